Source: an optimization exercise on an open RTL-to-GDS flow (aim: small area and a short achievable clock period). Production flows keep margins and buffers that such runs may drop. Only simulation tests tie the RTL to the original design; equivalence was not proved. Order is by start time. A run may have started before the one above it ended, and the first run may already hold edits. Some runs may be left out. An edit can pass the tests and still lose a function that they never use. Power figures rest on the tool's default switching activity, not on a simulated workload.

### design.v
module akkanat (
    input  wire clk_i,             
    input  wire rst_i,              
    input  wire [31:0]  inst_i,           
    input  wire [31:0]  data_mem_rdata_i,  
    output reg  [31:0]  pc_o,            
    output reg  [31:0]  data_mem_addr_o,    
    output reg  [31:0]  data_mem_wdata_o,   
    output reg data_mem_we_o,     
    output wire [1023:0] regs_o,          
    output reg  [1:0]  cur_stage_o        
);
    reg [2:0] state_q, state_next;
    reg [31:0] pc_next;
    reg [31:0] alu_out;   
    reg [31:0] mem_wdata_reg;   
    reg [31:0] temp_val_a;      
    reg [31:0] temp_val_b;     
    reg [31:0] cycle_cnt;      
    reg  found;         
    integer idx;           
    reg [1:0]  step;         
    reg [31:0] registers [0:31];
    integer i;
    genvar k;
    localparam S_FETCH = 3'b000;
    localparam S_DECODE= 3'b001;
    localparam S_EXECUTE = 3'b010;
    localparam S_WRITE = 3'b011;
    localparam OPC_LUI= 7'b0110111;
    localparam OPC_AUIPC = 7'b0010111;
    localparam OPC_JAL  = 7'b1101111;
    localparam OPC_JALR  = 7'b1100111;
    localparam OPC_BRANCH    = 7'b1100011;
    localparam OPC_LOAD = 7'b0000011;
    localparam OPC_STORE  = 7'b0100011;
    localparam OPC_OP_IMM    = 7'b0010011;  
    localparam OPC_OP = 7'b0110011;  
    localparam OPC_CUSTOM_1  = 7'b1110111;  
    localparam OPC_CUSTOM_2  = 7'b1111111;  
    wire [6:0] opcode = inst_i[6:0];
    wire [4:0] rd  = inst_i[11:7];
    wire [2:0] funct3 = inst_i[14:12];
    wire [4:0] rs1 = inst_i[19:15];
    wire [4:0] rs2 = inst_i[24:20];
    wire [6:0] funct7 = inst_i[31:25];
    wire [1:0] select_s2 = inst_i[26:25];
    wire [31:0] imm_I={{20{inst_i[31]}}, inst_i[31:20]};
    wire [31:0] imm_S={{20{inst_i[31]}}, inst_i[31:25], inst_i[11:7]};
    wire [31:0] imm_B={{19{inst_i[31]}}, inst_i[31], inst_i[7], inst_i[30:25], inst_i[11:8], 1'b0};
    wire [31:0] imm_U = {inst_i[31:12], 12'b0};
    wire [31:0] imm_J = {{11{inst_i[31]}}, inst_i[31], inst_i[19:12], inst_i[20], inst_i[30:21], 1'b0};
    wire [31:0] rdata1 = (rs1 == 0)?0:registers[rs1];
    wire [31:0] rdata2 = (rs2 == 0)?0:registers[rs2];
    generate
        for (k = 0; k < 32; k = k + 1) begin : reg_dump
            assign regs_o[k*32 +: 32] = registers[k];
        end
    endgenerate
    always @(posedge clk_i or posedge rst_i) begin
        if (rst_i) begin
            pc_next  <= 0;
            pc_o   <= 0;
            state_q  <= S_FETCH;
            cur_stage_o   <= S_FETCH[1:0];
            alu_out  <= 0;
            mem_wdata_reg  <= 0;
            cycle_cnt  <= 0;
            temp_val_a  <= 0;
            temp_val_b <= 0;
            step  <= 0;
            found  <= 0;
            for (i = 0; i < 32; i = i + 1) begin
                registers[i] <= 0;
            end
        end else begin
            state_q      <= state_next;
            cur_stage_o  <= state_next[1:0];
            if (state_q == S_DECODE) begin
                cycle_cnt <= 0;
            end
            if (state_q == S_EXECUTE) begin
                cycle_cnt <= cycle_cnt + 1;
                pc_next <= pc_o + 4;  
                case (opcode)
                    OPC_LUI:   alu_out <= imm_U;
                    OPC_AUIPC: alu_out <= pc_o+imm_U;
                    OPC_JAL: begin
                        alu_out <= pc_o + 4;
                        pc_next <= pc_o + imm_J;
                    end
                    OPC_JALR: begin
                        alu_out <= pc_o + 4;
                        pc_next <= rdata1 + imm_I;
                    end
                    OPC_BRANCH: begin
                        case (funct3)
                            3'b000: if (rdata1 == rdata2) pc_next<=pc_o+imm_B;  
                            3'b101: if ($signed(rdata1) >= $signed(rdata2)) pc_next <= pc_o + imm_B;  
                        endcase
                    end
                    OPC_LOAD:  alu_out <= rdata1 + imm_I;
                    OPC_STORE: begin
                        alu_out       <= rdata1 + imm_S;
                        mem_wdata_reg <= rdata2;
                    end
                    OPC_OP_IMM: begin
                        case (funct3)
                            3'b000: alu_out <= rdata1 + imm_I;      
                            3'b001: alu_out <= rdata1 << imm_I[4:0];          
                            3'b010: alu_out <= ($signed(rdata1) < $signed(imm_I)) ? 1 : 0;    
                            3'b011: alu_out <= (rdata1 < imm_I) ? 1 : 0;        
                            3'b100: alu_out <= rdata1 ^ imm_I;    
                            3'b110: alu_out <= rdata1 | imm_I;     
                            3'b111: alu_out <= rdata1 & imm_I;   
                        endcase
                    end
                    OPC_OP: begin
                        case (funct3)
                            3'b000: if (funct7[5]) alu_out <= rdata1 - rdata2;     
                                    else  alu_out <= rdata1 + rdata2;      
                            3'b001: alu_out <= rdata1 << rdata2[4:0];    
                            3'b010: alu_out <= ($signed(rdata1) < $signed(rdata2)) ? 1 : 0;   
                            3'b011: alu_out <= (rdata1 < rdata2) ? 1 : 0;     
                            3'b100: alu_out <= rdata1 ^ rdata2;          
                            3'b101: if (funct7[5]) alu_out <= $signed(rdata1) >>> rdata2[4:0];  
                                    else  
                                        alu_out <= rdata1 >> rdata2[4:0];    
                            3'b110: alu_out <= rdata1 | rdata2;   
                            3'b111: alu_out <= rdata1 & rdata2;      
                        endcase
                    end
                    OPC_CUSTOM_1: begin
                        case (funct3)
                            3'b000: alu_out <= (rdata1 > rdata2) ? (rdata1 - rdata2) : (rdata2 - rdata1); 
                            3'b010: begin 
                                if (inst_i[20] == 1'b1) alu_out <= {16'b0, rdata1[31:16]};
                                else                    alu_out <= {16'b0, rdata1[15:0]};
                            end
                            3'b100: alu_out <= ($signed(rdata1) + $signed(imm_I)) >>> 1; 
                            3'b101: alu_out <= {20'b0, inst_i[31:20]}; 
                            3'b111: begin
                                found = 0;
                                for (idx = 0; idx <= 24; idx = idx + 1) begin
                                    if (rdata1[idx +: 8] == rdata2[7:0]) found = 1;
                                end
                                alu_out <= found;
                            end
                            3'b001: begin 
                                if (cycle_cnt == 0) begin
                                    alu_out  <= ($signed(rdata1) < $signed(rdata2)) ? rdata1 : rdata2;  
                                    temp_val_a  <= ($signed(rdata1) < $signed(rdata2)) ? rdata2 : rdata1;  
                                end else begin
                                    alu_out  <= registers[rd] + 4;
                                    mem_wdata_reg <= temp_val_a; 
                                end
                            end
                            3'b110: begin 
                                if (cycle_cnt == 0) temp_val_a <= data_mem_rdata_i;  
                                if (cycle_cnt == 1) temp_val_b<=data_mem_rdata_i;  
                                if (cycle_cnt == 2) begin
                                    if (temp_val_a >= temp_val_b && temp_val_a>=data_mem_rdata_i)
                                        alu_out <= temp_val_a;
                                    else if (temp_val_b >= temp_val_a && temp_val_b>=data_mem_rdata_i)
                                        alu_out <= temp_val_b;
                                    else
                                        alu_out<=data_mem_rdata_i;
                                end
                            end
                        endcase
                    end
                    OPC_CUSTOM_2: begin
                        case (funct3)
                            3'b000: begin 
                                case (select_s2)
                                    2'b00: if ($signed(rdata1) == $signed(rdata2)) pc_next <= pc_o + imm_B;
                                    2'b01: if ($signed(rdata1) >= $signed(rdata2)) pc_next <= pc_o + imm_B;
                                    2'b10: if ($signed(rdata1) <  $signed(rdata2)) pc_next <= pc_o + imm_B;
                                    2'b11: pc_next <= pc_o + 4;  
                                endcase
                            end
                            3'b111: begin
                                step = cycle_cnt[1:0];  
                                if (step == 0) temp_val_a <= data_mem_rdata_i;  
                                if (step == 1) temp_val_b <= temp_val_a * data_mem_rdata_i;  
                            end
                        endcase
                    end
                endcase
            end
            if (state_q ==S_WRITE) begin
                if (opcode == OPC_JAL || opcode == OPC_JALR || opcode == OPC_BRANCH || (opcode == OPC_CUSTOM_2 && funct3 == 3'b000)) begin
                    pc_o <= pc_next;
                end else begin
                    pc_o <= pc_o + 4;
                end
                if (opcode != OPC_STORE && opcode != OPC_BRANCH && opcode != OPC_CUSTOM_2 &&
                    !(opcode == OPC_CUSTOM_1 && funct3 == 3'b001)) begin  
                    if (opcode == OPC_LOAD) begin if (rd != 0) registers[rd] <= data_mem_rdata_i; end  
                    else if (rd != 0)   registers[rd] <= alu_out;
                end
            end
        end
    end
    always @(*) begin
        state_next = state_q;
        data_mem_we_o = 0;
        data_mem_addr_o  = 0;
        data_mem_wdata_o = 0;
        case (state_q)
            S_FETCH:  state_next = S_DECODE;
            S_DECODE: state_next = S_EXECUTE;
            S_EXECUTE: begin
                state_next = S_WRITE; 
                if (opcode == OPC_LOAD) begin
                    data_mem_addr_o = alu_out;
                end
                if (opcode == OPC_CUSTOM_1) begin
                    if (funct3 ==3'b001) begin 
                        if (cycle_cnt == 0) begin
                            state_next= S_EXECUTE;
                            data_mem_we_o = 1;
                            data_mem_addr_o= registers[rd]; 
                            data_mem_wdata_o = ($signed(rdata1) < $signed(rdata2)) ? rdata1 : rdata2;  
                        end else begin
                            data_mem_we_o = 1;
                            data_mem_addr_o  = registers[rd] + 4; 
                            data_mem_wdata_o = temp_val_a;  
                        end
                    end
                    else if (funct3 == 3'b110) begin 
                        if (cycle_cnt == 0) begin state_next = S_EXECUTE; data_mem_addr_o = registers[rd]; end
                        if (cycle_cnt == 1) begin state_next = S_EXECUTE; data_mem_addr_o = registers[rs1]; end
                        if (cycle_cnt == 2) begin state_next = S_WRITE; data_mem_addr_o = registers[rs2]; end
                    end
                end
                if (opcode == OPC_CUSTOM_2 && funct3 == 3'b111) begin 
                    if (cycle_cnt < ((select_s2 + 1) * 4) - 1) begin
                        state_next = S_EXECUTE;
                    end
                    if (cycle_cnt[1:0] == 0) data_mem_addr_o = registers[rs1] + (cycle_cnt[31:2] << 2);
                    else if (cycle_cnt[1:0] == 1) data_mem_addr_o = registers[rs2] + (cycle_cnt[31:2] << 2);
                    else if (cycle_cnt[1:0] == 2) data_mem_addr_o = imm_S; 
                    else if (cycle_cnt[1:0] == 3) begin
                        data_mem_addr_o  = imm_S;
                        data_mem_we_o    = 1;
                        data_mem_wdata_o = data_mem_rdata_i + temp_val_b; 
                    end
                end
            end
            S_WRITE: begin
                state_next = S_FETCH;
                if (opcode==OPC_LOAD || opcode==OPC_STORE) begin
                     data_mem_addr_o = alu_out;
                     if (opcode==OPC_STORE) begin
                         data_mem_we_o =1;
                         data_mem_wdata_o = mem_wdata_reg;
                     end
                end
            end
        endcase
    end
endmodule
### config.mk
export PLATFORM = sky130hd
export DESIGN_NAME = akkanat
export DESIGN_NICKNAME = akkanat
export VERILOG_FILES = /design/flow/design.v
export SDC_FILE = /design/flow/constraint.sdc
export NUM_CORES = 8
export LEC_CHECK = 0
export CAP_MARGIN = 20
export CORE_MARGIN = 2
export CORE_UTILIZATION = 25
export PLACE_DENSITY = 0.3
export SETUP_SLACK_MARGIN = 0.6
export SLEW_MARGIN = 20
### run.sh
#!/bin/bash
# synth_recipe.tcl (not shown) runs the flow's synth.tcl, then flattens the netlist and writes it again
# the make line also repeats each setting of config.mk as NAME=value (left out here)
make -C /OpenROAD-flow-scripts/flow DESIGN_CONFIG=/design/flow/config.mk WORK_HOME=/design/flow/orfs CLKGATE_MAP_FILE= SYNTH_SCRIPT=/design/flow/synth_recipe.tcl finish
### constraint.sdc
create_clock -name core_clock -period 12.5 [get_ports {clk_i}]
set_input_delay 2.5000 -clock core_clock [delete_from_list [all_inputs] [get_ports {clk_i}]]
set_output_delay 2.5000 -clock core_clock [all_outputs]
set_load 0.01 [all_outputs]
==> key figures, run 1 <==
Status
  • Status: no timing/DRC/antenna violations

Timing
  • Fin Hold WS: 478 ps
  • Slew headroom: 0.0789
  • Fin. Hold Viols: 0
  • Final Critical Period: 12210 ps
  • Final period util: 0.977
  • Slew @ Worst Pin: 1380 ps
  • RSZ-0062 raised after global routing: false
  • Final Setup Violations: 0
  • Max Freq: 81.9 MHz
  • Final count of pins violating max slew: 0
  • TNS Setup: 0 ps
  • Worst Skew: 106 ps

Die
  • Die H: 707 um
  • Initial core utilization: 0.251
  • Ports: 1189
  • Die area: 0.500 mm^2
  • Die X: 707 um
  • Core ar.: 0.493 mm^2
  • # rows: 258

Placed design
  • RD Place Congestion: 1.12
  • Placed Cells: 23638
  • Dpl cell area: 0.149 mm^2
  • IO Port Bufs: 1156
  • Dpl hpwl: 958000 um

Routing
  • Antenna-violating nets left: 0
  • Pre-antenna DRT Iters: 14
  • DRC: 0
  • Initial DRC Count: 25862
  • DR vias: 157237
  • Routed len/inst: 51.5 um
  • Drt total wl: 1240000 um
  • Vias per std cell: 6.52

Power
  • P_leak: 0.0679 uW
  • Max VDD drop: 165 uV
  • Tot Pwr: 43900 uW
  • PD cells: 281 mW/mm^2

Synthesis
  • Share of flip-flops with an asynchronous set or reset: 1.00
  • Netlist Area Pre-Place: 0.124 mm^2
  • Sequential share of the synthesized area: 0.246
  • Top_reg_cell synth: dfrtp_1
  • Top-count cell post-synth: a21oi_1
  • Top cell type by total area after synthesis: dfrtp_1
  • Count of cell types in the netlist: 107
  • Post-Syn Area per Cell: 7.63 um^2
  • Yosys top cell area share: 0.246
  • Synth Register Bits: 1218
  • Post-synth EDFFs: 0
  • Area contributors post-synth: dfrtp_1 (25%), a21oi_1 (7.8%), ha_1 (6.9%)
  • Ys Warns: 2
  • Most instantiated cells after synthesis: a21oi_1 (1919), nor2_1 (1790), nand2_1 (1372), dfrtp_1 (1218), clkbuf_1 (1120)
  • Syn Inst Count: 16203

Final layout
  • Most flops, register: registers
  • Share of cells above drive strength 1: 0.118
  • Area growth, synth to finish: 26.4%
  • Finished Cell Area: 0.156 mm^2
  • Non-Filler Instances: 24131
  • Number of flip-flops in the largest register: 992
  • Nets: 18529

Global routing
  • Pin count of the biggest net entering global routing: 158
  • Global-route wire length before repair: 1580000 um
  • GRT overflow: 0
  • Number of antenna violations at the first check in global routing: 207
  • GRT Total Usage: 0.477
  • Vias in the first global route: 145027

Clock tree
  • CTS clk-pin slew, worst paths: 50 ps
  • Clk latency of the worst-skew pair: 990 ps
  • TritonCTS clock tree: built
  • Num Clock Sinks: 1218
  • Clk root buf: clkbuf_16
  • Clock Path Buffers: 4
  • CTS H-tree lvls: 4
  • Hold buffer count at CTS: 0
  • CTS buffer count: 167

Setup path
  • CP Class: primary input to primary output
  • Worst path slowest cell: a21oi_1
  • Max incr delay on CP: 760 ps
  • Worst Setup Start Kind: primary input
  • Crit. End Element: primary output
  • Crit-path most repeated cell: buf_4
  • Crit path max fanout: 13
  • Crit path arrival time: 9710 ps
  • Crit-path cells: buf_2, and3b_4, and2_2, buf_4, buf_4, a22oi_1, nand3_1, or4_1, nand2_1, nor3_1, nand4_1, nor2_1, xnor2_1, a2111oi_0, a21oi_1, or3b_1, clkdlybuf4s50_1
  • Req. time, crit path: 10000 ps

Worst hold path
  • HP Class: flip-flop to flip-flop

Flow run
  • Max-Cap Viols: 0
[worst max-delay path, delay by kind of cell]
family	cells	cell delay (ps)
and+or+nand+nor	9	3860
buffers and inverters	4	2080
xor gates and xnor gates	1	130
AOI/OAI and AO/OA	3	1010
[final timing paths]
kind	from	to	slack, ps	depth (start not counted)
min	pc_next[1]	pc_next[1]	480	1
max reg2reg	temp_val_a[3]	temp_val_b[31]	2650	30
max in group asynchronous	rst_i	registers[16][6]	8130	5
min in group asynchronous	rst_i	registers[11][27]	2180	3
min reg2reg	pc_next[1]	pc_next[1]	480	1
max	inst_i[10]	data_mem_addr_o[29]	290	17
[cells in the final DEF (no fill, tap or decap), drive strengths merged, types with 44 or more instances in the layout]
master / count
nand4: 270
o22ai: 88
o21a: 53
nor2: 1790
clkbuf: 237
o221ai: 72
nand2: 1374
conb: 59
nor2b: 86
nor4: 135
a222oi: 44
a21oi: 1921
a211oi: 126
a31oi: 110
o21bai: 68
nand3: 640
nor3: 193
xnor2: 476
xor2: 133
a21o: 125
fa: 419
buf: 1257
diode: 137
a221oi: 147
nand2b: 66
and2: 101
dfrtp: 1218
a22oi: 703
mux2i: 178
o21ai: 855
clkdlybuf4s50: 1130
a2111oi: 197
clkinv: 48
a22o: 85
inv: 861
or3: 55
and3: 658
ha: 678
o211ai: 135
[logic make-up after synthesis]
family,count (synthesis),share of synthesized area
adder cells (fa/ha/maj),1097,0.136
flip-flops,1218,0.246
other,2,0.0000607
multiplexers,237,0.0218
AO/OA/AOI/OAI,5130,0.265
XOR/XNOR,609,0.0431
AND/OR/NAND/NOR,5593,0.214
buffers and inverters,2317,0.0731
[stage by stage]
stage | utilization | worst slack, ps
after floorplan | - | -6830
after CTS | 0.314 | 591
after global placement | 0.302 | -427
final | 0.317 | 285
after global routing | 0.316 | 602
after detailed placement | 0.302 | -365
[report_power, final]
group	leakage (uW)	internal, uW	total, uW	switching (uW)
Clock	0.00276	2940	5220	2280
Combinational	0.0494	8720	26100	17400
Sequential	0.0158	5510	12600	7100
[metal layers]
metal	global-route usage	share of wire
met1	0.563	0.37
met2	0.683	0.41
met3	0.180	0.11
met4	0.398	0.10
met5	0.00682	0.0010
[final cells by class]
cell class | count | area (um^2)
Fill cell | 53321 | 337000
Multi-Input combinational cell | 12725 | 86700
Sequential cell | 1218 | 30500
Timing Repair Buffer | 2388 | 21800
Tap cell | 6500 | 8130
Clock buffer | 236 | 4720
Inverter | 866 | 3260
Clock inverter | 61 | 901
Antenna cell | 137 | 343
[what timing repair did]
item / CTS / global route
gates cloned: 0 / 1
buffers inserted: 20 / 34
endpoints found under the hold margin: 0 / 0
resized for setup: 58 / 80
pin swaps: 13 / 23
endpoints found under the setup margin: 43 / 42
==> run 2: changes to the inputs <==
==> design.v (replaced) <==
module akkanat (
    input  wire          clk_i,
    input  wire          rst_i,
    input  wire [31:0]   inst_i,
    input  wire [31:0]   data_mem_rdata_i,
    output wire [31:0]   pc_o,
    output wire [31:0]   data_mem_addr_o,
    output wire [31:0]   data_mem_wdata_o,
    output wire          data_mem_we_o,
    output wire [1023:0] regs_o,
    output wire [1:0]    cur_stage_o
);
    localparam S_F = 2'd0, S_D = 2'd1, S_E = 2'd2, S_W = 2'd3;
    reg  [1:0]  st;
    reg  [3:0]  cnt;
    reg  [31:0] pc;
    reg  [31:0] ir;        
    reg  [31:0] ra;        
    reg  [31:0] rb;        
    reg  [31:0] xq, yq;    
    reg  [31:0] res;       
    reg  [31:0] addr_q;
    reg  [31:0] wd_q;
    reg         we_q;
    reg  [31:0] rf [1:31];
    assign pc_o             = pc;
    assign cur_stage_o      = st;
    assign data_mem_addr_o  = addr_q;
    assign data_mem_wdata_o = wd_q;
    assign data_mem_we_o    = we_q;
    genvar g;
    assign regs_o[31:0] = 32'b0;
    generate
        for (g = 1; g < 32; g = g + 1) begin : dump
            assign regs_o[32*g +: 32] = rf[g];
        end
    endgenerate
    wire is_f = (st == S_F);
    wire is_d = (st == S_D);
    wire is_e = (st == S_E);
    wire is_w = (st == S_W);
    wire [4:0] idx1 = is_f ? inst_i[19:15] : ir[11:7];
    wire [4:0] idx2 = inst_i[24:20];
    reg  [31:0] p1, p2;
    integer k;
    always @(*) begin
        p1 = 32'b0;
        p2 = 32'b0;
        for (k = 1; k < 32; k = k + 1) begin
            p1 = p1 | ({32{idx1 == k}} & rf[k]);
            p2 = p2 | ({32{idx2 == k}} & rf[k]);
        end
    end
    wire [4:0] op = ir[6:2];
    wire [2:0] f3 = ir[14:12];
    wire [4:0] rd = ir[11:7];
    wire o_c    = (op[4:2] == 3'b111);                
    wire o_c2   = o_c & op[1];
    wire o_c1   = o_c & ~op[1];
    wire o_j    = op[4] & op[3] & ~op[2];             
    wire o_jal  = o_j & op[1];
    wire o_jalr = o_j & ~op[1] & op[0];
    wire o_br   = o_j & ~op[1] & ~op[0];
    wire o_lo   = ~op[4];                             
    wire o_u    = o_lo & op[0];                       
    wire o_lui  = o_u & op[3];
    wire o_auipc= o_u & ~op[3];
    wire o_mem  = o_lo & ~op[0] & ~op[2];             
    wire o_ld   = o_mem & ~op[3];
    wire o_st   = o_mem & op[3];
    wire o_alu  = o_lo & ~op[0] & op[2];              
    wire o_opr  = o_alu & op[3];
    wire o_opi  = o_alu & ~op[3];
    wire c_abs  = o_c1 & (f3 == 3'b000);
    wire c_srt  = o_c1 & (f3 == 3'b001);
    wire c_selp = o_c1 & (f3 == 3'b010);
    wire c_avg  = o_c1 & (f3 == 3'b100);
    wire c_movu = o_c1 & (f3 == 3'b101);
    wire c_ldm  = o_c1 & (f3 == 3'b110);
    wire c_srch = o_c1 & (f3 == 3'b111);
    wire c_mac  = o_c2 & f3[0];
    wire c_selc = o_c2 & ~f3[0];
    wire [1:0] s2 = ir[26:25];
    wire [31:0] imm_i = {{20{ir[31]}}, ir[31:20]};
    wire [31:0] imm_s = {{20{ir[31]}}, ir[31:25], ir[11:7]};
    wire [31:0] imm_b = {{19{ir[31]}}, ir[31], ir[7], ir[30:25], ir[11:8], 1'b0};
    wire [31:0] imm_u = {ir[31:12], 12'b0};
    wire [31:0] imm_j = {{11{ir[31]}}, ir[31], ir[19:12], ir[20], ir[30:21], 1'b0};
    wire [31:0] imm_s_in = {{20{inst_i[31]}}, inst_i[31:25], inst_i[11:7]};
    wire use_b = o_opr | o_br | o_c2 | (o_c1 & ~c_avg);
    wire [31:0] op2 = use_b ? rb : (o_st ? imm_s : imm_i);
    wire sub = (o_opr & (f3 == 3'b000) & ir[30]) | ((o_opr | o_opi) & (f3[2:1] == 2'b01))
             | o_br | (o_c & ~c_avg);
    wire [32:0] sum33 = {1'b0, ra} + {1'b0, op2 ^ {32{sub}}} + {32'b0, sub};
    wire [31:0] sum = sum33[31:0];
    wire cout = sum33[32];
    wire ltu = ~cout;
    wire lt  = (ra[31] ^ op2[31]) ? ra[31] : sum[31];
    wire [31:0] xr = ra ^ op2;
    wire eq  = ~|xr;
    wire [4:0] sh = op2[4:0];
    wire [31:0] shl = ra << sh;
    wire [31:0] shr = ($signed({ir[30] & ra[31], ra}) >>> sh);
    reg found;
    integer i;
    always @(*) begin
        found = 1'b0;
        for (i = 0; i <= 24; i = i + 1)
            if (ra[i +: 8] == rb[7:0]) found = 1'b1;
    end
    wire [31:0] absd = cout ? sum : (rb - ra);
    wire [31:0] pc4 = pc + 32'd4;
    wire [31:0] pcadd = pc + (o_jal ? imm_j : (o_u ? imm_u : imm_b));
    reg [31:0] alu;
    always @(*) begin
        alu = sum;
        if (o_alu) begin
            case (f3)
                3'b000: alu = sum;
                3'b001: alu = shl;
                3'b010: alu = {31'b0, lt};
                3'b011: alu = {31'b0, ltu};
                3'b100: alu = xr;
                3'b101: alu = shr;
                3'b110: alu = ra | op2;
                3'b111: alu = ra & op2;
            endcase
        end else if (o_lui) alu = imm_u;
        else if (o_auipc) alu = pcadd;
        else if (o_j) alu = pc4;
        else if (o_c1) begin
            case (f3)
                3'b000: alu = absd;
                3'b010: alu = {16'b0, ir[20] ? ra[31:16] : ra[15:0]};
                3'b100: alu = {sum[31], sum[31:1]};
                3'b101: alu = {20'b0, ir[31:20]};
                3'b111: alu = {31'b0, found};
                default: alu = sum;
            endcase
        end
    end
    reg taken;
    always @(*) begin
        if (o_br) taken = f3[2] ? ~lt : eq;
        else case (s2)
            2'b00: taken = eq;
            2'b01: taken = ~lt;
            2'b10: taken = lt;
            default: taken = 1'b0;
        endcase
    end
    wire [31:0] npc = o_jalr ? sum : ((o_jal | ((o_br | c_selc) & taken)) ? pcadd : pc4);
    wire x_ge_y = (xq >= yq);
    wire [31:0] mxy = x_ge_y ? xq : yq;
    wire [31:0] minab = lt ? ra : rb;
    wire [31:0] maxab = lt ? rb : ra;
    wire [1:0] jj = cnt[3:2];
    wire [1:0] kk = (cnt[1:0] == 2'b11) ? jj + 2'd1 : jj;
    wire [31:0] madd = ((cnt[1:0] == 2'b00) ? rb : ra) + {26'b0, kk, 2'b00};
    wire e_last = c_srt ? (cnt[0]) :
                  c_ldm ? (cnt[1]) :
                  c_mac ? ((cnt[1:0] == 2'b11) & (cnt[3:2] == s2)) : 1'b1;
    wire wr_en = ~(o_st | o_br | o_c2 | c_srt) & (rd != 5'd0);
    wire [31:0] wdata_rf = c_ldm ? mxy : res;
    always @(posedge clk_i or posedge rst_i) begin
        if (rst_i) begin
            st   <= S_F;
            pc   <= 32'b0;
            we_q <= 1'b0;
        end else begin
            case (st)
                S_F: begin st <= S_D; we_q <= 1'b0; end
                S_D: begin
                    st <= S_E;
                    we_q <= c_srt;
                end
                S_E: begin
                    if (e_last) st <= S_W;
                    we_q <= o_st | (c_srt & ~cnt[0]) | (c_mac & (cnt[1:0] == 2'b10));
                end
                default: begin
                    st <= S_F;
                    we_q <= 1'b0;
                    pc <= npc;
                end
            endcase
        end
    end
    integer r;
    always @(posedge clk_i or posedge rst_i) begin
        if (rst_i) begin
            for (r = 1; r < 32; r = r + 1) rf[r] <= 32'b0;
        end else if (is_w & wr_en) begin
            rf[rd] <= wdata_rf;
        end
    end
    always @(posedge clk_i) begin
        ir <= inst_i;
        rb <= p2;
        if (is_f) ra <= p1;
        cnt <= is_e ? cnt + 4'd1 : 4'd0;
        if (is_f) addr_q <= imm_s_in;
        else if (is_d) begin
            if (c_srt) addr_q <= p1;
            else if (o_mem) addr_q <= sum;
            else addr_q <= ra;                 
        end else if (is_e) begin
            if (o_st) addr_q <= sum;
            else if (c_srt) addr_q <= addr_q + 32'd4;
            else if (c_ldm) addr_q <= cnt[0] ? p1 : rb;
            else if (c_mac) begin
                if (cnt[1:0] == 2'b01) addr_q <= imm_s;
                else if (cnt[1:0] != 2'b10) addr_q <= madd;
            end
        end
        if (is_d) begin
            if (c_srt) wd_q <= minab;
            else wd_q <= data_mem_rdata_i;     
        end else if (is_e) begin
            if (o_st) wd_q <= rb;
            else if (c_srt) wd_q <= maxab;
            else if (c_mac & (cnt[1:0] == 2'b10)) wd_q <= wd_q + xq * yq;
        end
        if (is_e) begin
            if (c_mac) begin
                if (cnt[1:0] == 2'b00) xq <= data_mem_rdata_i;
                if (cnt[1:0] == 2'b01) yq <= data_mem_rdata_i;
            end else begin
                case (cnt[1:0])
                    2'b00: xq <= data_mem_rdata_i;
                    2'b01: yq <= data_mem_rdata_i;
                    default: begin xq <= mxy; yq <= data_mem_rdata_i; end
                endcase
            end
        end
        if (is_e) res <= o_ld ? data_mem_rdata_i : alu;
    end
endmodule
==> run 2 against run 1 <==
Clock skew shrank 11 ps; area after synthesis is 22% lower; register-to-register slack better by 730 ps; synthesized cell count shrank 31%; critical path type is now flip-flop to flip-flop; critical endpoint is now res[6]; largest cell class unchanged.
==> key figures, run 2 <==
Clock tree
  • Clk root buf: clkbuf_16
  • Hold buffer count at CTS: 0
  • Num Clock Sinks: 1285
  • Clock Path Buffers: 4
  • Post-CTS setup buffer count: 0
  • CTS clk-pin slew, worst paths: 70 ps
  • Clk latency of the worst-skew pair: 940 ps
  • CTS buffer count: 174
  • CTS resizes: 0
  • TritonCTS clock tree: built
  • CTS H-tree lvls: 4

Die
  • Core ar.: 0.383 mm^2
  • # rows: 227
  • Die H: 625 um
  • Die X: 625 um
  • Initial core utilization: 0.251
  • Ports: 1189
  • Die area: 0.390 mm^2

Final layout
  • Nets: 12914
  • Most flops, register: rf
  • Register area: 0.0328 mm^2
  • Area growth, synth to finish: 25.7%
  • Number of flip-flops in the largest register: 992
  • Number of fill cells in the layout: 40103
  • Area of the multi-input gates: 0.0585 mm^2
  • Most frequent cells in the layout: nand2_1 (1822), o21ai_0 (1405), clkdlybuf4s50_1 (1154)
  • Share of cells above drive strength 1: 0.0802
  • Non-Filler Instances: 17327
  • Commonest non-fill, non-tap cell in the layout: nand2_1

Timing
  • Slew headroom: 0.113
  • Worst Skew: 95.1 ps
  • Final count of pins violating max slew: 0
  • Fin. Hold Viols: 0
  • Slew @ Worst Pin: 1330 ps
  • Final period util: 0.729
  • RSZ-0062 raised after global routing: false
  • Final Setup Violations: 0
  • Final Critical Period: 9120 ps
  • Max Freq: 110 MHz

Synthesis
  • Top_reg_cell synth: dfrtp_1
  • Netlist Area Pre-Place: 0.0963 mm^2
  • Sequential share of the synthesized area: 0.341
  • Top cell type by total area after synthesis: dfrtp_1
  • Count of cell types in the netlist: 100
  • Share of flip-flops with an asynchronous set or reset: 0.799
  • Most instantiated cells after synthesis: nand2_1 (1856), o21ai_0 (1406), dfrtp_1 (1027), clkbuf_1 (792), inv_1 (626)
  • Synth Register Bits: 1285
  • Syn Inst Count: 11234
  • Post-synth EDFFs: 192
  • Yosys top cell area share: 0.267
  • Ys Warns: 2
  • Top-count cell post-synth: nand2_1
  • Area contributors post-synth: dfrtp_1 (27%), fa_1 (9.2%), o21ai_0 (7.3%)
  • Post-Syn Area per Cell: 8.57 um^2

Global routing
  • Number of antenna violations at the first check in global routing: 112
  • Vias in the first global route: 100174
  • GRT Total Usage: 0.413
  • Pin count of the biggest net entering global routing: 148
  • GRT overflow: 0
  • Global-route wire length before repair: 1070000 um

Routing
  • DRC: 0
  • Routed len/inst: 48.0 um
  • Initial DRC Count: 15155
  • DR vias: 106215
  • Pre-antenna DRT Iters: 10
  • Vias per std cell: 6.13
  • Drt total wl: 833000 um
  • Antenna-violating nets left: 0

Setup path
  • Crit path arrival time: 9650 ps
  • Crit. End Element: flip-flop
  • Crit path max fanout: 32
  • Worst Setup Start Kind: flip-flop
  • Req. time, crit path: 13030 ps
  • CP Class: flip-flop to flip-flop

Placed design
  • Placed Cells: 16927
  • RD Place Congestion: 0.989
  • IO Port Bufs: 1154
  • Dpl hpwl: 603000 um

Status
  • Status: no timing/DRC/antenna violations

Flow run
  • Max-Cap Viols: 0

Worst hold path
  • HP Class: flip-flop to flip-flop
[run 2: changes by cell type in the layout (fill, tap and decap cells not counted), moves of 209 or more]
| cell | delta |
|---|---|
| buf_4 | -701 |
| nor2_1 | -1279 |
| inv_1 | -209 |
| nand3_1 | -372 |
| o21ai_0 | +583 |
| a21oi_1 | -1401 |
| ha_1 | -338 |
| nand2_1 | +463 |
| and3_1 | -616 |
[run 2: cell type report]
class | instances | area share
clock inverters | 63 | 0.00569
inverters | 635 | 0.0197
well taps | 5038 | 0.0521
flip-flops and latches | 1285 | 0.271
diodes | 83 | 0.00172
repair buffers | 1610 | 0.124
clock buffers | 254 | 0.0416
multi-input cells | 8359 | 0.484
[run 2: metrics by stage]
step | utilization | cell area [um^2] | TNS (ps) | hold WS [ps] | worst slack (ps)
5_1_grt | 0.316 | 121000 | 0 | 573 | 3430
3_3_place_gp | 0.300 | 115000 | 0 | 515 | 3710
6_report | 0.316 | 121000 | 0 | 550 | 3380
3_5_place_dp | 0.300 | 115000 | 0 | 530 | 3740
2_1_floorplan | - | 96400 | -4268110 | 545 | -4160
4_1_cts | 0.315 | 121000 | 0 | 547 | 3670
[run 2: path summary, 6_finish.rpt]
check / start / endpoint / slack (ps) / cells past startpoint
max in group asynchronous: rst_i / rf[1][1] / 8010 / 5
hold / removal: rf[26][29] / rf[26][29] / 550 / 2
setup reg to reg: ir[14] / res[6] / 3380 / 20
min in group asynchronous: rst_i / rf[2][23] / 2130 / 3
setup / recovery: ir[14] / res[6] / 3380 / 20
hold reg to reg: rf[26][29] / rf[26][29] / 550 / 2
[run 2: logic make-up (layout without fill, tap and decap cells)]
kind of cell,count (synthesis),after routing,synth area share
buf+inv,1621,2562,0.0661
other cells,1,115,0.0000390
mux,206,206,0.0220
flops,1285,1285,0.341
compound gates,3616,3616,0.244
xor+xnor,481,481,0.0438
fa+ha+maj,783,783,0.136
simple gates,3241,3241,0.147
[run 2: layer usage]
metal  global-route usage  part of all wire
met4                0.305             0.091
met2                0.629              0.43
met1                0.493              0.38
met5             0.000864           0.00033
met3                0.121             0.095
[run 2: critical path, stage by stage, from the launching register on]
cell and delay, ps:
dfxtp_1 310, buf_4 310, or3b_1 740, o221ai_2 780, nand3_1 230, o21a_1 330
inv_2 90, buf_4 410, xnor2_1 130, ha_1 360, nor2b_1 170, o31a_1 290
o41ai_1 820, o211ai_1 550, a31oi_1 670, o211ai_1 180, buf_4 230, o221ai_1 830
a211oi_1 240, nor4_1 270, a221o_1 730
Power of run 2 is left out: the tool's default activity adds up to more than one toggle a clock period on the data nets, which glitch-free logic cannot reach.
==> run 3: changes to the inputs <==
==> flow/run.sh (new file) <==
#!/bin/bash
# Standard ORFS layout (standard.sh) with two changes:
#  - setup repair aims for a larger slack margin, so that the resizer works on paths
#    well below the clock period (the clock period and constraints are unchanged);
#  - port buffers use buf_1 instead of the default choice.
set -uo pipefail
MARGIN=$(cat flow/margin.txt 2>/dev/null || echo 6)
bash standard.sh SETUP_SLACK_MARGIN=$MARGIN \
  "BUFFER_PORTS_ARGS=-buffer_cell sky130_fd_sc_hd__buf_1" finish > standard.log 2>&1
==> flow/margin.txt (new file) <==
7
==> standard.sh (new file) <==
#!/bin/bash
# synth_recipe.tcl (not shown) runs the flow's synth.tcl, then flattens the netlist and writes it again
# the make line also repeats each setting of config.mk as NAME=value (left out here)
make -C /OpenROAD-flow-scripts/flow DESIGN_CONFIG=/design/flow/config.mk WORK_HOME=/design/flow/orfs CLKGATE_MAP_FILE= SYNTH_SCRIPT=/design/flow/synth_recipe.tcl "${@:-finish}"
--- a/config.mk
+++ b/config.mk
@@ -9,5 +9,4 @@
 export CORE_MARGIN = 2
 export CORE_UTILIZATION = 25
 export PLACE_DENSITY = 0.3
-export SETUP_SLACK_MARGIN = 0.6
 export SLEW_MARGIN = 20
removed: run.sh
==> run 3 against run 2 <==
Still clean on timing, DRC and antenna; highest routed layer unchanged; die area is the same; first-iteration DRC count shrank 2.5%; clock skew grew 43 ps.
==> key figures, run 3 <==
Status
  • Status: no timing/DRC/antenna violations

Final layout
  • Most flops, register: rf
  • Number of flip-flops in the largest register: 992
  • Commonest non-fill, non-tap cell in the layout: nand2_1
  • Post-layout util: 0.323
  • Number of fill cells in the layout: 40363
  • Nets: 13372
  • Most frequent cells in the layout: nand2_1 (1785), o21ai_0 (1370), buf_1 (1150)
  • Area growth, synth to finish: 28.3%
  • Share of cells above drive strength 1: 0.152

Setup path
  • Worst Setup Start Kind: flip-flop
  • Reg2reg setup slack: 5030 ps
  • Reg-to-Reg Start: yq[4]
  • CP startpoint: yq[4]
  • Reg-to-Reg End: wd_q[27]
  • Req. time, crit path: 13040 ps
  • Crit. End Element: flip-flop
  • Worst path slowest cell: fa_2
  • Max incr delay on CP: 570 ps
  • Crit path max fanout: 15
  • Bufs and invs on worst path: 6
  • Crit-path most repeated cell: fa_1
  • Stages on the worst setup path: 25
  • Crit path arrival time: 8010 ps
  • CP Class: flip-flop to flip-flop
  • Reg2Reg Depth: 25
  • CP endpoint: wd_q[27]
  • Crit path max-delay family: adder cells

Synthesis
  • Post-Syn Area per Cell: 8.57 um^2
  • Count of cell types in the netlist: 100
  • Netlist Area Pre-Place: 0.0963 mm^2
  • Ys Warns: 2
  • Post-synth EDFFs: 192
  • Most instantiated cells after synthesis: nand2_1 (1856), o21ai_0 (1406), dfrtp_1 (1027), clkbuf_1 (792), inv_1 (626)
  • Share of flip-flops with an asynchronous set or reset: 0.799
  • Sequential share of the synthesized area: 0.341
  • Yosys top cell area share: 0.267
  • Area contributors post-synth: dfrtp_1 (27%), fa_1 (9.2%), o21ai_0 (7.3%)
  • Syn Inst Count: 11234
  • Top_reg_cell synth: dfrtp_1
  • Top cell type by total area after synthesis: dfrtp_1
  • Synth Register Bits: 1285
  • Top-count cell post-synth: nand2_1

Global routing
  • GRT Total Usage: 0.418
  • Global-route wire length before repair: 1080000 um
  • Vias in the first global route: 102428
  • Pin count of the biggest net entering global routing: 150
  • GRT overflow: 0
  • Number of antenna violations at the first check in global routing: 90

Timing
  • Fin Hold WS: 540 ps
  • RSZ-0062 raised after global routing: true
  • Fin. Hold Viols: 0
  • Max Freq: 134 MHz
  • Slew @ Worst Pin: 1320 ps
  • Final count of pins violating max slew: 0
  • Final Setup Violations: 0
  • Final Critical Period: 7470 ps
  • Worst Skew: 138 ps
  • Slew headroom: 0.104
  • Final period util: 0.598

Placed design
  • Dpl hpwl: 594000 um
  • RD Place Congestion: 1.00
  • IO Port Bufs: 1154

Routing
  • DRC: 0
  • Routed len/inst: 47.6 um
  • Initial DRC Count: 14781
  • Drt total wl: 845000 um
  • Vias per std cell: 6.08
  • Pre-antenna DRT Iters: 9
  • Antenna-violating nets left: 0
  • DR vias: 107972

Die
  • Die H: 625 um
  • # rows: 227
  • Ports: 1189
  • Initial core utilization: 0.251
  • Die X: 625 um
  • Core ar.: 0.383 mm^2
  • Die area: 0.390 mm^2

Clock tree
  • CTS H-tree lvls: 4
  • Num Clock Sinks: 1285
  • CTS clk-pin slew, worst paths: 60 ps
  • TritonCTS clock tree: built
  • Hold buffer count at CTS: 0
  • CTS buffer count: 178
  • Clk root buf: clkbuf_16
  • Clock Path Buffers: 4
  • Clk latency of the worst-skew pair: 970 ps

Flow run
  • Max-Cap Viols: 0

Worst hold path
  • HP Class: flip-flop to flip-flop
==> run 3: cell types whose count changed in the layout (fill, tap and decap cells not counted), moves of 45 or more <==
cell / previous run / this run
a21oi_1: 452 / 396
buf_1: 0 / 1150
buf_12: 5 / 99
buf_4: 450 / 636
buf_6: 1 / 110
clkdlybuf4s50_1: 1154 / 0
fa_1: 442 / 397
fa_2: 0 / 45
ha_1: 336 / 291
==> run 3: worst min-delay path by stage <==
stage          startpoint          to  depth (start not counted)
3_3_place_gp    rf[31][7]   rf[31][7]                          2
3_5_place_dp     rf[2][3]    rf[2][3]                          2
4_1_cts          rf[2][3]    rf[2][3]                          2
5_1_grt        rf[19][28]  rf[19][28]                          2
6_report         rf[2][3]    rf[2][3]                          2
2_1_floorplan  rf[25][24]  rf[25][24]                          2
==> run 3: metal layers <==
| metal | global-route usage | routed length (um) | share of wire | vias up |
|---|---|---|---|---|
| li1 | - | - | - | 42648 |
| met1 | 0.500 | 321000 | 0.38 | 55670 |
| met2 | 0.627 | 361000 | 0.43 | 7408 |
| met3 | 0.130 | 84400 | 0.10 | 2206 |
| met4 | 0.314 | 79000 | 0.093 | 40 |
| met5 | 0.000988 | 289 | 0.00034 | - |
==> run 3: cell families after synthesis <==
family,Yosys count,share of synthesized area
compound gates,3616,0.244
xor+xnor,481,0.0438
fa+ha+maj,783,0.136
buf+inv,1621,0.0661
flops,1285,0.341
mux,206,0.0220
other cells,1,0.0000390
simple gates,3241,0.147
==> run 3: metrics by stage <==
stage                      TNS, ps  setup slack (ps)  cells  instance area [um^2]
after floorplan           -4268110             -4160  11265                 96700
after CTS                        0              5000  17599                121000
final                            0              5030  17753                124000
after detailed placement         0              3500  16927                108000
after global routing             0              4840  17711                123000
after global placement           0              3500  16923                108000
==> run 3: repair_timing <==
item,CTS,global route
resized for setup,731,283
pin swaps,240,177
buffers inserted,315,99
setup endpoints to repair,1160,253
gates cloned,31,7
==> run 3: worst min-delay path, delay by kind of cell (launching register included) <==
kind             cells  cell delay, ps
flip-flops           1             370
AND/OR/NAND/NOR      1              60
AO/OA/AOI/OAI        1              70
==> run 3: area by class of cell <==
type,instances,area [um^2],share of cell area
Multi-Input combinational cell,8364,62100,0.502
Antenna cell,46,115,0.000932
Timing Repair inverter,1,8.76,0.0000709
Tap cell,5038,6300,0.0510
Timing Repair Buffer,2058,13700,0.111
Inverter,635,2420,0.0196
Clock buffer,256,5160,0.0418
Sequential cell,1285,32800,0.266
Clock inverter,70,915,0.00740
Power of run 3 is left out for the same reason.
==> run 4: changes to the inputs <==
==> design.v (replaced) <==
module akkanat (
    input  wire          clk_i,
    input  wire          rst_i,
    input  wire [31:0]   inst_i,
    input  wire [31:0]   data_mem_rdata_i,
    output wire [31:0]   pc_o,
    output wire [31:0]   data_mem_addr_o,
    output wire [31:0]   data_mem_wdata_o,
    output wire          data_mem_we_o,
    output wire [1023:0] regs_o,
    output wire [1:0]    cur_stage_o
);
    localparam S_F = 2'd0, S_D = 2'd1, S_E = 2'd2, S_W = 2'd3;
    reg  [1:0]  st;
    reg  [3:0]  cnt;       
    reg  [31:0] pc;
    reg  [31:0] ir;        
    reg  [31:0] ra;        
    reg  [31:0] rb;        
    reg  [31:0] xq;        
    reg  [31:0] res;       
    reg  [31:0] addr_q;
    reg  [31:0] wd_q;
    reg         we_q;
    reg         taken_q;
    reg         fnd_q;
    reg         gt_q;
    reg  [31:0] rf [1:31];
    assign pc_o             = pc;
    assign cur_stage_o      = st;
    assign data_mem_addr_o  = addr_q;
    assign data_mem_wdata_o = wd_q;
    assign data_mem_we_o    = we_q;
    genvar g;
    assign regs_o[31:0] = 32'b0;
    generate
        for (g = 1; g < 32; g = g + 1) begin : dump
            assign regs_o[32*g +: 32] = rf[g];
        end
    endgenerate
    wire is_f = (st == S_F);
    wire is_d = (st == S_D);
    wire is_e = (st == S_E);
    wire is_w = (st == S_W);
    wire [4:0] idx1 = is_f ? inst_i[19:15] : ir[11:7];
    wire [4:0] idx2 = inst_i[24:20];
    reg  [31:0] p1, p2;
    integer k;
    always @(*) begin
        p1 = 32'b0;
        p2 = 32'b0;
        for (k = 1; k < 32; k = k + 1) begin
            p1 = p1 | ({32{idx1 == k}} & rf[k]);
            p2 = p2 | ({32{idx2 == k}} & rf[k]);
        end
    end
    wire [4:0] iop = inst_i[6:2];
    wire [2:0] if3 = inst_i[14:12];
    wire i_c    = (iop[4:2] == 3'b111);               
    wire i_c2   = i_c & iop[1];
    wire i_c1   = i_c & ~iop[1];
    wire i_j    = iop[4] & iop[3] & ~iop[2];          
    wire i_jal  = i_j & iop[1];
    wire i_jalr = i_j & ~iop[1] & iop[0];
    wire i_br   = i_j & ~iop[1] & ~iop[0];
    wire i_lo   = ~iop[4];                            
    wire i_u    = i_lo & iop[0];                      
    wire i_lui  = i_u & iop[3];
    wire i_auipc= i_u & ~iop[3];
    wire i_mem  = i_lo & ~iop[0] & ~iop[2];           
    wire i_ld   = i_mem & ~iop[3];
    wire i_st   = i_mem & iop[3];
    wire i_alu  = i_lo & ~iop[0] & iop[2];            
    wire i_opr  = i_alu & iop[3];
    wire i_abs  = i_c1 & (if3 == 3'b000);
    wire i_srt  = i_c1 & (if3 == 3'b001);
    wire i_avg  = i_c1 & (if3 == 3'b100);
    wire i_ldm  = i_c1 & (if3 == 3'b110);
    wire i_mac  = i_c2 & if3[0];
    wire i_selc = i_c2 & ~if3[0];
    wire i_bra  = i_br | i_selc;
    reg d_jal, d_jalr, d_bra, d_br, d_st, d_ld, d_mem, d_abs, d_srt, d_ldm, d_mac;
    reg d_useb, d_sub, d_wr, d_auipc;
    reg r_sum, r_sh, r_slt, r_sltu, r_log, r_imu, r_pc, r_absd, r_selp, r_avg, r_movu, r_srch;
    always @(posedge clk_i) begin
        d_jal  <= i_jal;
        d_jalr <= i_jalr;
        d_bra  <= i_bra;
        d_br   <= i_br;
        d_st   <= i_st;
        d_ld   <= i_ld;
        d_mem  <= i_mem;
        d_abs  <= i_abs;
        d_srt  <= i_srt;
        d_ldm  <= i_ldm;
        d_mac  <= i_mac;
        d_auipc<= i_auipc;
        d_useb <= i_opr | i_bra | (i_c1 & ~i_avg);
        d_sub  <= (i_opr & (if3 == 3'b000) & inst_i[30]) | (i_alu & (if3[2:1] == 2'b01))
                | i_bra | (i_c1 & ~i_avg);
        d_wr   <= ~(i_st | i_br | i_c2 | i_srt) & (inst_i[11:7] != 5'd0);
        r_sum  <= (i_alu & (if3 == 3'b000));
        r_sh   <= (i_alu & (if3[1:0] == 2'b01));
        r_slt  <= (i_alu & (if3 == 3'b010));
        r_sltu <= (i_alu & (if3 == 3'b011));
        r_log  <= (i_alu & if3[2] & (if3 != 3'b101));
        r_imu  <= i_lui;
        r_pc   <= i_u & ~iop[3] | i_j | i_selc;
        r_absd <= i_abs;
        r_selp <= i_c1 & (if3 == 3'b010);
        r_avg  <= i_avg;
        r_movu <= i_c1 & (if3 == 3'b101);
        r_srch <= i_c1 & (if3 == 3'b111);
    end
    wire [2:0] f3 = ir[14:12];
    wire [4:0] rd = ir[11:7];
    wire [1:0] s2 = ir[26:25];
    wire [31:0] imm_i = {{20{ir[31]}}, ir[31:20]};
    wire [31:0] imm_s = {{20{ir[31]}}, ir[31:25], ir[11:7]};
    wire [31:0] imm_b = {{19{ir[31]}}, ir[31], ir[7], ir[30:25], ir[11:8], 1'b0};
    wire [31:0] imm_u = {ir[31:12], 12'b0};
    wire [31:0] imm_j = {{11{ir[31]}}, ir[31], ir[19:12], ir[20], ir[30:21], 1'b0};
    wire [31:0] imm_s_in = {{20{inst_i[31]}}, inst_i[31:25], inst_i[11:7]};
    wire [31:0] op2 = d_useb ? rb : (d_st ? imm_s : imm_i);
    wire cin = d_sub & ~(d_abs & is_d);
    wire [32:0] sum33 = {1'b0, ra} + {1'b0, op2 ^ {32{d_sub}}} + {32'b0, cin};
    wire [31:0] sum = sum33[31:0];
    wire cout = sum33[32];                            
    wire lt  = (ra[31] ^ op2[31]) ? ra[31] : sum[31];
    wire [31:0] xr = ra ^ op2;
    wire eq  = ~|xr;
    function [31:0] rev32(input [31:0] v);
        integer n;
        for (n = 0; n < 32; n = n + 1) rev32[n] = v[31 - n];
    endfunction
    wire sh_left = ~f3[2];
    wire [31:0] sh_in = sh_left ? rev32(ra) : ra;
    wire [31:0] sh_r = $signed({ir[30] & ra[31] & ~sh_left, sh_in}) >>> op2[4:0];
    wire [31:0] sh_out = sh_left ? rev32(sh_r) : sh_r;
    wire [19:0] win = is_d ? ra[19:0] : ra[31:12];
    reg fnd;
    integer i;
    always @(*) begin
        fnd = 1'b0;
        for (i = 0; i <= 12; i = i + 1)
            if (win[i +: 8] == rb[7:0]) fnd = 1'b1;
    end
    wire [31:0] pcimm = is_w ? (d_jal ? imm_j : 32'd4)
                             : (d_auipc ? imm_u : (d_bra ? imm_b : 32'd4));
    wire [31:0] pcadd = pc + pcimm;
    wire [31:0] logic_out = (f3[1:0] == 2'b00) ? xr : ((f3[1:0] == 2'b10) ? (ra | op2) : (ra & op2));
    wire [31:0] alu =
          ({32{r_sum}}  & sum)
        | ({32{r_sh}}   & sh_out)
        | ({32{r_slt}}  & {31'b0, lt})
        | ({32{r_sltu}} & {31'b0, ~cout})
        | ({32{r_log}}  & logic_out)
        | ({32{r_imu}}  & imm_u)
        | ({32{r_pc}}   & pcadd)
        | ({32{r_absd}} & (gt_q ? sum : res))
        | ({32{r_selp}} & {16'b0, ir[20] ? ra[31:16] : ra[15:0]})
        | ({32{r_avg}}  & {sum[31], sum[31:1]})
        | ({32{r_movu}} & {20'b0, ir[31:20]})
        | ({32{r_srch}} & {31'b0, fnd | fnd_q});
    reg taken;
    always @(*) begin
        if (d_br) taken = f3[2] ? ~lt : eq;
        else case (s2)
            2'b00: taken = eq;
            2'b01: taken = ~lt;
            2'b10: taken = lt;
            default: taken = 1'b0;
        endcase
    end
    wire [31:0] npc = d_jalr ? sum : ((d_bra & taken_q) ? res : pcadd);
    wire [31:0] mx = (res >= xq) ? res : xq;          
    wire [31:0] wd_srt = (lt ^ is_e) ? ra : rb;       
    wire [1:0] jj = cnt[3:2];
    reg  [31:0] mbase;
    reg  [1:0]  mk;
    always @(*) begin
        mbase = ra; mk = 2'd0;
        if (is_e) begin
            if (d_srt) begin mbase = addr_q; mk = 2'd1; end
            else if (cnt[1:0] == 2'b00) begin mbase = rb; mk = jj; end
            else mk = jj + 2'd1;
        end
    end
    wire [31:0] madd = mbase + {26'b0, mk, 2'b00};
    wire e_last = d_srt ? cnt[0] :
                  d_ldm ? cnt[1] :
                  d_mac ? ((cnt[1:0] == 2'b11) & (cnt[3:2] == s2)) : 1'b1;
    wire [165:0] cs_d;
    reg  [165:0] cs_q;
    wire [31:0]  mac_out;
    mac_s1 u_mac1 (.x(xq), .y(data_mem_rdata_i), .acc(wd_q), .cs(cs_d));
    mac_s2 u_mac2 (.cs(cs_q), .out(mac_out));
    always @(posedge clk_i or posedge rst_i) begin
        if (rst_i) begin
            st   <= S_F;
            pc   <= 32'b0;
            we_q <= 1'b0;
        end else begin
            case (st)
                S_F: begin st <= S_D; we_q <= 1'b0; end
                S_D: begin st <= S_E; we_q <= d_srt; end
                S_E: begin
                    if (e_last) st <= S_W;
                    we_q <= d_st | (d_srt & ~cnt[0]) | (d_mac & (cnt[1:0] == 2'b10));
                end
                default: begin
                    st <= S_F;
                    we_q <= 1'b0;
                    pc <= npc;
                end
            endcase
        end
    end
    integer r;
    always @(posedge clk_i or posedge rst_i) begin
        if (rst_i) begin
            for (r = 1; r < 32; r = r + 1) rf[r] <= 32'b0;
        end else if (is_w & d_wr) begin
            rf[rd] <= res;
        end
    end
    always @(posedge clk_i) begin
        ir <= inst_i;
        rb <= p2;
        if (is_f) ra <= p1;
        cnt <= is_e ? cnt + 4'd1 : 4'd0;
        cs_q <= cs_d;
        xq <= data_mem_rdata_i;
        taken_q <= taken;
        fnd_q <= fnd;
        gt_q <= cout;
        if (is_d) res <= d_ldm ? data_mem_rdata_i : ~sum;
        else if (d_ld) res <= data_mem_rdata_i;
        else if (d_ldm) res <= mx;
        else res <= alu;
        if (is_f) addr_q <= (i_ldm ? p1 : imm_s_in);
        else if (is_d) begin
            if (d_srt | d_ldm) addr_q <= p1;
            else if (d_mem) addr_q <= sum;
            else addr_q <= madd;
        end else if (is_e) begin
            if (d_st) addr_q <= sum;
            else if (d_ldm) addr_q <= rb;
            else if (d_mac & (cnt[1:0] == 2'b01)) addr_q <= imm_s;
            else if (~(d_mac & (cnt[1:0] == 2'b10))) addr_q <= madd;
        end
        if (is_d) begin
            if (d_srt) wd_q <= wd_srt;
            else wd_q <= data_mem_rdata_i;     
        end else if (is_e) begin
            if (d_st) wd_q <= rb;
            else if (d_srt) wd_q <= wd_srt;
            else if (d_mac & (cnt[1:0] == 2'b10)) wd_q <= mac_out;
        end
    end
endmodule
module mac_s1(input [31:0] x, input [31:0] y, input [31:0] acc, output [165:0] cs);
  wire [31:0] x3 = x + {x[30:0], 1'b0};
  wire [3:0] q0 = {y[2],y[1],y[0],1'b0};
  wire neg0 = q0[3] & ~(q0[2] & q0[1] & q0[0]);
  wire m1_0 = (q0==4'b0001)|(q0==4'b0010)|(q0==4'b1101)|(q0==4'b1110);
  wire m2_0 = (q0==4'b0011)|(q0==4'b0100)|(q0==4'b1011)|(q0==4'b1100);
  wire m3_0 = (q0==4'b0101)|(q0==4'b0110)|(q0==4'b1001)|(q0==4'b1010);
  wire m4_0 = (q0==4'b0111)|(q0==4'b1000);
  wire p1 = ((m1_0 & x[0]) | (m2_0 & 1'b0) | (m3_0 & x3[0]) | (m4_0 & 1'b0)) ^ neg0;
  wire p2 = ((m1_0 & x[1]) | (m2_0 & x[0]) | (m3_0 & x3[1]) | (m4_0 & 1'b0)) ^ neg0;
  wire p3 = ((m1_0 & x[2]) | (m2_0 & x[1]) | (m3_0 & x3[2]) | (m4_0 & x[0])) ^ neg0;
  wire p4 = ((m1_0 & x[3]) | (m2_0 & x[2]) | (m3_0 & x3[3]) | (m4_0 & x[1])) ^ neg0;
  wire p5 = ((m1_0 & x[4]) | (m2_0 & x[3]) | (m3_0 & x3[4]) | (m4_0 & x[2])) ^ neg0;
  wire p6 = ((m1_0 & x[5]) | (m2_0 & x[4]) | (m3_0 & x3[5]) | (m4_0 & x[3])) ^ neg0;
  wire p7 = ((m1_0 & x[6]) | (m2_0 & x[5]) | (m3_0 & x3[6]) | (m4_0 & x[4])) ^ neg0;
  wire p8 = ((m1_0 & x[7]) | (m2_0 & x[6]) | (m3_0 & x3[7]) | (m4_0 & x[5])) ^ neg0;
  wire p9 = ((m1_0 & x[8]) | (m2_0 & x[7]) | (m3_0 & x3[8]) | (m4_0 & x[6])) ^ neg0;
  wire p10 = ((m1_0 & x[9]) | (m2_0 & x[8]) | (m3_0 & x3[9]) | (m4_0 & x[7])) ^ neg0;
  wire p11 = ((m1_0 & x[10]) | (m2_0 & x[9]) | (m3_0 & x3[10]) | (m4_0 & x[8])) ^ neg0;
  wire p12 = ((m1_0 & x[11]) | (m2_0 & x[10]) | (m3_0 & x3[11]) | (m4_0 & x[9])) ^ neg0;
  wire p13 = ((m1_0 & x[12]) | (m2_0 & x[11]) | (m3_0 & x3[12]) | (m4_0 & x[10])) ^ neg0;
  wire p14 = ((m1_0 & x[13]) | (m2_0 & x[12]) | (m3_0 & x3[13]) | (m4_0 & x[11])) ^ neg0;
  wire p15 = ((m1_0 & x[14]) | (m2_0 & x[13]) | (m3_0 & x3[14]) | (m4_0 & x[12])) ^ neg0;
  wire p16 = ((m1_0 & x[15]) | (m2_0 & x[14]) | (m3_0 & x3[15]) | (m4_0 & x[13])) ^ neg0;
  wire p17 = ((m1_0 & x[16]) | (m2_0 & x[15]) | (m3_0 & x3[16]) | (m4_0 & x[14])) ^ neg0;
  wire p18 = ((m1_0 & x[17]) | (m2_0 & x[16]) | (m3_0 & x3[17]) | (m4_0 & x[15])) ^ neg0;
  wire p19 = ((m1_0 & x[18]) | (m2_0 & x[17]) | (m3_0 & x3[18]) | (m4_0 & x[16])) ^ neg0;
  wire p20 = ((m1_0 & x[19]) | (m2_0 & x[18]) | (m3_0 & x3[19]) | (m4_0 & x[17])) ^ neg0;
  wire p21 = ((m1_0 & x[20]) | (m2_0 & x[19]) | (m3_0 & x3[20]) | (m4_0 & x[18])) ^ neg0;
  wire p22 = ((m1_0 & x[21]) | (m2_0 & x[20]) | (m3_0 & x3[21]) | (m4_0 & x[19])) ^ neg0;
  wire p23 = ((m1_0 & x[22]) | (m2_0 & x[21]) | (m3_0 & x3[22]) | (m4_0 & x[20])) ^ neg0;
  wire p24 = ((m1_0 & x[23]) | (m2_0 & x[22]) | (m3_0 & x3[23]) | (m4_0 & x[21])) ^ neg0;
  wire p25 = ((m1_0 & x[24]) | (m2_0 & x[23]) | (m3_0 & x3[24]) | (m4_0 & x[22])) ^ neg0;
  wire p26 = ((m1_0 & x[25]) | (m2_0 & x[24]) | (m3_0 & x3[25]) | (m4_0 & x[23])) ^ neg0;
  wire p27 = ((m1_0 & x[26]) | (m2_0 & x[25]) | (m3_0 & x3[26]) | (m4_0 & x[24])) ^ neg0;
  wire p28 = ((m1_0 & x[27]) | (m2_0 & x[26]) | (m3_0 & x3[27]) | (m4_0 & x[25])) ^ neg0;
  wire p29 = ((m1_0 & x[28]) | (m2_0 & x[27]) | (m3_0 & x3[28]) | (m4_0 & x[26])) ^ neg0;
  wire p30 = ((m1_0 & x[29]) | (m2_0 & x[28]) | (m3_0 & x3[29]) | (m4_0 & x[27])) ^ neg0;
  wire p31 = ((m1_0 & x[30]) | (m2_0 & x[29]) | (m3_0 & x3[30]) | (m4_0 & x[28])) ^ neg0;
  wire p32 = ((m1_0 & x[31]) | (m2_0 & x[30]) | (m3_0 & x3[31]) | (m4_0 & x[29])) ^ neg0;
  wire [3:0] q1 = {y[5],y[4],y[3],y[2]};
  wire neg1 = q1[3] & ~(q1[2] & q1[1] & q1[0]);
  wire m1_1 = (q1==4'b0001)|(q1==4'b0010)|(q1==4'b1101)|(q1==4'b1110);
  wire m2_1 = (q1==4'b0011)|(q1==4'b0100)|(q1==4'b1011)|(q1==4'b1100);
  wire m3_1 = (q1==4'b0101)|(q1==4'b0110)|(q1==4'b1001)|(q1==4'b1010);
  wire m4_1 = (q1==4'b0111)|(q1==4'b1000);
  wire p33 = ((m1_1 & x[0]) | (m2_1 & 1'b0) | (m3_1 & x3[0]) | (m4_1 & 1'b0)) ^ neg1;
  wire p34 = ((m1_1 & x[1]) | (m2_1 & x[0]) | (m3_1 & x3[1]) | (m4_1 & 1'b0)) ^ neg1;
  wire p35 = ((m1_1 & x[2]) | (m2_1 & x[1]) | (m3_1 & x3[2]) | (m4_1 & x[0])) ^ neg1;
  wire p36 = ((m1_1 & x[3]) | (m2_1 & x[2]) | (m3_1 & x3[3]) | (m4_1 & x[1])) ^ neg1;
  wire p37 = ((m1_1 & x[4]) | (m2_1 & x[3]) | (m3_1 & x3[4]) | (m4_1 & x[2])) ^ neg1;
  wire p38 = ((m1_1 & x[5]) | (m2_1 & x[4]) | (m3_1 & x3[5]) | (m4_1 & x[3])) ^ neg1;
  wire p39 = ((m1_1 & x[6]) | (m2_1 & x[5]) | (m3_1 & x3[6]) | (m4_1 & x[4])) ^ neg1;
  wire p40 = ((m1_1 & x[7]) | (m2_1 & x[6]) | (m3_1 & x3[7]) | (m4_1 & x[5])) ^ neg1;
  wire p41 = ((m1_1 & x[8]) | (m2_1 & x[7]) | (m3_1 & x3[8]) | (m4_1 & x[6])) ^ neg1;
  wire p42 = ((m1_1 & x[9]) | (m2_1 & x[8]) | (m3_1 & x3[9]) | (m4_1 & x[7])) ^ neg1;
  wire p43 = ((m1_1 & x[10]) | (m2_1 & x[9]) | (m3_1 & x3[10]) | (m4_1 & x[8])) ^ neg1;
  wire p44 = ((m1_1 & x[11]) | (m2_1 & x[10]) | (m3_1 & x3[11]) | (m4_1 & x[9])) ^ neg1;
  wire p45 = ((m1_1 & x[12]) | (m2_1 & x[11]) | (m3_1 & x3[12]) | (m4_1 & x[10])) ^ neg1;
  wire p46 = ((m1_1 & x[13]) | (m2_1 & x[12]) | (m3_1 & x3[13]) | (m4_1 & x[11])) ^ neg1;
  wire p47 = ((m1_1 & x[14]) | (m2_1 & x[13]) | (m3_1 & x3[14]) | (m4_1 & x[12])) ^ neg1;
  wire p48 = ((m1_1 & x[15]) | (m2_1 & x[14]) | (m3_1 & x3[15]) | (m4_1 & x[13])) ^ neg1;
  wire p49 = ((m1_1 & x[16]) | (m2_1 & x[15]) | (m3_1 & x3[16]) | (m4_1 & x[14])) ^ neg1;
  wire p50 = ((m1_1 & x[17]) | (m2_1 & x[16]) | (m3_1 & x3[17]) | (m4_1 & x[15])) ^ neg1;
  wire p51 = ((m1_1 & x[18]) | (m2_1 & x[17]) | (m3_1 & x3[18]) | (m4_1 & x[16])) ^ neg1;
  wire p52 = ((m1_1 & x[19]) | (m2_1 & x[18]) | (m3_1 & x3[19]) | (m4_1 & x[17])) ^ neg1;
  wire p53 = ((m1_1 & x[20]) | (m2_1 & x[19]) | (m3_1 & x3[20]) | (m4_1 & x[18])) ^ neg1;
  wire p54 = ((m1_1 & x[21]) | (m2_1 & x[20]) | (m3_1 & x3[21]) | (m4_1 & x[19])) ^ neg1;
  wire p55 = ((m1_1 & x[22]) | (m2_1 & x[21]) | (m3_1 & x3[22]) | (m4_1 & x[20])) ^ neg1;
  wire p56 = ((m1_1 & x[23]) | (m2_1 & x[22]) | (m3_1 & x3[23]) | (m4_1 & x[21])) ^ neg1;
  wire p57 = ((m1_1 & x[24]) | (m2_1 & x[23]) | (m3_1 & x3[24]) | (m4_1 & x[22])) ^ neg1;
  wire p58 = ((m1_1 & x[25]) | (m2_1 & x[24]) | (m3_1 & x3[25]) | (m4_1 & x[23])) ^ neg1;
  wire p59 = ((m1_1 & x[26]) | (m2_1 & x[25]) | (m3_1 & x3[26]) | (m4_1 & x[24])) ^ neg1;
  wire p60 = ((m1_1 & x[27]) | (m2_1 & x[26]) | (m3_1 & x3[27]) | (m4_1 & x[25])) ^ neg1;
  wire p61 = ((m1_1 & x[28]) | (m2_1 & x[27]) | (m3_1 & x3[28]) | (m4_1 & x[26])) ^ neg1;
  wire [3:0] q2 = {y[8],y[7],y[6],y[5]};
  wire neg2 = q2[3] & ~(q2[2] & q2[1] & q2[0]);
  wire m1_2 = (q2==4'b0001)|(q2==4'b0010)|(q2==4'b1101)|(q2==4'b1110);
  wire m2_2 = (q2==4'b0011)|(q2==4'b0100)|(q2==4'b1011)|(q2==4'b1100);
  wire m3_2 = (q2==4'b0101)|(q2==4'b0110)|(q2==4'b1001)|(q2==4'b1010);
  wire m4_2 = (q2==4'b0111)|(q2==4'b1000);
  wire p62 = ((m1_2 & x[0]) | (m2_2 & 1'b0) | (m3_2 & x3[0]) | (m4_2 & 1'b0)) ^ neg2;
  wire p63 = ((m1_2 & x[1]) | (m2_2 & x[0]) | (m3_2 & x3[1]) | (m4_2 & 1'b0)) ^ neg2;
  wire p64 = ((m1_2 & x[2]) | (m2_2 & x[1]) | (m3_2 & x3[2]) | (m4_2 & x[0])) ^ neg2;
  wire p65 = ((m1_2 & x[3]) | (m2_2 & x[2]) | (m3_2 & x3[3]) | (m4_2 & x[1])) ^ neg2;
  wire p66 = ((m1_2 & x[4]) | (m2_2 & x[3]) | (m3_2 & x3[4]) | (m4_2 & x[2])) ^ neg2;
  wire p67 = ((m1_2 & x[5]) | (m2_2 & x[4]) | (m3_2 & x3[5]) | (m4_2 & x[3])) ^ neg2;
  wire p68 = ((m1_2 & x[6]) | (m2_2 & x[5]) | (m3_2 & x3[6]) | (m4_2 & x[4])) ^ neg2;
  wire p69 = ((m1_2 & x[7]) | (m2_2 & x[6]) | (m3_2 & x3[7]) | (m4_2 & x[5])) ^ neg2;
  wire p70 = ((m1_2 & x[8]) | (m2_2 & x[7]) | (m3_2 & x3[8]) | (m4_2 & x[6])) ^ neg2;
  wire p71 = ((m1_2 & x[9]) | (m2_2 & x[8]) | (m3_2 & x3[9]) | (m4_2 & x[7])) ^ neg2;
  wire p72 = ((m1_2 & x[10]) | (m2_2 & x[9]) | (m3_2 & x3[10]) | (m4_2 & x[8])) ^ neg2;
  wire p73 = ((m1_2 & x[11]) | (m2_2 & x[10]) | (m3_2 & x3[11]) | (m4_2 & x[9])) ^ neg2;
  wire p74 = ((m1_2 & x[12]) | (m2_2 & x[11]) | (m3_2 & x3[12]) | (m4_2 & x[10])) ^ neg2;
  wire p75 = ((m1_2 & x[13]) | (m2_2 & x[12]) | (m3_2 & x3[13]) | (m4_2 & x[11])) ^ neg2;
  wire p76 = ((m1_2 & x[14]) | (m2_2 & x[13]) | (m3_2 & x3[14]) | (m4_2 & x[12])) ^ neg2;
  wire p77 = ((m1_2 & x[15]) | (m2_2 & x[14]) | (m3_2 & x3[15]) | (m4_2 & x[13])) ^ neg2;
  wire p78 = ((m1_2 & x[16]) | (m2_2 & x[15]) | (m3_2 & x3[16]) | (m4_2 & x[14])) ^ neg2;
  wire p79 = ((m1_2 & x[17]) | (m2_2 & x[16]) | (m3_2 & x3[17]) | (m4_2 & x[15])) ^ neg2;
  wire p80 = ((m1_2 & x[18]) | (m2_2 & x[17]) | (m3_2 & x3[18]) | (m4_2 & x[16])) ^ neg2;
  wire p81 = ((m1_2 & x[19]) | (m2_2 & x[18]) | (m3_2 & x3[19]) | (m4_2 & x[17])) ^ neg2;
  wire p82 = ((m1_2 & x[20]) | (m2_2 & x[19]) | (m3_2 & x3[20]) | (m4_2 & x[18])) ^ neg2;
  wire p83 = ((m1_2 & x[21]) | (m2_2 & x[20]) | (m3_2 & x3[21]) | (m4_2 & x[19])) ^ neg2;
  wire p84 = ((m1_2 & x[22]) | (m2_2 & x[21]) | (m3_2 & x3[22]) | (m4_2 & x[20])) ^ neg2;
  wire p85 = ((m1_2 & x[23]) | (m2_2 & x[22]) | (m3_2 & x3[23]) | (m4_2 & x[21])) ^ neg2;
  wire p86 = ((m1_2 & x[24]) | (m2_2 & x[23]) | (m3_2 & x3[24]) | (m4_2 & x[22])) ^ neg2;
  wire p87 = ((m1_2 & x[25]) | (m2_2 & x[24]) | (m3_2 & x3[25]) | (m4_2 & x[23])) ^ neg2;
  wire [3:0] q3 = {y[11],y[10],y[9],y[8]};
  wire neg3 = q3[3] & ~(q3[2] & q3[1] & q3[0]);
  wire m1_3 = (q3==4'b0001)|(q3==4'b0010)|(q3==4'b1101)|(q3==4'b1110);
  wire m2_3 = (q3==4'b0011)|(q3==4'b0100)|(q3==4'b1011)|(q3==4'b1100);
  wire m3_3 = (q3==4'b0101)|(q3==4'b0110)|(q3==4'b1001)|(q3==4'b1010);
  wire m4_3 = (q3==4'b0111)|(q3==4'b1000);
  wire p88 = ((m1_3 & x[0]) | (m2_3 & 1'b0) | (m3_3 & x3[0]) | (m4_3 & 1'b0)) ^ neg3;
  wire p89 = ((m1_3 & x[1]) | (m2_3 & x[0]) | (m3_3 & x3[1]) | (m4_3 & 1'b0)) ^ neg3;
  wire p90 = ((m1_3 & x[2]) | (m2_3 & x[1]) | (m3_3 & x3[2]) | (m4_3 & x[0])) ^ neg3;
  wire p91 = ((m1_3 & x[3]) | (m2_3 & x[2]) | (m3_3 & x3[3]) | (m4_3 & x[1])) ^ neg3;
  wire p92 = ((m1_3 & x[4]) | (m2_3 & x[3]) | (m3_3 & x3[4]) | (m4_3 & x[2])) ^ neg3;
  wire p93 = ((m1_3 & x[5]) | (m2_3 & x[4]) | (m3_3 & x3[5]) | (m4_3 & x[3])) ^ neg3;
  wire p94 = ((m1_3 & x[6]) | (m2_3 & x[5]) | (m3_3 & x3[6]) | (m4_3 & x[4])) ^ neg3;
  wire p95 = ((m1_3 & x[7]) | (m2_3 & x[6]) | (m3_3 & x3[7]) | (m4_3 & x[5])) ^ neg3;
  wire p96 = ((m1_3 & x[8]) | (m2_3 & x[7]) | (m3_3 & x3[8]) | (m4_3 & x[6])) ^ neg3;
  wire p97 = ((m1_3 & x[9]) | (m2_3 & x[8]) | (m3_3 & x3[9]) | (m4_3 & x[7])) ^ neg3;
  wire p98 = ((m1_3 & x[10]) | (m2_3 & x[9]) | (m3_3 & x3[10]) | (m4_3 & x[8])) ^ neg3;
  wire p99 = ((m1_3 & x[11]) | (m2_3 & x[10]) | (m3_3 & x3[11]) | (m4_3 & x[9])) ^ neg3;
  wire p100 = ((m1_3 & x[12]) | (m2_3 & x[11]) | (m3_3 & x3[12]) | (m4_3 & x[10])) ^ neg3;
  wire p101 = ((m1_3 & x[13]) | (m2_3 & x[12]) | (m3_3 & x3[13]) | (m4_3 & x[11])) ^ neg3;
  wire p102 = ((m1_3 & x[14]) | (m2_3 & x[13]) | (m3_3 & x3[14]) | (m4_3 & x[12])) ^ neg3;
  wire p103 = ((m1_3 & x[15]) | (m2_3 & x[14]) | (m3_3 & x3[15]) | (m4_3 & x[13])) ^ neg3;
  wire p104 = ((m1_3 & x[16]) | (m2_3 & x[15]) | (m3_3 & x3[16]) | (m4_3 & x[14])) ^ neg3;
  wire p105 = ((m1_3 & x[17]) | (m2_3 & x[16]) | (m3_3 & x3[17]) | (m4_3 & x[15])) ^ neg3;
  wire p106 = ((m1_3 & x[18]) | (m2_3 & x[17]) | (m3_3 & x3[18]) | (m4_3 & x[16])) ^ neg3;
  wire p107 = ((m1_3 & x[19]) | (m2_3 & x[18]) | (m3_3 & x3[19]) | (m4_3 & x[17])) ^ neg3;
  wire p108 = ((m1_3 & x[20]) | (m2_3 & x[19]) | (m3_3 & x3[20]) | (m4_3 & x[18])) ^ neg3;
  wire p109 = ((m1_3 & x[21]) | (m2_3 & x[20]) | (m3_3 & x3[21]) | (m4_3 & x[19])) ^ neg3;
  wire p110 = ((m1_3 & x[22]) | (m2_3 & x[21]) | (m3_3 & x3[22]) | (m4_3 & x[20])) ^ neg3;
  wire [3:0] q4 = {y[14],y[13],y[12],y[11]};
  wire neg4 = q4[3] & ~(q4[2] & q4[1] & q4[0]);
  wire m1_4 = (q4==4'b0001)|(q4==4'b0010)|(q4==4'b1101)|(q4==4'b1110);
  wire m2_4 = (q4==4'b0011)|(q4==4'b0100)|(q4==4'b1011)|(q4==4'b1100);
  wire m3_4 = (q4==4'b0101)|(q4==4'b0110)|(q4==4'b1001)|(q4==4'b1010);
  wire m4_4 = (q4==4'b0111)|(q4==4'b1000);
  wire p111 = ((m1_4 & x[0]) | (m2_4 & 1'b0) | (m3_4 & x3[0]) | (m4_4 & 1'b0)) ^ neg4;
  wire p112 = ((m1_4 & x[1]) | (m2_4 & x[0]) | (m3_4 & x3[1]) | (m4_4 & 1'b0)) ^ neg4;
  wire p113 = ((m1_4 & x[2]) | (m2_4 & x[1]) | (m3_4 & x3[2]) | (m4_4 & x[0])) ^ neg4;
  wire p114 = ((m1_4 & x[3]) | (m2_4 & x[2]) | (m3_4 & x3[3]) | (m4_4 & x[1])) ^ neg4;
  wire p115 = ((m1_4 & x[4]) | (m2_4 & x[3]) | (m3_4 & x3[4]) | (m4_4 & x[2])) ^ neg4;
  wire p116 = ((m1_4 & x[5]) | (m2_4 & x[4]) | (m3_4 & x3[5]) | (m4_4 & x[3])) ^ neg4;
  wire p117 = ((m1_4 & x[6]) | (m2_4 & x[5]) | (m3_4 & x3[6]) | (m4_4 & x[4])) ^ neg4;
  wire p118 = ((m1_4 & x[7]) | (m2_4 & x[6]) | (m3_4 & x3[7]) | (m4_4 & x[5])) ^ neg4;
  wire p119 = ((m1_4 & x[8]) | (m2_4 & x[7]) | (m3_4 & x3[8]) | (m4_4 & x[6])) ^ neg4;
  wire p120 = ((m1_4 & x[9]) | (m2_4 & x[8]) | (m3_4 & x3[9]) | (m4_4 & x[7])) ^ neg4;
  wire p121 = ((m1_4 & x[10]) | (m2_4 & x[9]) | (m3_4 & x3[10]) | (m4_4 & x[8])) ^ neg4;
  wire p122 = ((m1_4 & x[11]) | (m2_4 & x[10]) | (m3_4 & x3[11]) | (m4_4 & x[9])) ^ neg4;
  wire p123 = ((m1_4 & x[12]) | (m2_4 & x[11]) | (m3_4 & x3[12]) | (m4_4 & x[10])) ^ neg4;
  wire p124 = ((m1_4 & x[13]) | (m2_4 & x[12]) | (m3_4 & x3[13]) | (m4_4 & x[11])) ^ neg4;
  wire p125 = ((m1_4 & x[14]) | (m2_4 & x[13]) | (m3_4 & x3[14]) | (m4_4 & x[12])) ^ neg4;
  wire p126 = ((m1_4 & x[15]) | (m2_4 & x[14]) | (m3_4 & x3[15]) | (m4_4 & x[13])) ^ neg4;
  wire p127 = ((m1_4 & x[16]) | (m2_4 & x[15]) | (m3_4 & x3[16]) | (m4_4 & x[14])) ^ neg4;
  wire p128 = ((m1_4 & x[17]) | (m2_4 & x[16]) | (m3_4 & x3[17]) | (m4_4 & x[15])) ^ neg4;
  wire p129 = ((m1_4 & x[18]) | (m2_4 & x[17]) | (m3_4 & x3[18]) | (m4_4 & x[16])) ^ neg4;
  wire p130 = ((m1_4 & x[19]) | (m2_4 & x[18]) | (m3_4 & x3[19]) | (m4_4 & x[17])) ^ neg4;
  wire [3:0] q5 = {y[17],y[16],y[15],y[14]};
  wire neg5 = q5[3] & ~(q5[2] & q5[1] & q5[0]);
  wire m1_5 = (q5==4'b0001)|(q5==4'b0010)|(q5==4'b1101)|(q5==4'b1110);
  wire m2_5 = (q5==4'b0011)|(q5==4'b0100)|(q5==4'b1011)|(q5==4'b1100);
  wire m3_5 = (q5==4'b0101)|(q5==4'b0110)|(q5==4'b1001)|(q5==4'b1010);
  wire m4_5 = (q5==4'b0111)|(q5==4'b1000);
  wire p131 = ((m1_5 & x[0]) | (m2_5 & 1'b0) | (m3_5 & x3[0]) | (m4_5 & 1'b0)) ^ neg5;
  wire p132 = ((m1_5 & x[1]) | (m2_5 & x[0]) | (m3_5 & x3[1]) | (m4_5 & 1'b0)) ^ neg5;
  wire p133 = ((m1_5 & x[2]) | (m2_5 & x[1]) | (m3_5 & x3[2]) | (m4_5 & x[0])) ^ neg5;
  wire p134 = ((m1_5 & x[3]) | (m2_5 & x[2]) | (m3_5 & x3[3]) | (m4_5 & x[1])) ^ neg5;
  wire p135 = ((m1_5 & x[4]) | (m2_5 & x[3]) | (m3_5 & x3[4]) | (m4_5 & x[2])) ^ neg5;
  wire p136 = ((m1_5 & x[5]) | (m2_5 & x[4]) | (m3_5 & x3[5]) | (m4_5 & x[3])) ^ neg5;
  wire p137 = ((m1_5 & x[6]) | (m2_5 & x[5]) | (m3_5 & x3[6]) | (m4_5 & x[4])) ^ neg5;
  wire p138 = ((m1_5 & x[7]) | (m2_5 & x[6]) | (m3_5 & x3[7]) | (m4_5 & x[5])) ^ neg5;
  wire p139 = ((m1_5 & x[8]) | (m2_5 & x[7]) | (m3_5 & x3[8]) | (m4_5 & x[6])) ^ neg5;
  wire p140 = ((m1_5 & x[9]) | (m2_5 & x[8]) | (m3_5 & x3[9]) | (m4_5 & x[7])) ^ neg5;
  wire p141 = ((m1_5 & x[10]) | (m2_5 & x[9]) | (m3_5 & x3[10]) | (m4_5 & x[8])) ^ neg5;
  wire p142 = ((m1_5 & x[11]) | (m2_5 & x[10]) | (m3_5 & x3[11]) | (m4_5 & x[9])) ^ neg5;
  wire p143 = ((m1_5 & x[12]) | (m2_5 & x[11]) | (m3_5 & x3[12]) | (m4_5 & x[10])) ^ neg5;
  wire p144 = ((m1_5 & x[13]) | (m2_5 & x[12]) | (m3_5 & x3[13]) | (m4_5 & x[11])) ^ neg5;
  wire p145 = ((m1_5 & x[14]) | (m2_5 & x[13]) | (m3_5 & x3[14]) | (m4_5 & x[12])) ^ neg5;
  wire p146 = ((m1_5 & x[15]) | (m2_5 & x[14]) | (m3_5 & x3[15]) | (m4_5 & x[13])) ^ neg5;
  wire p147 = ((m1_5 & x[16]) | (m2_5 & x[15]) | (m3_5 & x3[16]) | (m4_5 & x[14])) ^ neg5;
  wire [3:0] q6 = {y[20],y[19],y[18],y[17]};
  wire neg6 = q6[3] & ~(q6[2] & q6[1] & q6[0]);
  wire m1_6 = (q6==4'b0001)|(q6==4'b0010)|(q6==4'b1101)|(q6==4'b1110);
  wire m2_6 = (q6==4'b0011)|(q6==4'b0100)|(q6==4'b1011)|(q6==4'b1100);
  wire m3_6 = (q6==4'b0101)|(q6==4'b0110)|(q6==4'b1001)|(q6==4'b1010);
  wire m4_6 = (q6==4'b0111)|(q6==4'b1000);
  wire p148 = ((m1_6 & x[0]) | (m2_6 & 1'b0) | (m3_6 & x3[0]) | (m4_6 & 1'b0)) ^ neg6;
  wire p149 = ((m1_6 & x[1]) | (m2_6 & x[0]) | (m3_6 & x3[1]) | (m4_6 & 1'b0)) ^ neg6;
  wire p150 = ((m1_6 & x[2]) | (m2_6 & x[1]) | (m3_6 & x3[2]) | (m4_6 & x[0])) ^ neg6;
  wire p151 = ((m1_6 & x[3]) | (m2_6 & x[2]) | (m3_6 & x3[3]) | (m4_6 & x[1])) ^ neg6;
  wire p152 = ((m1_6 & x[4]) | (m2_6 & x[3]) | (m3_6 & x3[4]) | (m4_6 & x[2])) ^ neg6;
  wire p153 = ((m1_6 & x[5]) | (m2_6 & x[4]) | (m3_6 & x3[5]) | (m4_6 & x[3])) ^ neg6;
  wire p154 = ((m1_6 & x[6]) | (m2_6 & x[5]) | (m3_6 & x3[6]) | (m4_6 & x[4])) ^ neg6;
  wire p155 = ((m1_6 & x[7]) | (m2_6 & x[6]) | (m3_6 & x3[7]) | (m4_6 & x[5])) ^ neg6;
  wire p156 = ((m1_6 & x[8]) | (m2_6 & x[7]) | (m3_6 & x3[8]) | (m4_6 & x[6])) ^ neg6;
  wire p157 = ((m1_6 & x[9]) | (m2_6 & x[8]) | (m3_6 & x3[9]) | (m4_6 & x[7])) ^ neg6;
  wire p158 = ((m1_6 & x[10]) | (m2_6 & x[9]) | (m3_6 & x3[10]) | (m4_6 & x[8])) ^ neg6;
  wire p159 = ((m1_6 & x[11]) | (m2_6 & x[10]) | (m3_6 & x3[11]) | (m4_6 & x[9])) ^ neg6;
  wire p160 = ((m1_6 & x[12]) | (m2_6 & x[11]) | (m3_6 & x3[12]) | (m4_6 & x[10])) ^ neg6;
  wire p161 = ((m1_6 & x[13]) | (m2_6 & x[12]) | (m3_6 & x3[13]) | (m4_6 & x[11])) ^ neg6;
  wire [3:0] q7 = {y[23],y[22],y[21],y[20]};
  wire neg7 = q7[3] & ~(q7[2] & q7[1] & q7[0]);
  wire m1_7 = (q7==4'b0001)|(q7==4'b0010)|(q7==4'b1101)|(q7==4'b1110);
  wire m2_7 = (q7==4'b0011)|(q7==4'b0100)|(q7==4'b1011)|(q7==4'b1100);
  wire m3_7 = (q7==4'b0101)|(q7==4'b0110)|(q7==4'b1001)|(q7==4'b1010);
  wire m4_7 = (q7==4'b0111)|(q7==4'b1000);
  wire p162 = ((m1_7 & x[0]) | (m2_7 & 1'b0) | (m3_7 & x3[0]) | (m4_7 & 1'b0)) ^ neg7;
  wire p163 = ((m1_7 & x[1]) | (m2_7 & x[0]) | (m3_7 & x3[1]) | (m4_7 & 1'b0)) ^ neg7;
  wire p164 = ((m1_7 & x[2]) | (m2_7 & x[1]) | (m3_7 & x3[2]) | (m4_7 & x[0])) ^ neg7;
  wire p165 = ((m1_7 & x[3]) | (m2_7 & x[2]) | (m3_7 & x3[3]) | (m4_7 & x[1])) ^ neg7;
  wire p166 = ((m1_7 & x[4]) | (m2_7 & x[3]) | (m3_7 & x3[4]) | (m4_7 & x[2])) ^ neg7;
  wire p167 = ((m1_7 & x[5]) | (m2_7 & x[4]) | (m3_7 & x3[5]) | (m4_7 & x[3])) ^ neg7;
  wire p168 = ((m1_7 & x[6]) | (m2_7 & x[5]) | (m3_7 & x3[6]) | (m4_7 & x[4])) ^ neg7;
  wire p169 = ((m1_7 & x[7]) | (m2_7 & x[6]) | (m3_7 & x3[7]) | (m4_7 & x[5])) ^ neg7;
  wire p170 = ((m1_7 & x[8]) | (m2_7 & x[7]) | (m3_7 & x3[8]) | (m4_7 & x[6])) ^ neg7;
  wire p171 = ((m1_7 & x[9]) | (m2_7 & x[8]) | (m3_7 & x3[9]) | (m4_7 & x[7])) ^ neg7;
  wire p172 = ((m1_7 & x[10]) | (m2_7 & x[9]) | (m3_7 & x3[10]) | (m4_7 & x[8])) ^ neg7;
  wire [3:0] q8 = {y[26],y[25],y[24],y[23]};
  wire neg8 = q8[3] & ~(q8[2] & q8[1] & q8[0]);
  wire m1_8 = (q8==4'b0001)|(q8==4'b0010)|(q8==4'b1101)|(q8==4'b1110);
  wire m2_8 = (q8==4'b0011)|(q8==4'b0100)|(q8==4'b1011)|(q8==4'b1100);
  wire m3_8 = (q8==4'b0101)|(q8==4'b0110)|(q8==4'b1001)|(q8==4'b1010);
  wire m4_8 = (q8==4'b0111)|(q8==4'b1000);
  wire p173 = ((m1_8 & x[0]) | (m2_8 & 1'b0) | (m3_8 & x3[0]) | (m4_8 & 1'b0)) ^ neg8;
  wire p174 = ((m1_8 & x[1]) | (m2_8 & x[0]) | (m3_8 & x3[1]) | (m4_8 & 1'b0)) ^ neg8;
  wire p175 = ((m1_8 & x[2]) | (m2_8 & x[1]) | (m3_8 & x3[2]) | (m4_8 & x[0])) ^ neg8;
  wire p176 = ((m1_8 & x[3]) | (m2_8 & x[2]) | (m3_8 & x3[3]) | (m4_8 & x[1])) ^ neg8;
  wire p177 = ((m1_8 & x[4]) | (m2_8 & x[3]) | (m3_8 & x3[4]) | (m4_8 & x[2])) ^ neg8;
  wire p178 = ((m1_8 & x[5]) | (m2_8 & x[4]) | (m3_8 & x3[5]) | (m4_8 & x[3])) ^ neg8;
  wire p179 = ((m1_8 & x[6]) | (m2_8 & x[5]) | (m3_8 & x3[6]) | (m4_8 & x[4])) ^ neg8;
  wire p180 = ((m1_8 & x[7]) | (m2_8 & x[6]) | (m3_8 & x3[7]) | (m4_8 & x[5])) ^ neg8;
  wire [3:0] q9 = {y[29],y[28],y[27],y[26]};
  wire neg9 = q9[3] & ~(q9[2] & q9[1] & q9[0]);
  wire m1_9 = (q9==4'b0001)|(q9==4'b0010)|(q9==4'b1101)|(q9==4'b1110);
  wire m2_9 = (q9==4'b0011)|(q9==4'b0100)|(q9==4'b1011)|(q9==4'b1100);
  wire m3_9 = (q9==4'b0101)|(q9==4'b0110)|(q9==4'b1001)|(q9==4'b1010);
  wire m4_9 = (q9==4'b0111)|(q9==4'b1000);
  wire p181 = ((m1_9 & x[0]) | (m2_9 & 1'b0) | (m3_9 & x3[0]) | (m4_9 & 1'b0)) ^ neg9;
  wire p182 = ((m1_9 & x[1]) | (m2_9 & x[0]) | (m3_9 & x3[1]) | (m4_9 & 1'b0)) ^ neg9;
  wire p183 = ((m1_9 & x[2]) | (m2_9 & x[1]) | (m3_9 & x3[2]) | (m4_9 & x[0])) ^ neg9;
  wire p184 = ((m1_9 & x[3]) | (m2_9 & x[2]) | (m3_9 & x3[3]) | (m4_9 & x[1])) ^ neg9;
  wire p185 = ((m1_9 & x[4]) | (m2_9 & x[3]) | (m3_9 & x3[4]) | (m4_9 & x[2])) ^ neg9;
  wire [3:0] q10 = {y[31],y[31],y[30],y[29]};
  wire neg10 = q10[3] & ~(q10[2] & q10[1] & q10[0]);
  wire m1_10 = (q10==4'b0001)|(q10==4'b0010)|(q10==4'b1101)|(q10==4'b1110);
  wire m2_10 = (q10==4'b0011)|(q10==4'b0100)|(q10==4'b1011)|(q10==4'b1100);
  wire m3_10 = (q10==4'b0101)|(q10==4'b0110)|(q10==4'b1001)|(q10==4'b1010);
  wire m4_10 = (q10==4'b0111)|(q10==4'b1000);
  wire p186 = ((m1_10 & x[0]) | (m2_10 & 1'b0) | (m3_10 & x3[0]) | (m4_10 & 1'b0)) ^ neg10;
  wire p187 = ((m1_10 & x[1]) | (m2_10 & x[0]) | (m3_10 & x3[1]) | (m4_10 & 1'b0)) ^ neg10;
  wire s188 = p22 ^ p51;
  wire c189 = p22 & p51;
  wire s190 = p23 ^ p52;
  wire c191 = p23 & p52;
  wire s192 = p24 ^ p53;
  wire c193 = p24 & p53;
  wire s194 = p25 ^ p54 ^ p80;
  wire c195 = (p25 & p54) | (p25 & p80) | (p54 & p80);
  wire s196 = p103 ^ p123;
  wire c197 = p103 & p123;
  wire s198 = p26 ^ p55 ^ p81;
  wire c199 = (p26 & p55) | (p26 & p81) | (p55 & p81);
  wire s200 = p104 ^ p124;
  wire c201 = p104 & p124;
  wire s202 = p27 ^ p56 ^ p82;
  wire c203 = (p27 & p56) | (p27 & p82) | (p56 & p82);
  wire s204 = p105 ^ p125;
  wire c205 = p105 & p125;
  wire s206 = p28 ^ p57 ^ p83;
  wire c207 = (p28 & p57) | (p28 & p83) | (p57 & p83);
  wire s208 = p106 ^ p126 ^ p143;
  wire c209 = (p106 & p126) | (p106 & p143) | (p126 & p143);
  wire s210 = p157 ^ p168;
  wire c211 = p157 & p168;
  wire s212 = p29 ^ p58 ^ p84;
  wire c213 = (p29 & p58) | (p29 & p84) | (p58 & p84);
  wire s214 = p107 ^ p127 ^ p144;
  wire c215 = (p107 & p127) | (p107 & p144) | (p127 & p144);
  wire s216 = p158 ^ p169;
  wire c217 = p158 & p169;
  wire s218 = p30 ^ p59 ^ p85;
  wire c219 = (p30 & p59) | (p30 & p85) | (p59 & p85);
  wire s220 = p108 ^ p128 ^ p145;
  wire c221 = (p108 & p128) | (p108 & p145) | (p128 & p145);
  wire s222 = p159 ^ p170;
  wire c223 = p159 & p170;
  wire s224 = p31 ^ p60 ^ p86;
  wire c225 = (p31 & p60) | (p31 & p86) | (p60 & p86);
  wire s226 = p109 ^ p129 ^ p146;
  wire c227 = (p109 & p129) | (p109 & p146) | (p129 & p146);
  wire s228 = p160 ^ p171 ^ p179;
  wire c229 = (p160 & p171) | (p160 & p179) | (p171 & p179);
  wire s230 = p184 ^ p186;
  wire c231 = p184 & p186;
  wire s232 = p32 ^ p61 ^ p87;
  wire c233 = (p32 & p61) | (p32 & p87) | (p61 & p87);
  wire s234 = p110 ^ p130 ^ p147;
  wire c235 = (p110 & p130) | (p110 & p147) | (p130 & p147);
  wire s236 = p161 ^ p172 ^ p180;
  wire c237 = (p161 & p172) | (p161 & p180) | (p172 & p180);
  wire s238 = p185 ^ p187;
  wire c239 = p185 & p187;
  wire s240 = p13 ^ p42;
  wire c241 = p13 & p42;
  wire s242 = p14 ^ p43;
  wire c243 = p14 & p43;
  wire s244 = p15 ^ p44;
  wire c245 = p15 & p44;
  wire s246 = p16 ^ p45 ^ p71;
  wire c247 = (p16 & p45) | (p16 & p71) | (p45 & p71);
  wire s248 = p94 ^ p114;
  wire c249 = p94 & p114;
  wire s250 = p17 ^ p46 ^ p72;
  wire c251 = (p17 & p46) | (p17 & p72) | (p46 & p72);
  wire s252 = p95 ^ p115;
  wire c253 = p95 & p115;
  wire s254 = p18 ^ p47 ^ p73;
  wire c255 = (p18 & p47) | (p18 & p73) | (p47 & p73);
  wire s256 = p96 ^ p116;
  wire c257 = p96 & p116;
  wire s258 = p19 ^ p48 ^ p74;
  wire c259 = (p19 & p48) | (p19 & p74) | (p48 & p74);
  wire s260 = p97 ^ p117 ^ p134;
  wire c261 = (p97 & p117) | (p97 & p134) | (p117 & p134);
  wire s262 = p148 ^ neg6;
  wire c263 = p148 & neg6;
  wire s264 = p20 ^ p49 ^ p75;
  wire c265 = (p20 & p49) | (p20 & p75) | (p49 & p75);
  wire s266 = p98 ^ p118 ^ p135;
  wire c267 = (p98 & p118) | (p98 & p135) | (p118 & p135);
  wire s268 = p149 ^ acc[19];
  wire c269 = p149 & acc[19];
  wire s270 = p21 ^ p50 ^ p76;
  wire c271 = (p21 & p50) | (p21 & p76) | (p50 & p76);
  wire s272 = p99 ^ p119 ^ p136;
  wire c273 = (p99 & p119) | (p99 & p136) | (p119 & p136);
  wire s274 = p150 ^ acc[20];
  wire c275 = p150 & acc[20];
  wire s276 = p77 ^ p100 ^ p120;
  wire c277 = (p77 & p100) | (p77 & p120) | (p100 & p120);
  wire s278 = p137 ^ p151 ^ p162;
  wire c279 = (p137 & p151) | (p137 & p162) | (p151 & p162);
  wire s280 = neg7 ^ acc[21] ^ s188;
  wire c281 = (neg7 & acc[21]) | (neg7 & s188) | (acc[21] & s188);
  wire s282 = p78 ^ p101 ^ p121;
  wire c283 = (p78 & p101) | (p78 & p121) | (p101 & p121);
  wire s284 = p138 ^ p152 ^ p163;
  wire c285 = (p138 & p152) | (p138 & p163) | (p152 & p163);
  wire s286 = acc[22] ^ s190 ^ c189;
  wire c287 = (acc[22] & s190) | (acc[22] & c189) | (s190 & c189);
  wire s288 = p79 ^ p102 ^ p122;
  wire c289 = (p79 & p102) | (p79 & p122) | (p102 & p122);
  wire s290 = p139 ^ p153 ^ p164;
  wire c291 = (p139 & p153) | (p139 & p164) | (p153 & p164);
  wire s292 = acc[23] ^ s192 ^ c191;
  wire c293 = (acc[23] & s192) | (acc[23] & c191) | (s192 & c191);
  wire s294 = p140 ^ p154 ^ p165;
  wire c295 = (p140 & p154) | (p140 & p165) | (p154 & p165);
  wire s296 = p173 ^ neg8 ^ acc[24];
  wire c297 = (p173 & neg8) | (p173 & acc[24]) | (neg8 & acc[24]);
  wire s298 = s194 ^ s196 ^ c193;
  wire c299 = (s194 & s196) | (s194 & c193) | (s196 & c193);
  wire s300 = p141 ^ p155 ^ p166;
  wire c301 = (p141 & p155) | (p141 & p166) | (p155 & p166);
  wire s302 = p174 ^ acc[25] ^ s198;
  wire c303 = (p174 & acc[25]) | (p174 & s198) | (acc[25] & s198);
  wire s304 = s200 ^ c195 ^ c197;
  wire c305 = (s200 & c195) | (s200 & c197) | (c195 & c197);
  wire s306 = p142 ^ p156 ^ p167;
  wire c307 = (p142 & p156) | (p142 & p167) | (p156 & p167);
  wire s308 = p175 ^ acc[26] ^ s202;
  wire c309 = (p175 & acc[26]) | (p175 & s202) | (acc[26] & s202);
  wire s310 = s204 ^ c199 ^ c201;
  wire c311 = (s204 & c199) | (s204 & c201) | (c199 & c201);
  wire s312 = p176 ^ p181 ^ neg9;
  wire c313 = (p176 & p181) | (p176 & neg9) | (p181 & neg9);
  wire s314 = acc[27] ^ s206 ^ s208;
  wire c315 = (acc[27] & s206) | (acc[27] & s208) | (s206 & s208);
  wire s316 = s210 ^ c203 ^ c205;
  wire c317 = (s210 & c203) | (s210 & c205) | (c203 & c205);
  wire s318 = p177 ^ p182 ^ acc[28];
  wire c319 = (p177 & p182) | (p177 & acc[28]) | (p182 & acc[28]);
  wire s320 = s212 ^ s214 ^ s216;
  wire c321 = (s212 & s214) | (s212 & s216) | (s214 & s216);
  wire s322 = c207 ^ c209 ^ c211;
  wire c323 = (c207 & c209) | (c207 & c211) | (c209 & c211);
  wire s324 = p178 ^ p183 ^ acc[29];
  wire c325 = (p178 & p183) | (p178 & acc[29]) | (p183 & acc[29]);
  wire s326 = s218 ^ s220 ^ s222;
  wire c327 = (s218 & s220) | (s218 & s222) | (s220 & s222);
  wire s328 = c213 ^ c215 ^ c217;
  wire c329 = (c213 & c215) | (c213 & c217) | (c215 & c217);
  wire s330 = neg10 ^ acc[30] ^ s224;
  wire c331 = (neg10 & acc[30]) | (neg10 & s224) | (acc[30] & s224);
  wire s332 = s226 ^ s228 ^ s230;
  wire c333 = (s226 & s228) | (s226 & s230) | (s228 & s230);
  wire s334 = c219 ^ c221 ^ c223;
  wire c335 = (c219 & c221) | (c219 & c223) | (c221 & c223);
  wire s336 = acc[31] ^ s232 ^ s234;
  wire c337 = (acc[31] & s232) | (acc[31] & s234) | (s232 & s234);
  wire s338 = s236 ^ s238 ^ c225;
  wire c339 = (s236 & s238) | (s236 & c225) | (s238 & c225);
  wire s340 = c227 ^ c229 ^ c231;
  wire c341 = (c227 & c229) | (c227 & c231) | (c229 & c231);
  assign cs = {c335, c333, c331, s340, s338, s336, c329, c327, c325, s334, s332, s330, c323, c321, c319, s328, s326, s324, c317, c315, c313, s322, s320, s318, c311, c309, c307, s316, s314, s312, c305, c303, c301, s310, s308, s306, c299, c297, c295, s304, s302, s300, c293, c291, c289, s298, s296, s294, c287, c285, c283, s292, s290, s288, c281, c279, c277, s286, s284, s282, c275, c273, c271, s280, s278, s276, c269, c267, c265, s274, s272, s270, c263, c261, c259, s268, s266, s264, c257, c255, s262, s260, s258, acc[18], c253, c251, s256, s254, acc[17], p133, c249, c247, s252, s250, acc[16], p132, c245, s248, s246, acc[15], neg5, p131, c243, s244, acc[14], p113, p93, p70, c241, s242, acc[13], p112, p92, p69, s240, acc[12], neg4, p111, p91, p68, acc[11], p90, p67, p41, p12, acc[10], p89, p66, p40, p11, acc[9], neg3, p88, p65, p39, p10, acc[8], p64, p38, p9, acc[7], p63, p37, p8, acc[6], neg2, p62, p36, p7, acc[5], p35, p6, acc[4], p34, p5, acc[3], neg1, p33, p4, acc[2], p3, acc[1], p2, acc[0], neg0, p1};
endmodule
module mac_s2(input [165:0] cs, output [31:0] out);
  wire s342 = cs[17] ^ cs[18];
  wire c343 = cs[17] & cs[18];
  wire s344 = cs[22] ^ cs[23];
  wire c345 = cs[22] & cs[23];
  wire s346 = cs[26] ^ cs[27];
  wire c347 = cs[26] & cs[27];
  wire s348 = cs[30] ^ cs[31] ^ cs[32];
  wire c349 = (cs[30] & cs[31]) | (cs[30] & cs[32]) | (cs[31] & cs[32]);
  wire s350 = cs[33] ^ cs[34];
  wire c351 = cs[33] & cs[34];
  wire s352 = cs[36] ^ cs[37] ^ cs[38];
  wire c353 = (cs[36] & cs[37]) | (cs[36] & cs[38]) | (cs[37] & cs[38]);
  wire s354 = cs[39] ^ cs[40];
  wire c355 = cs[39] & cs[40];
  wire s356 = cs[41] ^ cs[42] ^ cs[43];
  wire c357 = (cs[41] & cs[42]) | (cs[41] & cs[43]) | (cs[42] & cs[43]);
  wire s358 = cs[44] ^ cs[45];
  wire c359 = cs[44] & cs[45];
  wire s360 = cs[46] ^ cs[47] ^ cs[48];
  wire c361 = (cs[46] & cs[47]) | (cs[46] & cs[48]) | (cs[47] & cs[48]);
  wire s362 = cs[49] ^ cs[50] ^ cs[51];
  wire c363 = (cs[49] & cs[50]) | (cs[49] & cs[51]) | (cs[50] & cs[51]);
  wire s364 = cs[52] ^ cs[53] ^ cs[54];
  wire c365 = (cs[52] & cs[53]) | (cs[52] & cs[54]) | (cs[53] & cs[54]);
  wire s366 = cs[55] ^ cs[56] ^ cs[57];
  wire c367 = (cs[55] & cs[56]) | (cs[55] & cs[57]) | (cs[56] & cs[57]);
  wire s368 = cs[58] ^ cs[59] ^ cs[60];
  wire c369 = (cs[58] & cs[59]) | (cs[58] & cs[60]) | (cs[59] & cs[60]);
  wire s370 = cs[61] ^ cs[62] ^ cs[63];
  wire c371 = (cs[61] & cs[62]) | (cs[61] & cs[63]) | (cs[62] & cs[63]);
  wire s372 = cs[64] ^ cs[65] ^ cs[66];
  wire c373 = (cs[64] & cs[65]) | (cs[64] & cs[66]) | (cs[65] & cs[66]);
  wire s374 = cs[67] ^ cs[68] ^ cs[69];
  wire c375 = (cs[67] & cs[68]) | (cs[67] & cs[69]) | (cs[68] & cs[69]);
  wire s376 = cs[70] ^ cs[71] ^ cs[72];
  wire c377 = (cs[70] & cs[71]) | (cs[70] & cs[72]) | (cs[71] & cs[72]);
  wire s378 = cs[73] ^ cs[74] ^ cs[75];
  wire c379 = (cs[73] & cs[74]) | (cs[73] & cs[75]) | (cs[74] & cs[75]);
  wire s380 = cs[76] ^ cs[77] ^ cs[78];
  wire c381 = (cs[76] & cs[77]) | (cs[76] & cs[78]) | (cs[77] & cs[78]);
  wire s382 = cs[79] ^ cs[80] ^ cs[81];
  wire c383 = (cs[79] & cs[80]) | (cs[79] & cs[81]) | (cs[80] & cs[81]);
  wire s384 = cs[82] ^ cs[83] ^ cs[84];
  wire c385 = (cs[82] & cs[83]) | (cs[82] & cs[84]) | (cs[83] & cs[84]);
  wire s386 = cs[85] ^ cs[86] ^ cs[87];
  wire c387 = (cs[85] & cs[86]) | (cs[85] & cs[87]) | (cs[86] & cs[87]);
  wire s388 = cs[88] ^ cs[89] ^ cs[90];
  wire c389 = (cs[88] & cs[89]) | (cs[88] & cs[90]) | (cs[89] & cs[90]);
  wire s390 = cs[91] ^ cs[92] ^ cs[93];
  wire c391 = (cs[91] & cs[92]) | (cs[91] & cs[93]) | (cs[92] & cs[93]);
  wire s392 = cs[94] ^ cs[95] ^ cs[96];
  wire c393 = (cs[94] & cs[95]) | (cs[94] & cs[96]) | (cs[95] & cs[96]);
  wire s394 = cs[97] ^ cs[98] ^ cs[99];
  wire c395 = (cs[97] & cs[98]) | (cs[97] & cs[99]) | (cs[98] & cs[99]);
  wire s396 = cs[100] ^ cs[101] ^ cs[102];
  wire c397 = (cs[100] & cs[101]) | (cs[100] & cs[102]) | (cs[101] & cs[102]);
  wire s398 = cs[103] ^ cs[104] ^ cs[105];
  wire c399 = (cs[103] & cs[104]) | (cs[103] & cs[105]) | (cs[104] & cs[105]);
  wire s400 = cs[106] ^ cs[107] ^ cs[108];
  wire c401 = (cs[106] & cs[107]) | (cs[106] & cs[108]) | (cs[107] & cs[108]);
  wire s402 = cs[109] ^ cs[110] ^ cs[111];
  wire c403 = (cs[109] & cs[110]) | (cs[109] & cs[111]) | (cs[110] & cs[111]);
  wire s404 = cs[112] ^ cs[113] ^ cs[114];
  wire c405 = (cs[112] & cs[113]) | (cs[112] & cs[114]) | (cs[113] & cs[114]);
  wire s406 = cs[115] ^ cs[116] ^ cs[117];
  wire c407 = (cs[115] & cs[116]) | (cs[115] & cs[117]) | (cs[116] & cs[117]);
  wire s408 = cs[118] ^ cs[119] ^ cs[120];
  wire c409 = (cs[118] & cs[119]) | (cs[118] & cs[120]) | (cs[119] & cs[120]);
  wire s410 = cs[121] ^ cs[122] ^ cs[123];
  wire c411 = (cs[121] & cs[122]) | (cs[121] & cs[123]) | (cs[122] & cs[123]);
  wire s412 = cs[124] ^ cs[125] ^ cs[126];
  wire c413 = (cs[124] & cs[125]) | (cs[124] & cs[126]) | (cs[125] & cs[126]);
  wire s414 = cs[127] ^ cs[128] ^ cs[129];
  wire c415 = (cs[127] & cs[128]) | (cs[127] & cs[129]) | (cs[128] & cs[129]);
  wire s416 = cs[130] ^ cs[131] ^ cs[132];
  wire c417 = (cs[130] & cs[131]) | (cs[130] & cs[132]) | (cs[131] & cs[132]);
  wire s418 = cs[133] ^ cs[134] ^ cs[135];
  wire c419 = (cs[133] & cs[134]) | (cs[133] & cs[135]) | (cs[134] & cs[135]);
  wire s420 = cs[136] ^ cs[137] ^ cs[138];
  wire c421 = (cs[136] & cs[137]) | (cs[136] & cs[138]) | (cs[137] & cs[138]);
  wire s422 = cs[139] ^ cs[140] ^ cs[141];
  wire c423 = (cs[139] & cs[140]) | (cs[139] & cs[141]) | (cs[140] & cs[141]);
  wire s424 = cs[142] ^ cs[143] ^ cs[144];
  wire c425 = (cs[142] & cs[143]) | (cs[142] & cs[144]) | (cs[143] & cs[144]);
  wire s426 = cs[145] ^ cs[146] ^ cs[147];
  wire c427 = (cs[145] & cs[146]) | (cs[145] & cs[147]) | (cs[146] & cs[147]);
  wire s428 = cs[148] ^ cs[149] ^ cs[150];
  wire c429 = (cs[148] & cs[149]) | (cs[148] & cs[150]) | (cs[149] & cs[150]);
  wire s430 = cs[151] ^ cs[152] ^ cs[153];
  wire c431 = (cs[151] & cs[152]) | (cs[151] & cs[153]) | (cs[152] & cs[153]);
  wire s432 = cs[154] ^ cs[155] ^ cs[156];
  wire c433 = (cs[154] & cs[155]) | (cs[154] & cs[156]) | (cs[155] & cs[156]);
  wire s434 = cs[157] ^ cs[158] ^ cs[159];
  wire c435 = (cs[157] & cs[158]) | (cs[157] & cs[159]) | (cs[158] & cs[159]);
  wire s436 = cs[160] ^ cs[161] ^ cs[162];
  wire c437 = (cs[160] & cs[161]) | (cs[160] & cs[162]) | (cs[161] & cs[162]);
  wire s438 = cs[163] ^ cs[164] ^ cs[165];
  wire c439 = (cs[163] & cs[164]) | (cs[163] & cs[165]) | (cs[164] & cs[165]);
  wire s440 = cs[7] ^ cs[8];
  wire c441 = cs[7] & cs[8];
  wire s442 = cs[11] ^ cs[12];
  wire c443 = cs[11] & cs[12];
  wire s444 = cs[14] ^ cs[15];
  wire c445 = cs[14] & cs[15];
  wire s446 = cs[19] ^ cs[20] ^ cs[21];
  wire c447 = (cs[19] & cs[20]) | (cs[19] & cs[21]) | (cs[20] & cs[21]);
  wire s448 = cs[24] ^ cs[25] ^ s344;
  wire c449 = (cs[24] & cs[25]) | (cs[24] & s344) | (cs[25] & s344);
  wire s450 = cs[28] ^ cs[29] ^ s346;
  wire c451 = (cs[28] & cs[29]) | (cs[28] & s346) | (cs[29] & s346);
  wire s452 = cs[35] ^ s348 ^ s350;
  wire c453 = (cs[35] & s348) | (cs[35] & s350) | (s348 & s350);
  wire s454 = s352 ^ s354 ^ c349;
  wire c455 = (s352 & s354) | (s352 & c349) | (s354 & c349);
  wire s456 = s356 ^ s358 ^ c353;
  wire c457 = (s356 & s358) | (s356 & c353) | (s358 & c353);
  wire s458 = s360 ^ s362 ^ c357;
  wire c459 = (s360 & s362) | (s360 & c357) | (s362 & c357);
  wire s460 = s364 ^ s366 ^ c361;
  wire c461 = (s364 & s366) | (s364 & c361) | (s366 & c361);
  wire s462 = s368 ^ s370 ^ c365;
  wire c463 = (s368 & s370) | (s368 & c365) | (s370 & c365);
  wire s464 = s372 ^ s374 ^ c369;
  wire c465 = (s372 & s374) | (s372 & c369) | (s374 & c369);
  wire s466 = s376 ^ s378 ^ c373;
  wire c467 = (s376 & s378) | (s376 & c373) | (s378 & c373);
  wire s468 = s380 ^ s382 ^ c377;
  wire c469 = (s380 & s382) | (s380 & c377) | (s382 & c377);
  wire s470 = s384 ^ s386 ^ c381;
  wire c471 = (s384 & s386) | (s384 & c381) | (s386 & c381);
  wire s472 = s388 ^ s390 ^ c385;
  wire c473 = (s388 & s390) | (s388 & c385) | (s390 & c385);
  wire s474 = s392 ^ s394 ^ c389;
  wire c475 = (s392 & s394) | (s392 & c389) | (s394 & c389);
  wire s476 = s396 ^ s398 ^ c393;
  wire c477 = (s396 & s398) | (s396 & c393) | (s398 & c393);
  wire s478 = s400 ^ s402 ^ c397;
  wire c479 = (s400 & s402) | (s400 & c397) | (s402 & c397);
  wire s480 = s404 ^ s406 ^ c401;
  wire c481 = (s404 & s406) | (s404 & c401) | (s406 & c401);
  wire s482 = s408 ^ s410 ^ c405;
  wire c483 = (s408 & s410) | (s408 & c405) | (s410 & c405);
  wire s484 = s412 ^ s414 ^ c409;
  wire c485 = (s412 & s414) | (s412 & c409) | (s414 & c409);
  wire s486 = s416 ^ s418 ^ c413;
  wire c487 = (s416 & s418) | (s416 & c413) | (s418 & c413);
  wire s488 = s420 ^ s422 ^ c417;
  wire c489 = (s420 & s422) | (s420 & c417) | (s422 & c417);
  wire s490 = s424 ^ s426 ^ c421;
  wire c491 = (s424 & s426) | (s424 & c421) | (s426 & c421);
  wire s492 = s428 ^ s430 ^ c425;
  wire c493 = (s428 & s430) | (s428 & c425) | (s430 & c425);
  wire s494 = s432 ^ s434 ^ c429;
  wire c495 = (s432 & s434) | (s432 & c429) | (s434 & c429);
  wire s496 = s436 ^ s438 ^ c433;
  wire c497 = (s436 & s438) | (s436 & c433) | (s438 & c433);
  wire s498 = cs[0] ^ cs[1];
  wire c499 = cs[0] & cs[1];
  wire s500 = cs[3] ^ cs[4];
  wire c501 = cs[3] & cs[4];
  wire s502 = cs[5] ^ cs[6];
  wire c503 = cs[5] & cs[6];
  wire s504 = cs[9] ^ cs[10] ^ s440;
  wire c505 = (cs[9] & cs[10]) | (cs[9] & s440) | (cs[10] & s440);
  wire s506 = cs[13] ^ s442 ^ c441;
  wire c507 = (cs[13] & s442) | (cs[13] & c441) | (s442 & c441);
  wire s508 = cs[16] ^ s444 ^ c443;
  wire c509 = (cs[16] & s444) | (cs[16] & c443) | (s444 & c443);
  wire s510 = s342 ^ s446 ^ c445;
  wire c511 = (s342 & s446) | (s342 & c445) | (s446 & c445);
  wire s512 = c343 ^ s448 ^ c447;
  wire c513 = (c343 & s448) | (c343 & c447) | (s448 & c447);
  wire s514 = c345 ^ s450 ^ c449;
  wire c515 = (c345 & s450) | (c345 & c449) | (s450 & c449);
  wire s516 = c347 ^ s452 ^ c451;
  wire c517 = (c347 & s452) | (c347 & c451) | (s452 & c451);
  wire s518 = c351 ^ s454 ^ c453;
  wire c519 = (c351 & s454) | (c351 & c453) | (s454 & c453);
  wire s520 = c355 ^ s456 ^ c455;
  wire c521 = (c355 & s456) | (c355 & c455) | (s456 & c455);
  wire s522 = c359 ^ s458 ^ c457;
  wire c523 = (c359 & s458) | (c359 & c457) | (s458 & c457);
  wire s524 = c363 ^ s460 ^ c459;
  wire c525 = (c363 & s460) | (c363 & c459) | (s460 & c459);
  wire s526 = c367 ^ s462 ^ c461;
  wire c527 = (c367 & s462) | (c367 & c461) | (s462 & c461);
  wire s528 = c371 ^ s464 ^ c463;
  wire c529 = (c371 & s464) | (c371 & c463) | (s464 & c463);
  wire s530 = c375 ^ s466 ^ c465;
  wire c531 = (c375 & s466) | (c375 & c465) | (s466 & c465);
  wire s532 = c379 ^ s468 ^ c467;
  wire c533 = (c379 & s468) | (c379 & c467) | (s468 & c467);
  wire s534 = c383 ^ s470 ^ c469;
  wire c535 = (c383 & s470) | (c383 & c469) | (s470 & c469);
  wire s536 = c387 ^ s472 ^ c471;
  wire c537 = (c387 & s472) | (c387 & c471) | (s472 & c471);
  wire s538 = c391 ^ s474 ^ c473;
  wire c539 = (c391 & s474) | (c391 & c473) | (s474 & c473);
  wire s540 = c395 ^ s476 ^ c475;
  wire c541 = (c395 & s476) | (c395 & c475) | (s476 & c475);
  wire s542 = c399 ^ s478 ^ c477;
  wire c543 = (c399 & s478) | (c399 & c477) | (s478 & c477);
  wire s544 = c403 ^ s480 ^ c479;
  wire c545 = (c403 & s480) | (c403 & c479) | (s480 & c479);
  wire s546 = c407 ^ s482 ^ c481;
  wire c547 = (c407 & s482) | (c407 & c481) | (s482 & c481);
  wire s548 = c411 ^ s484 ^ c483;
  wire c549 = (c411 & s484) | (c411 & c483) | (s484 & c483);
  wire s550 = c415 ^ s486 ^ c485;
  wire c551 = (c415 & s486) | (c415 & c485) | (s486 & c485);
  wire s552 = c419 ^ s488 ^ c487;
  wire c553 = (c419 & s488) | (c419 & c487) | (s488 & c487);
  wire s554 = c423 ^ s490 ^ c489;
  wire c555 = (c423 & s490) | (c423 & c489) | (s490 & c489);
  wire s556 = c427 ^ s492 ^ c491;
  wire c557 = (c427 & s492) | (c427 & c491) | (s492 & c491);
  wire s558 = c431 ^ s494 ^ c493;
  wire c559 = (c431 & s494) | (c431 & c493) | (s494 & c493);
  wire s560 = c435 ^ s496 ^ c495;
  wire c561 = (c435 & s496) | (c435 & c495) | (s496 & c495);
  wire [31:0] ra = {s560, s558, s556, s554, s552, s550, s548, s546, s544, s542, s540, s538, s536, s534, s532, s530, s528, s526, s524, s522, s520, s518, s516, s514, s512, s510, s508, s506, s504, s502, s500, cs[2]};
  wire [31:0] rb = {c559, c557, c555, c553, c551, c549, c547, c545, c543, c541, c539, c537, c535, c533, c531, c529, c527, c525, c523, c521, c519, c517, c515, c513, c511, c509, c507, c505, c503, c501, c499, s498};
  assign out = ra + rb;
endmodule
==> flow/margin.txt (replaced) <==
8
==> run 4 against run 3 <==
Area after synthesis shrank 3.0%; wire length is 5.1% lower; critical path depth is 11 lower; clock-buffer cell count is 41 higher; flip-flop and latch count up 157; setup slack improved by 2300 ps; clock skew down 50 ps; critical path type is now primary input to flip-flop; critical endpoint is now addr_q[11]; highest routed layer unchanged.
==> key figures, run 4 <==
Status
  • Status: no timing/DRC/antenna violations

Final layout
  • Most flops, register: rf
  • Biggest regs: rf x992, cs_q x166
  • Most frequent cells in the layout: buf_1 (1116), mux2_2 (1033), dfrtp_1 (1025)
  • Area growth, synth to finish: 31.3%
  • Non-Filler Instances: 16025
  • Number of fill cells in the layout: 38585
  • Number of flip-flops in the largest register: 992
  • Post-layout util: 0.330
  • Share of cells above drive strength 1: 0.282
  • Nets: 11283
  • Commonest non-fill, non-tap cell in the layout: buf_1

Routing
  • Routed len/inst: 50.1 um
  • Initial DRC Count: 14894
  • Wire length on met1: 298000 um
  • Drt total wl: 802000 um
  • Pre-antenna DRT Iters: 12
  • Max layer used: met5
  • DR vias: 100109
  • Antenna-violating nets left: 0
  • Met2 WL: 350000 um
  • DRC: 0
  • WL met3: 80600 um
  • Vias per std cell: 6.25

Global routing
  • Global-route wire length before repair: 1020000 um
  • Number of antenna violations at the first check in global routing: 107
  • Pin count of the biggest net entering global routing: 138
  • GRT Total Usage: 0.407
  • Vias in the first global route: 94429
  • GRT overflow: 0

Clock tree
  • Clock Path Buffers: 4
  • Hold buffer count at CTS: 0
  • TritonCTS clock tree: built
  • CTS buffer count: 195
  • Num Clock Sinks: 1442
  • CTS clk-pin slew, worst paths: 60 ps
  • Clk latency of the worst-skew pair: 970 ps
  • Clk root buf: clkbuf_16
  • CTS H-tree lvls: 4

Setup path
  • Reg2Reg Depth: 17
  • CP endpoint: addr_q[11]
  • Reg2reg setup slack: 7470 ps
  • Crit path max fanout: 9
  • Worst Setup Start Kind: primary input
  • Reg-to-Reg Start: st[0]
  • Req. time, crit path: 13270 ps
  • Crit. End Element: flip-flop
  • Reg-to-Reg End: addr_q[11]
  • CP startpoint: inst_i[16]
  • CP Class: primary input to flip-flop
  • Crit path arrival time: 5930 ps

Timing
  • Slew headroom: 0.159
  • Final Setup Violations: 0
  • Final period util: 0.413
  • Final Critical Period: 5160 ps
  • Final count of pins violating max slew: 0
  • RSZ-0062 raised after global routing: true
  • Fin Hold WS: 396 ps
  • Fin. Hold Viols: 0
  • Max Freq: 194 MHz
  • Worst Skew: 88.1 ps
  • Slew @ Worst Pin: 1260 ps
  • TNS Setup: 0 ps

Synthesis
  • Sequential share of the synthesized area: 0.378
  • Top-count cell post-synth: mux2_2
  • Netlist Area Pre-Place: 0.0934 mm^2
  • Synth Register Bits: 1442
  • Area contributors post-synth: dfrtp_1 (28%), mux2_2 (12%), dfxtp_1 (6.2%)
  • Top_reg_cell synth: dfrtp_1
  • Most instantiated cells after synthesis: mux2_2 (1036), dfrtp_1 (1027), nand2_1 (655), clkbuf_1 (646), a22oi_1 (581)
  • Syn Inst Count: 9387
  • Ys Warns: 2
  • Count of cell types in the netlist: 117
  • Post-synth EDFFs: 128
  • Top cell type by total area after synthesis: dfrtp_1
  • Share of flip-flops with an asynchronous set or reset: 0.712
  • Yosys top cell area share: 0.275
  • Post-Syn Area per Cell: 9.95 um^2

Die
  • Initial core utilization: 0.251
  • Die H: 615 um
  • Ports: 1189
  • # rows: 224
  • Die area: 0.378 mm^2
  • Die X: 615 um
  • Core ar.: 0.372 mm^2

Power
  • Tot Pwr: 38200 uW
  • P_leak: 0.0515 uW
  • PD cells: 311 mW/mm^2
  • Max VDD drop: 568 uV

Worst hold path
  • HP Class: flip-flop to flip-flop
  • Hold wc startpoint: wd_q[14]

Placed design
  • RD Place Congestion: 0.971
  • Dpl hpwl: 559000 um
  • Placed Cells: 15136
  • IO Port Bufs: 1154

Flow run
  • Max-Cap Viols: 0
-- run 4: cell types whose count changed in the layout (fill, tap and decap cells not counted), sizes merged, moves of 64 or more --
cell	before	now
dfxtp	66	287
inv	637	371
nor2	479	345
fa	442	149
xor2	178	106
edfxtp	192	128
nand2	1857	657
a222oi	80	204
and2	101	21
mux2	25	1039
o21ai	1421	468
ha	341	262
xnor2	303	371
-- run 4: layout make-up --
| class | count | area [um^2] | area share |
|---|---|---|---|
| Antenna cell | 89 | 223 | 0.00182 |
| Clock buffer | 297 | 5850 | 0.0477 |
| Clock inverter | 58 | 783 | 0.00639 |
| Inverter | 377 | 1470 | 0.0120 |
| Multi-Input combinational cell | 6711 | 58100 | 0.474 |
| Sequential cell | 1442 | 35400 | 0.289 |
| Tap cell | 4972 | 6220 | 0.0508 |
| Timing Repair Buffer | 2077 | 14500 | 0.118 |
| Timing Repair inverter | 2 | 15.0 | 0.000122 |
-- run 4: worst min-delay path by stage --
stage | to | slack, ps | cells past startpoint
2_1_floorplan | cs_q[10] | 420 | 0
3_3_place_gp | cs_q[61] | 390 | 0
3_5_place_dp | cs_q[61] | 400 | 0
4_1_cts | cs_q[61] | 410 | 0
5_1_grt | cs_q[40] | 410 | 0
6_report | cs_q[61] | 400 | 0
-- run 4: repair_timing --
action	in CTS	in global routing
buffers inserted	331	84
gates cloned	30	0
pin swaps	279	259
endpoints found under the setup margin	283	188
gates resized for setup	914	398
-- run 4: logic make-up after synthesis --
| group | after synthesis | synth area share |
|---|---|---|
| AO/OA/AOI/OAI | 2755 | 0.213 |
| XOR/XNOR | 478 | 0.0451 |
| adder cells (fa/ha/maj) | 411 | 0.0671 |
| buffers and inverters | 1267 | 0.0549 |
| flip-flops | 1442 | 0.378 |
| multiplexers | 1264 | 0.151 |
| other | 1 | 0.0000402 |
| AND/OR/NAND/NOR | 1769 | 0.0905 |
-- run 4: power by group --
group | internal [uW] | total (uW) | switching, uW
Sequential | 6260 | 8390 | 2130
Clock | 3510 | 6050 | 2540
Combinational | 8570 | 23700 | 15100
-- run 4: critical path, stage by stage --
cell and delay [ps]:
buf_6 120, nor3b_2 420, o21ai_4 110, buf_12 170
nor2_4 590, buf_4 420, a22oi_1 140, nand3_1 90
nor2_1 40, nand4_1 610, buf_6 260, o21ai_2 60
a21oi_1 180, o21a_1 140
-- run 4: per-layer routing --
layer  global-route usage  vias to the layer above
li1                     -                    38280
met1                0.475                    52191
met2                0.625                     7386
met3                0.131                     2228
met4                0.301                       24
met5                    0                        -
-- run 4: metrics by stage --
step                instance area (um^2)  setup slack (ps)
finish                            123000              7340
CTS                               120000              7550
global placement                  105000              4820
floorplan                          93800             -4160
detailed placement                105000              4850
global route                      122000              7380
==> run 5: changes to the inputs <==
==> design.v (replaced) <==
module akkanat (
    input  wire          clk_i,
    input  wire          rst_i,
    input  wire [31:0]   inst_i,
    input  wire [31:0]   data_mem_rdata_i,
    output wire [31:0]   pc_o,
    output wire [31:0]   data_mem_addr_o,
    output wire [31:0]   data_mem_wdata_o,
    output wire          data_mem_we_o,
    output wire [1023:0] regs_o,
    output wire [1:0]    cur_stage_o
);
    localparam S_F = 2'd0, S_D = 2'd1, S_E = 2'd2, S_W = 2'd3;
    reg  [1:0]  st;
    reg  [3:0]  cnt;       
    reg  [31:0] pc;
    reg  [31:0] ir;        
    reg  [31:0] ra;        
    reg  [31:0] rb;        
    reg  [31:0] xq;        
    reg  [31:0] res;       
    reg  [31:0] addr_q;
    reg  [31:0] wd_q;
    reg         we_q;
    reg         taken_q;
    reg         fnd_q;
    reg         gt_q;
    reg  [31:0] x3q;       
    reg  [31:0] rf [1:31];
    assign pc_o             = pc;
    assign cur_stage_o      = st;
    assign data_mem_addr_o  = addr_q;
    assign data_mem_wdata_o = wd_q;
    assign data_mem_we_o    = we_q;
    genvar g;
    assign regs_o[31:0] = 32'b0;
    generate
        for (g = 1; g < 32; g = g + 1) begin : dump
            assign regs_o[32*g +: 32] = rf[g];
        end
    endgenerate
    wire is_f = (st == S_F);
    wire is_d = (st == S_D);
    wire is_e = (st == S_E);
    wire is_w = (st == S_W);
    wire [4:0] idx1 = is_f ? inst_i[19:15] : ir[11:7];
    wire [4:0] idx2 = inst_i[24:20];
    wire [31:0] sel1, sel2;
    dec5 u_dec1 (.a(idx1), .y(sel1));
    dec5 u_dec2 (.a(idx2), .y(sel2));
    wire [1023:0] rflat;
    assign rflat[31:0] = 32'b0;
    generate
        for (g = 1; g < 32; g = g + 1) begin : flat
            assign rflat[32*g +: 32] = rf[g];
        end
    endgenerate
    wire [31:0] p1, p2;
    rdport u_p1 (.sel(sel1), .rf(rflat), .p(p1));
    rdport u_p2 (.sel(sel2), .rf(rflat), .p(p2));
    wire [4:0] iop = inst_i[6:2];
    wire [2:0] if3 = inst_i[14:12];
    wire i_c    = (iop[4:2] == 3'b111);               
    wire i_c2   = i_c & iop[1];
    wire i_c1   = i_c & ~iop[1];
    wire i_j    = iop[4] & iop[3] & ~iop[2];          
    wire i_jal  = i_j & iop[1];
    wire i_jalr = i_j & ~iop[1] & iop[0];
    wire i_br   = i_j & ~iop[1] & ~iop[0];
    wire i_lo   = ~iop[4];                            
    wire i_u    = i_lo & iop[0];                      
    wire i_lui  = i_u & iop[3];
    wire i_auipc= i_u & ~iop[3];
    wire i_mem  = i_lo & ~iop[0] & ~iop[2];           
    wire i_ld   = i_mem & ~iop[3];
    wire i_st   = i_mem & iop[3];
    wire i_alu  = i_lo & ~iop[0] & iop[2];            
    wire i_opr  = i_alu & iop[3];
    wire i_abs  = i_c1 & (if3 == 3'b000);
    wire i_srt  = i_c1 & (if3 == 3'b001);
    wire i_avg  = i_c1 & (if3 == 3'b100);
    wire i_ldm  = i_c1 & (if3 == 3'b110);
    wire i_mac  = i_c2 & if3[0];
    wire i_selc = i_c2 & ~if3[0];
    wire i_bra  = i_br | i_selc;
    reg d_jal, d_jalr, d_bra, d_br, d_st, d_ld, d_mem, d_abs, d_srt, d_ldm, d_mac;
    reg d_useb, d_sub, d_wr, d_auipc;
    reg r_sum, r_sh, r_slt, r_sltu, r_log, r_imu, r_pc, r_absd, r_selp, r_avg, r_movu, r_srch;
    always @(posedge clk_i) begin
        d_jal  <= i_jal;
        d_jalr <= i_jalr;
        d_bra  <= i_bra;
        d_br   <= i_br;
        d_st   <= i_st;
        d_ld   <= i_ld;
        d_mem  <= i_mem;
        d_abs  <= i_abs;
        d_srt  <= i_srt;
        d_ldm  <= i_ldm;
        d_mac  <= i_mac;
        d_auipc<= i_auipc;
        d_useb <= i_opr | i_bra | (i_c1 & ~i_avg);
        d_sub  <= (i_opr & (if3 == 3'b000) & inst_i[30]) | (i_alu & (if3[2:1] == 2'b01))
                | i_bra | (i_c1 & ~i_avg);
        d_wr   <= ~(i_st | i_br | i_c2 | i_srt) & (inst_i[11:7] != 5'd0);
        r_sum  <= (i_alu & (if3 == 3'b000));
        r_sh   <= (i_alu & (if3[1:0] == 2'b01));
        r_slt  <= (i_alu & (if3 == 3'b010));
        r_sltu <= (i_alu & (if3 == 3'b011));
        r_log  <= (i_alu & if3[2] & (if3 != 3'b101));
        r_imu  <= i_lui;
        r_pc   <= i_u & ~iop[3] | i_j | i_selc;
        r_absd <= i_abs;
        r_selp <= i_c1 & (if3 == 3'b010);
        r_avg  <= i_avg;
        r_movu <= i_c1 & (if3 == 3'b101);
        r_srch <= i_c1 & (if3 == 3'b111);
    end
    wire [2:0] f3 = ir[14:12];
    wire [4:0] rd = ir[11:7];
    wire [1:0] s2 = ir[26:25];
    wire [31:0] imm_i = {{20{ir[31]}}, ir[31:20]};
    wire [31:0] imm_s = {{20{ir[31]}}, ir[31:25], ir[11:7]};
    wire [31:0] imm_b = {{19{ir[31]}}, ir[31], ir[7], ir[30:25], ir[11:8], 1'b0};
    wire [31:0] imm_u = {ir[31:12], 12'b0};
    wire [31:0] imm_j = {{11{ir[31]}}, ir[31], ir[19:12], ir[20], ir[30:21], 1'b0};
    wire [31:0] imm_s_in = {{20{inst_i[31]}}, inst_i[31:25], inst_i[11:7]};
    wire [31:0] op2 = d_useb ? rb : (d_st ? imm_s : imm_i);
    wire cin = d_sub & ~(d_abs & is_d);
    wire [32:0] sum33 = {1'b0, ra} + {1'b0, op2 ^ {32{d_sub}}} + {32'b0, cin};
    wire [31:0] sum = sum33[31:0];
    wire cout = sum33[32];                            
    wire lt  = (ra[31] ^ op2[31]) ? ra[31] : sum[31];
    wire [31:0] xr = ra ^ op2;
    wire eq  = ~|xr;
    wire [31:0] sh_r, sh_l;
    m_shift u_sh (.a(ra), .sh(op2[4:0]), .left(~f3[2]), .arith(ir[30]), .o(sh_r), .ol(sh_l));
    wire [31:0] sh_out = f3[2] ? sh_r : sh_l;
    wire [19:0] win = is_d ? ra[19:0] : ra[31:12];
    reg fnd;
    integer i;
    always @(*) begin
        fnd = 1'b0;
        for (i = 0; i <= 12; i = i + 1)
            if (win[i +: 8] == rb[7:0]) fnd = 1'b1;
    end
    wire [31:0] pcimm = is_w ? (d_jal ? imm_j : 32'd4)
                             : (d_auipc ? imm_u : (d_bra ? imm_b : 32'd4));
    wire [31:0] pcadd = pc + pcimm;
    wire [31:0] logic_out = (f3[1:0] == 2'b00) ? xr : ((f3[1:0] == 2'b10) ? (ra | op2) : (ra & op2));
    wire [31:0] alu =
          ({32{r_sum}}  & sum)
        | ({32{r_sh}}   & sh_out)
        | ({32{r_slt}}  & {31'b0, lt})
        | ({32{r_sltu}} & {31'b0, ~cout})
        | ({32{r_log}}  & logic_out)
        | ({32{r_imu}}  & imm_u)
        | ({32{r_pc}}   & pcadd)
        | ({32{r_absd}} & (gt_q ? sum : res))
        | ({32{r_selp}} & {16'b0, ir[20] ? ra[31:16] : ra[15:0]})
        | ({32{r_avg}}  & {sum[31], sum[31:1]})
        | ({32{r_movu}} & {20'b0, ir[31:20]})
        | ({32{r_srch}} & {31'b0, fnd | fnd_q});
    reg taken;
    always @(*) begin
        if (d_br) taken = f3[2] ? ~lt : eq;
        else case (s2)
            2'b00: taken = eq;
            2'b01: taken = ~lt;
            2'b10: taken = lt;
            default: taken = 1'b0;
        endcase
    end
    wire [31:0] npc = d_jalr ? sum : ((d_bra & taken_q) ? res : pcadd);
    wire [31:0] mx = (res >= xq) ? res : xq;          
    wire [31:0] wd_srt = (lt ^ is_e) ? ra : rb;       
    wire [1:0] jj = cnt[3:2];
    reg  [31:0] mbase;
    reg  [1:0]  mk;
    always @(*) begin
        mbase = ra; mk = 2'd0;
        if (is_e) begin
            if (d_srt) begin mbase = addr_q; mk = 2'd1; end
            else if (cnt[1:0] == 2'b00) begin mbase = rb; mk = jj; end
            else mk = jj + 2'd1;
        end
    end
    wire [31:0] madd = mbase + {26'b0, mk, 2'b00};
    wire e_last = d_srt ? cnt[0] :
                  d_ldm ? cnt[1] :
                  d_mac ? ((cnt[1:0] == 2'b11) & (cnt[3:2] == s2)) : 1'b1;
    wire [165:0] cs_d;
    reg  [165:0] cs_q;
    wire [31:0]  mac_out;
    mac_s1 u_mac1 (.x(xq), .x3(x3q), .y(data_mem_rdata_i), .acc(wd_q), .cs(cs_d));
    mac_s2 u_mac2 (.cs(cs_q), .out(mac_out));
    always @(posedge clk_i or posedge rst_i) begin
        if (rst_i) begin
            st   <= S_F;
            pc   <= 32'b0;
            we_q <= 1'b0;
        end else begin
            case (st)
                S_F: begin st <= S_D; we_q <= 1'b0; end
                S_D: begin st <= S_E; we_q <= d_srt; end
                S_E: begin
                    if (e_last) st <= S_W;
                    we_q <= d_st | (d_srt & ~cnt[0]) | (d_mac & (cnt[1:0] == 2'b10));
                end
                default: begin
                    st <= S_F;
                    we_q <= 1'b0;
                    pc <= npc;
                end
            endcase
        end
    end
    integer r;
    always @(posedge clk_i or posedge rst_i) begin
        if (rst_i) begin
            for (r = 1; r < 32; r = r + 1) rf[r] <= 32'b0;
        end else if (is_w & d_wr) begin
            rf[rd] <= d_ldm ? mx : res;
        end
    end
    always @(posedge clk_i) begin
        ir <= inst_i;
        rb <= p2;
        if (is_f) ra <= p1;
        cnt <= is_e ? cnt + 4'd1 : 4'd0;
        cs_q <= cs_d;
        xq <= data_mem_rdata_i;
        x3q <= data_mem_rdata_i + {data_mem_rdata_i[30:0], 1'b0};
        taken_q <= taken;
        fnd_q <= fnd;
        gt_q <= cout;
        if (is_d) res <= ~sum;
        else if (d_ld | (d_ldm & (cnt[1:0] == 2'b00))) res <= data_mem_rdata_i;
        else if (d_ldm) res <= mx;
        else res <= alu;
        if (is_f) addr_q <= imm_s_in;
        else if (is_d) begin
            if (d_srt) addr_q <= p1;
            else if (d_mem) addr_q <= sum;
            else addr_q <= madd;
        end else if (is_e) begin
            if (d_st) addr_q <= sum;
            else if (d_ldm) addr_q <= cnt[0] ? p1 : rb;
            else if (d_mac & (cnt[1:0] == 2'b01)) addr_q <= imm_s;
            else if (~(d_mac & (cnt[1:0] == 2'b10))) addr_q <= madd;
        end
        if (is_d) begin
            if (d_srt) wd_q <= wd_srt;
            else wd_q <= data_mem_rdata_i;     
        end else if (is_e) begin
            if (d_st) wd_q <= rb;
            else if (d_srt) wd_q <= wd_srt;
            else if (d_mac & (cnt[1:0] == 2'b10)) wd_q <= mac_out;
        end
    end
endmodule
module m_mux2i(input a, input b, input s, output y);
  assign y = ~(s ? b : a);
endmodule
module m_shift(input [31:0] a, input [4:0] sh, input left, input arith, output [31:0] o, output [31:0] ol);
  wire [31:0] t0, t1, t2, t3, t4, t5;    
  wire f = arith & a[31] & ~left;
  wire fn = ~f;
  genvar i;
  generate for (i = 0; i < 32; i = i + 1) begin : g
    m_mux2i r0 (.a(a[i]), .b(a[31-i]), .s(left), .y(t0[i]));                           
    m_mux2i r1 (.a(t0[i]), .b(i+1  < 32 ? t0[i+1]  : fn), .s(sh[0]), .y(t1[i]));     
    m_mux2i r2 (.a(t1[i]), .b(i+2  < 32 ? t1[i+2]  : f),  .s(sh[1]), .y(t2[i]));
    m_mux2i r3 (.a(t2[i]), .b(i+4  < 32 ? t2[i+4]  : fn), .s(sh[2]), .y(t3[i]));
    m_mux2i r4 (.a(t3[i]), .b(i+8  < 32 ? t3[i+8]  : f),  .s(sh[3]), .y(t4[i]));
    m_mux2i r5 (.a(t4[i]), .b(i+16 < 32 ? t4[i+16] : fn), .s(sh[4]), .y(t5[i]));
    assign o[i] = t5[i];
    assign ol[i] = t5[31-i];
  end endgenerate
endmodule
module mac_s1(input [31:0] x, input [31:0] x3, input [31:0] y, input [31:0] acc, output [165:0] cs);
  wire neg0, m1_0, m2_0, m3_0, m4_0;
  m_r8 r0 (.q({y[2],y[1],y[0],1'b0}), .neg(neg0), .m1(m1_0), .m2(m2_0), .m3(m3_0), .m4(m4_0));
  wire p1; m_ppb u2 (.m1(m1_0), .m2(m2_0), .m3(m3_0), .m4(m4_0), .neg(neg0), .x0(x[0]), .x1(1'b0), .x3(x3[0]), .x2(1'b0), .p(p1));
  wire p3; m_ppb u4 (.m1(m1_0), .m2(m2_0), .m3(m3_0), .m4(m4_0), .neg(neg0), .x0(x[1]), .x1(x[0]), .x3(x3[1]), .x2(1'b0), .p(p3));
  wire p5; m_ppb u6 (.m1(m1_0), .m2(m2_0), .m3(m3_0), .m4(m4_0), .neg(neg0), .x0(x[2]), .x1(x[1]), .x3(x3[2]), .x2(x[0]), .p(p5));
  wire p7; m_ppb u8 (.m1(m1_0), .m2(m2_0), .m3(m3_0), .m4(m4_0), .neg(neg0), .x0(x[3]), .x1(x[2]), .x3(x3[3]), .x2(x[1]), .p(p7));
  wire p9; m_ppb u10 (.m1(m1_0), .m2(m2_0), .m3(m3_0), .m4(m4_0), .neg(neg0), .x0(x[4]), .x1(x[3]), .x3(x3[4]), .x2(x[2]), .p(p9));
  wire p11; m_ppb u12 (.m1(m1_0), .m2(m2_0), .m3(m3_0), .m4(m4_0), .neg(neg0), .x0(x[5]), .x1(x[4]), .x3(x3[5]), .x2(x[3]), .p(p11));
  wire p13; m_ppb u14 (.m1(m1_0), .m2(m2_0), .m3(m3_0), .m4(m4_0), .neg(neg0), .x0(x[6]), .x1(x[5]), .x3(x3[6]), .x2(x[4]), .p(p13));
  wire p15; m_ppb u16 (.m1(m1_0), .m2(m2_0), .m3(m3_0), .m4(m4_0), .neg(neg0), .x0(x[7]), .x1(x[6]), .x3(x3[7]), .x2(x[5]), .p(p15));
  wire p17; m_ppb u18 (.m1(m1_0), .m2(m2_0), .m3(m3_0), .m4(m4_0), .neg(neg0), .x0(x[8]), .x1(x[7]), .x3(x3[8]), .x2(x[6]), .p(p17));
  wire p19; m_ppb u20 (.m1(m1_0), .m2(m2_0), .m3(m3_0), .m4(m4_0), .neg(neg0), .x0(x[9]), .x1(x[8]), .x3(x3[9]), .x2(x[7]), .p(p19));
  wire p21; m_ppb u22 (.m1(m1_0), .m2(m2_0), .m3(m3_0), .m4(m4_0), .neg(neg0), .x0(x[10]), .x1(x[9]), .x3(x3[10]), .x2(x[8]), .p(p21));
  wire p23; m_ppb u24 (.m1(m1_0), .m2(m2_0), .m3(m3_0), .m4(m4_0), .neg(neg0), .x0(x[11]), .x1(x[10]), .x3(x3[11]), .x2(x[9]), .p(p23));
  wire p25; m_ppb u26 (.m1(m1_0), .m2(m2_0), .m3(m3_0), .m4(m4_0), .neg(neg0), .x0(x[12]), .x1(x[11]), .x3(x3[12]), .x2(x[10]), .p(p25));
  wire p27; m_ppb u28 (.m1(m1_0), .m2(m2_0), .m3(m3_0), .m4(m4_0), .neg(neg0), .x0(x[13]), .x1(x[12]), .x3(x3[13]), .x2(x[11]), .p(p27));
  wire p29; m_ppb u30 (.m1(m1_0), .m2(m2_0), .m3(m3_0), .m4(m4_0), .neg(neg0), .x0(x[14]), .x1(x[13]), .x3(x3[14]), .x2(x[12]), .p(p29));
  wire p31; m_ppb u32 (.m1(m1_0), .m2(m2_0), .m3(m3_0), .m4(m4_0), .neg(neg0), .x0(x[15]), .x1(x[14]), .x3(x3[15]), .x2(x[13]), .p(p31));
  wire p33; m_ppb u34 (.m1(m1_0), .m2(m2_0), .m3(m3_0), .m4(m4_0), .neg(neg0), .x0(x[16]), .x1(x[15]), .x3(x3[16]), .x2(x[14]), .p(p33));
  wire p35; m_ppb u36 (.m1(m1_0), .m2(m2_0), .m3(m3_0), .m4(m4_0), .neg(neg0), .x0(x[17]), .x1(x[16]), .x3(x3[17]), .x2(x[15]), .p(p35));
  wire p37; m_ppb u38 (.m1(m1_0), .m2(m2_0), .m3(m3_0), .m4(m4_0), .neg(neg0), .x0(x[18]), .x1(x[17]), .x3(x3[18]), .x2(x[16]), .p(p37));
  wire p39; m_ppb u40 (.m1(m1_0), .m2(m2_0), .m3(m3_0), .m4(m4_0), .neg(neg0), .x0(x[19]), .x1(x[18]), .x3(x3[19]), .x2(x[17]), .p(p39));
  wire p41; m_ppb u42 (.m1(m1_0), .m2(m2_0), .m3(m3_0), .m4(m4_0), .neg(neg0), .x0(x[20]), .x1(x[19]), .x3(x3[20]), .x2(x[18]), .p(p41));
  wire p43; m_ppb u44 (.m1(m1_0), .m2(m2_0), .m3(m3_0), .m4(m4_0), .neg(neg0), .x0(x[21]), .x1(x[20]), .x3(x3[21]), .x2(x[19]), .p(p43));
  wire p45; m_ppb u46 (.m1(m1_0), .m2(m2_0), .m3(m3_0), .m4(m4_0), .neg(neg0), .x0(x[22]), .x1(x[21]), .x3(x3[22]), .x2(x[20]), .p(p45));
  wire p47; m_ppb u48 (.m1(m1_0), .m2(m2_0), .m3(m3_0), .m4(m4_0), .neg(neg0), .x0(x[23]), .x1(x[22]), .x3(x3[23]), .x2(x[21]), .p(p47));
  wire p49; m_ppb u50 (.m1(m1_0), .m2(m2_0), .m3(m3_0), .m4(m4_0), .neg(neg0), .x0(x[24]), .x1(x[23]), .x3(x3[24]), .x2(x[22]), .p(p49));
  wire p51; m_ppb u52 (.m1(m1_0), .m2(m2_0), .m3(m3_0), .m4(m4_0), .neg(neg0), .x0(x[25]), .x1(x[24]), .x3(x3[25]), .x2(x[23]), .p(p51));
  wire p53; m_ppb u54 (.m1(m1_0), .m2(m2_0), .m3(m3_0), .m4(m4_0), .neg(neg0), .x0(x[26]), .x1(x[25]), .x3(x3[26]), .x2(x[24]), .p(p53));
  wire p55; m_ppb u56 (.m1(m1_0), .m2(m2_0), .m3(m3_0), .m4(m4_0), .neg(neg0), .x0(x[27]), .x1(x[26]), .x3(x3[27]), .x2(x[25]), .p(p55));
  wire p57; m_ppb u58 (.m1(m1_0), .m2(m2_0), .m3(m3_0), .m4(m4_0), .neg(neg0), .x0(x[28]), .x1(x[27]), .x3(x3[28]), .x2(x[26]), .p(p57));
  wire p59; m_ppb u60 (.m1(m1_0), .m2(m2_0), .m3(m3_0), .m4(m4_0), .neg(neg0), .x0(x[29]), .x1(x[28]), .x3(x3[29]), .x2(x[27]), .p(p59));
  wire p61; m_ppb u62 (.m1(m1_0), .m2(m2_0), .m3(m3_0), .m4(m4_0), .neg(neg0), .x0(x[30]), .x1(x[29]), .x3(x3[30]), .x2(x[28]), .p(p61));
  wire p63; m_ppb u64 (.m1(m1_0), .m2(m2_0), .m3(m3_0), .m4(m4_0), .neg(neg0), .x0(x[31]), .x1(x[30]), .x3(x3[31]), .x2(x[29]), .p(p63));
  wire neg1, m1_1, m2_1, m3_1, m4_1;
  m_r8 r1 (.q({y[5],y[4],y[3],y[2]}), .neg(neg1), .m1(m1_1), .m2(m2_1), .m3(m3_1), .m4(m4_1));
  wire p65; m_ppb u66 (.m1(m1_1), .m2(m2_1), .m3(m3_1), .m4(m4_1), .neg(neg1), .x0(x[0]), .x1(1'b0), .x3(x3[0]), .x2(1'b0), .p(p65));
  wire p67; m_ppb u68 (.m1(m1_1), .m2(m2_1), .m3(m3_1), .m4(m4_1), .neg(neg1), .x0(x[1]), .x1(x[0]), .x3(x3[1]), .x2(1'b0), .p(p67));
  wire p69; m_ppb u70 (.m1(m1_1), .m2(m2_1), .m3(m3_1), .m4(m4_1), .neg(neg1), .x0(x[2]), .x1(x[1]), .x3(x3[2]), .x2(x[0]), .p(p69));
  wire p71; m_ppb u72 (.m1(m1_1), .m2(m2_1), .m3(m3_1), .m4(m4_1), .neg(neg1), .x0(x[3]), .x1(x[2]), .x3(x3[3]), .x2(x[1]), .p(p71));
  wire p73; m_ppb u74 (.m1(m1_1), .m2(m2_1), .m3(m3_1), .m4(m4_1), .neg(neg1), .x0(x[4]), .x1(x[3]), .x3(x3[4]), .x2(x[2]), .p(p73));
  wire p75; m_ppb u76 (.m1(m1_1), .m2(m2_1), .m3(m3_1), .m4(m4_1), .neg(neg1), .x0(x[5]), .x1(x[4]), .x3(x3[5]), .x2(x[3]), .p(p75));
  wire p77; m_ppb u78 (.m1(m1_1), .m2(m2_1), .m3(m3_1), .m4(m4_1), .neg(neg1), .x0(x[6]), .x1(x[5]), .x3(x3[6]), .x2(x[4]), .p(p77));
  wire p79; m_ppb u80 (.m1(m1_1), .m2(m2_1), .m3(m3_1), .m4(m4_1), .neg(neg1), .x0(x[7]), .x1(x[6]), .x3(x3[7]), .x2(x[5]), .p(p79));
  wire p81; m_ppb u82 (.m1(m1_1), .m2(m2_1), .m3(m3_1), .m4(m4_1), .neg(neg1), .x0(x[8]), .x1(x[7]), .x3(x3[8]), .x2(x[6]), .p(p81));
  wire p83; m_ppb u84 (.m1(m1_1), .m2(m2_1), .m3(m3_1), .m4(m4_1), .neg(neg1), .x0(x[9]), .x1(x[8]), .x3(x3[9]), .x2(x[7]), .p(p83));
  wire p85; m_ppb u86 (.m1(m1_1), .m2(m2_1), .m3(m3_1), .m4(m4_1), .neg(neg1), .x0(x[10]), .x1(x[9]), .x3(x3[10]), .x2(x[8]), .p(p85));
  wire p87; m_ppb u88 (.m1(m1_1), .m2(m2_1), .m3(m3_1), .m4(m4_1), .neg(neg1), .x0(x[11]), .x1(x[10]), .x3(x3[11]), .x2(x[9]), .p(p87));
  wire p89; m_ppb u90 (.m1(m1_1), .m2(m2_1), .m3(m3_1), .m4(m4_1), .neg(neg1), .x0(x[12]), .x1(x[11]), .x3(x3[12]), .x2(x[10]), .p(p89));
  wire p91; m_ppb u92 (.m1(m1_1), .m2(m2_1), .m3(m3_1), .m4(m4_1), .neg(neg1), .x0(x[13]), .x1(x[12]), .x3(x3[13]), .x2(x[11]), .p(p91));
  wire p93; m_ppb u94 (.m1(m1_1), .m2(m2_1), .m3(m3_1), .m4(m4_1), .neg(neg1), .x0(x[14]), .x1(x[13]), .x3(x3[14]), .x2(x[12]), .p(p93));
  wire p95; m_ppb u96 (.m1(m1_1), .m2(m2_1), .m3(m3_1), .m4(m4_1), .neg(neg1), .x0(x[15]), .x1(x[14]), .x3(x3[15]), .x2(x[13]), .p(p95));
  wire p97; m_ppb u98 (.m1(m1_1), .m2(m2_1), .m3(m3_1), .m4(m4_1), .neg(neg1), .x0(x[16]), .x1(x[15]), .x3(x3[16]), .x2(x[14]), .p(p97));
  wire p99; m_ppb u100 (.m1(m1_1), .m2(m2_1), .m3(m3_1), .m4(m4_1), .neg(neg1), .x0(x[17]), .x1(x[16]), .x3(x3[17]), .x2(x[15]), .p(p99));
  wire p101; m_ppb u102 (.m1(m1_1), .m2(m2_1), .m3(m3_1), .m4(m4_1), .neg(neg1), .x0(x[18]), .x1(x[17]), .x3(x3[18]), .x2(x[16]), .p(p101));
  wire p103; m_ppb u104 (.m1(m1_1), .m2(m2_1), .m3(m3_1), .m4(m4_1), .neg(neg1), .x0(x[19]), .x1(x[18]), .x3(x3[19]), .x2(x[17]), .p(p103));
  wire p105; m_ppb u106 (.m1(m1_1), .m2(m2_1), .m3(m3_1), .m4(m4_1), .neg(neg1), .x0(x[20]), .x1(x[19]), .x3(x3[20]), .x2(x[18]), .p(p105));
  wire p107; m_ppb u108 (.m1(m1_1), .m2(m2_1), .m3(m3_1), .m4(m4_1), .neg(neg1), .x0(x[21]), .x1(x[20]), .x3(x3[21]), .x2(x[19]), .p(p107));
  wire p109; m_ppb u110 (.m1(m1_1), .m2(m2_1), .m3(m3_1), .m4(m4_1), .neg(neg1), .x0(x[22]), .x1(x[21]), .x3(x3[22]), .x2(x[20]), .p(p109));
  wire p111; m_ppb u112 (.m1(m1_1), .m2(m2_1), .m3(m3_1), .m4(m4_1), .neg(neg1), .x0(x[23]), .x1(x[22]), .x3(x3[23]), .x2(x[21]), .p(p111));
  wire p113; m_ppb u114 (.m1(m1_1), .m2(m2_1), .m3(m3_1), .m4(m4_1), .neg(neg1), .x0(x[24]), .x1(x[23]), .x3(x3[24]), .x2(x[22]), .p(p113));
  wire p115; m_ppb u116 (.m1(m1_1), .m2(m2_1), .m3(m3_1), .m4(m4_1), .neg(neg1), .x0(x[25]), .x1(x[24]), .x3(x3[25]), .x2(x[23]), .p(p115));
  wire p117; m_ppb u118 (.m1(m1_1), .m2(m2_1), .m3(m3_1), .m4(m4_1), .neg(neg1), .x0(x[26]), .x1(x[25]), .x3(x3[26]), .x2(x[24]), .p(p117));
  wire p119; m_ppb u120 (.m1(m1_1), .m2(m2_1), .m3(m3_1), .m4(m4_1), .neg(neg1), .x0(x[27]), .x1(x[26]), .x3(x3[27]), .x2(x[25]), .p(p119));
  wire p121; m_ppb u122 (.m1(m1_1), .m2(m2_1), .m3(m3_1), .m4(m4_1), .neg(neg1), .x0(x[28]), .x1(x[27]), .x3(x3[28]), .x2(x[26]), .p(p121));
  wire neg2, m1_2, m2_2, m3_2, m4_2;
  m_r8 r2 (.q({y[8],y[7],y[6],y[5]}), .neg(neg2), .m1(m1_2), .m2(m2_2), .m3(m3_2), .m4(m4_2));
  wire p123; m_ppb u124 (.m1(m1_2), .m2(m2_2), .m3(m3_2), .m4(m4_2), .neg(neg2), .x0(x[0]), .x1(1'b0), .x3(x3[0]), .x2(1'b0), .p(p123));
  wire p125; m_ppb u126 (.m1(m1_2), .m2(m2_2), .m3(m3_2), .m4(m4_2), .neg(neg2), .x0(x[1]), .x1(x[0]), .x3(x3[1]), .x2(1'b0), .p(p125));
  wire p127; m_ppb u128 (.m1(m1_2), .m2(m2_2), .m3(m3_2), .m4(m4_2), .neg(neg2), .x0(x[2]), .x1(x[1]), .x3(x3[2]), .x2(x[0]), .p(p127));
  wire p129; m_ppb u130 (.m1(m1_2), .m2(m2_2), .m3(m3_2), .m4(m4_2), .neg(neg2), .x0(x[3]), .x1(x[2]), .x3(x3[3]), .x2(x[1]), .p(p129));
  wire p131; m_ppb u132 (.m1(m1_2), .m2(m2_2), .m3(m3_2), .m4(m4_2), .neg(neg2), .x0(x[4]), .x1(x[3]), .x3(x3[4]), .x2(x[2]), .p(p131));
  wire p133; m_ppb u134 (.m1(m1_2), .m2(m2_2), .m3(m3_2), .m4(m4_2), .neg(neg2), .x0(x[5]), .x1(x[4]), .x3(x3[5]), .x2(x[3]), .p(p133));
  wire p135; m_ppb u136 (.m1(m1_2), .m2(m2_2), .m3(m3_2), .m4(m4_2), .neg(neg2), .x0(x[6]), .x1(x[5]), .x3(x3[6]), .x2(x[4]), .p(p135));
  wire p137; m_ppb u138 (.m1(m1_2), .m2(m2_2), .m3(m3_2), .m4(m4_2), .neg(neg2), .x0(x[7]), .x1(x[6]), .x3(x3[7]), .x2(x[5]), .p(p137));
  wire p139; m_ppb u140 (.m1(m1_2), .m2(m2_2), .m3(m3_2), .m4(m4_2), .neg(neg2), .x0(x[8]), .x1(x[7]), .x3(x3[8]), .x2(x[6]), .p(p139));
  wire p141; m_ppb u142 (.m1(m1_2), .m2(m2_2), .m3(m3_2), .m4(m4_2), .neg(neg2), .x0(x[9]), .x1(x[8]), .x3(x3[9]), .x2(x[7]), .p(p141));
  wire p143; m_ppb u144 (.m1(m1_2), .m2(m2_2), .m3(m3_2), .m4(m4_2), .neg(neg2), .x0(x[10]), .x1(x[9]), .x3(x3[10]), .x2(x[8]), .p(p143));
  wire p145; m_ppb u146 (.m1(m1_2), .m2(m2_2), .m3(m3_2), .m4(m4_2), .neg(neg2), .x0(x[11]), .x1(x[10]), .x3(x3[11]), .x2(x[9]), .p(p145));
  wire p147; m_ppb u148 (.m1(m1_2), .m2(m2_2), .m3(m3_2), .m4(m4_2), .neg(neg2), .x0(x[12]), .x1(x[11]), .x3(x3[12]), .x2(x[10]), .p(p147));
  wire p149; m_ppb u150 (.m1(m1_2), .m2(m2_2), .m3(m3_2), .m4(m4_2), .neg(neg2), .x0(x[13]), .x1(x[12]), .x3(x3[13]), .x2(x[11]), .p(p149));
  wire p151; m_ppb u152 (.m1(m1_2), .m2(m2_2), .m3(m3_2), .m4(m4_2), .neg(neg2), .x0(x[14]), .x1(x[13]), .x3(x3[14]), .x2(x[12]), .p(p151));
  wire p153; m_ppb u154 (.m1(m1_2), .m2(m2_2), .m3(m3_2), .m4(m4_2), .neg(neg2), .x0(x[15]), .x1(x[14]), .x3(x3[15]), .x2(x[13]), .p(p153));
  wire p155; m_ppb u156 (.m1(m1_2), .m2(m2_2), .m3(m3_2), .m4(m4_2), .neg(neg2), .x0(x[16]), .x1(x[15]), .x3(x3[16]), .x2(x[14]), .p(p155));
  wire p157; m_ppb u158 (.m1(m1_2), .m2(m2_2), .m3(m3_2), .m4(m4_2), .neg(neg2), .x0(x[17]), .x1(x[16]), .x3(x3[17]), .x2(x[15]), .p(p157));
  wire p159; m_ppb u160 (.m1(m1_2), .m2(m2_2), .m3(m3_2), .m4(m4_2), .neg(neg2), .x0(x[18]), .x1(x[17]), .x3(x3[18]), .x2(x[16]), .p(p159));
  wire p161; m_ppb u162 (.m1(m1_2), .m2(m2_2), .m3(m3_2), .m4(m4_2), .neg(neg2), .x0(x[19]), .x1(x[18]), .x3(x3[19]), .x2(x[17]), .p(p161));
  wire p163; m_ppb u164 (.m1(m1_2), .m2(m2_2), .m3(m3_2), .m4(m4_2), .neg(neg2), .x0(x[20]), .x1(x[19]), .x3(x3[20]), .x2(x[18]), .p(p163));
  wire p165; m_ppb u166 (.m1(m1_2), .m2(m2_2), .m3(m3_2), .m4(m4_2), .neg(neg2), .x0(x[21]), .x1(x[20]), .x3(x3[21]), .x2(x[19]), .p(p165));
  wire p167; m_ppb u168 (.m1(m1_2), .m2(m2_2), .m3(m3_2), .m4(m4_2), .neg(neg2), .x0(x[22]), .x1(x[21]), .x3(x3[22]), .x2(x[20]), .p(p167));
  wire p169; m_ppb u170 (.m1(m1_2), .m2(m2_2), .m3(m3_2), .m4(m4_2), .neg(neg2), .x0(x[23]), .x1(x[22]), .x3(x3[23]), .x2(x[21]), .p(p169));
  wire p171; m_ppb u172 (.m1(m1_2), .m2(m2_2), .m3(m3_2), .m4(m4_2), .neg(neg2), .x0(x[24]), .x1(x[23]), .x3(x3[24]), .x2(x[22]), .p(p171));
  wire p173; m_ppb u174 (.m1(m1_2), .m2(m2_2), .m3(m3_2), .m4(m4_2), .neg(neg2), .x0(x[25]), .x1(x[24]), .x3(x3[25]), .x2(x[23]), .p(p173));
  wire neg3, m1_3, m2_3, m3_3, m4_3;
  m_r8 r3 (.q({y[11],y[10],y[9],y[8]}), .neg(neg3), .m1(m1_3), .m2(m2_3), .m3(m3_3), .m4(m4_3));
  wire p175; m_ppb u176 (.m1(m1_3), .m2(m2_3), .m3(m3_3), .m4(m4_3), .neg(neg3), .x0(x[0]), .x1(1'b0), .x3(x3[0]), .x2(1'b0), .p(p175));
  wire p177; m_ppb u178 (.m1(m1_3), .m2(m2_3), .m3(m3_3), .m4(m4_3), .neg(neg3), .x0(x[1]), .x1(x[0]), .x3(x3[1]), .x2(1'b0), .p(p177));
  wire p179; m_ppb u180 (.m1(m1_3), .m2(m2_3), .m3(m3_3), .m4(m4_3), .neg(neg3), .x0(x[2]), .x1(x[1]), .x3(x3[2]), .x2(x[0]), .p(p179));
  wire p181; m_ppb u182 (.m1(m1_3), .m2(m2_3), .m3(m3_3), .m4(m4_3), .neg(neg3), .x0(x[3]), .x1(x[2]), .x3(x3[3]), .x2(x[1]), .p(p181));
  wire p183; m_ppb u184 (.m1(m1_3), .m2(m2_3), .m3(m3_3), .m4(m4_3), .neg(neg3), .x0(x[4]), .x1(x[3]), .x3(x3[4]), .x2(x[2]), .p(p183));
  wire p185; m_ppb u186 (.m1(m1_3), .m2(m2_3), .m3(m3_3), .m4(m4_3), .neg(neg3), .x0(x[5]), .x1(x[4]), .x3(x3[5]), .x2(x[3]), .p(p185));
  wire p187; m_ppb u188 (.m1(m1_3), .m2(m2_3), .m3(m3_3), .m4(m4_3), .neg(neg3), .x0(x[6]), .x1(x[5]), .x3(x3[6]), .x2(x[4]), .p(p187));
  wire p189; m_ppb u190 (.m1(m1_3), .m2(m2_3), .m3(m3_3), .m4(m4_3), .neg(neg3), .x0(x[7]), .x1(x[6]), .x3(x3[7]), .x2(x[5]), .p(p189));
  wire p191; m_ppb u192 (.m1(m1_3), .m2(m2_3), .m3(m3_3), .m4(m4_3), .neg(neg3), .x0(x[8]), .x1(x[7]), .x3(x3[8]), .x2(x[6]), .p(p191));
  wire p193; m_ppb u194 (.m1(m1_3), .m2(m2_3), .m3(m3_3), .m4(m4_3), .neg(neg3), .x0(x[9]), .x1(x[8]), .x3(x3[9]), .x2(x[7]), .p(p193));
  wire p195; m_ppb u196 (.m1(m1_3), .m2(m2_3), .m3(m3_3), .m4(m4_3), .neg(neg3), .x0(x[10]), .x1(x[9]), .x3(x3[10]), .x2(x[8]), .p(p195));
  wire p197; m_ppb u198 (.m1(m1_3), .m2(m2_3), .m3(m3_3), .m4(m4_3), .neg(neg3), .x0(x[11]), .x1(x[10]), .x3(x3[11]), .x2(x[9]), .p(p197));
  wire p199; m_ppb u200 (.m1(m1_3), .m2(m2_3), .m3(m3_3), .m4(m4_3), .neg(neg3), .x0(x[12]), .x1(x[11]), .x3(x3[12]), .x2(x[10]), .p(p199));
  wire p201; m_ppb u202 (.m1(m1_3), .m2(m2_3), .m3(m3_3), .m4(m4_3), .neg(neg3), .x0(x[13]), .x1(x[12]), .x3(x3[13]), .x2(x[11]), .p(p201));
  wire p203; m_ppb u204 (.m1(m1_3), .m2(m2_3), .m3(m3_3), .m4(m4_3), .neg(neg3), .x0(x[14]), .x1(x[13]), .x3(x3[14]), .x2(x[12]), .p(p203));
  wire p205; m_ppb u206 (.m1(m1_3), .m2(m2_3), .m3(m3_3), .m4(m4_3), .neg(neg3), .x0(x[15]), .x1(x[14]), .x3(x3[15]), .x2(x[13]), .p(p205));
  wire p207; m_ppb u208 (.m1(m1_3), .m2(m2_3), .m3(m3_3), .m4(m4_3), .neg(neg3), .x0(x[16]), .x1(x[15]), .x3(x3[16]), .x2(x[14]), .p(p207));
  wire p209; m_ppb u210 (.m1(m1_3), .m2(m2_3), .m3(m3_3), .m4(m4_3), .neg(neg3), .x0(x[17]), .x1(x[16]), .x3(x3[17]), .x2(x[15]), .p(p209));
  wire p211; m_ppb u212 (.m1(m1_3), .m2(m2_3), .m3(m3_3), .m4(m4_3), .neg(neg3), .x0(x[18]), .x1(x[17]), .x3(x3[18]), .x2(x[16]), .p(p211));
  wire p213; m_ppb u214 (.m1(m1_3), .m2(m2_3), .m3(m3_3), .m4(m4_3), .neg(neg3), .x0(x[19]), .x1(x[18]), .x3(x3[19]), .x2(x[17]), .p(p213));
  wire p215; m_ppb u216 (.m1(m1_3), .m2(m2_3), .m3(m3_3), .m4(m4_3), .neg(neg3), .x0(x[20]), .x1(x[19]), .x3(x3[20]), .x2(x[18]), .p(p215));
  wire p217; m_ppb u218 (.m1(m1_3), .m2(m2_3), .m3(m3_3), .m4(m4_3), .neg(neg3), .x0(x[21]), .x1(x[20]), .x3(x3[21]), .x2(x[19]), .p(p217));
  wire p219; m_ppb u220 (.m1(m1_3), .m2(m2_3), .m3(m3_3), .m4(m4_3), .neg(neg3), .x0(x[22]), .x1(x[21]), .x3(x3[22]), .x2(x[20]), .p(p219));
  wire neg4, m1_4, m2_4, m3_4, m4_4;
  m_r8 r4 (.q({y[14],y[13],y[12],y[11]}), .neg(neg4), .m1(m1_4), .m2(m2_4), .m3(m3_4), .m4(m4_4));
  wire p221; m_ppb u222 (.m1(m1_4), .m2(m2_4), .m3(m3_4), .m4(m4_4), .neg(neg4), .x0(x[0]), .x1(1'b0), .x3(x3[0]), .x2(1'b0), .p(p221));
  wire p223; m_ppb u224 (.m1(m1_4), .m2(m2_4), .m3(m3_4), .m4(m4_4), .neg(neg4), .x0(x[1]), .x1(x[0]), .x3(x3[1]), .x2(1'b0), .p(p223));
  wire p225; m_ppb u226 (.m1(m1_4), .m2(m2_4), .m3(m3_4), .m4(m4_4), .neg(neg4), .x0(x[2]), .x1(x[1]), .x3(x3[2]), .x2(x[0]), .p(p225));
  wire p227; m_ppb u228 (.m1(m1_4), .m2(m2_4), .m3(m3_4), .m4(m4_4), .neg(neg4), .x0(x[3]), .x1(x[2]), .x3(x3[3]), .x2(x[1]), .p(p227));
  wire p229; m_ppb u230 (.m1(m1_4), .m2(m2_4), .m3(m3_4), .m4(m4_4), .neg(neg4), .x0(x[4]), .x1(x[3]), .x3(x3[4]), .x2(x[2]), .p(p229));
  wire p231; m_ppb u232 (.m1(m1_4), .m2(m2_4), .m3(m3_4), .m4(m4_4), .neg(neg4), .x0(x[5]), .x1(x[4]), .x3(x3[5]), .x2(x[3]), .p(p231));
  wire p233; m_ppb u234 (.m1(m1_4), .m2(m2_4), .m3(m3_4), .m4(m4_4), .neg(neg4), .x0(x[6]), .x1(x[5]), .x3(x3[6]), .x2(x[4]), .p(p233));
  wire p235; m_ppb u236 (.m1(m1_4), .m2(m2_4), .m3(m3_4), .m4(m4_4), .neg(neg4), .x0(x[7]), .x1(x[6]), .x3(x3[7]), .x2(x[5]), .p(p235));
  wire p237; m_ppb u238 (.m1(m1_4), .m2(m2_4), .m3(m3_4), .m4(m4_4), .neg(neg4), .x0(x[8]), .x1(x[7]), .x3(x3[8]), .x2(x[6]), .p(p237));
  wire p239; m_ppb u240 (.m1(m1_4), .m2(m2_4), .m3(m3_4), .m4(m4_4), .neg(neg4), .x0(x[9]), .x1(x[8]), .x3(x3[9]), .x2(x[7]), .p(p239));
  wire p241; m_ppb u242 (.m1(m1_4), .m2(m2_4), .m3(m3_4), .m4(m4_4), .neg(neg4), .x0(x[10]), .x1(x[9]), .x3(x3[10]), .x2(x[8]), .p(p241));
  wire p243; m_ppb u244 (.m1(m1_4), .m2(m2_4), .m3(m3_4), .m4(m4_4), .neg(neg4), .x0(x[11]), .x1(x[10]), .x3(x3[11]), .x2(x[9]), .p(p243));
  wire p245; m_ppb u246 (.m1(m1_4), .m2(m2_4), .m3(m3_4), .m4(m4_4), .neg(neg4), .x0(x[12]), .x1(x[11]), .x3(x3[12]), .x2(x[10]), .p(p245));
  wire p247; m_ppb u248 (.m1(m1_4), .m2(m2_4), .m3(m3_4), .m4(m4_4), .neg(neg4), .x0(x[13]), .x1(x[12]), .x3(x3[13]), .x2(x[11]), .p(p247));
  wire p249; m_ppb u250 (.m1(m1_4), .m2(m2_4), .m3(m3_4), .m4(m4_4), .neg(neg4), .x0(x[14]), .x1(x[13]), .x3(x3[14]), .x2(x[12]), .p(p249));
  wire p251; m_ppb u252 (.m1(m1_4), .m2(m2_4), .m3(m3_4), .m4(m4_4), .neg(neg4), .x0(x[15]), .x1(x[14]), .x3(x3[15]), .x2(x[13]), .p(p251));
  wire p253; m_ppb u254 (.m1(m1_4), .m2(m2_4), .m3(m3_4), .m4(m4_4), .neg(neg4), .x0(x[16]), .x1(x[15]), .x3(x3[16]), .x2(x[14]), .p(p253));
  wire p255; m_ppb u256 (.m1(m1_4), .m2(m2_4), .m3(m3_4), .m4(m4_4), .neg(neg4), .x0(x[17]), .x1(x[16]), .x3(x3[17]), .x2(x[15]), .p(p255));
  wire p257; m_ppb u258 (.m1(m1_4), .m2(m2_4), .m3(m3_4), .m4(m4_4), .neg(neg4), .x0(x[18]), .x1(x[17]), .x3(x3[18]), .x2(x[16]), .p(p257));
  wire p259; m_ppb u260 (.m1(m1_4), .m2(m2_4), .m3(m3_4), .m4(m4_4), .neg(neg4), .x0(x[19]), .x1(x[18]), .x3(x3[19]), .x2(x[17]), .p(p259));
  wire neg5, m1_5, m2_5, m3_5, m4_5;
  m_r8 r5 (.q({y[17],y[16],y[15],y[14]}), .neg(neg5), .m1(m1_5), .m2(m2_5), .m3(m3_5), .m4(m4_5));
  wire p261; m_ppb u262 (.m1(m1_5), .m2(m2_5), .m3(m3_5), .m4(m4_5), .neg(neg5), .x0(x[0]), .x1(1'b0), .x3(x3[0]), .x2(1'b0), .p(p261));
  wire p263; m_ppb u264 (.m1(m1_5), .m2(m2_5), .m3(m3_5), .m4(m4_5), .neg(neg5), .x0(x[1]), .x1(x[0]), .x3(x3[1]), .x2(1'b0), .p(p263));
  wire p265; m_ppb u266 (.m1(m1_5), .m2(m2_5), .m3(m3_5), .m4(m4_5), .neg(neg5), .x0(x[2]), .x1(x[1]), .x3(x3[2]), .x2(x[0]), .p(p265));
  wire p267; m_ppb u268 (.m1(m1_5), .m2(m2_5), .m3(m3_5), .m4(m4_5), .neg(neg5), .x0(x[3]), .x1(x[2]), .x3(x3[3]), .x2(x[1]), .p(p267));
  wire p269; m_ppb u270 (.m1(m1_5), .m2(m2_5), .m3(m3_5), .m4(m4_5), .neg(neg5), .x0(x[4]), .x1(x[3]), .x3(x3[4]), .x2(x[2]), .p(p269));
  wire p271; m_ppb u272 (.m1(m1_5), .m2(m2_5), .m3(m3_5), .m4(m4_5), .neg(neg5), .x0(x[5]), .x1(x[4]), .x3(x3[5]), .x2(x[3]), .p(p271));
  wire p273; m_ppb u274 (.m1(m1_5), .m2(m2_5), .m3(m3_5), .m4(m4_5), .neg(neg5), .x0(x[6]), .x1(x[5]), .x3(x3[6]), .x2(x[4]), .p(p273));
  wire p275; m_ppb u276 (.m1(m1_5), .m2(m2_5), .m3(m3_5), .m4(m4_5), .neg(neg5), .x0(x[7]), .x1(x[6]), .x3(x3[7]), .x2(x[5]), .p(p275));
  wire p277; m_ppb u278 (.m1(m1_5), .m2(m2_5), .m3(m3_5), .m4(m4_5), .neg(neg5), .x0(x[8]), .x1(x[7]), .x3(x3[8]), .x2(x[6]), .p(p277));
  wire p279; m_ppb u280 (.m1(m1_5), .m2(m2_5), .m3(m3_5), .m4(m4_5), .neg(neg5), .x0(x[9]), .x1(x[8]), .x3(x3[9]), .x2(x[7]), .p(p279));
  wire p281; m_ppb u282 (.m1(m1_5), .m2(m2_5), .m3(m3_5), .m4(m4_5), .neg(neg5), .x0(x[10]), .x1(x[9]), .x3(x3[10]), .x2(x[8]), .p(p281));
  wire p283; m_ppb u284 (.m1(m1_5), .m2(m2_5), .m3(m3_5), .m4(m4_5), .neg(neg5), .x0(x[11]), .x1(x[10]), .x3(x3[11]), .x2(x[9]), .p(p283));
  wire p285; m_ppb u286 (.m1(m1_5), .m2(m2_5), .m3(m3_5), .m4(m4_5), .neg(neg5), .x0(x[12]), .x1(x[11]), .x3(x3[12]), .x2(x[10]), .p(p285));
  wire p287; m_ppb u288 (.m1(m1_5), .m2(m2_5), .m3(m3_5), .m4(m4_5), .neg(neg5), .x0(x[13]), .x1(x[12]), .x3(x3[13]), .x2(x[11]), .p(p287));
  wire p289; m_ppb u290 (.m1(m1_5), .m2(m2_5), .m3(m3_5), .m4(m4_5), .neg(neg5), .x0(x[14]), .x1(x[13]), .x3(x3[14]), .x2(x[12]), .p(p289));
  wire p291; m_ppb u292 (.m1(m1_5), .m2(m2_5), .m3(m3_5), .m4(m4_5), .neg(neg5), .x0(x[15]), .x1(x[14]), .x3(x3[15]), .x2(x[13]), .p(p291));
  wire p293; m_ppb u294 (.m1(m1_5), .m2(m2_5), .m3(m3_5), .m4(m4_5), .neg(neg5), .x0(x[16]), .x1(x[15]), .x3(x3[16]), .x2(x[14]), .p(p293));
  wire neg6, m1_6, m2_6, m3_6, m4_6;
  m_r8 r6 (.q({y[20],y[19],y[18],y[17]}), .neg(neg6), .m1(m1_6), .m2(m2_6), .m3(m3_6), .m4(m4_6));
  wire p295; m_ppb u296 (.m1(m1_6), .m2(m2_6), .m3(m3_6), .m4(m4_6), .neg(neg6), .x0(x[0]), .x1(1'b0), .x3(x3[0]), .x2(1'b0), .p(p295));
  wire p297; m_ppb u298 (.m1(m1_6), .m2(m2_6), .m3(m3_6), .m4(m4_6), .neg(neg6), .x0(x[1]), .x1(x[0]), .x3(x3[1]), .x2(1'b0), .p(p297));
  wire p299; m_ppb u300 (.m1(m1_6), .m2(m2_6), .m3(m3_6), .m4(m4_6), .neg(neg6), .x0(x[2]), .x1(x[1]), .x3(x3[2]), .x2(x[0]), .p(p299));
  wire p301; m_ppb u302 (.m1(m1_6), .m2(m2_6), .m3(m3_6), .m4(m4_6), .neg(neg6), .x0(x[3]), .x1(x[2]), .x3(x3[3]), .x2(x[1]), .p(p301));
  wire p303; m_ppb u304 (.m1(m1_6), .m2(m2_6), .m3(m3_6), .m4(m4_6), .neg(neg6), .x0(x[4]), .x1(x[3]), .x3(x3[4]), .x2(x[2]), .p(p303));
  wire p305; m_ppb u306 (.m1(m1_6), .m2(m2_6), .m3(m3_6), .m4(m4_6), .neg(neg6), .x0(x[5]), .x1(x[4]), .x3(x3[5]), .x2(x[3]), .p(p305));
  wire p307; m_ppb u308 (.m1(m1_6), .m2(m2_6), .m3(m3_6), .m4(m4_6), .neg(neg6), .x0(x[6]), .x1(x[5]), .x3(x3[6]), .x2(x[4]), .p(p307));
  wire p309; m_ppb u310 (.m1(m1_6), .m2(m2_6), .m3(m3_6), .m4(m4_6), .neg(neg6), .x0(x[7]), .x1(x[6]), .x3(x3[7]), .x2(x[5]), .p(p309));
  wire p311; m_ppb u312 (.m1(m1_6), .m2(m2_6), .m3(m3_6), .m4(m4_6), .neg(neg6), .x0(x[8]), .x1(x[7]), .x3(x3[8]), .x2(x[6]), .p(p311));
  wire p313; m_ppb u314 (.m1(m1_6), .m2(m2_6), .m3(m3_6), .m4(m4_6), .neg(neg6), .x0(x[9]), .x1(x[8]), .x3(x3[9]), .x2(x[7]), .p(p313));
  wire p315; m_ppb u316 (.m1(m1_6), .m2(m2_6), .m3(m3_6), .m4(m4_6), .neg(neg6), .x0(x[10]), .x1(x[9]), .x3(x3[10]), .x2(x[8]), .p(p315));
  wire p317; m_ppb u318 (.m1(m1_6), .m2(m2_6), .m3(m3_6), .m4(m4_6), .neg(neg6), .x0(x[11]), .x1(x[10]), .x3(x3[11]), .x2(x[9]), .p(p317));
  wire p319; m_ppb u320 (.m1(m1_6), .m2(m2_6), .m3(m3_6), .m4(m4_6), .neg(neg6), .x0(x[12]), .x1(x[11]), .x3(x3[12]), .x2(x[10]), .p(p319));
  wire p321; m_ppb u322 (.m1(m1_6), .m2(m2_6), .m3(m3_6), .m4(m4_6), .neg(neg6), .x0(x[13]), .x1(x[12]), .x3(x3[13]), .x2(x[11]), .p(p321));
  wire neg7, m1_7, m2_7, m3_7, m4_7;
  m_r8 r7 (.q({y[23],y[22],y[21],y[20]}), .neg(neg7), .m1(m1_7), .m2(m2_7), .m3(m3_7), .m4(m4_7));
  wire p323; m_ppb u324 (.m1(m1_7), .m2(m2_7), .m3(m3_7), .m4(m4_7), .neg(neg7), .x0(x[0]), .x1(1'b0), .x3(x3[0]), .x2(1'b0), .p(p323));
  wire p325; m_ppb u326 (.m1(m1_7), .m2(m2_7), .m3(m3_7), .m4(m4_7), .neg(neg7), .x0(x[1]), .x1(x[0]), .x3(x3[1]), .x2(1'b0), .p(p325));
  wire p327; m_ppb u328 (.m1(m1_7), .m2(m2_7), .m3(m3_7), .m4(m4_7), .neg(neg7), .x0(x[2]), .x1(x[1]), .x3(x3[2]), .x2(x[0]), .p(p327));
  wire p329; m_ppb u330 (.m1(m1_7), .m2(m2_7), .m3(m3_7), .m4(m4_7), .neg(neg7), .x0(x[3]), .x1(x[2]), .x3(x3[3]), .x2(x[1]), .p(p329));
  wire p331; m_ppb u332 (.m1(m1_7), .m2(m2_7), .m3(m3_7), .m4(m4_7), .neg(neg7), .x0(x[4]), .x1(x[3]), .x3(x3[4]), .x2(x[2]), .p(p331));
  wire p333; m_ppb u334 (.m1(m1_7), .m2(m2_7), .m3(m3_7), .m4(m4_7), .neg(neg7), .x0(x[5]), .x1(x[4]), .x3(x3[5]), .x2(x[3]), .p(p333));
  wire p335; m_ppb u336 (.m1(m1_7), .m2(m2_7), .m3(m3_7), .m4(m4_7), .neg(neg7), .x0(x[6]), .x1(x[5]), .x3(x3[6]), .x2(x[4]), .p(p335));
  wire p337; m_ppb u338 (.m1(m1_7), .m2(m2_7), .m3(m3_7), .m4(m4_7), .neg(neg7), .x0(x[7]), .x1(x[6]), .x3(x3[7]), .x2(x[5]), .p(p337));
  wire p339; m_ppb u340 (.m1(m1_7), .m2(m2_7), .m3(m3_7), .m4(m4_7), .neg(neg7), .x0(x[8]), .x1(x[7]), .x3(x3[8]), .x2(x[6]), .p(p339));
  wire p341; m_ppb u342 (.m1(m1_7), .m2(m2_7), .m3(m3_7), .m4(m4_7), .neg(neg7), .x0(x[9]), .x1(x[8]), .x3(x3[9]), .x2(x[7]), .p(p341));
  wire p343; m_ppb u344 (.m1(m1_7), .m2(m2_7), .m3(m3_7), .m4(m4_7), .neg(neg7), .x0(x[10]), .x1(x[9]), .x3(x3[10]), .x2(x[8]), .p(p343));
  wire neg8, m1_8, m2_8, m3_8, m4_8;
  m_r8 r8 (.q({y[26],y[25],y[24],y[23]}), .neg(neg8), .m1(m1_8), .m2(m2_8), .m3(m3_8), .m4(m4_8));
  wire p345; m_ppb u346 (.m1(m1_8), .m2(m2_8), .m3(m3_8), .m4(m4_8), .neg(neg8), .x0(x[0]), .x1(1'b0), .x3(x3[0]), .x2(1'b0), .p(p345));
  wire p347; m_ppb u348 (.m1(m1_8), .m2(m2_8), .m3(m3_8), .m4(m4_8), .neg(neg8), .x0(x[1]), .x1(x[0]), .x3(x3[1]), .x2(1'b0), .p(p347));
  wire p349; m_ppb u350 (.m1(m1_8), .m2(m2_8), .m3(m3_8), .m4(m4_8), .neg(neg8), .x0(x[2]), .x1(x[1]), .x3(x3[2]), .x2(x[0]), .p(p349));
  wire p351; m_ppb u352 (.m1(m1_8), .m2(m2_8), .m3(m3_8), .m4(m4_8), .neg(neg8), .x0(x[3]), .x1(x[2]), .x3(x3[3]), .x2(x[1]), .p(p351));
  wire p353; m_ppb u354 (.m1(m1_8), .m2(m2_8), .m3(m3_8), .m4(m4_8), .neg(neg8), .x0(x[4]), .x1(x[3]), .x3(x3[4]), .x2(x[2]), .p(p353));
  wire p355; m_ppb u356 (.m1(m1_8), .m2(m2_8), .m3(m3_8), .m4(m4_8), .neg(neg8), .x0(x[5]), .x1(x[4]), .x3(x3[5]), .x2(x[3]), .p(p355));
  wire p357; m_ppb u358 (.m1(m1_8), .m2(m2_8), .m3(m3_8), .m4(m4_8), .neg(neg8), .x0(x[6]), .x1(x[5]), .x3(x3[6]), .x2(x[4]), .p(p357));
  wire p359; m_ppb u360 (.m1(m1_8), .m2(m2_8), .m3(m3_8), .m4(m4_8), .neg(neg8), .x0(x[7]), .x1(x[6]), .x3(x3[7]), .x2(x[5]), .p(p359));
  wire neg9, m1_9, m2_9, m3_9, m4_9;
  m_r8 r9 (.q({y[29],y[28],y[27],y[26]}), .neg(neg9), .m1(m1_9), .m2(m2_9), .m3(m3_9), .m4(m4_9));
  wire p361; m_ppb u362 (.m1(m1_9), .m2(m2_9), .m3(m3_9), .m4(m4_9), .neg(neg9), .x0(x[0]), .x1(1'b0), .x3(x3[0]), .x2(1'b0), .p(p361));
  wire p363; m_ppb u364 (.m1(m1_9), .m2(m2_9), .m3(m3_9), .m4(m4_9), .neg(neg9), .x0(x[1]), .x1(x[0]), .x3(x3[1]), .x2(1'b0), .p(p363));
  wire p365; m_ppb u366 (.m1(m1_9), .m2(m2_9), .m3(m3_9), .m4(m4_9), .neg(neg9), .x0(x[2]), .x1(x[1]), .x3(x3[2]), .x2(x[0]), .p(p365));
  wire p367; m_ppb u368 (.m1(m1_9), .m2(m2_9), .m3(m3_9), .m4(m4_9), .neg(neg9), .x0(x[3]), .x1(x[2]), .x3(x3[3]), .x2(x[1]), .p(p367));
  wire p369; m_ppb u370 (.m1(m1_9), .m2(m2_9), .m3(m3_9), .m4(m4_9), .neg(neg9), .x0(x[4]), .x1(x[3]), .x3(x3[4]), .x2(x[2]), .p(p369));
  wire neg10, m1_10, m2_10, m3_10, m4_10;
  m_r8 r10 (.q({y[31],y[31],y[30],y[29]}), .neg(neg10), .m1(m1_10), .m2(m2_10), .m3(m3_10), .m4(m4_10));
  wire p371; m_ppb u372 (.m1(m1_10), .m2(m2_10), .m3(m3_10), .m4(m4_10), .neg(neg10), .x0(x[0]), .x1(1'b0), .x3(x3[0]), .x2(1'b0), .p(p371));
  wire p373; m_ppb u374 (.m1(m1_10), .m2(m2_10), .m3(m3_10), .m4(m4_10), .neg(neg10), .x0(x[1]), .x1(x[0]), .x3(x3[1]), .x2(1'b0), .p(p373));
  wire s375, c376; m_ha u377 (.a(p43), .b(p101), .s(s375), .co(c376));
  wire s378, c379; m_ha u380 (.a(p45), .b(p103), .s(s378), .co(c379));
  wire s381, c382; m_ha u383 (.a(p47), .b(p105), .s(s381), .co(c382));
  wire s384, c385; m_fa u386 (.a(p49), .b(p107), .c(p159), .s(s384), .co(c385));
  wire s387, c388; m_ha u389 (.a(p205), .b(p245), .s(s387), .co(c388));
  wire s390, c391; m_fa u392 (.a(p51), .b(p109), .c(p161), .s(s390), .co(c391));
  wire s393, c394; m_ha u395 (.a(p207), .b(p247), .s(s393), .co(c394));
  wire s396, c397; m_fa u398 (.a(p53), .b(p111), .c(p163), .s(s396), .co(c397));
  wire s399, c400; m_ha u401 (.a(p209), .b(p249), .s(s399), .co(c400));
  wire s402, c403; m_fa u404 (.a(p55), .b(p113), .c(p165), .s(s402), .co(c403));
  wire s405, c406; m_fa u407 (.a(p211), .b(p251), .c(p285), .s(s405), .co(c406));
  wire s408, c409; m_ha u410 (.a(p313), .b(p335), .s(s408), .co(c409));
  wire s411, c412; m_fa u413 (.a(p57), .b(p115), .c(p167), .s(s411), .co(c412));
  wire s414, c415; m_fa u416 (.a(p213), .b(p253), .c(p287), .s(s414), .co(c415));
  wire s417, c418; m_ha u419 (.a(p315), .b(p337), .s(s417), .co(c418));
  wire s420, c421; m_fa u422 (.a(p59), .b(p117), .c(p169), .s(s420), .co(c421));
  wire s423, c424; m_fa u425 (.a(p215), .b(p255), .c(p289), .s(s423), .co(c424));
  wire s426, c427; m_ha u428 (.a(p317), .b(p339), .s(s426), .co(c427));
  wire s429, c430; m_fa u431 (.a(p61), .b(p119), .c(p171), .s(s429), .co(c430));
  wire s432, c433; m_fa u434 (.a(p217), .b(p257), .c(p291), .s(s432), .co(c433));
  wire s435, c436; m_fa u437 (.a(p319), .b(p341), .c(p357), .s(s435), .co(c436));
  wire s438, c439; m_ha u440 (.a(p367), .b(p371), .s(s438), .co(c439));
  wire s441 = p63 ^ p121 ^ p173;
  wire s443 = p219 ^ p259 ^ p293;
  wire s445 = p321 ^ p343 ^ p359;
  wire s447 = p369 ^ p373;
  wire s449, c450; m_ha u451 (.a(p25), .b(p83), .s(s449), .co(c450));
  wire s452, c453; m_ha u454 (.a(p27), .b(p85), .s(s452), .co(c453));
  wire s455, c456; m_ha u457 (.a(p29), .b(p87), .s(s455), .co(c456));
  wire s458, c459; m_fa u460 (.a(p31), .b(p89), .c(p141), .s(s458), .co(c459));
  wire s461, c462; m_ha u463 (.a(p187), .b(p227), .s(s461), .co(c462));
  wire s464, c465; m_fa u466 (.a(p33), .b(p91), .c(p143), .s(s464), .co(c465));
  wire s467, c468; m_ha u469 (.a(p189), .b(p229), .s(s467), .co(c468));
  wire s470, c471; m_fa u472 (.a(p35), .b(p93), .c(p145), .s(s470), .co(c471));
  wire s473, c474; m_ha u475 (.a(p191), .b(p231), .s(s473), .co(c474));
  wire s476, c477; m_fa u478 (.a(p37), .b(p95), .c(p147), .s(s476), .co(c477));
  wire s479, c480; m_fa u481 (.a(p193), .b(p233), .c(p267), .s(s479), .co(c480));
  wire s482, c483; m_ha u484 (.a(p295), .b(neg6), .s(s482), .co(c483));
  wire s485, c486; m_fa u487 (.a(p39), .b(p97), .c(p149), .s(s485), .co(c486));
  wire s488, c489; m_fa u490 (.a(p195), .b(p235), .c(p269), .s(s488), .co(c489));
  wire s491, c492; m_ha u493 (.a(p297), .b(acc[19]), .s(s491), .co(c492));
  wire s494, c495; m_fa u496 (.a(p41), .b(p99), .c(p151), .s(s494), .co(c495));
  wire s497, c498; m_fa u499 (.a(p197), .b(p237), .c(p271), .s(s497), .co(c498));
  wire s500, c501; m_ha u502 (.a(p299), .b(acc[20]), .s(s500), .co(c501));
  wire s503, c504; m_fa u505 (.a(p153), .b(p199), .c(p239), .s(s503), .co(c504));
  wire s506, c507; m_fa u508 (.a(p273), .b(p301), .c(p323), .s(s506), .co(c507));
  wire s509, c510; m_fa u511 (.a(neg7), .b(acc[21]), .c(s375), .s(s509), .co(c510));
  wire s512, c513; m_fa u514 (.a(p155), .b(p201), .c(p241), .s(s512), .co(c513));
  wire s515, c516; m_fa u517 (.a(p275), .b(p303), .c(p325), .s(s515), .co(c516));
  wire s518, c519; m_fa u520 (.a(acc[22]), .b(s378), .c(c376), .s(s518), .co(c519));
  wire s521, c522; m_fa u523 (.a(p157), .b(p203), .c(p243), .s(s521), .co(c522));
  wire s524, c525; m_fa u526 (.a(p277), .b(p305), .c(p327), .s(s524), .co(c525));
  wire s527, c528; m_fa u529 (.a(acc[23]), .b(s381), .c(c379), .s(s527), .co(c528));
  wire s530, c531; m_fa u532 (.a(p279), .b(p307), .c(p329), .s(s530), .co(c531));
  wire s533, c534; m_fa u535 (.a(p345), .b(neg8), .c(acc[24]), .s(s533), .co(c534));
  wire s536, c537; m_fa u538 (.a(s384), .b(s387), .c(c382), .s(s536), .co(c537));
  wire s539, c540; m_fa u541 (.a(p281), .b(p309), .c(p331), .s(s539), .co(c540));
  wire s542, c543; m_fa u544 (.a(p347), .b(acc[25]), .c(s390), .s(s542), .co(c543));
  wire s545, c546; m_fa u547 (.a(s393), .b(c385), .c(c388), .s(s545), .co(c546));
  wire s548, c549; m_fa u550 (.a(p283), .b(p311), .c(p333), .s(s548), .co(c549));
  wire s551, c552; m_fa u553 (.a(p349), .b(acc[26]), .c(s396), .s(s551), .co(c552));
  wire s554, c555; m_fa u556 (.a(s399), .b(c391), .c(c394), .s(s554), .co(c555));
  wire s557, c558; m_fa u559 (.a(p351), .b(p361), .c(neg9), .s(s557), .co(c558));
  wire s560, c561; m_fa u562 (.a(acc[27]), .b(s402), .c(s405), .s(s560), .co(c561));
  wire s563, c564; m_fa u565 (.a(s408), .b(c397), .c(c400), .s(s563), .co(c564));
  wire s566, c567; m_fa u568 (.a(p353), .b(p363), .c(acc[28]), .s(s566), .co(c567));
  wire s569, c570; m_fa u571 (.a(s411), .b(s414), .c(s417), .s(s569), .co(c570));
  wire s572, c573; m_fa u574 (.a(c403), .b(c406), .c(c409), .s(s572), .co(c573));
  wire s575, c576; m_fa u577 (.a(p355), .b(p365), .c(acc[29]), .s(s575), .co(c576));
  wire s578, c579; m_fa u580 (.a(s420), .b(s423), .c(s426), .s(s578), .co(c579));
  wire s581, c582; m_fa u583 (.a(c412), .b(c415), .c(c418), .s(s581), .co(c582));
  wire s584, c585; m_fa u586 (.a(neg10), .b(acc[30]), .c(s429), .s(s584), .co(c585));
  wire s587, c588; m_fa u589 (.a(s432), .b(s435), .c(s438), .s(s587), .co(c588));
  wire s590, c591; m_fa u592 (.a(c421), .b(c424), .c(c427), .s(s590), .co(c591));
  wire s593 = acc[31] ^ s441 ^ s443;
  wire s595 = s445 ^ s447 ^ c430;
  wire s597 = c433 ^ c436 ^ c439;
  assign cs = {c591, c588, c585, s597, s595, s593, c582, c579, c576, s590, s587, s584, c573, c570, c567, s581, s578, s575, c564, c561, c558, s572, s569, s566, c555, c552, c549, s563, s560, s557, c546, c543, c540, s554, s551, s548, c537, c534, c531, s545, s542, s539, c528, c525, c522, s536, s533, s530, c519, c516, c513, s527, s524, s521, c510, c507, c504, s518, s515, s512, c501, c498, c495, s509, s506, s503, c492, c489, c486, s500, s497, s494, c483, c480, c477, s491, s488, s485, c474, c471, s482, s479, s476, acc[18], c468, c465, s473, s470, acc[17], p265, c462, c459, s467, s464, acc[16], p263, c456, s461, s458, acc[15], neg5, p261, c453, s455, acc[14], p225, p185, p139, c450, s452, acc[13], p223, p183, p137, s449, acc[12], neg4, p221, p181, p135, acc[11], p179, p133, p81, p23, acc[10], p177, p131, p79, p21, acc[9], neg3, p175, p129, p77, p19, acc[8], p127, p75, p17, acc[7], p125, p73, p15, acc[6], neg2, p123, p71, p13, acc[5], p69, p11, acc[4], p67, p9, acc[3], neg1, p65, p7, acc[2], p5, acc[1], p3, acc[0], neg0, p1};
endmodule
module mac_s2(input [165:0] cs, output [31:0] out);
  wire s599, c600; m_ha u601 (.a(cs[17]), .b(cs[18]), .s(s599), .co(c600));
  wire s602, c603; m_ha u604 (.a(cs[22]), .b(cs[23]), .s(s602), .co(c603));
  wire s605, c606; m_ha u607 (.a(cs[26]), .b(cs[27]), .s(s605), .co(c606));
  wire s608, c609; m_fa u610 (.a(cs[30]), .b(cs[31]), .c(cs[32]), .s(s608), .co(c609));
  wire s611, c612; m_ha u613 (.a(cs[33]), .b(cs[34]), .s(s611), .co(c612));
  wire s614, c615; m_fa u616 (.a(cs[36]), .b(cs[37]), .c(cs[38]), .s(s614), .co(c615));
  wire s617, c618; m_ha u619 (.a(cs[39]), .b(cs[40]), .s(s617), .co(c618));
  wire s620, c621; m_fa u622 (.a(cs[41]), .b(cs[42]), .c(cs[43]), .s(s620), .co(c621));
  wire s623, c624; m_ha u625 (.a(cs[44]), .b(cs[45]), .s(s623), .co(c624));
  wire s626, c627; m_fa u628 (.a(cs[46]), .b(cs[47]), .c(cs[48]), .s(s626), .co(c627));
  wire s629, c630; m_fa u631 (.a(cs[49]), .b(cs[50]), .c(cs[51]), .s(s629), .co(c630));
  wire s632, c633; m_fa u634 (.a(cs[52]), .b(cs[53]), .c(cs[54]), .s(s632), .co(c633));
  wire s635, c636; m_fa u637 (.a(cs[55]), .b(cs[56]), .c(cs[57]), .s(s635), .co(c636));
  wire s638, c639; m_fa u640 (.a(cs[58]), .b(cs[59]), .c(cs[60]), .s(s638), .co(c639));
  wire s641, c642; m_fa u643 (.a(cs[61]), .b(cs[62]), .c(cs[63]), .s(s641), .co(c642));
  wire s644, c645; m_fa u646 (.a(cs[64]), .b(cs[65]), .c(cs[66]), .s(s644), .co(c645));
  wire s647, c648; m_fa u649 (.a(cs[67]), .b(cs[68]), .c(cs[69]), .s(s647), .co(c648));
  wire s650, c651; m_fa u652 (.a(cs[70]), .b(cs[71]), .c(cs[72]), .s(s650), .co(c651));
  wire s653, c654; m_fa u655 (.a(cs[73]), .b(cs[74]), .c(cs[75]), .s(s653), .co(c654));
  wire s656, c657; m_fa u658 (.a(cs[76]), .b(cs[77]), .c(cs[78]), .s(s656), .co(c657));
  wire s659, c660; m_fa u661 (.a(cs[79]), .b(cs[80]), .c(cs[81]), .s(s659), .co(c660));
  wire s662, c663; m_fa u664 (.a(cs[82]), .b(cs[83]), .c(cs[84]), .s(s662), .co(c663));
  wire s665, c666; m_fa u667 (.a(cs[85]), .b(cs[86]), .c(cs[87]), .s(s665), .co(c666));
  wire s668, c669; m_fa u670 (.a(cs[88]), .b(cs[89]), .c(cs[90]), .s(s668), .co(c669));
  wire s671, c672; m_fa u673 (.a(cs[91]), .b(cs[92]), .c(cs[93]), .s(s671), .co(c672));
  wire s674, c675; m_fa u676 (.a(cs[94]), .b(cs[95]), .c(cs[96]), .s(s674), .co(c675));
  wire s677, c678; m_fa u679 (.a(cs[97]), .b(cs[98]), .c(cs[99]), .s(s677), .co(c678));
  wire s680, c681; m_fa u682 (.a(cs[100]), .b(cs[101]), .c(cs[102]), .s(s680), .co(c681));
  wire s683, c684; m_fa u685 (.a(cs[103]), .b(cs[104]), .c(cs[105]), .s(s683), .co(c684));
  wire s686, c687; m_fa u688 (.a(cs[106]), .b(cs[107]), .c(cs[108]), .s(s686), .co(c687));
  wire s689, c690; m_fa u691 (.a(cs[109]), .b(cs[110]), .c(cs[111]), .s(s689), .co(c690));
  wire s692, c693; m_fa u694 (.a(cs[112]), .b(cs[113]), .c(cs[114]), .s(s692), .co(c693));
  wire s695, c696; m_fa u697 (.a(cs[115]), .b(cs[116]), .c(cs[117]), .s(s695), .co(c696));
  wire s698, c699; m_fa u700 (.a(cs[118]), .b(cs[119]), .c(cs[120]), .s(s698), .co(c699));
  wire s701, c702; m_fa u703 (.a(cs[121]), .b(cs[122]), .c(cs[123]), .s(s701), .co(c702));
  wire s704, c705; m_fa u706 (.a(cs[124]), .b(cs[125]), .c(cs[126]), .s(s704), .co(c705));
  wire s707, c708; m_fa u709 (.a(cs[127]), .b(cs[128]), .c(cs[129]), .s(s707), .co(c708));
  wire s710, c711; m_fa u712 (.a(cs[130]), .b(cs[131]), .c(cs[132]), .s(s710), .co(c711));
  wire s713, c714; m_fa u715 (.a(cs[133]), .b(cs[134]), .c(cs[135]), .s(s713), .co(c714));
  wire s716, c717; m_fa u718 (.a(cs[136]), .b(cs[137]), .c(cs[138]), .s(s716), .co(c717));
  wire s719, c720; m_fa u721 (.a(cs[139]), .b(cs[140]), .c(cs[141]), .s(s719), .co(c720));
  wire s722, c723; m_fa u724 (.a(cs[142]), .b(cs[143]), .c(cs[144]), .s(s722), .co(c723));
  wire s725, c726; m_fa u727 (.a(cs[145]), .b(cs[146]), .c(cs[147]), .s(s725), .co(c726));
  wire s728, c729; m_fa u730 (.a(cs[148]), .b(cs[149]), .c(cs[150]), .s(s728), .co(c729));
  wire s731, c732; m_fa u733 (.a(cs[151]), .b(cs[152]), .c(cs[153]), .s(s731), .co(c732));
  wire s734, c735; m_fa u736 (.a(cs[154]), .b(cs[155]), .c(cs[156]), .s(s734), .co(c735));
  wire s737, c738; m_fa u739 (.a(cs[157]), .b(cs[158]), .c(cs[159]), .s(s737), .co(c738));
  wire s740 = cs[160] ^ cs[161] ^ cs[162];
  wire s742 = cs[163] ^ cs[164] ^ cs[165];
  wire s744, c745; m_ha u746 (.a(cs[7]), .b(cs[8]), .s(s744), .co(c745));
  wire s747, c748; m_ha u749 (.a(cs[11]), .b(cs[12]), .s(s747), .co(c748));
  wire s750, c751; m_ha u752 (.a(cs[14]), .b(cs[15]), .s(s750), .co(c751));
  wire s753, c754; m_fa u755 (.a(cs[19]), .b(cs[20]), .c(cs[21]), .s(s753), .co(c754));
  wire s756, c757; m_fa u758 (.a(cs[24]), .b(cs[25]), .c(s602), .s(s756), .co(c757));
  wire s759, c760; m_fa u761 (.a(cs[28]), .b(cs[29]), .c(s605), .s(s759), .co(c760));
  wire s762, c763; m_fa u764 (.a(cs[35]), .b(s608), .c(s611), .s(s762), .co(c763));
  wire s765, c766; m_fa u767 (.a(s614), .b(s617), .c(c609), .s(s765), .co(c766));
  wire s768, c769; m_fa u770 (.a(s620), .b(s623), .c(c615), .s(s768), .co(c769));
  wire s771, c772; m_fa u773 (.a(s626), .b(s629), .c(c621), .s(s771), .co(c772));
  wire s774, c775; m_fa u776 (.a(s632), .b(s635), .c(c627), .s(s774), .co(c775));
  wire s777, c778; m_fa u779 (.a(s638), .b(s641), .c(c633), .s(s777), .co(c778));
  wire s780, c781; m_fa u782 (.a(s644), .b(s647), .c(c639), .s(s780), .co(c781));
  wire s783, c784; m_fa u785 (.a(s650), .b(s653), .c(c645), .s(s783), .co(c784));
  wire s786, c787; m_fa u788 (.a(s656), .b(s659), .c(c651), .s(s786), .co(c787));
  wire s789, c790; m_fa u791 (.a(s662), .b(s665), .c(c657), .s(s789), .co(c790));
  wire s792, c793; m_fa u794 (.a(s668), .b(s671), .c(c663), .s(s792), .co(c793));
  wire s795, c796; m_fa u797 (.a(s674), .b(s677), .c(c669), .s(s795), .co(c796));
  wire s798, c799; m_fa u800 (.a(s680), .b(s683), .c(c675), .s(s798), .co(c799));
  wire s801, c802; m_fa u803 (.a(s686), .b(s689), .c(c681), .s(s801), .co(c802));
  wire s804, c805; m_fa u806 (.a(s692), .b(s695), .c(c687), .s(s804), .co(c805));
  wire s807, c808; m_fa u809 (.a(s698), .b(s701), .c(c693), .s(s807), .co(c808));
  wire s810, c811; m_fa u812 (.a(s704), .b(s707), .c(c699), .s(s810), .co(c811));
  wire s813, c814; m_fa u815 (.a(s710), .b(s713), .c(c705), .s(s813), .co(c814));
  wire s816, c817; m_fa u818 (.a(s716), .b(s719), .c(c711), .s(s816), .co(c817));
  wire s819, c820; m_fa u821 (.a(s722), .b(s725), .c(c717), .s(s819), .co(c820));
  wire s822, c823; m_fa u824 (.a(s728), .b(s731), .c(c723), .s(s822), .co(c823));
  wire s825, c826; m_fa u827 (.a(s734), .b(s737), .c(c729), .s(s825), .co(c826));
  wire s828 = s740 ^ s742 ^ c735;
  wire s830, c831; m_ha u832 (.a(cs[0]), .b(cs[1]), .s(s830), .co(c831));
  wire s833, c834; m_ha u835 (.a(cs[3]), .b(cs[4]), .s(s833), .co(c834));
  wire s836, c837; m_ha u838 (.a(cs[5]), .b(cs[6]), .s(s836), .co(c837));
  wire s839, c840; m_fa u841 (.a(cs[9]), .b(cs[10]), .c(s744), .s(s839), .co(c840));
  wire s842, c843; m_fa u844 (.a(cs[13]), .b(s747), .c(c745), .s(s842), .co(c843));
  wire s845, c846; m_fa u847 (.a(cs[16]), .b(s750), .c(c748), .s(s845), .co(c846));
  wire s848, c849; m_fa u850 (.a(s599), .b(s753), .c(c751), .s(s848), .co(c849));
  wire s851, c852; m_fa u853 (.a(c600), .b(s756), .c(c754), .s(s851), .co(c852));
  wire s854, c855; m_fa u856 (.a(c603), .b(s759), .c(c757), .s(s854), .co(c855));
  wire s857, c858; m_fa u859 (.a(c606), .b(s762), .c(c760), .s(s857), .co(c858));
  wire s860, c861; m_fa u862 (.a(c612), .b(s765), .c(c763), .s(s860), .co(c861));
  wire s863, c864; m_fa u865 (.a(c618), .b(s768), .c(c766), .s(s863), .co(c864));
  wire s866, c867; m_fa u868 (.a(c624), .b(s771), .c(c769), .s(s866), .co(c867));
  wire s869, c870; m_fa u871 (.a(c630), .b(s774), .c(c772), .s(s869), .co(c870));
  wire s872, c873; m_fa u874 (.a(c636), .b(s777), .c(c775), .s(s872), .co(c873));
  wire s875, c876; m_fa u877 (.a(c642), .b(s780), .c(c778), .s(s875), .co(c876));
  wire s878, c879; m_fa u880 (.a(c648), .b(s783), .c(c781), .s(s878), .co(c879));
  wire s881, c882; m_fa u883 (.a(c654), .b(s786), .c(c784), .s(s881), .co(c882));
  wire s884, c885; m_fa u886 (.a(c660), .b(s789), .c(c787), .s(s884), .co(c885));
  wire s887, c888; m_fa u889 (.a(c666), .b(s792), .c(c790), .s(s887), .co(c888));
  wire s890, c891; m_fa u892 (.a(c672), .b(s795), .c(c793), .s(s890), .co(c891));
  wire s893, c894; m_fa u895 (.a(c678), .b(s798), .c(c796), .s(s893), .co(c894));
  wire s896, c897; m_fa u898 (.a(c684), .b(s801), .c(c799), .s(s896), .co(c897));
  wire s899, c900; m_fa u901 (.a(c690), .b(s804), .c(c802), .s(s899), .co(c900));
  wire s902, c903; m_fa u904 (.a(c696), .b(s807), .c(c805), .s(s902), .co(c903));
  wire s905, c906; m_fa u907 (.a(c702), .b(s810), .c(c808), .s(s905), .co(c906));
  wire s908, c909; m_fa u910 (.a(c708), .b(s813), .c(c811), .s(s908), .co(c909));
  wire s911, c912; m_fa u913 (.a(c714), .b(s816), .c(c814), .s(s911), .co(c912));
  wire s914, c915; m_fa u916 (.a(c720), .b(s819), .c(c817), .s(s914), .co(c915));
  wire s917, c918; m_fa u919 (.a(c726), .b(s822), .c(c820), .s(s917), .co(c918));
  wire s920, c921; m_fa u922 (.a(c732), .b(s825), .c(c823), .s(s920), .co(c921));
  wire s923 = c738 ^ s828 ^ c826;
  wire [31:0] ra = {s923, s920, s917, s914, s911, s908, s905, s902, s899, s896, s893, s890, s887, s884, s881, s878, s875, s872, s869, s866, s863, s860, s857, s854, s851, s848, s845, s842, s839, s836, s833, cs[2]};
  wire [31:0] rb = {c921, c918, c915, c912, c909, c906, c903, c900, c897, c894, c891, c888, c885, c882, c879, c876, c873, c870, c867, c864, c861, c858, c855, c852, c849, c846, c843, c840, c837, c834, c831, s830};
  m_add32 u_add (.a(ra), .b(rb), .s(out));
endmodule
module m_fa(input a, input b, input c, output s, output co);
  assign s = a ^ b ^ c;
  assign co = (a & b) | (a & c) | (b & c);
endmodule
module m_ha(input a, input b, output s, output co);
  assign s = a ^ b;
  assign co = a & b;
endmodule
module m_r8(input [3:0] q, output neg, output m1, output m2, output m3, output m4);
  assign neg = q[3] & ~(q[2] & q[1] & q[0]);
  assign m1 = (q == 4'b0001) | (q == 4'b0010) | (q == 4'b1101) | (q == 4'b1110);
  assign m2 = (q == 4'b0011) | (q == 4'b0100) | (q == 4'b1011) | (q == 4'b1100);
  assign m3 = (q == 4'b0101) | (q == 4'b0110) | (q == 4'b1001) | (q == 4'b1010);
  assign m4 = (q == 4'b0111) | (q == 4'b1000);
endmodule
module m_ppb(input m1, input m2, input m3, input m4, input neg, input x0, input x1, input x3, input x2, output p);
  assign p = ((m1 & x0) | (m2 & x1) | (m3 & x3) | (m4 & x2)) ^ neg;
endmodule
module m_add32(input [31:0] a, input [31:0] b, output [31:0] s);
  assign s = a + b;
endmodule
module dec5(input [4:0] a, output [31:0] y);
  genvar i;
  generate for (i = 0; i < 32; i = i + 1) begin : o
    assign y[i] = (a == i);
  end endgenerate
endmodule
module m_aoi22(input a1, input a2, input b1, input b2, output y);
  assign y = ~((a1 & a2) | (b1 & b2));
endmodule
module m_nand2(input a, input b, output y);
  assign y = ~(a & b);
endmodule
module m_nor2(input a, input b, output y);
  assign y = ~(a | b);
endmodule
module m_inv(input a, output y);
  assign y = ~a;
endmodule
module rdport(input [31:0] sel, input [1023:0] rf, output [31:0] p);
  genvar b, j;
  generate for (b = 0; b < 32; b = b + 1) begin : bt
    wire [15:0] t;    
    wire [7:0]  u;    
    wire [3:0]  v;    
    wire [1:0]  w;    
    wire        x;    
    for (j = 0; j < 16; j = j + 1) begin : pr
      if (j == 0)
        m_nand2 a (.a(sel[1]), .b(rf[32+b]), .y(t[0]));
      else
        m_aoi22 a (.a1(sel[2*j]), .a2(rf[32*(2*j)+b]), .b1(sel[2*j+1]), .b2(rf[32*(2*j+1)+b]), .y(t[j]));
    end
    for (j = 0; j < 8; j = j + 1) begin : l1
      m_nand2 n (.a(t[2*j]), .b(t[2*j+1]), .y(u[j]));
    end
    for (j = 0; j < 4; j = j + 1) begin : l2
      m_nor2 n (.a(u[2*j]), .b(u[2*j+1]), .y(v[j]));
    end
    for (j = 0; j < 2; j = j + 1) begin : l3
      m_nand2 n (.a(v[2*j]), .b(v[2*j+1]), .y(w[j]));
    end
    m_nor2 l4 (.a(w[0]), .b(w[1]), .y(x));
    m_inv l5 (.a(x), .y(p[b]));
  end endgenerate
endmodule
==> flow/run.sh (replaced) <==
#!/bin/bash
# The standard layout (standard.sh: ORFS with the standard flow's config and synthesis), with
# three repair settings changed; the clock period and constraints are untouched:
#  - setup repair aims for a slack margin of MARGIN ns (flow/margin.txt), so that the
#    resizer also works on paths well inside the clock period;
#  - the resizer may swap cells of different footprints (MATCH_CELL_FOOTPRINT=0);
#  - port buffers are buf_1 cells.
# Every tool's output goes to ORFS's own logs under orfs/logs; make's output to standard.log.
set -uo pipefail
MARGIN=$(cat flow/margin.txt 2>/dev/null || echo 8)
bash standard.sh SETUP_SLACK_MARGIN=$MARGIN MATCH_CELL_FOOTPRINT=0 \
  "BUFFER_PORTS_ARGS=-buffer_cell sky130_fd_sc_hd__buf_1" finish > standard.log 2>&1
--- a/config.mk
+++ b/config.mk
@@ -7,6 +7,8 @@
 export LEC_CHECK = 0
 export CAP_MARGIN = 20
 export CORE_MARGIN = 2
-export CORE_UTILIZATION = 25
-export PLACE_DENSITY = 0.3
+export CORE_UTILIZATION = 50
+export CTS_BUF_LIST = sky130_fd_sc_hd__clkbuf_4 sky130_fd_sc_hd__clkbuf_8
+export PLACE_DENSITY = 0.6
 export SLEW_MARGIN = 20
+export SYNTH_HIERARCHICAL = 1
==> run 5 against run 4 <==
Still clean; first-iteration DRC count grew 9.5%; clock-buffer cell count grew 151; clock skew grew 31 ps; synthesized cell count grew 12%; utilization grew 28 points.
==> key figures, run 5 <==
Clock tree
  • CTS clk-pin slew, worst paths: 60 ps
  • Clk root buf: clkbuf_8
  • TritonCTS clock tree: built
  • Hold buffer count at CTS: 0
  • CTS H-tree lvls: 5
  • Clk latency of the worst-skew pair: 1160 ps
  • Clock Path Buffers: 4
  • Num Clock Sinks: 1474
  • CTS buffer count: 291

Routing
  • DR vias: 102441
  • Pre-antenna DRT Iters: 9
  • Routed len/inst: 39.1 um
  • DRC: 0
  • Drt total wl: 577000 um
  • Antenna-violating nets left: 0
  • Initial DRC Count: 16316
  • Vias per std cell: 6.93

Timing
  • Min setup slack post-route: 7890 ps
  • Slew @ Worst Pin: 1330 ps
  • RSZ-0062 raised after global routing: true
  • Final Setup Violations: 0
  • Max Freq: 217 MHz
  • Fin. Hold Viols: 0
  • Final Critical Period: 4610 ps
  • Final period util: 0.369
  • Final count of pins violating max slew: 0
  • Worst Skew: 119 ps
  • Slew headroom: 0.108

Synthesis
  • Syn Inst Count: 10542
  • Post-Syn Area per Cell: 9.29 um^2
  • Ys Warns: 8
  • Netlist Area Pre-Place: 0.0979 mm^2

Die
  • Die area: 0.199 mm^2
  • Die H: 447 um
  • Die X: 447 um
  • Ports: 1189
  • Initial core utilization: 0.503
  • # rows: 162
  • Core ar.: 0.195 mm^2

Placed design
  • Pre-CTS setup slack: 5470 ps
  • Placed Cells: 14000
  • Dpl hpwl: 408000 um
  • RD Place Congestion: 1.08
  • IO Port Bufs: 1154

Final layout
  • Commonest non-fill, non-tap cell in the layout: nand2_1
  • Biggest regs: rf x992, cs_q x166
  • Nets: 12397
  • Number of flip-flops in the largest register: 992
  • Number of fill cells in the layout: 17140
  • Most flops, register: rf
  • Share of cells above drive strength 1: 0.251
  • Most frequent cells in the layout: nand2_1 (1380), nor2_1 (1170), buf_1 (1063)
  • Area growth, synth to finish: 20.4%
  • Non-Filler Instances: 14773

Status
  • Status: no timing/DRC/antenna violations

Setup path
  • Reg-to-Reg End: wd_q[14]
  • Crit-path cells: buf_12, mux2_4, or3b_4, buf_4, nor2_4, buf_6, a22oi_2, nand2_1, nor2_4, nand2_1, nor2_1, inv_2, mux2i_1, nor2_1, a21oi_1, o21ai_1, o21ai_2, o21ai_1
  • Crit. End Element: flip-flop
  • CP startpoint: inst_i[16]
  • CP endpoint: addr_q[4]
  • Req. time, crit path: 13320 ps
  • Worst Setup Start Kind: primary input
  • Worst path slowest cell: mux2_4
  • Reg-to-Reg Start: ir[31]
  • Max incr delay on CP: 340 ps
  • Reg2Reg Depth: 16
  • Crit path max fanout: 17
  • Crit path arrival time: 5430 ps
  • CP Class: primary input to flip-flop
  • Reg2reg setup slack: 7940 ps

Global routing
  • Number of antenna violations at the first check in global routing: 37
  • Global-route wire length before repair: 770000 um
  • GRT Total Usage: 0.554
  • Pin count of the biggest net entering global routing: 147
  • GRT overflow: 0
  • Vias in the first global route: 93346

Flow run
  • Max-Cap Viols: 0

Worst hold path
  • HP Class: flip-flop to flip-flop
## run 5: worst max-delay path: cells and delay by family
kind / cells / cell delay [ps]
compound gates: 5 / 780
buf+inv: 4 / 510
mux: 2 / 480
simple gates: 7 / 1070
## run 5: final cells by class
class / instances / area (um^2) / share of cell area
Clock buffer: 448 / 5620 / 0.0477
Antenna cell: 29 / 72.6 / 0.000615
Timing Repair Buffer: 1776 / 10700 / 0.0908
Inverter: 231 / 890 / 0.00754
Tap cell: 2624 / 3280 / 0.0278
Clock inverter: 44 / 344 / 0.00292
Sequential cell: 1474 / 35700 / 0.302
Multi-Input combinational cell: 8147 / 61300 / 0.520
## run 5: metrics by stage
step | setup TNS, ps | cell area [um^2] | utilization | hold slack (ps)
after floorplan | -4268110 | 98500 | - | 443
after global placement | 0 | 106000 | 0.546 | 355
after detailed placement | 0 | 106000 | 0.546 | 357
after CTS | 0 | 115000 | 0.593 | 377
after global routing | 0 | 118000 | 0.605 | 394
final | 0 | 118000 | 0.605 | 373
## run 5: how the worst min path moves through the flow
stage                     startpoint  endpoint  slack (ps)  depth (start not counted)
after floorplan                 d_br   taken_q         440                          1
final                        wd_q[9]  cs_q[35]         370                          0
after global routing         wd_q[9]  cs_q[35]         390                          0
after detailed placement     wd_q[9]  cs_q[35]         360                          0
after global placement       wd_q[3]  cs_q[10]         350                          0
after CTS                    wd_q[9]  cs_q[35]         380                          0
## run 5: routing by layer
metal,track usage,up-vias,wire length [um]
li1,-,40831,-
met1,0.644,49856,191000
met2,0.770,8918,231000
met3,0.214,2810,83600
met4,0.533,26,71900
met5,0.00391,-,273
## run 5: repair_timing
action / in CTS / in global routing
setup endpoints to repair: 1291 / 765
pin swaps: 64 / 167
gates cloned: 18 / 10
resized for setup: 478 / 351
hold endpoints to repair: 0 / 0
setup buffers: 132 / 92
Power of run 5 is not shown: the default activity estimate is doubtful for this run.
==> run 6: changes to the inputs <==
--- a/design.v
+++ b/design.v
@@ -83,8 +83,14 @@
     wire i_mac  = i_c2 & if3[0];
     wire i_selc = i_c2 & ~if3[0];
     wire i_bra  = i_br | i_selc;
+    wire i_useb = i_opr | i_bra | (i_c1 & ~i_avg);
+    wire i_sub  = (i_opr & (if3 == 3'b000) & inst_i[30]) | (i_alu & (if3[2:1] == 2'b01))
+                | i_bra | (i_c1 & ~i_avg);
+    wire [31:0] imm_i_in = {{20{inst_i[31]}}, inst_i[31:20]};
+    wire [31:0] imm_s_in = {{20{inst_i[31]}}, inst_i[31:25], inst_i[11:7]};
     reg d_jal, d_jalr, d_bra, d_br, d_st, d_ld, d_mem, d_abs, d_srt, d_ldm, d_mac;
-    reg d_useb, d_sub, d_wr, d_auipc;
+    reg d_sub, d_wr, d_auipc;
+    reg [31:0] opx;
     reg r_sum, r_sh, r_slt, r_sltu, r_log, r_imu, r_pc, r_absd, r_selp, r_avg, r_movu, r_srch;
     always @(posedge clk_i) begin
         d_jal  <= i_jal;
@@ -99,9 +105,8 @@
         d_ldm  <= i_ldm;
         d_mac  <= i_mac;
         d_auipc<= i_auipc;
-        d_useb <= i_opr | i_bra | (i_c1 & ~i_avg);
-        d_sub  <= (i_opr & (if3 == 3'b000) & inst_i[30]) | (i_alu & (if3[2:1] == 2'b01))
-                | i_bra | (i_c1 & ~i_avg);
+        d_sub  <= i_sub;
+        opx    <= (i_useb ? p2 : (i_st ? imm_s_in : imm_i_in)) ^ {32{i_sub}};
         d_wr   <= ~(i_st | i_br | i_c2 | i_srt) & (inst_i[11:7] != 5'd0);
         r_sum  <= (i_alu & (if3 == 3'b000));
         r_sh   <= (i_alu & (if3[1:0] == 2'b01));
@@ -124,17 +129,15 @@
     wire [31:0] imm_b = {{19{ir[31]}}, ir[31], ir[7], ir[30:25], ir[11:8], 1'b0};
     wire [31:0] imm_u = {ir[31:12], 12'b0};
     wire [31:0] imm_j = {{11{ir[31]}}, ir[31], ir[19:12], ir[20], ir[30:21], 1'b0};
-    wire [31:0] imm_s_in = {{20{inst_i[31]}}, inst_i[31:25], inst_i[11:7]};
-    wire [31:0] op2 = d_useb ? rb : (d_st ? imm_s : imm_i);
     wire cin = d_sub & ~(d_abs & is_d);
-    wire [32:0] sum33 = {1'b0, ra} + {1'b0, op2 ^ {32{d_sub}}} + {32'b0, cin};
-    wire [31:0] sum = sum33[31:0];
-    wire cout = sum33[32];                            
-    wire lt  = (ra[31] ^ op2[31]) ? ra[31] : sum[31];
-    wire [31:0] xr = ra ^ op2;
-    wire eq  = ~|xr;
+    wire [31:0] sum;
+    wire cout;                                        
+    m_add33 u_add (.a(ra), .b(opx), .cin(cin), .s(sum), .co(cout));
+    wire lt  = (ra[31] == opx[31]) ? ra[31] : sum[31];    
+    wire [31:0] xr = ra ^ opx;
+    wire eq  = &xr;                                   
     wire [31:0] sh_r, sh_l;
-    m_shift u_sh (.a(ra), .sh(op2[4:0]), .left(~f3[2]), .arith(ir[30]), .o(sh_r), .ol(sh_l));
+    m_shift u_sh (.a(ra), .sh(opx[4:0]), .left(~f3[2]), .arith(ir[30]), .o(sh_r), .ol(sh_l));
     wire [31:0] sh_out = f3[2] ? sh_r : sh_l;
     wire [19:0] win = is_d ? ra[19:0] : ra[31:12];
     reg fnd;
@@ -147,7 +150,7 @@
     wire [31:0] pcimm = is_w ? (d_jal ? imm_j : 32'd4)
                              : (d_auipc ? imm_u : (d_bra ? imm_b : 32'd4));
     wire [31:0] pcadd = pc + pcimm;
-    wire [31:0] logic_out = (f3[1:0] == 2'b00) ? xr : ((f3[1:0] == 2'b10) ? (ra | op2) : (ra & op2));
+    wire [31:0] logic_out = (f3[1:0] == 2'b00) ? xr : ((f3[1:0] == 2'b10) ? (ra | opx) : (ra & opx));
     wire [31:0] alu =
           ({32{r_sum}}  & sum)
         | ({32{r_sh}}   & sh_out)
@@ -698,7 +701,15 @@
   assign m4 = (q == 4'b0111) | (q == 4'b1000);
 endmodule
 module m_ppb(input m1, input m2, input m3, input m4, input neg, input x0, input x1, input x3, input x2, output p);
-  assign p = ((m1 & x0) | (m2 & x1) | (m3 & x3) | (m4 & x2)) ^ neg;
+  wire t;
+  m_ao4 u_s (.s0(m1), .d0(x0), .s1(m2), .d1(x1), .s2(m3), .d2(x3), .s3(m4), .d3(x2), .y(t));
+  m_xor2 u_x (.a(t), .b(neg), .y(p));
+endmodule
+module m_xor2(input a, input b, output y);
+  assign y = a ^ b;
+endmodule
+module m_add33(input [31:0] a, input [31:0] b, input cin, output [31:0] s, output co);
+  assign {co, s} = {1'b0, a} + {1'b0, b} + {32'b0, cin};
 endmodule
 module m_add32(input [31:0] a, input [31:0] b, output [31:0] s);
   assign s = a + b;
@@ -709,8 +720,8 @@
     assign y[i] = (a == i);
   end endgenerate
 endmodule
-module m_aoi22(input a1, input a2, input b1, input b2, output y);
-  assign y = ~((a1 & a2) | (b1 & b2));
+module m_ao4(input s0, input d0, input s1, input d1, input s2, input d2, input s3, input d3, output y);
+  assign y = (s0 & d0) | (s1 & d1) | (s2 & d2) | (s3 & d3);
 endmodule
 module m_nand2(input a, input b, output y);
   assign y = ~(a & b);
@@ -724,19 +735,13 @@
 module rdport(input [31:0] sel, input [1023:0] rf, output [31:0] p);
   genvar b, j;
   generate for (b = 0; b < 32; b = b + 1) begin : bt
-    wire [15:0] t;    
-    wire [7:0]  u;    
-    wire [3:0]  v;    
-    wire [1:0]  w;    
-    wire        x;    
-    for (j = 0; j < 16; j = j + 1) begin : pr
-      if (j == 0)
-        m_nand2 a (.a(sel[1]), .b(rf[32+b]), .y(t[0]));
-      else
-        m_aoi22 a (.a1(sel[2*j]), .a2(rf[32*(2*j)+b]), .b1(sel[2*j+1]), .b2(rf[32*(2*j+1)+b]), .y(t[j]));
-    end
-    for (j = 0; j < 8; j = j + 1) begin : l1
-      m_nand2 n (.a(t[2*j]), .b(t[2*j+1]), .y(u[j]));
+    wire [7:0] u;    
+    wire [3:0] v;    
+    wire [1:0] w;    
+    wire       x;    
+    for (j = 0; j < 8; j = j + 1) begin : q
+      m_ao4 a (.s0(sel[4*j]),   .d0(rf[32*(4*j)+b]),   .s1(sel[4*j+1]), .d1(rf[32*(4*j+1)+b]),
+               .s2(sel[4*j+2]), .d2(rf[32*(4*j+2)+b]), .s3(sel[4*j+3]), .d3(rf[32*(4*j+3)+b]), .y(u[j]));
     end
     for (j = 0; j < 4; j = j + 1) begin : l2
       m_nor2 n (.a(u[2*j]), .b(u[2*j+1]), .y(v[j]));
==> run 6 against run 5 <==
Sequential share of layout area grew 1.7 points; utilization grew 0.75 points; flip-flop and latch count up 31; die area fell by 4.8%; clock-buffer cell count decreased by 26; critical path depth is 1 higher; first-iteration DRC count is 24% higher; fmax is 3.7% lower.
==> key figures, run 6 <==
Synthesis
  • Netlist Area Pre-Place: 0.0931 mm^2
  • Most instantiated cells after synthesis: nand2_1 (1491), a22oi_1 (1437), nor2_1 (1333), dfrtp_1 (1027), a21oi_1 (1020)
  • Yosys top cell area share: 0.276
  • Top_reg_cell synth: dfrtp_1
  • Sequential share of the synthesized area: 0.389
  • Syn Inst Count: 10770
  • Area contributors post-synth: dfrtp_1 (28%), a22oi_1 (12%), dfxtp_1 (8.2%)
  • Synth Register Bits: 1505
  • Post-Syn Area per Cell: 8.65 um^2
  • Top cell type by total area after synthesis: dfrtp_1
  • Post-synth EDFFs: 96
  • Ys Warns: 8
  • Top-count cell post-synth: nand2_1
  • Share of flip-flops with an asynchronous set or reset: 0.682
  • Count of cell types in the netlist: 113

Final layout
  • Nets: 12667
  • Most flops, register: rf
  • Biggest regs: rf x992, cs_q x166
  • Share of cells above drive strength 1: 0.150
  • Post-layout util: 0.613
  • Commonest non-fill, non-tap cell in the layout: nand2_1
  • Most frequent cells in the layout: nand2_1 (1416), a22oi_1 (1365), nor2_1 (1156)
  • Non-Filler Instances: 14910
  • Area growth, synth to finish: 21.9%
  • Number of flip-flops in the largest register: 992
  • Finished Cell Area: 0.114 mm^2

Routing
  • DRC: 0
  • Antenna-violating nets left: 0
  • Pre-antenna DRT Iters: 14
  • Vias per std cell: 7.13
  • Routed len/inst: 39.4 um
  • DR vias: 106380
  • Initial DRC Count: 20244
  • Drt total wl: 587000 um

Timing
  • Final count of pins violating max slew: 0
  • Fin. Hold Viols: 0
  • Final Setup Violations: 0
  • RSZ-0062 raised after global routing: true
  • Slew @ Worst Pin: 1380 ps
  • Max Freq: 209 MHz
  • Slew headroom: 0.0769
  • Final period util: 0.383
  • Final Critical Period: 4790 ps
  • Worst Skew: 121 ps
  • Min setup slack post-route: 7710 ps

Setup path
  • Reg2reg setup slack: 7710 ps
  • CP Class: primary input to flip-flop
  • Crit path max fanout: 6
  • Reg2Reg Depth: 22
  • CP startpoint: inst_i[15]
  • Crit path arrival time: 5630 ps
  • Reg-to-Reg Start: st[1]
  • Worst Setup Start Kind: primary input
  • Crit. End Element: flip-flop
  • Req. time, crit path: 13340 ps

Clock tree
  • Clk root buf: clkbuf_8
  • Hold buffer count at CTS: 0
  • Num Clock Sinks: 1505
  • Clk latency of the worst-skew pair: 1160 ps
  • Clock Path Buffers: 4
  • CTS H-tree lvls: 5
  • CTS buffer count: 290
  • TritonCTS clock tree: built
  • CTS clk-pin slew, worst paths: 60 ps

Die
  • Die X: 436 um
  • Initial core utilization: 0.503
  • Ports: 1189
  • Die H: 436 um
  • # rows: 158
  • Die area: 0.190 mm^2
  • Core ar.: 0.185 mm^2

Placed design
  • RD Place Congestion: 1.13
  • IO Port Bufs: 1154
  • Dpl hpwl: 403000 um
  • Placed Cells: 14103
  • Dpl cell area: 0.101 mm^2
  • Pre-CTS setup slack: 5780 ps

Global routing
  • GRT overflow: 0
  • Number of antenna violations at the first check in global routing: 57
  • Global-route wire length before repair: 782000 um
  • Vias in the first global route: 96455
  • Pin count of the biggest net entering global routing: 168
  • GRT Total Usage: 0.586

Worst hold path
  • Hold wc startpoint: wd_q[4]
  • HP Class: flip-flop to flip-flop
  • Hold Path Depth: 0

Flow run
  • Max-Cap Viols: 0

Status
  • Status: no timing/DRC/antenna violations
-- run 6: worst paths after layout --
check / end
setup / recovery: addr_q[28]
hold / removal: cs_q[13]
setup reg to reg: wd_q[12]
hold reg to reg: cs_q[13]
max in group asynchronous: rf[31][7]
min in group asynchronous: rf[17][25]
-- run 6: metal layers --
metal / GRT usage / part of all wire / vias to the layer above
li1: - / - / 41543
met1: 0.664 / 0.32 / 50830
met2: 0.794 / 0.38 / 10593
met3: 0.285 / 0.16 / 3386
met4: 0.567 / 0.13 / 28
met5: 0.000252 / 0.0011 / -
-- run 6: layout make-up --
type                    count  area (um^2)
clock buffers             422         5280
diodes                     52          130
fillers                 16440        71700
flip-flops and latches   1505        36300
clock inverters            57          662
repair buffers           1767        11100
well taps                2480         3100
multi-input cells        8394        56100
inverters                 233          891
-- run 6: timing repair --
action / CTS / global route
pin swaps: 125 / 224
setup endpoints to repair: 938 / 208
buffers inserted: 118 / 117
cloned: 20 / 15
resized for setup: 442 / 409
-- run 6: critical path: stages --
cell and delay [ps]:
buf_8 100, mux2_4 300, or3b_4 310, buf_6 120, nor2_4 40, buf_12 140, clkbuf_16 170, buf_16 180
buf_4 180, a22oi_1 170, nand2_1 90, nor2_2 250, nand2_2 130, nor2_1 120, inv_1 100, mux2i_1 140
o21ai_1 80, o221a_1 240, o31a_1 240
-- run 6: Yosys stat by module (local to each module, per instance), a selection --
| module | cell area, um^2 | copies in the design | cells inside | flip-flops and latches |
|---|---|---|---|---|
| m_add32 | 1710 | 1 | 236 | 0 |
| mac_s1 | 1380 | 1 | 177 | 0 |
| mac_s2 | 82.6 | 1 | 7 | 0 |
| m_r8 | 71.3 | 11 | 11 | 0 |
| m_fa | 20.0 | 145 | 1 | 0 |
| m_ha | 12.5 | 31 | 1 | 0 |
| m_xor2 | 8.76 | 187 | 1 | 0 |
| m_nand2 | 3.75 | 128 | 1 | 0 |
-- run 6: logic make-up after synthesis --
family / after synthesis / share of synthesized area
buf+inv: 1009 / 0.0508
fa+ha+maj: 410 / 0.0672
flops: 1505 / 0.389
simple gates: 3305 / 0.147
other cells: 2 / 0.0000806
compound gates: 3643 / 0.255
mux: 401 / 0.0439
xor+xnor: 495 / 0.0472
-- run 6: stage by stage --
stage                TNS, ps  hold slack, ps
finish                     0             394
global route               0             402
CTS                        0             390
detailed placement         0             378
global placement           0             382
floorplan           -4268110             419
Power of run 6 is not shown: the default activity estimate is doubtful for this run.
==> run 7: changes to the inputs <==
--- a/design.v
+++ b/design.v
@@ -90,6 +90,7 @@
     wire [31:0] imm_s_in = {{20{inst_i[31]}}, inst_i[31:25], inst_i[11:7]};
     reg d_jal, d_jalr, d_bra, d_br, d_st, d_ld, d_mem, d_abs, d_srt, d_ldm, d_mac;
     reg d_sub, d_wr, d_auipc;
+    reg cin_q;            
     reg [31:0] opx;
     reg r_sum, r_sh, r_slt, r_sltu, r_log, r_imu, r_pc, r_absd, r_selp, r_avg, r_movu, r_srch;
     always @(posedge clk_i) begin
@@ -106,6 +107,7 @@
         d_mac  <= i_mac;
         d_auipc<= i_auipc;
         d_sub  <= i_sub;
+        cin_q  <= is_f ? (i_sub & ~i_abs) : d_sub;
         opx    <= (i_useb ? p2 : (i_st ? imm_s_in : imm_i_in)) ^ {32{i_sub}};
         d_wr   <= ~(i_st | i_br | i_c2 | i_srt) & (inst_i[11:7] != 5'd0);
         r_sum  <= (i_alu & (if3 == 3'b000));
@@ -129,7 +131,7 @@
     wire [31:0] imm_b = {{19{ir[31]}}, ir[31], ir[7], ir[30:25], ir[11:8], 1'b0};
     wire [31:0] imm_u = {ir[31:12], 12'b0};
     wire [31:0] imm_j = {{11{ir[31]}}, ir[31], ir[19:12], ir[20], ir[30:21], 1'b0};
-    wire cin = d_sub & ~(d_abs & is_d);
+    wire cin = cin_q;
     wire [31:0] sum;
     wire cout;                                        
     m_add33 u_add (.a(ra), .b(opx), .cin(cin), .s(sum), .co(cout));
@@ -176,7 +178,6 @@
     end
     wire [31:0] npc = d_jalr ? sum : ((d_bra & taken_q) ? res : pcadd);
     wire [31:0] mx = (res >= xq) ? res : xq;          
-    wire [31:0] wd_srt = (lt ^ is_e) ? ra : rb;       
     wire [1:0] jj = cnt[3:2];
     reg  [31:0] mbase;
     reg  [1:0]  mk;
@@ -197,6 +198,28 @@
     wire [31:0]  mac_out;
     mac_s1 u_mac1 (.x(xq), .x3(x3q), .y(data_mem_rdata_i), .acc(wd_q), .cs(cs_d));
     mac_s2 u_mac2 (.cs(cs_q), .out(mac_out));
+    wire c0 = (cnt[1:0] == 2'b00), c1 = (cnt[1:0] == 2'b01), c2 = (cnt[1:0] == 2'b10);
+    wire rs_rd = ~is_d & (d_ld | (d_ldm & c0));
+    wire rs_mx = ~is_d & d_ldm & ~c0;
+    wire rs_al = ~is_d & ~d_ld & ~d_ldm;
+    wire [31:0] res_n = ({32{is_d}} & ~sum) | ({32{rs_rd}} & data_mem_rdata_i)
+                      | ({32{rs_mx}} & mx) | ({32{rs_al}} & alu);
+    wire as_imm_in = is_f;
+    wire as_p1   = (is_d & d_srt) | (is_e & d_ldm & cnt[0]);
+    wire as_sum  = (is_d & d_mem) | (is_e & d_st);
+    wire as_imms = is_e & d_mac & c1;
+    wire as_hold = (is_e & d_mac & c2) | is_w;
+    wire as_madd = ~(as_imm_in | as_p1 | as_sum | as_imms | as_hold);
+    wire [31:0] addr_n = ({32{as_imm_in}} & imm_s_in) | ({32{as_p1}} & p1) | ({32{as_sum}} & sum)
+                       | ({32{as_imms}} & imm_s) | ({32{as_hold}} & addr_q) | ({32{as_madd}} & madd);
+    wire ws_srt  = (is_d | is_e) & d_srt;
+    wire ws_ra   = ws_srt & (lt ^ is_e);              
+    wire ws_rb   = (ws_srt & ~(lt ^ is_e)) | (is_e & d_st);
+    wire ws_rd   = is_d & ~d_srt;                     
+    wire ws_mac  = is_e & d_mac & c2;
+    wire ws_hold = ~((is_d | is_e) & d_srt) & ~ws_rd & ~(is_e & d_st) & ~ws_mac;
+    wire [31:0] wd_n = ({32{ws_ra}} & ra) | ({32{ws_rb}} & rb) | ({32{ws_rd}} & data_mem_rdata_i)
+                     | ({32{ws_mac}} & mac_out) | ({32{ws_hold}} & wd_q);
     always @(posedge clk_i or posedge rst_i) begin
         if (rst_i) begin
             st   <= S_F;
@@ -237,29 +260,9 @@
         taken_q <= taken;
         fnd_q <= fnd;
         gt_q <= cout;
-        if (is_d) res <= ~sum;
-        else if (d_ld | (d_ldm & (cnt[1:0] == 2'b00))) res <= data_mem_rdata_i;
-        else if (d_ldm) res <= mx;
-        else res <= alu;
-        if (is_f) addr_q <= imm_s_in;
-        else if (is_d) begin
-            if (d_srt) addr_q <= p1;
-            else if (d_mem) addr_q <= sum;
-            else addr_q <= madd;
-        end else if (is_e) begin
-            if (d_st) addr_q <= sum;
-            else if (d_ldm) addr_q <= cnt[0] ? p1 : rb;
-            else if (d_mac & (cnt[1:0] == 2'b01)) addr_q <= imm_s;
-            else if (~(d_mac & (cnt[1:0] == 2'b10))) addr_q <= madd;
-        end
-        if (is_d) begin
-            if (d_srt) wd_q <= wd_srt;
-            else wd_q <= data_mem_rdata_i;     
-        end else if (is_e) begin
-            if (d_st) wd_q <= rb;
-            else if (d_srt) wd_q <= wd_srt;
-            else if (d_mac & (cnt[1:0] == 2'b10)) wd_q <= mac_out;
-        end
+        res <= res_n;
+        addr_q <= addr_n;
+        wd_q <= wd_n;
     end
 endmodule
 module m_mux2i(input a, input b, input s, output y);
@@ -709,7 +712,25 @@
   assign y = a ^ b;
 endmodule
 module m_add33(input [31:0] a, input [31:0] b, input cin, output [31:0] s, output co);
-  assign {co, s} = {1'b0, a} + {1'b0, b} + {32'b0, cin};
+  wire [32:0] g0, p0;
+  assign g0 = {a & b, cin};
+  assign p0 = {a ^ b, 1'b0};
+  wire [32:0] g1, p1, g2, p2, g3, p3, g4, p4, g5, p5;
+  genvar i;
+  generate for (i = 0; i < 33; i = i + 1) begin : l
+    if (i >= 1)  begin assign g1[i] = g0[i] | (p0[i] & g0[i-1]);  assign p1[i] = p0[i] & p0[i-1];  end
+    else         begin assign g1[i] = g0[i]; assign p1[i] = p0[i]; end
+    if (i >= 2)  begin assign g2[i] = g1[i] | (p1[i] & g1[i-2]);  assign p2[i] = p1[i] & p1[i-2];  end
+    else         begin assign g2[i] = g1[i]; assign p2[i] = p1[i]; end
+    if (i >= 4)  begin assign g3[i] = g2[i] | (p2[i] & g2[i-4]);  assign p3[i] = p2[i] & p2[i-4];  end
+    else         begin assign g3[i] = g2[i]; assign p3[i] = p2[i]; end
+    if (i >= 8)  begin assign g4[i] = g3[i] | (p3[i] & g3[i-8]);  assign p4[i] = p3[i] & p3[i-8];  end
+    else         begin assign g4[i] = g3[i]; assign p4[i] = p3[i]; end
+    if (i >= 16) begin assign g5[i] = g4[i] | (p4[i] & g4[i-16]); assign p5[i] = p4[i] & p4[i-16]; end
+    else         begin assign g5[i] = g4[i]; assign p5[i] = p4[i]; end
+  end endgenerate
+  assign s = p0[32:1] ^ g5[31:0];
+  assign co = g5[32] | (p5[32] & g0[0]);
 endmodule
 module m_add32(input [31:0] a, input [31:0] b, output [31:0] s);
   assign s = a + b;
@@ -735,21 +756,27 @@
 module rdport(input [31:0] sel, input [1023:0] rf, output [31:0] p);
   genvar b, j;
   generate for (b = 0; b < 32; b = b + 1) begin : bt
-    wire [7:0] u;    
-    wire [3:0] v;    
-    wire [1:0] w;    
-    wire       x;    
-    for (j = 0; j < 8; j = j + 1) begin : q
-      m_ao4 a (.s0(sel[4*j]),   .d0(rf[32*(4*j)+b]),   .s1(sel[4*j+1]), .d1(rf[32*(4*j+1)+b]),
-               .s2(sel[4*j+2]), .d2(rf[32*(4*j+2)+b]), .s3(sel[4*j+3]), .d3(rf[32*(4*j+3)+b]), .y(u[j]));
+    wire [10:0] t;    
+    wire [5:0]  u;    
+    wire [2:0]  v;    
+    for (j = 0; j < 10; j = j + 1) begin : q
+      m_aoi222 a (.a1(sel[3*j+1]), .a2(rf[32*(3*j+1)+b]), .b1(sel[3*j+2]), .b2(rf[32*(3*j+2)+b]),
+                  .c1(sel[3*j+3]), .c2(rf[32*(3*j+3)+b]), .y(t[j]));
     end
-    for (j = 0; j < 4; j = j + 1) begin : l2
-      m_nor2 n (.a(u[2*j]), .b(u[2*j+1]), .y(v[j]));
+    m_nand2 a10 (.a(sel[31]), .b(rf[32*31+b]), .y(t[10]));
+    for (j = 0; j < 5; j = j + 1) begin : l1
+      m_nand2 n (.a(t[2*j]), .b(t[2*j+1]), .y(u[j]));
     end
-    for (j = 0; j < 2; j = j + 1) begin : l3
-      m_nand2 n (.a(v[2*j]), .b(v[2*j+1]), .y(w[j]));
+    m_inv l1x (.a(t[10]), .y(u[5]));
+    for (j = 0; j < 3; j = j + 1) begin : l2
+      m_nor2 n (.a(u[2*j]), .b(u[2*j+1]), .y(v[j]));
     end
-    m_nor2 l4 (.a(w[0]), .b(w[1]), .y(x));
-    m_inv l5 (.a(x), .y(p[b]));
+    m_nand3 l3 (.a(v[0]), .b(v[1]), .c(v[2]), .y(p[b]));
   end endgenerate
 endmodule
+module m_aoi222(input a1, input a2, input b1, input b2, input c1, input c2, output y);
+  assign y = ~((a1 & a2) | (b1 & b2) | (c1 & c2));
+endmodule
+module m_nand3(input a, input b, input c, output y);
+  assign y = ~(a & b & c);
+endmodule
--- a/config.mk
+++ b/config.mk
@@ -8,7 +8,9 @@
 export CAP_MARGIN = 20
 export CORE_MARGIN = 2
 export CORE_UTILIZATION = 50
-export CTS_BUF_LIST = sky130_fd_sc_hd__clkbuf_4 sky130_fd_sc_hd__clkbuf_8
+export CTS_BUF_LIST = sky130_fd_sc_hd__clkbuf_8 sky130_fd_sc_hd__clkbuf_16
+export CTS_CLUSTER_DIAMETER = 60
+export CTS_CLUSTER_SIZE = 30
 export PLACE_DENSITY = 0.6
 export SLEW_MARGIN = 20
 export SYNTH_HIERARCHICAL = 1
==> run 7 against run 6 <==
Still clean; global-route usage shrank 2.9 points; area after synthesis down 5.6%; setup slack better by 57 ps; worst hold slack better by 67 ps; non-clock buffer count down 148; synthesized cell count decreased by 10%; via count decreased by 9.5%; utilization fell by 1.7 points; final cell count decreased by 11%; sequential share of layout area increased by 2.4 points; critical endpoint is now opx[31]; highest routed layer unchanged.
==> key figures, run 7 <==
Status
  • Status: no timing/DRC/antenna violations

Die
  • Die area: 0.179 mm^2
  • Die H: 423 um
  • Initial core utilization: 0.505
  • # rows: 153
  • Core ar.: 0.174 mm^2
  • Die X: 423 um
  • Ports: 1189

Timing
  • Fin. Hold Viols: 0
  • Final Setup Violations: 0
  • TNS Setup: 0 ps
  • Slew @ Worst Pin: 1380 ps
  • Worst Skew: 52.9 ps
  • Final period util: 0.379
  • RSZ-0062 raised after global routing: true
  • Final Critical Period: 4730 ps
  • Slew headroom: 0.0798
  • Final count of pins violating max slew: 0
  • Min setup slack post-route: 7770 ps
  • Max Freq: 211 MHz

Setup path
  • Req. time, crit path: 13210 ps
  • Crit path max fanout: 32
  • Crit path arrival time: 5440 ps
  • CP Class: primary input to flip-flop
  • Bufs and invs on worst path: 3
  • Crit-path most repeated cell: buf_4
  • Max incr delay on CP: 480 ps
  • Crit-path cells: clkbuf_2, nand3b_1, buf_4, nor2_4, buf_4, a222oi_1, nand2_1, nor2_1, nand3_1, a21oi_1, xnor2_1
  • Crit. End Element: flip-flop
  • Worst Setup Start Kind: primary input
  • Worst path slowest cell: nor2_1
  • Crit path max-delay family: simple AND/OR/NAND/NOR gates

Final layout
  • Commonest non-fill, non-tap cell in the layout: nor2_1
  • Non-Filler Instances: 13266
  • Share of cells above drive strength 1: 0.114
  • Number of fill cells in the layout: 15585
  • Finished Cell Area: 0.104 mm^2
  • Most flops, register: rf
  • Nets: 11262
  • Area growth, synth to finish: 18.0%
  • Area of the multi-input gates: 0.0506 mm^2
  • Register area: 0.0356 mm^2
  • Number of flip-flops in the largest register: 992
  • Most frequent cells in the layout: nor2_1 (1154), buf_1 (1132), nand2_1 (1086)
  • Biggest regs: rf x992, cs_q x166

Power
  • P_leak: 0.0457 uW
  • Max VDD drop: 482 uV
  • PD cells: 346 mW/mm^2
  • Tot Pwr: 35900 uW

Placed design
  • IO Port Bufs: 1154
  • Dpl hpwl: 376000 um
  • Pre-CTS setup slack: 5800 ps
  • Placed Cells: 12798
  • RD Place Congestion: 1.10
  • Dpl cell area: 0.0955 mm^2

Synthesis
  • Post-Syn Area per Cell: 9.08 um^2
  • Ys Warns: 8
  • Netlist Area Pre-Place: 0.0879 mm^2
  • Syn Inst Count: 9676

Global routing
  • Vias in the first global route: 87134
  • GRT Total Usage: 0.557
  • Pin count of the biggest net entering global routing: 154
  • Number of antenna violations at the first check in global routing: 31
  • Global-route wire length before repair: 704000 um
  • GRT overflow: 0

Clock tree
  • Clk latency of the worst-skew pair: 880 ps
  • CTS H-tree lvls: 4
  • Clk root buf: clkbuf_16
  • TritonCTS clock tree: built
  • Hold buffer count at CTS: 0
  • Num Clock Sinks: 1506
  • CTS buffer count: 140
  • CTS clk-pin slew, worst paths: 80 ps
  • Clock Path Buffers: 3

Routing
  • DRC: 0
  • Pre-antenna DRT Iters: 19
  • Vias per std cell: 7.26
  • Drt total wl: 522000 um
  • Routed len/inst: 39.3 um
  • Initial DRC Count: 22008
  • DR vias: 96263
  • Antenna-violating nets left: 0

Worst hold path
  • HP Class: flip-flop to flip-flop

Flow run
  • Max-Cap Viols: 0
## run 7: cell count changes in the layout (fill, tap and decap cells not counted), sizes merged, moves of 54 or more
| cell | change |
|---|---|
| nand3 | +83 |
| nand2 | -393 |
| a211oi | -54 |
| a21oi | +57 |
| a222oi | +699 |
| inv | +70 |
| dfxtp | +65 |
| o21ai | -248 |
| buf | -99 |
| a22oi | -1007 |
| clkbuf | -318 |
| edfxtp | -64 |
| conb | -64 |
## run 7: layout make-up
cell class | instances | area share
Clock buffer | 153 | 0.0358
Clock inverter | 109 | 0.0123
Sequential cell | 1506 | 0.343
Multi-Input combinational cell | 7268 | 0.488
Timing Repair Buffer | 1619 | 0.0821
Tap cell | 2325 | 0.0280
Antenna cell | 35 | 0.000844
Inverter | 251 | 0.00915
## run 7: metal layers
metal  up-vias  wire length, um  track usage
met5         -              439       0.0145
met4        24            55300        0.443
met3      2536            92100        0.289
met2      9453           202000        0.749
met1     46362           173000        0.658
li1      37888                -            -
## run 7: worst register-to-register path, cell delays in order, from the launching register on
cell,delay [ps]
dfxtp_1,320
fa_1,570
fa_1,460
fa_2,590
ha_4,240
a21oi_2,190
o21ai_4,90
buf_4,140
a21o_1,190
a21oi_4,190
o21bai_4,90
xnor2_2,160
a222oi_1,1020
nand3_1,190
## run 7: worst paths after layout
kind	from	end	slack [ps]	depth (start not counted)
worst max-delay path	inst_i[20]	opx[31]	7770	11
worst min-delay path	d_sub	cin_q	460	2
worst max register to register	cs_q[30]	wd_q[15]	7860	13
worst min register to register	d_sub	cin_q	460	2
max in group asynchronous	rst_i	rf[1][28]	8390	5
min in group asynchronous	rst_i	rf[18][30]	1790	2
## run 7: repair_timing
item | 4_1_cts | 5_1_grt
gates cloned | 10 | 1
setup endpoints to repair | 1063 | 222
pin swaps | 65 | 78
hold endpoints to repair | 0 | 0
gates resized for setup | 231 | 220
setup buffers | 96 | 63
## run 7: report_power, final
group / total (uW) / switching [uW] / internal (uW)
combinational: 22300 / 14600 / 7700
clock: 4780 / 2320 / 2460
sequential: 8770 / 2250 / 6520
## run 7: stage by stage
step           hold slack, ps   util
3_5_place_dp              436  0.548
6_report                  461  0.595
5_1_grt                   481  0.595
2_1_floorplan             415      -
3_3_place_gp              433  0.548
4_1_cts                   456  0.587
==> run 8: changes to the inputs <==
==> flow/margin.txt (replaced) <==
8.15
==> run 8 against run 7 <==
Critical path type unchanged; utilization is 1.3 points higher; non-clock buffer count rose by 89; critical path depth grew 3; largest cell class unchanged; area after synthesis stayed put; clock-buffer cell count is the same; setup slack gained 33 ps; clock power about the same; synthesized cell count stayed put; worst hold slack better by 4.8 ps.
==> key figures, run 8 <==
Timing
  • Max Freq: 213 MHz
  • Final count of pins violating max slew: 0
  • Fin Hold WS: 466 ps
  • Slew headroom: 0.0650
  • RSZ-0062 raised after global routing: true
  • Final Critical Period: 4700 ps
  • Fin. Hold Viols: 0
  • Slew @ Worst Pin: 1400 ps
  • Final period util: 0.376
  • Final Setup Violations: 0
  • Worst Skew: 59.1 ps

Die
  • Initial core utilization: 0.505
  • # rows: 153
  • Die H: 423 um
  • Die area: 0.179 mm^2
  • Die X: 423 um
  • Core ar.: 0.174 mm^2
  • Ports: 1189

Final layout
  • Post-layout util: 0.609
  • Biggest regs: rf x992, cs_q x166
  • Commonest non-fill, non-tap cell in the layout: nor2_1
  • Area of the multi-input gates: 0.0515 mm^2
  • Register area: 0.0356 mm^2
  • Nets: 11358
  • Area growth, synth to finish: 20.6%
  • Number of fill cells in the layout: 15345
  • Share of cells above drive strength 1: 0.134
  • Most frequent cells in the layout: nor2_1 (1128), buf_1 (1104), nand2_1 (1078)
  • Finished Cell Area: 0.106 mm^2
  • Most flops, register: rf
  • Number of flip-flops in the largest register: 992

Placed design
  • Dpl cell area: 0.0955 mm^2
  • Dpl hpwl: 376000 um
  • IO Port Bufs: 1154
  • RD Place Congestion: 1.10

Setup path
  • Worst Setup Start Kind: primary input
  • CP endpoint: addr_q[30]
  • Max incr delay on CP: 670 ps
  • Reg-to-Reg Start: cs_q[30]
  • CP startpoint: inst_i[19]
  • CP Class: primary input to flip-flop
  • Reg2reg setup slack: 7870 ps
  • Reg-to-Reg End: wd_q[18]
  • Crit path arrival time: 5400 ps
  • Worst path slowest cell: a222oi_1
  • Reg2Reg Depth: 13
  • Crit path max fanout: 13
  • Crit. End Element: flip-flop
  • Crit-path cells: clkbuf_4, mux2_4, nand2b_4, buf_4, buf_12, nor2_4, buf_8, a222oi_1, nand2_1, nor2_2, nand3_4, a22oi_2, and3_1, o21ai_0
  • Req. time, crit path: 13200 ps

Synthesis
  • Post-Syn Area per Cell: 9.08 um^2
  • Ys Warns: 8
  • Syn Inst Count: 9676
  • Netlist Area Pre-Place: 0.0879 mm^2

Routing
  • Drt total wl: 534000 um
  • DR vias: 97117
  • Initial DRC Count: 22831
  • Pre-antenna DRT Iters: 17
  • Vias per std cell: 7.27
  • Routed len/inst: 40.0 um
  • Antenna-violating nets left: 0
  • DRC: 0

Clock tree
  • Clk latency of the worst-skew pair: 890 ps
  • TritonCTS clock tree: built
  • Num Clock Sinks: 1506
  • Clk root buf: clkbuf_16
  • CTS H-tree lvls: 4
  • CTS buffer count: 140
  • Clock Path Buffers: 3
  • CTS clk-pin slew, worst paths: 80 ps

Global routing
  • Number of antenna violations at the first check in global routing: 44
  • Vias in the first global route: 87428
  • Pin count of the biggest net entering global routing: 154
  • GRT Total Usage: 0.561
  • GRT overflow: 0
  • Global-route wire length before repair: 708000 um

Power
  • Pint: 17100 uW
  • Logic pwr share: 0.632
  • P_leak: 0.0467 uW
  • Switching part of the total: 0.535
  • PD cells: 347 mW/mm^2
  • Sw Pwr: 19700 uW
  • Max VDD drop: 512 uV
  • Sequential power share: 0.238
  • Clk pwr share: 0.130

Flow run
  • Max-Cap Viols: 0

Worst hold path
  • Hold Path Depth: 2
  • HP Class: flip-flop to flip-flop

Status
  • Status: no timing/DRC/antenna violations
run 8: stage by stage:
stage	setup WS (ps)	power (uW)	TNS (ps)	cells
after detailed placement	5800	27600	0	12798
final	7800	36800	0	13354
after floorplan	-4160	19600	-4268110	9744
after global placement	5810	27400	0	12796
after global routing	7890	37600	0	13339
after CTS	7990	34100	0	13201
run 8: critical path, delay by kind of cell:
family / cells / cell delay (ps)
and+or+nand+nor: 6 / 940
AOI/OAI and AO/OA: 3 / 930
buffers and inverters: 4 / 650
muxes: 1 / 360
run 8: layout make-up:
| cell class | count | share of cell area |
|---|---|---|
| diodes | 27 | 0.000637 |
| clock buffers | 153 | 0.0351 |
| clock inverters | 109 | 0.0120 |
| inverters | 251 | 0.00899 |
| multi-input cells | 7274 | 0.486 |
| flip-flops and latches | 1506 | 0.336 |
| well taps | 2325 | 0.0274 |
| repair buffers | 1708 | 0.0941 |
| repair inverters | 1 | 0.0000472 |
run 8: how the worst min path moves through the flow:
stage	start	endpoint	slack, ps
after CTS	d_sub	cin_q	460
after detailed placement	d_sub	cin_q	440
after global placement	d_sub	cin_q	430
after floorplan	d_sub	cin_q	420
final	d_sub	cin_q	470
after global routing	d_sub	cin_q	480
run 8: repair_timing:
item / CTS / global route
pin swaps: 94 / 149
buffers inserted: 127 / 103
resized for setup: 390 / 380
cloned: 14 / 23
hold buffers: 0 / 0
endpoints found under the setup margin: 1117 / 824
run 8: per-layer routing:
metal / wire length, um / share of wire / global-route usage
met5: 937 / 0.0018 / 0.0132
met4: 60900 / 0.11 / 0.444
met3: 95000 / 0.18 / 0.291
met2: 204000 / 0.38 / 0.755
met1: 174000 / 0.33 / 0.663
run 8: power by group through the flow:
stage	clock [uW]	sequential, uW	combinational, uW
3_5_place_dp	0	8780	18900
2_1_floorplan	0	8500	11100
4_1_cts	4760	8590	20800
3_3_place_gp	0	8680	18700
5_1_grt	4950	8810	23800
6_report	4790	8760	23300
==> run 9: changes to the inputs <==
--- a/design.v
+++ b/design.v
@@ -756,27 +756,21 @@
 module rdport(input [31:0] sel, input [1023:0] rf, output [31:0] p);
   genvar b, j;
   generate for (b = 0; b < 32; b = b + 1) begin : bt
-    wire [10:0] t;    
-    wire [5:0]  u;    
-    wire [2:0]  v;    
-    for (j = 0; j < 10; j = j + 1) begin : q
-      m_aoi222 a (.a1(sel[3*j+1]), .a2(rf[32*(3*j+1)+b]), .b1(sel[3*j+2]), .b2(rf[32*(3*j+2)+b]),
-                  .c1(sel[3*j+3]), .c2(rf[32*(3*j+3)+b]), .y(t[j]));
+    wire [7:0] u;    
+    wire [3:0] v;    
+    wire [1:0] w;    
+    wire       x;    
+    for (j = 0; j < 8; j = j + 1) begin : q
+      m_ao4 a (.s0(sel[4*j]),   .d0(rf[32*(4*j)+b]),   .s1(sel[4*j+1]), .d1(rf[32*(4*j+1)+b]),
+               .s2(sel[4*j+2]), .d2(rf[32*(4*j+2)+b]), .s3(sel[4*j+3]), .d3(rf[32*(4*j+3)+b]), .y(u[j]));
     end
-    m_nand2 a10 (.a(sel[31]), .b(rf[32*31+b]), .y(t[10]));
-    for (j = 0; j < 5; j = j + 1) begin : l1
-      m_nand2 n (.a(t[2*j]), .b(t[2*j+1]), .y(u[j]));
-    end
-    m_inv l1x (.a(t[10]), .y(u[5]));
-    for (j = 0; j < 3; j = j + 1) begin : l2
+    for (j = 0; j < 4; j = j + 1) begin : l2
       m_nor2 n (.a(u[2*j]), .b(u[2*j+1]), .y(v[j]));
     end
-    m_nand3 l3 (.a(v[0]), .b(v[1]), .c(v[2]), .y(p[b]));
+    for (j = 0; j < 2; j = j + 1) begin : l3
+      m_nand2 n (.a(v[2*j]), .b(v[2*j+1]), .y(w[j]));
+    end
+    m_nor2 l4 (.a(w[0]), .b(w[1]), .y(x));
+    m_inv l5 (.a(x), .y(p[b]));
   end endgenerate
 endmodule
-module m_aoi222(input a1, input a2, input b1, input b2, input c1, input c2, output y);
-  assign y = ~((a1 & a2) | (b1 & b2) | (c1 & c2));
-endmodule
-module m_nand3(input a, input b, input c, output y);
-  assign y = ~(a & b & c);
-endmodule
==> flow/margin.txt (replaced) <==
8
==> run 9 against run 8 <==
Synthesized cell count rose by 7.3%; wire length fell by 2.4%; power fell by 5.9%; sequential share of layout area rose by 0.22 points; critical endpoint is now addr_q[7]; largest cell class unchanged; highest routed layer unchanged.
==> key figures, run 9 <==
Synthesis
  • Share of flip-flops with an asynchronous set or reset: 0.682
  • Area contributors post-synth: dfrtp_1 (28%), a22oi_1 (12%), dfxtp_1 (9.9%)
  • Multiplexer area fraction after synthesis: 0.0400
  • Syn Inst Count: 10382
  • Post-Synth Simple-Gate Area: 0.148
  • Yosys top cell area share: 0.285
  • Synth Register Bits: 1506
  • Netlist Area Pre-Place: 0.0903 mm^2
  • Top cell type by total area after synthesis: dfrtp_1
  • Post-Synth Adder-Cell Area: 0.0693
  • Post-Syn Area per Cell: 8.70 um^2
  • Compound-gate portion of the synthesized area: 0.246
  • Largest family of logic cells by synthesized area: compound AO/OA/AOI/OAI gates
  • Post-synth EDFFs: 32
  • Top-count cell post-synth: a22oi_1
  • Post-synthesis xor/xnor area fraction: 0.0499
  • Ys Warns: 8
  • Most instantiated cells after synthesis: a22oi_1 (1453), nor2_1 (1436), nand2_1 (1353), a21oi_1 (1075), dfrtp_1 (1027)
  • Count of cell types in the netlist: 104
  • Top_reg_cell synth: dfrtp_1
  • Sequential share of the synthesized area: 0.394

Final layout
  • Non-Filler Instances: 13960
  • Most flops, register: rf
  • Biggest regs: rf x992, cs_q x166
  • Number of flip-flops in the largest register: 992
  • Nets: 11953
  • Commonest non-fill, non-tap cell in the layout: a22oi_1
  • Area growth, synth to finish: 16.6%
  • Most frequent cells in the layout: a22oi_1 (1449), nand2_1 (1343), nor2_1 (1313)
  • Post-layout util: 0.588
  • Share of cells above drive strength 1: 0.0951
  • Finished Cell Area: 0.105 mm^2

Clock tree
  • CTS clk-pin slew, worst paths: 100 ps
  • Clk root buf: clkbuf_16
  • TritonCTS clock tree: built
  • Clock Path Buffers: 3
  • Clk latency of the worst-skew pair: 870 ps
  • CTS buffer count: 136
  • Num Clock Sinks: 1506
  • Hold buffer count at CTS: 0
  • CTS H-tree lvls: 4

Placed design
  • Dpl cell area: 0.0982 mm^2
  • Placed Cells: 13591
  • Dpl hpwl: 380000 um
  • IO Port Bufs: 1154
  • RD Place Congestion: 1.10

Timing
  • Worst Skew: 55.3 ps
  • Slew headroom: 0.178
  • Final Critical Period: 4670 ps
  • Fin Hold WS: 455 ps
  • Slew @ Worst Pin: 1230 ps
  • TNS Setup: 0 ps
  • RSZ-0062 raised after global routing: true
  • Max Freq: 214 MHz
  • Final period util: 0.373
  • Fin. Hold Viols: 0
  • Final count of pins violating max slew: 0
  • Final Setup Violations: 0

Global routing
  • Pin count of the biggest net entering global routing: 180
  • GRT overflow: 0
  • Global-route wire length before repair: 708000 um
  • Vias in the first global route: 87181
  • GRT Total Usage: 0.543
  • Number of antenna violations at the first check in global routing: 29

Routing
  • Wire length on met1: 177000 um
  • DRC: 0
  • Max layer used: met5
  • Drt total wl: 522000 um
  • Vias per std cell: 6.95
  • Antenna-violating nets left: 0
  • DR vias: 96961
  • Met2 WL: 206000 um
  • Pre-antenna DRT Iters: 13
  • Initial DRC Count: 18102
  • Routed len/inst: 37.4 um
  • WL met3: 84400 um

Die
  • Ports: 1189
  • Die X: 429 um
  • Die area: 0.184 mm^2
  • Core ar.: 0.179 mm^2
  • # rows: 155
  • Die H: 429 um
  • Initial core utilization: 0.504

Power
  • P_leak: 0.0472 uW
  • PD cells: 329 mW/mm^2
  • Max VDD drop: 570 uV

Setup path
  • Reg2Reg Depth: 17
  • Worst Setup Start Kind: primary input
  • Req. time, crit path: 13170 ps
  • Crit path max fanout: 32
  • Crit path arrival time: 5340 ps
  • Crit. End Element: flip-flop
  • CP Class: primary input to flip-flop

Status
  • Status: no timing/DRC/antenna violations

Flow run
  • Max-Cap Viols: 0

Worst hold path
  • HP Class: flip-flop to flip-flop
  • Hold Path Depth: 2
[run 9: repair_timing]
action,in CTS,in global routing
pin swaps,22,22
endpoints found under the hold margin,0,0
endpoints found under the setup margin,1013,932
cloned,6,3
setup buffers,37,56
resized for setup,152,208
[run 9: worst paths after layout]
check / start / end / slack (ps)
max: inst_i[16] / addr_q[7] / 7830
min: d_sub / cin_q / 460
max reg2reg: st[0] / res[23] / 7970
min reg2reg: d_sub / cin_q / 460
max in group asynchronous: rst_i / rf[5][24] / 8650
min in group asynchronous: rst_i / rf[19][0] / 1700
[run 9: cells by family (layout without fill, tap and decap cells)]
logic type | after synthesis | count (layout)
AOI/OAI and AO/OA | 3378 | 3381
and+or+nand+nor | 3242 | 3247
DFF | 1506 | 1506
buffers and inverters | 980 | 2045
xor gates and xnor gates | 507 | 507
adders and majority gates | 410 | 410
muxes | 357 | 357
other | 2 | 152
[run 9: critical path, stage by stage]
cell	delay [ps]
clkbuf_2	210
mux2_4	400
nand3b_1	200
nor2_4	50
buf_4	350
a22oi_1	320
nand2_1	110
nor2_1	360
nand2_1	180
nor2_1	180
inv_1	130
a22oi_1	170
o211ai_1	130
[run 9: power breakdown]
group / total [uW] / internal (uW) / leakage (uW) / switching, uW
clock network: 4760 / 2430 / 0.00244 / 2320
registers: 8780 / 6520 / 0.0176 / 2260
logic: 21100 / 6970 / 0.0272 / 14200
total: 34700 / 15900 / 0.0472 / 18700
[run 9: routing by layer]
metal	GRT usage	up-vias
li1	-	39277
met1	0.656	46847
met2	0.751	8608
met3	0.238	2205
met4	0.427	24
met5	0.00130	-
[run 9: per-module statistics from Yosys, one instance, submodules excluded, excerpt]
module	times used	flip-flops and latches	cell area, um^2	cells
akkanat	1	1506	61900	6284
dec5	2	0	221	47
m_add32	1	0	1750	243
m_add33	1	0	1850	258
m_ao4	699	0	18.8	3
m_fa	145	0	20.0	1
m_ha	31	0	12.5	1
m_inv	64	0	3.75	1
m_mux2i	192	0	10.0	1
m_nand2	128	0	3.75	1
m_nor2	320	0	3.75	1
m_r8	11	0	71.3	11
m_shift	1	0	256	34
m_xor2	187	0	8.76	1
mac_s1	1	0	1380	177
[run 9: layout make-up]
type	instances	area, um^2
inverter	251	950
timing repair buffer	1546	7950
clock buffer	150	3700
tap	2355	2950
fill	16067	73700
multi-input combinational	8036	52900
antenna	18	45.0
clock inverter	98	1250
sequential	1506	35600
[run 9: per-stage QoR]
| step | total power [uW] | worst slack (ps) |
|---|---|---|
| CTS | 32900 | 7960 |
| global route | 35500 | 7900 |
| finish | 34700 | 7830 |
| detailed placement | 27900 | 6330 |
| global placement | 27700 | 6350 |
| floorplan | 19800 | -4160 |
==> run 10: changes to the inputs <==
--- a/design.v
+++ b/design.v
@@ -756,21 +756,27 @@
 module rdport(input [31:0] sel, input [1023:0] rf, output [31:0] p);
   genvar b, j;
   generate for (b = 0; b < 32; b = b + 1) begin : bt
-    wire [7:0] u;    
-    wire [3:0] v;    
-    wire [1:0] w;    
-    wire       x;    
-    for (j = 0; j < 8; j = j + 1) begin : q
-      m_ao4 a (.s0(sel[4*j]),   .d0(rf[32*(4*j)+b]),   .s1(sel[4*j+1]), .d1(rf[32*(4*j+1)+b]),
-               .s2(sel[4*j+2]), .d2(rf[32*(4*j+2)+b]), .s3(sel[4*j+3]), .d3(rf[32*(4*j+3)+b]), .y(u[j]));
+    wire [10:0] t;    
+    wire [5:0]  u;    
+    wire [2:0]  v;    
+    for (j = 0; j < 10; j = j + 1) begin : q
+      m_aoi222 a (.a1(sel[3*j+1]), .a2(rf[32*(3*j+1)+b]), .b1(sel[3*j+2]), .b2(rf[32*(3*j+2)+b]),
+                  .c1(sel[3*j+3]), .c2(rf[32*(3*j+3)+b]), .y(t[j]));
     end
-    for (j = 0; j < 4; j = j + 1) begin : l2
-      m_nor2 n (.a(u[2*j]), .b(u[2*j+1]), .y(v[j]));
+    m_nand2 a10 (.a(sel[31]), .b(rf[32*31+b]), .y(t[10]));
+    for (j = 0; j < 5; j = j + 1) begin : l1
+      m_nand2 n (.a(t[2*j]), .b(t[2*j+1]), .y(u[j]));
     end
-    for (j = 0; j < 2; j = j + 1) begin : l3
-      m_nand2 n (.a(v[2*j]), .b(v[2*j+1]), .y(w[j]));
+    m_inv l1x (.a(t[10]), .y(u[5]));
+    for (j = 0; j < 3; j = j + 1) begin : l2
+      m_nor2 n (.a(u[2*j]), .b(u[2*j+1]), .y(v[j]));
     end
-    m_nor2 l4 (.a(w[0]), .b(w[1]), .y(x));
-    m_inv l5 (.a(x), .y(p[b]));
+    m_nand3 l3 (.a(v[0]), .b(v[1]), .c(v[2]), .y(p[b]));
   end endgenerate
 endmodule
+module m_aoi222(input a1, input a2, input b1, input b2, input c1, input c2, output y);
+  assign y = ~((a1 & a2) | (b1 & b2) | (c1 & c2));
+endmodule
+module m_nand3(input a, input b, input c, output y);
+  assign y = ~(a & b & c);
+endmodule
==> flow/run.sh (replaced) <==
#!/bin/bash
# The standard layout (standard.sh: ORFS with the standard flow's config and synthesis), with
# these layout settings changed; the clock period and constraints are untouched:
#  - setup repair aims for a slack margin of MARGIN ns (flow/margin.txt), so that the
#    resizer also works on paths well inside the clock period;
#  - the resizer may swap cells of different footprints (MATCH_CELL_FOOTPRINT=0);
#  - port buffers are buf_1 cells;
#  - clock tree synthesis gets its arguments explicitly (the same as config.mk's CTS
#    settings give it) plus -dont_use_dummy_load, so it adds no dummy load cells.
# Every tool's output goes to ORFS's own logs under orfs/logs; make's output to standard.log.
set -uo pipefail
MARGIN=$(cat flow/margin.txt 2>/dev/null || echo 8)
bash standard.sh SETUP_SLACK_MARGIN=$MARGIN MATCH_CELL_FOOTPRINT=0 \
  "BUFFER_PORTS_ARGS=-buffer_cell sky130_fd_sc_hd__buf_1" \
  "CTS_ARGS=-sink_clustering_enable -repair_clock_nets -sink_clustering_size 30 -sink_clustering_max_diameter 60 -buf_list {sky130_fd_sc_hd__clkbuf_8 sky130_fd_sc_hd__clkbuf_16} -dont_use_dummy_load" \
  finish > standard.log 2>&1
==> run 10 against run 9 <==
Die area fell by 2.6%; non-clock buffer count increased by 91; cell area decreased by 2.7%; critical path depth shrank 3; wire length is essentially flat; flip-flop and latch count unchanged; clock-buffer cell count decreased by 10; first-iteration DRC count grew 19%; final cell count decreased by 5.8%; clock power is 18% lower; clock skew grew 48 ps; synthesized cell count decreased by 6.8%; critical path type unchanged; critical endpoint is now opx[31].
==> key figures, run 10 <==
Status
  • Status: no timing/DRC/antenna violations

Power
  • Clk pwr share: 0.112
  • Switching part of the total: 0.537
  • Max VDD drop: 415 uV
  • Logic pwr share: 0.635
  • PD cells: 339 mW/mm^2
  • P_leak: 0.0451 uW
  • Sw Pwr: 18600 uW
  • Pint: 16100 uW
  • Sequential power share: 0.253

Setup path
  • Reg-to-Reg End: wd_q[18]
  • CP Class: primary input to flip-flop
  • Worst Setup Start Kind: primary input
  • Crit. End Element: flip-flop
  • Max incr delay on CP: 510 ps
  • Req. time, crit path: 13190 ps
  • Worst path slowest cell: nor2_1
  • Reg2reg setup slack: 7870 ps
  • Crit path arrival time: 5370 ps
  • Reg2Reg Depth: 13
  • Reg-to-Reg Start: cs_q[30]
  • Crit path max fanout: 32
  • Crit-path cells: clkbuf_4, or2_4, nor2_4, buf_4, a222oi_1, nand2_1, nor2_1, nand3_1, a21oi_1, xnor2_1

Clock tree
  • CTS clk-pin slew, worst paths: 60 ps
  • Clk latency of the worst-skew pair: 880 ps
  • Hold buffer count at CTS: 0
  • Clock Path Buffers: 3
  • Num Clock Sinks: 1506
  • TritonCTS clock tree: built
  • CTS H-tree lvls: 4
  • CTS buffer count: 140
  • Clk root buf: clkbuf_16

Routing
  • Antenna-violating nets left: 0
  • Drt total wl: 522000 um
  • DRC: 0
  • Pre-antenna DRT Iters: 17
  • Vias per std cell: 7.27
  • Initial DRC Count: 21481
  • Routed len/inst: 39.6 um
  • DR vias: 95693

Placed design
  • RD Place Congestion: 1.10
  • IO Port Bufs: 1154
  • Dpl cell area: 0.0955 mm^2
  • Dpl hpwl: 376000 um

Global routing
  • Pin count of the biggest net entering global routing: 154
  • Vias in the first global route: 86632
  • Global-route wire length before repair: 701000 um
  • Number of antenna violations at the first check in global routing: 35
  • GRT Total Usage: 0.555
  • GRT overflow: 0

Final layout
  • Area of the multi-input gates: 0.0507 mm^2
  • Register area: 0.0356 mm^2
  • Most frequent cells in the layout: nor2_1 (1156), buf_1 (1131), nand2_1 (1088)
  • Number of fill cells in the layout: 15752
  • Share of cells above drive strength 1: 0.106
  • Number of flip-flops in the largest register: 992
  • Most flops, register: rf
  • Biggest regs: rf x992, cs_q x166
  • Post-layout util: 0.588
  • Area growth, synth to finish: 16.6%
  • Finished Cell Area: 0.103 mm^2
  • Nets: 11282
  • Commonest non-fill, non-tap cell in the layout: nor2_1

Die
  • Die H: 423 um
  • Die area: 0.179 mm^2
  • Core ar.: 0.174 mm^2
  • Initial core utilization: 0.505
  • # rows: 153
  • Ports: 1189
  • Die X: 423 um

Synthesis
  • Syn Inst Count: 9676
  • Ys Warns: 8
  • Netlist Area Pre-Place: 0.0879 mm^2
  • Post-Syn Area per Cell: 9.08 um^2

Worst hold path
  • Hold wc startpoint: wd_q[0]
  • Hold Path Depth: 0
  • Hold Path End: cs_q[2]
  • HP Class: flip-flop to flip-flop

Flow run
  • Max-Cap Viols: 0

Timing
  • Final count of pins violating max slew: 0
  • Max Freq: 213 MHz
  • Worst Skew: 103 ps
  • Final Critical Period: 4680 ps
  • Fin. Hold Viols: 0
  • Slew @ Worst Pin: 1330 ps
  • Slew headroom: 0.108
  • Final period util: 0.375
  • RSZ-0062 raised after global routing: true
  • Final Setup Violations: 0
==> run 10: through the flow <==
step	setup WS (ps)	TNS [ps]	power (uW)	hold WS, ps	instances
after floorplan	-4160	-4268110	19600	415	9744
after global placement	5810	0	27400	433	12796
after detailed placement	5800	0	27600	436	12798
after CTS	7780	0	32200	430	13039
after global routing	7850	0	35500	433	13137
final	7820	0	34700	459	13157
==> run 10: critical path, delay by kind of cell <==
kind / cells / cell delay, ps
AOI/OAI and AO/OA: 2 / 650
xor gates and xnor gates: 1 / 80
buffers and inverters: 2 / 630
and+or+nand+nor: 5 / 1480
==> run 10: final cells by class <==
cell class,count,share of cell area
inverter,251,0.00926
clock buffer,140,0.0342
tap,2325,0.0284
multi-input combinational,7270,0.494
sequential,1506,0.348
antenna,28,0.000683
timing repair buffer,1637,0.0859
==> run 10: power by group through the flow <==
stage               combinational, uW  sequential, uW  clock, uW
finish                          22100            8770       3880
global route                    22700            8830       4020
CTS                             19700            8600       3840
detailed placement              18900            8780          0
global placement                18700            8680          0
floorplan                       11100            8500          0
==> run 10: what timing repair did <==
action                                  4_1_cts  5_1_grt
endpoints found under the setup margin     1069      226
resized for setup                           237      220
buffers inserted                             92       82
pin swaps                                    63       76
cloned                                        9        7
==> run 10: worst max path at each step <==
stage	start	end	depth (start not counted)
after detailed placement	inst_i[17]	addr_q[30]	13
after CTS	xq[12]	rf[4][0]	13
final	inst_i[22]	opx[31]	10
after global placement	inst_i[17]	addr_q[30]	13
after global routing	cs_q[41]	wd_q[18]	13
after floorplan	rst_i	pc[0]	1
==> run 10: routing by layer <==
metal | up-vias | wire [um] | share of wire | GRT usage
met4 | 32 | 55700 | 0.11 | 0.441
met1 | 46147 | 172000 | 0.33 | 0.658
met5 | - | 642 | 0.0012 | 0.0220
met3 | 2611 | 90700 | 0.17 | 0.279
li1 | 37737 | - | - | -
met2 | 9166 | 202000 | 0.39 | 0.749
==> run 11: changes to the inputs <==
==> flow/run.sh (replaced) <==
#!/bin/bash
# The standard layout (standard.sh: ORFS with the standard flow's config and synthesis), with
# these layout settings changed; the clock period and constraints are untouched:
#  - setup repair aims for a slack margin (flow/margin.txt: one value up to and including
#    clock tree synthesis, a second one for the repair after global routing, which
#    makes up for the slack that detailed routing usually takes away), so that the
#    resizer also works on paths well inside the clock period;
#  - the resizer may swap cells of different footprints (MATCH_CELL_FOOTPRINT=0);
#  - port buffers are buf_1 cells;
#  - clock tree synthesis gets its arguments explicitly (the same as config.mk's CTS
#    settings give it) plus -dont_use_dummy_load, so it adds no dummy load cells.
# Every tool's output goes to ORFS's own logs under orfs/logs; make's output to
# standard_cts.log and standard.log.
set -uo pipefail
read -r M1 M2 < flow/margin.txt
M2=${M2:-$M1}
ARGS=(MATCH_CELL_FOOTPRINT=0
  "BUFFER_PORTS_ARGS=-buffer_cell sky130_fd_sc_hd__buf_1"
  "CTS_ARGS=-sink_clustering_enable -repair_clock_nets -sink_clustering_size 30 -sink_clustering_max_diameter 60 -buf_list {sky130_fd_sc_hd__clkbuf_8 sky130_fd_sc_hd__clkbuf_16} -dont_use_dummy_load")
bash standard.sh SETUP_SLACK_MARGIN=$M1 "${ARGS[@]}" cts > standard_cts.log 2>&1
bash standard.sh SETUP_SLACK_MARGIN=$M2 "${ARGS[@]}" finish > standard.log 2>&1
==> flow/margin.txt (replaced) <==
8 8.3
==> run 11 against run 10 <==
Fmax is 2.0% higher; global-route usage unchanged; worst hold slack better by 4.0 ps; cell area up 5.4%; area after synthesis unchanged; sequential share of layout area decreased by 1.8 points.
==> key figures, run 11 <==
Final layout
  • Number of fill cells in the layout: 15127
  • Finished Cell Area: 0.108 mm^2
  • Nets: 11542
  • Post-layout util: 0.620
  • Share of cells above drive strength 1: 0.158
  • Area of the multi-input gates: 0.0526 mm^2
  • Most frequent cells in the layout: nor2_1 (1105), nand2_1 (1064), buf_1 (1056)
  • Commonest non-fill, non-tap cell in the layout: nor2_1
  • Biggest regs: rf x992, cs_q x166
  • Register area: 0.0356 mm^2
  • Most flops, register: rf
  • Number of flip-flops in the largest register: 992
  • Area growth, synth to finish: 22.9%

Setup path
  • Crit. End Element: flip-flop
  • Reg-to-Reg End: wd_q[18]
  • Crit path max fanout: 6
  • Reg-to-Reg Start: cs_q[26]
  • Crit path arrival time: 5250 ps
  • Reg2Reg Depth: 13
  • Worst Setup Start Kind: flip-flop
  • Req. time, crit path: 13160 ps
  • CP Class: flip-flop to flip-flop
  • Reg2reg setup slack: 7910 ps

Routing
  • Pre-antenna DRT Iters: 15
  • Routed len/inst: 40.4 um
  • Antenna-violating nets left: 0
  • Drt total wl: 542000 um
  • DR vias: 98404
  • Vias per std cell: 7.34
  • Initial DRC Count: 23225
  • DRC: 0

Worst hold path
  • HP Class: flip-flop to flip-flop
  • Hold Path End: cin_q
  • Hold Path Depth: 2
  • Hold wc startpoint: d_sub

Synthesis
  • Syn Inst Count: 9676
  • Netlist Area Pre-Place: 0.0879 mm^2
  • Post-Syn Area per Cell: 9.08 um^2
  • Ys Warns: 8

Status
  • Status: no timing/DRC/antenna violations

Global routing
  • GRT overflow: 0
  • Global-route wire length before repair: 701000 um
  • Pin count of the biggest net entering global routing: 154
  • Vias in the first global route: 86632
  • Number of antenna violations at the first check in global routing: 27
  • GRT Total Usage: 0.555

Placed design
  • Dpl cell area: 0.0955 mm^2
  • IO Port Bufs: 1154
  • Dpl hpwl: 376000 um
  • RD Place Congestion: 1.10

Clock tree
  • Clk latency of the worst-skew pair: 870 ps
  • CTS clk-pin slew, worst paths: 80 ps
  • Num Clock Sinks: 1506
  • TritonCTS clock tree: built
  • CTS buffer count: 140
  • Clock Path Buffers: 3
  • Hold buffer count at CTS: 0
  • Clk root buf: clkbuf_16
  • CTS H-tree lvls: 4

Timing
  • RSZ-0062 raised after global routing: true
  • Max Freq: 218 MHz
  • Final period util: 0.367
  • Slew @ Worst Pin: 1350 ps
  • Worst Skew: 99.7 ps
  • Final Setup Violations: 0
  • Final Critical Period: 4590 ps
  • Slew headroom: 0.101
  • Fin. Hold Viols: 0
  • TNS Setup: 0 ps
  • Final count of pins violating max slew: 0

Flow run
  • Max-Cap Viols: 0

Die
  • # rows: 153
  • Die area: 0.179 mm^2
  • Core ar.: 0.174 mm^2
  • Initial core utilization: 0.505
  • Die H: 423 um
  • Die X: 423 um
  • Ports: 1189
run 11: cell types whose count changed in the layout (fill, tap and decap cells not counted), sizes merged:
cell / before / now
buf: 1618 / 1789
clkbuf: 159 / 238
diode: 28 / 20
nor2: 1313 / 1317
clkinvlp: 2 / 5
clkdlybuf4s15: 0 / 2
inv: 248 / 246
o21ai: 368 / 370
nor2b: 49 / 50
run 11: worst max-delay path by stage:
stage                     startpoint         end  slack [ps]  cells past startpoint
after floorplan                rst_i       pc[0]       -4160                      1
after global placement    inst_i[17]  addr_q[30]        5810                     13
after detailed placement  inst_i[17]  addr_q[30]        5800                     13
after CTS                     xq[12]    rf[4][0]        7780                     13
after global routing        cs_q[30]    wd_q[15]        7890                     13
final                       cs_q[26]    wd_q[18]        7910                     13
run 11: worst max-delay path, cell delays in order (launching register included):
cell and delay [ps]:
dfxtp_1 310, ha_1 330, fa_1 580, fa_1 520, ha_4 350, nand3_2 140, nor2_2 190, a21oi_4 100
a21o_4 270, a211o_1 250, and3b_1 180, xnor2_1 150, a222oi_1 910, nand3_1 140
run 11: cell type report:
| class | instances | share of cell area |
|---|---|---|
| well taps | 2325 | 0.0269 |
| diodes | 20 | 0.000463 |
| clock buffers | 140 | 0.0324 |
| repair inverters | 1 | 0.0000463 |
| repair buffers | 1889 | 0.115 |
| flip-flops and latches | 1506 | 0.330 |
| inverters | 251 | 0.00886 |
| multi-input cells | 7277 | 0.487 |
run 11: metrics by stage:
step	std cells	hold slack (ps)	setup slack (ps)
6_report	13409	463	7910
5_1_grt	13394	432	7890
3_5_place_dp	12798	436	5800
2_1_floorplan	9744	415	-4160
3_3_place_gp	12796	433	5810
4_1_cts	13039	430	7780
run 11: repair_timing:
action	4_1_cts	5_1_grt
endpoints found under the setup margin	1069	1395
gates resized for setup	237	1006
cloned	9	43
buffers inserted	92	306
pin swaps	63	447
run 11: metal layers:
layer / vias up / part of all wire / global-route usage
li1: 38265 / - / -
met1: 47308 / 0.32 / 0.658
met2: 9827 / 0.38 / 0.749
met3: 2980 / 0.18 / 0.279
met4: 24 / 0.12 / 0.441
met5: - / 0.0013 / 0.0220
Power of run 11 is not shown: the default activity estimate is doubtful for this run.
==> run 12: changes to the inputs <==
--- a/design.v
+++ b/design.v
@@ -88,10 +88,12 @@
                 | i_bra | (i_c1 & ~i_avg);
     wire [31:0] imm_i_in = {{20{inst_i[31]}}, inst_i[31:20]};
     wire [31:0] imm_s_in = {{20{inst_i[31]}}, inst_i[31:25], inst_i[11:7]};
+    wire [31:0] i_immx = (i_st ? imm_s_in : imm_i_in) ^ {32{i_sub}};
     reg d_jal, d_jalr, d_bra, d_br, d_st, d_ld, d_mem, d_abs, d_srt, d_ldm, d_mac;
     reg d_sub, d_wr, d_auipc;
     reg cin_q;            
     reg [31:0] opx;
+    wire [31:0] opx_n;
     reg r_sum, r_sh, r_slt, r_sltu, r_log, r_imu, r_pc, r_absd, r_selp, r_avg, r_movu, r_srch;
     always @(posedge clk_i) begin
         d_jal  <= i_jal;
@@ -108,7 +110,7 @@
         d_auipc<= i_auipc;
         d_sub  <= i_sub;
         cin_q  <= is_f ? (i_sub & ~i_abs) : d_sub;
-        opx    <= (i_useb ? p2 : (i_st ? imm_s_in : imm_i_in)) ^ {32{i_sub}};
+        opx    <= opx_n;
         d_wr   <= ~(i_st | i_br | i_c2 | i_srt) & (inst_i[11:7] != 5'd0);
         r_sum  <= (i_alu & (if3 == 3'b000));
         r_sh   <= (i_alu & (if3[1:0] == 2'b01));
@@ -210,8 +212,16 @@
     wire as_imms = is_e & d_mac & c1;
     wire as_hold = (is_e & d_mac & c2) | is_w;
     wire as_madd = ~(as_imm_in | as_p1 | as_sum | as_imms | as_hold);
-    wire [31:0] addr_n = ({32{as_imm_in}} & imm_s_in) | ({32{as_p1}} & p1) | ({32{as_sum}} & sum)
+    wire [31:0] addr_o = ({32{as_imm_in}} & imm_s_in) | ({32{as_sum}} & sum)
                        | ({32{as_imms}} & imm_s) | ({32{as_hold}} & addr_q) | ({32{as_madd}} & madd);
+    wire [31:0] addr_n;
+    genvar gb;
+    generate
+        for (gb = 0; gb < 32; gb = gb + 1) begin : an
+            m_a21o u_a (.a1(as_p1), .a2(p1[gb]), .b1(addr_o[gb]), .x(addr_n[gb]));
+            m_opsel u_o (.p(p2[gb]), .useb(i_useb), .sub(i_sub), .immx(i_immx[gb]), .y(opx_n[gb]));
+        end
+    endgenerate
     wire ws_srt  = (is_d | is_e) & d_srt;
     wire ws_ra   = ws_srt & (lt ^ is_e);              
     wire ws_rb   = (ws_srt & ~(lt ^ is_e)) | (is_e & d_st);
@@ -780,3 +790,9 @@
 module m_nand3(input a, input b, input c, output y);
   assign y = ~(a & b & c);
 endmodule
+module m_a21o(input a1, input a2, input b1, output x);
+  assign x = (a1 & a2) | b1;
+endmodule
+module m_opsel(input p, input useb, input sub, input immx, output y);
+  assign y = useb ? (p ^ sub) : immx;
+endmodule
==> flow/run.sh (replaced) <==
#!/bin/bash
# The standard layout (standard.sh: ORFS with the standard flow's config and synthesis), with
# these layout settings changed; the clock period and constraints are untouched:
#  - setup repair aims for a slack margin of MARGIN ns (flow/margin.txt), so that the
#    resizer also works on paths well inside the clock period;
#  - the resizer may swap cells of different footprints (MATCH_CELL_FOOTPRINT=0);
#  - port buffers are buf_1 cells;
#  - clock tree synthesis gets its arguments explicitly (the same as config.mk's CTS
#    settings give it) plus -dont_use_dummy_load, so it adds no dummy load cells.
# Every tool's output goes to ORFS's own logs under orfs/logs; make's output to standard.log.
set -uo pipefail
MARGIN=$(cat flow/margin.txt 2>/dev/null || echo 8)
bash standard.sh SETUP_SLACK_MARGIN=$MARGIN MATCH_CELL_FOOTPRINT=0 \
  "BUFFER_PORTS_ARGS=-buffer_cell sky130_fd_sc_hd__buf_1" \
  "CTS_ARGS=-sink_clustering_enable -repair_clock_nets -sink_clustering_size 30 -sink_clustering_max_diameter 60 -buf_list {sky130_fd_sc_hd__clkbuf_8 sky130_fd_sc_hd__clkbuf_16} -dont_use_dummy_load" \
  finish > standard.log 2>&1
==> flow/margin.txt (replaced) <==
8
==> run 12 against run 11 <==
Still clean on timing, DRC and antenna; cell area down 4.9%; utilization down 3.5 points; die area rose by 0.33%; area after synthesis is 0.33% higher; flip-flop and latch count unchanged.
==> key figures, run 12 <==
Status
  • Status: no timing/DRC/antenna violations

Placed design
  • Dpl cell area: 0.0959 mm^2
  • IO Port Bufs: 1154
  • Dpl hpwl: 379000 um
  • RD Place Congestion: 1.10

Clock tree
  • Clk latency of the worst-skew pair: 870 ps
  • Clk root buf: clkbuf_16
  • Num Clock Sinks: 1506
  • TritonCTS clock tree: built
  • CTS clk-pin slew, worst paths: 80 ps
  • Clock Path Buffers: 3
  • Hold buffer count at CTS: 0
  • CTS buffer count: 140
  • CTS H-tree lvls: 4

Global routing
  • Global-route wire length before repair: 703000 um
  • Vias in the first global route: 86441
  • M3 GR Usage: 0.272
  • Global-route met2 utilization: 0.749
  • Number of antenna violations at the first check in global routing: 25
  • Pin count of the biggest net entering global routing: 173
  • GRT overflow: 0
  • GRT Total Usage: 0.556
  • Met1 usage: 0.670
  • Global routing's busiest layer: met2

Setup path
  • CP endpoint: opx[21]
  • Reg-to-Reg Start: cs_q[76]
  • Reg-to-Reg End: wd_q[28]
  • CP Class: primary input to flip-flop
  • Worst path slowest cell: a222oi_1
  • Max incr delay on CP: 410 ps
  • Reg2reg setup slack: 7880 ps
  • Crit path max fanout: 32
  • Reg2Reg Depth: 12
  • Bufs and invs on worst path: 5
  • CP startpoint: inst_i[23]
  • Crit-path most repeated cell: buf_6
  • Crit. End Element: flip-flop
  • Crit path arrival time: 5360 ps
  • Crit-path cells: buf_1, buf_6, nand3b_1, buf_4, buf_12, nor2_4, buf_6, a222oi_1, nand2_1, nor2_1, nand3_1, xnor2_1, a21oi_1
  • Crit path max-delay family: simple AND/OR/NAND/NOR gates
  • Worst Setup Start Kind: primary input
  • Req. time, crit path: 13180 ps
  • Stages on the worst setup path: 13

Die
  • # rows: 154
  • Ports: 1189
  • Initial core utilization: 0.502
  • Die X: 424 um
  • Core ar.: 0.176 mm^2
  • Die H: 424 um
  • Die area: 0.180 mm^2

Routing
  • Vias per std cell: 7.25
  • Antenna-violating nets left: 0
  • Pre-antenna DRT Iters: 17
  • DRC: 0
  • Drt total wl: 522000 um
  • Initial DRC Count: 22546
  • Routed len/inst: 39.6 um
  • DR vias: 95664

Final layout
  • Most flops, register: rf
  • Nets: 11304
  • Share of cells above drive strength 1: 0.108
  • Area growth, synth to finish: 16.5%
  • Number of flip-flops in the largest register: 992
  • Biggest regs: rf x992, cs_q x166
  • Most frequent cells in the layout: nor2_1 (1155), buf_1 (1132), nand2_1 (1125)
  • Finished Cell Area: 0.103 mm^2
  • Commonest non-fill, non-tap cell in the layout: nor2_1

Timing
  • Slew @ Worst Pin: 1290 ps
  • Worst Skew: 104 ps
  • Final count of pins violating max slew: 0
  • RSZ-0062 raised after global routing: true
  • Final Setup Violations: 0
  • Final period util: 0.374
  • Fin. Hold Viols: 0
  • Slew headroom: 0.141
  • Final Critical Period: 4680 ps
  • Max Freq: 214 MHz

Flow run
  • Max-Cap Viols: 0

Synthesis
  • Syn Inst Count: 9732
  • Netlist Area Pre-Place: 0.0882 mm^2
  • Post-Syn Area per Cell: 9.06 um^2
  • Ys Warns: 8

Worst hold path
  • HP Class: flip-flop to flip-flop
==> run 12: layout make-up <==
type	count	area, um^2
antenna	21	52.6
clock buffer	140	3500
fill	15885	73000
inverter	248	935
multi-input combinational	7338	51200
sequential	1506	35600
tap	2340	2930
timing repair buffer	1594	8460
==> run 12: worst min path at each step <==
stage	startpoint	end	slack [ps]	depth (start not counted)
5_1_grt	wd_q[3]	cs_q[10]	400	0
6_report	wd_q[3]	cs_q[10]	390	0
2_1_floorplan	d_sub	cin_q	420	2
3_3_place_gp	wd_q[4]	cs_q[13]	370	0
3_5_place_dp	wd_q[6]	cs_q[21]	380	0
4_1_cts	wd_q[6]	cs_q[21]	390	0
==> run 12: stage by stage <==
| step | utilization | setup TNS (ps) | std cells | hold WS (ps) | setup WS, ps |
|---|---|---|---|---|---|
| after floorplan | - | -4268110 | 9800 | 415 | -4160 |
| after global placement | 0.545 | 0 | 12876 | 373 | 6110 |
| after detailed placement | 0.545 | 0 | 12878 | 377 | 5990 |
| after CTS | 0.574 | 0 | 13085 | 386 | 7910 |
| after global routing | 0.584 | 0 | 13171 | 396 | 7850 |
| final | 0.585 | 0 | 13187 | 390 | 7820 |
==> run 12: timing repair <==
item	CTS	global route
setup buffers	56	74
setup endpoints to repair	1239	936
pin swaps	41	94
gates cloned	11	5
resized for setup	264	264
==> run 12: metal layers <==
layer	wire [um]	vias up
met5	306	-
met4	55800	10
met3	89400	2480
met2	201000	9228
met1	175000	46141
li1	-	37805
==> run 12: worst register-to-register path, delay by kind of cell, from the launching register on <==
family                     cells  cell delay [ps]
DFF                            1              320
AOI/OAI and AO/OA              6             1850
and+or+nand+nor                1              110
xor gates and xnor gates       1              200
adders and majority gates      4             2010
Power of run 12 is not shown: the default activity estimate is doubtful for this run.
==> run 13: changes to the inputs <==
--- a/design.v
+++ b/design.v
@@ -88,12 +88,10 @@
                 | i_bra | (i_c1 & ~i_avg);
     wire [31:0] imm_i_in = {{20{inst_i[31]}}, inst_i[31:20]};
     wire [31:0] imm_s_in = {{20{inst_i[31]}}, inst_i[31:25], inst_i[11:7]};
-    wire [31:0] i_immx = (i_st ? imm_s_in : imm_i_in) ^ {32{i_sub}};
     reg d_jal, d_jalr, d_bra, d_br, d_st, d_ld, d_mem, d_abs, d_srt, d_ldm, d_mac;
     reg d_sub, d_wr, d_auipc;
     reg cin_q;            
     reg [31:0] opx;
-    wire [31:0] opx_n;
     reg r_sum, r_sh, r_slt, r_sltu, r_log, r_imu, r_pc, r_absd, r_selp, r_avg, r_movu, r_srch;
     always @(posedge clk_i) begin
         d_jal  <= i_jal;
@@ -110,7 +108,7 @@
         d_auipc<= i_auipc;
         d_sub  <= i_sub;
         cin_q  <= is_f ? (i_sub & ~i_abs) : d_sub;
-        opx    <= opx_n;
+        opx    <= (i_useb ? p2 : (i_st ? imm_s_in : imm_i_in)) ^ {32{i_sub}};
         d_wr   <= ~(i_st | i_br | i_c2 | i_srt) & (inst_i[11:7] != 5'd0);
         r_sum  <= (i_alu & (if3 == 3'b000));
         r_sh   <= (i_alu & (if3[1:0] == 2'b01));
@@ -212,16 +210,8 @@
     wire as_imms = is_e & d_mac & c1;
     wire as_hold = (is_e & d_mac & c2) | is_w;
     wire as_madd = ~(as_imm_in | as_p1 | as_sum | as_imms | as_hold);
-    wire [31:0] addr_o = ({32{as_imm_in}} & imm_s_in) | ({32{as_sum}} & sum)
+    wire [31:0] addr_n = ({32{as_imm_in}} & imm_s_in) | ({32{as_p1}} & p1) | ({32{as_sum}} & sum)
                        | ({32{as_imms}} & imm_s) | ({32{as_hold}} & addr_q) | ({32{as_madd}} & madd);
-    wire [31:0] addr_n;
-    genvar gb;
-    generate
-        for (gb = 0; gb < 32; gb = gb + 1) begin : an
-            m_a21o u_a (.a1(as_p1), .a2(p1[gb]), .b1(addr_o[gb]), .x(addr_n[gb]));
-            m_opsel u_o (.p(p2[gb]), .useb(i_useb), .sub(i_sub), .immx(i_immx[gb]), .y(opx_n[gb]));
-        end
-    endgenerate
     wire ws_srt  = (is_d | is_e) & d_srt;
     wire ws_ra   = ws_srt & (lt ^ is_e);              
     wire ws_rb   = (ws_srt & ~(lt ^ is_e)) | (is_e & d_st);
@@ -790,9 +780,3 @@
 module m_nand3(input a, input b, input c, output y);
   assign y = ~(a & b & c);
 endmodule
-module m_a21o(input a1, input a2, input b1, output x);
-  assign x = (a1 & a2) | b1;
-endmodule
-module m_opsel(input p, input useb, input sub, input immx, output y);
-  assign y = useb ? (p ^ sub) : immx;
-endmodule
==> flow/margin.txt (replaced) <==
7.8
==> run 13 against run 12 <==
Die area fell by 0.33%; worst hold slack improved by 67 ps; clock-buffer cell count did not move; register-to-register slack got worse by 150 ps; synthesized cell count is 0.58% lower; wire length fell by 0.78%; global-route usage down 0.063 points; clock skew grew 19 ps; critical path depth decreased by 3; setup slack got worse by 360 ps; area after synthesis shrank 0.33%; critical path type unchanged; critical endpoint is now opx[29]; highest routed layer unchanged.
==> key figures, run 13 <==
Routing
  • WL met3: 88800 um
  • Met2 WL: 200000 um
  • DRC: 0
  • Initial DRC Count: 22247
  • Vias per std cell: 7.25
  • Max layer used: met5
  • Wire length on met1: 175000 um
  • DR vias: 94816
  • Pre-antenna DRT Iters: 16
  • Routed len/inst: 39.6 um
  • Antenna-violating nets left: 0
  • Drt total wl: 518000 um

Synthesis
  • Syn Inst Count: 9676
  • Post-Syn Area per Cell: 9.08 um^2
  • Netlist Area Pre-Place: 0.0879 mm^2
  • Ys Warns: 8

Final layout
  • Most frequent cells in the layout: nor2_1 (1169), buf_1 (1136), nand2_1 (1094)
  • Share of cells above drive strength 1: 0.0948
  • Number of flip-flops in the largest register: 992
  • Commonest non-fill, non-tap cell in the layout: nor2_1
  • Nets: 11204
  • Biggest regs: rf x992, cs_q x166
  • Non-Filler Instances: 13076
  • Area growth, synth to finish: 15.0%
  • Finished Cell Area: 0.101 mm^2
  • Most flops, register: rf

Setup path
  • Worst Setup Start Kind: primary input
  • CP startpoint: inst_i[21]
  • Crit path max fanout: 14
  • Crit. End Element: flip-flop
  • Reg2reg setup slack: 7730 ps
  • CP Class: primary input to flip-flop
  • Reg-to-Reg Start: st[1]
  • Crit path arrival time: 5680 ps
  • Req. time, crit path: 13140 ps

Die
  • Initial core utilization: 0.505
  • Ports: 1189
  • Die H: 423 um
  • Die X: 423 um
  • # rows: 153
  • Core ar.: 0.174 mm^2
  • Die area: 0.179 mm^2

Placed design
  • IO Port Bufs: 1154
  • Dpl cell area: 0.0955 mm^2
  • Pre-CTS setup slack: 6100 ps
  • RD Place Congestion: 1.11
  • Dpl hpwl: 378000 um
  • Placed Cells: 12791

Status
  • Status: no timing/DRC/antenna violations

Power
  • PD cells: 335 mW/mm^2
  • P_leak: 0.0445 uW
  • Max VDD drop: 499 uV
  • Tot Pwr: 33900 uW

Global routing
  • Global-route wire length before repair: 703000 um
  • GRT overflow: 0
  • GRT Total Usage: 0.556
  • Number of antenna violations at the first check in global routing: 25
  • Vias in the first global route: 86136
  • Pin count of the biggest net entering global routing: 148

Clock tree
  • Clk latency of the worst-skew pair: 880 ps
  • Clk root buf: clkbuf_16
  • CTS buffer count: 140
  • Hold buffer count at CTS: 0
  • Clock Path Buffers: 3
  • TritonCTS clock tree: built
  • Num Clock Sinks: 1506
  • CTS H-tree lvls: 4
  • CTS clk-pin slew, worst paths: 70 ps

Timing
  • Final count of pins violating max slew: 0
  • Fin. Hold Viols: 0
  • RSZ-0062 raised after global routing: true
  • Slew @ Worst Pin: 1220 ps
  • Final Critical Period: 5040 ps
  • Worst Skew: 123 ps
  • Min setup slack post-route: 7460 ps
  • Max Freq: 199 MHz
  • Slew headroom: 0.184
  • TNS Setup: 0 ps
  • Final Setup Violations: 0
  • Final period util: 0.403

Worst hold path
  • HP Class: flip-flop to flip-flop
  • Hold wc startpoint: d_sub

Flow run
  • Max-Cap Viols: 0
## run 13: final timing paths
| check | endpoint | cells past startpoint |
|---|---|---|
| worst max-delay path | opx[29] | 10 |
| worst min-delay path | cin_q | 2 |
| worst max register to register | res[0] | 12 |
| worst min register to register | cin_q | 2 |
| max in group asynchronous | pc[21] | 5 |
| min in group asynchronous | rf[14][0] | 3 |
## run 13: timing repair
| item | 4_1_cts | 5_1_grt |
|---|---|---|
| setup endpoints to repair | 905 | 138 |
| buffers inserted | 74 | 38 |
| pin swaps | 36 | 35 |
| gates resized for setup | 112 | 134 |
| gates cloned | 4 | 1 |
## run 13: per-stage QoR
step	hold WS [ps]	util
floorplan	415	-
global placement	434	0.548
detailed placement	436	0.548
CTS	449	0.574
global route	461	0.580
finish	457	0.580
## run 13: layer usage
metal	GRT usage	vias to the layer above
li1	-	37581
met1	0.672	45879
met2	0.750	8981
met3	0.275	2349
met4	0.421	26
met5	0.00591	-
## run 13: final cells by class
cell class                 count  area, um^2
fill                       15836       73100
inverter                     251         953
tap                         2325        2910
antenna                       25        62.6
timing repair buffer        1566        7860
clock buffer                 140        3500
sequential                  1506       35600
multi-input combinational   7263       50200
## run 13: critical path, stage by stage
cell and delay (ps):
clkbuf_2 450, or3_1 360, nor2_4 120, buf_4 250, a222oi_1 650, nand2_1 230, nor2_2 400, nand3_1 340
a21oi_1 260, xnor2_1 80
## run 13: power by group
| group | total, uW | internal, uW | leakage, uW | switching (uW) |
|---|---|---|---|---|
| Clock | 3870 | 1960 | 0.00173 | 1910 |
| Combinational | 21100 | 6930 | 0.0252 | 14100 |
| Sequential | 8930 | 6530 | 0.0176 | 2400 |
==> run 14: changes to the inputs <==
--- a/design.v
+++ b/design.v
@@ -88,13 +88,19 @@
                 | i_bra | (i_c1 & ~i_avg);
     wire [31:0] imm_i_in = {{20{inst_i[31]}}, inst_i[31:20]};
     wire [31:0] imm_s_in = {{20{inst_i[31]}}, inst_i[31:25], inst_i[11:7]};
+    wire [31:0] i_immx = (i_st ? imm_s_in : imm_i_in) ^ {32{i_sub}};
     reg d_jal, d_jalr, d_bra, d_br, d_st, d_ld, d_mem, d_abs, d_srt, d_ldm, d_mac;
     reg d_sub, d_wr, d_auipc;
+    reg d_shl, d_shr, d_sra;    
     reg cin_q;            
     reg [31:0] opx;
+    wire [31:0] opx_n;
     reg r_sum, r_sh, r_slt, r_sltu, r_log, r_imu, r_pc, r_absd, r_selp, r_avg, r_movu, r_srch;
     always @(posedge clk_i) begin
         d_jal  <= i_jal;
+        d_shl  <= ~if3[2];
+        d_shr  <= if3[2];
+        d_sra  <= inst_i[30];
         d_jalr <= i_jalr;
         d_bra  <= i_bra;
         d_br   <= i_br;
@@ -108,7 +114,7 @@
         d_auipc<= i_auipc;
         d_sub  <= i_sub;
         cin_q  <= is_f ? (i_sub & ~i_abs) : d_sub;
-        opx    <= (i_useb ? p2 : (i_st ? imm_s_in : imm_i_in)) ^ {32{i_sub}};
+        opx    <= opx_n;
         d_wr   <= ~(i_st | i_br | i_c2 | i_srt) & (inst_i[11:7] != 5'd0);
         r_sum  <= (i_alu & (if3 == 3'b000));
         r_sh   <= (i_alu & (if3[1:0] == 2'b01));
@@ -139,8 +145,8 @@
     wire [31:0] xr = ra ^ opx;
     wire eq  = &xr;                                   
     wire [31:0] sh_r, sh_l;
-    m_shift u_sh (.a(ra), .sh(opx[4:0]), .left(~f3[2]), .arith(ir[30]), .o(sh_r), .ol(sh_l));
-    wire [31:0] sh_out = f3[2] ? sh_r : sh_l;
+    m_shift u_sh (.a(ra), .sh(opx[4:0]), .left(d_shl), .arith(d_sra), .o(sh_r), .ol(sh_l));
+    wire [31:0] sh_out = d_shr ? sh_r : sh_l;
     wire [19:0] win = is_d ? ra[19:0] : ra[31:12];
     reg fnd;
     integer i;
@@ -210,16 +216,33 @@
     wire as_imms = is_e & d_mac & c1;
     wire as_hold = (is_e & d_mac & c2) | is_w;
     wire as_madd = ~(as_imm_in | as_p1 | as_sum | as_imms | as_hold);
-    wire [31:0] addr_n = ({32{as_imm_in}} & imm_s_in) | ({32{as_p1}} & p1) | ({32{as_sum}} & sum)
+    wire [31:0] addr_o = ({32{as_imm_in}} & imm_s_in) | ({32{as_sum}} & sum)
                        | ({32{as_imms}} & imm_s) | ({32{as_hold}} & addr_q) | ({32{as_madd}} & madd);
+    wire [31:0] addr_n;
+    genvar gb;
+    generate
+        for (gb = 0; gb < 32; gb = gb + 1) begin : an
+            m_a21o u_a (.a1(as_p1), .a2(p1[gb]), .b1(addr_o[gb]), .x(addr_n[gb]));
+            m_opsel u_o (.p(p2[gb]), .useb(i_useb), .sub(i_sub), .immx(i_immx[gb]), .y(opx_n[gb]));
+        end
+    endgenerate
     wire ws_srt  = (is_d | is_e) & d_srt;
-    wire ws_ra   = ws_srt & (lt ^ is_e);              
-    wire ws_rb   = (ws_srt & ~(lt ^ is_e)) | (is_e & d_st);
     wire ws_rd   = is_d & ~d_srt;                     
     wire ws_mac  = is_e & d_mac & c2;
     wire ws_hold = ~((is_d | is_e) & d_srt) & ~ws_rd & ~(is_e & d_st) & ~ws_mac;
-    wire [31:0] wd_n = ({32{ws_ra}} & ra) | ({32{ws_rb}} & rb) | ({32{ws_rd}} & data_mem_rdata_i)
-                     | ({32{ws_mac}} & mac_out) | ({32{ws_hold}} & wd_q);
+    wire ws_st = is_e & d_st;
+    wire [31:0] wd_o = ({32{ws_st}} & rb) | ({32{ws_rd}} & data_mem_rdata_i) | ({32{ws_hold}} & wd_q);
+    wire [31:0] wd_t1 = ws_srt ? ra : wd_o;
+    wire [31:0] wd_t0 = ws_srt ? rb : wd_o;
+    wire lt_x = lt ^ is_e;                            
+    wire [31:0] wd_n;
+    generate
+        for (gb = 0; gb < 32; gb = gb + 1) begin : wn
+            wire m;
+            m_mux2 u_m (.a(wd_t0[gb]), .b(wd_t1[gb]), .s(lt_x), .y(m));
+            m_a21o u_a (.a1(ws_mac), .a2(mac_out[gb]), .b1(m), .x(wd_n[gb]));
+        end
+    endgenerate
     always @(posedge clk_i or posedge rst_i) begin
         if (rst_i) begin
             st   <= S_F;
@@ -780,3 +803,12 @@
 module m_nand3(input a, input b, input c, output y);
   assign y = ~(a & b & c);
 endmodule
+module m_a21o(input a1, input a2, input b1, output x);
+  assign x = (a1 & a2) | b1;
+endmodule
+module m_opsel(input p, input useb, input sub, input immx, output y);
+  assign y = useb ? (p ^ sub) : immx;
+endmodule
+module m_mux2(input a, input b, input s, output y);
+  assign y = s ? b : a;
+endmodule
==> flow/margin.txt (replaced) <==
8
==> run 14 against run 13 <==
Cell area up 1.7%; wire length up 2.2%; sequential share of layout area down 0.55 points; still clean; worst hold slack worse by 69 ps; die area up 1.1%; largest cell class unchanged; first-iteration DRC count up 1.6%; register-to-register slack better by 130 ps; clock-buffer cell count down 7; via count up 1.5%.
==> key figures, run 14 <==
Timing
  • RSZ-0062 raised after global routing: false
  • Final count of pins violating max slew: 0
  • Final Setup Violations: 0
  • Slew @ Worst Pin: 1360 ps
  • TNS Setup: 0 ps
  • Final Critical Period: 4720 ps
  • Worst Skew: 111 ps
  • Final period util: 0.378
  • Fin. Hold Viols: 0
  • Slew headroom: 0.0875
  • Max Freq: 212 MHz

Placed design
  • RD Place Congestion: 1.11
  • Dpl hpwl: 383000 um
  • IO Port Bufs: 1154
  • Dpl cell area: 0.0964 mm^2

Routing
  • Wire length on met1: 173000 um
  • Max layer used: met5
  • DR vias: 96241
  • Pre-antenna DRT Iters: 17
  • DRC: 0
  • Vias per std cell: 7.25
  • WL met3: 87600 um
  • Met2 WL: 203000 um
  • Initial DRC Count: 22605
  • Antenna-violating nets left: 0
  • Routed len/inst: 39.9 um
  • Drt total wl: 529000 um

Final layout
  • Finished Cell Area: 0.103 mm^2
  • Share of cells above drive strength 1: 0.0977
  • Area growth, synth to finish: 15.7%
  • Nets: 11384
  • Number of flip-flops in the largest register: 992
  • Most frequent cells in the layout: nor2_1 (1312), a21oi_1 (1248), buf_1 (1130)
  • Biggest regs: rf x992, cs_q x166
  • Commonest non-fill, non-tap cell in the layout: nor2_1
  • Most flops, register: rf

Worst hold path
  • Hold Path End: cs_q[2]
  • HP Class: flip-flop to flip-flop
  • Hold wc startpoint: wd_q[0]
  • Hold Path Depth: 0

Setup path
  • Crit. End Element: flip-flop
  • CP Class: primary input to flip-flop
  • Reg-to-Reg End: addr_q[22]
  • Req. time, crit path: 13140 ps
  • Reg2reg setup slack: 7860 ps
  • Worst Setup Start Kind: primary input
  • Crit path max fanout: 17
  • Crit path arrival time: 5360 ps
  • Reg-to-Reg Start: st[1]
  • Reg2Reg Depth: 11

Flow run
  • Max-Cap Viols: 0

Clock tree
  • CTS H-tree lvls: 4
  • CTS clk-pin slew, worst paths: 60 ps
  • Num Clock Sinks: 1507
  • Clk latency of the worst-skew pair: 870 ps
  • TritonCTS clock tree: built
  • Clock Path Buffers: 3
  • CTS buffer count: 133
  • Hold buffer count at CTS: 0
  • Clk root buf: clkbuf_16

Die
  • Die H: 426 um
  • Ports: 1189
  • Core ar.: 0.176 mm^2
  • # rows: 154
  • Die area: 0.181 mm^2
  • Initial core utilization: 0.504
  • Die X: 426 um

Global routing
  • Number of antenna violations at the first check in global routing: 34
  • Vias in the first global route: 88068
  • GRT Total Usage: 0.559
  • Pin count of the biggest net entering global routing: 163
  • Global-route wire length before repair: 710000 um
  • GRT overflow: 0

Synthesis
  • Syn Inst Count: 9823
  • Ys Warns: 8
  • Post-Syn Area per Cell: 9.04 um^2
  • Netlist Area Pre-Place: 0.0888 mm^2

Status
  • Status: no timing/DRC/antenna violations
-- run 14: metrics by stage --
| stage | hold slack, ps | setup slack, ps | instances | util |
|---|---|---|---|---|
| after global placement | 364 | 6070 | 12954 | 0.547 |
| after global routing | 393 | 7950 | 13250 | 0.583 |
| after detailed placement | 378 | 6010 | 12956 | 0.547 |
| final | 388 | 7780 | 13267 | 0.583 |
| after CTS | 385 | 8000 | 13182 | 0.575 |
| after floorplan | 415 | -4160 | 9891 | - |
-- run 14: what timing repair did --
action / in CTS / in global routing
buffers inserted: 81 / 55
endpoints found under the setup margin: 1304 / 463
gates cloned: 12 / 8
pin swaps: 41 / 53
resized for setup: 230 / 184
-- run 14: worst max-delay path, cell delays in order --
cell and delay [ps]:
buf_4 230, or2_4 310, nor2_4 220, buf_4 320, a222oi_1 790, nand2_1 270
nor2_4 270, nand3_1 160, xnor2_1 190, a21oi_1 80
-- run 14: cell type report --
type	count	area [um^2]
tap	2340	2930
antenna	21	52.6
fill	15988	73500
multi-input combinational	7411	51500
inverter	276	1040
timing repair buffer	1579	8320
sequential	1507	35700
clock buffer	133	3330
-- run 14: layer usage --
layer | vias up | global-route usage
met5 | - | 0.000265
li1 | 38142 | -
met2 | 9365 | 0.746
met1 | 46127 | 0.667
met3 | 2585 | 0.244
met4 | 22 | 0.523
-- run 14: worst max path at each step --
stage                          start         end  slack [ps]  cells after the start
after floorplan                rst_i       pc[0]       -4160                      1
after global placement    inst_i[17]       ra[7]        6070                     10
after detailed placement  inst_i[17]       ra[7]        6010                     10
after CTS                 inst_i[18]  addr_q[14]        8000                     10
after global routing      inst_i[18]  addr_q[30]        7950                     10
final                     inst_i[22]     opx[30]        7780                     10
Power of run 14 is not shown: the default activity estimate is doubtful for this run.
==> run 15: changes to the inputs <==
==> design.v: back to that of run 12 <==
--- a/flow/run.sh
+++ b/flow/run.sh
@@ -12,5 +12,5 @@
 MARGIN=$(cat flow/margin.txt 2>/dev/null || echo 8)
 bash standard.sh SETUP_SLACK_MARGIN=$MARGIN MATCH_CELL_FOOTPRINT=0 \
   "BUFFER_PORTS_ARGS=-buffer_cell sky130_fd_sc_hd__buf_1" \
-  "CTS_ARGS=-sink_clustering_enable -repair_clock_nets -sink_clustering_size 30 -sink_clustering_max_diameter 60 -buf_list {sky130_fd_sc_hd__clkbuf_8 sky130_fd_sc_hd__clkbuf_16} -dont_use_dummy_load" \
+  "CTS_ARGS=-sink_clustering_enable -repair_clock_nets -sink_clustering_size 40 -sink_clustering_max_diameter 60 -buf_list {sky130_fd_sc_hd__clkbuf_8 sky130_fd_sc_hd__clkbuf_16} -dont_use_dummy_load" \
   finish > standard.log 2>&1
--- a/config.mk
+++ b/config.mk
@@ -10,7 +10,7 @@
 export CORE_UTILIZATION = 50
 export CTS_BUF_LIST = sky130_fd_sc_hd__clkbuf_8 sky130_fd_sc_hd__clkbuf_16
 export CTS_CLUSTER_DIAMETER = 60
-export CTS_CLUSTER_SIZE = 30
+export CTS_CLUSTER_SIZE = 40
 export PLACE_DENSITY = 0.6
 export SLEW_MARGIN = 20
 export SYNTH_HIERARCHICAL = 1
==> run 15 against run 14 <==
Cell area about the same; still clean; largest cell class unchanged; area after synthesis decreased by 0.74%; final cell count decreased by 0.54%; critical path type unchanged; clock skew decreased by 23 ps; sequential share of layout area decreased by 0.052 points.
==> key figures, run 15 <==
Clock tree
  • Clk latency of the worst-skew pair: 860 ps
  • CTS buffer count: 140
  • Hold buffer count at CTS: 0
  • Clock Path Buffers: 3
  • CTS clk-pin slew, worst paths: 70 ps
  • Clk root buf: clkbuf_16
  • TritonCTS clock tree: built
  • CTS H-tree lvls: 4
  • Num Clock Sinks: 1506

Timing
  • Fin Hold WS: 392 ps
  • Final period util: 0.374
  • Final Critical Period: 4670 ps
  • Final count of pins violating max slew: 0
  • Slew @ Worst Pin: 1290 ps
  • Min setup slack post-route: 7830 ps
  • RSZ-0062 raised after global routing: true
  • Fin. Hold Viols: 0
  • Max Freq: 214 MHz
  • Final Setup Violations: 0
  • Worst Skew: 88.1 ps
  • Slew headroom: 0.141

Synthesis
  • Syn Inst Count: 9732
  • Post-Syn Area per Cell: 9.06 um^2
  • Netlist Area Pre-Place: 0.0882 mm^2
  • Ys Warns: 8

Setup path
  • Crit path max fanout: 32
  • Worst Setup Start Kind: primary input
  • Reg-to-Reg Start: st[1]
  • CP startpoint: inst_i[17]
  • Crit. End Element: flip-flop
  • Req. time, crit path: 13010 ps
  • Reg-to-Reg End: res[0]
  • Crit path arrival time: 5180 ps
  • Reg2Reg Depth: 12
  • CP Class: primary input to flip-flop
  • CP endpoint: ra[21]
  • Worst path slowest cell: a222oi_1
  • Reg2reg setup slack: 7880 ps
  • Max incr delay on CP: 460 ps
  • Crit-path cells: clkbuf_2, nand2_1, o21ai_4, nand2b_4, nor2_4, buf_4, a222oi_1, nand2_1, nor2_1, nand3_1
  • Crit-path most repeated cell: nand2_1

Routing
  • Antenna-violating nets left: 0
  • Routed len/inst: 39.6 um
  • DRC: 0
  • Pre-antenna DRT Iters: 20
  • Drt total wl: 523000 um
  • Vias per std cell: 7.28
  • DR vias: 95995
  • Initial DRC Count: 22383

Die
  • Core ar.: 0.176 mm^2
  • Die H: 424 um
  • # rows: 154
  • Die area: 0.180 mm^2
  • Initial core utilization: 0.502
  • Die X: 424 um
  • Ports: 1189

Final layout
  • Number of fill cells in the layout: 15895
  • Most flops, register: rf
  • Area growth, synth to finish: 16.6%
  • Commonest non-fill, non-tap cell in the layout: nor2_1
  • Share of cells above drive strength 1: 0.109
  • Nets: 11310
  • Finished Cell Area: 0.103 mm^2
  • Non-Filler Instances: 13195
  • Most frequent cells in the layout: nor2_1 (1152), buf_1 (1135), nand2_1 (1121)
  • Biggest regs: rf x992, cs_q x166
  • Number of flip-flops in the largest register: 992

Global routing
  • GRT overflow: 0
  • Vias in the first global route: 86468
  • GRT Total Usage: 0.556
  • Pin count of the biggest net entering global routing: 173
  • Number of antenna violations at the first check in global routing: 30
  • Global-route wire length before repair: 704000 um

Placed design
  • RD Place Congestion: 1.10
  • Pre-CTS setup slack: 5990 ps
  • Placed Cells: 12878
  • Dpl cell area: 0.0959 mm^2
  • Dpl hpwl: 379000 um
  • IO Port Bufs: 1154

Flow run
  • Max-Cap Viols: 0

Worst hold path
  • HP Class: flip-flop to flip-flop

Status
  • Status: no timing/DRC/antenna violations
[run 15: cell types whose count changed in the layout (fill, tap and decap cells not counted), moves of 30 or more]
cell,previous run,this run
nand2_1,925,1121
nor2_1,1312,1152
nand3_1,132,164
o21a_1,60,30
o21ai_1,14,95
a21oi_1,1248,1051
mux2_4,36,4
a21boi_0,35,5
o21ai_0,222,252
mux2_2,12,42
[run 15: layer usage]
metal	global-route usage	vias to the layer above	share of wire
li1	-	37821	-
met1	0.668	46252	0.33
met2	0.752	9345	0.39
met3	0.271	2553	0.17
met4	0.434	24	0.11
met5	0.0124	-	0.00093
[run 15: layout make-up]
| cell class | count | area (um^2) | area share |
|---|---|---|---|
| multi-input cells | 7339 | 51200 | 0.498 |
| inverters | 248 | 935 | 0.00909 |
| flip-flops and latches | 1506 | 35600 | 0.346 |
| diodes | 23 | 57.6 | 0.000560 |
| well taps | 2340 | 2930 | 0.0285 |
| clock buffers | 140 | 3500 | 0.0341 |
| repair buffers | 1599 | 8560 | 0.0833 |
[run 15: worst max-delay path: cells and delay by family]
family	cells	cell delay [ps]
AOI/OAI and AO/OA	2	650
and+or+nand+nor	6	1420
buffers and inverters	2	530
[run 15: how the worst min path moves through the flow]
stage | depth (start not counted) | slack (ps) | to | start
final | 0 | 390 | cs_q[21] | wd_q[6]
after global routing | 0 | 390 | cs_q[10] | wd_q[3]
after CTS | 0 | 390 | cs_q[21] | wd_q[6]
after detailed placement | 0 | 380 | cs_q[21] | wd_q[6]
after global placement | 0 | 370 | cs_q[13] | wd_q[4]
after floorplan | 2 | 420 | cin_q | d_sub
[run 15: metrics by stage]
step	setup TNS, ps	utilization
2_1_floorplan	-4268110	-
3_3_place_gp	0	0.545
3_5_place_dp	0	0.545
4_1_cts	0	0.574
5_1_grt	0	0.585
6_report	0	0.585
[run 15: timing repair]
item / CTS / global route
pin swaps: 40 / 94
gates resized for setup: 247 / 298
endpoints found under the hold margin: 0 / 0
gates cloned: 11 / 7
setup buffers: 56 / 78
setup endpoints to repair: 1239 / 1047
Power of run 15 is not shown: the default activity estimate is doubtful for this run.

-- what the ideal ports hide --
How much do the figures lean on ideal ports? The routed layouts below were timed once more, with nothing changed but the port constraints.
Step 1 (the two cells are an assumption about what drives the block):
set clk [get_ports {clk_i}]
set_driving_cell -lib_cell sky130_fd_sc_hd__clkbuf_16 $clk
set_driving_cell -lib_cell sky130_fd_sc_hd__buf_2 [delete_from_list [all_inputs] $clk]
Step 2 times the ports against the registers' clock, not the clock port: input delays grow and output delays shrink by t, the midpoint of the rising clock arrivals with the driver on.
Slacks: no drivers / after step 1 / after step 2; pairs: no drivers / after step 1.
run | t (ns) | slack for setup (ns) | worst data-port slew with drivers (ns)
run 1 | 1.079 | 0.285 / 0.054 / 0.054 | 0.43
run 2 | 1.028 | 3.384 / 3.384 / 3.384 | 0.29
run 3 | 1.032 | 5.030 / 5.030 / 5.030 | 0.26
run 4 | 1.065 | 7.341 / 7.334 / 6.269 | 0.24
run 5 | 1.201 | 7.887 / 7.835 / 6.736 | 0.32
run 6 | 1.198 | 7.711 / 7.664 / 6.466 | 0.28
run 7 | 0.964 | 7.768 / 7.760 / 6.797 | 0.16
run 8 | 0.965 | 7.801 / 7.836 / 6.871 | 0.18
run 9 | 0.946 | 7.835 / 7.830 / 6.940 | 0.14
run 10 | 0.927 | 7.816 / 7.751 / 6.824 | 0.16
run 11 | 0.923 | 7.909 / 7.909 / 7.030 | 0.18
run 12 | 0.934 | 7.822 / 7.812 / 6.877 | 0.14
run 13 | 0.908 | 7.463 / 7.428 / 6.519 | 0.17
run 14 | 0.914 | 7.777 / 7.797 / 6.883 | 0.12
run 15 | 0.930 | 7.826 / 7.796 / 6.865 | 0.14
After both steps every run listed still meets setup and hold. For run 6, which loses most, drivers alone change the setup slack by -0.047 ns; drivers and shift together by -1.245 ns.
